What follows belongs to an exercise in optimizing a design on an open flow for small area, a short achievable clock period and few clock cycles; a production flow would make more cautious choices. At most, simulation tests tie the RTL to the original design; equivalence was not proved. Order is by start time. A run may have started before the one above it ended, and the first run may already hold edits. Some runs may be left out. An edit can pass the tests and still lose a function that they never use. Function not checked in runs 6, 8, 10, 13, 15 to 17, 20 to 23, 25 and 29: the RTL went through the layout flow alone.

[design/flow/design.v]
module rle (
    clk,        
    nreset,     
    start,
    message_addr,   
    message_size,   
    rle_addr,   
    rle_size,   
    done,       
    port_A_data_in,
    port_A_data_out,
    port_A_addr,
    port_A_we
    );
input   clk;
input   nreset;
input   start;
input   [31:0] message_addr;
input   [31:0] message_size;
input   [31:0] rle_addr;
input   [31:0] port_A_data_out;
output reg [31:0] port_A_data_in;
output  [15:0] port_A_addr;
output  port_A_we;
output reg [31:0] rle_size;
output  done;  
reg [31:0] size_count;     
reg [31:0] port_A_addr_read;
reg [31:0] port_A_addr_write;
wire       read_req;
reg        write_req;
reg [1:0]  proc_count;  
parameter IDLE = 2'b00,
          READ_DATA = 2'b01,
          PROCESS = 2'b10,
          DONE = 2'b11;
reg [1:0] state,next_state;
always@(posedge clk or negedge nreset)
begin
    if(nreset == 1'b0)
        state <= IDLE;
    else
        state <= next_state;
end
always@(*)
begin
    if(nreset == 1'b0)
        next_state = IDLE;
    else
    begin
        case(state)
        IDLE:
        begin
            if(start == 1'b1)
                next_state = READ_DATA;
            else
                next_state = IDLE;
        end
        READ_DATA:
        begin
            if(port_A_we == 1'b1)
                next_state = READ_DATA;
            else
                next_state = PROCESS;
        end
        PROCESS:
        begin
            if(size_count <= 32'd4 && (proc_count + 1 == size_count[2:0]))
                next_state = DONE;
            else if(proc_count == 2'd3)
                next_state = READ_DATA;
            else
                next_state = PROCESS;
        end
        DONE:
            next_state = IDLE;
        endcase
    end
end                                                                  
assign done = (state == IDLE);
always@(posedge clk or negedge nreset)
begin
    if(nreset == 1'b0)
        size_count <= 32'd0;
    else if(state == IDLE && start == 1)
        size_count <= message_size;
    else if(read_req)
        size_count <= size_count - 4;
end
always@(posedge clk or negedge nreset)
begin
    if(nreset == 1'b0)
        port_A_addr_read <= 32'd0;
    else if(state == IDLE && start == 1)
        port_A_addr_read <= message_addr;
    else if(read_req)
        port_A_addr_read <= port_A_addr_read + 4;
end
always@(posedge clk or negedge nreset)
begin
    if(nreset == 1'b0)
        port_A_addr_write <= 32'd0;
    else if(state == IDLE && start == 1'b1)
        port_A_addr_write <= rle_addr;
    else if(write_req)
        port_A_addr_write <= port_A_addr_write + 4;
end
assign read_req = (state == PROCESS && next_state == READ_DATA);
always@(posedge clk or negedge nreset)
begin
    if(nreset == 1'b0)
        proc_count <= 2'd0;
    else if(state == PROCESS)
        proc_count <= proc_count + 1'd1;
    else
        proc_count <= 2'd0;
end
reg first_data_flag;
always@(posedge clk or negedge nreset)
begin
    if(nreset == 1'b0)
        first_data_flag <= 1'd0;
    else if(state == PROCESS)
        first_data_flag <= 1'd1;
    else if(done)
        first_data_flag <= 1'd0;
end
reg [7:0] data_num;        
reg [7:0] data_value;      
reg [7:0] curr_data;       
reg       pos_cnt;         
wire       run_end = (data_value != curr_data) || (data_num == 8'd255);
always@(*)
begin
    case(proc_count)
    2'd0: curr_data = port_A_data_out[7:0];
    2'd1: curr_data = port_A_data_out[15:8];
    2'd2: curr_data = port_A_data_out[23:16];
    2'd3: curr_data = port_A_data_out[31:24];
    endcase
end
always@(posedge clk or negedge nreset)
begin
    if(nreset == 1'b0)
    begin
        data_num <= 8'd0;
        data_value <= 8'd0;
        pos_cnt <= 1'd0;
    end
    else if(start == 1'b1)
    begin
        data_num <= 8'd0;
        data_value <= 8'd0;
        pos_cnt <= 1'd0;
    end
    else if(state == PROCESS && first_data_flag == 1'b0)
    begin
        data_num <= 8'd1;
        data_value <= port_A_data_out[7:0];
    end
    else if(state == PROCESS)
    begin
        if(!run_end)
            data_num <= data_num + 1;
        else
        begin
            pos_cnt <= pos_cnt + 1;
            data_num <= 8'd1;
            data_value <= curr_data;
        end
    end
end
reg remain_data;
always@(posedge clk or negedge nreset)
begin
    if(nreset == 1'b0)
    begin
        port_A_data_in <= 32'd0;
        write_req <= 1'd0;
        rle_size <= 0;
        remain_data <= 0;
    end
    else if(start == 1'b1)
    begin
        port_A_data_in <= 32'd0;
        write_req <= 1'd0;
        rle_size <= 0;
        remain_data <= 0;
    end
    else if(state == PROCESS && first_data_flag == 1'b1)
    begin
        if(run_end)
        begin
            if(pos_cnt == 1'b0)
            begin
                port_A_data_in[15:0] <= {data_value,data_num};
                if(next_state == DONE)
                begin
                    port_A_data_in[31:16] <= {curr_data,8'b01};
                    write_req <= 1'b1;
                    rle_size <= rle_size + 4;
                end
                else
                    write_req <= 1'b0;
            end                
            else
            begin 
                port_A_data_in[31:16] <= {data_value,data_num};
                write_req <= 1'b1;
                rle_size <= rle_size + 4;
                remain_data <= (next_state == DONE) ? 1'b1 : 1'b0;
            end
        end
        else if(next_state == DONE)
        begin
            if(pos_cnt == 1'b0)
            begin
                port_A_data_in <= {16'b0,data_value,data_num + 8'd1};
                rle_size <= rle_size + 2;
            end
            else
            begin
                port_A_data_in[31:16] <= {data_value,data_num + 8'd1};
                rle_size <= rle_size + 4;
            end
            write_req <= 1'b1;
        end
        else
            write_req <= 1'b0;
    end
    else if(state == PROCESS && next_state == DONE)
    begin
        port_A_data_in <= {16'b0,port_A_data_out[7:0],8'd1};
        rle_size <= rle_size + 2;
        write_req <= 1'b1;
    end
    else if(state == DONE && remain_data)
    begin
        port_A_data_in <= {16'b0,data_value,data_num};
        rle_size <= rle_size + 2;
        write_req <= 1'b1;
        remain_data <= 1'b0;
    end
    else
        write_req <= 1'b0;
end
assign port_A_we = write_req ? 1'b1 : 1'b0;
assign port_A_addr = write_req ? port_A_addr_write : port_A_addr_read;
endmodule
[design/flow/run.sh]
#!/bin/bash
# synth_recipe.tcl (not shown) runs the flow's synth.tcl, then flattens the netlist and writes it again
# the make line also repeats each setting of config.mk as NAME=value (left out here)
make -C /OpenROAD-flow-scripts/flow DESIGN_CONFIG=/design/flow/config.mk WORK_HOME=/design/flow/orfs CLKGATE_MAP_FILE= SYNTH_SCRIPT=/design/flow/synth_recipe.tcl finish
[design/flow/config.mk]
export PLATFORM = sky130hd
export DESIGN_NAME = rle
export DESIGN_NICKNAME = rle
export VERILOG_FILES = /design/flow/design.v
export SDC_FILE = /design/flow/constraint.sdc
export NUM_CORES = 4
export LEC_CHECK = 0
export CAP_MARGIN = 20
export CORE_MARGIN = 2
export CORE_UTILIZATION = 40
export SLEW_MARGIN = 20
[design/flow/constraint.sdc]
create_clock -name core_clock -period 4.5 [get_ports {clk}]
set_input_delay 0.9000 -clock core_clock [delete_from_list [all_inputs] [get_ports {clk}]]
set_output_delay 0.9000 -clock core_clock [all_outputs]
set_load 0.01 [all_outputs]
==> reports/results.txt, run 1 <==
Vias after detailed routing = 7,846
Max clock buf depth = 2
First-pass GRT wire length = 40,000 microns
Initial antenna violation count = 0
Area delta synth->final = 29.1%
YS warnings = 1
Post-Synth XOR/XNOR Area = 6.91%
Grt total ovfl = 0
Top-count cell post-synth = dfrtp_1
CP max-delay cell = a222oi_1
Fill cells = 2,087
Final number of hold-violating endpoints = 0
Met3 WL = 1170 microns
CP cell instances = ha_1 -> a222oi_1 -> mux2i_1 -> xnor2_1 -> and4_1 -> nand3_1 -> inv_1 -> buf_4 -> ha_1 -> nor2_1 -> a311oi_1 -> mux2_2
DR WL met2 = 11,800 microns
Max incr delay on CP = 510 ps
Mapped Area = 0.00900 sq mm
Yosys top cell area share = 42.0%
Hold_ws = 476 ps
Measured slew at the worst slew-check pin = 991 ps
Reg clk slew, reported paths = 60 ps
Final Skew = 16.5 ps
Main combinational cell family by area after synthesis = simple AND/OR/NAND/NOR gates
Crit-path max FO = 20
Initial drt markers = 430
TritonRoute pass-1 iters = 5
Area share of fa/ha/maj cells after synthesis = 1.67%
H-tree lvl count = 4
Startpoint types = flop
Die H = 154 microns
Sequential fraction of the synthesis area = 42.0%
Post-DP HPWL = 17,500 microns
Clock sinks = 151
Overall routing resource usage = 21.1%
RSZ-0062 raised after global routing = no
Setup WS pre-CTS = 371 ps
Period utilisation layout = 80.2%
Critical Path AT = 3920 ps
Post-Synthesis Cells = 1,008
Status = finished clean
Buffers on Ports = 179
Core area = 0.0220 sq mm
Cell family with most CP delay = adder cells
Vias in the first global route = 7,490
Simple-gate area share of the yosys netlist = 22.5%
Length of routed wiring on met1 = 11,200 microns
Post-CTS Setup Bufs = 0
WL per Instance = 16.9 microns
Flops & latches, synth = 151
GPL Wtd Cong = 0.813
Drt drc = 0
Setup Crit Path Kind = flop to flop
Cell mode on critical path = ha_1
CP Buf/Inv Count = 2
Fin Setup TNS = 0 ps
Slew margin rel. = 33.9%
Fmax = 277 MHz
Share of layout cells above drive strength 1 = 9.13%
# rows = 54
Worst EP required = 4810 ps
Async S/R FF share, synth = 100%
Fin crit period = 3610 ps
Total Die Area = 0.0237 sq mm
Clock tree root buffer cell = clkbuf_16
Post-cts repair resize count = 0
TritonCTS clock tree = built
Unique masters post-synth = 67
Final worst setup slack = 892 ps
Largest net degree at the start of global routing = 111
I/O Pins = 213
Post-synthesis mux area share = 7.04%
Final setup viols = 0
Final WL = 24,500 microns
Cell accounting for the most synthesized area = dfrtp_1
DP Area = 0.0110 sq mm
Total CTS buffers = 17
DIE WIDTH = 154 microns
Clock Latency Late Sink = 440 ps
Layout Cell Area excl Fill = 0.0116 sq mm
Number of flops mapped to enable cells by yosys = 0
Max-cap viol count = 0
Max-slew violations = 0
Fin nets = 1,304
Crit end category = flop
Synth cell count leaders = dfrtp_1 (151), nand2_1 (140), nor2_1 (95)
Ant. Diodes = 0
Synth area leaders = dfrtp_1 (42%), nand2_1 (5.8%), mux2_2 (4.4%)
Antenna viol nets, final = 0
Highest metal used = met4
DR vias/cell = 5.40
Starting Density = 41.0%
Post-synthesis average cell area = 8.93 sq um
Synth Flop Type = dfrtp_1
Synth Area in Compound Gates = 16.0%
Hold bufs inserted after CTS = 0
Hold crit path type = flop to flop
-- stage by stage --
step / utilization (%) / instances
2_1_floorplan: - / 1008
3_3_place_gp: 50.2 / 1421
3_5_place_dp: 50.2 / 1421
4_1_cts: 52.9 / 1451
5_1_grt: 53.0 / 1452
6_report: 53.0 / 1452
-- worst min-delay path: stages (launching register included) --
cell and delay [ps]:
dfrtp_1 340, nand2_1 50, nand2_1 50
-- placed cells by master (no fill, tap or decap), types with 18 or more instances in the layout --
cell,n
nand4_1,18
or4_1,21
xnor2_1,40
xor2_1,31
mux2_2,35
nand2_1,140
o21ai_0,77
nor2_1,95
and3_1,18
nand3_1,33
mux2i_1,24
inv_1,22
clkdlybuf4s50_1,177
a21oi_1,39
buf_4,18
dfrtp_1,151
o31ai_1,24
-- final timing paths --
| check | startpoint | end | slack [ps] | cells past startpoint |
|---|---|---|---|---|
| max reg2reg | proc_count[0] | port_A_data_in[0] | 890 | 12 |
| max in group asynchronous | nreset | size_count[27] | 2690 | 3 |
| min in group asynchronous | nreset | rle_size[15] | 580 | 2 |
| max | proc_count[0] | port_A_data_in[0] | 890 | 12 |
| min | port_A_addr_read[0] | port_A_addr_read[0] | 480 | 2 |
| min reg2reg | port_A_addr_read[0] | port_A_addr_read[0] | 480 | 2 |
-- cells by family (layout without fill, tap and decap cells) --
group / Yosys count / count (layout)
compound gates: 220 / 220
other cells: 1 / 1
xor+xnor: 71 / 71
mux: 59 / 59
buf+inv: 86 / 250
simple gates: 408 / 408
flops: 151 / 151
fa+ha+maj: 12 / 12
-- flip-flops by register name, indices dropped and copies added (netlist names) --
signal,cells
size_count,32
rle_size,31
proc_count,2
data_value,8
port_A_addr_write,16
remain_data,1
data_num,8
port_A_addr_read,16
port_A_data_in,32
state,2
pos_cnt,1
write_req,1
first_data_flag,1
-- layout make-up --
cell class                 instances  area [sq um]  share of cell area (%)
clock inverter                    11           146                    1.26
multi-input combinational        771          4880                    42.0
tap                              280           350                    3.01
inverter                          22          82.6                   0.710
timing repair buffer             198          1930                    16.6
sequential                       151          3780                    32.5
clock buffer                      19           453                    3.89
-- per-layer routing --
metal	GRT usage (%)	up-vias
li1	-	3917
met1	29.0	3718
met2	33.9	187
met3	4.76	24
met4	4.94	0
met5	0	-
Testbench counts, summed over its fixed seeds: cycles 22,564.
Power of run 1 is not shown: the default activity estimate is doubtful for this run.
==> run 2, diff against run 1 <==
==> design/flow/design.v (replaced) <==
module rle (
    clk,
    nreset,
    start,
    message_addr,
    message_size,
    rle_addr,
    rle_size,
    done,
    port_A_data_in,
    port_A_data_out,
    port_A_addr,
    port_A_we
    );
input   clk;
input   nreset;
input   start;
input   [31:0] message_addr;
input   [31:0] message_size;
input   [31:0] rle_addr;
input   [31:0] port_A_data_out;
output reg [31:0] port_A_data_in;
output  [15:0] port_A_addr;
output reg port_A_we;
output  [31:0] rle_size;
output  done;
reg        busy;        
reg        rnew;        
reg        dpend;       
reg        dlast;       
reg        flush;       
reg [13:0] rleft;       
reg [1:0]  lastidx;     
reg [13:0] raddr;
reg [13:0] waddr;
reg [7:0]  v;           
reg [7:0]  c;           
reg        have;        
reg [15:0] rem;
reg        rem_v;
reg        rem_2;       
reg        rem_last;    
reg [15:0] pend;        
reg        pend_v;
reg [15:0] rs;          
assign done = ~busy;
assign rle_size = {16'd0, rs};
assign port_A_addr = {port_A_we ? waddr : raddr, 2'b00};
wire        act = rem_v | dpend;
wire [31:0] s   = rem_v ? {16'd0, rem} : port_A_data_out;
wire [1:0]  last = rem_v ? {1'b0, rem_2} : (dlast ? lastidx : 2'd3);
wire        slast = rem_v ? rem_last : dlast;    
wire [7:0] s0 = s[7:0];
wire [7:0] s1 = s[15:8];
wire [7:0] s2 = s[23:16];
wire [7:0] s3 = s[31:24];
wire eq0 = (s0 == v);
wire eq1 = (s1 == s0);
wire eq2 = (s2 == s1);
wire eq3 = (s3 == s2);
wire cap0 = (c == 8'd255);
wire cap1 = (c == 8'd254) & eq0;
wire cap2 = (c == 8'd253) & eq0 & eq1;
wire cap3 = (c == 8'd252) & eq0 & eq1 & eq2;
wire [3:0] bnd;
assign bnd[0] = have & (~eq0 | cap0);
assign bnd[1] = (last >= 2'd1) & (~eq1 | cap1);
assign bnd[2] = (last >= 2'd2) & (~eq2 | cap2);
assign bnd[3] = (last == 2'd3) & (~eq3 | cap3);
reg [1:0] nb;           
reg [1:0] i1, i2, i3;   
always @(*) begin
    nb = 2'd0; i1 = 2'd0; i2 = 2'd0; i3 = 2'd0;
    case (bnd)
    4'b0000: begin nb = 2'd0; end
    4'b0001: begin nb = 2'd1; i1 = 2'd0; end
    4'b0010: begin nb = 2'd1; i1 = 2'd1; end
    4'b0100: begin nb = 2'd1; i1 = 2'd2; end
    4'b1000: begin nb = 2'd1; i1 = 2'd3; end
    4'b0011: begin nb = 2'd2; i1 = 2'd0; i2 = 2'd1; end
    4'b0101: begin nb = 2'd2; i1 = 2'd0; i2 = 2'd2; end
    4'b1001: begin nb = 2'd2; i1 = 2'd0; i2 = 2'd3; end
    4'b0110: begin nb = 2'd2; i1 = 2'd1; i2 = 2'd2; end
    4'b1010: begin nb = 2'd2; i1 = 2'd1; i2 = 2'd3; end
    4'b1100: begin nb = 2'd2; i1 = 2'd2; i2 = 2'd3; end
    4'b0111: begin nb = 2'd3; i1 = 2'd0; i2 = 2'd1; i3 = 2'd2; end
    4'b1011: begin nb = 2'd3; i1 = 2'd0; i2 = 2'd1; i3 = 2'd3; end
    4'b1101: begin nb = 2'd3; i1 = 2'd0; i2 = 2'd2; i3 = 2'd3; end
    4'b1110: begin nb = 2'd3; i1 = 2'd1; i2 = 2'd2; i3 = 2'd3; end
    4'b1111: begin nb = 2'd3; i1 = 2'd0; i2 = 2'd1; i3 = 2'd2; end
    endcase
end
function [7:0] sel;
    input [31:0] w;
    input [1:0]  i;
    case (i)
    2'd0: sel = w[7:0];
    2'd1: sel = w[15:8];
    2'd2: sel = w[23:16];
    default: sel = w[31:24];
    endcase
endfunction
wire [7:0]  veff = have ? v : s0;           
wire [15:0] p1 = {veff, c + {6'd0, i1}};    
wire [15:0] p2 = {sel(s, i1), {6'd0, i2 - i1}};    
reg  [1:0]  k;          
reg  [15:0] q1, q2;
always @(*) begin
    k = 2'd0; q1 = p1; q2 = p2;
    if (act) begin
        k = (nb == 2'd3) ? 2'd2 : nb;
    end else if (flush) begin
        k = 2'd1; q1 = {v, c};
    end
end
reg        out;         
reg [31:0] ow;
reg [15:0] pend_n;
reg        pend_vn;
always @(*) begin
    out = 1'b0; ow = {q1, pend}; pend_n = pend; pend_vn = pend_v;
    if (flush & ~act) begin
        out = 1'b1;
        ow = pend_v ? {q1, pend} : {16'd0, q1};
        pend_vn = 1'b0;
    end else if (k == 2'd1) begin
        if (pend_v) begin
            out = 1'b1; ow = {q1, pend}; pend_vn = 1'b0;
        end else begin
            pend_n = q1; pend_vn = 1'b1;
        end
    end else if (k == 2'd2) begin
        out = 1'b1;
        if (pend_v) begin
            ow = {q1, pend}; pend_n = q2;
        end else
            ow = {q2, q1};
    end
end
always @(posedge clk or negedge nreset) begin
    if (!nreset) begin
        busy <= 1'b0;
        rnew <= 1'b0;
        dpend <= 1'b0;
        rem_v <= 1'b0;
        flush <= 1'b0;
        port_A_we <= 1'b0;
    end else if (!busy) begin
        port_A_we <= 1'b0;
        rem_v <= 1'b0;
        dpend <= 1'b0;
        flush <= 1'b0;
        if (start) begin
            busy <= 1'b1;
            rnew <= 1'b1;
        end else
            rnew <= 1'b0;
    end else begin
        port_A_we <= out;
        rnew <= ~out & (rleft != 14'd0) & ~(rnew & (rleft == 14'd1));
        dpend <= rnew | (dpend & rem_v);
        rem_v <= act & (nb == 2'd3);
        flush <= (act & slast & (nb != 2'd3)) | (flush & act);
        if (flush & ~act)
            busy <= 1'b0;
    end
end
always @(posedge clk) begin
    if (!busy) begin
        raddr <= message_addr[15:2];
        waddr <= rle_addr[15:2];
        rleft <= message_size[15:2] + {13'd0, message_size[1:0] != 2'd0};
        lastidx <= message_size[1:0] - 2'd1;
        c <= 8'd0;
        have <= 1'b0;
        pend_v <= 1'b0;
        if (start)
            rs <= 16'd0;
    end else begin
        if (rnew) begin
            raddr <= raddr + 14'd1;
            rleft <= rleft - 14'd1;
        end
        if (port_A_we)
            waddr <= waddr + 14'd1;
        if (rnew)
            dlast <= (rleft == 14'd1);
        if (act) begin
            have <= 1'b1;
            case (nb)
            2'd0: begin v <= veff; c <= c + {6'd0, last} + 8'd1; end
            2'd1: begin v <= sel(s, i1); c <= {6'd0, last - i1} + 8'd1; end
            2'd2: begin v <= sel(s, i2); c <= {6'd0, last - i2} + 8'd1; end
            default: begin v <= sel(s, i2); c <= {6'd0, i3 - i2}; end
            endcase
        end
        if (act & (nb == 2'd3)) begin
            rem <= (i3 == 2'd2) ? s[31:16] : {8'd0, s3};
            rem_2 <= (i3 == 2'd2) & (last == 2'd3);
            rem_last <= slast;
        end
        pend <= pend_n;
        pend_v <= pend_vn;
        if (out)
            port_A_data_in <= ow;
        rs <= rs + {13'd0, k, 1'b0};
    end
end
endmodule
==> reports/results.txt, run 2 <==
Status = complete, but fails checks (was finished clean)
Layout violations = negative setup slack
YS warnings = 1 (unchanged)
Final worst setup slack = -132 ps (was 892 ps)
GPL Wtd Cong = 0.876 (was 0.813)
Grt total ovfl = 0 (unchanged)
Max reg flops = 32
Die H = 163 microns (was 154 microns)
Max-slew violations = 0 (unchanged)
Synth cell count leaders = edfxtp_1 (134), nor2_1 (120), nand2_1 (110) (was dfrtp_1 (151), nand2_1 (140), nor2_1 (95))
Slew margin rel. = 47.0% (was 33.9%)
Fin nets = 1,540 (was 1,304)
TritonCTS clock tree = built (unchanged)
# rows = 58 (was 54)
Fin crit period = 4630 ps (was 3610 ps)
Sequential fraction of the synthesis area = 43.2% (was 42.0%)
Clock sinks = 150 (was 151)
Synth area leaders = edfxtp_1 (40%), xnor2_1 (5.7%), nor2_1 (4.4%) (was dfrtp_1 (42%), nand2_1 (5.8%), mux2_2 (4.4%))
Fin Setup TNS = -166 ps (was 0 ps)
Commonest non-fill, non-tap cell in the layout = buf_4 (was clkdlybuf4s50_1)
Cell mode on critical path = buf_4 (was ha_1)
DIE WIDTH = 163 microns (was 154 microns)
Clock tree root buffer cell = clkbuf_16 (unchanged)
I/O Pins = 213 (unchanged)
Final Skew = 11.9 ps (was 16.5 ps)
Total CTS buffers = 17 (unchanged)
Vias after detailed routing = 9,149 (was 7,846)
Crit end category = flop (unchanged)
Reg with most FFs = port_A_data_in
Area delta synth->final = 44.8% (was 29.1%)
Share of layout cells above drive strength 1 = 27.2% (was 9.13%)
CP max-delay cell = dlygate4sd2_1 (was a222oi_1)
Crit-path max FO = 2 (was 20)
Final WL = 30,200 microns (was 24,500 microns)
Ant. Diodes = 0 (unchanged)
Hold bufs inserted after CTS = 0 (unchanged)
Buffers on Ports = 141 (was 179)
Period utilisation layout = 103% (was 80.2%)
Max-cap viol count = 0 (unchanged)
Clock Latency Late Sink = 430 ps (was 440 ps)
Antenna viol nets, final = 0 (unchanged)
Max incr delay on CP = 330 ps (was 510 ps)
Post-DP HPWL = 20,800 microns (was 17,500 microns)
Async S/R FF share, synth = 4.00% (was 100%)
Final number of hold-violating endpoints = 0 (unchanged)
Largest net degree at the start of global routing = 80 (was 111)
Unique masters post-synth = 75 (was 67)
Cell accounting for the most synthesized area = edfxtp_1 (was dfrtp_1)
Inst Count DP = 1,633 (was 1,421)
Biggest registers after layout = port_A_data_in x32, pend x16, rem x16 (was port_A_data_in x32, size_count x32, rle_size x31)
Total Die Area = 0.0266 sq mm (was 0.0237 sq mm)
Overall routing resource usage = 22.2% (was 21.1%)
Initial drt markers = 659 (was 430)
Measured slew at the worst slew-check pin = 795 ps (was 991 ps)
Initial antenna violation count = 0 (unchanged)
DR vias/cell = 5.31 (was 5.40)
Synth Flop Type = edfxtp_1 (was dfrtp_1)
Yosys top cell area share = 39.7% (was 42.0%)
Startpoint types = input port (was flop)
Reg clk slew, reported paths = 70 ps (was 60 ps)
Flops & latches, synth = 150 (was 151)
Core area = 0.0250 sq mm (was 0.0220 sq mm)
Most frequent cells in the layout = buf_4 (184), edfxtp_1 (134), clkdlybuf4s50_1 (118) (was clkdlybuf4s50_1 (177), dfrtp_1 (151), nand2_1 (140))
Post-synthesis average cell area = 9.47 sq um (was 8.93 sq um)
Drt drc = 0 (unchanged)
Final setup viols = 2 (was 0)
Max clock buf depth = 2 (unchanged)
RSZ-0062 raised after global routing = yes (was no)
Vias in the first global route = 8,751 (was 7,490)
Setup Crit Path Kind = input port to flop (was flop to flop)
H-tree lvl count = 4 (unchanged)
Top-count cell post-synth = edfxtp_1 (was dfrtp_1)
Hold crit path type = flop to flop (unchanged)
WL per Instance = 17.5 microns (was 16.9 microns)
TritonRoute pass-1 iters = 5 (unchanged)
Worst EP required = 4790 ps (was 4810 ps)
Number of flops mapped to enable cells by yosys = 134 (was 0)
Fmax = 216 MHz (was 277 MHz)
Critical Path AT = 4930 ps (was 3920 ps)
Fill cells = 2,171 (was 2,087)
Final instance count without filler cells = 1,722 (was 1,452)
Post-Synthesis Cells = 1,069 (was 1,008)
First-pass GRT wire length = 45,900 microns (was 40,000 microns)
Starting Density = 40.5% (was 41.0%)
Mapped Area = 0.0101 sq mm (was 0.00900 sq mm)
## run 2: kinds of logic after synthesis
kind of cell,after synthesis,share of synthesized area (%)
adders and majority gates,30,3.93
muxes,62,6.86
xor gates and xnor gates,105,9.15
other,1,0.0370
DFF,150,43.2
and+or+nand+nor,390,18.2
AOI/OAI and AO/OA,214,13.4
buffers and inverters,117,5.26
## run 2: final timing paths
check	startpoint	endpoint	slack [ps]	cells after the start
worst max-delay path	port_A_data_out[5]	v[5]	-130	31
worst min-delay path	dpend	dpend	540	2
worst max register to register	rem_v	v[5]	-80	32
worst min register to register	dpend	dpend	540	2
max in group asynchronous	nreset	busy	3510	1
min in group asynchronous	nreset	busy	730	1
## run 2: per-stage QoR
stage                     area, sq um  hold slack [ps]  util [%]  worst slack [ps]
after floorplan                 10300              485         -              -148
after global placement          13000              517      51.7              -729
after detailed placement        13000              524      51.7              -842
after CTS                       14100              539      56.2             0.182
after global routing            14700              567      58.6              -116
final                           14700              538      58.6              -132
## run 2: per-layer routing
layer	GRT usage (%)	vias up	routed length, microns
met4	9.05	0	1130
met5	0	-	0
li1	-	4425	-
met2	36.0	335	14200
met1	29.6	4307	13200
met3	3.76	82	1600
## run 2: cell type report
class	count	area, sq um	area share (%)
multi-input combinational	820	5950	40.6
sequential	150	4380	29.8
timing repair buffer	350	3160	21.5
clock buffer	17	425	2.90
tap	330	413	2.82
clock inverter	15	188	1.28
inverter	40	158	1.08
## run 2: what timing repair did
| action | 4_1_cts | 5_1_grt |
|---|---|---|
| setup endpoints to repair | 96 | 97 |
| pin swaps | 24 | 31 |
| gates resized for setup | 69 | 86 |
| setup buffers | 38 | 18 |
| cloned | 0 | 2 |
| endpoints found under the hold margin | 0 | 0 |
## run 2: worst max-delay path, delay by kind of cell
kind	cells	cell delay (ps)
AOI/OAI and AO/OA	2	220
buffers and inverters	28	3680
muxes	1	120
Testbench counts for the RTL of run 2, summed over its fixed seeds: cycles 6,590.
Power of run 2 is not shown: the default activity estimate is doubtful for this run.
==> run 3, diff against run 2 <==
==> design/flow/design.v (replaced) <==
module rle (
    clk,
    nreset,
    start,
    message_addr,
    message_size,
    rle_addr,
    rle_size,
    done,
    port_A_data_in,
    port_A_data_out,
    port_A_addr,
    port_A_we
    );
input   clk;
input   nreset;
input   start;
input   [31:0] message_addr;
input   [31:0] message_size;
input   [31:0] rle_addr;
input   [31:0] port_A_data_out;
output reg [31:0] port_A_data_in;
output  [15:0] port_A_addr;
output reg port_A_we;
output  [31:0] rle_size;
output  done;
reg        busy;        
reg        rnew;        
reg        dpend;       
reg        dlast;       
reg        flush;       
reg [13:0] rleft;       
reg [1:0]  lastidx;     
reg [13:0] raddr;
reg [13:0] waddr;
reg [7:0]  v;           
reg [7:0]  c;           
reg        have;        
reg [15:0] rem;
reg        rem_v;
reg        rem_2;       
reg        rem_b1;      
reg        rem_last;    
reg [15:0] pend;        
reg        pend_v;
reg [13:0] rsw;         
reg        odd;         
assign done = ~busy;
assign rle_size = {16'd0, rsw, odd, 1'b0};
assign port_A_addr = {port_A_we ? waddr : raddr, 2'b00};
wire [31:0] d = port_A_data_out;
wire        dact = dpend & ~rem_v;           
wire        act = rem_v | dpend | flush;
wire [1:0]  dlst = dlast ? lastidx : 2'd3;
wire eq0 = (d[7:0]   == v);
wire eq1 = (d[15:8]  == d[7:0]);
wire eq2 = (d[23:16] == d[15:8]);
wire eq3 = (d[31:24] == d[23:16]);
wire c255 = (c == 8'd255);
wire c254 = (c == 8'd254);
wire c253 = (c == 8'd253);
wire c252 = (c == 8'd252);
wire [3:0] dbnd;
assign dbnd[0] = have & (~eq0 | c255);
assign dbnd[1] = (dlst != 2'd0) & (~eq1 | (c254 & eq0));
assign dbnd[2] = dlst[1] & (~eq2 | (c253 & eq0 & eq1));
assign dbnd[3] = (dlst == 2'd3) & (~eq3 | (c252 & eq0 & eq1 & eq2));
wire [3:0]  bnd  = rem_v ? {2'b00, rem_2 & rem_b1, 1'b1} :
                   dpend ? dbnd : {3'b000, flush};
wire [1:0]  last = rem_v ? {1'b0, rem_2} : dlst;
wire [31:0] s    = rem_v ? {16'd0, rem} : d;
wire [3:0] f1, f2, f3;
assign f1[0] = bnd[0];
assign f1[1] = bnd[1] & ~bnd[0];
assign f1[2] = bnd[2] & ~bnd[1] & ~bnd[0];
assign f1[3] = bnd[3] & ~bnd[2] & ~bnd[1] & ~bnd[0];
assign f2[0] = 1'b0;
assign f2[1] = bnd[1] & bnd[0];
assign f2[2] = bnd[2] & (bnd[1] ^ bnd[0]);
assign f2[3] = bnd[3] & ((bnd[2] & ~bnd[1] & ~bnd[0]) | (~bnd[2] & (bnd[1] ^ bnd[0])));
assign f3[2] = bnd[2] & bnd[1] & bnd[0];
assign f3[3] = bnd[3] & ((bnd[2] & (bnd[1] ^ bnd[0])) | (~bnd[2] & bnd[1] & bnd[0]));
assign f3[1:0] = 2'b00;
wire nb0 = (bnd == 4'd0);
wire nb3 = f3[2] | f3[3];
wire nb1 = ~nb0 & ~(f2[1] | f2[2] | f2[3]);
wire [7:0] c1 = c + 8'd1;
wire [7:0] c2 = c + 8'd2;
wire [7:0] c3 = c + 8'd3;
wire [7:0] veff = have ? v : d[7:0];         
wire [7:0] len1 = ({8{f1[0]}} & c) | ({8{f1[1]}} & c1) |
                  ({8{f1[2]}} & c2) | ({8{f1[3]}} & c3);
wire [7:0] val2 = ({8{f1[0]}} & s[7:0]) | ({8{f1[1]}} & s[15:8]) |
                  ({8{f1[2]}} & s[23:16]);
reg  [1:0] len2;        
always @(*) begin
    case (bnd[2:0])
    3'b011, 3'b110: len2 = 2'd1;
    3'b101:         len2 = 2'd2;
    3'b001:         len2 = bnd[3] ? 2'd3 : 2'd1;
    3'b010:         len2 = bnd[3] ? 2'd2 : 2'd1;
    3'b100:         len2 = 2'd1;
    default:        len2 = 2'd1;
    endcase
end
wire [15:0] p1 = {veff, len1};
wire [15:0] p2 = {val2, 6'd0, len2};
reg [7:0] vlast;
always @(*) begin
    case (last)
    2'd0: vlast = s[7:0];
    2'd1: vlast = s[15:8];
    2'd2: vlast = s[23:16];
    default: vlast = s[31:24];
    endcase
end
wire [7:0] v_n = nb3 ? (f3[2] ? s[15:8] : s[23:16]) : vlast;
reg [2:0] cs;
always @(*) begin
    if (nb3)
        cs = f3[2] ? (f2[1] ? 3'd1 : 3'd2) : (f2[2] ? 3'd1 : 3'd2);
    else if (bnd[3])
        cs = {1'b0, last == 2'd3};
    else if (bnd[2])
        cs = {1'b0, last} - 3'd1;
    else if (bnd[1])
        cs = {1'b0, last};
    else
        cs = {1'b0, last} + 3'd1;
end
wire [7:0] clast = c + {6'd0, last} + 8'd1;
wire [7:0] c_n = nb0 ? clast : {5'd0, cs};
wire        out = flush | (act & ~nb0 & ~(nb1 & ~pend_v));
wire [31:0] ow = pend_v ? {p1, pend} : {flush ? 16'd0 : p2, p1};
always @(posedge clk or negedge nreset) begin
    if (!nreset) begin
        busy <= 1'b0;
        rnew <= 1'b0;
        dpend <= 1'b0;
        rem_v <= 1'b0;
        flush <= 1'b0;
        port_A_we <= 1'b0;
    end else if (!busy) begin
        port_A_we <= 1'b0;
        rem_v <= 1'b0;
        dpend <= 1'b0;
        flush <= 1'b0;
        busy <= start;
        rnew <= start;
    end else begin
        port_A_we <= out;
        rnew <= ~out & (rnew ? (rleft != 14'd1) : (rleft != 14'd0));
        dpend <= rnew | (dpend & rem_v);
        rem_v <= dact & nb3;
        flush <= (dact & dlast & ~nb3) | (rem_v & rem_last);
        if (flush)
            busy <= 1'b0;
    end
end
always @(posedge clk) begin
    rem <= f3[2] ? d[31:16] : {8'd0, d[31:24]};
    rem_2 <= f3[2] & (dlst == 2'd3);
    rem_b1 <= dbnd[3];
    rem_last <= dlast;
    port_A_data_in <= ow;
end
always @(posedge clk) begin
    if (!busy) begin
        raddr <= message_addr[15:2];
        waddr <= rle_addr[15:2];
        rleft <= message_size[15:2] + {13'd0, message_size[1:0] != 2'd0};
        lastidx <= message_size[1:0] - 2'd1;
        c <= 8'd0;
        have <= 1'b0;
        pend_v <= 1'b0;
        if (start) begin
            rsw <= 14'd0;
            odd <= 1'b0;
        end
    end else begin
        if (rnew) begin
            raddr <= raddr + 14'd1;
            rleft <= rleft - 14'd1;
            dlast <= (rleft == 14'd1);
        end
        if (port_A_we)
            waddr <= waddr + 14'd1;
        if (act) begin
            have <= 1'b1;
            v <= v_n;
            c <= c_n;
        end
        if (act & ~nb0)
            pend <= pend_v ? p2 : p1;
        pend_v <= pend_v ^ (act & nb1);
        if (out & ~(flush & ~pend_v))
            rsw <= rsw + 14'd1;
        if (flush)
            odd <= ~pend_v;
    end
end
endmodule
==> reports/results.txt, run 3 <==
Max-cap viol count = 0 (unchanged)
R2R Path End = pend[4] (was v[5])
Post-synthesis average cell area = 9.35 sq um (was 9.47 sq um)
Top-count cell post-synth = nor2_1 (was edfxtp_1)
Reg with most FFs = port_A_data_in (unchanged)
Fin Setup TNS = 0 ps (was -166 ps)
Async S/R FF share, synth = 3.97% (was 4.00%)
GPL Wtd Cong = 0.873 (was 0.876)
Grt total ovfl = 0 (unchanged)
Setup Crit Path Kind = input port to flop (unchanged)
Clock Latency Late Sink = 430 ps (about the same)
Vias in the first global route = 7,316 (was 8,751)
Ant. Diodes = 0 (unchanged)
RSZ-0062 raised after global routing = no (was yes)
Clock sinks = 151 (was 150)
Buffers on Ports = 141 (unchanged)
Setup WS pre-CTS = 290 ps (was -842 ps)
Starting Density = 41.1% (was 40.5%)
Final Skew = 10.6 ps (was 11.9 ps)
FF-to-FF path depth = 13 (was 32)
Hold EP = port_A_data_in[7] (was dpend)
Cell accounting for the most synthesized area = edfxtp_1 (unchanged)
Worst EP required = 4690 ps (was 4790 ps)
Slew margin rel. = 49.7% (was 47.0%)
Largest net degree at the start of global routing = 78 (was 80)
Max clock buf depth = 2 (unchanged)
Total CTS buffers = 17 (unchanged)
Antenna viol nets, final = 0 (unchanged)
Critical Path AT = 4000 ps (was 4930 ps)
Initial drt markers = 653 (was 659)
Hold_ws = 452 ps (was 538 ps)
Fmax = 262 MHz (was 216 MHz)
DIE WIDTH = 157 microns (was 163 microns)
Fin crit period = 3810 ps (was 4630 ps)
Post-cts repair resize count = 0 (was 69)
Total Die Area = 0.0246 sq mm (was 0.0266 sq mm)
Final WL = 24,700 microns (was 30,200 microns)
Area delta synth->final = 24.1% (was 44.8%)
Core area = 0.0228 sq mm (was 0.0250 sq mm)
Overall routing resource usage = 20.2% (was 22.2%)
Commonest non-fill, non-tap cell in the layout = clkdlybuf4s50_1 (was buf_4)
Reg clk slew, reported paths = 70 ps (about the same)
YS warnings = 1 (unchanged)
Crit-path max FO = 17 (was 2)
Most frequent cells in the layout = clkdlybuf4s50_1 (141), nor2_1 (103), nand2_1 (95) (was buf_4 (184), edfxtp_1 (134), clkdlybuf4s50_1 (118))
Synth Flop Type = edfxtp_1 (unchanged)
Clock tree root buffer cell = clkbuf_16 (unchanged)
Share of layout cells above drive strength 1 = 11.2% (was 27.2%)
Startpoint types = input port (unchanged)
Reg-to-reg startpoint = c[3] (was rem_v)
Biggest registers after layout = port_A_data_in x32, pend x16, rem x16 (unchanged)
Number of flops mapped to enable cells by yosys = 84 (was 134)
Post-DP HPWL = 17,600 microns (was 20,800 microns)
DR vias/cell = 5.38 (was 5.31)
Max reg flops = 32 (unchanged)
WL per Instance = 17.0 microns (was 17.5 microns)
Die H = 157 microns (was 163 microns)
Hold Path Stages = 1 (was 2)
Fin nets = 1,284 (was 1,540)
Final worst setup slack = 685 ps (was -132 ps)
R2R Setup Slk = 980 ps (was -80 ps)
Status = finished clean (was complete, but fails checks)
I/O Pins = 213 (unchanged)
Unique masters post-synth = 91 (was 75)
# rows = 55 (was 58)
Drt drc = 0 (unchanged)
Flops & latches, synth = 151 (was 150)
Post-CTS Setup Bufs = 0 (was 38)
TritonRoute pass-1 iters = 7 (was 5)
Measured slew at the worst slew-check pin = 754 ps (was 795 ps)
Hold crit path type = flop to flop (unchanged)
Yosys top cell area share = 26.9% (was 39.7%)
Synth cell count leaders = nor2_1 (103), nand2_1 (95), edfxtp_1 (84) (was edfxtp_1 (134), nor2_1 (120), nand2_1 (110))
Mapped Area = 0.00936 sq mm (was 0.0101 sq mm)
Sequential fraction of the synthesis area = 41.6% (was 43.2%)
Crit end category = flop (unchanged)
Final setup viols = 0 (was 2)
Worst min-delay path startpoint = pend[7] (was dpend)
Hold bufs inserted after CTS = 0 (unchanged)
Post-Synthesis Cells = 1,001 (was 1,069)
First-pass GRT wire length = 38,800 microns (was 45,900 microns)
H-tree lvl count = 4 (unchanged)
Vias after detailed routing = 7,811 (was 9,149)
Period utilisation layout = 84.8% (was 103%)
TritonCTS clock tree = built (unchanged)
Max-slew violations = 0 (unchanged)
Synth area leaders = edfxtp_1 (27%), dfxtp_1 (13%), xor2_1 (5.1%) (was edfxtp_1 (40%), xnor2_1 (5.7%), nor2_1 (4.4%))
Initial antenna violation count = 0 (unchanged)
Final number of hold-violating endpoints = 0 (unchanged)
[run 3: cell types whose count changed after synthesis, moves of 15 or more]
| cell | delta |
|---|---|
| dfxtp_1 | +51 |
| edfxtp_1 | -50 |
| mux2i_1 | -18 |
| nand2_1 | -15 |
| nor2_1 | -17 |
| xnor2_1 | -27 |
| xor2_1 | +16 |
[run 3: logic make-up (layout without fill, tap and decap cells)]
logic type,Yosys count,in the layout,synth area share (%)
fa+ha+maj,26,26,3.55
other cells,1,19,0.0401
xor+xnor,93,93,8.70
mux,49,49,5.80
simple gates,352,352,18.5
compound gates,218,218,16.0
buf+inv,111,232,5.80
flops,151,151,41.6
[run 3: per-layer routing]
layer	GRT usage [%]	wire [microns]	up-vias
met4	5.42	337	0
li1	-	-	3827
met5	0	0	-
met2	32.4	11400	262
met3	3.85	1410	22
met1	27.9	11600	3700
[run 3: stage by stage]
| stage | instances | instance area (sq um) | util [%] |
|---|---|---|---|
| global route | 1453 | 11600 | 51.0 |
| detailed placement | 1421 | 11000 | 48.4 |
| global placement | 1421 | 11000 | 48.4 |
| CTS | 1453 | 11600 | 51.0 |
| floorplan | 1019 | 9430 | - |
| finish | 1453 | 11600 | 51.0 |
[run 3: cell type report]
type / instances / area [sq um]
fillers: 2144 / 11200
inverters: 35 / 133
flip-flops and latches: 151 / 3890
multi-input cells: 757 / 5000
well taps: 313 / 392
repair buffers: 165 / 1600
clock buffers: 19 / 464
clock inverters: 13 / 131
[run 3: worst max-delay path, stage by stage]
cell and delay (ps):
clkdlybuf4s50_1 560, xnor2_1 320, nand4_1 160, a2111oi_2 590
nor2_4 170, ha_1 410, o311a_4 510, a22o_1 230
a21o_1 150
[run 3: worst max-delay path by stage]
stage	start	to	slack, ps	cells past startpoint
6_report	port_A_data_out[3]	v[7]	690	9
5_1_grt	port_A_data_out[3]	pend[6]	560	13
3_5_place_dp	port_A_data_out[3]	v[7]	290	9
2_1_floorplan	port_A_data_out[4]	rsw[0]	220	9
3_3_place_gp	port_A_data_out[3]	v[7]	340	9
4_1_cts	port_A_data_out[3]	v[7]	740	9
Testbench counts for the RTL of run 3, summed over its fixed seeds: cycles 6,590.
Power of run 3 is not shown: the default activity estimate is doubtful for this run.
==> run 4, diff against run 3 <==
==> design/flow/flow/run.sh (new file) <==
#!/bin/bash
# Standard layout, with plain buf_1 cells as the port buffers.
export BUFFER_PORTS_ARGS="-buffer_cell sky130_fd_sc_hd__buf_1"
bash standard.sh > standard.log 2>&1
==> design/flow/standard.sh (new file) <==
#!/bin/bash
# synth_recipe.tcl (not shown) runs the flow's synth.tcl, then flattens the netlist and writes it again
# the make line also repeats each setting of config.mk as NAME=value (left out here)
make -C /OpenROAD-flow-scripts/flow DESIGN_CONFIG=/design/flow/config.mk WORK_HOME=/design/flow/orfs CLKGATE_MAP_FILE= SYNTH_SCRIPT=/design/flow/synth_recipe.tcl "${@:-finish}"
removed: design/flow/run.sh
==> reports/results.txt, run 4 <==
Reg with most FFs = port_A_data_in (unchanged)
Largest net degree at the start of global routing = 78 (unchanged)
Cell accounting for the most synthesized area = edfxtp_1 (unchanged)
Total CTS buffers = 17 (unchanged)
Unique masters post-synth = 91 (unchanged)
# rows = 55 (unchanged)
Met1 Usage GRT = 26.3% (was 27.9%)
Commonest non-fill, non-tap cell in the layout = buf_1 (was clkdlybuf4s50_1)
Number of flops mapped to enable cells by yosys = 84 (unchanged)
WP depth = 13 (was 9)
Cell mode on critical path = nor2_1
DR vias/cell = 5.38 (about the same)
RSZ-0062 raised after global routing = no (unchanged)
Antenna viol nets, final = 0 (unchanged)
Fill cells = 2,190 (was 2,144)
Worst EP required = 4670 ps (was 4690 ps)
Post-CTS Setup Bufs = 0 (unchanged)
CP max-delay cell = dfxtp_1 (was a2111oi_2)
Post-synthesis mux area share = 5.80% (unchanged)
Area delta synth->final = 14.6% (was 24.1%)
Initial antenna violation count = 1 (was 0)
Post-Synthesis Cells = 1,001 (unchanged)
Flops & latches, synth = 151 (unchanged)
Vias after detailed routing = 7,787 (was 7,811)
Grt total ovfl = 0 (unchanged)
Clock tree root buffer cell = clkbuf_16 (unchanged)
Crit end category = flop (unchanged)
Overall routing resource usage = 19.7% (was 20.2%)
Synth Area in Compound Gates = 16.0% (unchanged)
Max-cap viol count = 0 (unchanged)
Share of layout cells above drive strength 1 = 10.8% (was 11.2%)
GRT met3 Usage = 3.99% (was 3.85%)
GPL Wtd Cong = 0.876 (was 0.873)
Final setup viols = 0 (unchanged)
Reg clk slew, reported paths = 70 ps (about the same)
Hold bufs inserted after CTS = 0 (unchanged)
R2R Setup Slk = 900 ps (was 980 ps)
Max incr delay on CP = 640 ps (was 590 ps)
Sequential fraction of the synthesis area = 41.6% (unchanged)
Clock Latency Late Sink = 430 ps (about the same)
FF-to-FF path depth = 13 (unchanged)
Critical Path AT = 3770 ps (was 4000 ps)
Worst setup path startpoint = c[3] (was port_A_data_out[3])
Final WL = 24,300 microns (was 24,700 microns)
Fin Setup TNS = 0 ps (unchanged)
DIE WIDTH = 157 microns (unchanged)
Yosys top cell area share = 26.9% (unchanged)
H-tree lvl count = 4 (unchanged)
Hold crit path type = input port to asynchronous set/reset pin (was flop to flop)
Max clock buf depth = 2 (unchanged)
Status = finished clean (unchanged)
Drt drc = 0 (unchanged)
Die H = 157 microns (unchanged)
Fmax = 278 MHz (was 262 MHz)
Crit-path max FO = 13 (was 17)
Final Skew = 19.3 ps (was 10.6 ps)
DP Area = 0.0101 sq mm (was 0.0110 sq mm)
Synth area leaders = edfxtp_1 (27%), dfxtp_1 (13%), xor2_1 (5.1%) (unchanged)
Measured slew at the worst slew-check pin = 809 ps (was 754 ps)
Final number of hold-violating endpoints = 0 (unchanged)
Slew margin rel. = 45.8% (was 49.7%)
TritonRoute pass-1 iters = 6 (was 7)
Biggest registers after layout = port_A_data_in x32, pend x16, rem x16 (unchanged)
R2R Path End = pend[4] (unchanged)
Cell family with most CP delay = simple AND/OR/NAND/NOR gates (was compound AO/OA/AOI/OAI gates)
Top-count cell post-synth = nor2_1 (unchanged)
Gr busiest metal = met2 (unchanged)
YS warnings = 1 (unchanged)
Main combinational cell family by area after synthesis = simple AND/OR/NAND/NOR gates (unchanged)
Post-Synth XOR/XNOR Area = 8.70% (unchanged)
Starting Density = 41.1% (unchanged)
Post-synthesis average cell area = 9.35 sq um (unchanged)
Total Die Area = 0.0246 sq mm (unchanged)
Max reg flops = 32 (unchanged)
Synth cell count leaders = nor2_1 (103), nand2_1 (95), edfxtp_1 (84) (unchanged)
Setup Crit Path Kind = flop to flop (was input port to flop)
CP cell instances = nand4_2 -> nor2_1 -> a2111oi_2 -> nor2_4 -> clkinv_2 -> ha_1 -> buf_4 -> nand2_1 -> o211ai_1 -> a31oi_1 -> o22ai_1 -> a22oi_1 -> nor2_1 (was clkdlybuf4s50_1 -> xnor2_1 -> nand4_1 -> a2111oi_2 -> nor2_4 -> ha_1 -> o311a_4 -> a22o_1 -> a21o_1)
Post-cts repair resize count = 0 (unchanged)
Startpoint types = flop (was input port)
Synth Flop Type = edfxtp_1 (unchanged)
Met2 Usage GRT = 32.3% (was 32.4%)
Final instance count without filler cells = 1,447 (was 1,453)
Most frequent cells in the layout = buf_1 (141), nor2_1 (103), nand2_1 (95) (was clkdlybuf4s50_1 (141), nor2_1 (103), nand2_1 (95))
Ant. Diodes = 0 (unchanged)
Fin crit period = 3600 ps (was 3810 ps)
Buffers on Ports = 141 (unchanged)
Layout Cell Area excl Fill = 0.0107 sq mm (was 0.0116 sq mm)
Max-slew violations = 0 (unchanged)
Clock sinks = 151 (unchanged)
CP Buf/Inv Count = 2 (was 1)
Period utilisation layout = 80.0% (was 84.8%)
Simple-gate area share of the yosys netlist = 18.5% (unchanged)
Mapped Area = 0.00936 sq mm (unchanged)
TritonCTS clock tree = built (unchanged)
Initial drt markers = 581 (was 653)
Fin util = 47.1% (was 51.0%)
Post-DP HPWL = 17,100 microns (was 17,600 microns)
Vias in the first global route = 7,335 (was 7,316)
Async S/R FF share, synth = 3.97% (unchanged)
I/O Pins = 213 (unchanged)
Reg-to-reg startpoint = c[3] (unchanged)
Area share of fa/ha/maj cells after synthesis = 3.55% (unchanged)
WL per Instance = 16.8 microns (was 17.0 microns)
Core area = 0.0228 sq mm (unchanged)
Inst Count DP = 1,415 (was 1,421)
Fin nets = 1,278 (was 1,284)
First-pass GRT wire length = 38,400 microns (was 38,800 microns)
run 4: changes by cell type in the layout (fill, tap and decap cells not counted):
cell and delta:
clkinvlp_4 -2, inv_8 +2, buf_4 -5, buf_12 -1, clkdlybuf4s50_1 -141, clkinv_2 -1, clkbuf_8 -1, buf_1 +141
inv_4 -1, bufinv_16 +2, inv_6 +1
run 4: final cells by class:
type,count,area [sq um],area share [%]
clock buffers,18,450,4.20
clock inverters,14,196,1.83
inverters,35,133,1.24
multi-input cells,757,5000,46.6
flip-flops and latches,151,3890,36.3
well taps,313,392,3.65
repair buffers,159,664,6.19
run 4: how the worst max path moves through the flow:
stage | endpoint | slack [ps]
floorplan | rsw[0] | 220
global placement | pend[7] | 560
detailed placement | pend[7] | 590
CTS | pend[4] | 970
global route | pend[4] | 710
finish | pend[4] | 900
run 4: logic make-up (layout without fill, tap and decap cells):
family | Yosys count | after routing
simple gates | 352 | 352
compound gates | 218 | 218
flops | 151 | 151
buf+inv | 111 | 226
xor+xnor | 93 | 93
mux | 49 | 49
fa+ha+maj | 26 | 26
other cells | 1 | 19
run 4: metrics by stage:
step	setup slack [ps]	hold WS, ps
after floorplan	218	421
after global placement	565	429
after detailed placement	586	439
after CTS	967	329
after global routing	709	363
final	900	344
run 4: per-layer routing:
layer / wire length (microns) / vias up
met2: 11300 / 241
met1: 11100 / 3704
li1: - / 3810
met5: 13 / -
met4: 363 / 2
met3: 1460 / 30
Power of run 4 is not shown: the default activity estimate is doubtful for this run.
==> run 5, diff against run 4 <==
==> design/flow/run.sh (new file) <==
#!/bin/bash
# synth_recipe.tcl (not shown) runs the flow's synth.tcl, then flattens the netlist and writes it again
# the make line also repeats each setting of config.mk as NAME=value (left out here)
make -C /OpenROAD-flow-scripts/flow DESIGN_CONFIG=/design/flow/config.mk WORK_HOME=/design/flow/orfs CLKGATE_MAP_FILE= SYNTH_SCRIPT=/design/flow/synth_recipe.tcl finish
--- a/design/flow/config.mk
+++ b/design/flow/config.mk
@@ -8,4 +8,5 @@
 export CAP_MARGIN = 20
 export CORE_MARGIN = 2
 export CORE_UTILIZATION = 40
+export SETUP_SLACK_MARGIN = 1.5
 export SLEW_MARGIN = 20
removed: design/flow/flow/run.sh
removed: design/flow/standard.sh
==> reports/results.txt, run 5 <==
Antenna viol nets, final = 0 (unchanged)
Fmax = 333 MHz (was 278 MHz)
Core area = 0.0228 sq mm (unchanged)
Unique masters post-synth = 91 (unchanged)
Fin nets = 1,324 (was 1,278)
I/O Pins = 213 (unchanged)
H-tree lvl count = 4 (unchanged)
TritonCTS clock tree = built (unchanged)
Critical Path AT = 3140 ps (was 3770 ps)
Async S/R FF share, synth = 3.97% (unchanged)
Most frequent cells in the layout = clkdlybuf4s50_1 (109), nor2_1 (101), nand2_1 (93) (was buf_1 (141), nor2_1 (103), nand2_1 (95))
Post-Synthesis Cells = 1,001 (unchanged)
Worst EP required = 4640 ps (was 4670 ps)
Measured slew at the worst slew-check pin = 924 ps (was 809 ps)
Final instance count without filler cells = 1,493 (was 1,447)
Fin Setup TNS = 0 ps (unchanged)
Share of layout cells above drive strength 1 = 21.2% (was 10.8%)
Crit-path max FO = 7 (was 13)
Number of flops mapped to enable cells by yosys = 84 (unchanged)
CP cell instances = dlygate4sd2_1 -> xor2_1 -> nor4_1 -> nand2_1 -> a41o_4 -> a21oi_4 -> and4b_1 -> o31ai_4 -> buf_6 (was nand4_2 -> nor2_1 -> a2111oi_2 -> nor2_4 -> clkinv_2 -> ha_1 -> buf_4 -> nand2_1 -> o211ai_1 -> a31oi_1 -> o22ai_1 -> a22oi_1 -> nor2_1)
DIE WIDTH = 157 microns (unchanged)
Clock sinks = 151 (unchanged)
Status = finished clean (unchanged)
Max reg flops = 32 (unchanged)
Setup Crit Path Kind = input port to flop (was flop to flop)
Final worst setup slack = 1500 ps (was 900 ps)
Post-DP HPWL = 18,100 microns (was 17,100 microns)
TritonRoute pass-1 iters = 7 (was 6)
Hold Path Stages = 1
Vias in the first global route = 7,675 (was 7,335)
Drt drc = 0 (unchanged)
CP max-delay cell = nor4_1 (was dfxtp_1)
Clock tree root buffer cell = clkbuf_16 (unchanged)
Top-count cell post-synth = nor2_1 (unchanged)
Hold bufs inserted after CTS = 0 (unchanged)
Area delta synth->final = 32.6% (was 14.6%)
Die H = 157 microns (unchanged)
Ant. Diodes = 0 (unchanged)
Max clock buf depth = 2 (unchanged)
Yosys top cell area share = 26.9% (unchanged)
Sequential cell area = 0.00391 sq mm (was 0.00389 sq mm)
Post-synthesis average cell area = 9.35 sq um (unchanged)
R2R Path End = rsw[0] (was pend[4])
# rows = 55 (unchanged)
Clock Latency Late Sink = 430 ps (about the same)
Commonest non-fill, non-tap cell in the layout = clkdlybuf4s50_1 (was buf_1)
Crit end category = flop (unchanged)
Period utilisation layout = 66.8% (was 80.0%)
Max-slew violations = 0 (unchanged)
Max-cap viol count = 0 (unchanged)
Final number of hold-violating endpoints = 0 (unchanged)
Setup WS pre-CTS = 287 ps (was 586 ps)
Synth Flop Type = edfxtp_1 (unchanged)
Starting Density = 41.1% (unchanged)
Hold EP = port_A_data_in[0]
CP Buf/Inv Count = 2 (unchanged)
GPL Wtd Cong = 0.919 (was 0.876)
Fin crit period = 3000 ps (was 3600 ps)
Hold crit path type = flop to flop (was input port to asynchronous set/reset pin)
First-pass GRT wire length = 40,800 microns (was 38,400 microns)
Cell family with most CP delay = compound AO/OA/AOI/OAI gates (was simple AND/OR/NAND/NOR gates)
Vias after detailed routing = 8,251 (was 7,787)
Overall routing resource usage = 21.2% (was 19.7%)
YS warnings = 1 (unchanged)
RSZ-0062 raised after global routing = yes (was no)
DR vias/cell = 5.53 (was 5.38)
Startpoint types = input port (was flop)
Final WL = 27,200 microns (was 24,300 microns)
Fill cells = 2,037 (was 2,190)
Slew margin rel. = 38.2% (was 45.8%)
Multi-input combinational cell area = 0.00548 sq mm (was 0.00500 sq mm)
Max incr delay on CP = 340 ps (was 640 ps)
Total Die Area = 0.0246 sq mm (unchanged)
Biggest registers after layout = port_A_data_in x32, pend x16, rem x16 (unchanged)
Buffers on Ports = 141 (unchanged)
Grt total ovfl = 0 (unchanged)
Synth cell count leaders = nor2_1 (103), nand2_1 (95), edfxtp_1 (84) (unchanged)
Sequential fraction of the synthesis area = 41.6% (unchanged)
Total CTS buffers = 17 (unchanged)
Initial drt markers = 712 (was 581)
Reg clk slew, reported paths = 60 ps (was 70 ps)
Mapped Area = 0.00936 sq mm (unchanged)
Initial antenna violation count = 0 (was 1)
Largest net degree at the start of global routing = 81 (was 78)
FF-to-FF path depth = 11 (was 13)
Reg with most FFs = port_A_data_in (unchanged)
Synth area leaders = edfxtp_1 (27%), dfxtp_1 (13%), xor2_1 (5.1%) (unchanged)
WL per Instance = 18.2 microns (was 16.8 microns)
Worst min-delay path startpoint = pend[0]
Reg-to-reg startpoint = c[2] (was c[3])
Flops & latches, synth = 151 (unchanged)
Inst Count DP = 1,415 (unchanged)
R2R Setup Slk = 1650 ps (was 900 ps)
Final Skew = 10.2 ps (was 19.3 ps)
Final setup viols = 0 (unchanged)
Cell accounting for the most synthesized area = edfxtp_1 (unchanged)
[run 5: cell count changes in the layout (fill, tap and decap cells not counted), sizes merged, moves of 2 or more]
cell	delta
bufinv	-2
clkdlybuf4s50	+109
clkbuf	+8
inv	-6
clkinv	+5
dlygate4sd2	+7
o311a	+2
buf	-79
[run 5: timing repair]
item / CTS / global route
buffers inserted: 20 / 22
gates resized for setup: 139 / 94
cloned: 1 / 3
setup endpoints to repair: 116 / 74
pin swaps: 22 / 36
[run 5: how the worst max path moves through the flow]
stage                   startpoint                end  slack (ps)  cells after the start
3_5_place_dp    port_A_data_out[6]            pend[7]         290                     12
5_1_grt        port_A_data_out[12]  port_A_data_in[7]        1380                     14
3_3_place_gp    port_A_data_out[6]            pend[7]         320                     12
6_report       port_A_data_out[30]             rsw[0]        1500                      9
4_1_cts         port_A_data_out[2]             rsw[0]        1500                     11
2_1_floorplan   port_A_data_out[2]             rsw[0]        1220                      9
[run 5: cells by family after synthesis]
family / Yosys count / share of synthesized area, %
flops: 151 / 41.6
xor+xnor: 93 / 8.70
compound gates: 218 / 16.0
other cells: 1 / 0.0401
fa+ha+maj: 26 / 3.55
simple gates: 352 / 18.5
mux: 49 / 5.80
buf+inv: 111 / 5.80
[run 5: metrics by stage]
stage                     area (sq um)  hold slack (ps)  util (%)
after floorplan                   9600              421         -
after global placement           11100              431      48.7
after detailed placement         11100              440      48.7
after CTS                        11900              454      52.1
after global routing             12400              470      54.5
final                            12400              446      54.5
[run 5: final cells by class]
type                       instances  share of cell area (%)
multi-input combinational        759                    44.1
sequential                       151                    31.5
timing repair buffer             203                    15.3
clock buffer                      20                    3.86
tap                              313                    3.15
inverter                          35                    1.19
clock inverter                    12                   0.887
[run 5: metal layers]
layer	GRT usage, %	vias up	share of wire (%)
met5	0	-	0
met4	6.73	0	2.3
met3	3.88	48	7.2
met2	35.6	341	48
met1	27.7	3957	43
li1	-	3905	-
[run 5: worst register-to-register path: stages, from the launching register on]
cell	delay [ps]
dfxtp_2	480
nand4_2	200
nor4_1	300
nand4_1	140
and3_4	220
buf_4	140
buf_4	140
ha_4	170
o21ai_2	140
a21oi_2	60
o31ai_4	370
buf_6	200
Power of run 5 is not shown: the default activity estimate is doubtful for this run.
==> run 6, diff against run 5 <==
--- a/design/flow/design.v
+++ b/design/flow/design.v
@@ -36,7 +36,8 @@
 reg [7:0]  v;           
 reg [7:0]  c;           
 reg        have;        
-reg [15:0] rem;
+reg [7:0]  rem_b;       
+reg [7:0]  rem_l;       
 reg        rem_v;
 reg        rem_2;       
 reg        rem_b1;      
@@ -47,7 +48,9 @@
 reg        odd;         
 assign done = ~busy;
 assign rle_size = {16'd0, rsw, odd, 1'b0};
-assign port_A_addr = {port_A_we ? waddr : raddr, 2'b00};
+wire [13:0] aword = port_A_we ? waddr : raddr;
+assign port_A_addr = {aword, 2'b00};
+wire [13:0] anext = aword + 14'd1;      
 wire [31:0] d = port_A_data_out;
 wire        dact = dpend & ~rem_v;           
 wire        act = rem_v | dpend | flush;
@@ -68,7 +71,6 @@
 wire [3:0]  bnd  = rem_v ? {2'b00, rem_2 & rem_b1, 1'b1} :
                    dpend ? dbnd : {3'b000, flush};
 wire [1:0]  last = rem_v ? {1'b0, rem_2} : dlst;
-wire [31:0] s    = rem_v ? {16'd0, rem} : d;
 wire [3:0] f1, f2, f3;
 assign f1[0] = bnd[0];
 assign f1[1] = bnd[1] & ~bnd[0];
@@ -90,8 +92,9 @@
 wire [7:0] veff = have ? v : d[7:0];         
 wire [7:0] len1 = ({8{f1[0]}} & c) | ({8{f1[1]}} & c1) |
                   ({8{f1[2]}} & c2) | ({8{f1[3]}} & c3);
-wire [7:0] val2 = ({8{f1[0]}} & s[7:0]) | ({8{f1[1]}} & s[15:8]) |
-                  ({8{f1[2]}} & s[23:16]);
+wire [7:0] val2 = rem_v ? rem_b :
+                  ({8{f1[0]}} & d[7:0]) | ({8{f1[1]}} & d[15:8]) |
+                  ({8{f1[2]}} & d[23:16]);
 reg  [1:0] len2;        
 always @(*) begin
     case (bnd[2:0])
@@ -107,14 +110,14 @@
 wire [15:0] p2 = {val2, 6'd0, len2};
 reg [7:0] vlast;
 always @(*) begin
-    case (last)
-    2'd0: vlast = s[7:0];
-    2'd1: vlast = s[15:8];
-    2'd2: vlast = s[23:16];
-    default: vlast = s[31:24];
+    case (dlst)
+    2'd0: vlast = d[7:0];
+    2'd1: vlast = d[15:8];
+    2'd2: vlast = d[23:16];
+    default: vlast = d[31:24];
     endcase
 end
-wire [7:0] v_n = nb3 ? (f3[2] ? s[15:8] : s[23:16]) : vlast;
+wire [7:0] v_n = rem_v ? rem_l : nb3 ? (f3[2] ? d[15:8] : d[23:16]) : vlast;
 reg [2:0] cs;
 always @(*) begin
     if (nb3)
@@ -128,7 +131,7 @@
     else
         cs = {1'b0, last} + 3'd1;
 end
-wire [7:0] clast = c + {6'd0, last} + 8'd1;
+wire [7:0] clast = c + {6'd0, dlst} + 8'd1;
 wire [7:0] c_n = nb0 ? clast : {5'd0, cs};
 wire        out = flush | (act & ~nb0 & ~(nb1 & ~pend_v));
 wire [31:0] ow = pend_v ? {p1, pend} : {flush ? 16'd0 : p2, p1};
@@ -158,7 +161,8 @@
     end
 end
 always @(posedge clk) begin
-    rem <= f3[2] ? d[31:16] : {8'd0, d[31:24]};
+    rem_b <= d[23:16];
+    rem_l <= vlast;
     rem_2 <= f3[2] & (dlst == 2'd3);
     rem_b1 <= dbnd[3];
     rem_last <= dlast;
@@ -179,12 +183,12 @@
         end
     end else begin
         if (rnew) begin
-            raddr <= raddr + 14'd1;
+            raddr <= anext;
             rleft <= rleft - 14'd1;
             dlast <= (rleft == 14'd1);
         end
         if (port_A_we)
-            waddr <= waddr + 14'd1;
+            waddr <= anext;
         if (act) begin
             have <= 1'b1;
             v <= v_n;
==> design/flow/flow/run.sh (new file) <==
#!/bin/bash
# Standard layout, with plain buf_1 cells as the port buffers and a clock
# tree of smaller buffers without dummy loads.
export BUFFER_PORTS_ARGS="-buffer_cell sky130_fd_sc_hd__buf_1"
export CTS_ARGS="-sink_clustering_enable -repair_clock_nets -buf_list {sky130_fd_sc_hd__clkbuf_4 sky130_fd_sc_hd__clkbuf_8} -dont_use_dummy_load"
bash standard.sh > standard.log 2>&1
==> design/flow/standard.sh (new file) <==
#!/bin/bash
# synth_recipe.tcl (not shown) runs the flow's synth.tcl, then flattens the netlist and writes it again
# the make line also repeats each setting of config.mk as NAME=value (left out here)
make -C /OpenROAD-flow-scripts/flow DESIGN_CONFIG=/design/flow/config.mk WORK_HOME=/design/flow/orfs CLKGATE_MAP_FILE= SYNTH_SCRIPT=/design/flow/synth_recipe.tcl "${@:-finish}"
--- a/design/flow/config.mk
+++ b/design/flow/config.mk
@@ -8,5 +8,4 @@
 export CAP_MARGIN = 20
 export CORE_MARGIN = 2
 export CORE_UTILIZATION = 40
-export SETUP_SLACK_MARGIN = 1.5
 export SLEW_MARGIN = 20
removed: design/flow/run.sh
==> reports/results.txt, run 6 <==
First-pass GRT wire length = 34,900 microns (was 40,800 microns)
Post-Synthesis Cells = 946 (was 1,001)
Reg clk slew, reported paths = 60 ps (about the same)
Status = finished clean (unchanged)
Die H = 153 microns (was 157 microns)
Final number of hold-violating endpoints = 0 (unchanged)
Clock sinks = 151 (unchanged)
Share of layout cells above drive strength 1 = 9.67% (was 21.2%)
Final setup viols = 0 (unchanged)
Fin crit period = 3810 ps (was 3000 ps)
Antenna viol nets, final = 0 (unchanged)
Cell mode on critical path = o21ai_0
Fin nets = 1,231 (was 1,324)
Core area = 0.0218 sq mm (was 0.0228 sq mm)
Reg with most FFs = port_A_data_in (unchanged)
Fin Setup TNS = 0 ps (unchanged)
Initial drt markers = 389 (was 712)
CP cell instances = or3_1 -> o21ai_0 -> a31oi_2 -> inv_2 -> ha_1 -> inv_1 -> a21oi_1 -> o21ai_0 -> o21ai_0 -> a211o_1 -> and2_1 (was dlygate4sd2_1 -> xor2_1 -> nor4_1 -> nand2_1 -> a41o_4 -> a21oi_4 -> and4b_1 -> o31ai_4 -> buf_6)
Fill cells = 2,168 (was 2,037)
H-tree lvl count = 4 (unchanged)
Unique masters post-synth = 79 (was 91)
Initial antenna violation count = 0 (unchanged)
Post-CTS Setup Bufs = 0 (was 20)
Slew margin rel. = 42.3% (was 38.2%)
Starting Density = 40.7% (was 41.1%)
Ant. Diodes = 0 (unchanged)
Period utilisation layout = 84.7% (was 66.8%)
Buffers on Ports = 141 (unchanged)
Setup Crit Path Kind = flop to flop (was input port to flop)
DIE WIDTH = 153 microns (was 157 microns)
Post-DP HPWL = 15,700 microns (was 18,100 microns)
DR vias/cell = 5.26 (was 5.53)
Sequential fraction of the synthesis area = 43.8% (was 41.6%)
Post-synthesis average cell area = 9.39 sq um (was 9.35 sq um)
Vias in the first global route = 6,729 (was 7,675)
Critical Path AT = 4000 ps (was 3140 ps)
RSZ-0062 raised after global routing = no (was yes)
Clock tree root buffer cell = clkbuf_8 (was clkbuf_16)
Sequential cell area = 0.00390 sq mm (was 0.00391 sq mm)
R2R Path End = pend[6] (was rsw[0])
Grt total ovfl = 0 (unchanged)
I/O Pins = 213 (unchanged)
Hold crit path type = input port to asynchronous set/reset pin (was flop to flop)
Max incr delay on CP = 740 ps (was 340 ps)
R2R Setup Slk = 690 ps (was 1650 ps)
TritonRoute pass-1 iters = 5 (was 7)
Async S/R FF share, synth = 3.97% (unchanged)
Vias after detailed routing = 7,121 (was 8,251)
WL per Instance = 15.8 microns (was 18.2 microns)
Worst EP required = 4690 ps (was 4640 ps)
Mapped Area = 0.00888 sq mm (was 0.00936 sq mm)
Max clock buf depth = 2 (unchanged)
Total CTS buffers = 17 (unchanged)
CP max-delay cell = dfrtp_1 (was nor4_1)
YS warnings = 1 (unchanged)
FF-to-FF path depth = 11 (unchanged)
Synth cell count leaders = nand2_1 (92), edfxtp_1 (84), nor2_1 (84) (was nor2_1 (103), nand2_1 (95), edfxtp_1 (84))
Crit end category = flop (unchanged)
Clock Latency Late Sink = 460 ps (was 430 ps)
Cell accounting for the most synthesized area = edfxtp_1 (unchanged)
Largest net degree at the start of global routing = 64 (was 81)
Total Die Area = 0.0234 sq mm (was 0.0246 sq mm)
Number of flops mapped to enable cells by yosys = 84 (unchanged)
Final WL = 21,400 microns (was 27,200 microns)
Fmax = 262 MHz (was 333 MHz)
Startpoint types = flop (was input port)
Measured slew at the worst slew-check pin = 863 ps (was 924 ps)
Synth area leaders = edfxtp_1 (28%), dfxtp_1 (14%), mux2_2 (5.1%) (was edfxtp_1 (27%), dfxtp_1 (13%), xor2_1 (5.1%))
Top-count cell post-synth = nand2_1 (was nor2_1)
Multi-input combinational cell area = 0.00447 sq mm (was 0.00548 sq mm)
Crit-path max FO = 15 (was 7)
Max reg flops = 32 (unchanged)
Drt drc = 0 (unchanged)
Final Skew = 31.2 ps (was 10.2 ps)
Overall routing resource usage = 18.4% (was 21.2%)
# rows = 54 (was 55)
Reg-to-reg startpoint = flush (was c[2])
Commonest non-fill, non-tap cell in the layout = buf_1 (was clkdlybuf4s50_1)
Hold bufs inserted after CTS = 0 (unchanged)
Max-cap viol count = 0 (unchanged)
Flops & latches, synth = 151 (unchanged)
Worst setup path startpoint = flush (was port_A_data_out[30])
Most frequent cells in the layout = buf_1 (141), nand2_1 (92), nor2_1 (84), edfxtp_1 (84), inv_1 (68) (was clkdlybuf4s50_1 (109), nor2_1 (101), nand2_1 (93))
TritonCTS clock tree = built (unchanged)
Area delta synth->final = 11.4% (was 32.6%)
Post-cts repair resize count = 0 (was 139)
Yosys top cell area share = 28.4% (was 26.9%)
Biggest registers after layout = port_A_data_in x32, pend x16 (was port_A_data_in x32, pend x16, rem x16)
GPL Wtd Cong = 0.891 (was 0.919)
Max-slew violations = 0 (unchanged)
Synth Flop Type = edfxtp_1 (unchanged)
## run 6: worst max-delay path, delay by kind of cell, from the launching register on
| kind | cells | cell delay (ps) |
|---|---|---|
| compound gates | 6 | 1440 |
| buf+inv | 2 | 420 |
| fa+ha+maj | 1 | 350 |
| simple gates | 2 | 610 |
| flops | 1 | 740 |
## run 6: worst max-delay path by stage
stage | end | slack [ps]
after CTS | pend[6] | 750
final | pend[6] | 690
after global routing | pend[6] | 440
after floorplan | rsw[0] | 260
after global placement | rsw[5] | 460
after detailed placement | rsw[9] | 450
## run 6: kinds of logic (layout without fill, tap and decap cells)
| logic type | count (synthesis) | count (layout) | share of synthesized area (%) |
|---|---|---|---|
| xor gates and xnor gates | 82 | 82 | 8.08 |
| DFF | 151 | 151 | 43.8 |
| adders and majority gates | 23 | 23 | 3.32 |
| other | 1 | 19 | 0.0422 |
| buffers and inverters | 138 | 249 | 6.79 |
| and+or+nand+nor | 291 | 291 | 15.7 |
| AOI/OAI and AO/OA | 206 | 206 | 15.4 |
| muxes | 54 | 54 | 6.79 |
## run 6: stage by stage
step / utilization (%) / hold WS [ps] / cell area [sq um] / worst slack [ps] / std cells
after floorplan: - / 421 / 8950 / 258 / 964
after global placement: 44.3 / 431 / 9660 / 456 / 1338
after detailed placement: 44.3 / 445 / 9660 / 447 / 1338
after CTS: 45.4 / 298 / 9900 / 753 / 1355
after global routing: 45.4 / 318 / 9900 / 443 / 1355
final: 45.4 / 317 / 9900 / 686 / 1355
## run 6: routing by layer
metal / track usage, % / routed length [microns] / vias to the layer above
met1: 26.1 / 10100 / 3321
met3: 3.29 / 1310 / 25
met2: 28.5 / 9690 / 224
met5: 0 / 0 / -
li1: - / - / 3551
met4: 5.86 / 340 / 0
## run 6: cell type report
type | instances | area share [%]
sequential | 151 | 39.4
timing repair buffer | 161 | 6.86
tap | 280 | 3.54
inverter | 71 | 2.69
clock buffer | 17 | 2.36
multi-input combinational | 675 | 45.2
Power of run 6 is not shown: the default activity estimate is doubtful for this run.
==> run 7, diff against run 6 <==
--- a/design/flow/design.v
+++ b/design/flow/design.v
@@ -83,9 +83,12 @@
 assign f3[2] = bnd[2] & bnd[1] & bnd[0];
 assign f3[3] = bnd[3] & ((bnd[2] & (bnd[1] ^ bnd[0])) | (~bnd[2] & bnd[1] & bnd[0]));
 assign f3[1:0] = 2'b00;
-wire nb0 = (bnd == 4'd0);
-wire nb3 = f3[2] | f3[3];
-wire nb1 = ~nb0 & ~(f2[1] | f2[2] | f2[3]);
+wire nb0 = ~|bnd;
+wire ge2 = (bnd[0] & bnd[1]) | (bnd[0] & bnd[2]) | (bnd[0] & bnd[3]) |
+           (bnd[1] & bnd[2]) | (bnd[1] & bnd[3]) | (bnd[2] & bnd[3]);
+wire nb3 = (bnd[0] & bnd[1] & bnd[2]) | (bnd[0] & bnd[1] & bnd[3]) |
+           (bnd[0] & bnd[2] & bnd[3]) | (bnd[1] & bnd[2] & bnd[3]);
+wire nb1 = ~nb0 & ~ge2;
 wire [7:0] c1 = c + 8'd1;
 wire [7:0] c2 = c + 8'd2;
 wire [7:0] c3 = c + 8'd3;
@@ -133,7 +136,7 @@
 end
 wire [7:0] clast = c + {6'd0, dlst} + 8'd1;
 wire [7:0] c_n = nb0 ? clast : {5'd0, cs};
-wire        out = flush | (act & ~nb0 & ~(nb1 & ~pend_v));
+wire        out = flush | ge2 | (~nb0 & pend_v);
 wire [31:0] ow = pend_v ? {p1, pend} : {flush ? 16'd0 : p2, p1};
 always @(posedge clk or negedge nreset) begin
     if (!nreset) begin
@@ -197,8 +200,7 @@
         if (act & ~nb0)
             pend <= pend_v ? p2 : p1;
         pend_v <= pend_v ^ (act & nb1);
-        if (out & ~(flush & ~pend_v))
-            rsw <= rsw + 14'd1;
+        rsw <= rsw + {13'd0, port_A_we} + {13'd0, flush & pend_v};
         if (flush)
             odd <= ~pend_v;
     end
--- a/design/flow/config.mk
+++ b/design/flow/config.mk
@@ -8,4 +8,5 @@
 export CAP_MARGIN = 20
 export CORE_MARGIN = 2
 export CORE_UTILIZATION = 40
+export SETUP_SLACK_MARGIN = 2.0
 export SLEW_MARGIN = 20
==> reports/results.txt, run 7 <==
Critical Path AT = 3390 ps (was 4000 ps)
Post-synthesis average cell area = 9.35 sq um (was 9.39 sq um)
Worst EP required = 4840 ps (was 4690 ps)
Highest metal used = met4 (unchanged)
Clock sinks = 151 (unchanged)
Vias in the first global route = 7,464 (was 6,729)
TritonCTS clock tree = built (unchanged)
Fmax = 328 MHz (was 262 MHz)
Max-cap viol count = 0 (unchanged)
Sequential fraction of the synthesis area = 44.1% (was 43.8%)
TritonRoute pass-1 iters = 5 (unchanged)
Period utilisation layout = 67.7% (was 84.7%)
Final number of hold-violating endpoints = 0 (unchanged)
FF-to-FF path depth = 13 (was 11)
DIE WIDTH = 153 microns (about the same)
I/O Pins = 213 (unchanged)
WL per Instance = 17.4 microns (was 15.8 microns)
Sequential cell area = 0.00392 sq mm (was 0.00390 sq mm)
Fin nets = 1,320 (was 1,231)
Worst setup path startpoint = port_A_data_out[4] (was flush)
Overall routing resource usage = 20.1% (was 18.4%)
Worst setup endpoint = c[0] (was pend[6])
Setup Crit Path Kind = input port to flop (was flop to flop)
Fin crit period = 3050 ps (was 3810 ps)
R2R Path End = c[0] (was pend[6])
Crit-path max FO = 6 (was 15)
Crit end category = flop (unchanged)
Biggest registers after layout = port_A_data_in x32, pend x16 (unchanged)
Cell accounting for the most synthesized area = edfxtp_1 (unchanged)
Post-Synthesis Cells = 945 (was 946)
Grt total ovfl = 0 (unchanged)
Antenna viol nets, final = 0 (unchanged)
Most frequent cells in the layout = buf_1 (107), edfxtp_1 (84), nand2_1 (78) (was buf_1 (141), nand2_1 (92), nor2_1 (84), edfxtp_1 (84), inv_1 (68))
Buffers on Ports = 141 (unchanged)
Final setup viols = 0 (unchanged)
H-tree lvl count = 4 (unchanged)
Top-count cell post-synth = edfxtp_1 (was nand2_1)
Ant. Diodes = 0 (unchanged)
Met3 WL = 1480 microns (was 1310 microns)
# rows = 54 (unchanged)
Core area = 0.0218 sq mm (about the same)
Max reg flops = 32 (unchanged)
Starting Density = 40.6% (was 40.7%)
Startpoint types = input port (was flop)
Reg clk slew, reported paths = 70 ps (was 60 ps)
Commonest non-fill, non-tap cell in the layout = buf_1 (unchanged)
Hold crit path type = input port to asynchronous set/reset pin (unchanged)
Final WL = 25,100 microns (was 21,400 microns)
Total Die Area = 0.0233 sq mm (was 0.0234 sq mm)
R2R Setup Slk = 1530 ps (was 690 ps)
Fill cells = 1,903 (was 2,168)
Status = finished clean (unchanged)
DR vias/cell = 5.45 (was 5.26)
Share of layout cells above drive strength 1 = 28.5% (was 9.67%)
RSZ-0062 raised after global routing = yes (was no)
Slew margin rel. = 37.9% (was 42.3%)
Max-slew violations = 0 (unchanged)
Async S/R FF share, synth = 3.97% (unchanged)
Synth area leaders = edfxtp_1 (29%), dfxtp_1 (14%), xor2_1 (4.2%) (was edfxtp_1 (28%), dfxtp_1 (14%), mux2_2 (5.1%))
Measured slew at the worst slew-check pin = 924 ps (was 863 ps)
GPL Wtd Cong = 0.863 (was 0.891)
Reg-to-reg startpoint = v[0] (was flush)
Multi-input combinational cell area = 0.00544 sq mm (was 0.00447 sq mm)
Vias after detailed routing = 7,866 (was 7,121)
Reg with most FFs = port_A_data_in (unchanged)
YS warnings = 1 (unchanged)
Clock Latency Late Sink = 470 ps (was 460 ps)
Die H = 153 microns (about the same)
Unique masters post-synth = 73 (was 79)
Initial antenna violation count = 0 (unchanged)
Initial drt markers = 498 (was 389)
Number of flops mapped to enable cells by yosys = 84 (unchanged)
Mapped Area = 0.00883 sq mm (was 0.00888 sq mm)
Yosys top cell area share = 28.6% (was 28.4%)
Max clock buf depth = 2 (unchanged)
Synth cell count leaders = edfxtp_1 (84), nand2_1 (82), o21ai_0 (70) (was nand2_1 (92), edfxtp_1 (84), nor2_1 (84))
Fin Setup TNS = 0 ps (unchanged)
Length of routed wiring on met1 = 11,000 microns (was 10,100 microns)
First-pass GRT wire length = 38,400 microns (was 34,900 microns)
DR WL met2 = 12,000 microns (was 9690 microns)
Synth Flop Type = edfxtp_1 (unchanged)
Drt drc = 0 (unchanged)
Area delta synth->final = 36.5% (was 11.4%)
Post-DP HPWL = 15,500 microns (was 15,700 microns)
Largest net degree at the start of global routing = 62 (was 64)
Flops & latches, synth = 151 (unchanged)
Clock tree root buffer cell = clkbuf_8 (unchanged)
Total CTS buffers = 17 (unchanged)
Final Skew = 30.5 ps (was 31.2 ps)
==> run 7: cell count changes in the layout (fill, tap and decap cells not counted), sizes merged, moves of 5 or more <==
cell,delta
buf,+88
mux2,-23
mux2i,+13
nand2,-8
nor2,-18
nor4,+12
o21ai,+9
o2bb2ai,+6
o31ai,-6
or2,+11
xor2,-5
==> run 7: cell families (layout without fill, tap and decap cells) <==
kind of cell / after synthesis / after routing / synth area share (%)
AO/OA/AOI/OAI: 215 / 215 / 15.9
flip-flops: 151 / 151 / 44.1
adder cells (fa/ha/maj): 24 / 24 / 3.57
XOR/XNOR: 80 / 80 / 7.93
multiplexers: 44 / 44 / 5.28
other: 1 / 19 / 0.0425
buffers and inverters: 143 / 342 / 7.29
AND/OR/NAND/NOR: 287 / 288 / 15.8
==> run 7: metrics by stage <==
step | setup WS, ps | area, sq um | instances | hold WS [ps] | utilization, %
after floorplan | 1160 | 9040 | 963 | 404 | -
after global placement | 534 | 9620 | 1327 | 430 | 44.2
after detailed placement | 538 | 9620 | 1327 | 429 | 44.2
after CTS | 1650 | 11300 | 1417 | 316 | 52.1
after global routing | 1350 | 12100 | 1443 | 332 | 55.4
final | 1450 | 12100 | 1443 | 321 | 55.4
==> run 7: what timing repair did <==
action | in CTS | in global routing
pin swaps | 80 | 52
endpoints found under the setup margin | 113 | 106
cloned | 1 | 3
hold buffers | 0 | 0
resized for setup | 215 | 107
setup buffers | 72 | 23
==> run 7: routing by layer <==
layer  vias up  GRT usage, %
li1       3756             -
met1      3773          27.1
met2       286          32.8
met3        51          3.38
met4         0          7.14
met5         -             0
==> run 7: final cells by class <==
| cell class | count | share of cell area, % |
|---|---|---|
| clock buffers | 17 | 1.94 |
| inverters | 72 | 2.45 |
| multi-input cells | 670 | 45.1 |
| flip-flops and latches | 151 | 32.5 |
| well taps | 280 | 2.91 |
| repair buffers | 253 | 15.1 |
==> run 7: worst min path at each step <==
| stage | cells after the start | end |
|---|---|---|
| after floorplan | 0 | rem_last |
| after global placement | 2 | flush |
| after detailed placement | 1 | port_A_data_in[6] |
| after CTS | 1 | port_A_we |
| after global routing | 1 | port_A_we |
| final | 1 | port_A_we |
==> run 7: worst max-delay path, stage by stage <==
cell and delay (ps):
buf_6 120, xor2_1 160, nor4_2 290, buf_4 190, nand2_4 60, o221a_4 270, buf_6 120, buf_6 110
buf_8 130, ha_4 270, a21boi_2 160, o32ai_2 110, a211o_1 310, a21o_1 180
Testbench counts for the RTL of run 7, summed over its fixed seeds: cycles 6,590.
Power of run 7 is not shown: the default activity estimate is doubtful for this run.
==> run 8, diff against run 7 <==
--- a/design/flow/design.v
+++ b/design/flow/design.v
@@ -68,49 +68,35 @@
 assign dbnd[1] = (dlst != 2'd0) & (~eq1 | (c254 & eq0));
 assign dbnd[2] = dlst[1] & (~eq2 | (c253 & eq0 & eq1));
 assign dbnd[3] = (dlst == 2'd3) & (~eq3 | (c252 & eq0 & eq1 & eq2));
-wire [3:0]  bnd  = rem_v ? {2'b00, rem_2 & rem_b1, 1'b1} :
-                   dpend ? dbnd : {3'b000, flush};
-wire [1:0]  last = rem_v ? {1'b0, rem_2} : dlst;
-wire [3:0] f1, f2, f3;
-assign f1[0] = bnd[0];
-assign f1[1] = bnd[1] & ~bnd[0];
-assign f1[2] = bnd[2] & ~bnd[1] & ~bnd[0];
-assign f1[3] = bnd[3] & ~bnd[2] & ~bnd[1] & ~bnd[0];
-assign f2[0] = 1'b0;
-assign f2[1] = bnd[1] & bnd[0];
-assign f2[2] = bnd[2] & (bnd[1] ^ bnd[0]);
-assign f2[3] = bnd[3] & ((bnd[2] & ~bnd[1] & ~bnd[0]) | (~bnd[2] & (bnd[1] ^ bnd[0])));
-assign f3[2] = bnd[2] & bnd[1] & bnd[0];
-assign f3[3] = bnd[3] & ((bnd[2] & (bnd[1] ^ bnd[0])) | (~bnd[2] & bnd[1] & bnd[0]));
-assign f3[1:0] = 2'b00;
-wire nb0 = ~|bnd;
-wire ge2 = (bnd[0] & bnd[1]) | (bnd[0] & bnd[2]) | (bnd[0] & bnd[3]) |
-           (bnd[1] & bnd[2]) | (bnd[1] & bnd[3]) | (bnd[2] & bnd[3]);
-wire nb3 = (bnd[0] & bnd[1] & bnd[2]) | (bnd[0] & bnd[1] & bnd[3]) |
-           (bnd[0] & bnd[2] & bnd[3]) | (bnd[1] & bnd[2] & bnd[3]);
-wire nb1 = ~nb0 & ~ge2;
+wire [3:0] b = dbnd;
+wire d_nb0 = ~|b;
+wire d_ge2 = (b[0] & b[1]) | (b[0] & b[2]) | (b[0] & b[3]) |
+             (b[1] & b[2]) | (b[1] & b[3]) | (b[2] & b[3]);
+wire d_nb3 = (b[0] & b[1] & b[2]) | (b[0] & b[1] & b[3]) |
+             (b[0] & b[2] & b[3]) | (b[1] & b[2] & b[3]);
+wire d_three = b[0] & b[1] & b[2];           
+wire [3:0] f1;
+assign f1[0] = b[0];
+assign f1[1] = b[1] & ~b[0];
+assign f1[2] = b[2] & ~b[1] & ~b[0];
+assign f1[3] = b[3] & ~b[2] & ~b[1] & ~b[0];
 wire [7:0] c1 = c + 8'd1;
 wire [7:0] c2 = c + 8'd2;
 wire [7:0] c3 = c + 8'd3;
 wire [7:0] veff = have ? v : d[7:0];         
-wire [7:0] len1 = ({8{f1[0]}} & c) | ({8{f1[1]}} & c1) |
-                  ({8{f1[2]}} & c2) | ({8{f1[3]}} & c3);
-wire [7:0] val2 = rem_v ? rem_b :
-                  ({8{f1[0]}} & d[7:0]) | ({8{f1[1]}} & d[15:8]) |
-                  ({8{f1[2]}} & d[23:16]);
-reg  [1:0] len2;        
+wire [7:0] d_len1 = ({8{f1[0]}} & c) | ({8{f1[1]}} & c1) |
+                    ({8{f1[2]}} & c2) | ({8{f1[3]}} & c3);
+wire [7:0] d_val2 = ({8{f1[0]}} & d[7:0]) | ({8{f1[1]}} & d[15:8]) |
+                    ({8{f1[2]}} & d[23:16]);
+reg  [1:0] d_len2;      
 always @(*) begin
-    case (bnd[2:0])
-    3'b011, 3'b110: len2 = 2'd1;
-    3'b101:         len2 = 2'd2;
-    3'b001:         len2 = bnd[3] ? 2'd3 : 2'd1;
-    3'b010:         len2 = bnd[3] ? 2'd2 : 2'd1;
-    3'b100:         len2 = 2'd1;
-    default:        len2 = 2'd1;
+    case (b[2:0])
+    3'b101:  d_len2 = 2'd2;
+    3'b001:  d_len2 = b[3] ? 2'd3 : 2'd1;
+    3'b010:  d_len2 = b[3] ? 2'd2 : 2'd1;
+    default: d_len2 = 2'd1;
     endcase
 end
-wire [15:0] p1 = {veff, len1};
-wire [15:0] p2 = {val2, 6'd0, len2};
 reg [7:0] vlast;
 always @(*) begin
     case (dlst)
@@ -120,22 +106,31 @@
     default: vlast = d[31:24];
     endcase
 end
-wire [7:0] v_n = rem_v ? rem_l : nb3 ? (f3[2] ? d[15:8] : d[23:16]) : vlast;
-reg [2:0] cs;
+wire [7:0] d_v = d_nb3 ? (d_three ? d[15:8] : d[23:16]) : vlast;
+reg [2:0] d_cs;
 always @(*) begin
-    if (nb3)
-        cs = f3[2] ? (f2[1] ? 3'd1 : 3'd2) : (f2[2] ? 3'd1 : 3'd2);
-    else if (bnd[3])
-        cs = {1'b0, last == 2'd3};
-    else if (bnd[2])
-        cs = {1'b0, last} - 3'd1;
-    else if (bnd[1])
-        cs = {1'b0, last};
+    if (d_nb3)
+        d_cs = d_three ? 3'd1 : (b[2] ? 3'd1 : 3'd2);
+    else if (b[3])
+        d_cs = 3'd1;
+    else if (b[2])
+        d_cs = {1'b0, dlst} - 3'd1;
+    else if (b[1])
+        d_cs = {1'b0, dlst};
     else
-        cs = {1'b0, last} + 3'd1;
+        d_cs = {1'b0, dlst} + 3'd1;
 end
 wire [7:0] clast = c + {6'd0, dlst} + 8'd1;
-wire [7:0] c_n = nb0 ? clast : {5'd0, cs};
+wire [7:0] d_c = d_nb0 ? clast : {5'd0, d_cs};
+wire r_two = rem_v & rem_2 & rem_b1;
+wire [15:0] p1 = dact ? {veff, d_len1} : {v, c};
+wire [15:0] p2 = dact ? {d_val2, 6'd0, d_len2} : {rem_b, 8'd1};
+wire nb0 = dact ? d_nb0 : ~(rem_v | flush);
+wire ge2 = dact ? d_ge2 : r_two;
+wire nb1 = ~nb0 & ~ge2;
+wire nb3 = dact & d_nb3;
+wire [7:0] v_n = dact ? d_v : rem_l;
+wire [7:0] c_n = dact ? d_c : {6'd0, rem_2 & ~rem_b1, ~(rem_2 & ~rem_b1)};
 wire        out = flush | ge2 | (~nb0 & pend_v);
 wire [31:0] ow = pend_v ? {p1, pend} : {flush ? 16'd0 : p2, p1};
 always @(posedge clk or negedge nreset) begin
@@ -166,7 +161,7 @@
 always @(posedge clk) begin
     rem_b <= d[23:16];
     rem_l <= vlast;
-    rem_2 <= f3[2] & (dlst == 2'd3);
+    rem_2 <= d_three & (dlst == 2'd3);
     rem_b1 <= dbnd[3];
     rem_last <= dlast;
     port_A_data_in <= ow;
--- a/design/flow/config.mk
+++ b/design/flow/config.mk
@@ -8,5 +8,5 @@
 export CAP_MARGIN = 20
 export CORE_MARGIN = 2
 export CORE_UTILIZATION = 40
-export SETUP_SLACK_MARGIN = 2.0
+export SETUP_SLACK_MARGIN = 1.3
 export SLEW_MARGIN = 20
==> reports/results.txt, run 8 <==
Grt total ovfl = 0 (unchanged)
Mapped Area = 0.00865 sq mm (was 0.00883 sq mm)
Area share of fa/ha/maj cells after synthesis = 3.33% (was 3.57%)
Crit end category = flop (unchanged)
CP Buf/Inv Count = 2 (was 5)
Vias after detailed routing = 7,165 (was 7,866)
# rows = 53 (was 54)
Fill cells = 2,105 (was 1,903)
First-pass GRT wire length = 34,000 microns (was 38,400 microns)
Flops & latches, synth = 151 (unchanged)
YS warnings = 1 (unchanged)
RSZ-0062 raised after global routing = yes (unchanged)
Post-Synth XOR/XNOR Area = 7.90% (was 7.93%)
Core area = 0.0211 sq mm (was 0.0218 sq mm)
CP cell instances = buf_1 -> xnor2_1 -> nand4_1 -> or2_2 -> o32a_1 -> nor3_4 -> buf_4 -> mux2i_1 -> o311ai_0 (was buf_6 -> xor2_1 -> nor4_2 -> buf_4 -> nand2_4 -> o221a_4 -> buf_6 -> buf_6 -> buf_8 -> ha_4 -> a21boi_2 -> o32ai_2 -> a211o_1 -> a21o_1)
Buffers on Ports = 141 (unchanged)
Hold crit path type = input port to asynchronous set/reset pin (unchanged)
Final WL = 21,300 microns (was 25,100 microns)
WL per Instance = 16.0 microns (was 17.4 microns)
GPL Wtd Cong = 0.871 (was 0.863)
Vias in the first global route = 6,607 (was 7,464)
Area delta synth->final = 12.8% (was 36.5%)
Clock sinks = 151 (unchanged)
Clock tree root buffer cell = clkbuf_8 (unchanged)
DIE WIDTH = 151 microns (was 153 microns)
TritonCTS clock tree = built (unchanged)
Starting Density = 41.0% (was 40.6%)
Max reg flops = 32 (unchanged)
Total CTS buffers = 17 (unchanged)
Worst EP required = 4700 ps (was 4840 ps)
Share of layout cells above drive strength 1 = 8.02% (was 28.5%)
Critical Path AT = 3380 ps (was 3390 ps)
Fin Setup TNS = 0 ps (unchanged)
Post-synthesis average cell area = 9.26 sq um (was 9.35 sq um)
Die H = 151 microns (was 153 microns)
R2R Setup Slk = 1450 ps (was 1530 ps)
Reg clk slew, reported paths = 70 ps (about the same)
Slew margin rel. = 44.9% (was 37.9%)
Async S/R FF share, synth = 3.97% (unchanged)
Synth cell count leaders = edfxtp_1 (84), nor2_1 (78), nand2_1 (76) (was edfxtp_1 (84), nand2_1 (82), o21ai_0 (70))
R2R Path End = v[1] (was c[0])
Max-slew violations = 0 (unchanged)
TritonRoute pass-1 iters = 5 (unchanged)
H-tree lvl count = 4 (unchanged)
Most frequent cells in the layout = buf_1 (140), edfxtp_1 (84), nor2_1 (77) (was buf_1 (107), edfxtp_1 (84), nand2_1 (78))
Measured slew at the worst slew-check pin = 824 ps (was 924 ps)
FF-to-FF path depth = 10 (was 13)
Reg-to-reg startpoint = dlast (was v[0])
Unique masters post-synth = 69 (was 73)
Post-Synthesis Cells = 934 (was 945)
Clock Latency Late Sink = 470 ps (about the same)
Antenna viol nets, final = 0 (unchanged)
Max-cap viol count = 0 (unchanged)
Crit-path max FO = 9 (was 6)
Setup Crit Path Kind = input port to flop (unchanged)
Period utilisation layout = 70.6% (was 67.7%)
Yosys top cell area share = 29.2% (was 28.6%)
Initial antenna violation count = 0 (unchanged)
Number of flops mapped to enable cells by yosys = 84 (unchanged)
CP max-delay cell = o32a_1 (was a211o_1)
Max clock buf depth = 2 (unchanged)
Fmax = 315 MHz (was 328 MHz)
Final setup viols = 0 (unchanged)
Cell accounting for the most synthesized area = edfxtp_1 (unchanged)
Fin nets = 1,214 (was 1,320)
Final Skew = 45.0 ps (was 30.5 ps)
Ant. Diodes = 0 (unchanged)
Final number of hold-violating endpoints = 0 (unchanged)
Initial drt markers = 542 (was 498)
Commonest non-fill, non-tap cell in the layout = buf_1 (unchanged)
Post-synthesis mux area share = 4.49% (was 5.28%)
Top-count cell post-synth = edfxtp_1 (unchanged)
Max incr delay on CP = 520 ps (was 310 ps)
Sequential fraction of the synthesis area = 45.0% (was 44.1%)
Main combinational cell family by area after synthesis = simple AND/OR/NAND/NOR gates (was compound AO/OA/AOI/OAI gates)
Simple-gate area share of the yosys netlist = 16.5% (was 15.8%)
WP depth = 9 (was 14)
Fin crit period = 3180 ps (was 3050 ps)
Overall routing resource usage = 18.9% (was 20.1%)
Worst setup endpoint = v[1] (was c[0])
Synth Area in Compound Gates = 16.0% (was 15.9%)
Total Die Area = 0.0228 sq mm (was 0.0233 sq mm)
Worst setup path startpoint = port_A_data_out[9] (was port_A_data_out[4])
Status = finished clean (unchanged)
Cell family with most CP delay = compound AO/OA/AOI/OAI gates (unchanged)
I/O Pins = 213 (unchanged)
Hold bufs inserted after CTS = 0 (unchanged)
Synth Flop Type = edfxtp_1 (unchanged)
Drt drc = 0 (unchanged)
Reg with most FFs = port_A_data_in (unchanged)
Synth area leaders = edfxtp_1 (29%), dfxtp_1 (14%), xnor2_1 (5.5%) (was edfxtp_1 (29%), dfxtp_1 (14%), xor2_1 (4.2%))
DR vias/cell = 5.37 (was 5.45)
Biggest registers after layout = port_A_data_in x32, pend x16 (unchanged)
Post-DP HPWL = 15,200 microns (was 15,500 microns)
Largest net degree at the start of global routing = 60 (was 62)
Startpoint types = input port (unchanged)
## run 8: cell families (layout without fill, tap and decap cells)
| group | count (synthesis) | count (layout) |
|---|---|---|
| DFF | 151 | 151 |
| xor gates and xnor gates | 78 | 78 |
| adders and majority gates | 22 | 22 |
| muxes | 37 | 37 |
| other | 1 | 19 |
| and+or+nand+nor | 298 | 298 |
| buffers and inverters | 134 | 242 |
| AOI/OAI and AO/OA | 213 | 213 |
## run 8: final cells by class
| class | instances | area (sq um) | share of cell area [%] |
|---|---|---|---|
| Sequential cell | 151 | 3900 | 39.9 |
| Inverter | 62 | 236 | 2.42 |
| Tap cell | 275 | 344 | 3.53 |
| Multi-Input combinational cell | 667 | 4320 | 44.3 |
| Clock buffer | 17 | 234 | 2.40 |
| Timing Repair Buffer | 163 | 721 | 7.39 |
## run 8: metal layers
metal,wire length [microns],GRT usage [%]
met1,9770,25.8
met2,9960,30.6
met3,1300,3.34
met4,295,5.84
met5,0,0
## run 8: repair_timing
| item | in CTS | in global routing |
|---|---|---|
| pin swaps | 2 | 2 |
| setup buffers | 6 | 3 |
| endpoints found under the hold margin | 0 | 0 |
| gates resized for setup | 8 | 15 |
| setup endpoints to repair | 60 | 49 |
## run 8: through the flow
step | area, sq um | worst slack [ps] | cells | util [%] | hold WS, ps
2_1_floorplan | 8720 | 1310 | 952 | - | 394
3_3_place_gp | 9340 | 682 | 1309 | 44.3 | 430
3_5_place_dp | 9340 | 664 | 1309 | 44.3 | 429
4_1_cts | 9680 | 1320 | 1332 | 45.9 | 318
5_1_grt | 9760 | 1220 | 1335 | 46.3 | 336
6_report | 9760 | 1320 | 1335 | 46.3 | 336
## run 8: worst min path at each step
stage | from | end | slack, ps | depth (start not counted)
global route | nreset | rnew | 340 | 1
global placement | dlast | rem_last | 430 | 0
detailed placement | dlast | rem_last | 430 | 0
finish | nreset | rnew | 340 | 1
floorplan | dlast | rem_last | 390 | 0
CTS | nreset | rnew | 320 | 1
Power of run 8 is not shown: the default activity estimate is doubtful for this run.
==> run 9, diff against run 8 <==
==> design/flow/design.v: back to that of run 7 <==
--- a/design/flow/config.mk
+++ b/design/flow/config.mk
@@ -8,5 +8,5 @@
 export CAP_MARGIN = 20
 export CORE_MARGIN = 2
 export CORE_UTILIZATION = 40
-export SETUP_SLACK_MARGIN = 1.3
+export SETUP_SLACK_MARGIN = 1.0
 export SLEW_MARGIN = 20
==> reports/results.txt, run 9 <==
Status = finished clean (unchanged)
WL per Instance = 15.8 microns (was 16.0 microns)
Unique masters post-synth = 73 (was 69)
Number of flops mapped to enable cells by yosys = 84 (unchanged)
Core area = 0.0218 sq mm (was 0.0211 sq mm)
Setup Crit Path Kind = input port to flop (unchanged)
Share of layout cells above drive strength 1 = 9.52% (was 8.02%)
Met2 Usage GRT = 29.4% (was 30.6%)
Top-count cell post-synth = edfxtp_1 (unchanged)
Post-DP HPWL = 15,400 microns (was 15,200 microns)
Total Die Area = 0.0233 sq mm (was 0.0228 sq mm)
Final number of hold-violating endpoints = 0 (unchanged)
TritonRoute pass-1 iters = 5 (unchanged)
GRT met3 Usage = 3.10% (was 3.34%)
H-tree lvl count = 4 (unchanged)
GPL Wtd Cong = 0.848 (was 0.871)
Slew margin rel. = 49.8% (was 44.9%)
I/O Pins = 213 (unchanged)
Clock Latency Late Sink = 450 ps (was 470 ps)
Max-slew violations = 0 (unchanged)
# rows = 54 (was 53)
Gr busiest metal = met2 (unchanged)
YS warnings = 1 (unchanged)
Fin crit period = 3390 ps (was 3180 ps)
Period utilisation layout = 75.2% (was 70.6%)
Buffers on Ports = 141 (unchanged)
Max clock buf depth = 2 (unchanged)
DR vias/cell = 5.25 (was 5.37)
Flops & latches, synth = 151 (unchanged)
Yosys top cell area share = 28.6% (was 29.2%)
Synth area leaders = edfxtp_1 (29%), dfxtp_1 (14%), xor2_1 (4.2%) (was edfxtp_1 (29%), dfxtp_1 (14%), xnor2_1 (5.5%))
TritonCTS clock tree = built (unchanged)
Measured slew at the worst slew-check pin = 747 ps (was 824 ps)
Max reg flops = 32 (unchanged)
Final setup viols = 0 (unchanged)
Fin nets = 1,228 (was 1,214)
Vias in the first global route = 6,772 (was 6,607)
Total CTS buffers = 17 (unchanged)
Fmax = 295 MHz (was 315 MHz)
Initial drt markers = 403 (was 542)
Area delta synth->final = 11.8% (was 12.8%)
Fill cells = 2,157 (was 2,105)
Die H = 153 microns (was 151 microns)
Reg clk slew, reported paths = 60 ps (was 70 ps)
Initial antenna violation count = 1 (was 0)
Sequential cell area = 0.00390 sq mm (about the same)
Multi-input combinational cell area = 0.00442 sq mm (was 0.00432 sq mm)
Final WL = 21,300 microns (about the same)
Hold bufs inserted after CTS = 0 (unchanged)
Most frequent cells in the layout = buf_1 (132), edfxtp_1 (84), nand2_1 (82) (was buf_1 (140), edfxtp_1 (84), nor2_1 (77))
Grt total ovfl = 0 (unchanged)
Cell accounting for the most synthesized area = edfxtp_1 (unchanged)
Crit end category = flop (unchanged)
Largest net degree at the start of global routing = 70 (was 60)
Starting Density = 40.6% (was 41.0%)
Clock tree root buffer cell = clkbuf_8 (unchanged)
DIE WIDTH = 153 microns (was 151 microns)
Biggest registers after layout = port_A_data_in x32, pend x16 (unchanged)
Synth Flop Type = edfxtp_1 (unchanged)
Reg with most FFs = port_A_data_in (unchanged)
Overall routing resource usage = 18.3% (was 18.9%)
Post-synthesis average cell area = 9.35 sq um (was 9.26 sq um)
Drt drc = 0 (unchanged)
Final Skew = 33.6 ps (was 45.0 ps)
First-pass GRT wire length = 35,100 microns (was 34,000 microns)
Critical Path AT = 3690 ps (was 3380 ps)
Fin Setup TNS = 0 ps (unchanged)
FF-to-FF path depth = 8 (was 10)
Commonest non-fill, non-tap cell in the layout = buf_1 (unchanged)
Met1 Usage GRT = 25.5% (was 25.8%)
Hold crit path type = input port to asynchronous set/reset pin (unchanged)
RSZ-0062 raised after global routing = no (was yes)
Max-cap viol count = 0 (unchanged)
Post-Synthesis Cells = 945 (was 934)
Worst EP required = 4800 ps (was 4700 ps)
Crit-path max FO = 6 (was 9)
Clock sinks = 151 (unchanged)
Antenna viol nets, final = 0 (unchanged)
Sequential fraction of the synthesis area = 44.1% (was 45.0%)
Async S/R FF share, synth = 3.97% (unchanged)
Vias after detailed routing = 7,101 (was 7,165)
Mapped Area = 0.00883 sq mm (was 0.00865 sq mm)
Synth cell count leaders = edfxtp_1 (84), nand2_1 (82), o21ai_0 (70) (was edfxtp_1 (84), nor2_1 (78), nand2_1 (76))
Startpoint types = input port (unchanged)
-- run 9: cell types whose count changed after synthesis, sizes merged, moves of 8 or more --
cell	delta
a221oi	+8
a22o	+8
nor2	-12
a31oi	-12
xnor2	-16
inv	+9
o2bb2ai	+8
xor2	+18
clkbuf	-8
a222oi	-8
nand3	-8
-- run 9: cells by family after synthesis --
logic type	count (synthesis)	share of synthesized area, %
other	1	0.0425
xor gates and xnor gates	80	7.93
buffers and inverters	143	7.29
adders and majority gates	24	3.57
AOI/OAI and AO/OA	215	15.9
and+or+nand+nor	287	15.8
muxes	44	5.28
DFF	151	44.1
-- run 9: per-layer routing --
metal	part of all wire, %	wire length [microns]
met4	1.4	297
met2	46	9750
met5	0	0
met3	5.5	1160
met1	47	10100
-- run 9: timing repair --
action                                  CTS  global route
pin swaps                                 0             2
gates resized for setup                   4            15
setup buffers                             0             3
endpoints found under the setup margin   22            22
-- run 9: critical path: stages --
cell and delay, ps:
buf_1 150, xor2_1 190, nor4_1 280, buf_4 170, and3_1 210, a41oi_2 250, nor2_1 310, nand4_1 430
o31ai_1 600, and2_1 190
-- run 9: stage by stage --
step	util, %	area [sq um]	cells	worst slack, ps	hold WS (ps)
after floorplan	-	8900	963	1020	404
after global placement	43.9	9550	1331	343	431
after detailed placement	43.9	9550	1331	338	433
after CTS	45.1	9810	1348	1070	317
after global routing	45.4	9870	1351	980	338
final	45.4	9880	1352	1110	328
-- run 9: layout make-up --
class / instances / area share (%)
clock buffers: 17 / 2.37
repair buffers: 162 / 7.07
flip-flops and latches: 151 / 39.5
multi-input cells: 669 / 44.7
diodes: 1 / 0.0253
inverters: 72 / 2.79
well taps: 280 / 3.55
-- run 9: worst paths after layout --
kind                                endpoint          startpoint  slack [ps]
max                                  pend[4]  port_A_data_out[1]        1110
min                                     rnew              nreset         330
max reg2reg                          pend[4]                c[2]        1280
min reg2reg                port_A_data_in[3]             pend[3]         440
max in group asynchronous              rem_v              nreset        3900
min in group core_clock    port_A_data_in[3]             pend[3]         440
Testbench counts for the RTL of run 9, summed over its fixed seeds: cycles 6,590.
Power of run 9 is not shown: the default activity estimate is doubtful for this run.
==> run 10, diff against run 9 <==
==> design/flow/design.v: back to that of run 8 <==
--- a/design/flow/config.mk
+++ b/design/flow/config.mk
@@ -8,5 +8,5 @@
 export CAP_MARGIN = 20
 export CORE_MARGIN = 2
 export CORE_UTILIZATION = 40
-export SETUP_SLACK_MARGIN = 1.0
+export SETUP_SLACK_MARGIN = 1.7
 export SLEW_MARGIN = 20
==> reports/results.txt, run 10 <==
TritonCTS clock tree = built (unchanged)
Total Die Area = 0.0228 sq mm (was 0.0233 sq mm)
Final setup viols = 0 (unchanged)
Core area = 0.0211 sq mm (was 0.0218 sq mm)
Period utilisation layout = 66.4% (was 75.2%)
Post-synthesis average cell area = 9.26 sq um (was 9.35 sq um)
Fin util = 49.7% (was 45.4%)
Post-synthesis mux area share = 4.49% (was 5.28%)
H-tree lvl count = 4 (unchanged)
Post-DP HPWL = 14,900 microns (was 15,400 microns)
Final number of hold-violating endpoints = 0 (unchanged)
Mapped Area = 0.00865 sq mm (was 0.00883 sq mm)
FF-to-FF path depth = 10 (was 8)
Worst setup endpoint = pend[2] (was pend[4])
Total CTS buffers = 17 (unchanged)
Sequential fraction of the synthesis area = 45.0% (was 44.1%)
Initial drt markers = 528 (was 403)
Area share of fa/ha/maj cells after synthesis = 3.33% (was 3.57%)
RSZ-0062 raised after global routing = yes (was no)
Slew margin rel. = 42.6% (was 49.8%)
Die H = 151 microns (was 153 microns)
Hold bufs inserted after CTS = 0 (unchanged)
Reg with most FFs = port_A_data_in (unchanged)
Most frequent cells in the layout = buf_1 (117), edfxtp_1 (84), nand2_1 (74), nor2_1 (74), o21ai_0 (60) (was buf_1 (132), edfxtp_1 (84), nand2_1 (82))
Overall routing resource usage = 19.3% (was 18.3%)
Largest net degree at the start of global routing = 60 (was 70)
WL per Instance = 16.1 microns (was 15.8 microns)
Crit-path max FO = 8 (was 6)
Critical Path AT = 3150 ps (was 3690 ps)
Starting Density = 41.0% (was 40.6%)
GPL Wtd Cong = 0.860 (was 0.848)
Top-count cell post-synth = edfxtp_1 (unchanged)
Vias after detailed routing = 7,298 (was 7,101)
Grt total ovfl = 0 (unchanged)
Simple-gate area share of the yosys netlist = 16.5% (was 15.8%)
Antenna viol nets, final = 0 (unchanged)
Max clock buf depth = 2 (unchanged)
Max-cap viol count = 0 (unchanged)
Hold crit path type = input port to asynchronous set/reset pin (unchanged)
Reg clk slew, reported paths = 70 ps (was 60 ps)
Buffers on Ports = 141 (unchanged)
Synth cell count leaders = edfxtp_1 (84), nor2_1 (78), nand2_1 (76) (was edfxtp_1 (84), nand2_1 (82), o21ai_0 (70))
Synth area leaders = edfxtp_1 (29%), dfxtp_1 (14%), xnor2_1 (5.5%) (was edfxtp_1 (29%), dfxtp_1 (14%), xor2_1 (4.2%))
First-pass GRT wire length = 35,000 microns (was 35,100 microns)
TritonRoute pass-1 iters = 5 (unchanged)
Clock Latency Late Sink = 460 ps (was 450 ps)
Area delta synth->final = 21.1% (was 11.8%)
Commonest non-fill, non-tap cell in the layout = buf_1 (unchanged)
Clock tree root buffer cell = clkbuf_8 (unchanged)
Initial antenna violation count = 0 (was 1)
Yosys top cell area share = 29.2% (was 28.6%)
Worst setup path startpoint = port_A_data_out[0] (was port_A_data_out[1])
Fin nets = 1,240 (was 1,228)
Cell accounting for the most synthesized area = edfxtp_1 (unchanged)
Synth Area in Compound Gates = 16.0% (was 15.9%)
# rows = 53 (was 54)
DR vias/cell = 5.36 (was 5.25)
Biggest registers after layout = port_A_data_in x32, pend x16 (unchanged)
Ant. Diodes = 0 (was 1)
R2R Path End = pend[2] (was pend[4])
Fin Setup TNS = 0 ps (unchanged)
Final WL = 21,900 microns (was 21,300 microns)
YS warnings = 1 (unchanged)
I/O Pins = 213 (unchanged)
Fmax = 334 MHz (was 295 MHz)
Max-slew violations = 0 (unchanged)
Number of flops mapped to enable cells by yosys = 84 (unchanged)
Fin crit period = 2990 ps (was 3390 ps)
Drt drc = 0 (unchanged)
Measured slew at the worst slew-check pin = 858 ps (was 747 ps)
Share of layout cells above drive strength 1 = 17.5% (was 9.52%)
Async S/R FF share, synth = 3.97% (unchanged)
Setup Crit Path Kind = input port to flop (unchanged)
Vias in the first global route = 6,878 (was 6,772)
Flops & latches, synth = 151 (unchanged)
Post-Synthesis Cells = 934 (was 945)
Status = finished clean (unchanged)
Final Skew = 28.5 ps (was 33.6 ps)
Post-Synth XOR/XNOR Area = 7.90% (was 7.93%)
Max reg flops = 32 (unchanged)
Main combinational cell family by area after synthesis = simple AND/OR/NAND/NOR gates (was compound AO/OA/AOI/OAI gates)
Clock sinks = 151 (unchanged)
R2R Setup Slk = 1610 ps (was 1280 ps)
Crit end category = flop (unchanged)
Worst EP required = 4660 ps (was 4800 ps)
Layout Cell Area excl Fill = 0.0105 sq mm (was 0.00988 sq mm)
Synth Flop Type = edfxtp_1 (unchanged)
DIE WIDTH = 151 microns (was 153 microns)
Unique masters post-synth = 69 (was 73)
Startpoint types = input port (unchanged)
Reg-to-reg startpoint = v[2] (was c[2])
DP Area = 0.00944 sq mm (was 0.00955 sq mm)
run 10: worst min-delay path by stage:
stage	depth (start not counted)	slack (ps)	endpoint	from
after global placement	1	430	port_A_data_in[1]	pend[1]
after global routing	1	330	port_A_we	nreset
after floorplan	0	390	rem_last	dlast
final	1	340	port_A_we	nreset
after CTS	1	330	rem_v	nreset
after detailed placement	1	430	port_A_data_in[1]	pend[1]
run 10: what timing repair did:
item,4_1_cts,5_1_grt
endpoints found under the setup margin,93,63
buffers inserted,20,14
cloned,1,2
resized for setup,87,36
pin swaps,19,10
run 10: area by class of cell:
class / instances / area (sq um)
fillers: 2020 / 10600
multi-input cells: 668 / 4720
clock buffers: 17 / 234
inverters: 62 / 234
flip-flops and latches: 151 / 3900
repair buffers: 188 / 1040
well taps: 275 / 344
run 10: kinds of logic after synthesis:
family                     Yosys count
AOI/OAI and AO/OA                  213
xor gates and xnor gates            78
adders and majority gates           22
buffers and inverters              134
DFF                                151
muxes                               37
other                                1
and+or+nand+nor                    298
run 10: per-layer routing:
metal	up-vias	wire length [microns]	global-route usage [%]
met5	-	0	0
met4	0	361	5.14
met3	34	1230	3.98
met2	247	10300	31.9
met1	3399	9990	25.8
li1	3618	-	-
run 10: metrics by stage:
stage	hold WS, ps	instances	setup WS [ps]
detailed placement	435	1307	663
floorplan	394	952	1340
finish	340	1361	1510
CTS	328	1345	1660
global placement	432	1307	734
global route	327	1361	1460
run 10: worst max-delay path, cell delays in order:
cell and delay, ps:
buf_6 110, xnor2_2 150, nand4_1 280, or2_4 360
o32ai_4 350, buf_6 160, buf_4 120, nor3_2 50
a21o_1 210, nor2_4 230, clkbuf_16 200
Power of run 10 is not shown: the default activity estimate is doubtful for this run.
==> run 11, diff against run 10 <==
--- a/design/flow/design.v
+++ b/design/flow/design.v
@@ -28,7 +28,7 @@
 reg        rnew;        
 reg        dpend;       
 reg        dlast;       
-reg        flush;       
+reg        fl;          
 reg [13:0] rleft;       
 reg [1:0]  lastidx;     
 reg [13:0] raddr;
@@ -41,7 +41,6 @@
 reg        rem_v;
 reg        rem_2;       
 reg        rem_b1;      
-reg        rem_last;    
 reg [15:0] pend;        
 reg        pend_v;
 reg [13:0] rsw;         
@@ -53,7 +52,8 @@
 wire [13:0] anext = aword + 14'd1;      
 wire [31:0] d = port_A_data_out;
 wire        dact = dpend & ~rem_v;           
-wire        act = rem_v | dpend | flush;
+wire        flush = fl & ~rem_v;             
+wire        act = rem_v | dpend | fl;
 wire [1:0]  dlst = dlast ? lastidx : 2'd3;
 wire eq0 = (d[7:0]   == v);
 wire eq1 = (d[15:8]  == d[7:0]);
@@ -139,13 +139,13 @@
         rnew <= 1'b0;
         dpend <= 1'b0;
         rem_v <= 1'b0;
-        flush <= 1'b0;
+        fl <= 1'b0;
         port_A_we <= 1'b0;
     end else if (!busy) begin
         port_A_we <= 1'b0;
         rem_v <= 1'b0;
         dpend <= 1'b0;
-        flush <= 1'b0;
+        fl <= 1'b0;
         busy <= start;
         rnew <= start;
     end else begin
@@ -153,7 +153,7 @@
         rnew <= ~out & (rnew ? (rleft != 14'd1) : (rleft != 14'd0));
         dpend <= rnew | (dpend & rem_v);
         rem_v <= dact & nb3;
-        flush <= (dact & dlast & ~nb3) | (rem_v & rem_last);
+        fl <= fl | (dact & dlast);
         if (flush)
             busy <= 1'b0;
     end
@@ -163,7 +163,6 @@
     rem_l <= vlast;
     rem_2 <= d_three & (dlst == 2'd3);
     rem_b1 <= dbnd[3];
-    rem_last <= dlast;
     port_A_data_in <= ow;
 end
 always @(posedge clk) begin
--- a/design/flow/config.mk
+++ b/design/flow/config.mk
@@ -7,6 +7,6 @@
 export LEC_CHECK = 0
 export CAP_MARGIN = 20
 export CORE_MARGIN = 2
-export CORE_UTILIZATION = 40
-export SETUP_SLACK_MARGIN = 1.7
+export CORE_UTILIZATION = 60
+export SETUP_SLACK_MARGIN = 1.4
 export SLEW_MARGIN = 20
==> reports/results.txt, run 11 <==
Status = finished clean (unchanged)
DP Area = 0.00923 sq mm (was 0.00944 sq mm)
WL per Instance = 15.8 microns (was 16.1 microns)
Measured slew at the worst slew-check pin = 814 ps (was 858 ps)
Ant. Diodes = 0 (unchanged)
Fin nets = 1,220 (was 1,240)
Clock Latency Late Sink = 440 ps (was 460 ps)
Top-count cell post-synth = edfxtp_1 (unchanged)
Biggest registers after layout = port_A_data_in x32, pend x16 (unchanged)
Sequential fraction of the synthesis area = 45.0% (about the same)
Post-Synthesis Cells = 938 (was 934)
Final setup viols = 0 (unchanged)
TritonCTS clock tree = built (unchanged)
Max clock buf depth = 2 (unchanged)
R2R Setup Slk = 1500 ps (was 1610 ps)
H-tree lvl count = 4 (unchanged)
Synth cell count leaders = edfxtp_1 (84), nand2_1 (76), nor2_1 (76) (was edfxtp_1 (84), nor2_1 (78), nand2_1 (76))
Synth area leaders = edfxtp_1 (29%), dfxtp_1 (14%), xnor2_1 (4.7%) (was edfxtp_1 (29%), dfxtp_1 (14%), xnor2_1 (5.5%))
Core area = 0.0139 sq mm (was 0.0211 sq mm)
Startpoint types = input port (unchanged)
DIE WIDTH = 124 microns (was 151 microns)
RSZ-0062 raised after global routing = yes (unchanged)
Async S/R FF share, synth = 4.00% (was 3.97%)
Die H = 124 microns (was 151 microns)
Cell accounting for the most synthesized area = edfxtp_1 (unchanged)
Final number of hold-violating endpoints = 0 (unchanged)
Vias in the first global route = 6,665 (was 6,878)
Clock sinks = 150 (was 151)
Layout Cell Area excl Fill = 0.00960 sq mm (was 0.0105 sq mm)
I/O Pins = 213 (unchanged)
Final Skew = 16.4 ps (was 28.5 ps)
Crit-path max FO = 9 (was 8)
Hold crit path type = input port to asynchronous set/reset pin (unchanged)
Area delta synth->final = 11.4% (was 21.1%)
Flops & latches, synth = 150 (was 151)
Initial antenna violation count = 0 (unchanged)
Final WL = 19,600 microns (was 21,900 microns)
Fin crit period = 3090 ps (was 2990 ps)
First-pass GRT wire length = 31,800 microns (was 35,000 microns)
Max-cap viol count = 0 (unchanged)
Fin Setup TNS = 0 ps (unchanged)
Reg clk slew, reported paths = 70 ps (about the same)
GPL Wtd Cong = 0.974 (was 0.860)
Hold_ws = 322 ps (was 340 ps)
Hold bufs inserted after CTS = 0 (unchanged)
Clock tree root buffer cell = clkbuf_8 (unchanged)
Post-DP HPWL = 14,200 microns (was 14,900 microns)
Crit end category = flop (unchanged)
R2R Path End = v[2] (was pend[2])
Worst setup path startpoint = port_A_data_out[1] (was port_A_data_out[0])
Most frequent cells in the layout = buf_1 (134), edfxtp_1 (84), nand2_1 (76) (was buf_1 (117), edfxtp_1 (84), nand2_1 (74), nor2_1 (74), o21ai_0 (60))
Share of layout cells above drive strength 1 = 9.01% (was 17.5%)
Commonest non-fill, non-tap cell in the layout = buf_1 (unchanged)
Drt drc = 0 (unchanged)
Post-synthesis average cell area = 9.18 sq um (was 9.26 sq um)
Initial drt markers = 531 (was 528)
Synth Flop Type = edfxtp_1 (unchanged)
Overall routing resource usage = 26.5% (was 19.3%)
Vias after detailed routing = 7,165 (was 7,298)
Starting Density = 61.8% (was 41.0%)
Total Die Area = 0.0153 sq mm (was 0.0228 sq mm)
Yosys top cell area share = 29.3% (was 29.2%)
Max-slew violations = 0 (unchanged)
Antenna viol nets, final = 0 (unchanged)
Fin util = 68.9% (was 49.7%)
Slew margin rel. = 45.3% (was 42.6%)
FF-to-FF path depth = 9 (was 10)
Number of flops mapped to enable cells by yosys = 84 (unchanged)
Unique masters post-synth = 62 (was 69)
Mapped Area = 0.00861 sq mm (was 0.00865 sq mm)
Period utilisation layout = 68.6% (was 66.4%)
DR vias/cell = 5.75 (was 5.36)
Reg-to-reg startpoint = c[5] (was v[2])
YS warnings = 1 (unchanged)
Worst EP required = 4690 ps (was 4660 ps)
Grt total ovfl = 0 (unchanged)
Reg with most FFs = port_A_data_in (unchanged)
# rows = 43 (was 53)
Setup Crit Path Kind = input port to flop (unchanged)
Fmax = 324 MHz (was 334 MHz)
Largest net degree at the start of global routing = 66 (was 60)
Critical Path AT = 3270 ps (was 3150 ps)
Total CTS buffers = 17 (unchanged)
Max reg flops = 32 (unchanged)
TritonRoute pass-1 iters = 5 (unchanged)
Buffers on Ports = 141 (unchanged)
-- run 11: layout make-up --
cell class | instances | area [sq um]
fillers | 1178 | 4340
multi-input cells | 669 | 4290
flip-flops and latches | 150 | 3880
repair buffers | 162 | 716
inverters | 68 | 255
clock buffers | 17 | 234
well taps | 180 | 225
-- run 11: routing by layer --
metal  vias to the layer above  share of wire (%)  track usage [%]
met5                         -                  0                0
met3                        36                5.7             4.53
met2                       236                 47             43.2
met1                      3359                 45             35.1
li1                       3534                  -                -
met4                         0                2.5             11.1
-- run 11: worst max-delay path: stages --
cell and delay [ps]:
buf_2 150, xnor2_2 180, nand4_1 210, or4_4 580, a21o_2 300, maj3_2 350, o21ai_4 180, buf_12 150
mux2i_1 190, o21ai_1 70
-- run 11: timing repair --
action,4_1_cts,5_1_grt
gates resized for setup,11,17
buffers inserted,2,3
setup endpoints to repair,49,50
pin swaps,1,5
-- run 11: worst max path at each step --
stage / to / slack [ps] / cells past startpoint
2_1_floorplan: v[0] / 1380 / 8
4_1_cts: v[7] / 1410 / 10
6_report: v[2] / 1410 / 10
3_3_place_gp: port_A_we / 710 / 10
3_5_place_dp: port_A_we / 710 / 10
5_1_grt: v[5] / 1360 / 10
-- run 11: cells by family after synthesis --
kind of cell | share of synthesized area, %
adders and majority gates | 3.36
DFF | 45.0
muxes | 5.17
AOI/OAI and AO/OA | 15.4
and+or+nand+nor | 16.0
other | 0.0435
xor gates and xnor gates | 7.93
buffers and inverters | 7.06
-- run 11: stage by stage --
| step | worst slack, ps | instances |
|---|---|---|
| global route | 1360 | 1246 |
| CTS | 1410 | 1243 |
| finish | 1410 | 1246 |
| global placement | 709 | 1224 |
| detailed placement | 706 | 1224 |
| floorplan | 1380 | 956 |
Testbench counts for the RTL of run 11, summed over its fixed seeds: cycles 6,590.
Power of run 11 is not shown: the default activity estimate is doubtful for this run.
==> run 12, diff against run 11 <==
--- a/design/flow/config.mk
+++ b/design/flow/config.mk
@@ -7,6 +7,6 @@
 export LEC_CHECK = 0
 export CAP_MARGIN = 20
 export CORE_MARGIN = 2
-export CORE_UTILIZATION = 60
+export CORE_UTILIZATION = 40
 export SETUP_SLACK_MARGIN = 1.4
 export SLEW_MARGIN = 20
==> reports/results.txt, run 12 <==
GPL Wtd Cong = 0.920 (was 0.974)
Final number of hold-violating endpoints = 0 (unchanged)
Post-DP HPWL = 15,300 microns (was 14,200 microns)
Post-Synth XOR/XNOR Area = 7.93% (unchanged)
Async S/R FF share, synth = 4.00% (unchanged)
YS warnings = 1 (unchanged)
Buffers on Ports = 141 (unchanged)
Number of flops mapped to enable cells by yosys = 84 (unchanged)
Sequential fraction of the synthesis area = 45.0% (unchanged)
Fill cells = 2,083 (was 1,178)
Main combinational cell family by area after synthesis = simple AND/OR/NAND/NOR gates (unchanged)
Crit-path max FO = 6 (was 9)
TritonCTS clock tree = built (unchanged)
Initial drt markers = 417 (was 531)
Initial antenna violation count = 0 (unchanged)
Antenna viol nets, final = 0 (unchanged)
Largest net degree at the start of global routing = 66 (unchanged)
Drt drc = 0 (unchanged)
Unique masters post-synth = 62 (unchanged)
Post-synthesis average cell area = 9.18 sq um (unchanged)
Crit end category = flop (unchanged)
Clock Latency Late Sink = 460 ps (was 440 ps)
First-pass GRT wire length = 33,700 microns (was 31,800 microns)
Synth cell count leaders = edfxtp_1 (84), nand2_1 (76), nor2_1 (76) (unchanged)
Biggest registers after layout = port_A_data_in x32, pend x16 (unchanged)
Share of layout cells above drive strength 1 = 10.1% (was 9.01%)
Sequential cell area = 0.00388 sq mm (about the same)
Max clock buf depth = 2 (unchanged)
H-tree lvl count = 4 (unchanged)
Area delta synth->final = 14.3% (was 11.4%)
Fin Setup TNS = 0 ps (unchanged)
Ant. Diodes = 0 (unchanged)
# rows = 53 (was 43)
Vias in the first global route = 6,594 (was 6,665)
Synth area leaders = edfxtp_1 (29%), dfxtp_1 (14%), xnor2_1 (4.7%) (unchanged)
Yosys top cell area share = 29.3% (unchanged)
Reg clk slew, reported paths = 70 ps (about the same)
Setup Crit Path Kind = input port to flop (unchanged)
Post-synthesis mux area share = 5.17% (unchanged)
Area share of fa/ha/maj cells after synthesis = 3.36% (unchanged)
Commonest non-fill, non-tap cell in the layout = buf_1 (unchanged)
Core area = 0.0211 sq mm (was 0.0139 sq mm)
Mapped Area = 0.00861 sq mm (unchanged)
Final setup viols = 0 (unchanged)
Fin nets = 1,224 (was 1,220)
Max-cap viol count = 0 (unchanged)
Status = finished clean (unchanged)
Simple-gate area share of the yosys netlist = 16.0% (unchanged)
Multi-input combinational cell area = 0.00434 sq mm (was 0.00429 sq mm)
Final Skew = 35.7 ps (was 16.4 ps)
Critical Path AT = 3240 ps (was 3270 ps)
DP Area = 0.00936 sq mm (was 0.00923 sq mm)
I/O Pins = 213 (unchanged)
Top-count cell post-synth = edfxtp_1 (unchanged)
Measured slew at the worst slew-check pin = 1000 ps (was 814 ps)
Layout Cell Area excl Fill = 0.00985 sq mm (was 0.00960 sq mm)
Fmax = 325 MHz (was 324 MHz)
Grt total ovfl = 0 (unchanged)
WL per Instance = 15.8 microns (about the same)
DIE WIDTH = 151 microns (was 124 microns)
Starting Density = 40.9% (was 61.8%)
Max-slew violations = 0 (unchanged)
RSZ-0062 raised after global routing = yes (unchanged)
Hold bufs inserted after CTS = 0 (unchanged)
Reg with most FFs = port_A_data_in (unchanged)
Post-Synthesis Cells = 938 (unchanged)
Vias after detailed routing = 7,079 (was 7,165)
Total Die Area = 0.0227 sq mm (was 0.0153 sq mm)
Max reg flops = 32 (unchanged)
Hold crit path type = input port to asynchronous set/reset pin (unchanged)
Synth Area in Compound Gates = 15.4% (unchanged)
Fin crit period = 3080 ps (was 3090 ps)
Period utilisation layout = 68.4% (was 68.6%)
Clock sinks = 150 (unchanged)
Clock tree root buffer cell = clkbuf_8 (unchanged)
Slew margin rel. = 32.9% (was 45.3%)
Overall routing resource usage = 18.8% (was 26.5%)
TritonRoute pass-1 iters = 5 (unchanged)
Flops & latches, synth = 150 (unchanged)
Total CTS buffers = 17 (unchanged)
DR vias/cell = 5.26 (was 5.75)
Startpoint types = input port (unchanged)
Synth Flop Type = edfxtp_1 (unchanged)
Worst EP required = 4670 ps (was 4690 ps)
Most frequent cells in the layout = buf_1 (132), edfxtp_1 (84), nand2_1 (76) (was buf_1 (134), edfxtp_1 (84), nand2_1 (76))
Final WL = 21,200 microns (was 19,600 microns)
Cell accounting for the most synthesized area = edfxtp_1 (unchanged)
Die H = 151 microns (was 124 microns)
## run 12: cell counts after synthesis
Identical to the previous run, type by type.
## run 12: what timing repair did
| action | 4_1_cts | 5_1_grt |
|---|---|---|
| setup buffers | 2 | 5 |
| gates cloned | 0 | 1 |
| pin swaps | 2 | 11 |
| gates resized for setup | 16 | 36 |
| setup endpoints to repair | 50 | 58 |
## run 12: layout make-up
type / instances / share of cell area, %
Tap cell: 275 / 3.49
Inverter: 68 / 2.59
Clock buffer: 17 / 2.38
Timing Repair Buffer: 166 / 8.08
Multi-Input combinational cell: 669 / 44.0
Sequential cell: 150 / 39.4
## run 12: routing by layer
layer | up-vias | global-route usage, % | part of all wire, %
met5 | - | 0 | 0
met4 | 0 | 7.06 | 2.2
met3 | 34 | 3.33 | 5.2
met2 | 211 | 29.8 | 46
met1 | 3290 | 25.8 | 47
li1 | 3544 | - | -
## run 12: cells by family (layout without fill, tap and decap cells)
group | count (synthesis) | after routing
other cells | 1 | 19
flops | 150 | 150
compound gates | 222 | 222
xor+xnor | 78 | 78
mux | 42 | 42
simple gates | 286 | 286
buf+inv | 137 | 251
fa+ha+maj | 22 | 22
## run 12: worst paths after layout
| path | end | startpoint | depth (start not counted) | slack (ps) |
|---|---|---|---|---|
| max in group asynchronous | port_A_we | nreset | 1 | 3870 |
| worst min-delay path | rem_v | nreset | 1 | 340 |
| worst min register to register | port_A_data_in[7] | pend[7] | 2 | 460 |
| worst max register to register | v[4] | v[2] | 9 | 1490 |
| min in group core_clock | port_A_data_in[7] | pend[7] | 2 | 460 |
| worst max-delay path | v[4] | port_A_data_out[7] | 10 | 1420 |
## run 12: worst max-delay path: stages
cell and delay (ps):
buf_6 110, xnor2_2 160, nand4_1 190, or4_4 630
a21o_4 260, maj3_2 350, o21ai_4 200, clkbuf_16 180
mux2i_1 190, o21ai_1 70
## run 12: metrics by stage
stage	utilization (%)	cells	setup slack [ps]	hold slack, ps
after floorplan	-	956	1380	422
after global placement	44.4	1320	734	431
after detailed placement	44.4	1320	692	447
after CTS	45.7	1339	1400	339
after global routing	46.7	1345	1370	353
final	46.7	1345	1420	343
Power of run 12 is not shown: the default activity estimate is doubtful for this run.
==> run 13, diff against run 12 <==
--- a/design/flow/design.v
+++ b/design/flow/design.v
@@ -37,7 +37,8 @@
 reg [7:0]  c;           
 reg        have;        
 reg [7:0]  rem_b;       
-reg [7:0]  rem_l;       
+reg [7:0]  rem_rv;      
+reg        rem_rc2;     
 reg        rem_v;
 reg        rem_2;       
 reg        rem_b1;      
@@ -106,12 +107,9 @@
     default: vlast = d[31:24];
     endcase
 end
-wire [7:0] d_v = d_nb3 ? (d_three ? d[15:8] : d[23:16]) : vlast;
 reg [2:0] d_cs;
 always @(*) begin
-    if (d_nb3)
-        d_cs = d_three ? 3'd1 : (b[2] ? 3'd1 : 3'd2);
-    else if (b[3])
+    if (b[3])
         d_cs = 3'd1;
     else if (b[2])
         d_cs = {1'b0, dlst} - 3'd1;
@@ -123,13 +121,13 @@
 wire [7:0] clast = c + {6'd0, dlst} + 8'd1;
 wire [7:0] d_c = d_nb0 ? clast : {5'd0, d_cs};
 wire r_two = rem_v & rem_2 & rem_b1;
-wire [15:0] p1 = dact ? {veff, d_len1} : {v, c};
+wire [15:0] p1 = dact ? {veff, d_len1} :
+                 rem_v ? {rem_rv, 6'd0, rem_rc2, ~rem_rc2} : {v, c};
 wire [15:0] p2 = dact ? {d_val2, 6'd0, d_len2} : {rem_b, 8'd1};
 wire nb0 = dact ? d_nb0 : ~(rem_v | flush);
 wire ge2 = dact ? d_ge2 : r_two;
 wire nb1 = ~nb0 & ~ge2;
 wire nb3 = dact & d_nb3;
-wire [7:0] v_n = dact ? d_v : rem_l;
 wire [7:0] c_n = dact ? d_c : {6'd0, rem_2 & ~rem_b1, ~(rem_2 & ~rem_b1)};
 wire        out = flush | ge2 | (~nb0 & pend_v);
 wire [31:0] ow = pend_v ? {p1, pend} : {flush ? 16'd0 : p2, p1};
@@ -160,7 +158,8 @@
 end
 always @(posedge clk) begin
     rem_b <= d[23:16];
-    rem_l <= vlast;
+    rem_rv <= d_three ? d[15:8] : d[23:16];
+    rem_rc2 <= ~(d_three | b[2]);
     rem_2 <= d_three & (dlst == 2'd3);
     rem_b1 <= dbnd[3];
     port_A_data_in <= ow;
@@ -188,7 +187,8 @@
             waddr <= anext;
         if (act) begin
             have <= 1'b1;
-            v <= v_n;
+            if (dact)
+                v <= vlast;
             c <= c_n;
         end
         if (act & ~nb0)
--- a/design/flow/config.mk
+++ b/design/flow/config.mk
@@ -7,6 +7,6 @@
 export LEC_CHECK = 0
 export CAP_MARGIN = 20
 export CORE_MARGIN = 2
-export CORE_UTILIZATION = 40
+export CORE_UTILIZATION = 60
 export SETUP_SLACK_MARGIN = 1.4
 export SLEW_MARGIN = 20
==> reports/results.txt, run 13 <==
Fin Setup TNS = 0 ps (unchanged)
Setup Crit Path Kind = input port to flop (unchanged)
Total Die Area = 0.0155 sq mm (was 0.0227 sq mm)
Ant. Diodes = 0 (unchanged)
Reg clk slew, reported paths = 80 ps (was 70 ps)
Crit-path max FO = 13 (was 6)
Worst EP required = 4690 ps (was 4670 ps)
Measured slew at the worst slew-check pin = 848 ps (was 1000 ps)
Unique masters post-synth = 78 (was 62)
Number of flops mapped to enable cells by yosys = 84 (unchanged)
Drt drc = 0 (unchanged)
FF-to-FF path depth = 10 (was 9)
Final setup viols = 0 (unchanged)
Hold bufs inserted after CTS = 0 (unchanged)
Initial drt markers = 512 (was 417)
Sequential fraction of the synthesis area = 44.7% (was 45.0%)
Max-slew violations = 0 (unchanged)
R2R Setup Slk = 1510 ps (was 1490 ps)
Overall routing resource usage = 25.9% (was 18.8%)
DR vias/cell = 5.83 (was 5.26)
RSZ-0062 raised after global routing = yes (unchanged)
# rows = 44 (was 53)
Max clock buf depth = 2 (unchanged)
Crit end category = flop (unchanged)
Synth area leaders = edfxtp_1 (29%), dfxtp_1 (14%), xnor2_1 (4.7%) (unchanged)
Yosys top cell area share = 29.0% (was 29.3%)
YS warnings = 1 (unchanged)
Share of layout cells above drive strength 1 = 8.68% (was 10.1%)
DIE WIDTH = 124 microns (was 151 microns)
Fmax = 327 MHz (was 325 MHz)
Grt total ovfl = 0 (unchanged)
Commonest non-fill, non-tap cell in the layout = buf_1 (unchanged)
First-pass GRT wire length = 32,400 microns (was 33,700 microns)
Synth Flop Type = edfxtp_1 (unchanged)
Max-cap viol count = 0 (unchanged)
Antenna viol nets, final = 0 (unchanged)
Total CTS buffers = 17 (unchanged)
Synth cell count leaders = nor2_1 (86), edfxtp_1 (84), nand2_1 (67) (was edfxtp_1 (84), nand2_1 (76), nor2_1 (76))
Clock sinks = 151 (was 150)
Starting Density = 60.6% (was 40.9%)
Max reg flops = 32 (unchanged)
Top-count cell post-synth = nor2_1 (was edfxtp_1)
Area delta synth->final = 10.2% (was 14.3%)
TritonRoute pass-1 iters = 8 (was 5)
Final instance count without filler cells = 1,221 (was 1,345)
Reg with most FFs = port_A_data_in (unchanged)
Core area = 0.0144 sq mm (was 0.0211 sq mm)
Startpoint types = input port (unchanged)
Post-synthesis average cell area = 9.50 sq um (was 9.18 sq um)
Fin nets = 1,191 (was 1,224)
Clock tree root buffer cell = clkbuf_8 (unchanged)
Largest net degree at the start of global routing = 66 (unchanged)
Clock Latency Late Sink = 470 ps (was 460 ps)
Period utilisation layout = 67.9% (was 68.4%)
Most frequent cells in the layout = buf_1 (141), nor2_1 (84), edfxtp_1 (84) (was buf_1 (132), edfxtp_1 (84), nand2_1 (76))
Post-Synthesis Cells = 917 (was 938)
Final number of hold-violating endpoints = 0 (unchanged)
Inst Count DP = 1,201 (was 1,320)
TritonCTS clock tree = built (unchanged)
GPL Wtd Cong = 0.853 (was 0.920)
Vias in the first global route = 6,518 (was 6,594)
Reg-to-reg startpoint = c[3] (was v[2])
Vias after detailed routing = 7,113 (was 7,079)
Post-DP HPWL = 14,000 microns (was 15,300 microns)
Cell accounting for the most synthesized area = edfxtp_1 (unchanged)
Buffers on Ports = 141 (unchanged)
Flops & latches, synth = 151 (was 150)
Fill cells = 1,248 (was 2,083)
R2R Path End = pend[2] (was v[4])
DP Area = 0.00926 sq mm (was 0.00936 sq mm)
Initial antenna violation count = 0 (unchanged)
Critical Path AT = 3250 ps (was 3240 ps)
H-tree lvl count = 4 (unchanged)
Slew margin rel. = 43.2% (was 32.9%)
Async S/R FF share, synth = 3.97% (was 4.00%)
Fin crit period = 3060 ps (was 3080 ps)
Die H = 124 microns (was 151 microns)
Biggest registers after layout = port_A_data_in x32, pend x16 (unchanged)
Hold crit path type = input port to asynchronous set/reset pin (unchanged)
Status = finished clean (unchanged)
I/O Pins = 213 (unchanged)
Mapped Area = 0.00871 sq mm (was 0.00861 sq mm)
Layout Cell Area excl Fill = 0.00960 sq mm (was 0.00985 sq mm)
Final WL = 20,400 microns (was 21,200 microns)
WL per Instance = 16.7 microns (was 15.8 microns)
Final Skew = 22.4 ps (was 35.7 ps)
Fin util = 66.8% (was 46.7%)
==> run 13: changes by cell type after synthesis, sizes merged, moves of 9 or more <==
| cell | delta |
|---|---|
| a21o | +26 |
| inv | -19 |
| a21oi | -16 |
| o21ai | -15 |
| nor2 | +11 |
| and3 | +10 |
| mux2i | -10 |
| and2 | -9 |
==> run 13: metal layers <==
layer | wire length [microns] | GRT usage, % | up-vias
met5 | 0 | 0 | -
met4 | 365 | 8.86 | 0
met3 | 1440 | 5.76 | 29
met2 | 9550 | 41.8 | 285
met1 | 9030 | 34.7 | 3336
li1 | - | - | 3463
==> run 13: repair_timing <==
| action | 4_1_cts | 5_1_grt |
|---|---|---|
| resized for setup | 2 | 9 |
| setup buffers | 0 | 1 |
| setup endpoints to repair | 16 | 36 |
| pin swaps | 0 | 2 |
| gates cloned | 0 | 2 |
| endpoints found under the hold margin | 0 | 0 |
==> run 13: kinds of logic (layout without fill, tap and decap cells) <==
group	count (synthesis)	count (layout)	synth area share [%]
AND/OR/NAND/NOR	289	289	16.4
AO/OA/AOI/OAI	215	216	16.4
flip-flops	151	151	44.7
buffers and inverters	122	223	6.55
XOR/XNOR	83	83	8.35
multiplexers	34	34	4.27
adder cells (fa/ha/maj)	22	22	3.32
other	1	19	0.0430
==> run 13: worst max-delay path: stages <==
cell	delay (ps)
buf_1	210
xor2_1	160
nor4_4	420
and2_4	250
a31o_4	280
clkinv_4	170
nand3_2	140
buf_4	160
a211oi_1	70
a2111oi_4	400
nor2_1	70
==> run 13: final cells by class <==
class	count	area [sq um]	area share [%]
tap	184	230	2.40
inverter	50	196	2.05
multi-input combinational	663	4390	45.7
timing repair buffer	155	647	6.74
timing repair inverter	1	5.00	0.0521
sequential	151	3890	40.6
clock buffer	17	234	2.44
==> run 13: worst max path at each step <==
stage,end,slack (ps),start,cells after the start
final,pend[2],1440,port_A_data_out[4],11
after global routing,pend[2],1320,port_A_data_out[4],11
after CTS,pend[6],1400,port_A_data_out[4],9
after detailed placement,pend[14],610,port_A_data_out[7],9
after global placement,pend[14],580,port_A_data_out[4],9
after floorplan,pend[0],1470,port_A_data_out[20],8
==> run 13: per-stage QoR <==
stage | worst slack [ps] | hold slack (ps)
after floorplan | 1470 | 421
after global placement | 579 | 427
after detailed placement | 607 | 435
after CTS | 1400 | 294
after global routing | 1320 | 307
final | 1440 | 299
Power of run 13 is not shown: the default activity estimate is doubtful for this run.
==> run 14, diff against run 13 <==
--- a/design/flow/design.v
+++ b/design/flow/design.v
@@ -37,8 +37,7 @@
 reg [7:0]  c;           
 reg        have;        
 reg [7:0]  rem_b;       
-reg [7:0]  rem_rv;      
-reg        rem_rc2;     
+reg [7:0]  rem_l;       
 reg        rem_v;
 reg        rem_2;       
 reg        rem_b1;      
@@ -107,9 +106,12 @@
     default: vlast = d[31:24];
     endcase
 end
+wire [7:0] d_v = d_nb3 ? (d_three ? d[15:8] : d[23:16]) : vlast;
 reg [2:0] d_cs;
 always @(*) begin
-    if (b[3])
+    if (d_nb3)
+        d_cs = d_three ? 3'd1 : (b[2] ? 3'd1 : 3'd2);
+    else if (b[3])
         d_cs = 3'd1;
     else if (b[2])
         d_cs = {1'b0, dlst} - 3'd1;
@@ -121,13 +123,13 @@
 wire [7:0] clast = c + {6'd0, dlst} + 8'd1;
 wire [7:0] d_c = d_nb0 ? clast : {5'd0, d_cs};
 wire r_two = rem_v & rem_2 & rem_b1;
-wire [15:0] p1 = dact ? {veff, d_len1} :
-                 rem_v ? {rem_rv, 6'd0, rem_rc2, ~rem_rc2} : {v, c};
+wire [15:0] p1 = dact ? {veff, d_len1} : {v, c};
 wire [15:0] p2 = dact ? {d_val2, 6'd0, d_len2} : {rem_b, 8'd1};
 wire nb0 = dact ? d_nb0 : ~(rem_v | flush);
 wire ge2 = dact ? d_ge2 : r_two;
 wire nb1 = ~nb0 & ~ge2;
 wire nb3 = dact & d_nb3;
+wire [7:0] v_n = dact ? d_v : rem_l;
 wire [7:0] c_n = dact ? d_c : {6'd0, rem_2 & ~rem_b1, ~(rem_2 & ~rem_b1)};
 wire        out = flush | ge2 | (~nb0 & pend_v);
 wire [31:0] ow = pend_v ? {p1, pend} : {flush ? 16'd0 : p2, p1};
@@ -158,8 +160,7 @@
 end
 always @(posedge clk) begin
     rem_b <= d[23:16];
-    rem_rv <= d_three ? d[15:8] : d[23:16];
-    rem_rc2 <= ~(d_three | b[2]);
+    rem_l <= vlast;
     rem_2 <= d_three & (dlst == 2'd3);
     rem_b1 <= dbnd[3];
     port_A_data_in <= ow;
@@ -187,8 +188,7 @@
             waddr <= anext;
         if (act) begin
             have <= 1'b1;
-            if (dact)
-                v <= vlast;
+            v <= v_n;
             c <= c_n;
         end
         if (act & ~nb0)
==> design/flow/flow/run.sh (replaced) <==
#!/bin/bash
# Standard layout, with plain buf_1 cells as the port buffers and a clock
# tree of smaller buffers, larger sink clusters and no dummy loads.
export BUFFER_PORTS_ARGS="-buffer_cell sky130_fd_sc_hd__buf_1"
export CTS_ARGS="-sink_clustering_enable -repair_clock_nets -sink_clustering_size 40 -sink_clustering_max_diameter 100 -buf_list {sky130_fd_sc_hd__clkbuf_4 sky130_fd_sc_hd__clkbuf_8} -dont_use_dummy_load"
bash standard.sh > standard.log 2>&1
==> reports/results.txt, run 14 <==
Status = finished clean (unchanged)
Clock Latency Late Sink = 440 ps (was 470 ps)
Final setup viols = 0 (unchanged)
Fmax = 324 MHz (was 327 MHz)
Fin nets = 1,220 (was 1,191)
Startpoint types = input port (unchanged)
Mapped Area = 0.00861 sq mm (was 0.00871 sq mm)
# rows = 43 (was 44)
YS warnings = 1 (unchanged)
Crit-path max FO = 9 (was 13)
Max-slew violations = 0 (unchanged)
Initial drt markers = 531 (was 512)
Reg clk slew, reported paths = 70 ps (was 80 ps)
Main combinational cell family by area after synthesis = simple AND/OR/NAND/NOR gates (was compound AO/OA/AOI/OAI gates)
Yosys top cell area share = 29.3% (was 29.0%)
Post-Synthesis Cells = 938 (was 917)
Post-Synth XOR/XNOR Area = 7.93% (was 8.35%)
Cell accounting for the most synthesized area = edfxtp_1 (unchanged)
CP max-delay cell = or4_4 (was nor4_4)
Fin crit period = 3090 ps (was 3060 ps)
Vias after detailed routing = 7,165 (was 7,113)
Max incr delay on CP = 580 ps (was 420 ps)
Synth cell count leaders = edfxtp_1 (84), nand2_1 (76), nor2_1 (76) (was nor2_1 (86), edfxtp_1 (84), nand2_1 (67))
Max-cap viol count = 0 (unchanged)
Initial antenna violation count = 0 (unchanged)
Share of layout cells above drive strength 1 = 9.01% (was 8.68%)
Hold bufs inserted after CTS = 0 (unchanged)
Ant. Diodes = 0 (unchanged)
DIE WIDTH = 124 microns (about the same)
Antenna viol nets, final = 0 (unchanged)
Clock sinks = 150 (was 151)
Crit end category = flop (unchanged)
Hold_ws = 322 ps (was 299 ps)
Async S/R FF share, synth = 4.00% (was 3.97%)
Critical Path AT = 3270 ps (was 3250 ps)
Biggest registers after layout = port_A_data_in x32, pend x16 (unchanged)
Final WL = 19,600 microns (was 20,400 microns)
Simple-gate area share of the yosys netlist = 16.0% (was 16.4%)
Total Die Area = 0.0153 sq mm (was 0.0155 sq mm)
Max reg flops = 32 (unchanged)
Area share of fa/ha/maj cells after synthesis = 3.36% (was 3.32%)
Measured slew at the worst slew-check pin = 814 ps (was 848 ps)
First-pass GRT wire length = 31,800 microns (was 32,400 microns)
Drt drc = 0 (unchanged)
Commonest non-fill, non-tap cell in the layout = buf_1 (unchanged)
I/O Pins = 213 (unchanged)
Die H = 124 microns (about the same)
Period utilisation layout = 68.6% (was 67.9%)
Total CTS buffers = 17 (unchanged)
Final Skew = 16.4 ps (was 22.4 ps)
Fin Setup TNS = 0 ps (unchanged)
Reg with most FFs = port_A_data_in (unchanged)
RSZ-0062 raised after global routing = yes (unchanged)
Top-count cell post-synth = edfxtp_1 (was nor2_1)
Post-DP HPWL = 14,200 microns (was 14,000 microns)
Largest net degree at the start of global routing = 66 (unchanged)
Buffers on Ports = 141 (unchanged)
Clock tree root buffer cell = clkbuf_8 (unchanged)
Slew margin rel. = 45.3% (was 43.2%)
Flops & latches, synth = 150 (was 151)
Fin util = 68.9% (was 66.8%)
TritonRoute pass-1 iters = 5 (was 8)
Synth Flop Type = edfxtp_1 (unchanged)
Area delta synth->final = 11.4% (was 10.2%)
Post-synthesis mux area share = 5.17% (was 4.27%)
Starting Density = 61.8% (was 60.6%)
Max clock buf depth = 2 (unchanged)
Post-synthesis average cell area = 9.18 sq um (was 9.50 sq um)
Sequential fraction of the synthesis area = 45.0% (was 44.7%)
Grt total ovfl = 0 (unchanged)
Core area = 0.0139 sq mm (was 0.0144 sq mm)
H-tree lvl count = 4 (unchanged)
Fill cells = 1,178 (was 1,248)
Hold crit path type = input port to asynchronous set/reset pin (unchanged)
Worst EP required = 4690 ps (about the same)
Setup Crit Path Kind = input port to flop (unchanged)
Number of flops mapped to enable cells by yosys = 84 (unchanged)
Synth area leaders = edfxtp_1 (29%), dfxtp_1 (14%), xnor2_1 (4.7%) (unchanged)
Most frequent cells in the layout = buf_1 (134), edfxtp_1 (84), nand2_1 (76) (was buf_1 (141), nor2_1 (84), edfxtp_1 (84))
CP cell instances = buf_2 -> xnor2_2 -> nand4_1 -> or4_4 -> a21o_2 -> maj3_2 -> o21ai_4 -> buf_12 -> mux2i_1 -> o21ai_1 (was buf_1 -> xor2_1 -> nor4_4 -> and2_4 -> a31o_4 -> clkinv_4 -> nand3_2 -> buf_4 -> a211oi_1 -> a2111oi_4 -> nor2_1)
DR vias/cell = 5.75 (was 5.83)
Final number of hold-violating endpoints = 0 (unchanged)
Synth Area in Compound Gates = 15.4% (was 16.4%)
Overall routing resource usage = 26.5% (was 25.9%)
Vias in the first global route = 6,665 (was 6,518)
WL per Instance = 15.8 microns (was 16.7 microns)
Unique masters post-synth = 62 (was 78)
GPL Wtd Cong = 0.974 (was 0.853)
TritonCTS clock tree = built (unchanged)
## run 14: metal layers
metal | track usage (%) | share of wire [%] | up-vias
li1 | - | - | 3534
met1 | 35.1 | 45 | 3359
met2 | 43.2 | 47 | 236
met3 | 4.53 | 5.7 | 36
met4 | 11.1 | 2.5 | 0
met5 | 0 | 0 | -
## run 14: timing repair
item,4_1_cts,5_1_grt
gates cloned,0,0
pin swaps,1,5
endpoints found under the setup margin,49,50
gates resized for setup,11,17
buffers inserted,2,3
## run 14: path summary, 6_finish.rpt
| check | cells past startpoint | slack [ps] | endpoint | start |
|---|---|---|---|---|
| max | 10 | 1410 | v[2] | port_A_data_out[1] |
| min | 1 | 320 | busy | nreset |
| max reg2reg | 9 | 1500 | v[2] | c[5] |
| min reg2reg | 2 | 440 | port_A_data_in[5] | pend[5] |
| max in group asynchronous | 1 | 3910 | port_A_we | nreset |
| min in group core_clock | 2 | 440 | port_A_data_in[5] | pend[5] |
## run 14: through the flow
| step | area [sq um] | instances | worst slack (ps) |
|---|---|---|---|
| finish | 9600 | 1246 | 1410 |
| global route | 9600 | 1246 | 1360 |
| CTS | 9520 | 1243 | 1410 |
| detailed placement | 9230 | 1224 | 706 |
| global placement | 9230 | 1224 | 709 |
| floorplan | 8710 | 956 | 1380 |
## run 14: area by class of cell
cell class	instances	area, sq um	area share (%)
Multi-Input combinational cell	669	4290	44.7
Sequential cell	150	3880	40.4
Timing Repair Buffer	162	716	7.46
Inverter	68	255	2.66
Clock buffer	17	234	2.44
Tap cell	180	225	2.35
## run 14: cell families after synthesis
kind of cell / count (synthesis)
fa+ha+maj: 22
compound gates: 222
buf+inv: 137
xor+xnor: 78
flops: 150
simple gates: 286
mux: 42
other cells: 1
## run 14: critical path: cells and delay by family
family,cells,cell delay [ps]
AOI/OAI and AO/OA,3,550
xor gates and xnor gates,1,180
adders and majority gates,1,350
buffers and inverters,2,300
muxes,1,190
and+or+nand+nor,2,790
Testbench counts for the RTL of run 14, summed over its fixed seeds: cycles 6,590.
Power of run 14 is not shown: the default activity estimate is doubtful for this run.
==> run 15, diff against run 14 <==
--- a/design/flow/design.v
+++ b/design/flow/design.v
@@ -26,8 +26,12 @@
 output  done;
 reg        busy;        
 reg        rnew;        
-reg        dpend;       
+reg        dv;          
 reg        dlast;       
+reg [31:0] q;           
+reg [3:0]  qe;          
+reg        q_v;         
+reg        qlast;       
 reg        fl;          
 reg [13:0] rleft;       
 reg [1:0]  lastidx;     
@@ -37,7 +41,8 @@
 reg [7:0]  c;           
 reg        have;        
 reg [7:0]  rem_b;       
-reg [7:0]  rem_l;       
+reg [7:0]  rem_rv;      
+reg        rem_rc2;     
 reg        rem_v;
 reg        rem_2;       
 reg        rem_b1;      
@@ -50,15 +55,25 @@
 wire [13:0] aword = port_A_we ? waddr : raddr;
 assign port_A_addr = {aword, 2'b00};
 wire [13:0] anext = aword + 14'd1;      
-wire [31:0] d = port_A_data_out;
-wire        dact = dpend & ~rem_v;           
+wire [31:0] x = port_A_data_out;
+wire        cap = dv & ~(q_v & rem_v);
+always @(posedge clk) begin
+    if (cap) begin
+        q <= x;
+        qe <= {x[31:24] == x[23:16], x[23:16] == x[15:8],
+               x[15:8] == x[7:0], x[7:0] == q[31:24]};
+        qlast <= dlast;
+    end
+end
+wire [31:0] d = q;
+wire        dact = q_v & ~rem_v;             
 wire        flush = fl & ~rem_v;             
-wire        act = rem_v | dpend | fl;
-wire [1:0]  dlst = dlast ? lastidx : 2'd3;
-wire eq0 = (d[7:0]   == v);
-wire eq1 = (d[15:8]  == d[7:0]);
-wire eq2 = (d[23:16] == d[15:8]);
-wire eq3 = (d[31:24] == d[23:16]);
+wire        act = rem_v | q_v | fl;
+wire [1:0]  dlst = qlast ? lastidx : 2'd3;
+wire eq0 = qe[0];
+wire eq1 = qe[1];
+wire eq2 = qe[2];
+wire eq3 = qe[3];
 wire c255 = (c == 8'd255);
 wire c254 = (c == 8'd254);
 wire c253 = (c == 8'd253);
@@ -106,12 +121,9 @@
     default: vlast = d[31:24];
     endcase
 end
-wire [7:0] d_v = d_nb3 ? (d_three ? d[15:8] : d[23:16]) : vlast;
 reg [2:0] d_cs;
 always @(*) begin
-    if (d_nb3)
-        d_cs = d_three ? 3'd1 : (b[2] ? 3'd1 : 3'd2);
-    else if (b[3])
+    if (b[3])
         d_cs = 3'd1;
     else if (b[2])
         d_cs = {1'b0, dlst} - 3'd1;
@@ -123,13 +135,13 @@
 wire [7:0] clast = c + {6'd0, dlst} + 8'd1;
 wire [7:0] d_c = d_nb0 ? clast : {5'd0, d_cs};
 wire r_two = rem_v & rem_2 & rem_b1;
-wire [15:0] p1 = dact ? {veff, d_len1} : {v, c};
+wire [15:0] p1 = dact ? {veff, d_len1} :
+                 rem_v ? {rem_rv, 6'd0, rem_rc2, ~rem_rc2} : {v, c};
 wire [15:0] p2 = dact ? {d_val2, 6'd0, d_len2} : {rem_b, 8'd1};
 wire nb0 = dact ? d_nb0 : ~(rem_v | flush);
 wire ge2 = dact ? d_ge2 : r_two;
 wire nb1 = ~nb0 & ~ge2;
 wire nb3 = dact & d_nb3;
-wire [7:0] v_n = dact ? d_v : rem_l;
 wire [7:0] c_n = dact ? d_c : {6'd0, rem_2 & ~rem_b1, ~(rem_2 & ~rem_b1)};
 wire        out = flush | ge2 | (~nb0 & pend_v);
 wire [31:0] ow = pend_v ? {p1, pend} : {flush ? 16'd0 : p2, p1};
@@ -137,30 +149,34 @@
     if (!nreset) begin
         busy <= 1'b0;
         rnew <= 1'b0;
-        dpend <= 1'b0;
+        dv <= 1'b0;
+        q_v <= 1'b0;
         rem_v <= 1'b0;
         fl <= 1'b0;
         port_A_we <= 1'b0;
     end else if (!busy) begin
         port_A_we <= 1'b0;
         rem_v <= 1'b0;
-        dpend <= 1'b0;
+        dv <= 1'b0;
+        q_v <= 1'b0;
         fl <= 1'b0;
         busy <= start;
         rnew <= start;
     end else begin
         port_A_we <= out;
         rnew <= ~out & (rnew ? (rleft != 14'd1) : (rleft != 14'd0));
-        dpend <= rnew | (dpend & rem_v);
+        dv <= rnew | (dv & ~cap);
+        q_v <= cap | (q_v & rem_v);
         rem_v <= dact & nb3;
-        fl <= fl | (dact & dlast);
+        fl <= fl | (dact & qlast);
         if (flush)
             busy <= 1'b0;
     end
 end
 always @(posedge clk) begin
     rem_b <= d[23:16];
-    rem_l <= vlast;
+    rem_rv <= d_three ? d[15:8] : d[23:16];
+    rem_rc2 <= ~(d_three | b[2]);
     rem_2 <= d_three & (dlst == 2'd3);
     rem_b1 <= dbnd[3];
     port_A_data_in <= ow;
@@ -188,7 +204,8 @@
             waddr <= anext;
         if (act) begin
             have <= 1'b1;
-            v <= v_n;
+            if (dact)
+                v <= vlast;
             c <= c_n;
         end
         if (act & ~nb0)
==> design/flow/flow/run.sh (replaced) <==
#!/bin/bash
# Standard layout, with plain buf_1 cells as the port buffers and a clock
# tree of smaller buffers without dummy loads.
export BUFFER_PORTS_ARGS="-buffer_cell sky130_fd_sc_hd__buf_1"
export CTS_ARGS="-sink_clustering_enable -repair_clock_nets -buf_list {sky130_fd_sc_hd__clkbuf_4 sky130_fd_sc_hd__clkbuf_8} -dont_use_dummy_load"
bash standard.sh > standard.log 2>&1
--- a/design/flow/config.mk
+++ b/design/flow/config.mk
@@ -8,5 +8,5 @@
 export CAP_MARGIN = 20
 export CORE_MARGIN = 2
 export CORE_UTILIZATION = 60
-export SETUP_SLACK_MARGIN = 1.4
+export SETUP_SLACK_MARGIN = 2.4
 export SLEW_MARGIN = 20
==> reports/results.txt, run 15 <==
Synth Flop Type = edfxtp_1 (unchanged)
Status = finished clean (unchanged)
TritonRoute pass-1 iters = 7 (was 5)
DR vias/cell = 6.06 (was 5.75)
WL per Instance = 19.8 microns (was 15.8 microns)
Area delta synth->final = 28.4% (was 11.4%)
Cell accounting for the most synthesized area = edfxtp_1 (unchanged)
Slew margin rel. = 31.2% (was 45.3%)
Flops & latches, synth = 189 (was 150)
GPL Wtd Cong = 0.860 (was 0.974)
Largest net degree at the start of global routing = 61 (was 66)
Fin nets = 1,337 (was 1,220)
Core area = 0.0164 sq mm (was 0.0139 sq mm)
Reg clk slew, reported paths = 80 ps (was 70 ps)
RSZ-0062 raised after global routing = yes (unchanged)
Clock Latency Late Sink = 470 ps (was 440 ps)
Met1 Usage GRT = 40.2% (was 35.1%)
Setup WS pre-CTS = 1400 ps (was 706 ps)
Total CTS buffers = 17 (unchanged)
First-pass GRT wire length = 40,600 microns (was 31,800 microns)
CP max-delay cell = edfxtp_1 (was or4_4)
Post-Synthesis Cells = 966 (was 938)
Clock sinks = 189 (was 150)
Fin crit period = 2550 ps (was 3090 ps)
Fin Setup TNS = 0 ps (unchanged)
Crit-path max FO = 4 (was 9)
Vias in the first global route = 7,957 (was 6,665)
Unique masters post-synth = 80 (was 62)
Fin util = 77.7% (was 68.9%)
CP cell instances = nor2b_4 -> clkinv_8 -> ha_4 -> and4_4 -> a31oi_4 -> inv_4 -> a311oi_2 -> a211oi_2 -> buf_4 -> nor4_4 -> a22o_1 (was buf_2 -> xnor2_2 -> nand4_1 -> or4_4 -> a21o_2 -> maj3_2 -> o21ai_4 -> buf_12 -> mux2i_1 -> o21ai_1)
Initial drt markers = 743 (was 531)
Antenna viol nets, final = 0 (unchanged)
Post-synthesis average cell area = 10.3 sq um (was 9.18 sq um)
Gr busiest metal = met2 (unchanged)
Total Die Area = 0.0176 sq mm (was 0.0153 sq mm)
Final Skew = 32.8 ps (was 16.4 ps)
Ant. Diodes = 0 (unchanged)
Number of flops mapped to enable cells by yosys = 121 (was 84)
Worst EP required = 4880 ps (was 4690 ps)
Biggest registers after layout = port_A_data_in x32, q x32, pend x16 (was port_A_data_in x32, pend x16)
Hold bufs inserted after CTS = 0 (unchanged)
# rows = 47 (was 43)
Period utilisation layout = 56.7% (was 68.6%)
Crit end category = flop (unchanged)
Share of layout cells above drive strength 1 = 26.7% (was 9.01%)
Final number of hold-violating endpoints = 0 (unchanged)
Drt drc = 0 (unchanged)
Clock tree root buffer cell = clkbuf_8 (unchanged)
Vias after detailed routing = 8,492 (was 7,165)
Synth cell count leaders = edfxtp_1 (121), nor2_1 (89), nand2_1 (71) (was edfxtp_1 (84), nand2_1 (76), nor2_1 (76))
Initial antenna violation count = 0 (unchanged)
Sequential fraction of the synthesis area = 50.6% (was 45.0%)
Commonest non-fill, non-tap cell in the layout = buf_1 (unchanged)
Synth area leaders = edfxtp_1 (37%), dfxtp_1 (12%), xnor2_1 (4.9%) (was edfxtp_1 (29%), dfxtp_1 (14%), xnor2_1 (4.7%))
I/O Pins = 213 (unchanged)
Post-DP HPWL = 16,100 microns (was 14,200 microns)
Measured slew at the worst slew-check pin = 1030 ps (was 814 ps)
Starting Density = 60.5% (was 61.8%)
Max-cap viol count = 0 (unchanged)
Top-count cell post-synth = edfxtp_1 (unchanged)
Grt total ovfl = 0 (unchanged)
Max clock buf depth = 2 (unchanged)
Max incr delay on CP = 420 ps (was 580 ps)
Yosys top cell area share = 36.6% (was 29.3%)
Async S/R FF share, synth = 3.70% (was 4.00%)
Buffers on Ports = 141 (unchanged)
H-tree lvl count = 4 (unchanged)
Die H = 133 microns (was 124 microns)
YS warnings = 1 (unchanged)
Final worst setup slack = 1950 ps (was 1410 ps)
Met2 Usage GRT = 47.3% (was 43.2%)
Max-slew violations = 0 (unchanged)
Mapped Area = 0.00993 sq mm (was 0.00861 sq mm)
Fmax = 392 MHz (was 324 MHz)
Final setup viols = 0 (unchanged)
TritonCTS clock tree = built (unchanged)
DIE WIDTH = 133 microns (was 124 microns)
Overall routing resource usage = 29.2% (was 26.5%)
Startpoint types = flop (was input port)
Final WL = 27,700 microns (was 19,600 microns)
Critical Path AT = 2930 ps (was 3270 ps)
Most frequent cells in the layout = buf_1 (133), edfxtp_1 (121), nor2_1 (81) (was buf_1 (134), edfxtp_1 (84), nand2_1 (76))
Hold crit path type = input port to asynchronous set/reset pin (unchanged)
Setup Crit Path Kind = flop to flop (was input port to flop)
GRT met3 Usage = 5.21% (was 4.53%)
==> run 15: cell count changes in the layout (fill, tap and decap cells not counted), moves of 15 or more <==
cell	delta
o21ai_0	-15
buf_6	+30
a21oi_1	-41
buf_4	+52
inv_1	-29
edfxtp_1	+37
a21o_1	+16
==> run 15: worst paths after layout <==
| kind | depth (start not counted) | slack [ps] | end | start |
|---|---|---|---|---|
| min in group core_clock | 0 | 420 | qlast | dlast |
| setup / recovery | 11 | 1950 | rnew | lastidx[1] |
| setup reg to reg | 11 | 1950 | rnew | lastidx[1] |
| hold / removal | 1 | 350 | fl | nreset |
| hold reg to reg | 0 | 420 | qlast | dlast |
| max in group asynchronous | 1 | 3800 | rem_v | nreset |
==> run 15: what timing repair did <==
item,4_1_cts,5_1_grt
endpoints found under the hold margin,0,0
setup buffers,63,31
cloned,5,1
setup endpoints to repair,164,179
pin swaps,29,53
gates resized for setup,103,98
==> run 15: area by class of cell <==
type,count,area (sq um)
fillers,1081,3660
repair inverters,2,17.5
inverters,53,234
repair buffers,246,1550
flip-flops and latches,189,5070
clock buffers,17,234
multi-input cells,675,5380
well taps,220,275
==> run 15: metrics by stage <==
step	hold WS [ps]	instances	cell area, sq um
6_report	353	1402	12700
5_1_grt	343	1402	12700
4_1_cts	333	1370	12000
3_5_place_dp	405	1285	10800
3_3_place_gp	407	1285	10800
2_1_floorplan	400	984	10400
==> run 15: layer usage <==
metal	wire, microns	share of wire [%]	up-vias
met1	11300	41	4065
met5	0	0	-
met2	13600	49	436
li1	-	-	3904
met4	806	2.9	0
met3	1970	7.1	87
==> run 15: cells by family after synthesis <==
| kind of cell | Yosys count | share of synthesized area, % |
|---|---|---|
| AO/OA/AOI/OAI | 222 | 15.5 |
| buffers and inverters | 123 | 5.78 |
| adder cells (fa/ha/maj) | 22 | 2.92 |
| flip-flops | 189 | 50.6 |
| XOR/XNOR | 76 | 6.70 |
| multiplexers | 37 | 3.99 |
| AND/OR/NAND/NOR | 296 | 14.4 |
| other | 1 | 0.0378 |
==> run 15: worst max-delay path, delay by kind of cell, from the launching register on <==
family | cells | cell delay, ps
AO/OA/AOI/OAI | 4 | 810
AND/OR/NAND/NOR | 3 | 710
flip-flops | 1 | 420
buffers and inverters | 3 | 350
adder cells (fa/ha/maj) | 1 | 170
Power of run 15 is not shown: the default activity estimate is doubtful for this run.
==> run 16, diff against run 15 <==
--- a/design/flow/config.mk
+++ b/design/flow/config.mk
@@ -8,5 +8,5 @@
 export CAP_MARGIN = 20
 export CORE_MARGIN = 2
 export CORE_UTILIZATION = 60
-export SETUP_SLACK_MARGIN = 2.4
+export SETUP_SLACK_MARGIN = 2.0
 export SLEW_MARGIN = 20
==> reports/results.txt, run 16 <==
Status = finished clean (unchanged)
# rows = 47 (unchanged)
Post-synthesis average cell area = 10.3 sq um (unchanged)
Final WL = 23,300 microns (was 27,700 microns)
Max-cap viol count = 0 (unchanged)
First-pass GRT wire length = 36,200 microns (was 40,600 microns)
Main combinational cell family by area after synthesis = compound AO/OA/AOI/OAI gates (unchanged)
Antenna viol nets, final = 0 (unchanged)
Synth area leaders = edfxtp_1 (37%), dfxtp_1 (12%), xnor2_1 (4.9%) (unchanged)
Largest net degree at the start of global routing = 61 (unchanged)
Share of layout cells above drive strength 1 = 16.7% (was 26.7%)
Vias in the first global route = 7,209 (was 7,957)
Overall routing resource usage = 25.9% (was 29.2%)
Grt total ovfl = 0 (unchanged)
Flops & latches, synth = 189 (unchanged)
Starting Density = 60.5% (unchanged)
Hold crit path type = input port to asynchronous set/reset pin (unchanged)
Max-slew violations = 0 (unchanged)
CP Buf/Inv Count = 4 (was 3)
Drt drc = 0 (unchanged)
Area delta synth->final = 17.6% (was 28.4%)
Fin crit period = 2540 ps (was 2550 ps)
Async S/R FF share, synth = 3.70% (unchanged)
Reg clk slew, reported paths = 90 ps (was 80 ps)
Clock sinks = 189 (unchanged)
Total Die Area = 0.0176 sq mm (unchanged)
Clock tree root buffer cell = clkbuf_8 (unchanged)
YS warnings = 1 (unchanged)
Core area = 0.0164 sq mm (unchanged)
Cell accounting for the most synthesized area = edfxtp_1 (unchanged)
Post-Synth XOR/XNOR Area = 6.70% (unchanged)
CP cell instances = nor2b_4 -> buf_6 -> inv_6 -> ha_4 -> and4_4 -> a31oi_4 -> clkinv_4 -> buf_4 -> o41ai_4 -> or3_4 -> mux2_4 (was nor2b_4 -> clkinv_8 -> ha_4 -> and4_4 -> a31oi_4 -> inv_4 -> a311oi_2 -> a211oi_2 -> buf_4 -> nor4_4 -> a22o_1)
Max incr delay on CP = 430 ps (was 420 ps)
CP max-delay cell = o41ai_4 (was edfxtp_1)
Setup Crit Path Kind = flop to flop (unchanged)
Total CTS buffers = 17 (unchanged)
Area share of fa/ha/maj cells after synthesis = 2.92% (unchanged)
I/O Pins = 213 (unchanged)
Initial antenna violation count = 0 (unchanged)
Synth Flop Type = edfxtp_1 (unchanged)
Buffers on Ports = 141 (unchanged)
Top-count cell post-synth = edfxtp_1 (unchanged)
R2R Path End = pend_v (was rnew)
Die H = 133 microns (unchanged)
Crit end category = flop (unchanged)
Crit-path max FO = 5 (was 4)
TritonRoute pass-1 iters = 7 (unchanged)
Hold bufs inserted after CTS = 0 (unchanged)
Number of flops mapped to enable cells by yosys = 121 (unchanged)
Cell family with most CP delay = compound AO/OA/AOI/OAI gates (unchanged)
Post-synthesis mux area share = 3.99% (unchanged)
DIE WIDTH = 133 microns (unchanged)
TritonCTS clock tree = built (unchanged)
Period utilisation layout = 56.5% (was 56.7%)
Startpoint types = flop (unchanged)
Post-DP HPWL = 15,700 microns (was 16,100 microns)
Measured slew at the worst slew-check pin = 778 ps (was 1030 ps)
Sequential fraction of the synthesis area = 50.6% (unchanged)
Simple-gate area share of the yosys netlist = 14.4% (unchanged)
Max clock buf depth = 2 (unchanged)
Final number of hold-violating endpoints = 0 (unchanged)
Worst EP required = 4830 ps (was 4880 ps)
WL per Instance = 17.3 microns (was 19.8 microns)
Reg-to-reg startpoint = lastidx[0] (was lastidx[1])
GPL Wtd Cong = 0.871 (was 0.860)
RSZ-0062 raised after global routing = yes (unchanged)
Fill cells = 1,278 (was 1,081)
Yosys top cell area share = 36.6% (unchanged)
FF-to-FF path depth = 11 (unchanged)
H-tree lvl count = 4 (unchanged)
Fmax = 393 MHz (was 392 MHz)
Biggest registers after layout = port_A_data_in x32, q x32, pend x16 (unchanged)
Mapped Area = 0.00993 sq mm (unchanged)
Fin nets = 1,285 (was 1,337)
Final Skew = 42.3 ps (was 32.8 ps)
Commonest non-fill, non-tap cell in the layout = buf_1 (unchanged)
Final setup viols = 0 (unchanged)
Clock Latency Late Sink = 480 ps (was 470 ps)
Post-Synthesis Cells = 966 (unchanged)
Ant. Diodes = 0 (unchanged)
Critical Path AT = 2880 ps (was 2930 ps)
Unique masters post-synth = 80 (unchanged)
Initial drt markers = 498 (was 743)
R2R Setup Slk = 1960 ps (was 1950 ps)
Fin Setup TNS = 0 ps (unchanged)
Slew margin rel. = 48.0% (was 31.2%)
Synth Area in Compound Gates = 15.5% (unchanged)
Most frequent cells in the layout = buf_1 (129), edfxtp_1 (121), nor2_1 (87) (was buf_1 (133), edfxtp_1 (121), nor2_1 (81))
Vias after detailed routing = 7,802 (was 8,492)
DR vias/cell = 5.78 (was 6.06)
Synth cell count leaders = edfxtp_1 (121), nor2_1 (89), nand2_1 (71) (unchanged)
-- run 16: cell count changes in the layout (fill, tap and decap cells not counted), moves of 5 or more --
| cell | previous run | this run |
|---|---|---|
| o21ai_0 | 54 | 62 |
| a221oi_1 | 0 | 7 |
| a221oi_4 | 8 | 0 |
| buf_6 | 30 | 12 |
| a21oi_2 | 9 | 2 |
| nand3_2 | 7 | 2 |
| o21ai_2 | 12 | 4 |
| a21oi_1 | 34 | 42 |
| nor2_1 | 81 | 87 |
| nand3_1 | 24 | 32 |
| dfxtp_4 | 7 | 1 |
| ha_1 | 11 | 18 |
| buf_4 | 71 | 48 |
-- run 16: cells by family after synthesis --
kind of cell    after synthesis
compound gates              222
xor+xnor                     76
fa+ha+maj                    22
buf+inv                     123
flops                       189
mux                          37
other cells                   1
simple gates                296
-- run 16: stage by stage --
step / worst slack (ps) / cells / hold WS [ps] / util [%] / cell area (sq um)
global route: 1880 / 1350 / 329 / 71.2 / 11700
finish: 1960 / 1350 / 327 / 71.2 / 11700
floorplan: 2000 / 984 / 387 / - / 10000
global placement: 1150 / 1284 / 409 / 64.2 / 10500
CTS: 1960 / 1325 / 314 / 68.6 / 11300
detailed placement: 1100 / 1284 / 408 / 64.2 / 10500
-- run 16: worst max-delay path by stage --
stage / start / end / slack [ps] / cells after the start
floorplan: lastidx[1] / pend_v / 2000 / 11
CTS: port_A_we / port_A_addr[14] / 1960 / 3
finish: lastidx[0] / pend_v / 1960 / 11
global route: c[1] / port_A_data_in[5] / 1880 / 9
detailed placement: qlast / pend[13] / 1100 / 9
global placement: qlast / pend[14] / 1150 / 9
-- run 16: per-layer routing --
metal / vias to the layer above / GRT usage, % / wire (microns)
li1: 3801 / - / -
met1: 3726 / 35.8 / 10600
met2: 241 / 42.0 / 11300
met3: 34 / 4.90 / 1120
met4: 0 / 7.35 / 361
met5: - / 0 / 0
-- run 16: layout make-up --
class | instances | area, sq um | share of cell area, %
Sequential cell | 189 | 5040 | 43.2
Multi-Input combinational cell | 673 | 4790 | 41.0
Timing Repair Buffer | 198 | 1110 | 9.52
Tap cell | 220 | 275 | 2.36
Clock buffer | 17 | 234 | 2.00
Inverter | 53 | 221 | 1.90
-- run 16: timing repair --
item	CTS	global route
pin swaps	12	14
gates resized for setup	68	62
cloned	1	0
setup endpoints to repair	120	70
setup buffers	23	24
Power of run 16 is not shown: the default activity estimate is doubtful for this run.
==> run 17, diff against run 16 <==
--- a/design/flow/config.mk
+++ b/design/flow/config.mk
@@ -8,5 +8,5 @@
 export CAP_MARGIN = 20
 export CORE_MARGIN = 2
 export CORE_UTILIZATION = 60
-export SETUP_SLACK_MARGIN = 2.0
+export SETUP_SLACK_MARGIN = 1.6
 export SLEW_MARGIN = 20
==> reports/results.txt, run 17 <==
I/O Pins = 213 (unchanged)
RSZ-0062 raised after global routing = no (was yes)
Vias after detailed routing = 7,517 (was 7,802)
Starting Density = 60.5% (unchanged)
First-pass GRT wire length = 34,700 microns (was 36,200 microns)
DIE WIDTH = 133 microns (unchanged)
Critical Path AT = 3100 ps (was 2880 ps)
R2R Path End = pend_v (unchanged)
Total Die Area = 0.0176 sq mm (unchanged)
Largest net degree at the start of global routing = 61 (unchanged)
Crit-path max FO = 11 (was 5)
Cell accounting for the most synthesized area = edfxtp_1 (unchanged)
Worst EP required = 4840 ps (was 4830 ps)
Number of flops mapped to enable cells by yosys = 121 (unchanged)
Post-synthesis average cell area = 10.3 sq um (unchanged)
TritonCTS clock tree = built (unchanged)
Ant. Diodes = 0 (unchanged)
Post-DP HPWL = 15,100 microns (was 15,700 microns)
Fin Setup TNS = 0 ps (unchanged)
Fin crit period = 2760 ps (was 2540 ps)
Grt total ovfl = 0 (unchanged)
Max-slew violations = 0 (unchanged)
Max clock buf depth = 2 (unchanged)
Sequential fraction of the synthesis area = 50.6% (unchanged)
Total CTS buffers = 17 (unchanged)
Synth area leaders = edfxtp_1 (37%), dfxtp_1 (12%), xnor2_1 (4.9%) (unchanged)
Overall routing resource usage = 24.8% (was 25.9%)
Synth Flop Type = edfxtp_1 (unchanged)
Flops & latches, synth = 189 (unchanged)
Commonest non-fill, non-tap cell in the layout = buf_1 (unchanged)
Drt drc = 0 (unchanged)
Clock tree root buffer cell = clkbuf_8 (unchanged)
Max-cap viol count = 0 (unchanged)
Most frequent cells in the layout = buf_1 (141), edfxtp_1 (121), nor2_1 (87) (was buf_1 (129), edfxtp_1 (121), nor2_1 (87))
Measured slew at the worst slew-check pin = 937 ps (was 778 ps)
Synth cell count leaders = edfxtp_1 (121), nor2_1 (89), nand2_1 (71) (unchanged)
Period utilisation layout = 61.4% (was 56.5%)
Final setup viols = 0 (unchanged)
Reg clk slew, reported paths = 70 ps (was 90 ps)
WL per Instance = 16.6 microns (was 17.3 microns)
Final WL = 21,800 microns (was 23,300 microns)
DR vias/cell = 5.73 (was 5.78)
Fmax = 362 MHz (was 393 MHz)
Hold bufs inserted after CTS = 0 (unchanged)
Initial antenna violation count = 0 (unchanged)
# rows = 47 (unchanged)
Initial drt markers = 760 (was 498)
Mapped Area = 0.00993 sq mm (unchanged)
Area delta synth->final = 10.3% (was 17.6%)
Clock sinks = 189 (unchanged)
H-tree lvl count = 4 (unchanged)
Fill cells = 1,366 (was 1,278)
GPL Wtd Cong = 0.869 (was 0.871)
Slew margin rel. = 37.5% (was 48.0%)
Worst setup path startpoint = c[0] (was lastidx[0])
Crit end category = flop (unchanged)
Share of layout cells above drive strength 1 = 8.52% (was 16.7%)
Reg-to-reg startpoint = c[0] (was lastidx[0])
Final number of hold-violating endpoints = 0 (unchanged)
Yosys top cell area share = 36.6% (unchanged)
Buffers on Ports = 141 (unchanged)
FF-to-FF path depth = 9 (was 11)
Vias in the first global route = 6,728 (was 7,209)
Antenna viol nets, final = 0 (unchanged)
Status = finished clean (unchanged)
TritonRoute pass-1 iters = 6 (was 7)
Top-count cell post-synth = edfxtp_1 (unchanged)
Setup Crit Path Kind = flop to flop (unchanged)
Fin nets = 1,247 (was 1,285)
Worst setup endpoint = pend_v (unchanged)
Hold crit path type = input port to asynchronous set/reset pin (unchanged)
Async S/R FF share, synth = 3.70% (unchanged)
Clock Latency Late Sink = 470 ps (was 480 ps)
Startpoint types = flop (unchanged)
Unique masters post-synth = 80 (unchanged)
Core area = 0.0164 sq mm (unchanged)
Post-Synthesis Cells = 966 (unchanged)
Biggest registers after layout = port_A_data_in x32, q x32, pend x16 (unchanged)
Die H = 133 microns (unchanged)
YS warnings = 1 (unchanged)
R2R Setup Slk = 1740 ps (was 1960 ps)
Final Skew = 29.0 ps (was 42.3 ps)
run 17: changes by cell type in the layout (fill, tap and decap cells not counted), sizes merged:
cell    before  now
buf        197  160
clkbuf      18   17
inv         50   52
clkinv       3    1
run 17: cell type report:
cell class | count | area, sq um | area share, %
sequential | 189 | 5040 | 46.0
tap | 220 | 275 | 2.51
multi-input combinational | 673 | 4500 | 41.1
inverter | 53 | 209 | 1.91
clock buffer | 17 | 234 | 2.14
timing repair buffer | 160 | 696 | 6.35
run 17: cells by family (layout without fill, tap and decap cells):
| group | after synthesis | in the layout | share of synthesized area [%] |
|---|---|---|---|
| mux | 37 | 37 | 3.99 |
| buf+inv | 123 | 230 | 5.78 |
| other cells | 1 | 19 | 0.0378 |
| compound gates | 222 | 223 | 15.5 |
| flops | 189 | 189 | 50.6 |
| fa+ha+maj | 22 | 22 | 2.92 |
| xor+xnor | 76 | 76 | 6.70 |
| simple gates | 296 | 296 | 14.4 |
run 17: critical path: stages, from the launching register on:
cell,delay [ps]
dfxtp_1,500
inv_1,260
ha_1,250
nor2b_1,160
a31oi_1,180
buf_4,210
nand2_1,190
o41ai_4,390
or3_1,200
mux2_4,300
run 17: what timing repair did:
item,4_1_cts,5_1_grt
resized for setup,9,14
endpoints found under the setup margin,72,49
pin swaps,2,0
setup buffers,4,7
gates cloned,0,1
run 17: stage by stage:
step           instance area (sq um)  utilization (%)  hold slack [ps]  std cells  setup WS (ps)
2_1_floorplan                  10000                -              387        984           1610
6_report                       11000             66.8              325       1312           1740
5_1_grt                        11000             66.8              343       1312           1570
4_1_cts                        10800             65.9              321       1303           1610
3_3_place_gp                   10500             64.0              405       1282           1020
3_5_place_dp                   10500             64.0              410       1282            982
run 17: worst min-delay path by stage:
stage	to	slack [ps]	cells past startpoint
after CTS	dv	320	1
after detailed placement	qlast	410	0
final	dv	330	1
after global routing	dv	340	1
after global placement	qlast	400	0
after floorplan	rem_b[0]	390	0
run 17: metal layers:
metal  up-vias  track usage, %  routed length [microns]
li1       3723               -                        -
met4         0            8.78                      333
met1      3498            38.1                    10700
met2       266            35.4                     9640
met3        30            4.33                     1190
met5         -               0                        0
Power of run 17 is not shown: the default activity estimate is doubtful for this run.
==> run 18, diff against run 17 <==
--- a/design/flow/design.v
+++ b/design/flow/design.v
@@ -32,6 +32,8 @@
 reg [3:0]  qe;          
 reg        q_v;         
 reg        qlast;       
+reg [1:0]  qlst;        
+reg [3:1]  qne;         
 reg        fl;          
 reg [13:0] rleft;       
 reg [1:0]  lastidx;     
@@ -57,19 +59,24 @@
 wire [13:0] anext = aword + 14'd1;      
 wire [31:0] x = port_A_data_out;
 wire        cap = dv & ~(q_v & rem_v);
+wire [1:0]  xlst = dlast ? lastidx : 2'd3;
 always @(posedge clk) begin
     if (cap) begin
         q <= x;
         qe <= {x[31:24] == x[23:16], x[23:16] == x[15:8],
                x[15:8] == x[7:0], x[7:0] == q[31:24]};
         qlast <= dlast;
+        qlst <= xlst;
+        qne <= {(xlst == 2'd3) & (x[31:24] != x[23:16]),
+                xlst[1] & (x[23:16] != x[15:8]),
+                (xlst != 2'd0) & (x[15:8] != x[7:0])};
     end
 end
 wire [31:0] d = q;
 wire        dact = q_v & ~rem_v;             
 wire        flush = fl & ~rem_v;             
 wire        act = rem_v | q_v | fl;
-wire [1:0]  dlst = qlast ? lastidx : 2'd3;
+wire [1:0]  dlst = qlst;
 wire eq0 = qe[0];
 wire eq1 = qe[1];
 wire eq2 = qe[2];
@@ -80,9 +87,9 @@
 wire c252 = (c == 8'd252);
 wire [3:0] dbnd;
 assign dbnd[0] = have & (~eq0 | c255);
-assign dbnd[1] = (dlst != 2'd0) & (~eq1 | (c254 & eq0));
-assign dbnd[2] = dlst[1] & (~eq2 | (c253 & eq0 & eq1));
-assign dbnd[3] = (dlst == 2'd3) & (~eq3 | (c252 & eq0 & eq1 & eq2));
+assign dbnd[1] = qne[1] | ((dlst != 2'd0) & c254 & eq0);
+assign dbnd[2] = qne[2] | (dlst[1] & c253 & eq0 & eq1);
+assign dbnd[3] = qne[3] | ((dlst == 2'd3) & c252 & eq0 & eq1 & eq2);
 wire [3:0] b = dbnd;
 wire d_nb0 = ~|b;
 wire d_ge2 = (b[0] & b[1]) | (b[0] & b[2]) | (b[0] & b[3]) |
--- a/design/flow/config.mk
+++ b/design/flow/config.mk
@@ -8,5 +8,5 @@
 export CAP_MARGIN = 20
 export CORE_MARGIN = 2
 export CORE_UTILIZATION = 60
-export SETUP_SLACK_MARGIN = 1.6
+export SETUP_SLACK_MARGIN = 2.0
 export SLEW_MARGIN = 20
==> reports/results.txt, run 18 <==
Hold bufs inserted after CTS = 0 (unchanged)
Unique masters post-synth = 79 (was 80)
Starting Density = 61.6% (was 60.5%)
Synth Flop Type = edfxtp_1 (unchanged)
R2R Setup Slk = 2090 ps (was 1740 ps)
Top-count cell post-synth = edfxtp_1 (unchanged)
Max-slew violations = 0 (unchanged)
Crit end category = output port (was flop)
Die H = 134 microns (was 133 microns)
Flops & latches, synth = 193 (was 189)
Buffers on Ports = 141 (unchanged)
Commonest non-fill, non-tap cell in the layout = buf_1 (unchanged)
WL per Instance = 17.2 microns (was 16.6 microns)
Overall routing resource usage = 25.9% (was 24.8%)
Status = finished clean (unchanged)
Worst EP required = 3600 ps (was 4840 ps)
Slew margin rel. = 41.8% (was 37.5%)
Async S/R FF share, synth = 3.63% (was 3.70%)
Fmax = 406 MHz (was 362 MHz)
Post-Synthesis Cells = 977 (was 966)
Final WL = 23,100 microns (was 21,800 microns)
TritonCTS clock tree = built (unchanged)
Setup Crit Path Kind = flop to output port (was flop to flop)
First-pass GRT wire length = 36,900 microns (was 34,700 microns)
FF-to-FF path depth = 9 (unchanged)
# rows = 47 (unchanged)
Initial drt markers = 740 (was 760)
DIE WIDTH = 134 microns (was 133 microns)
Max clock buf depth = 2 (unchanged)
Clock sinks = 193 (was 189)
Post-synthesis average cell area = 10.4 sq um (was 10.3 sq um)
RSZ-0062 raised after global routing = yes (was no)
Critical Path AT = 1560 ps (was 3100 ps)
H-tree lvl count = 4 (unchanged)
Max-cap viol count = 0 (unchanged)
YS warnings = 1 (unchanged)
Final number of hold-violating endpoints = 0 (unchanged)
Mapped Area = 0.0102 sq mm (was 0.00993 sq mm)
Cell accounting for the most synthesized area = edfxtp_1 (unchanged)
Final setup viols = 0 (unchanged)
Sequential fraction of the synthesis area = 50.4% (was 50.6%)
Post-DP HPWL = 15,900 microns (was 15,100 microns)
Fin crit period = 2460 ps (was 2760 ps)
Core area = 0.0166 sq mm (was 0.0164 sq mm)
DR vias/cell = 5.83 (was 5.73)
TritonRoute pass-1 iters = 6 (unchanged)
Final Skew = 41.3 ps (was 29.0 ps)
Yosys top cell area share = 36.8% (was 36.6%)
Drt drc = 0 (unchanged)
I/O Pins = 213 (unchanged)
Synth area leaders = edfxtp_1 (37%), dfxtp_1 (12%), xnor2_1 (5.2%) (was edfxtp_1 (37%), dfxtp_1 (12%), xnor2_1 (4.9%))
Clock tree root buffer cell = clkbuf_8 (unchanged)
Reg-to-reg startpoint = qlst[0] (was c[0])
Fin Setup TNS = 0 ps (unchanged)
Antenna viol nets, final = 0 (unchanged)
Number of flops mapped to enable cells by yosys = 125 (was 121)
Fin nets = 1,278 (was 1,247)
Biggest registers after layout = port_A_data_in x32, q x32, pend x16 (unchanged)
Ant. Diodes = 0 (unchanged)
Fill cells = 1,349 (was 1,366)
Most frequent cells in the layout = buf_1 (138), edfxtp_1 (125), nor2_1 (88) (was buf_1 (141), edfxtp_1 (121), nor2_1 (87))
Total CTS buffers = 17 (unchanged)
Total Die Area = 0.0181 sq mm (was 0.0176 sq mm)
Hold crit path type = input port to asynchronous set/reset pin (unchanged)
Sequential cell area = 0.00518 sq mm (was 0.00504 sq mm)
Vias in the first global route = 7,283 (was 6,728)
Multi-input combinational cell area = 0.00471 sq mm (was 0.00450 sq mm)
R2R Path End = pend[4] (was pend_v)
Initial antenna violation count = 0 (unchanged)
Share of layout cells above drive strength 1 = 12.5% (was 8.52%)
Largest net degree at the start of global routing = 43 (was 61)
GPL Wtd Cong = 0.866 (was 0.869)
Reg clk slew, reported paths = 80 ps (was 70 ps)
Vias after detailed routing = 7,820 (was 7,517)
Startpoint types = flop (unchanged)
Crit-path max FO = 12 (was 11)
Clock Latency Late Sink = 460 ps (was 470 ps)
Measured slew at the worst slew-check pin = 868 ps (was 937 ps)
Period utilisation layout = 54.7% (was 61.4%)
Synth cell count leaders = edfxtp_1 (125), nor2_1 (89), nand2_1 (64) (was edfxtp_1 (121), nor2_1 (89), nand2_1 (71))
Grt total ovfl = 0 (unchanged)
Area delta synth->final = 12.7% (was 10.3%)
[run 18: how the worst max path moves through the flow]
stage,start,slack [ps],end
floorplan,pend_v,2000,rsw[13]
global placement,c[6],1470,pend[8]
detailed placement,c[6],1440,pend[8]
CTS,port_A_we,1930,port_A_addr[9]
global route,port_A_we,1970,waddr[12]
finish,port_A_we,2040,port_A_addr[5]
[run 18: cells by family after synthesis]
logic type	count (synthesis)	synth area share (%)
flip-flops	193	50.4
adder cells (fa/ha/maj)	23	2.97
AND/OR/NAND/NOR	294	14.8
other	1	0.0367
multiplexers	45	4.66
XOR/XNOR	81	6.95
AO/OA/AOI/OAI	208	14.0
buffers and inverters	132	6.10
[run 18: final cells by class]
class / instances / area share, %
clock buffers: 17 / 2.03
multi-input cells: 670 / 41.0
flip-flops and latches: 193 / 45.0
repair buffers: 180 / 7.41
well taps: 220 / 2.39
inverters: 62 / 2.20
[run 18: repair_timing]
action                                  4_1_cts  5_1_grt
endpoints found under the setup margin      126       78
cloned                                        0        0
pin swaps                                     5        4
gates resized for setup                      26       34
endpoints found under the hold margin         0        0
setup buffers                                 9       19
[run 18: layer usage]
| layer | track usage (%) | share of wire (%) | up-vias | routed length (microns) |
|---|---|---|---|---|
| met4 | 6.90 | 1.5 | 0 | 351 |
| met1 | 37.1 | 45 | 3723 | 10300 |
| met2 | 41.1 | 47 | 296 | 10800 |
| met5 | 0 | 0 | - | 0 |
| met3 | 4.50 | 7.1 | 33 | 1640 |
| li1 | - | - | 3768 | - |
[run 18: worst max-delay path: stages, from the launching register on]
cell and delay (ps):
dfrtp_4 500, buf_12 170, mux2_4 330, clkbuf_2 140
[run 18: per-stage QoR]
stage	util, %	cells	hold WS (ps)	setup WS (ps)	instance area [sq um]
after detailed placement	65.1	1297	436	1440	10800
final	69.4	1342	333	2040	11500
after global routing	69.4	1342	354	1970	11500
after floorplan	-	995	389	2000	10300
after global placement	65.1	1297	430	1470	10800
after CTS	67.5	1323	320	1930	11200
Testbench counts for the RTL of run 18, summed over its fixed seeds: cycles 6,649.
Power of run 18 is not shown: the default activity estimate is doubtful for this run.
==> run 19, diff against run 18 <==
--- a/design/flow/config.mk
+++ b/design/flow/config.mk
@@ -8,5 +8,5 @@
 export CAP_MARGIN = 20
 export CORE_MARGIN = 2
 export CORE_UTILIZATION = 60
-export SETUP_SLACK_MARGIN = 2.0
+export SETUP_SLACK_MARGIN = 2.3
 export SLEW_MARGIN = 20
==> reports/results.txt, run 19 <==
I/O Pins = 213 (unchanged)
Vias in the first global route = 7,821 (was 7,283)
Inst Count DP = 1,296 (was 1,297)
Total CTS buffers = 17 (unchanged)
Clock sinks = 193 (unchanged)
Final setup viols = 0 (unchanged)
Overall routing resource usage = 27.4% (was 25.9%)
Biggest registers after layout = port_A_data_in x32, q x32, pend x16 (unchanged)
Final number of hold-violating endpoints = 0 (unchanged)
Sequential fraction of the synthesis area = 50.4% (unchanged)
TritonCTS clock tree = built (unchanged)
Status = finished clean (unchanged)
Largest net degree at the start of global routing = 72 (was 43)
Fin Setup TNS = 0 ps (unchanged)
Most frequent cells in the layout = buf_1 (129), edfxtp_1 (125), nor2_1 (85) (was buf_1 (138), edfxtp_1 (125), nor2_1 (88))
DIE WIDTH = 134 microns (unchanged)
Post-DP HPWL = 15,900 microns (about the same)
Share of layout cells above drive strength 1 = 25.5% (was 12.5%)
Post-synthesis average cell area = 10.4 sq um (unchanged)
Cell accounting for the most synthesized area = edfxtp_1 (unchanged)
Fin util = 77.9% (was 69.4%)
Slew margin rel. = 26.7% (was 41.8%)
Yosys top cell area share = 36.8% (unchanged)
Unique masters post-synth = 79 (unchanged)
Clock tree root buffer cell = clkbuf_8 (unchanged)
First-pass GRT wire length = 39,100 microns (was 36,900 microns)
Worst EP required = 3600 ps (about the same)
Ant. Diodes = 0 (unchanged)
Vias after detailed routing = 8,428 (was 7,820)
DR vias/cell = 5.98 (was 5.83)
TritonRoute pass-1 iters = 7 (was 6)
Final WL = 27,400 microns (was 23,100 microns)
WL per Instance = 19.5 microns (was 17.2 microns)
# rows = 47 (unchanged)
Commonest non-fill, non-tap cell in the layout = buf_1 (unchanged)
Reg clk slew, reported paths = 90 ps (was 80 ps)
Total Die Area = 0.0181 sq mm (unchanged)
Buffers on Ports = 141 (unchanged)
Max-cap viol count = 0 (unchanged)
Synth cell count leaders = edfxtp_1 (125), nor2_1 (89), nand2_1 (64) (unchanged)
Hold crit path type = input port to asynchronous set/reset pin (unchanged)
Crit end category = output port (unchanged)
Async S/R FF share, synth = 3.63% (unchanged)
Initial antenna violation count = 0 (unchanged)
Final instance count without filler cells = 1,409 (was 1,342)
Period utilisation layout = 55.2% (was 54.7%)
Number of flops mapped to enable cells by yosys = 125 (unchanged)
GPL Wtd Cong = 0.874 (was 0.866)
Top-count cell post-synth = edfxtp_1 (unchanged)
Area delta synth->final = 26.6% (was 12.7%)
Critical Path AT = 1580 ps (was 1560 ps)
Die H = 134 microns (unchanged)
Antenna viol nets, final = 0 (unchanged)
Final Skew = 37.5 ps (was 41.3 ps)
Drt drc = 0 (unchanged)
RSZ-0062 raised after global routing = yes (unchanged)
Grt total ovfl = 0 (unchanged)
Initial drt markers = 832 (was 740)
Setup Crit Path Kind = flop to output port (unchanged)
Fin nets = 1,345 (was 1,278)
Synth area leaders = edfxtp_1 (37%), dfxtp_1 (12%), xnor2_1 (5.2%) (unchanged)
Max clock buf depth = 2 (unchanged)
Fmax = 403 MHz (was 406 MHz)
H-tree lvl count = 4 (unchanged)
Max-slew violations = 0 (unchanged)
Fin crit period = 2480 ps (was 2460 ps)
YS warnings = 1 (unchanged)
Post-Synthesis Cells = 977 (unchanged)
Crit-path max FO = 8 (was 12)
Clock Latency Late Sink = 480 ps (was 460 ps)
Core area = 0.0166 sq mm (unchanged)
FF-to-FF path depth = 10 (was 9)
Synth Flop Type = edfxtp_1 (unchanged)
Startpoint types = flop (unchanged)
Starting Density = 61.6% (unchanged)
Mapped Area = 0.0102 sq mm (unchanged)
Flops & latches, synth = 193 (unchanged)
Measured slew at the worst slew-check pin = 1100 ps (was 868 ps)
-- run 19: cell counts after synthesis --
No cell type changed its count.
-- run 19: final cells by class --
type / instances / area [sq um]
Clock buffer: 17 / 234
Fill cell: 1098 / 3660
Inverter: 62 / 255
Multi-Input combinational cell: 673 / 5440
Sequential cell: 193 / 5180
Tap cell: 220 / 275
Timing Repair Buffer: 242 / 1520
Timing Repair inverter: 2 / 17.5
-- run 19: cell families (layout without fill, tap and decap cells) --
| family | after synthesis | in the layout | synth area share (%) |
|---|---|---|---|
| and+or+nand+nor | 294 | 296 | 14.8 |
| AOI/OAI and AO/OA | 208 | 209 | 14.0 |
| DFF | 193 | 193 | 50.4 |
| buffers and inverters | 132 | 323 | 6.10 |
| xor gates and xnor gates | 81 | 81 | 6.95 |
| muxes | 45 | 45 | 4.66 |
| adders and majority gates | 23 | 23 | 2.97 |
| other | 1 | 19 | 0.0367 |
-- run 19: routing by layer --
metal / part of all wire, % / vias to the layer above / global-route usage, %
li1: - / 3907 / -
met1: 39 / 3950 / 35.0
met2: 50 / 448 / 45.7
met3: 6.5 / 123 / 4.95
met4: 4.5 / 0 / 12.3
met5: 0 / - / 0
-- run 19: final timing paths --
path | from | slack [ps] | end
max | port_A_we | 2020 | port_A_addr[11]
min | nreset | 310 | rnew
max reg2reg | qlst[1] | 2050 | pend[7]
min reg2reg | pend[9] | 450 | port_A_data_in[9]
max in group asynchronous | nreset | 3880 | port_A_we
min in group core_clock | pend[9] | 450 | port_A_data_in[9]
-- run 19: worst max-delay path, cell delays in order (launching register included) --
cell	delay, ps
dfrtp_4	520
buf_12	160
mux2_4	310
buf_6	120
-- run 19: what timing repair did --
item,4_1_cts,5_1_grt
pin swaps,33,65
hold buffers,0,0
gates cloned,5,1
endpoints found under the setup margin,140,134
gates resized for setup,113,119
setup buffers,58,32
-- run 19: stage by stage --
step / area, sq um / hold slack (ps) / setup WS [ps]
detailed placement: 10800 / 427 / 1520
floorplan: 10400 / 389 / 2270
global route: 12900 / 332 / 1950
finish: 12900 / 314 / 2020
CTS: 12000 / 315 / 2010
global placement: 10800 / 427 / 1510
Power of run 19 is not shown: the default activity estimate is doubtful for this run.
==> run 20, diff against run 19 <==
--- a/design/flow/design.v
+++ b/design/flow/design.v
@@ -54,9 +54,11 @@
 reg        odd;         
 assign done = ~busy;
 assign rle_size = {16'd0, rsw, odd, 1'b0};
-wire [13:0] aword = port_A_we ? waddr : raddr;
+reg  [13:0] aword;      
 assign port_A_addr = {aword, 2'b00};
 wire [13:0] anext = aword + 14'd1;      
+wire [13:0] raddr_n = rnew ? anext : raddr;
+wire [13:0] waddr_n = port_A_we ? anext : waddr;
 wire [31:0] x = port_A_data_out;
 wire        cap = dv & ~(q_v & rem_v);
 wire [1:0]  xlst = dlast ? lastidx : 2'd3;
@@ -192,6 +194,7 @@
     if (!busy) begin
         raddr <= message_addr[15:2];
         waddr <= rle_addr[15:2];
+        aword <= message_addr[15:2];
         rleft <= message_size[15:2] + {13'd0, message_size[1:0] != 2'd0};
         lastidx <= message_size[1:0] - 2'd1;
         c <= 8'd0;
@@ -203,12 +206,13 @@
         end
     end else begin
         if (rnew) begin
-            raddr <= anext;
+            raddr <= raddr_n;
             rleft <= rleft - 14'd1;
             dlast <= (rleft == 14'd1);
         end
         if (port_A_we)
-            waddr <= anext;
+            waddr <= waddr_n;
+        aword <= out ? waddr_n : raddr_n;
         if (act) begin
             have <= 1'b1;
             if (dact)
--- a/design/flow/config.mk
+++ b/design/flow/config.mk
@@ -8,5 +8,5 @@
 export CAP_MARGIN = 20
 export CORE_MARGIN = 2
 export CORE_UTILIZATION = 60
-export SETUP_SLACK_MARGIN = 2.3
+export SETUP_SLACK_MARGIN = 2.0
 export SLEW_MARGIN = 20
==> reports/results.txt, run 20 <==
Status = finished clean (unchanged)
Fmax = 400 MHz (was 403 MHz)
Mapped Area = 0.0107 sq mm (was 0.0102 sq mm)
Yosys top cell area share = 34.9% (was 36.8%)
TritonCTS clock tree = built (unchanged)
Number of flops mapped to enable cells by yosys = 125 (unchanged)
Sequential fraction of the synthesis area = 50.6% (was 50.4%)
Max-cap viol count = 0 (unchanged)
Reg clk slew, reported paths = 60 ps (was 90 ps)
Clock sinks = 207 (was 193)
Starting Density = 61.7% (was 61.6%)
Measured slew at the worst slew-check pin = 1080 ps (was 1100 ps)
Crit-path max FO = 11 (was 8)
Flops & latches, synth = 207 (was 193)
Final number of hold-violating endpoints = 0 (unchanged)
RSZ-0062 raised after global routing = yes (unchanged)
Cell accounting for the most synthesized area = edfxtp_1 (unchanged)
Critical Path AT = 2920 ps (was 1580 ps)
Overall routing resource usage = 27.5% (was 27.4%)
Fin crit period = 2500 ps (was 2480 ps)
Max incr delay on CP = 480 ps (was 520 ps)
Core area = 0.0174 sq mm (was 0.0166 sq mm)
Die H = 138 microns (was 134 microns)
CP max-delay cell = edfxtp_1 (was dfrtp_4)
Share of layout cells above drive strength 1 = 14.0% (was 25.5%)
Hold crit path type = input port to asynchronous set/reset pin (unchanged)
Synth area leaders = edfxtp_1 (35%), dfxtp_1 (14%), xnor2_1 (4.6%) (was edfxtp_1 (37%), dfxtp_1 (12%), xnor2_1 (5.2%))
Slew margin rel. = 27.8% (was 26.7%)
Synth Flop Type = edfxtp_1 (unchanged)
# rows = 48 (was 47)
Post-DP HPWL = 17,500 microns (was 15,900 microns)
TritonRoute pass-1 iters = 6 (was 7)
Crit end category = flop (was output port)
Antenna viol nets, final = 0 (unchanged)
Total Die Area = 0.0190 sq mm (was 0.0181 sq mm)
I/O Pins = 213 (unchanged)
DR vias/cell = 5.93 (was 5.98)
Unique masters post-synth = 77 (was 79)
Final WL = 26,700 microns (was 27,400 microns)
Cell family with most CP delay = compound AO/OA/AOI/OAI gates (was flip-flops)
Initial antenna violation count = 0 (unchanged)
Clock tree root buffer cell = clkbuf_8 (unchanged)
Layout Cell Area excl Fill = 0.0125 sq mm (was 0.0129 sq mm)
GPL Wtd Cong = 0.883 (was 0.874)
Max clock buf depth = 3 (was 2)
Vias in the first global route = 8,040 (was 7,821)
Post-synthesis average cell area = 10.0 sq um (was 10.4 sq um)
Final Skew = 46.1 ps (was 37.5 ps)
Ant. Diodes = 0 (unchanged)
Max-slew violations = 0 (unchanged)
Post-Synthesis Cells = 1,073 (was 977)
Period utilisation layout = 55.6% (was 55.2%)
Worst EP required = 4920 ps (was 3600 ps)
First-pass GRT wire length = 40,700 microns (was 39,100 microns)
Area delta synth->final = 15.9% (was 26.6%)
Initial drt markers = 730 (was 832)
CP cell instances = ha_2 -> and3_1 -> a41oi_4 -> clkinv_4 -> a211oi_4 -> o31ai_4 -> buf_6 -> or3_4 -> a21oi_2 (was buf_12 -> mux2_4 -> buf_6)
CP Buf/Inv Count = 2 (unchanged)
Vias after detailed routing = 8,737 (was 8,428)
Drt drc = 0 (unchanged)
Largest net degree at the start of global routing = 71 (was 72)
Commonest non-fill, non-tap cell in the layout = buf_1 (unchanged)
Biggest registers after layout = port_A_data_in x32, q x32, pend x16 (unchanged)
Top-count cell post-synth = edfxtp_1 (unchanged)
Hold bufs inserted after CTS = 0 (unchanged)
Final worst setup slack = 2000 ps (was 2020 ps)
Total CTS buffers = 37 (was 17)
Setup WS pre-CTS = 1230 ps (was 1520 ps)
Startpoint types = flop (unchanged)
Synth cell count leaders = edfxtp_1 (125), nand2_1 (122), nor2_1 (78) (was edfxtp_1 (125), nor2_1 (89), nand2_1 (64))
WL per Instance = 18.1 microns (was 19.5 microns)
H-tree lvl count = 2 (was 4)
Buffers on Ports = 141 (unchanged)
Fin nets = 1,404 (was 1,345)
Async S/R FF share, synth = 3.38% (was 3.63%)
YS warnings = 1 (unchanged)
DP Area = 0.0113 sq mm (was 0.0108 sq mm)
Most frequent cells in the layout = buf_1 (141), edfxtp_1 (125), nand2_1 (121) (was buf_1 (129), edfxtp_1 (125), nor2_1 (85))
Grt total ovfl = 0 (unchanged)
Setup Crit Path Kind = flop to flop (was flop to output port)
Final setup viols = 0 (unchanged)
Fin Setup TNS = 0 ps (unchanged)
DIE WIDTH = 138 microns (was 134 microns)
Clock Latency Late Sink = 530 ps (was 480 ps)
[run 20: cell types whose count changed after synthesis, moves of 7 or more]
cell	change
buf_1	+10
mux2_2	-8
a21oi_1	+29
nor3_1	+7
inv_1	-20
a221oi_1	-7
o2bb2ai_1	-9
nor2_1	-11
o211ai_1	+21
dfxtp_1	+14
a21o_1	-13
nand2_1	+58
[run 20: cell families (layout without fill, tap and decap cells)]
| kind of cell | after synthesis | in the layout | synth area share, % |
|---|---|---|---|
| AO/OA/AOI/OAI | 250 | 251 | 15.6 |
| XOR/XNOR | 78 | 78 | 6.36 |
| adder cells (fa/ha/maj) | 23 | 23 | 2.82 |
| buffers and inverters | 129 | 284 | 5.80 |
| flip-flops | 207 | 207 | 50.6 |
| multiplexers | 32 | 32 | 3.11 |
| other | 1 | 19 | 0.0349 |
| AND/OR/NAND/NOR | 353 | 354 | 15.7 |
[run 20: per-stage QoR]
stage	hold slack (ps)	util, %	cells
3_5_place_dp	435	64.9	1385
4_1_cts	303	70.0	1452
3_3_place_gp	434	64.9	1385
2_1_floorplan	387	-	1091
6_report	315	71.5	1473
5_1_grt	327	71.5	1473
[run 20: final cells by class]
cell class / count / area [sq um]
sequential: 207 / 5450
tap: 225 / 282
fill: 1390 / 4970
clock buffer: 37 / 509
timing repair buffer: 205 / 1070
inverter: 42 / 180
multi-input combinational: 757 / 4960
[run 20: worst reg2reg max path, delay by kind of cell, from the launching register on]
family	cells	cell delay, ps
compound gates	4	760
fa+ha+maj	1	240
buf+inv	2	370
flops	1	480
simple gates	2	550
[run 20: final timing paths]
path | from | end | slack [ps] | depth (start not counted)
max reg2reg | qlst[1] | pend_v | 2000 | 9
min in group core_clock | q[21] | rem_b[5] | 440 | 0
min | nreset | rem_v | 310 | 1
max | qlst[1] | pend_v | 2000 | 9
max in group asynchronous | nreset | busy | 3840 | 1
min reg2reg | q[21] | rem_b[5] | 440 | 0
[run 20: layer usage]
layer / GRT usage [%] / up-vias / share of wire (%)
met4: 9.52 / 0 / 2.3
met2: 43.7 / 383 / 47
met5: 0 / - / 0
met1: 38.1 / 4099 / 43
li1: - / 4197 / -
met3: 4.89 / 58 / 7.7
[run 20: timing repair]
action	CTS	global route
endpoints found under the hold margin	0	0
setup endpoints to repair	90	54
setup buffers	29	20
pin swaps	13	11
gates resized for setup	32	28
cloned	1	1
Power of run 20 is not shown: the default activity estimate is doubtful for this run.
==> run 21, diff against run 20 <==
--- a/design/flow/config.mk
+++ b/design/flow/config.mk
@@ -8,5 +8,5 @@
 export CAP_MARGIN = 20
 export CORE_MARGIN = 2
 export CORE_UTILIZATION = 60
-export SETUP_SLACK_MARGIN = 2.0
+export SETUP_SLACK_MARGIN = 2.3
 export SLEW_MARGIN = 20
==> reports/results.txt, run 21 <==
Status = finished clean (unchanged)
CP max-delay cell = dfrtp_2 (was edfxtp_1)
YS warnings = 1 (unchanged)
Reg clk slew, reported paths = 50 ps (was 60 ps)
Total CTS buffers = 36 (was 37)
Startpoint types = flop (unchanged)
Mapped Area = 0.0107 sq mm (unchanged)
Post-synthesis average cell area = 10.0 sq um (unchanged)
Initial drt markers = 939 (was 730)
Overall routing resource usage = 28.7% (was 27.5%)
Period utilisation layout = 53.3% (was 55.6%)
Async S/R FF share, synth = 3.38% (unchanged)
TritonRoute pass-1 iters = 5 (was 6)
Multi-input combinational cell area = 0.00536 sq mm (was 0.00496 sq mm)
Final number of hold-violating endpoints = 0 (unchanged)
GPL Wtd Cong = 0.866 (was 0.883)
CP Buf/Inv Count = 3 (was 2)
Max-slew violations = 0 (unchanged)
Area delta synth->final = 24.7% (was 15.9%)
Worst EP required = 4890 ps (was 4920 ps)
I/O Pins = 213 (unchanged)
Grt total ovfl = 0 (unchanged)
Most frequent cells in the layout = buf_1 (140), edfxtp_1 (125), nand2_1 (115) (was buf_1 (141), edfxtp_1 (125), nand2_1 (121))
Critical Path AT = 2790 ps (was 2920 ps)
GRT met3 Usage = 5.33% (was 4.89%)
Cell family with most CP delay = compound AO/OA/AOI/OAI gates (unchanged)
Crit-path max FO = 19 (was 11)
Final setup viols = 0 (unchanged)
Slew margin rel. = 49.2% (was 27.8%)
Sequential cell area = 0.00547 sq mm (was 0.00545 sq mm)
Largest net degree at the start of global routing = 71 (unchanged)
Fin crit period = 2400 ps (was 2500 ps)
Final WL = 29,800 microns (was 26,700 microns)
Met2 Usage GRT = 47.1% (was 43.7%)
Sequential fraction of the synthesis area = 50.6% (unchanged)
Number of flops mapped to enable cells by yosys = 125 (unchanged)
Flops & latches, synth = 207 (unchanged)
Commonest non-fill, non-tap cell in the layout = buf_1 (unchanged)
Synth Flop Type = edfxtp_1 (unchanged)
Yosys top cell area share = 34.9% (unchanged)
Max incr delay on CP = 680 ps (was 480 ps)
Vias in the first global route = 8,317 (was 8,040)
Antenna viol nets, final = 0 (unchanged)
CP cell instances = inv_1 -> nor2_1 -> o31ai_4 -> o31ai_4 -> buf_12 -> nor2_4 -> buf_12 -> a221o_1 (was ha_2 -> and3_1 -> a41oi_4 -> clkinv_4 -> a211oi_4 -> o31ai_4 -> buf_6 -> or3_4 -> a21oi_2)
Fill cells = 1,190 (was 1,390)
Fin nets = 1,445 (was 1,404)
Drt drc = 0 (unchanged)
Initial antenna violation count = 0 (unchanged)
Synth area leaders = edfxtp_1 (35%), dfxtp_1 (14%), xnor2_1 (4.6%) (unchanged)
Top-count cell post-synth = edfxtp_1 (unchanged)
Max clock buf depth = 3 (unchanged)
# rows = 48 (unchanged)
Core area = 0.0174 sq mm (unchanged)
TritonCTS clock tree = built (unchanged)
Clock tree root buffer cell = clkbuf_8 (unchanged)
Synth cell count leaders = edfxtp_1 (125), nand2_1 (122), nor2_1 (78) (unchanged)
Ant. Diodes = 0 (unchanged)
Fin util = 76.9% (was 71.5%)
DIE WIDTH = 138 microns (unchanged)
Fin Setup TNS = 0 ps (unchanged)
Fmax = 417 MHz (was 400 MHz)
Gr busiest metal = met2 (unchanged)
Max-cap viol count = 0 (unchanged)
Biggest registers after layout = port_A_data_in x32, q x32, pend x16 (unchanged)
Die H = 138 microns (unchanged)
Final Skew = 41.4 ps (was 46.1 ps)
Buffers on Ports = 141 (unchanged)
Post-DP HPWL = 17,500 microns (about the same)
Clock sinks = 207 (unchanged)
RSZ-0062 raised after global routing = yes (unchanged)
Hold crit path type = input port to asynchronous set/reset pin (unchanged)
Total Die Area = 0.0190 sq mm (unchanged)
First-pass GRT wire length = 42,200 microns (was 40,700 microns)
Clock Latency Late Sink = 540 ps (was 530 ps)
Cell accounting for the most synthesized area = edfxtp_1 (unchanged)
Post-Synthesis Cells = 1,073 (unchanged)
Setup Crit Path Kind = flop to flop (unchanged)
Measured slew at the worst slew-check pin = 762 ps (was 1080 ps)
Crit end category = flop (unchanged)
Unique masters post-synth = 77 (unchanged)
Vias after detailed routing = 9,174 (was 8,737)
DR vias/cell = 6.06 (was 5.93)
Met1 Usage GRT = 38.1% (about the same)
Share of layout cells above drive strength 1 = 22.0% (was 14.0%)
WL per Instance = 19.7 microns (was 18.1 microns)
Hold bufs inserted after CTS = 0 (unchanged)
H-tree lvl count = 2 (unchanged)
Hold_ws = 316 ps (was 315 ps)
Starting Density = 61.7% (unchanged)
## run 21: cell counts after synthesis
Identical to the previous run, type by type.
## run 21: layout make-up
cell class / count / share of cell area, %
timing repair buffer: 246 / 11.7
tap: 225 / 2.10
sequential: 207 / 40.8
clock buffer: 36 / 3.70
timing repair inverter: 2 / 0.131
inverter: 42 / 1.50
multi-input combinational: 756 / 40.0
## run 21: cell families after synthesis
group                    Yosys count  synth area share [%]
multiplexers                      32                  3.11
buffers and inverters            129                  5.80
adder cells (fa/ha/maj)           23                  2.82
other                              1                0.0349
AO/OA/AOI/OAI                    250                  15.6
AND/OR/NAND/NOR                  353                  15.7
flip-flops                       207                  50.6
XOR/XNOR                          78                  6.36
## run 21: path summary, 6_finish.rpt
path                                      to  cells past startpoint  slack [ps]    start
min                                     busy                      1         320   nreset
max reg2reg                         aword[8]                      8        2100      q_v
max                                 aword[8]                      8        2100      q_v
min reg2reg                port_A_data_in[2]                      2         440  pend[2]
min in group core_clock    port_A_data_in[2]                      2         440  pend[2]
max in group asynchronous          port_A_we                      1        3830   nreset
## run 21: repair_timing
item                                   CTS  global route
setup endpoints to repair              133           150
buffers inserted                        53            39
endpoints found under the hold margin    0             0
pin swaps                               29            44
cloned                                   2             2
resized for setup                       60           109
## run 21: per-layer routing
layer  share of wire, %  up-vias
li1                   -     4279
met1                 41     4329
met2                 48      483
met3                7.8       83
met4                2.9        0
met5                  0        -
## run 21: metrics by stage
step / area [sq um] / setup WS, ps / cells
2_1_floorplan: 11000 / 2180 / 1091
6_report: 13400 / 2100 / 1514
3_5_place_dp: 11400 / 1230 / 1382
5_1_grt: 13400 / 2070 / 1514
3_3_place_gp: 11400 / 1250 / 1382
4_1_cts: 12600 / 2130 / 1473
## run 21: worst reg2reg max path, stage by stage, from the launching register on
cell and delay, ps:
dfrtp_2 680, inv_1 280, nor2_1 290, o31ai_4 140, o31ai_4 260, buf_12 140
nor2_4 40, buf_12 130, a221o_1 330
Power of run 21 is not shown: the default activity estimate is doubtful for this run.
==> run 22, diff against run 21 <==
--- a/design/flow/design.v
+++ b/design/flow/design.v
@@ -29,7 +29,7 @@
 reg        dv;          
 reg        dlast;       
 reg [31:0] q;           
-reg [3:0]  qe;          
+reg        qe0;         
 reg        q_v;         
 reg        qlast;       
 reg [1:0]  qlst;        
@@ -54,19 +54,16 @@
 reg        odd;         
 assign done = ~busy;
 assign rle_size = {16'd0, rsw, odd, 1'b0};
-reg  [13:0] aword;      
+wire [13:0] aword = port_A_we ? waddr : raddr;
 assign port_A_addr = {aword, 2'b00};
 wire [13:0] anext = aword + 14'd1;      
-wire [13:0] raddr_n = rnew ? anext : raddr;
-wire [13:0] waddr_n = port_A_we ? anext : waddr;
 wire [31:0] x = port_A_data_out;
 wire        cap = dv & ~(q_v & rem_v);
 wire [1:0]  xlst = dlast ? lastidx : 2'd3;
 always @(posedge clk) begin
     if (cap) begin
         q <= x;
-        qe <= {x[31:24] == x[23:16], x[23:16] == x[15:8],
-               x[15:8] == x[7:0], x[7:0] == q[31:24]};
+        qe0 <= (x[7:0] == q[31:24]);
         qlast <= dlast;
         qlst <= xlst;
         qne <= {(xlst == 2'd3) & (x[31:24] != x[23:16]),
@@ -79,10 +76,9 @@
 wire        flush = fl & ~rem_v;             
 wire        act = rem_v | q_v | fl;
 wire [1:0]  dlst = qlst;
-wire eq0 = qe[0];
-wire eq1 = qe[1];
-wire eq2 = qe[2];
-wire eq3 = qe[3];
+wire eq0 = qe0;
+wire eq1 = ~qne[1];
+wire eq2 = ~qne[2];
 wire c255 = (c == 8'd255);
 wire c254 = (c == 8'd254);
 wire c253 = (c == 8'd253);
@@ -194,7 +190,6 @@
     if (!busy) begin
         raddr <= message_addr[15:2];
         waddr <= rle_addr[15:2];
-        aword <= message_addr[15:2];
         rleft <= message_size[15:2] + {13'd0, message_size[1:0] != 2'd0};
         lastidx <= message_size[1:0] - 2'd1;
         c <= 8'd0;
@@ -206,13 +201,12 @@
         end
     end else begin
         if (rnew) begin
-            raddr <= raddr_n;
+            raddr <= anext;
             rleft <= rleft - 14'd1;
             dlast <= (rleft == 14'd1);
         end
         if (port_A_we)
-            waddr <= waddr_n;
-        aword <= out ? waddr_n : raddr_n;
+            waddr <= anext;
         if (act) begin
             have <= 1'b1;
             if (dact)
--- a/design/flow/config.mk
+++ b/design/flow/config.mk
@@ -8,5 +8,5 @@
 export CAP_MARGIN = 20
 export CORE_MARGIN = 2
 export CORE_UTILIZATION = 60
-export SETUP_SLACK_MARGIN = 2.3
+export SETUP_SLACK_MARGIN = 2.0
 export SLEW_MARGIN = 20
==> reports/results.txt, run 22 <==
YS warnings = 1 (unchanged)
CP max-delay cell = dfxtp_4 (was dfrtp_2)
Starting Density = 61.5% (was 61.7%)
Final setup viols = 0 (unchanged)
Initial drt markers = 639 (was 939)
Clock sinks = 191 (was 207)
Total Die Area = 0.0181 sq mm (was 0.0190 sq mm)
Yosys top cell area share = 36.2% (was 34.9%)
Biggest registers after layout = port_A_data_in x32, q x32, pend x16 (unchanged)
Buffers on Ports = 141 (unchanged)
Cell accounting for the most synthesized area = edfxtp_1 (unchanged)
Period utilisation layout = 57.0% (was 53.3%)
DIE WIDTH = 134 microns (was 138 microns)
Hold bufs inserted after CTS = 0 (unchanged)
Fin Setup TNS = 0 ps (unchanged)
Setup Crit Path Kind = flop to flop (unchanged)
FF-to-FF path depth = 9 (was 8)
First-pass GRT wire length = 38,600 microns (was 42,200 microns)
Clock tree root buffer cell = clkbuf_8 (unchanged)
Slew margin rel. = 41.1% (was 49.2%)
DR vias/cell = 5.89 (was 6.06)
H-tree lvl count = 4 (was 2)
Unique masters post-synth = 77 (unchanged)
Post-DP HPWL = 16,500 microns (was 17,500 microns)
Status = finished clean (unchanged)
# rows = 47 (was 48)
Initial antenna violation count = 0 (unchanged)
Flops & latches, synth = 191 (was 207)
Startpoint types = flop (unchanged)
CP cell instances = clkinvlp_4 -> ha_1 -> and4_1 -> a41o_4 -> buf_6 -> mux2_2 -> o2111a_1 -> o311ai_2 -> nand2_1 (was inv_1 -> nor2_1 -> o31ai_4 -> o31ai_4 -> buf_12 -> nor2_4 -> buf_12 -> a221o_1)
Max clock buf depth = 2 (was 3)
Crit end category = flop (unchanged)
Post-Synthesis Cells = 998 (was 1,073)
Share of layout cells above drive strength 1 = 14.1% (was 22.0%)
Drt drc = 0 (unchanged)
Async S/R FF share, synth = 3.66% (was 3.38%)
Grt total ovfl = 0 (unchanged)
Fmax = 390 MHz (was 417 MHz)
Sequential cell area = 0.00512 sq mm (was 0.00547 sq mm)
Final WL = 24,300 microns (was 29,800 microns)
Top-count cell post-synth = edfxtp_1 (unchanged)
Max-cap viol count = 0 (unchanged)
Critical Path AT = 2770 ps (was 2790 ps)
Fin crit period = 2560 ps (was 2400 ps)
Synth Flop Type = edfxtp_1 (unchanged)
Mapped Area = 0.0102 sq mm (was 0.0107 sq mm)
Synth area leaders = edfxtp_1 (36%), dfxtp_1 (12%), xnor2_1 (3.6%) (was edfxtp_1 (35%), dfxtp_1 (14%), xnor2_1 (4.6%))
Final Skew = 34.4 ps (was 41.4 ps)
Overall routing resource usage = 27.0% (was 28.7%)
Worst EP required = 4700 ps (was 4890 ps)
Reg clk slew, reported paths = 80 ps (was 50 ps)
Most frequent cells in the layout = buf_1 (134), edfxtp_1 (123), nor2_1 (76) (was buf_1 (140), edfxtp_1 (125), nand2_1 (115))
Post-synthesis average cell area = 10.2 sq um (was 10.0 sq um)
Vias after detailed routing = 8,089 (was 9,174)
Clock Latency Late Sink = 480 ps (was 540 ps)
Number of flops mapped to enable cells by yosys = 123 (was 125)
Vias in the first global route = 7,576 (was 8,317)
Antenna viol nets, final = 0 (unchanged)
Crit-path max FO = 9 (was 19)
Fill cells = 1,312 (was 1,190)
Largest net degree at the start of global routing = 68 (was 71)
RSZ-0062 raised after global routing = yes (unchanged)
Area delta synth->final = 15.0% (was 24.7%)
Commonest non-fill, non-tap cell in the layout = buf_1 (unchanged)
Final number of hold-violating endpoints = 0 (unchanged)
GPL Wtd Cong = 0.920 (was 0.866)
Sequential fraction of the synthesis area = 49.9% (was 50.6%)
Total CTS buffers = 17 (was 36)
TritonRoute pass-1 iters = 6 (was 5)
Synth cell count leaders = edfxtp_1 (123), nor2_1 (79), inv_1 (66) (was edfxtp_1 (125), nand2_1 (122), nor2_1 (78))
Max incr delay on CP = 390 ps (was 680 ps)
Max-slew violations = 0 (unchanged)
Multi-input combinational cell area = 0.00480 sq mm (was 0.00536 sq mm)
Hold crit path type = input port to asynchronous set/reset pin (unchanged)
Core area = 0.0166 sq mm (was 0.0174 sq mm)
TritonCTS clock tree = built (unchanged)
Fin nets = 1,310 (was 1,445)
Die H = 134 microns (was 138 microns)
Measured slew at the worst slew-check pin = 876 ps (was 762 ps)
Ant. Diodes = 0 (unchanged)
I/O Pins = 213 (unchanged)
WL per Instance = 17.7 microns (was 19.7 microns)
run 22: cell count changes in the layout (fill, tap and decap cells not counted), moves of 15 or more:
cell	delta
o21ai_0	+16
buf_4	-21
nand2_1	-58
buf_6	-15
o211ai_1	-22
clkbuf_8	-19
a21oi_1	-25
mux2_2	+15
inv_1	+31
run 22: worst paths after layout:
path | startpoint | endpoint | slack, ps
setup / recovery | c[1] | pend[7] | 1940
hold / removal | nreset | q_v | 330
setup reg to reg | c[1] | pend[7] | 1940
hold reg to reg | pend[15] | port_A_data_in[15] | 430
max in group asynchronous | nreset | port_A_we | 3860
min in group core_clock | pend[15] | port_A_data_in[15] | 430
run 22: metal layers:
layer	vias to the layer above	routed length, microns	global-route usage (%)
met5	-	0	0
met4	0	457	8.07
met3	43	1520	5.56
met2	326	11100	41.5
met1	3826	11200	38.7
li1	3894	-	-
run 22: worst max-delay path, delay by kind of cell, from the launching register on:
family	cells	cell delay [ps]
AOI/OAI and AO/OA	3	850
DFF	1	390
adders and majority gates	1	200
buffers and inverters	2	260
and+or+nand+nor	2	330
muxes	1	290
run 22: area by class of cell:
cell class	count	share of cell area [%]
clock buffer	17	1.99
inverter	68	2.25
multi-input combinational	682	40.9
sequential	191	43.6
tap	220	2.35
timing repair buffer	196	8.90
run 22: through the flow:
step	instances	hold WS, ps	utilization, %	worst slack [ps]	area (sq um)
final	1374	334	70.8	1940	11700
after CTS	1350	328	68.4	1910	11300
after floorplan	1016	379	-	2030	10300
after global placement	1314	430	65.1	1340	10800
after detailed placement	1314	430	65.1	1350	10800
after global routing	1374	353	70.8	1880	11700
run 22: logic make-up after synthesis:
family,after synthesis,synth area share (%)
other,1,0.0368
adders and majority gates,23,2.97
buffers and inverters,143,6.26
muxes,45,4.69
DFF,191,49.9
xor gates and xnor gates,75,6.44
and+or+nand+nor,292,14.4
AOI/OAI and AO/OA,228,15.4
run 22: timing repair:
item / CTS / global route
endpoints found under the setup margin: 123 / 53
setup buffers: 19 / 22
pin swaps: 4 / 13
gates cloned: 0 / 1
gates resized for setup: 43 / 52
Power of run 22 is not shown: the default activity estimate is doubtful for this run.
==> run 23, diff against run 22 <==
--- a/design/flow/config.mk
+++ b/design/flow/config.mk
@@ -8,5 +8,5 @@
 export CAP_MARGIN = 20
 export CORE_MARGIN = 2
 export CORE_UTILIZATION = 60
-export SETUP_SLACK_MARGIN = 2.0
+export SETUP_SLACK_MARGIN = 1.8
 export SLEW_MARGIN = 20
==> reports/results.txt, run 23 <==
H-tree lvl count = 4 (unchanged)
Synth area leaders = edfxtp_1 (36%), dfxtp_1 (12%), xnor2_1 (3.6%) (unchanged)
YS warnings = 1 (unchanged)
R2R Path End = pend[9] (was pend[7])
Final WL = 23,700 microns (was 24,300 microns)
Cell family with most CP delay = compound AO/OA/AOI/OAI gates (unchanged)
Most frequent cells in the layout = buf_1 (141), edfxtp_1 (123), nor2_1 (78) (was buf_1 (134), edfxtp_1 (123), nor2_1 (76))
Total CTS buffers = 17 (unchanged)
Vias after detailed routing = 7,974 (was 8,089)
Inst Count DP = 1,313 (was 1,314)
Period utilisation layout = 59.4% (was 57.0%)
Max-cap viol count = 0 (unchanged)
Clock Latency Late Sink = 480 ps (about the same)
TritonCTS clock tree = built (unchanged)
Reg-to-reg startpoint = c[0] (was c[1])
Clock tree root buffer cell = clkbuf_8 (unchanged)
Status = finished clean (unchanged)
First-pass GRT wire length = 37,900 microns (was 38,600 microns)
Fin Setup TNS = 0 ps (unchanged)
Crit end category = flop (unchanged)
Final Skew = 46.9 ps (was 34.4 ps)
DIE WIDTH = 134 microns (unchanged)
Clock sinks = 191 (unchanged)
Antenna viol nets, final = 0 (unchanged)
Slew margin rel. = 37.3% (was 41.1%)
Main combinational cell family by area after synthesis = compound AO/OA/AOI/OAI gates (unchanged)
Cell accounting for the most synthesized area = edfxtp_1 (unchanged)
Initial antenna violation count = 0 (unchanged)
Critical Path AT = 3020 ps (was 2770 ps)
Starting Density = 61.5% (unchanged)
Startpoint types = flop (unchanged)
Async S/R FF share, synth = 3.66% (unchanged)
Grt total ovfl = 0 (unchanged)
DR vias/cell = 5.92 (was 5.89)
# rows = 47 (unchanged)
Top-count cell post-synth = edfxtp_1 (unchanged)
Worst EP required = 4850 ps (was 4700 ps)
FF-to-FF path depth = 8 (was 9)
Post-DP HPWL = 16,300 microns (was 16,500 microns)
Post-Synth XOR/XNOR Area = 6.44% (unchanged)
Layout Cell Area excl Fill = 0.0113 sq mm (was 0.0117 sq mm)
Initial drt markers = 739 (was 639)
Worst setup path startpoint = c[0] (was c[1])
Drt drc = 0 (unchanged)
DP Area = 0.0108 sq mm (about the same)
Buffers on Ports = 141 (unchanged)
Post-Synthesis Cells = 998 (unchanged)
Area delta synth->final = 10.6% (was 15.0%)
Sequential fraction of the synthesis area = 49.9% (unchanged)
Crit-path max FO = 18 (was 9)
Reg clk slew, reported paths = 90 ps (was 80 ps)
Biggest registers after layout = port_A_data_in x32, q x32, pend x16 (unchanged)
Area share of fa/ha/maj cells after synthesis = 2.97% (unchanged)
Flops & latches, synth = 191 (unchanged)
Ant. Diodes = 0 (unchanged)
Unique masters post-synth = 77 (unchanged)
RSZ-0062 raised after global routing = yes (unchanged)
CP max-delay cell = a31oi_4 (was dfxtp_4)
Total Die Area = 0.0181 sq mm (unchanged)
Setup Crit Path Kind = flop to flop (unchanged)
Max-slew violations = 0 (unchanged)
Synth cell count leaders = edfxtp_1 (123), nor2_1 (79), inv_1 (66) (unchanged)
Commonest non-fill, non-tap cell in the layout = buf_1 (unchanged)
Final number of hold-violating endpoints = 0 (unchanged)
Simple-gate area share of the yosys netlist = 14.4% (unchanged)
Fmax = 374 MHz (was 390 MHz)
Largest net degree at the start of global routing = 69 (was 68)
WL per Instance = 17.6 microns (was 17.7 microns)
Fin crit period = 2670 ps (was 2560 ps)
Hold crit path type = input port to asynchronous set/reset pin (unchanged)
Post-synthesis average cell area = 10.2 sq um (unchanged)
Final instance count without filler cells = 1,347 (was 1,374)
Hold bufs inserted after CTS = 0 (unchanged)
Measured slew at the worst slew-check pin = 937 ps (was 876 ps)
Share of layout cells above drive strength 1 = 9.32% (was 14.1%)
CP Buf/Inv Count = 1 (was 2)
Core area = 0.0166 sq mm (unchanged)
Synth Area in Compound Gates = 15.4% (unchanged)
Final setup viols = 0 (unchanged)
Max incr delay on CP = 530 ps (was 390 ps)
Max clock buf depth = 2 (unchanged)
Yosys top cell area share = 36.2% (unchanged)
GPL Wtd Cong = 0.937 (was 0.920)
TritonRoute pass-1 iters = 7 (was 6)
Fin nets = 1,283 (was 1,310)
Mapped Area = 0.0102 sq mm (unchanged)
I/O Pins = 213 (unchanged)
Vias in the first global route = 7,352 (was 7,576)
Overall routing resource usage = 26.6% (was 27.0%)
Number of flops mapped to enable cells by yosys = 123 (unchanged)
CP cell instances = inv_1 -> ha_1 -> nor2b_1 -> a31oi_4 -> and3_1 -> a21oi_1 -> a211oi_1 -> a21o_1 (was clkinvlp_4 -> ha_1 -> and4_1 -> a41o_4 -> buf_6 -> mux2_2 -> o2111a_1 -> o311ai_2 -> nand2_1)
Post-synthesis mux area share = 4.69% (unchanged)
Synth Flop Type = edfxtp_1 (unchanged)
R2R Setup Slk = 1830 ps (was 1940 ps)
Die H = 134 microns (unchanged)
[run 23: worst max path at each step]
stage	to	slack, ps	depth (start not counted)
after floorplan	pend[0]	1930	7
after global placement	pend[14]	1220	6
after detailed placement	pend[14]	1190	6
after CTS	done	1800	2
after global routing	pend[3]	1720	9
final	pend[9]	1830	8
[run 23: timing repair]
item,4_1_cts,5_1_grt
endpoints found under the hold margin,0,0
pin swaps,3,3
buffers inserted,10,6
resized for setup,21,12
gates cloned,1,0
setup endpoints to repair,100,19
[run 23: per-layer routing]
layer,wire (microns),share of wire [%],track usage (%)
met5,0,0,0
met4,417,1.8,7.72
met3,1690,7.1,5.48
met2,10600,45,40.5
met1,10900,46,38.8
[run 23: stage by stage]
stage	setup slack, ps	utilization (%)	hold WS (ps)
2_1_floorplan	1930	-	379
3_3_place_gp	1220	65.0	414
3_5_place_dp	1190	65.0	405
4_1_cts	1800	67.4	332
5_1_grt	1720	68.0	348
6_report	1830	68.0	344
[run 23: kinds of logic (layout without fill, tap and decap cells)]
group	after synthesis	count (layout)
simple gates	292	292
compound gates	228	229
flops	191	191
buf+inv	143	253
xor+xnor	75	75
mux	45	45
fa+ha+maj	23	23
other cells	1	19
[run 23: area by class of cell]
cell class              count  area, sq um
inverters                  68          259
fillers                  1366         5310
flip-flops and latches    191         5110
clock buffers              17          234
multi-input cells         683         4660
repair buffers            168          732
well taps                 220          275
Power of run 23 is not shown: the default activity estimate is doubtful for this run.
==> run 24, diff against run 23 <==
--- a/design/flow/design.v
+++ b/design/flow/design.v
@@ -29,7 +29,7 @@
 reg        dv;          
 reg        dlast;       
 reg [31:0] q;           
-reg        qe0;         
+reg [3:0]  qe;          
 reg        q_v;         
 reg        qlast;       
 reg [1:0]  qlst;        
@@ -63,7 +63,8 @@
 always @(posedge clk) begin
     if (cap) begin
         q <= x;
-        qe0 <= (x[7:0] == q[31:24]);
+        qe <= {x[31:24] == x[23:16], x[23:16] == x[15:8],
+               x[15:8] == x[7:0], x[7:0] == q[31:24]};
         qlast <= dlast;
         qlst <= xlst;
         qne <= {(xlst == 2'd3) & (x[31:24] != x[23:16]),
@@ -76,9 +77,10 @@
 wire        flush = fl & ~rem_v;             
 wire        act = rem_v | q_v | fl;
 wire [1:0]  dlst = qlst;
-wire eq0 = qe0;
-wire eq1 = ~qne[1];
-wire eq2 = ~qne[2];
+wire eq0 = qe[0];
+wire eq1 = qe[1];
+wire eq2 = qe[2];
+wire eq3 = qe[3];
 wire c255 = (c == 8'd255);
 wire c254 = (c == 8'd254);
 wire c253 = (c == 8'd253);
--- a/design/flow/config.mk
+++ b/design/flow/config.mk
@@ -7,6 +7,6 @@
 export LEC_CHECK = 0
 export CAP_MARGIN = 20
 export CORE_MARGIN = 2
-export CORE_UTILIZATION = 60
-export SETUP_SLACK_MARGIN = 1.8
+export CORE_UTILIZATION = 70
+export SETUP_SLACK_MARGIN = 2.0
 export SLEW_MARGIN = 20
==> reports/results.txt, run 24 <==
Fmax = 392 MHz (was 374 MHz)
WP depth = 9 (was 8)
Antenna viol nets, final = 0 (unchanged)
RSZ-0062 raised after global routing = yes (unchanged)
Grt total ovfl = 0 (unchanged)
TritonCTS clock tree = built (unchanged)
Largest net degree at the start of global routing = 66 (was 69)
DIE WIDTH = 125 microns (was 134 microns)
Crit-path max FO = 8 (was 18)
Most frequent cells in the layout = buf_1 (138), edfxtp_1 (125), nor2_1 (88) (was buf_1 (141), edfxtp_1 (123), nor2_1 (78))
Yosys top cell area share = 36.8% (was 36.2%)
Measured slew at the worst slew-check pin = 860 ps (was 937 ps)
Hold bufs inserted after CTS = 0 (unchanged)
Critical Path AT = 2900 ps (was 3020 ps)
Overall routing resource usage = 29.6% (was 26.6%)
I/O Pins = 213 (unchanged)
Buffers on Ports = 141 (unchanged)
Initial drt markers = 862 (was 739)
Share of layout cells above drive strength 1 = 12.3% (was 9.32%)
CP Buf/Inv Count = 2 (was 1)
Synth cell count leaders = edfxtp_1 (125), nor2_1 (89), nand2_1 (64) (was edfxtp_1 (123), nor2_1 (79), inv_1 (66))
Post-Synthesis Cells = 977 (was 998)
Setup WS pre-CTS = 1180 ps (was 1190 ps)
Drt drc = 0 (unchanged)
Synth Flop Type = edfxtp_1 (unchanged)
Final worst setup slack = 1950 ps (was 1830 ps)
Starting Density = 71.0% (was 61.5%)
Final number of hold-violating endpoints = 0 (unchanged)
Period utilisation layout = 56.7% (was 59.4%)
H-tree lvl count = 4 (unchanged)
DR vias/cell = 6.07 (was 5.92)
Final setup viols = 0 (unchanged)
GPL Wtd Cong = 0.870 (was 0.937)
Top-count cell post-synth = edfxtp_1 (unchanged)
Startpoint types = flop (unchanged)
WL per Instance = 17.8 microns (was 17.6 microns)
Reg clk slew, reported paths = 80 ps (was 90 ps)
Fin Setup TNS = 0 ps (unchanged)
Fin crit period = 2550 ps (was 2670 ps)
Clock sinks = 193 (was 191)
Hold crit path type = input port to asynchronous set/reset pin (unchanged)
Post-DP HPWL = 15,500 microns (was 16,300 microns)
FF-to-FF path depth = 9 (was 8)
Cell accounting for the most synthesized area = edfxtp_1 (unchanged)
Max-slew violations = 0 (unchanged)
Max incr delay on CP = 430 ps (was 530 ps)
Mapped Area = 0.0102 sq mm (about the same)
Vias after detailed routing = 7,904 (was 7,974)
Sequential fraction of the synthesis area = 50.4% (was 49.9%)
Post-synthesis average cell area = 10.4 sq um (was 10.2 sq um)
Final Skew = 35.1 ps (was 46.9 ps)
Worst EP required = 4840 ps (was 4850 ps)
Flops & latches, synth = 193 (was 191)
Biggest registers after layout = port_A_data_in x32, q x32, pend x16 (unchanged)
Number of flops mapped to enable cells by yosys = 125 (was 123)
Area delta synth->final = 12.2% (was 10.6%)
Core area = 0.0144 sq mm (was 0.0166 sq mm)
Max clock buf depth = 2 (unchanged)
Synth area leaders = edfxtp_1 (37%), dfxtp_1 (12%), xnor2_1 (5.2%) (was edfxtp_1 (36%), dfxtp_1 (12%), xnor2_1 (3.6%))
CP max-delay cell = dfxtp_4 (was a31oi_4)
CP cell instances = clkinvlp_4 -> ha_1 -> and3b_2 -> o2111ai_4 -> buf_4 -> o211ai_1 -> a31oi_1 -> nand3_1 -> mux2_1 (was inv_1 -> ha_1 -> nor2b_1 -> a31oi_4 -> and3_1 -> a21oi_1 -> a211oi_1 -> a21o_1)
Total CTS buffers = 17 (unchanged)
Initial antenna violation count = 0 (unchanged)
Async S/R FF share, synth = 3.63% (was 3.66%)
Slew margin rel. = 42.3% (was 37.3%)
First-pass GRT wire length = 36,800 microns (was 37,900 microns)
Total Die Area = 0.0156 sq mm (was 0.0181 sq mm)
# rows = 44 (was 47)
YS warnings = 1 (unchanged)
Final WL = 23,200 microns (was 23,700 microns)
Commonest non-fill, non-tap cell in the layout = buf_1 (unchanged)
Clock tree root buffer cell = clkbuf_8 (unchanged)
Fin nets = 1,275 (was 1,283)
Clock Latency Late Sink = 480 ps (about the same)
Status = finished clean (unchanged)
Setup Crit Path Kind = flop to flop (unchanged)
Max-cap viol count = 0 (unchanged)
Fill cells = 931 (was 1,366)
Die H = 125 microns (was 134 microns)
Crit end category = flop (unchanged)
Unique masters post-synth = 79 (was 77)
Vias in the first global route = 7,569 (was 7,352)
Ant. Diodes = 0 (unchanged)
Cell family with most CP delay = compound AO/OA/AOI/OAI gates (unchanged)
TritonRoute pass-1 iters = 6 (was 7)
run 24: cell type report:
class | instances | area (sq um) | share of cell area [%]
clock buffers | 17 | 234 | 2.04
inverters | 62 | 253 | 2.21
multi-input cells | 671 | 4720 | 41.2
flip-flops and latches | 193 | 5180 | 45.2
well taps | 184 | 230 | 2.01
repair buffers | 176 | 841 | 7.34
run 24: kinds of logic after synthesis:
logic type | after synthesis | share of synthesized area (%)
AND/OR/NAND/NOR | 294 | 14.8
AO/OA/AOI/OAI | 208 | 14.0
flip-flops | 193 | 50.4
buffers and inverters | 132 | 6.10
XOR/XNOR | 81 | 6.95
multiplexers | 45 | 4.66
adder cells (fa/ha/maj) | 23 | 2.97
other | 1 | 0.0367
run 24: path summary, 6_finish.rpt:
path                             start         to  slack [ps]
worst max-delay path              c[0]     pend_v        1950
worst min-delay path            nreset         dv         320
worst min register to register   q[23]   rem_b[7]         430
max in group asynchronous       nreset  port_A_we        3870
worst max register to register    c[0]     pend_v        1950
min in group core_clock          q[23]   rem_b[7]         430
run 24: timing repair:
| action | CTS | global route |
|---|---|---|
| pin swaps | 3 | 7 |
| resized for setup | 26 | 34 |
| setup endpoints to repair | 126 | 82 |
| cloned | 1 | 0 |
| setup buffers | 9 | 15 |
run 24: per-layer routing:
layer / global-route usage (%) / vias to the layer above / share of wire (%)
li1: - / 3768 / -
met1: 39.6 / 3722 / 42
met2: 47.9 / 348 / 48
met3: 6.10 / 66 / 6.8
met4: 11.7 / 0 / 2.7
met5: 0 / - / 0
run 24: per-stage QoR:
step	util (%)	hold slack, ps	instance area (sq um)	cells
6_report	79.7	324	11500	1303
3_5_place_dp	74.9	421	10800	1261
4_1_cts	78.0	310	11200	1288
2_1_floorplan	-	389	10300	995
3_3_place_gp	74.7	423	10700	1260
5_1_grt	79.7	338	11500	1303
Testbench counts for the RTL of run 24, summed over its fixed seeds: cycles 6,649.
Power of run 24 is not shown: the default activity estimate is doubtful for this run.
==> run 25, diff against run 24 <==
--- a/design/flow/design.v
+++ b/design/flow/design.v
@@ -29,11 +29,12 @@
 reg        dv;          
 reg        dlast;       
 reg [31:0] q;           
-reg [3:0]  qe;          
+reg        qe0;         
 reg        q_v;         
 reg        qlast;       
 reg [1:0]  qlst;        
 reg [3:1]  qne;         
+reg [3:1]  qok;         
 reg        fl;          
 reg [13:0] rleft;       
 reg [1:0]  lastidx;     
@@ -63,10 +64,10 @@
 always @(posedge clk) begin
     if (cap) begin
         q <= x;
-        qe <= {x[31:24] == x[23:16], x[23:16] == x[15:8],
-               x[15:8] == x[7:0], x[7:0] == q[31:24]};
+        qe0 <= (x[7:0] == q[31:24]);
         qlast <= dlast;
         qlst <= xlst;
+        qok <= {xlst == 2'd3, xlst[1], xlst != 2'd0};
         qne <= {(xlst == 2'd3) & (x[31:24] != x[23:16]),
                 xlst[1] & (x[23:16] != x[15:8]),
                 (xlst != 2'd0) & (x[15:8] != x[7:0])};
@@ -77,19 +78,18 @@
 wire        flush = fl & ~rem_v;             
 wire        act = rem_v | q_v | fl;
 wire [1:0]  dlst = qlst;
-wire eq0 = qe[0];
-wire eq1 = qe[1];
-wire eq2 = qe[2];
-wire eq3 = qe[3];
+wire eq0 = qe0;
+wire eq1 = ~qne[1];
+wire eq2 = ~qne[2];
 wire c255 = (c == 8'd255);
 wire c254 = (c == 8'd254);
 wire c253 = (c == 8'd253);
 wire c252 = (c == 8'd252);
 wire [3:0] dbnd;
 assign dbnd[0] = have & (~eq0 | c255);
-assign dbnd[1] = qne[1] | ((dlst != 2'd0) & c254 & eq0);
-assign dbnd[2] = qne[2] | (dlst[1] & c253 & eq0 & eq1);
-assign dbnd[3] = qne[3] | ((dlst == 2'd3) & c252 & eq0 & eq1 & eq2);
+assign dbnd[1] = qne[1] | (qok[1] & c254 & eq0);
+assign dbnd[2] = qne[2] | (qok[2] & c253 & eq0 & eq1);
+assign dbnd[3] = qne[3] | (qok[3] & c252 & eq0 & eq1 & eq2);
 wire [3:0] b = dbnd;
 wire d_nb0 = ~|b;
 wire d_ge2 = (b[0] & b[1]) | (b[0] & b[2]) | (b[0] & b[3]) |
--- a/design/flow/config.mk
+++ b/design/flow/config.mk
@@ -7,6 +7,6 @@
 export LEC_CHECK = 0
 export CAP_MARGIN = 20
 export CORE_MARGIN = 2
-export CORE_UTILIZATION = 70
+export CORE_UTILIZATION = 60
 export SETUP_SLACK_MARGIN = 2.0
 export SLEW_MARGIN = 20
==> reports/results.txt, run 25 <==
Starting Density = 61.9% (was 71.0%)
CP Buf/Inv Count = 2 (unchanged)
Fin Setup TNS = 0 ps (unchanged)
Post-DP HPWL = 16,800 microns (was 15,500 microns)
Post-synthesis mux area share = 4.67% (was 4.66%)
Hold bufs inserted after CTS = 0 (unchanged)
Share of layout cells above drive strength 1 = 13.2% (was 12.3%)
Crit-path max FO = 5 (was 8)
Biggest registers after layout = port_A_data_in x32, q x32, pend x16 (unchanged)
R2R Setup Slk = 2060 ps (was 1950 ps)
GPL Wtd Cong = 0.903 (was 0.870)
Total Die Area = 0.0183 sq mm (was 0.0156 sq mm)
Worst EP required = 3600 ps (was 4840 ps)
Area share of fa/ha/maj cells after synthesis = 2.93% (was 2.97%)
Critical Path AT = 1590 ps (was 2900 ps)
Clock sinks = 193 (unchanged)
Antenna viol nets, final = 0 (unchanged)
Final Skew = 37.3 ps (was 35.1 ps)
Total CTS buffers = 17 (unchanged)
Status = finished clean (unchanged)
Vias after detailed routing = 7,773 (was 7,904)
Commonest non-fill, non-tap cell in the layout = buf_1 (unchanged)
TritonCTS clock tree = built (unchanged)
Final number of hold-violating endpoints = 0 (unchanged)
First-pass GRT wire length = 37,200 microns (was 36,800 microns)
YS warnings = 1 (unchanged)
Simple-gate area share of the yosys netlist = 14.8% (about the same)
CP cell instances = buf_12 -> mux2_4 -> buf_6 (was clkinvlp_4 -> ha_1 -> and3b_2 -> o2111ai_4 -> buf_4 -> o211ai_1 -> a31oi_1 -> nand3_1 -> mux2_1)
Mapped Area = 0.0103 sq mm (was 0.0102 sq mm)
Initial antenna violation count = 0 (unchanged)
Hold crit path type = input port to asynchronous set/reset pin (unchanged)
Drt drc = 0 (unchanged)
Vias in the first global route = 7,313 (was 7,569)
Slew margin rel. = 43.8% (was 42.3%)
R2R Path End = pend[3] (was pend_v)
Startpoint types = flop (unchanged)
DIE WIDTH = 135 microns (was 125 microns)
Cell accounting for the most synthesized area = edfxtp_1 (unchanged)
Post-Synthesis Cells = 980 (was 977)
Number of flops mapped to enable cells by yosys = 125 (unchanged)
Setup Crit Path Kind = flop to output port (was flop to flop)
Post-synthesis average cell area = 10.5 sq um (was 10.4 sq um)
Final WL = 23,800 microns (was 23,200 microns)
Max-slew violations = 0 (unchanged)
Async S/R FF share, synth = 3.63% (unchanged)
Clock Latency Late Sink = 480 ps (about the same)
Synth area leaders = edfxtp_1 (36%), dfxtp_1 (12%), xor2_1 (4.0%) (was edfxtp_1 (37%), dfxtp_1 (12%), xnor2_1 (5.2%))
Fmax = 402 MHz (was 392 MHz)
Synth Flop Type = edfxtp_1 (unchanged)
Synth cell count leaders = edfxtp_1 (125), nand2_1 (81), nor2_1 (69) (was edfxtp_1 (125), nor2_1 (89), nand2_1 (64))
RSZ-0062 raised after global routing = yes (unchanged)
Sequential fraction of the synthesis area = 49.8% (was 50.4%)
Reg clk slew, reported paths = 70 ps (was 80 ps)
Clock tree root buffer cell = clkbuf_8 (unchanged)
Flops & latches, synth = 193 (unchanged)
FF-to-FF path depth = 6 (was 9)
Max clock buf depth = 2 (unchanged)
Reg-to-reg startpoint = c[3] (was c[0])
WL per Instance = 17.9 microns (was 17.8 microns)
TritonRoute pass-1 iters = 5 (was 6)
Period utilisation layout = 55.2% (was 56.7%)
Synth Area in Compound Gates = 15.0% (was 14.0%)
Unique masters post-synth = 91 (was 79)
Largest net degree at the start of global routing = 58 (was 66)
Max-cap viol count = 0 (unchanged)
Fin nets = 1,266 (was 1,275)
Most frequent cells in the layout = buf_1 (133), edfxtp_1 (125), nand2_1 (80) (was buf_1 (138), edfxtp_1 (125), nor2_1 (88))
Cell family with most CP delay = flip-flops (was compound AO/OA/AOI/OAI gates)
Measured slew at the worst slew-check pin = 840 ps (was 860 ps)
Post-Synth XOR/XNOR Area = 6.69% (was 6.95%)
Final setup viols = 0 (unchanged)
Main combinational cell family by area after synthesis = compound AO/OA/AOI/OAI gates (was simple AND/OR/NAND/NOR gates)
Overall routing resource usage = 26.1% (was 29.6%)
Initial drt markers = 650 (was 862)
# rows = 47 (was 44)
Max incr delay on CP = 520 ps (was 430 ps)
Fin crit period = 2490 ps (was 2550 ps)
H-tree lvl count = 4 (unchanged)
Buffers on Ports = 141 (unchanged)
Ant. Diodes = 0 (unchanged)
Yosys top cell area share = 36.3% (was 36.8%)
I/O Pins = 213 (unchanged)
Die H = 135 microns (was 125 microns)
Grt total ovfl = 0 (unchanged)
Core area = 0.0167 sq mm (was 0.0144 sq mm)
DR vias/cell = 5.84 (was 6.07)
Area delta synth->final = 11.5% (was 12.2%)
CP max-delay cell = dfrtp_4 (was dfxtp_4)
Top-count cell post-synth = edfxtp_1 (unchanged)
Crit end category = output port (was flop)
[run 25: changes by cell type in the layout (fill, tap and decap cells not counted), sizes merged, moves of 8 or more]
cell / before / now
xnor2: 61 / 32
xor2: 20 / 47
a21oi: 48 / 30
nor2: 91 / 73
nand2: 65 / 82
a31o: 0 / 11
and2: 10 / 20
buf: 174 / 164
o21ai: 52 / 62
or2: 3 / 11
[run 25: logic make-up (layout without fill, tap and decap cells)]
group | after synthesis | after routing
other | 1 | 19
flip-flops | 193 | 193
buffers and inverters | 132 | 244
adder cells (fa/ha/maj) | 23 | 23
AND/OR/NAND/NOR | 296 | 296
multiplexers | 45 | 45
AO/OA/AOI/OAI | 211 | 211
XOR/XNOR | 79 | 79
[run 25: final cells by class]
class / instances / area [sq um]
repair buffers: 167 / 808
well taps: 220 / 275
multi-input cells: 673 / 4790
inverters: 60 / 246
clock buffers: 17 / 234
fillers: 1318 / 5180
flip-flops and latches: 193 / 5170
[run 25: what timing repair did]
action / CTS / global route
gates resized for setup: 31 / 36
pin swaps: 6 / 4
buffers inserted: 8 / 9
setup endpoints to repair: 112 / 61
[run 25: per-layer routing]
metal	GRT usage, %	wire, microns
met5	0	0
met3	5.39	1450
met1	36.2	10700
met4	8.16	463
met2	41.4	11200
[run 25: worst max path at each step]
stage	to	cells past startpoint	slack, ps	from
floorplan	pend[0]	8	2030	c[1]
global placement	pend[6]	6	1210	c[1]
detailed placement	pend[4]	6	1210	c[1]
CTS	port_A_addr[13]	4	1960	port_A_we
global route	port_A_addr[6]	3	1960	port_A_we
finish	port_A_addr[15]	3	2010	port_A_we
[run 25: through the flow]
step	hold slack [ps]	worst slack, ps	std cells	instance area [sq um]	utilization (%)
detailed placement	434	1210	1295	10900	65.2
floorplan	384	2030	998	10400	-
global placement	430	1210	1295	10900	65.2
global route	333	1960	1330	11500	69.0
finish	327	2010	1330	11500	69.0
CTS	323	1960	1320	11300	67.7
[run 25: worst reg2reg max path: stages, from the launching register on]
cell	delay, ps
dfxtp_2	490
nand4_4	230
o41a_2	700
o2111a_1	310
a311o_1	340
o31ai_2	90
and2_1	180
Power of run 25 is not shown: the default activity estimate is doubtful for this run.
==> run 26, diff against run 25 <==
--- a/design/flow/design.v
+++ b/design/flow/design.v
@@ -55,9 +55,8 @@
 reg        odd;         
 assign done = ~busy;
 assign rle_size = {16'd0, rsw, odd, 1'b0};
-wire [13:0] aword = port_A_we ? waddr : raddr;
-assign port_A_addr = {aword, 2'b00};
-wire [13:0] anext = aword + 14'd1;      
+reg         asel;       
+assign port_A_addr = {asel ? waddr : raddr, 2'b00};
 wire [31:0] x = port_A_data_out;
 wire        cap = dv & ~(q_v & rem_v);
 wire [1:0]  xlst = dlast ? lastidx : 2'd3;
@@ -187,6 +186,7 @@
     rem_2 <= d_three & (dlst == 2'd3);
     rem_b1 <= dbnd[3];
     port_A_data_in <= ow;
+    asel <= busy & out;
 end
 always @(posedge clk) begin
     if (!busy) begin
@@ -203,12 +203,12 @@
         end
     end else begin
         if (rnew) begin
-            raddr <= anext;
+            raddr <= raddr + 14'd1;
             rleft <= rleft - 14'd1;
             dlast <= (rleft == 14'd1);
         end
         if (port_A_we)
-            waddr <= anext;
+            waddr <= waddr + 14'd1;
         if (act) begin
             have <= 1'b1;
             if (dact)
==> reports/results.txt, run 26 <==
Status = finished clean (unchanged)
Measured slew at the worst slew-check pin = 765 ps (was 840 ps)
TritonRoute pass-1 iters = 7 (was 5)
Clock Latency Late Sink = 470 ps (was 480 ps)
# rows = 47 (unchanged)
Worst EP required = 4800 ps (was 3600 ps)
Share of layout cells above drive strength 1 = 9.99% (was 13.2%)
WL per Instance = 17.7 microns (was 17.9 microns)
Starting Density = 61.6% (was 61.9%)
CP Buf/Inv Count = 1 (was 2)
Critical Path AT = 2720 ps (was 1590 ps)
Synth Flop Type = edfxtp_1 (unchanged)
Grt total ovfl = 0 (unchanged)
Max-slew violations = 0 (unchanged)
GPL Wtd Cong = 0.922 (was 0.903)
Cell family with most CP delay = compound AO/OA/AOI/OAI gates (was flip-flops)
Hold crit path type = input port to asynchronous set/reset pin (unchanged)
Met3 WL = 1800 microns (was 1450 microns)
Most frequent cells in the layout = buf_1 (141), edfxtp_1 (125), nor2_1 (100) (was buf_1 (133), edfxtp_1 (125), nand2_1 (80))
Reg clk slew, reported paths = 90 ps (was 70 ps)
Overall routing resource usage = 25.9% (was 26.1%)
Initial drt markers = 850 (was 650)
YS warnings = 1 (unchanged)
Drt drc = 0 (unchanged)
Fin crit period = 2420 ps (was 2490 ps)
DR WL met2 = 10,300 microns (was 11,200 microns)
Number of flops mapped to enable cells by yosys = 125 (unchanged)
Yosys top cell area share = 36.6% (was 36.3%)
Top-count cell post-synth = edfxtp_1 (unchanged)
First-pass GRT wire length = 36,900 microns (was 37,200 microns)
Period utilisation layout = 53.8% (was 55.2%)
Final Skew = 38.4 ps (was 37.3 ps)
Fin nets = 1,268 (was 1,266)
Hold bufs inserted after CTS = 0 (unchanged)
Clock tree root buffer cell = clkbuf_8 (unchanged)
Largest net degree at the start of global routing = 75 (was 58)
DR vias/cell = 5.85 (was 5.84)
Crit-path max FO = 22 (was 5)
I/O Pins = 213 (unchanged)
H-tree lvl count = 4 (unchanged)
TritonCTS clock tree = built (unchanged)
Max-cap viol count = 0 (unchanged)
Total CTS buffers = 17 (unchanged)
Max incr delay on CP = 420 ps (was 520 ps)
Area delta synth->final = 10.4% (was 11.5%)
Cell accounting for the most synthesized area = edfxtp_1 (unchanged)
Ant. Diodes = 0 (unchanged)
Post-DP HPWL = 16,500 microns (was 16,800 microns)
Crit end category = flop (was output port)
Async S/R FF share, synth = 3.61% (was 3.63%)
Startpoint types = flop (unchanged)
Synth cell count leaders = edfxtp_1 (125), nor2_1 (103), a21oi_1 (73) (was edfxtp_1 (125), nand2_1 (81), nor2_1 (69))
CP cell instances = inv_1 -> ha_1 -> and3_1 -> a31o_4 -> maj3_1 -> o21ai_1 -> and3b_1 -> a21oi_1 (was buf_12 -> mux2_4 -> buf_6)
Commonest non-fill, non-tap cell in the layout = buf_1 (unchanged)
Highest metal used = met4 (unchanged)
Die H = 135 microns (about the same)
Final WL = 23,600 microns (was 23,800 microns)
Fill cells = 1,374 (was 1,318)
Clock sinks = 194 (was 193)
Fmax = 413 MHz (was 402 MHz)
Antenna viol nets, final = 0 (unchanged)
Synth area leaders = edfxtp_1 (37%), dfxtp_1 (12%), xor2_1 (4.5%) (was edfxtp_1 (36%), dfxtp_1 (12%), xor2_1 (4.0%))
Core area = 0.0166 sq mm (was 0.0167 sq mm)
Final number of hold-violating endpoints = 0 (unchanged)
Slew margin rel. = 49.0% (was 43.8%)
Vias after detailed routing = 7,789 (was 7,773)
Max clock buf depth = 2 (unchanged)
Initial antenna violation count = 0 (unchanged)
Layout Cell Area excl Fill = 0.0113 sq mm (was 0.0115 sq mm)
Total Die Area = 0.0181 sq mm (was 0.0183 sq mm)
DIE WIDTH = 135 microns (about the same)
Unique masters post-synth = 72 (was 91)
Post-synthesis average cell area = 10.4 sq um (was 10.5 sq um)
Length of routed wiring on met1 = 11,100 microns (was 10,700 microns)
Mapped Area = 0.0102 sq mm (was 0.0103 sq mm)
Setup Crit Path Kind = flop to flop (was flop to output port)
Biggest registers after layout = port_A_data_in x32, q x32, pend x16 (unchanged)
Fin util = 68.0% (was 69.0%)
Final setup viols = 0 (unchanged)
Fin Setup TNS = 0 ps (unchanged)
Flops & latches, synth = 194 (was 193)
CP max-delay cell = dfxtp_4 (was dfrtp_4)
RSZ-0062 raised after global routing = yes (unchanged)
DP Area = 0.0109 sq mm (about the same)
Post-Synthesis Cells = 989 (was 980)
Vias in the first global route = 6,979 (was 7,313)
Buffers on Ports = 141 (unchanged)
Sequential fraction of the synthesis area = 50.5% (was 49.8%)
[run 26: changes by cell type after synthesis, sizes merged, moves of 8 or more]
| cell | change |
|---|---|
| inv | -28 |
| a32o | -8 |
| nand2 | -30 |
| nor3 | +25 |
| nand3 | +8 |
| a21oi | +43 |
| nor2 | +31 |
| o21ai | -26 |
| or2 | -8 |
[run 26: metrics by stage]
step | hold WS, ps | instances | setup WS (ps)
2_1_floorplan | 389 | 1007 | 2050
3_3_place_gp | 423 | 1307 | 1490
3_5_place_dp | 434 | 1307 | 1500
4_1_cts | 333 | 1330 | 2010
5_1_grt | 360 | 1331 | 1960
6_report | 336 | 1331 | 2080
[run 26: layout make-up]
cell class | instances | area [sq um] | area share [%]
sequential | 194 | 5190 | 45.9
tap | 220 | 275 | 2.43
multi-input combinational | 707 | 4770 | 42.2
timing repair buffer | 161 | 699 | 6.18
inverter | 32 | 136 | 1.21
clock buffer | 17 | 234 | 2.07
[run 26: layer usage]
metal | vias up | global-route usage [%]
li1 | 3808 | -
met1 | 3623 | 40.4
met2 | 331 | 37.6
met3 | 27 | 4.54
met4 | 0 | 6.37
met5 | - | 0
[run 26: what timing repair did]
action,in CTS,in global routing
pin swaps,1,3
buffers inserted,6,0
setup endpoints to repair,91,59
resized for setup,26,17
[run 26: final timing paths]
kind                                           end  startpoint  cells after the start  slack, ps
worst max-delay path                     port_A_we        c[0]                      8       2080
max in group asynchronous                     busy      nreset                      1       3850
min in group core_clock         port_A_data_in[14]    pend[14]                      1        420
worst min register to register  port_A_data_in[14]    pend[14]                      1        420
worst min-delay path                            dv      nreset                      1        340
worst max register to register           port_A_we        c[0]                      8       2080
[run 26: cells by family (layout without fill, tap and decap cells)]
family / Yosys count / after routing / share of synthesized area [%]
flip-flops: 194 / 194 / 50.5
XOR/XNOR: 92 / 92 / 7.87
AO/OA/AOI/OAI: 207 / 207 / 13.2
multiplexers: 45 / 45 / 4.73
AND/OR/NAND/NOR: 319 / 319 / 15.6
buffers and inverters: 106 / 210 / 4.93
other: 1 / 19 / 0.0366
adder cells (fa/ha/maj): 25 / 25 / 3.18
Testbench counts for the RTL of run 26, summed over its fixed seeds: cycles 6,649.
Power of run 26 is not shown: the default activity estimate is doubtful for this run.
==> run 27, diff against run 26 <==
--- a/design/flow/config.mk
+++ b/design/flow/config.mk
@@ -8,5 +8,5 @@
 export CAP_MARGIN = 20
 export CORE_MARGIN = 2
 export CORE_UTILIZATION = 60
-export SETUP_SLACK_MARGIN = 2.0
+export SETUP_SLACK_MARGIN = 2.2
 export SLEW_MARGIN = 20
==> reports/results.txt, run 27 <==
Total Die Area = 0.0181 sq mm (unchanged)
Synth area leaders = edfxtp_1 (37%), dfxtp_1 (12%), xor2_1 (4.5%) (unchanged)
Initial antenna violation count = 0 (unchanged)
TritonRoute pass-1 iters = 5 (was 7)
Setup Crit Path Kind = flop to output port (was flop to flop)
Area delta synth->final = 14.7% (was 10.4%)
Fill cells = 1,312 (was 1,374)
Starting Density = 61.6% (unchanged)
Slew margin rel. = 47.6% (was 49.0%)
Max clock buf depth = 2 (unchanged)
RSZ-0062 raised after global routing = yes (unchanged)
Cell accounting for the most synthesized area = edfxtp_1 (unchanged)
Final WL = 24,900 microns (was 23,600 microns)
Final setup viols = 0 (unchanged)
Gr busiest metal = met2 (was met1)
Synth Flop Type = edfxtp_1 (unchanged)
Vias after detailed routing = 8,060 (was 7,789)
Critical Path AT = 1430 ps (was 2720 ps)
Overall routing resource usage = 27.2% (was 25.9%)
Final Skew = 34.9 ps (was 38.4 ps)
Sequential fraction of the synthesis area = 50.5% (unchanged)
WL per Instance = 18.4 microns (was 17.7 microns)
H-tree lvl count = 4 (unchanged)
Period utilisation layout = 51.8% (was 53.8%)
Max-slew violations = 0 (unchanged)
Clock tree root buffer cell = clkbuf_8 (unchanged)
Clock Latency Late Sink = 490 ps (was 470 ps)
Max-cap viol count = 0 (unchanged)
TritonCTS clock tree = built (unchanged)
Synth cell count leaders = edfxtp_1 (125), nor2_1 (103), a21oi_1 (73) (unchanged)
Top-count cell post-synth = edfxtp_1 (unchanged)
GRT met3 Usage = 4.69% (was 4.54%)
GPL Wtd Cong = 0.916 (was 0.922)
Grt total ovfl = 0 (unchanged)
Async S/R FF share, synth = 3.61% (unchanged)
Unique masters post-synth = 72 (unchanged)
Status = finished clean (unchanged)
Buffers on Ports = 141 (unchanged)
Hold crit path type = input port to asynchronous set/reset pin (unchanged)
DP Area = 0.0109 sq mm (about the same)
Reg clk slew, reported paths = 90 ps (about the same)
First-pass GRT wire length = 38,500 microns (was 36,900 microns)
FF-to-FF path depth = 8 (unchanged)
# rows = 47 (unchanged)
Flops & latches, synth = 194 (unchanged)
Number of flops mapped to enable cells by yosys = 125 (unchanged)
Crit-path max FO = 7 (was 22)
DR vias/cell = 5.95 (was 5.85)
Commonest non-fill, non-tap cell in the layout = buf_1 (unchanged)
Die H = 135 microns (unchanged)
Post-synthesis average cell area = 10.4 sq um (unchanged)
Setup WS pre-CTS = 1420 ps (was 1500 ps)
Clock sinks = 194 (unchanged)
Met2 Usage GRT = 40.8% (was 37.6%)
Fin Setup TNS = 0 ps (unchanged)
Drt drc = 0 (unchanged)
DIE WIDTH = 135 microns (unchanged)
Layout Cell Area excl Fill = 0.0118 sq mm (was 0.0113 sq mm)
Worst EP required = 3600 ps (was 4800 ps)
Fmax = 429 MHz (was 413 MHz)
Measured slew at the worst slew-check pin = 785 ps (was 765 ps)
Fin crit period = 2330 ps (was 2420 ps)
Fin nets = 1,291 (was 1,268)
Initial drt markers = 725 (was 850)
I/O Pins = 213 (unchanged)
Ant. Diodes = 0 (unchanged)
Post-DP HPWL = 16,800 microns (was 16,500 microns)
Crit end category = output port (was flop)
Yosys top cell area share = 36.6% (unchanged)
Final worst setup slack = 2170 ps (was 2080 ps)
Startpoint types = flop (unchanged)
Vias in the first global route = 7,365 (was 6,979)
YS warnings = 1 (unchanged)
Most frequent cells in the layout = buf_1 (128), edfxtp_1 (125), nor2_1 (101) (was buf_1 (141), edfxtp_1 (125), nor2_1 (100))
Core area = 0.0166 sq mm (unchanged)
Mapped Area = 0.0102 sq mm (unchanged)
Final number of hold-violating endpoints = 0 (unchanged)
Total CTS buffers = 17 (unchanged)
Share of layout cells above drive strength 1 = 14.4% (was 9.99%)
Post-Synthesis Cells = 989 (unchanged)
Biggest registers after layout = port_A_data_in x32, q x32, pend x16 (unchanged)
Antenna viol nets, final = 0 (unchanged)
Largest net degree at the start of global routing = 75 (unchanged)
Met1 Usage GRT = 40.6% (was 40.4%)
-- run 27: critical path: stages (launching register included) --
cell     delay (ps)
dfxtp_4         380
buf_8           140
mux2_4          310
buf_6           120
-- run 27: cell type report --
cell class / instances / area (sq um) / area share (%)
Multi-Input combinational cell: 711 / 4930 / 41.9
Timing Repair inverter: 1 / 5.00 / 0.0426
Clock buffer: 17 / 234 / 1.99
Inverter: 32 / 144 / 1.22
Timing Repair Buffer: 179 / 960 / 8.17
Sequential cell: 194 / 5210 / 44.3
Tap cell: 220 / 275 / 2.34
-- run 27: cell families after synthesis --
logic type               Yosys count  synth area share (%)
AND/OR/NAND/NOR                  319                  15.6
flip-flops                       194                  50.5
other                              1                0.0366
XOR/XNOR                          92                  7.87
AO/OA/AOI/OAI                    207                  13.2
adder cells (fa/ha/maj)           25                  3.18
multiplexers                      45                  4.73
buffers and inverters            106                  4.93
-- run 27: timing repair --
item | in CTS | in global routing
gates resized for setup | 51 | 72
gates cloned | 2 | 3
buffers inserted | 16 | 10
hold buffers | 0 | 0
endpoints found under the hold margin | 0 | 0
endpoints found under the setup margin | 98 | 66
pin swaps | 6 | 6
-- run 27: routing by layer --
| metal | routed length (microns) | vias up |
|---|---|---|
| li1 | - | 3872 |
| met1 | 11500 | 3778 |
| met2 | 11000 | 367 |
| met3 | 2040 | 43 |
| met4 | 475 | 0 |
| met5 | 0 | - |
-- run 27: stage by stage --
| stage | util, % | hold slack [ps] | cells |
|---|---|---|---|
| after floorplan | - | 389 | 1007 |
| after global placement | 65.2 | 427 | 1305 |
| after detailed placement | 65.3 | 435 | 1306 |
| after CTS | 68.7 | 310 | 1341 |
| after global routing | 70.6 | 319 | 1354 |
| final | 70.6 | 318 | 1354 |
-- run 27: final timing paths --
path,from,end,slack [ps]
setup / recovery,asel,port_A_addr[10],2170
hold / removal,nreset,port_A_we,320
setup reg to reg,c[1],pend[2],2200
hold reg to reg,pend[12],port_A_data_in[12],440
max in group asynchronous,nreset,busy,3850
min in group core_clock,pend[12],port_A_data_in[12],440
Power of run 27 is not shown: the default activity estimate is doubtful for this run.
==> run 28, diff against run 27 <==
--- a/design/flow/config.mk
+++ b/design/flow/config.mk
@@ -8,5 +8,5 @@
 export CAP_MARGIN = 20
 export CORE_MARGIN = 2
 export CORE_UTILIZATION = 60
-export SETUP_SLACK_MARGIN = 2.2
+export SETUP_SLACK_MARGIN = 2.5
 export SLEW_MARGIN = 20
==> reports/results.txt, run 28 <==
Status = finished clean (unchanged)
FF-to-FF path depth = 7 (was 8)
Final Skew = 31.2 ps (was 34.9 ps)
Vias in the first global route = 8,293 (was 7,365)
Buffers on Ports = 141 (unchanged)
Antenna viol nets, final = 0 (unchanged)
YS warnings = 1 (unchanged)
Worst setup path startpoint = qe0 (was asel)
Top-count cell post-synth = edfxtp_1 (unchanged)
R2R Setup Slk = 2100 ps (was 2200 ps)
Share of layout cells above drive strength 1 = 29.1% (was 14.4%)
Hold bufs inserted after CTS = 0 (unchanged)
Area delta synth->final = 32.4% (was 14.7%)
Commonest non-fill, non-tap cell in the layout = edfxtp_1 (was buf_1)
Hold_ws = 320 ps (was 318 ps)
Max-cap viol count = 0 (unchanged)
Max-slew violations = 0 (unchanged)
Clock sinks = 194 (unchanged)
Mapped Area = 0.0102 sq mm (unchanged)
I/O Pins = 213 (unchanged)
Fin Setup TNS = 0 ps (unchanged)
Clock tree root buffer cell = clkbuf_8 (unchanged)
Vias after detailed routing = 9,344 (was 8,060)
CP max-delay cell = edfxtp_1 (was dfxtp_4)
Sequential fraction of the synthesis area = 50.5% (unchanged)
Slew margin rel. = 36.5% (was 47.6%)
Initial drt markers = 1,285 (was 725)
WL per Instance = 21.9 microns (was 18.4 microns)
TritonCTS clock tree = built (unchanged)
GPL Wtd Cong = 0.934 (was 0.916)
Drt drc = 0 (unchanged)
Setup Crit Path Kind = flop to flop (was flop to output port)
Biggest registers after layout = port_A_data_in x32, q x32, pend x16 (unchanged)
Async S/R FF share, synth = 3.61% (unchanged)
Starting Density = 61.6% (unchanged)
Post-DP HPWL = 16,800 microns (about the same)
Total Die Area = 0.0181 sq mm (unchanged)
Hold crit path type = input port to asynchronous set/reset pin (unchanged)
Synth Flop Type = edfxtp_1 (unchanged)
Period utilisation layout = 53.3% (was 51.8%)
Final number of hold-violating endpoints = 0 (unchanged)
Reg-to-reg startpoint = qe0 (was c[1])
Total CTS buffers = 17 (unchanged)
Measured slew at the worst slew-check pin = 952 ps (was 785 ps)
Crit-path max FO = 8 (was 7)
CP Buf/Inv Count = 3 (was 2)
Cell accounting for the most synthesized area = edfxtp_1 (unchanged)
Grt total ovfl = 0 (unchanged)
Post-Synthesis Cells = 989 (unchanged)
Number of flops mapped to enable cells by yosys = 125 (unchanged)
Max clock buf depth = 2 (unchanged)
Worst EP required = 4710 ps (was 3600 ps)
DIE WIDTH = 135 microns (unchanged)
Core area = 0.0166 sq mm (unchanged)
TritonRoute pass-1 iters = 8 (was 5)
Crit end category = flop (was output port)
Max incr delay on CP = 620 ps (was 380 ps)
Worst setup endpoint = pend[12] (was port_A_addr[10])
H-tree lvl count = 4 (unchanged)
Final setup viols = 0 (unchanged)
Initial antenna violation count = 0 (unchanged)
Unique masters post-synth = 72 (unchanged)
CP cell instances = nand4b_1 -> buf_6 -> a211o_1 -> and4_4 -> nor3_4 -> buf_6 -> buf_16 (was buf_8 -> mux2_4 -> buf_6)
Yosys top cell area share = 36.6% (unchanged)
RSZ-0062 raised after global routing = yes (unchanged)
Cell mode on critical path = buf_6
DR vias/cell = 6.42 (was 5.95)
First-pass GRT wire length = 44,400 microns (was 38,500 microns)
Overall routing resource usage = 31.5% (was 27.2%)
R2R Path End = pend[12] (was pend[2])
WP depth = 7 (was 3)
Synth area leaders = edfxtp_1 (37%), dfxtp_1 (12%), xor2_1 (4.5%) (unchanged)
Ant. Diodes = 0 (unchanged)
Die H = 135 microns (unchanged)
Flops & latches, synth = 194 (unchanged)
Post-synthesis average cell area = 10.4 sq um (unchanged)
Critical Path AT = 2610 ps (was 1430 ps)
# rows = 47 (unchanged)
Largest net degree at the start of global routing = 75 (unchanged)
Cell family with most CP delay = simple AND/OR/NAND/NOR gates (was flip-flops)
Reg clk slew, reported paths = 90 ps (about the same)
Final WL = 31,900 microns (was 24,900 microns)
Startpoint types = flop (unchanged)
Fin nets = 1,393 (was 1,291)
Synth cell count leaders = edfxtp_1 (125), nor2_1 (103), a21oi_1 (73) (unchanged)
Most frequent cells in the layout = edfxtp_1 (125), buf_1 (124), nor2_1 (95) (was buf_1 (128), edfxtp_1 (125), nor2_1 (101))
Clock Latency Late Sink = 500 ps (was 490 ps)
Fin crit period = 2400 ps (was 2330 ps)
Fmax = 417 MHz (was 429 MHz)
[run 28: cell counts after synthesis]
No cell type changed its count.
[run 28: kinds of logic after synthesis]
group	Yosys count	synth area share, %
buffers and inverters	106	4.93
adders and majority gates	25	3.18
and+or+nand+nor	319	15.6
DFF	194	50.5
xor gates and xnor gates	92	7.87
AOI/OAI and AO/OA	207	13.2
muxes	45	4.73
other	1	0.0366
[run 28: how the worst min path moves through the flow]
| stage | startpoint | end | slack, ps | cells after the start |
|---|---|---|---|---|
| floorplan | q[17] | rem_b[1] | 390 | 0 |
| global placement | pend[6] | port_A_data_in[6] | 430 | 2 |
| global route | nreset | port_A_we | 330 | 1 |
| CTS | nreset | fl | 330 | 1 |
| finish | nreset | fl | 320 | 1 |
| detailed placement | pend[13] | port_A_data_in[13] | 440 | 1 |
[run 28: cell type report]
type / count / area [sq um]
fillers: 1010 / 3080
multi-input cells: 712 / 5650
repair buffers: 281 / 2030
flip-flops and latches: 194 / 5220
inverters: 32 / 165
clock buffers: 17 / 234
well taps: 220 / 275
[run 28: timing repair]
| action | 4_1_cts | 5_1_grt |
|---|---|---|
| buffers inserted | 87 | 39 |
| gates resized for setup | 157 | 113 |
| pin swaps | 55 | 61 |
| endpoints found under the setup margin | 153 | 132 |
| cloned | 8 | 0 |
[run 28: metrics by stage]
stage / utilization [%] / setup WS (ps) / std cells / instance area (sq um)
finish: 81.5 / 2100 / 1456 / 13600
global route: 81.5 / 2080 / 1456 / 13600
CTS: 76.6 / 2170 / 1417 / 12800
detailed placement: 66.5 / 1470 / 1305 / 11100
global placement: 66.5 / 1470 / 1305 / 11100
floorplan: - / 2430 / 1007 / 10600
[run 28: layer usage]
layer  up-vias  share of wire (%)  GRT usage [%]
met5         -                  0              0
met4         0                4.9           11.6
met3       184                 11           7.85
met2       726                 45           47.0
met1      4368                 39           44.7
li1       4066                  -              -
Power of run 28 is not shown: the default activity estimate is doubtful for this run.
==> run 29, diff against run 28 <==
--- a/design/flow/design.v
+++ b/design/flow/design.v
@@ -55,8 +55,10 @@
 reg        odd;         
 assign done = ~busy;
 assign rle_size = {16'd0, rsw, odd, 1'b0};
-reg         asel;       
-assign port_A_addr = {asel ? waddr : raddr, 2'b00};
+reg  [13:0] aword;      
+assign port_A_addr = {aword, 2'b00};
+wire [13:0] raddr_n = rnew ? raddr + 14'd1 : raddr;
+wire [13:0] waddr_n = port_A_we ? waddr + 14'd1 : waddr;
 wire [31:0] x = port_A_data_out;
 wire        cap = dv & ~(q_v & rem_v);
 wire [1:0]  xlst = dlast ? lastidx : 2'd3;
@@ -186,12 +188,12 @@
     rem_2 <= d_three & (dlst == 2'd3);
     rem_b1 <= dbnd[3];
     port_A_data_in <= ow;
-    asel <= busy & out;
 end
 always @(posedge clk) begin
     if (!busy) begin
         raddr <= message_addr[15:2];
         waddr <= rle_addr[15:2];
+        aword <= message_addr[15:2];
         rleft <= message_size[15:2] + {13'd0, message_size[1:0] != 2'd0};
         lastidx <= message_size[1:0] - 2'd1;
         c <= 8'd0;
@@ -203,12 +205,13 @@
         end
     end else begin
         if (rnew) begin
-            raddr <= raddr + 14'd1;
+            raddr <= raddr_n;
             rleft <= rleft - 14'd1;
             dlast <= (rleft == 14'd1);
         end
         if (port_A_we)
-            waddr <= waddr + 14'd1;
+            waddr <= waddr_n;
+        aword <= out ? waddr_n : raddr_n;
         if (act) begin
             have <= 1'b1;
             if (dact)
--- a/design/flow/config.mk
+++ b/design/flow/config.mk
@@ -8,5 +8,5 @@
 export CAP_MARGIN = 20
 export CORE_MARGIN = 2
 export CORE_UTILIZATION = 60
-export SETUP_SLACK_MARGIN = 2.5
+export SETUP_SLACK_MARGIN = 2.2
 export SLEW_MARGIN = 20
==> reports/results.txt, run 29 <==
Final number of hold-violating endpoints = 0 (unchanged)
Starting Density = 61.8% (was 61.6%)
Final setup viols = 0 (unchanged)
Top-count cell post-synth = edfxtp_1 (unchanged)
Vias in the first global route = 8,143 (was 8,293)
Max-cap viol count = 0 (unchanged)
Clock Latency Late Sink = 530 ps (was 500 ps)
Initial antenna violation count = 0 (unchanged)
Startpoint types = flop (unchanged)
Overall routing resource usage = 28.6% (was 31.5%)
Setup Crit Path Kind = flop to flop (unchanged)
Measured slew at the worst slew-check pin = 1000 ps (was 952 ps)
Post-synthesis average cell area = 10.3 sq um (was 10.4 sq um)
Sequential fraction of the synthesis area = 50.5% (about the same)
FF-to-FF path depth = 9 (was 7)
Largest net degree at the start of global routing = 73 (was 75)
TritonCTS clock tree = built (unchanged)
Total Die Area = 0.0190 sq mm (was 0.0181 sq mm)
Mapped Area = 0.0108 sq mm (was 0.0102 sq mm)
Biggest registers after layout = port_A_data_in x32, q x32, pend x16 (unchanged)
Crit-path max FO = 12 (was 8)
Slew margin rel. = 32.5% (was 36.5%)
Fin crit period = 2460 ps (was 2400 ps)
Clock sinks = 207 (was 194)
Status = finished clean (unchanged)
Initial drt markers = 680 (was 1,285)
Number of flops mapped to enable cells by yosys = 125 (unchanged)
Share of layout cells above drive strength 1 = 17.8% (was 29.1%)
Area delta synth->final = 21.0% (was 32.4%)
GPL Wtd Cong = 0.881 (was 0.934)
Final Skew = 45.1 ps (was 31.2 ps)
Ant. Diodes = 0 (unchanged)
Synth cell count leaders = edfxtp_1 (125), nand2_1 (110), nor2_1 (92) (was edfxtp_1 (125), nor2_1 (103), a21oi_1 (73))
Total CTS buffers = 36 (was 17)
Vias after detailed routing = 8,907 (was 9,344)
Reg clk slew, reported paths = 60 ps (was 90 ps)
Async S/R FF share, synth = 3.38% (was 3.61%)
Period utilisation layout = 54.6% (was 53.3%)
Cell accounting for the most synthesized area = edfxtp_1 (unchanged)
First-pass GRT wire length = 42,100 microns (was 44,400 microns)
DIE WIDTH = 138 microns (was 135 microns)
Worst EP required = 4900 ps (was 4710 ps)
Synth Flop Type = edfxtp_1 (unchanged)
I/O Pins = 213 (unchanged)
Core area = 0.0174 sq mm (was 0.0166 sq mm)
Unique masters post-synth = 84 (was 72)
Final WL = 28,200 microns (was 31,900 microns)
Critical Path AT = 2860 ps (was 2610 ps)
Clock tree root buffer cell = clkbuf_8 (unchanged)
Fmax = 407 MHz (was 417 MHz)
CP cell instances = nand4_2 -> o41ai_4 -> buf_6 -> inv_4 -> o211ai_1 -> o21ai_2 -> buf_6 -> a311o_1 -> o311ai_4 (was nand4b_1 -> buf_6 -> a211o_1 -> and4_4 -> nor3_4 -> buf_6 -> buf_16)
Flops & latches, synth = 207 (was 194)
Yosys top cell area share = 34.9% (was 36.6%)
Post-Synthesis Cells = 1,049 (was 989)
Buffers on Ports = 141 (unchanged)
Die H = 138 microns (was 135 microns)
Crit end category = flop (unchanged)
Synth area leaders = edfxtp_1 (35%), dfxtp_1 (14%), xor2_1 (4.5%) (was edfxtp_1 (37%), dfxtp_1 (12%), xor2_1 (4.5%))
Most frequent cells in the layout = buf_1 (141), edfxtp_1 (125), nand2_1 (107) (was edfxtp_1 (125), buf_1 (124), nor2_1 (95))
Hold crit path type = input port to asynchronous set/reset pin (unchanged)
Fin Setup TNS = 0 ps (unchanged)
Commonest non-fill, non-tap cell in the layout = buf_1 (was edfxtp_1)
Antenna viol nets, final = 0 (unchanged)
TritonRoute pass-1 iters = 5 (was 8)
Max-slew violations = 0 (unchanged)
H-tree lvl count = 2 (was 4)
Post-DP HPWL = 17,700 microns (was 16,800 microns)
Max clock buf depth = 3 (was 2)
Grt total ovfl = 0 (unchanged)
CP max-delay cell = dfxtp_2 (was edfxtp_1)
WL per Instance = 19.1 microns (was 21.9 microns)
Max incr delay on CP = 470 ps (was 620 ps)
# rows = 48 (was 47)
Fin nets = 1,410 (was 1,393)
Drt drc = 0 (unchanged)
RSZ-0062 raised after global routing = yes (unchanged)
Cell mode on critical path = buf_6 (unchanged)
YS warnings = 1 (unchanged)
DR vias/cell = 6.03 (was 6.42)
==> run 29: area by class of cell <==
cell class	instances	area [sq um]
tap	225	282
timing repair buffer	222	1300
fill	1266	4400
inverter	40	173
clock buffer	36	495
sequential	207	5460
multi-input combinational	748	5310
==> run 29: critical path: cells and delay by family (launching register included) <==
kind / cells / cell delay [ps]
AND/OR/NAND/NOR: 1 / 170
flip-flops: 1 / 470
AO/OA/AOI/OAI: 5 / 1280
buffers and inverters: 3 / 430
==> run 29: kinds of logic (layout without fill, tap and decap cells) <==
kind of cell,Yosys count,in the layout,share of synthesized area (%)
multiplexers,27,27,2.62
buffers and inverters,116,298,5.26
other,1,19,0.0349
AO/OA/AOI/OAI,236,239,15.7
adder cells (fa/ha/maj),24,24,2.93
XOR/XNOR,91,91,7.41
AND/OR/NAND/NOR,347,348,15.6
flip-flops,207,207,50.5
==> run 29: routing by layer <==
| metal | part of all wire, % | GRT usage [%] |
|---|---|---|
| met1 | 42 | 39.4 |
| met4 | 3.3 | 11.1 |
| met2 | 46 | 44.8 |
| met5 | 0 | 0 |
| met3 | 8.3 | 5.37 |
==> run 29: path summary, 6_finish.rpt <==
path                       startpoint           endpoint  slack, ps
max                              c[6]           aword[6]       2040
min                            nreset                 dv        290
max reg2reg                      c[6]           aword[6]       2040
min reg2reg                   pend[9]  port_A_data_in[9]        420
max in group asynchronous      nreset              rem_v       3900
min in group core_clock       pend[9]  port_A_data_in[9]        420
==> run 29: stage by stage <==
stage	setup slack, ps	util (%)	instances	hold WS, ps	area [sq um]
2_1_floorplan	2120	-	1067	387	11000
3_3_place_gp	1350	65.6	1366	427	11400
3_5_place_dp	1350	65.6	1366	433	11400
4_1_cts	2130	72.4	1456	288	12600
5_1_grt	2010	74.8	1478	310	13000
6_report	2040	74.8	1478	289	13000
==> run 29: timing repair <==
item                                   4_1_cts  5_1_grt
endpoints found under the hold margin        0        0
gates cloned                                 4        1
setup buffers                               50       21
hold buffers                                 0        0
pin swaps                                   19       39
setup endpoints to repair                  102       68
gates resized for setup                     50       49
Power of run 29 is not shown: the default activity estimate is doubtful for this run.
==> run 30, diff against run 29 <==
--- a/design/flow/design.v
+++ b/design/flow/design.v
@@ -55,10 +55,8 @@
 reg        odd;         
 assign done = ~busy;
 assign rle_size = {16'd0, rsw, odd, 1'b0};
-reg  [13:0] aword;      
-assign port_A_addr = {aword, 2'b00};
-wire [13:0] raddr_n = rnew ? raddr + 14'd1 : raddr;
-wire [13:0] waddr_n = port_A_we ? waddr + 14'd1 : waddr;
+reg         asel;       
+assign port_A_addr = {asel ? waddr : raddr, 2'b00};
 wire [31:0] x = port_A_data_out;
 wire        cap = dv & ~(q_v & rem_v);
 wire [1:0]  xlst = dlast ? lastidx : 2'd3;
@@ -188,12 +186,12 @@
     rem_2 <= d_three & (dlst == 2'd3);
     rem_b1 <= dbnd[3];
     port_A_data_in <= ow;
+    asel <= busy & out;
 end
 always @(posedge clk) begin
     if (!busy) begin
         raddr <= message_addr[15:2];
         waddr <= rle_addr[15:2];
-        aword <= message_addr[15:2];
         rleft <= message_size[15:2] + {13'd0, message_size[1:0] != 2'd0};
         lastidx <= message_size[1:0] - 2'd1;
         c <= 8'd0;
@@ -205,13 +203,12 @@
         end
     end else begin
         if (rnew) begin
-            raddr <= raddr_n;
+            raddr <= raddr + 14'd1;
             rleft <= rleft - 14'd1;
             dlast <= (rleft == 14'd1);
         end
         if (port_A_we)
-            waddr <= waddr_n;
-        aword <= out ? waddr_n : raddr_n;
+            waddr <= waddr + 14'd1;
         if (act) begin
             have <= 1'b1;
             if (dact)
--- a/design/flow/config.mk
+++ b/design/flow/config.mk
@@ -7,6 +7,6 @@
 export LEC_CHECK = 0
 export CAP_MARGIN = 20
 export CORE_MARGIN = 2
-export CORE_UTILIZATION = 60
+export CORE_UTILIZATION = 50
 export SETUP_SLACK_MARGIN = 2.2
 export SLEW_MARGIN = 20
==> reports/results.txt, run 30 <==
Status = finished clean (unchanged)
Drt drc = 0 (unchanged)
Total CTS buffers = 17 (was 36)
Cell family with most CP delay = flip-flops (was compound AO/OA/AOI/OAI gates)
RSZ-0062 raised after global routing = yes (unchanged)
TritonCTS clock tree = built (unchanged)
Post-DP HPWL = 16,900 microns (was 17,700 microns)
Max-slew violations = 0 (unchanged)
CP cell instances = buf_8 -> mux2_2 -> buf_1 (was nand4_2 -> o41ai_4 -> buf_6 -> inv_4 -> o211ai_1 -> o21ai_2 -> buf_6 -> a311o_1 -> o311ai_4)
Startpoint types = flop (unchanged)
Max clock buf depth = 2 (was 3)
Clock sinks = 194 (was 207)
GPL Wtd Cong = 0.882 (was 0.881)
Overall routing resource usage = 22.7% (was 28.6%)
Measured slew at the worst slew-check pin = 793 ps (was 1000 ps)
Fin util = 58.7% (was 74.8%)
Final number of hold-violating endpoints = 0 (unchanged)
Clock Latency Late Sink = 470 ps (was 530 ps)
Async S/R FF share, synth = 3.61% (was 3.38%)
Flops & latches, synth = 194 (was 207)
Period utilisation layout = 51.4% (was 54.6%)
Commonest non-fill, non-tap cell in the layout = buf_1 (unchanged)
Reg clk slew, reported paths = 80 ps (was 60 ps)
Final WL = 24,700 microns (was 28,200 microns)
Total Die Area = 0.0217 sq mm (was 0.0190 sq mm)
Fin Setup TNS = 0 ps (unchanged)
Biggest registers after layout = port_A_data_in x32, q x32, pend x16 (unchanged)
TritonRoute pass-1 iters = 5 (unchanged)
Unique masters post-synth = 72 (was 84)
CP max-delay cell = dfxtp_4 (was dfxtp_2)
Share of layout cells above drive strength 1 = 15.0% (was 17.8%)
DIE WIDTH = 147 microns (was 138 microns)
Most frequent cells in the layout = buf_1 (130), edfxtp_1 (125), nor2_1 (100) (was buf_1 (141), edfxtp_1 (125), nand2_1 (107))
Yosys top cell area share = 36.6% (was 34.9%)
CP Buf/Inv Count = 2 (was 3)
H-tree lvl count = 4 (was 2)
Buffers on Ports = 141 (unchanged)
Synth Flop Type = edfxtp_1 (unchanged)
Vias after detailed routing = 7,858 (was 8,907)
WL per Instance = 17.6 microns (was 19.1 microns)
Fin nets = 1,292 (was 1,410)
Antenna viol nets, final = 0 (unchanged)
Grt total ovfl = 0 (unchanged)
Top-count cell post-synth = edfxtp_1 (unchanged)
Synth cell count leaders = edfxtp_1 (125), nor2_1 (103), a21oi_1 (73) (was edfxtp_1 (125), nand2_1 (110), nor2_1 (92))
I/O Pins = 213 (unchanged)
Slew margin rel. = 47.1% (was 32.5%)
Number of flops mapped to enable cells by yosys = 125 (unchanged)
Largest net degree at the start of global routing = 75 (was 73)
First-pass GRT wire length = 39,000 microns (was 42,100 microns)
Max-cap viol count = 0 (unchanged)
Post-Synthesis Cells = 989 (was 1,049)
Starting Density = 50.8% (was 61.8%)
Critical Path AT = 1410 ps (was 2860 ps)
Setup WS pre-CTS = 1390 ps (was 1350 ps)
Vias in the first global route = 7,429 (was 8,143)
# rows = 52 (was 48)
Sequential fraction of the synthesis area = 50.5% (about the same)
Post-synthesis average cell area = 10.4 sq um (was 10.3 sq um)
Ant. Diodes = 0 (unchanged)
Crit-path max FO = 7 (was 12)
Area delta synth->final = 15.5% (was 21.0%)
Initial antenna violation count = 1 (was 0)
DR vias/cell = 5.59 (was 6.03)
Worst EP required = 3600 ps (was 4900 ps)
Final Skew = 33.9 ps (was 45.1 ps)
Hold bufs inserted after CTS = 0 (unchanged)
YS warnings = 1 (unchanged)
Fin crit period = 2310 ps (was 2460 ps)
Final worst setup slack = 2190 ps (was 2040 ps)
Die H = 147 microns (was 138 microns)
Final setup viols = 0 (unchanged)
Initial drt markers = 559 (was 680)
Synth area leaders = edfxtp_1 (37%), dfxtp_1 (12%), xor2_1 (4.5%) (was edfxtp_1 (35%), dfxtp_1 (14%), xor2_1 (4.5%))
Crit end category = output port (was flop)
Clock tree root buffer cell = clkbuf_8 (unchanged)
Core area = 0.0202 sq mm (was 0.0174 sq mm)
Mapped Area = 0.0102 sq mm (was 0.0108 sq mm)
Max incr delay on CP = 370 ps (was 470 ps)
Cell accounting for the most synthesized area = edfxtp_1 (unchanged)
Fmax = 432 MHz (was 407 MHz)
Hold crit path type = input port to asynchronous set/reset pin (unchanged)
Setup Crit Path Kind = flop to output port (was flop to flop)
## run 30: cell types whose count changed in the layout (fill, tap and decap cells not counted), sizes merged, moves of 8 or more
| cell | before | now |
|---|---|---|
| dfxtp | 75 | 62 |
| a21o | 3 | 18 |
| o311ai | 8 | 0 |
| inv | 39 | 30 |
| a21oi | 60 | 73 |
| o31a | 10 | 1 |
| buf | 222 | 182 |
| nand2 | 110 | 52 |
| o21ai | 48 | 36 |
| mux2 | 9 | 27 |
| clkbuf | 36 | 19 |
| nor3 | 19 | 37 |
| o22ai | 10 | 1 |
| nor2 | 96 | 104 |
## run 30: final timing paths
path	startpoint	end	slack [ps]	depth (start not counted)
worst min-delay path	nreset	dv	340	1
worst max-delay path	asel	port_A_addr[11]	2190	3
worst max register to register	c[1]	pend[2]	2230	9
worst min register to register	pend[8]	port_A_data_in[8]	440	1
max in group asynchronous	nreset	q_v	3820	1
min in group core_clock	pend[8]	port_A_data_in[8]	440	1
## run 30: metal layers
| layer | track usage (%) | part of all wire (%) |
|---|---|---|
| met5 | 0 | 0 |
| met4 | 6.44 | 1.8 |
| met3 | 4.44 | 5.8 |
| met2 | 34.5 | 44 |
| met1 | 33.1 | 48 |
## run 30: repair_timing
item	4_1_cts	5_1_grt
endpoints found under the setup margin	95	76
buffers inserted	13	19
pin swaps	9	16
resized for setup	45	71
cloned	1	0
## run 30: worst reg2reg max path, delay by kind of cell, from the launching register on
kind	cells	cell delay, ps
buffers and inverters	3	340
adders and majority gates	1	200
and+or+nand+nor	2	380
DFF	1	400
AOI/OAI and AO/OA	3	730
## run 30: logic make-up after synthesis
family,after synthesis,share of synthesized area (%)
and+or+nand+nor,319,15.6
AOI/OAI and AO/OA,207,13.2
DFF,194,50.5
buffers and inverters,106,4.93
xor gates and xnor gates,92,7.87
muxes,45,4.73
adders and majority gates,25,3.18
other,1,0.0366
## run 30: layout make-up
type	count	area, sq um
Tap cell	270	338
Clock buffer	17	234
Inverter	32	139
Timing Repair Buffer	184	998
Sequential cell	194	5190
Fill cell	1793	8340
Multi-Input combinational cell	708	4930
## run 30: per-stage QoR
step                      instances  instance area [sq um]  hold slack (ps)
after detailed placement       1355                  10900              435
after CTS                      1386                  11400              326
final                          1405                  11800              344
after floorplan                1007                  10300              389
after global placement         1355                  10900              429
after global routing           1405                  11800              349
Testbench counts for the RTL of run 30, summed over its fixed seeds: cycles 6,649.
Power of run 30 is not shown: the default activity estimate is doubtful for this run.

==> port drivers added, routing unchanged <==
Ports are ideal in the flow. The routed layouts listed here were re-timed in OpenROAD. Step 1 sets driving cells, clkbuf_16 on the clock port and buf_2 on the other inputs (assumed; they add their load-dependent delay and slew). Step 2 also shifts input and output timing later by t, the mid clock arrival at the registers, as if the neighbouring blocks saw the same clock. Three values: no drivers, after step 1, after step 2; two values: the first two.
run | t (ns) | setup WS [ns] | worst setup path at the end
run 1 | 0.472 | 0.892 / 0.892 / 0.491 | input to register
run 2 | 0.472 | -0.132 / -0.120 / -0.592 | input to register
run 3 | 0.466 | 0.685 / 0.710 / 0.244 | input to register
run 4 | 0.464 | 0.900 / 0.900 / 0.505 | input to register
run 5 | 0.475 | 1.496 / 1.521 / 1.046 | input to register
run 6 | 0.484 | 0.686 / 0.686 / 0.351 | input to register
run 7 | 0.495 | 1.453 / 1.463 / 0.968 | input to register
run 8 | 0.488 | 1.324 / 1.332 / 0.844 | input to register
run 9 | 0.479 | 1.114 / 1.134 / 0.655 | input to register
run 10 | 0.486 | 1.510 / 1.500 / 1.014 | input to register
run 11 | 0.471 | 1.415 / 1.418 / 0.947 | input to register
run 12 | 0.477 | 1.422 / 1.429 / 0.952 | input to register
run 13 | 0.491 | 1.443 / 1.449 / 0.957 | input to register
run 14 | 0.471 | 1.415 / 1.418 / 0.947 | input to register
run 15 | 0.499 | 1.948 / 1.936 / 1.948 | register to register
run 16 | 0.502 | 1.957 / 1.953 / 1.957 | register to register
run 17 | 0.494 | 1.737 / 1.737 / 1.737 | register to register
run 18 | 0.485 | 2.038 / 1.997 / 1.840 | input to register
run 19 | 0.498 | 2.017 / 1.978 / 2.007 | input to register
run 20 | 0.547 | 2.000 / 2.000 / 1.865 | input to register
run 21 | 0.565 | 2.100 / 2.100 / 2.022 | input to register
run 22 | 0.497 | 1.937 / 1.921 / 1.854 | input to register
run 23 | 0.499 | 1.827 / 1.827 / 1.827 | register to register
run 24 | 0.505 | 1.948 / 1.948 / 1.828 | input to register
run 25 | 0.501 | 2.014 / 1.974 / 1.931 | input to register
run 26 | 0.488 | 2.081 / 2.081 / 1.932 | input to register
run 27 | 0.515 | 2.169 / 2.127 / 1.938 | input to register
run 28 | 0.518 | 2.101 / 2.101 / 2.068 | input to register
run 29 | 0.554 | 2.043 / 2.043 / 2.014 | input to register
run 30 | 0.503 | 2.188 / 2.143 / 1.886 | input to register
For run 10, which loses most, drivers alone change the setup slack by -0.010 ns; drivers and shift together by -0.496 ns.
